What follows belongs to an exercise in optimizing a design on an open flow for small area and a short achievable clock period; a production flow would make more cautious choices.
At most, simulation tests tie the RTL to the original design; equivalence was not proved.
Runs are listed by start time; runs that overlapped did not see each other's results, and the first one shown may already differ from the original design.
Some runs may be left out. An edit can pass the tests and still lose a function that they never use.
Only the layout flow was run in runs 2 to 12, 20, 21, 27, 28, 34, 35, 43, 46 to 48, 50, 58, 79 and 83 to 86; the RTL was not checked for function there.
No activity file was given, so power comes from the tool's default toggle rates.

$ cat config.mk
export PLATFORM = sky130hd
export DESIGN_NAME = fadd_sub
export DESIGN_NICKNAME = fadd_sub
export VERILOG_FILES = /design/flow/design.v
export SDC_FILE = /design/flow/constraint.sdc
export NUM_CORES = 4
export LEC_CHECK = 0
export CAP_MARGIN = 20
export CORE_MARGIN = 2
export CORE_UTILIZATION = 40
export SLEW_MARGIN = 20
$ cat constraint.sdc
create_clock -name core_clock -period 12.0 [get_ports {clk_i}]
set_input_delay 2.4000 -clock core_clock [delete_from_list [all_inputs] [get_ports {clk_i}]]
set_output_delay 2.4000 -clock core_clock [all_outputs]
set_load 0.01 [all_outputs]
$ cat run.sh
#!/bin/bash
# synth_recipe.tcl (not shown) runs the flow's synth.tcl, then flattens the netlist and writes it again
# the make line also repeats each setting of config.mk as NAME=value (left out here)
make -C /OpenROAD-flow-scripts/flow DESIGN_CONFIG=/design/flow/config.mk WORK_HOME=/design/flow/orfs CLKGATE_MAP_FILE= SYNTH_SCRIPT=/design/flow/synth_recipe.tcl finish
$ cat design.v
/*verilator lint_off UNUSEDSIGNAL*/
/*verilator lint_off MULTITOP*/
/*verilator lint_off WIDTH*//*verilator lint_off LATCH*/
module fadd_sub(
  input logic        clk_i,
  input logic [31:0] operand_a,
  input logic [31:0] operand_b,
  output logic[31:0] result_o
);
  logic [7:0]  a_exponent, b_exponent;             
  logic [7:0]  result_exponent;
  logic [23:0] a_mantissa, b_mantissa;             
  logic [24:0] result_mantissa;
  logic        a_sign, b_sign, result_sign;        
  logic [23:0] tmp_mantissa;
  logic [7:0]  in_e, out_e;
  logic [24:0] in_m, out_m;
  logic [7:0]  diff;
always_ff@(posedge(clk_i))
begin
  a_sign <= operand_a[31];
  b_sign <= operand_b[31];
  if(operand_a[30:23]==0)
    begin
      a_exponent <= (operand_a[22:0] != 0)? 8'b00000001 : 8'b00000000;
      a_mantissa <= {1'b0,operand_a[22:0]};
    end
  else
    begin
      a_exponent <= operand_a[30:23];
      a_mantissa <= {1'b1,operand_a[22:0]};
    end
  if(operand_b[30:23]==0)
    begin
      b_exponent <= (operand_b[22:0] != 0)? 8'b00000001 : 8'b00000000;
      b_mantissa <= {1'b0,operand_b[22:0]};
    end
  else
    begin
      b_exponent <= operand_b[30:23];
      b_mantissa <= {1'b1,operand_b[22:0]};
    end
end
always_comb
begin
  diff         = 8'd0;
  tmp_mantissa = 24'd0;
  if(a_exponent == b_exponent)
    begin
      result_exponent = a_exponent;
      if(a_sign == b_sign)                                                     
        begin
          result_sign           = a_sign;
          result_mantissa       = a_mantissa + b_mantissa;
        end
      else                                                                    
        begin
          if(a_mantissa > b_mantissa)
            begin
              result_sign     = a_sign;
              result_mantissa = a_mantissa - b_mantissa;
            end
          else
            begin
              result_sign     = b_sign;
              result_mantissa = b_mantissa - a_mantissa;
            end
        end
    end
  else                                                                               
    begin
      if(a_exponent > b_exponent)
        begin
          result_sign     = a_sign;
          result_exponent = a_exponent;
          diff            = a_exponent - b_exponent;
          tmp_mantissa    = b_mantissa >> diff;
          if(a_sign == b_sign)
            result_mantissa = a_mantissa + tmp_mantissa;
          else
            result_mantissa = a_mantissa - tmp_mantissa;
        end
      else
        begin
          result_sign      = b_sign;
          result_exponent  = b_exponent;
          diff             = b_exponent - a_exponent;
          tmp_mantissa     = a_mantissa >> diff;
          if(a_sign == b_sign)
            result_mantissa  = b_mantissa + tmp_mantissa;
          else
            result_mantissa  = b_mantissa - tmp_mantissa;
        end
    end
  if(result_mantissa[24]==1)
    begin
      result_exponent = result_exponent + 8'd1;
      result_mantissa = result_mantissa >> 1;
    end
  result_o = {result_sign, result_exponent, result_mantissa[22:0]};
end
endmodule
==> impl_metrics.tcl, run 1 <==
set metrics [dict create \
    status "timing/DRC/antenna clean" \
    syn2layout_area_growth_pct 11.4 \
    grt_pass1_wl_mm 86.0 \
    synth_top_cell_by_area "ha_1" \
    tritoncts "yes" \
    cp_slowest_cell "ha_1" \
    post-route-period-util_pct 94.9 \
    clockBufferDepth 2 \
    synthFlopType "dfxtp_1" \
    rows 68 \
    synth_edf_count 0 \
    antenna_found_initial 0 \
    grt_max_degree 57 \
    async_flop_share_pct 0 \
    cpLargestDelayFamily "simple AND/OR/NAND/NOR gates" \
    switching_share_pct 49.8 \
    synth_fp_nets 2126 \
    postPlaceCellArea_um2 15200 \
    drt-total-wl_mm 57.1 \
    power.switching_mw 1.13 \
    fin_nets 2141 \
    synth_cell_type_count 82 \
    firstDrtPassIters 7 \
    core_um2 34500 \
    cp_common_cell "ha_1" \
    grt_pass1_vias 14025 \
    drc_errors 0 \
    fmax_ghz 0.0878 \
    ys_seq_area_share_pct 9.47 \
    synth-seq-cells 66 \
    tns_ns 0 \
    cts_resized 0 \
    maxCapViolations 0 \
    drive_gt1_share_pct 8.07 \
    cts_num_sinks 66 \
    clk_pin_slew_ns 0.06 \
    antenna_left 0 \
    ir_drop_uv 123 \
    syn_inst 1914 \
    syn-cell-area_um2 13900 \
    cts_setup_buffers 0 \
    p_clk_share_pct 12.1 \
    arrival_ns 8.99 \
    pin_count 97 \
    startpoint_type "flop" \
    power.leakage_nw 6.71 \
    worstMarginPinSlew_ns 1.11 \
    cts_buffers 9 \
    seq_power_share_pct 11.8 \
    crit_path_max_fanout 21 \
    setup-violations-final 0 \
    ctsHoldBuffers 0 \
    period_needed_ns 11.39 \
    path_class "reg -> out" \
    synthTopCellsByCount "a21oi_1, nand2_1, nor2_1" \
    portBuffers 96 \
    avgSynthCellArea_um2 7.29 \
    die_w_um 191 \
    fillers 3493 \
    crit_required_ns 9.60 \
    globalRoute.totalOverflow 0 \
    hp-class "in -> reg" \
    fp.dieH_um 191 \
    first_iter_violations 1830 \
    post_drt_wl_per_cell_um 23.9 \
    dieArea_um2 36400 \
    hold_violations 0 \
    critPathBufInv 3 \
    crit_path_end_kind "output pin" \
    combinationalPowerShare_pct 76.1 \
    initial_core_util_pct 40.5 \
    p_int_mw 1.14 \
    yosys-top-cells-area "ha_1, dfxtp_1, mux2i_1" \
    finalPower_mw 2.27 \
    synth_top_area_share_pct 12.6 \
    grt_usage_pct 31.0 \
    dp_hpwl_mm 45.3 \
    final_area_um2 15500 \
    yosysWarnings 1 \
    vias_per_cell 6.38 \
    antennaDiodeCount 0 \
    rsz0062_at_grt "false" \
    cts_htree_levels 3 \
    gp_congestion 0.987 \
    routed-via-count 15241 \
    powerDensity_nw_per_um2 146 \
    relSlewSlack_pct 25.0 \
    slew_viol_final 0 \
    clock-root-buffer "clkbuf_16" \
    slowest_delay_ns 0.83 \
]
[cells in the final DEF (no fill, tap or decap), types with 9 or more instances in the layout]
cell	n
mux2i_1	101
o21bai_1	17
o31ai_1	23
nor3_1	49
nor4_1	26
a21o_1	55
clkdlybuf4s50_1	96
nor2_1	150
or3_1	15
xor2_1	44
o21ai_0	129
nand3_1	47
a211oi_1	31
and2_1	17
nor2b_1	16
nand4_1	14
nand2_1	168
a21oi_1	167
mux2_2	33
clkbuf_16	9
o211ai_1	33
or2_2	16
mux4_2	29
and3_1	12
nand2b_1	17
buf_4	28
inv_1	110
dfxtp_1	66
xnor2_1	52
ha_1	139
o21a_1	14
a31oi_1	30
[through the flow]
stage | instances | worst slack, ns | util, % | hold WS, ns
2_1_floorplan | 1914 | 2.95 | - | 2.43
3_3_place_gp | 2373 | 1.25 | 44.2 | 2.85
3_5_place_dp | 2373 | 1.17 | 44.2 | 2.86
4_1_cts | 2388 | 0.755 | 45.1 | 2.49
5_1_grt | 2388 | 0.0400 | 45.1 | 2.50
6_report | 2388 | 0.608 | 45.1 | 2.49
[sequential cells by signal, summed over array words and instances, names as in the netlist]
name / cells
a_exponent: 8
a_mantissa: 24
a_sign: 1
b_exponent: 8
b_mantissa: 24
b_sign: 1
[path summary, 6_finish.rpt]
check,startpoint,end,depth (start not counted)
worst max-delay path,a_exponent[2],result_o[4],27
worst min-delay path,operand_b[31],b_sign,1
[routing by layer]
metal,part of all wire [%],global-route usage (%)
met1,43,42.7
met2,41,45.4
met3,9.6,6.07
met4,6.0,16.2
met5,0,0
[final cells by class]
| cell class | count | area [um^2] | share of cell area (%) |
|---|---|---|---|
| Multi-Input combinational cell | 1618 | 11800 | 75.7 |
| Sequential cell | 66 | 1320 | 8.50 |
| Clock buffer | 11 | 253 | 1.63 |
| Tap cell | 455 | 569 | 3.66 |
| Clock inverter | 4 | 51.3 | 0.330 |
| Timing Repair Buffer | 124 | 1170 | 7.54 |
| Inverter | 110 | 413 | 2.66 |
[kinds of logic (layout without fill, tap and decap cells)]
family | Yosys count | after routing | share of synthesized area [%]
compound gates | 623 | 623 | 29.0
simple gates | 580 | 580 | 19.9
buf+inv | 230 | 249 | 6.62
mux | 167 | 167 | 14.9
fa+ha+maj | 147 | 147 | 13.6
xor+xnor | 101 | 101 | 6.48
flops | 66 | 66 | 9.47
[power by group through the flow]
stage	Clock, mW	Combinational (mW)	Sequential (mW)
2_1_floorplan	0	1.15	0.250
3_3_place_gp	0	1.67	0.272
3_5_place_dp	0	1.68	0.271
4_1_cts	0.277	1.69	0.267
5_1_grt	0.287	1.87	0.268
6_report	0.275	1.73	0.269
==> run 2: changes to the inputs <==
==> design.v (replaced) <==
module fadd_sub(
  input  logic        clk_i,
  input  logic [31:0] operand_a,
  input  logic [31:0] operand_b,
  output logic [31:0] result_o
);
  logic        za, zb;             
  logic        a_gt_b;             
  logic [7:0]  ea1, eb1;           
  logic [8:0]  dab, dba;
  logic [7:0]  d;                  
  logic        big_sign, sub;
  logic [7:0]  big_exp;
  logic [23:0] big_man, small_man;
  logic [23:0] sh1, sh2, sh4;
  assign za = (operand_a[30:23] == 8'd0);
  assign zb = (operand_b[30:23] == 8'd0);
  assign a_gt_b = operand_a[30:0] > operand_b[30:0];
  assign ea1 = {operand_a[30:24], operand_a[23] | za};
  assign eb1 = {operand_b[30:24], operand_b[23] | zb};
  assign dab = {1'b0, ea1} - {1'b0, eb1};
  assign dba = {1'b0, eb1} - {1'b0, ea1};
  assign d   = dab[8] ? dba[7:0] : dab[7:0];
  assign sub      = operand_a[31] ^ operand_b[31];
  assign big_sign = a_gt_b ? operand_a[31] : operand_b[31];
  assign big_exp  = a_gt_b ? {operand_a[30:24], operand_a[23] | (za & (operand_a[22:0] != 0))}
                           : {operand_b[30:24], operand_b[23] | (zb & (operand_b[22:0] != 0))};
  assign big_man   = a_gt_b ? {~za, operand_a[22:0]} : {~zb, operand_b[22:0]};
  assign small_man = a_gt_b ? {~zb, operand_b[22:0]} : {~za, operand_a[22:0]};
  assign sh1 = d[0] ? {1'b0, small_man[23:1]} : small_man;
  assign sh2 = d[1] ? {2'b0, sh1[23:2]}       : sh1;
  assign sh4 = d[2] ? {4'b0, sh2[23:4]}       : sh2;
  logic        r_sign, r_sub, r_zero;
  logic [1:0]  r_d;
  logic [7:0]  r_exp;
  logic [23:0] r_big, r_small;
  always_ff @(posedge clk_i) begin
    r_sign  <= big_sign;
    r_sub   <= sub;
    r_exp   <= big_exp;
    r_big   <= big_man;
    r_small <= sh4;
    r_d     <= d[4:3];
    r_zero  <= (d[7:5] != 3'd0) | (d[4] & d[3]);
  end
  logic [23:0] sh8, sh16, y;
  logic [24:0] rm;
  logic        norm;
  assign sh8  = r_d[0] ? {8'b0,  r_small[23:8]}  : r_small;
  assign sh16 = r_d[1] ? {16'b0, sh8[23:16]}     : sh8;
  assign y    = r_zero ? 24'd0 : sh16;
  assign rm   = r_sub ? {1'b0, r_big} - {1'b0, y} : {1'b0, r_big} + {1'b0, y};
  assign norm = rm[24];
  assign result_o = {r_sign,
                     norm ? r_exp + 8'd1 : r_exp,
                     norm ? rm[23:1] : rm[22:0]};
endmodule
==> run 2 against run 1 <==
Net effect:
- core utilization up 4.0 points
- largest power group unchanged
- cell count is 53% lower
- fmax increased by 34%
- cell area is 48% lower
- critical path type unchanged
==> impl_metrics.tcl, run 2 <==
set metrics [dict create \
    synthFlopType "dfxtp_1" \
    drive_gt1_share_pct 9.28 \
    fin_nets 1033 \
    status "timing/DRC/antenna clean" \
    hold_violations 0 \
    gp_congestion 0.894 \
    worstMarginPinSlew_ns 0.987 \
    drt-total-wl_mm 18.7 \
    ir_drop_uv 186 \
    seq_cell_power_mw 0.310 \
    cts_htree_levels 3 \
    clockBufferDepth 2 \
    dp_slack_ns 3.88 \
    grt_usage_pct 20.7 \
    p_clk_mw 0.229 \
    core_um2 16500 \
    syn_inst 829 \
    postPlaceCellArea_um2 7830 \
    post-route-period-util_pct 70.7 \
    cts_setup_buffers 0 \
    synth-seq-cells 61 \
    mostFrequentLayoutCell "nand2_1" \
    antenna_left 0 \
    portBuffers 96 \
    startpoint_type "flop" \
    hp-start "operand_a[31]" \
    worstHoldEndpoint "r_sub" \
    crit_path_max_fanout 34 \
    power.switching_mw 0.762 \
    ctsHoldBuffers 0 \
    pin_count 97 \
    yosys-top-cells-area "dfxtp_1, ha_1, mux4_2" \
    antenna_found_initial 0 \
    synth_top_area_share_pct 18.1 \
    async_flop_share_pct 0 \
    syn2layout_area_growth_pct 20.1 \
    arrival_ns 6.08 \
    power.leakage_nw 3.34 \
    setup-violations-final 0 \
    maxCapViolations 0 \
    whs_path_depth 2 \
    clk_pin_slew_ns 0.05 \
    synth_edf_count 0 \
    crit_required_ns 9.60 \
    p_clk_share_pct 12.6 \
    cp_num_cells 20 \
    crit_path_start "r_d[0]" \
    rows 47 \
    cp_slowest_cell "dfxtp_1" \
    relSlewSlack_pct 34.1 \
    crit_path_end_kind "output pin" \
    p_int_mw 1.05 \
    dp_hpwl_mm 15.6 \
    path_class "reg -> out" \
    tns_ns 0 \
    slowest_delay_ns 0.97 \
    cpLargestDelayFamily "simple AND/OR/NAND/NOR gates" \
    dieArea_um2 17900 \
    first_iter_violations 514 \
    synth_cell_type_count 72 \
    ys_seq_area_share_pct 18.1 \
    combinationalPowerShare_pct 70.3 \
    fmax_ghz 0.118 \
    powerComb_mw 1.28 \
    synthTopCellsByCount "nand2_1, ha_1, inv_1" \
    grt_pass1_vias 5717 \
    antennaDiodeCount 0 \
    avgSynthCellArea_um2 8.14 \
    synth_top_cell_by_area "dfxtp_1" \
    initial_core_util_pct 40.9 \
    endpoint "result_o[28]" \
]
==> run 2: cell count changes in the layout (fill, tap and decap cells not counted), moves of 46 or more <==
cell / change
a21oi_1: -121
ha_1: -74
inv_1: -46
mux2i_1: -71
nand2_1: -70
nor2_1: -96
o21ai_0: -73
==> run 2: kinds of logic after synthesis <==
| group | Yosys count | synth area share, % |
|---|---|---|
| AND/OR/NAND/NOR | 249 | 17.4 |
| AO/OA/AOI/OAI | 223 | 22.5 |
| buffers and inverters | 106 | 6.73 |
| multiplexers | 73 | 15.7 |
| adder cells (fa/ha/maj) | 68 | 12.9 |
| flip-flops | 61 | 18.1 |
| XOR/XNOR | 49 | 6.63 |
==> run 2: layout make-up <==
type,count,area (um^2)
Fill cell,1611,8420
Multi-Input combinational cell,662,5090
Sequential cell,61,1220
Timing Repair Buffer,102,1010
Tap cell,220,275
Inverter,64,240
Clock buffer,9,225
Clock inverter,7,52.6
==> run 2: routing by layer <==
layer	share of wire (%)	global-route usage [%]	routed length, um
met3	4.6	1.70	868
met4	1.4	5.56	266
met2	43	31.7	8130
met1	50	31.2	9450
met5	0	0	0
==> run 3: changes to the inputs <==
==> design.v (replaced) <==
module fadd_sub(input logic clk_i, input logic [31:0] operand_a, input logic [31:0] operand_b, output logic [31:0] result_o);
  logic [31:0] A, B;
  assign A = operand_a;
  assign B = operand_b;
  logic        za, zb;
  logic        a_gt_b;
  logic [7:0]  ea1, eb1;
  logic [8:0]  dab, dba;
  logic [7:0]  d;
  logic        big_sign, sub, zero;
  logic [7:0]  big_exp;
  logic [23:0] big_man, small_man;
  logic [23:0] sh1, sh2, sh4, sh8, sh16, y;
  logic [24:0] rm;
  logic        norm;
  logic [31:0] f;
  assign za = (A[30:23] == 8'd0);
  assign zb = (B[30:23] == 8'd0);
  assign a_gt_b = A[30:0] > B[30:0];
  assign ea1 = {A[30:24], A[23] | za};
  assign eb1 = {B[30:24], B[23] | zb};
  assign dab = {1'b0, ea1} - {1'b0, eb1};
  assign dba = {1'b0, eb1} - {1'b0, ea1};
  assign d   = dab[8] ? dba[7:0] : dab[7:0];
  assign zero = (d[7:5] != 3'd0) | (d[4] & d[3]);
  assign sub      = A[31] ^ B[31];
  assign big_sign = a_gt_b ? A[31] : B[31];
  assign big_exp  = a_gt_b ? {A[30:24], A[23] | (za & (A[22:0] != 0))}
                           : {B[30:24], B[23] | (zb & (B[22:0] != 0))};
  assign big_man   = a_gt_b ? {~za, A[22:0]} : {~zb, B[22:0]};
  assign small_man = a_gt_b ? {~zb, B[22:0]} : {~za, A[22:0]};
  assign sh1  = d[0] ? {1'b0, small_man[23:1]} : small_man;
  assign sh2  = d[1] ? {2'b0, sh1[23:2]}       : sh1;
  assign sh4  = d[2] ? {4'b0, sh2[23:4]}       : sh2;
  assign sh8  = d[3] ? {8'b0, sh4[23:8]}       : sh4;
  assign sh16 = d[4] ? {16'b0, sh8[23:16]}     : sh8;
  assign y    = zero ? 24'd0 : sh16;
  assign rm   = sub ? {1'b0, big_man} - {1'b0, y} : {1'b0, big_man} + {1'b0, y};
  assign norm = rm[24];
  assign f = {big_sign, norm ? big_exp + 8'd1 : big_exp, norm ? rm[23:1] : rm[22:0]};
  always_ff @(posedge clk_i) result_o <= f;
endmodule
==> run 3 against run 2 <==
Net effect:
- sequential cell count shrank 29
- synthesized cell count grew 23%
- total power fell by 7.1%
- clock power is 44% lower
- count of clock-buffer cells in the layout decreased by 2
- worst setup slack got worse by 2.7 ns
- hold slack better by 0.094 ns
- cell count is 18% higher
- via count is 28% higher
- critical path depth grew 12
- routed wire length is 41% higher
- combinational power up 8%
- critical path type is now in -> reg
- highest routed layer unchanged
==> impl_metrics.tcl, run 3 <==
set metrics [dict create \
    multiInputGateArea_um2 6270 \
    syn_inst 1016 \
    dieArea_um2 19700 \
    core_um2 18100 \
    antenna_left 0 \
    seq_area_um2 641 \
    antenna_found_initial 0 \
    cpLargestDelayFamily "compound AO/OA/AOI/OAI gates" \
    synthFlopType "dfxtp_1" \
    fmax_ghz 0.0891 \
    setup-violations-final 0 \
    mostFrequentLayoutCell "nand2_1" \
    clockBufferDepth 2 \
    fillers 1840 \
    pin_count 97 \
    yosys-top-cells-area "ha_1, dfxtp_1, mux2i_1" \
    grt_pass1_vias 7477 \
    clk_pin_slew_ns 0.05 \
    synth_top_cell_by_area "ha_1" \
    cts_htree_levels 2 \
    avgSynthCellArea_um2 7.32 \
    cp_slowest_cell "xnor2_4" \
    fin_nets 1227 \
    initial_core_util_pct 41.1 \
    path_class "in -> reg" \
    first_iter_violations 686 \
    cts_setup_buffers 0 \
    synth-seq-cells 32 \
    syn2layout_area_growth_pct 18.0 \
    combinationalPowerShare_pct 81.6 \
    crit_path_max_fanout 35 \
    dp_hpwl_mm 21.4 \
    async_flop_share_pct 0 \
    gp_congestion 0.984 \
    portBuffers 96 \
    seq_cell_power_mw 0.182 \
    hold_violations 0 \
    post-route-period-util_pct 93.5 \
    synth_edf_count 0 \
    power.switching_mw 0.808 \
    antennaDiodeCount 0 \
    crit_required_ns 12.16 \
    p_clk_share_pct 7.6 \
    status "timing/DRC/antenna clean" \
    hp-start "operand_b[31]" \
    synthTopCellsByCount "nand2_1, nor2_1, a21oi_1" \
    maxCapViolations 0 \
    drt-total-wl_mm 26.4 \
    p_clk_mw 0.128 \
]
==> run 3: per-stage QoR <==
step           cell area, um^2  utilization [%]  worst slack (ns)  power (mW)
2_1_floorplan             7430                -              2.57        1.20
3_3_place_gp              8620             47.6             0.549        1.53
3_5_place_dp              8620             47.6             0.329        1.55
4_1_cts                   8770             48.5             0.602        1.69
5_1_grt                   8770             48.5            0.0137        1.84
6_report                  8770             48.5             0.780        1.69
==> run 3: path summary, 6_finish.rpt <==
path / end / slack, ns / cells after the start
worst min-delay path: result_o[31] / 2.77 / 3
worst max-delay path: result_o[3] / 0.78 / 32
==> run 3: area by class of cell <==
cell class	instances	share of cell area (%)
multi-input combinational	867	71.5
timing repair buffer	127	13.6
sequential	32	7.30
tap	229	3.27
inverter	61	2.61
clock buffer	7	1.74
==> run 3: metal layers <==
layer	track usage, %	part of all wire (%)
met1	36.8	45
met2	41.4	44
met3	3.73	7.7
met4	8.67	3.2
met5	0	0
==> run 3: cells by family after synthesis <==
family | Yosys count | synth area share (%)
DFF | 32 | 8.62
adders and majority gates | 68 | 11.7
xor gates and xnor gates | 53 | 6.60
and+or+nand+nor | 362 | 24.5
buffers and inverters | 117 | 7.09
AOI/OAI and AO/OA | 292 | 26.5
muxes | 92 | 15.0
==> run 4: changes to the inputs <==
==> design.v (replaced) <==
module fadd_sub(
  input  logic        clk_i,
  input  logic [31:0] operand_a,
  input  logic [31:0] operand_b,
  output logic [31:0] result_o
);
  logic        za, zb;             
  logic        a_gt_b;             
  logic [7:0]  ea1, eb1;           
  logic [8:0]  dab, dba;
  logic [7:0]  d;                  
  logic        zero;               
  logic [23:0] big_man, small_man;
  logic [23:0] sh1, sh2, sh4, sh8, sh16;
  assign za = (operand_a[30:23] == 8'd0);
  assign zb = (operand_b[30:23] == 8'd0);
  assign a_gt_b = operand_a[30:0] > operand_b[30:0];
  assign ea1 = {operand_a[30:24], operand_a[23] | za};
  assign eb1 = {operand_b[30:24], operand_b[23] | zb};
  assign dab = {1'b0, ea1} - {1'b0, eb1};
  assign dba = {1'b0, eb1} - {1'b0, ea1};
  assign d   = dab[8] ? dba[7:0] : dab[7:0];
  assign zero = (d[7:5] != 3'd0) | (d[4] & d[3]);
  assign big_man   = a_gt_b ? {~za, operand_a[22:0]} : {~zb, operand_b[22:0]};
  assign small_man = a_gt_b ? {~zb, operand_b[22:0]} : {~za, operand_a[22:0]};
  assign sh1  = d[0] ? {1'b0,  small_man[23:1]} : small_man;
  assign sh2  = d[1] ? {2'b0,  sh1[23:2]}       : sh1;
  assign sh4  = d[2] ? {4'b0,  sh2[23:4]}       : sh2;
  assign sh8  = d[3] ? {8'b0,  sh4[23:8]}       : sh4;
  assign sh16 = d[4] ? {16'b0, sh8[23:16]}      : sh8;
  logic        r_sign, r_sub;
  logic [7:0]  r_exp;
  logic [23:0] r_big, r_small;
  always_ff @(posedge clk_i) begin
    r_sign  <= a_gt_b ? operand_a[31] : operand_b[31];
    r_sub   <= operand_a[31] ^ operand_b[31];
    r_exp   <= a_gt_b ? {operand_a[30:24], operand_a[23] | (za & (operand_a[22:0] != 0))}
                      : {operand_b[30:24], operand_b[23] | (zb & (operand_b[22:0] != 0))};
    r_big   <= big_man;
    r_small <= zero ? 24'd0 : sh16;
  end
  logic [25:0] s;
  logic        norm;
  assign s    = {1'b0, r_big, r_sub} + {1'b0, r_small ^ {24{r_sub}}, r_sub};
  assign norm = s[25] & ~r_sub;
  assign result_o = {r_sign,
                     norm ? r_exp + 8'd1 : r_exp,
                     norm ? s[24:2] : s[23:1]};
endmodule
--- a/config.mk
+++ b/config.mk
@@ -10,2 +10,3 @@
 export CORE_UTILIZATION = 40
+export SETUP_SLACK_MARGIN = 5
 export SLEW_MARGIN = 20
==> run 4 against run 3 <==
Net effect:
- sequential cell count increased by 26
- cell area decreased by 4.9%
- hold slack got worse by 0.092 ns
- area after synthesis decreased by 6.9%
- die area decreased by 6.7%
- clock power increased by 87%
- critical path type is now reg -> out
- critical endpoint is now result_o[9]
==> impl_metrics.tcl, run 4 <==
set metrics [dict create \
    status "timing/DRC/antenna clean" \
    cpLargestDelayFamily "compound AO/OA/AOI/OAI gates" \
    cts_htree_levels 3 \
    fin_ws_ns 5.33 \
    portBuffers 96 \
    drt-total-wl_mm 22.7 \
    dp_slack_ns 4.85 \
    antennaDiodeCount 0 \
    fin_nets 1092 \
    grt_use_met3_pct 3.52 \
    mostFrequentLayoutCell "clkdlybuf4s50_1" \
    initial_core_util_pct 40.4 \
    pin_count 97 \
    syn2layout_area_growth_pct 20.5 \
    grt_use_met1_pct 35.5 \
    crit_path_max_fanout 34 \
    endpoint "result_o[9]" \
    synth-seq-cells 58 \
    rows 48 \
    finalPower_mw 1.31 \
    wl_met2_mm 9.80 \
    highest_layer "met5" \
    grt_use_met2_pct 37.3 \
    setup-violations-final 0 \
    relSlewSlack_pct 21.5 \
    avgSynthCellArea_um2 7.77 \
    core_um2 17100 \
    first_iter_violations 571 \
    synthFlopType "dfxtp_1" \
    wl_met3_mm 1.71 \
    holdWs_ns 2.68 \
    yosys-top-cells-area "dfxtp_1, ha_1, o21ai_0" \
    hp-start "operand_b[31]" \
    synthTopCellsByCount "nand2_1, o21ai_0, nor2_1" \
    vias_per_cell 5.93 \
    path_class "reg -> out" \
    syn_inst 890 \
    synth_top_cell_by_area "dfxtp_1" \
    antenna_left 0 \
    postPlaceCellArea_um2 8020 \
    synth_edf_count 0 \
    crit_required_ns 9.60 \
    antenna_found_initial 4 \
    async_flop_share_pct 0 \
    wl_met1_mm 10.5 \
    clockBufferDepth 2 \
    dp_hpwl_mm 18.3 \
    fmax_ghz 0.150 \
    hold_violations 0 \
]
==> run 4: logic make-up after synthesis <==
kind of cell | Yosys count | synth area share [%]
fa+ha+maj | 66 | 12.2
xor+xnor | 57 | 7.33
flops | 58 | 16.8
buf+inv | 99 | 5.88
mux | 55 | 11.0
simple gates | 289 | 20.4
compound gates | 266 | 26.4
==> run 4: worst min path at each step <==
stage | endpoint | slack [ns] | cells after the start
after floorplan | r_sub | 2.49 | 1
after global placement | r_sign | 3.00 | 3
after detailed placement | r_sign | 3.00 | 3
after CTS | r_sign | 2.66 | 3
after global routing | r_sign | 2.71 | 3
final | r_sign | 2.68 | 3
==> run 4: timing repair <==
action                                  in CTS  in global routing
cloned                                       0                  1
resized for setup                            1                  5
pin swaps                                    1                  1
setup buffers                                0                  0
endpoints found under the setup margin      25                 32
==> run 4: final cells by class <==
type / count / area, um^2
sequential: 58 / 1160
inverter: 55 / 210
multi-input combinational: 734 / 5380
tap: 225 / 282
timing repair buffer: 103 / 1020
clock buffer: 10 / 229
clock inverter: 5 / 56.3
fill: 1730 / 8780
==> run 4: report_power, final <==
part | switching, mW | internal [mW]
combinational | 0.444 | 0.393
clock | 0.0808 | 0.158
sequential | 0.0144 | 0.220
==> run 5: changes to the inputs <==
==> flow/run.sh (new file) <==
#!/bin/bash
# Own layout flow: the standard ORFS flow (standard.sh), with two changes:
#  - ports are buffered with sky130_fd_sc_hd__buf_1 (which repair may upsize)
#    instead of the clkdlybuf4s50_1 that buffer_ports picks by default;
#  - repair_timing aims for a setup slack margin of MARGIN ns.
# Every tool's output goes to the ORFS logs under orfs/logs and to standard.log.
set -euo pipefail
MARGIN=$(cat flow/margin 2>/dev/null || echo 5)
export BUFFER_PORTS_ARGS="-buffer_cell sky130_fd_sc_hd__buf_1"
bash standard.sh SETUP_SLACK_MARGIN=$MARGIN finish > standard.log 2>&1
==> flow/margin (new file) <==
5
==> standard.sh (new file) <==
#!/bin/bash
# synth_recipe.tcl (not shown) runs the flow's synth.tcl, then flattens the netlist and writes it again
# the make line also repeats each setting of config.mk as NAME=value (left out here)
make -C /OpenROAD-flow-scripts/flow DESIGN_CONFIG=/design/flow/config.mk WORK_HOME=/design/flow/orfs CLKGATE_MAP_FILE= SYNTH_SCRIPT=/design/flow/synth_recipe.tcl "${@:-finish}"
--- a/config.mk
+++ b/config.mk
@@ -10,3 +10,2 @@
 export CORE_UTILIZATION = 40
-export SETUP_SLACK_MARGIN = 5
 export SLEW_MARGIN = 20
removed: run.sh
==> run 5 against run 4 <==
Net effect:
- combinational power down 12%
- fmax is 1.7% higher
- worst setup slack better by 0.11 ns
- via count increased by 0.71%
==> impl_metrics.tcl, run 5 <==
set metrics [dict create \
    avgSynthCellArea_um2 7.77 \
    crit_path_max_fanout 33 \
    drt-total-wl_mm 22.0 \
    cts_htree_levels 3 \
    finalPower_mw 1.21 \
    antenna_left 0 \
    synth_edf_count 0 \
    first_iter_violations 505 \
    vias_per_cell 5.97 \
    holdWs_ns 2.32 \
    cts_setup_buffers 0 \
    fmax_ghz 0.152 \
    yosys-top-cells-area "dfxtp_1, ha_1, o21ai_0" \
    core_um2 17100 \
    setup-violations-final 0 \
    portBuffers 96 \
    pin_count 97 \
    status "timing/DRC/antenna clean" \
    syn2layout_area_growth_pct 11.5 \
    cpLargestDelayFamily "compound AO/OA/AOI/OAI gates" \
    dp_hpwl_mm 17.8 \
    antennaDiodeCount 0 \
    initial_core_util_pct 40.4 \
    relSlewSlack_pct 30.0 \
    dp_slack_ns 5.25 \
    synthTopCellsByCount "nand2_1, o21ai_0, nor2_1" \
    hp-class "in -> reg" \
    mostFrequentLayoutCell "buf_1" \
    synth_compound_area_share_pct 26.4 \
    synth_top_family_by_area "compound AO/OA/AOI/OAI gates" \
    hold_violations 0 \
    path_class "reg -> out" \
    postPlaceCellArea_um2 7420 \
    synth_top_cell_by_area "dfxtp_1" \
    antenna_found_initial 2 \
    synthXorXnorAreaFrac_pct 7.33 \
    yosysMostFrequentCell "nand2_1" \
    rows 48 \
    yosys.area_share.adder_pct 12.2 \
    arrival_ns 4.16 \
    gp_congestion 0.935 \
    synthFlopType "dfxtp_1" \
    synthSimpleGateAreaFrac_pct 20.4 \
    synth-seq-cells 58 \
    crit_required_ns 9.60 \
    async_flop_share_pct 0 \
    muxShareOfSynthArea_pct 11.0 \
    fin_nets 1091 \
    fp.dieH_um 136 \
]
run 5: cell counts after synthesis:
Identical to the previous run, type by type.
run 5: layout make-up:
type | count | area [um^2]
fill | 1772 | 9400
multi-input combinational | 733 | 5360
sequential | 58 | 1160
timing repair buffer | 103 | 413
tap | 225 | 282
clock buffer | 11 | 233
inverter | 55 | 206
clock inverter | 5 | 55.1
run 5: logic make-up after synthesis:
family                     Yosys count
AOI/OAI and AO/OA                  266
xor gates and xnor gates            57
adders and majority gates           66
buffers and inverters               99
DFF                                 58
muxes                               55
and+or+nand+nor                    289
run 5: report_power, final:
part           internal (mW)  switching, mW  total, mW
Sequential             0.220         0.0140      0.234
Combinational          0.292          0.441      0.734
Clock                  0.159         0.0810      0.241
Total                  0.672          0.536       1.21
run 5: path summary, 6_finish.rpt:
kind                      endpoint  cells past startpoint           from  slack [ns]
worst max-delay path  result_o[28]                     13          r_sub        5.44
worst min-delay path         r_sub                      2  operand_b[31]        2.32
run 5: routing by layer:
layer	wire length [um]	share of wire, %	GRT usage [%]	up-vias
li1	-	-	-	3460
met1	10100	46	34.1	3278
met2	9630	44	37.7	320
met3	1760	8.0	2.99	44
met4	553	2.5	7.58	2
met5	10	0.045	0	-
==> run 6: changes to the inputs <==
==> flow/margin (replaced) <==
7
==> run 6 against run 5 <==
Net effect:
- still clean
- count of clock-buffer cells in the layout unchanged
- routed wire length up 28%
- cell count up 14%
- highest routed layer is now met4
==> impl_metrics.tcl, run 6 <==
set metrics [dict create \
    hp-start "operand_a[31]" \
    crit_path_start "r_sub" \
    gp_congestion 0.926 \
    async_flop_share_pct 0 \
    portBuffers 96 \
    multiInputGateArea_um2 6680 \
    crit_required_ns 9.60 \
    synthFlopType "dfxtp_1" \
    synth-seq-cells 58 \
    crit_path_end_kind "output pin" \
    antenna_found_initial 1 \
    dp_slack_ns 5.17 \
    dp_hpwl_mm 18.0 \
    synth_edf_count 0 \
    period_needed_ns 5.70 \
    hp-class "in -> reg" \
    relSlewSlack_pct 58.4 \
    mostFrequentLayoutCell "buf_4" \
    fmax_ghz 0.176 \
    first_iter_violations 852 \
    worstHoldEndpoint "r_sub" \
    grt_usage_pct 28.5 \
    arrival_ns 3.30 \
    fillers 1349 \
    cts_htree_levels 3 \
    hold_violations 0 \
    syn-cell-area_um2 6920 \
    status "timing/DRC/antenna clean" \
    routed-via-count 8253 \
    setup-violations-final 0 \
    seq_area_um2 1160 \
    endpoint "result_o[30]" \
    synthTopCellsByCount "nand2_1, o21ai_0, nor2_1" \
    vias_per_cell 6.10 \
    yosys-top-cells-area "dfxtp_1, ha_1, o21ai_0" \
    synth_top_cell_by_area "dfxtp_1" \
    rows 48 \
    antennaDiodeCount 0 \
    avgSynthCellArea_um2 7.77 \
    initial_core_util_pct 40.4 \
    path_class "reg -> out" \
    cts_setup_buffers 119 \
    crit_path_max_fanout 6 \
    ys_seq_area_share_pct 16.8 \
    synth_fp_nets 1021 \
    pin_count 97 \
    core_um2 17100 \
    syn2layout_area_growth_pct 56.3 \
    antenna_left 0 \
]
==> run 6: report_power, final <==
part	internal [mW]	leakage, nW	total, mW	switching [mW]
Combinational	0.545	3.98	1.16	0.611
Sequential	0.220	0.481	0.237	0.0174
Clock	0.186	0.156	0.270	0.0838
Total	0.951	4.61	1.66	0.712
==> run 6: cell type report <==
cell class	count	area share, %
clock inverter	5	0.717
tap	225	2.60
sequential	58	10.8
multi-input combinational	739	61.7
inverter	55	2.23
timing repair buffer	261	19.7
clock buffer	11	2.24
==> run 6: worst max-delay path: cells and delay by family (launching register included) <==
kind / cells / cell delay [ns]
fa+ha+maj: 1 / 0.37
buf+inv: 4 / 0.63
simple gates: 5 / 0.70
flops: 1 / 0.38
xor+xnor: 2 / 0.30
compound gates: 3 / 0.59
==> run 6: cell families after synthesis <==
group,Yosys count,synth area share (%)
buffers and inverters,99,5.88
DFF,58,16.8
muxes,55,11.0
AOI/OAI and AO/OA,266,26.4
and+or+nand+nor,289,20.4
xor gates and xnor gates,57,7.33
adders and majority gates,66,12.2
==> run 6: metal layers <==
layer  part of all wire (%)  GRT usage [%]
met5                      0              0
met2                     46           46.0
met1                     40           37.9
met4                    5.3           12.9
met3                    8.7           4.00
==> run 7: changes to the inputs <==
==> design.v (replaced) <==
module fadd_sub(
  input  logic        clk_i,
  input  logic [31:0] operand_a,
  input  logic [31:0] operand_b,
  output logic [31:0] result_o
);
  wire        sa = operand_a[31], sb = operand_b[31];
  wire [7:0]  fa = operand_a[30:23], fb = operand_b[30:23];
  wire        za = (fa == 8'd0), zb = (fb == 8'd0);    
  wire [7:0]  ea1 = {fa[7:1], fa[0] | za};             
  wire [7:0]  eb1 = {fb[7:1], fb[0] | zb};
  wire [23:0] ma = {~za, operand_a[22:0]};
  wire [23:0] mb = {~zb, operand_b[22:0]};
  wire [7:0]  ea = {fa[7:1], fa[0] | (za & (operand_a[22:0] != 23'd0))};
  wire [7:0]  eb = {fb[7:1], fb[0] | (zb & (operand_b[22:0] != 23'd0))};
  wire [7:0]  xp = fa ^ ~fb;
  wire [7:0]  xg = fa & ~fb;
  wire eg0 = xg[1] | (xp[1] & xg[0]);
  wire ep0 = xp[1] & xp[0];
  wire eg1 = xg[3] | (xp[3] & xg[2]);
  wire ep1 = xp[3] & xp[2];
  wire eg2 = xg[5] | (xp[5] & xg[4]);
  wire ep2 = xp[5] & xp[4];
  wire eg3 = xg[7] | (xp[7] & xg[6]);
  wire ep3 = xp[7] & xp[6];
  wire eg4 = xg[2] | (xp[2] & eg0);
  wire ep4 = xp[2] & ep0;
  wire eg5 = eg1 | (ep1 & eg0);
  wire ep5 = ep1 & ep0;
  wire eg6 = xg[6] | (xp[6] & eg2);
  wire ep6 = xp[6] & ep2;
  wire eg7 = eg3 | (ep3 & eg2);
  wire ep7 = ep3 & ep2;
  wire eg8 = xg[4] | (xp[4] & eg5);
  wire ep8 = xp[4] & ep5;
  wire eg9 = eg2 | (ep2 & eg5);
  wire ep9 = ep2 & ep5;
  wire eg10 = eg6 | (ep6 & eg5);
  wire ep10 = ep6 & ep5;
  wire eg11 = eg7 | (ep7 & eg5);
  wire ep11 = ep7 & ep5;
  wire [7:0]  xG = {eg11, eg10, eg9, eg8, eg5, eg4, eg0, xg[0]};
  wire [7:0]  xP;
  assign xP[0] = xp[0];
  assign xP[1] = xP[0] & xp[1];
  assign xP[2] = xP[1] & xp[2];
  assign xP[3] = xP[2] & xp[3];
  assign xP[4] = xP[3] & xp[4];
  assign xP[5] = xP[4] & xp[5];
  assign xP[6] = xP[5] & xp[6];
  assign xP[7] = xP[6] & xp[7];
  wire        a_exp_gt = xG[7];               
  wire        exp_eq = xP[7];                 
  wire [7:0]  d;                              
  wire        corr = za ^ zb;
  assign d[0] = a_exp_gt ? (xp[0] ^ ~corr) : ~(xp[0] ^ corr);
  assign d[1] = a_exp_gt ? (xp[1] ^ (xG[0] | (xP[0] & ~corr))) : ~(xp[1] ^ (xG[0] | (xP[0] & corr)));
  assign d[2] = a_exp_gt ? (xp[2] ^ (xG[1] | (xP[1] & ~corr))) : ~(xp[2] ^ (xG[1] | (xP[1] & corr)));
  assign d[3] = a_exp_gt ? (xp[3] ^ (xG[2] | (xP[2] & ~corr))) : ~(xp[3] ^ (xG[2] | (xP[2] & corr)));
  assign d[4] = a_exp_gt ? (xp[4] ^ (xG[3] | (xP[3] & ~corr))) : ~(xp[4] ^ (xG[3] | (xP[3] & corr)));
  assign d[5] = a_exp_gt ? (xp[5] ^ (xG[4] | (xP[4] & ~corr))) : ~(xp[5] ^ (xG[4] | (xP[4] & corr)));
  assign d[6] = a_exp_gt ? (xp[6] ^ (xG[5] | (xP[5] & ~corr))) : ~(xp[6] ^ (xG[5] | (xP[5] & corr)));
  assign d[7] = a_exp_gt ? (xp[7] ^ (xG[6] | (xP[6] & ~corr))) : ~(xp[7] ^ (xG[6] | (xP[6] & corr)));
  wire [23:0] ma_s = ma, mb_s = mb;
  wire        a_gt_b = a_exp_gt | (exp_eq & (operand_a[22:0] > operand_b[22:0]));
  wire        zero = (d[7:5] != 3'd0);                      
  wire        sub = sa ^ sb;
  wire [23:0] big   = a_gt_b ? ma : mb;
  wire [23:0] small = a_gt_b ? mb_s : ma_s;
  wire [23:0] sh1 = d[0] ? {1'b0, small[23:1]} : small;
  wire [23:0] sh2 = d[1] ? {2'b0, sh1[23:2]} : sh1;
  wire [23:0] sh4 = d[2] ? {4'b0, sh2[23:4]} : sh2;
  wire [23:0] sh8 = d[3] ? {8'b0, sh4[23:8]} : sh4;
  wire [23:0] sh16 = d[4] ? {16'b0, sh8[23:16]} : sh8;
  wire [23:0] y = (zero ? 24'd0 : sh16) ^ {24{sub}};
  logic        r_sign, r_sub;
  logic [7:0]  r_exp;
  logic [23:0] r_x, r_y;
  always_ff @(posedge clk_i) begin
    r_sign <= a_gt_b ? sa : sb;
    r_sub  <= sub;
    r_exp  <= a_gt_b ? ea : eb;
    r_x    <= big;
    r_y    <= y;
  end
  wire [24:0] p = {r_x ^ r_y, 1'b0};
  wire [24:0] g = {r_x & r_y, r_sub};
  wire [24:0] s;    
  wire cg12 = g[1] | (p[1] & g[0]);
  wire cp12 = p[1] & p[0];
  wire cg13 = g[3] | (p[3] & g[2]);
  wire cp13 = p[3] & p[2];
  wire cg14 = g[5] | (p[5] & g[4]);
  wire cp14 = p[5] & p[4];
  wire cg15 = g[7] | (p[7] & g[6]);
  wire cp15 = p[7] & p[6];
  wire cg16 = g[9] | (p[9] & g[8]);
  wire cp16 = p[9] & p[8];
  wire cg17 = g[11] | (p[11] & g[10]);
  wire cp17 = p[11] & p[10];
  wire cg18 = g[13] | (p[13] & g[12]);
  wire cp18 = p[13] & p[12];
  wire cg19 = g[15] | (p[15] & g[14]);
  wire cp19 = p[15] & p[14];
  wire cg20 = g[17] | (p[17] & g[16]);
  wire cp20 = p[17] & p[16];
  wire cg21 = g[19] | (p[19] & g[18]);
  wire cp21 = p[19] & p[18];
  wire cg22 = g[21] | (p[21] & g[20]);
  wire cp22 = p[21] & p[20];
  wire cg23 = g[23] | (p[23] & g[22]);
  wire cp23 = p[23] & p[22];
  wire cg24 = g[2] | (p[2] & cg12);
  wire cp24 = p[2] & cp12;
  wire cg25 = cg13 | (cp13 & cg12);
  wire cp25 = cp13 & cp12;
  wire cg26 = g[6] | (p[6] & cg14);
  wire cp26 = p[6] & cp14;
  wire cg27 = cg15 | (cp15 & cg14);
  wire cp27 = cp15 & cp14;
  wire cg28 = g[10] | (p[10] & cg16);
  wire cp28 = p[10] & cp16;
  wire cg29 = cg17 | (cp17 & cg16);
  wire cp29 = cp17 & cp16;
  wire cg30 = g[14] | (p[14] & cg18);
  wire cp30 = p[14] & cp18;
  wire cg31 = cg19 | (cp19 & cg18);
  wire cp31 = cp19 & cp18;
  wire cg32 = g[18] | (p[18] & cg20);
  wire cp32 = p[18] & cp20;
  wire cg33 = cg21 | (cp21 & cg20);
  wire cp33 = cp21 & cp20;
  wire cg34 = g[22] | (p[22] & cg22);
  wire cp34 = p[22] & cp22;
  wire cg35 = cg23 | (cp23 & cg22);
  wire cp35 = cp23 & cp22;
  wire cg36 = g[4] | (p[4] & cg25);
  wire cp36 = p[4] & cp25;
  wire cg37 = cg14 | (cp14 & cg25);
  wire cp37 = cp14 & cp25;
  wire cg38 = cg26 | (cp26 & cg25);
  wire cp38 = cp26 & cp25;
  wire cg39 = cg27 | (cp27 & cg25);
  wire cp39 = cp27 & cp25;
  wire cg40 = g[12] | (p[12] & cg29);
  wire cp40 = p[12] & cp29;
  wire cg41 = cg18 | (cp18 & cg29);
  wire cp41 = cp18 & cp29;
  wire cg42 = cg30 | (cp30 & cg29);
  wire cp42 = cp30 & cp29;
  wire cg43 = cg31 | (cp31 & cg29);
  wire cp43 = cp31 & cp29;
  wire cg44 = g[20] | (p[20] & cg33);
  wire cp44 = p[20] & cp33;
  wire cg45 = cg22 | (cp22 & cg33);
  wire cp45 = cp22 & cp33;
  wire cg46 = cg34 | (cp34 & cg33);
  wire cp46 = cp34 & cp33;
  wire cg47 = cg35 | (cp35 & cg33);
  wire cp47 = cp35 & cp33;
  wire cg48 = g[8] | (p[8] & cg39);
  wire cp48 = p[8] & cp39;
  wire cg49 = cg16 | (cp16 & cg39);
  wire cp49 = cp16 & cp39;
  wire cg50 = cg28 | (cp28 & cg39);
  wire cp50 = cp28 & cp39;
  wire cg51 = cg29 | (cp29 & cg39);
  wire cp51 = cp29 & cp39;
  wire cg52 = cg40 | (cp40 & cg39);
  wire cp52 = cp40 & cp39;
  wire cg53 = cg41 | (cp41 & cg39);
  wire cp53 = cp41 & cp39;
  wire cg54 = cg42 | (cp42 & cg39);
  wire cp54 = cp42 & cp39;
  wire cg55 = cg43 | (cp43 & cg39);
  wire cp55 = cp43 & cp39;
  wire cg56 = g[24] | (p[24] & cg47);
  wire cp56 = p[24] & cp47;
  wire cg57 = g[16] | (p[16] & cg55);
  wire cp57 = p[16] & cp55;
  wire cg58 = cg20 | (cp20 & cg55);
  wire cp58 = cp20 & cp55;
  wire cg59 = cg32 | (cp32 & cg55);
  wire cp59 = cp32 & cp55;
  wire cg60 = cg33 | (cp33 & cg55);
  wire cp60 = cp33 & cp55;
  wire cg61 = cg44 | (cp44 & cg55);
  wire cp61 = cp44 & cp55;
  wire cg62 = cg45 | (cp45 & cg55);
  wire cp62 = cp45 & cp55;
  wire cg63 = cg46 | (cp46 & cg55);
  wire cp63 = cp46 & cp55;
  wire cg64 = cg47 | (cp47 & cg55);
  wire cp64 = cp47 & cp55;
  wire cg65 = cg56 | (cp56 & cg55);
  wire cp65 = cp56 & cp55;
  assign s[0] = p[1] ^ g[0];
  assign s[1] = p[2] ^ cg12;
  assign s[2] = p[3] ^ cg24;
  assign s[3] = p[4] ^ cg25;
  assign s[4] = p[5] ^ cg36;
  assign s[5] = p[6] ^ cg37;
  assign s[6] = p[7] ^ cg38;
  assign s[7] = p[8] ^ cg39;
  assign s[8] = p[9] ^ cg48;
  assign s[9] = p[10] ^ cg49;
  assign s[10] = p[11] ^ cg50;
  assign s[11] = p[12] ^ cg51;
  assign s[12] = p[13] ^ cg52;
  assign s[13] = p[14] ^ cg53;
  assign s[14] = p[15] ^ cg54;
  assign s[15] = p[16] ^ cg55;
  assign s[16] = p[17] ^ cg57;
  assign s[17] = p[18] ^ cg58;
  assign s[18] = p[19] ^ cg59;
  assign s[19] = p[20] ^ cg60;
  assign s[20] = p[21] ^ cg61;
  assign s[21] = p[22] ^ cg62;
  assign s[22] = p[23] ^ cg63;
  assign s[23] = p[24] ^ cg64;
  assign s[24] = cg65;
  wire        norm = s[24] & ~r_sub;    
  assign result_o = {r_sign,
                     norm ? r_exp + 8'd1 : r_exp,
                     norm ? s[23:1] : s[22:0]};
endmodule
==> flow/margin (replaced) <==
5
==> run 7 against run 6 <==
Net effect:
- count of clock-buffer cells in the layout is 1 lower
- cell count is 16% lower
- still clean on timing, DRC and antenna
- fmax down 14%
==> impl_metrics.tcl, run 7 <==
set metrics [dict create \
    status "timing/DRC/antenna clean" \
    crit_path_start "r_sub" \
    seq_cells 58 \
    mostFrequentLayoutCell "buf_1" \
    powerComb_mw 0.653 \
    power-top-group "combinational cells" \
    synth_fp_nets 960 \
    path_class "reg -> out" \
    rows 47 \
    yosys-top-cells-area "dfxtp_1, ha_1, mux4_2" \
    portBuffers 96 \
    antenna_found_initial 0 \
    buf_share_pct 5.79 \
    dp_slack_ns 4.61 \
    fmax_ghz 0.151 \
    vias_per_cell 5.94 \
    initial_core_util_pct 40.8 \
    power.switching_mw 0.491 \
    fillers 1699 \
    worstHoldEndpoint "r_sign" \
    synthFlopType "dfxtp_1" \
    pin_count 97 \
    grt_usage_pct 22.8 \
    crit_required_ns 9.60 \
    async_flop_share_pct 0 \
    nClkBuffers 10 \
    antenna_left 0 \
    setup-violations-final 0 \
    seq_cell_power_mw 0.238 \
    crit_path_end_kind "output pin" \
    first_iter_violations 535 \
    gp_congestion 0.943 \
    nNonClkInverters 52 \
    core_um2 16600 \
    critPathBufInv 3 \
    seq_power_share_pct 20.8 \
    dp_hpwl_mm 16.7 \
    num-multi-input-gates 681 \
    nNonClkBuffers 106 \
    final-clk-cell-share_pct 4.02 \
    nWellTaps 220 \
    arrival_ns 4.21 \
    multi_input_area_share_pct 68.7 \
    synth_top_cell_by_area "dfxtp_1" \
    seq_area_share_pct 15.3 \
    switching_share_pct 43.0 \
    biggestCellCategory "multi-input combinational cells" \
    seq_area_um2 1160 \
    synth_edf_count 0 \
]
==> run 7: timing repair <==
action,4_1_cts,5_1_grt
endpoints found under the setup margin,3,8
resized for setup,2,2
pin swaps,0,1
cloned,0,0
buffers inserted,0,1
==> run 7: cell families after synthesis <==
family                   after synthesis  share of synthesized area [%]
adder cells (fa/ha/maj)               62                           12.2
flip-flops                            58                           17.2
AND/OR/NAND/NOR                      268                           20.1
AO/OA/AOI/OAI                        228                           22.5
multiplexers                          81                           16.2
buffers and inverters                 94                           6.05
XOR/XNOR                              42                           5.66
==> run 7: metal layers <==
layer  vias up  global-route usage, %  wire length, um
met2       274                   34.8             8870
met4         0                   8.25              600
met1      3135                   32.7             9630
met3        42                   3.10             1440
met5         -                      0                0
li1       3282                      -                -
==> run 7: through the flow <==
step / util, % / area [um^2]
after floorplan: - / 6760
after global placement: 43.8 / 7270
after detailed placement: 43.8 / 7270
after CTS: 45.7 / 7570
after global routing: 45.8 / 7590
final: 45.8 / 7590
==> run 7: worst max-delay path by stage <==
stage,to,slack (ns),depth (start not counted)
finish,result_o[11],5.39,14
global route,result_o[20],4.99,14
CTS,r_y[8],5.12,14
detailed placement,r_y[8],4.61,14
global placement,r_y[8],4.82,14
floorplan,r_y[8],5.96,12
==> run 8: changes to the inputs <==
--- a/design.v
+++ b/design.v
@@ -73,4 +73,2 @@
   wire [23:0] sh8 = d[3] ? {8'b0, sh4[23:8]} : sh4;
-  wire [23:0] sh16 = d[4] ? {16'b0, sh8[23:16]} : sh8;
-  wire [23:0] y = (zero ? 24'd0 : sh16) ^ {24{sub}};
   logic        r_sign, r_sub;
@@ -78,2 +76,4 @@
   logic [23:0] r_x, r_y;
+  logic [4:4] r_d;
+  logic        r_zero;
   always_ff @(posedge clk_i) begin
@@ -83,6 +83,10 @@
     r_x    <= big;
-    r_y    <= y;
+    r_y    <= sh8;
+    r_d    <= d[4:4];
+    r_zero <= zero;
   end
-  wire [24:0] p = {r_x ^ r_y, 1'b0};
-  wire [24:0] g = {r_x & r_y, r_sub};
+  wire [23:0] r_sh16 = r_d[4] ? {16'b0, r_y[23:16]} : r_y;
+  wire [23:0] y = (r_zero ? 24'd0 : r_sh16) ^ {24{r_sub}};
+  wire [24:0] p = {r_x ^ y, 1'b0};
+  wire [24:0] g = {r_x & y, r_sub};
   wire [24:0] s;    
==> run 8 against run 7 <==
Net effect:
- critical path depth down 1
- cell count down 13%
- sequential share of layout area up 1.6 points
- highest routed layer unchanged
==> impl_metrics.tcl, run 8 <==
set metrics [dict create \
    top_usage_layer "met2" \
    synthFlopType "dfxtp_1" \
    highest_layer "met4" \
    grt_pass1_vias 5139 \
    grt_use_met3_pct 2.00 \
    yosysMostFrequentCell "nand2_1" \
    grt_use_met2_pct 32.3 \
    synth_top_cell_by_area "dfxtp_1" \
    clock-root-buffer "clkbuf_16" \
    critPathBufInv 1 \
    dieArea_um2 16600 \
    fmax_ghz 0.148 \
    power-top-group "combinational cells" \
    crit_required_ns 9.60 \
    grt_usage_pct 21.1 \
    portBuffers 96 \
    final_area_um2 7110 \
    rows 45 \
    ctsHoldBuffers 0 \
    wl_met1_mm 8.57 \
    cp_num_cells 13 \
    arrival_ns 4.35 \
    synth_cell_type_count 67 \
    path_class "reg -> out" \
    final_util_pct 46.8 \
    die_w_um 129 \
    status "timing/DRC/antenna clean" \
    whs_path_depth 2 \
    tritoncts "yes" \
    synth_fp_nets 834 \
    synth_edf_count 0 \
    dp_hpwl_mm 13.8 \
    crit_path_start "r_d" \
    fp.dieH_um 129 \
    grt_use_met1_pct 31.8 \
    relSlewSlack_pct 37.8 \
    globalRoute.totalOverflow 0 \
    switching_share_pct 40.2 \
    mostFrequentLayoutCell "buf_1" \
    maxCapViolations 0 \
    postPlaceCellArea_um2 6730 \
    grt_max_degree 61 \
    gp_congestion 0.893 \
    async_flop_share_pct 0 \
    ys_seq_area_share_pct 19.3 \
    pin_count 97 \
    wl_met3_um 821 \
    dp_slack_ns 4.96 \
    cts_num_sinks 60 \
    initial_core_util_pct 41.0 \
    antennaDiodeCount 0 \
    setup-violations-final 0 \
    yosys-top-cells-area "dfxtp_1, ha_1, mux2_2" \
    vias_per_cell 5.68 \
    antenna_found_initial 0 \
    antenna_left 0 \
    first_iter_violations 424 \
    endpoint "result_o[13]" \
    avgSynthCellArea_um2 8.80 \
    powerComb_mw 0.643 \
    worstHoldEndpoint "r_sub" \
    seq_cell_power_mw 0.282 \
    crit_path_end_kind "output pin" \
    cts_setup_buffers 0 \
    core_um2 15200 \
    wl_met2_mm 7.78 \
    seq_power_share_pct 23.3 \
    power.switching_mw 0.486 \
    hold_violations 0 \
    clockBufferDepth 2 \
    synth_top_area_share_pct 19.3 \
]
-- run 8: changes by cell type in the layout (fill, tap and decap cells not counted), sizes merged, moves of 8 or more --
cell | previous run | this run
o211ai | 16 | 4
xor2 | 6 | 14
nor2 | 76 | 49
mux2 | 34 | 44
a21oi | 49 | 31
or4 | 8 | 0
o21ai | 57 | 25
o31ai | 9 | 1
mux2i | 28 | 38
-- run 8: kinds of logic after synthesis --
kind of cell / Yosys count / synth area share (%)
AND/OR/NAND/NOR: 210 / 16.1
buffers and inverters: 77 / 5.50
XOR/XNOR: 55 / 7.73
multiplexers: 105 / 22.7
adder cells (fa/ha/maj): 61 / 13.0
AO/OA/AOI/OAI: 140 / 15.7
flip-flops: 60 / 19.3
-- run 8: layout make-up --
type / count / area (um^2)
tap: 188 / 235
sequential: 60 / 1200
inverter: 46 / 173
clock inverter: 5 / 83.8
clock buffer: 11 / 253
timing repair buffer: 103 / 413
multi-input combinational: 573 / 4750
fill: 1526 / 8090
-- run 8: timing repair --
action                     in CTS  in global routing
hold endpoints to repair        0                  0
gates cloned                    1                  1
setup endpoints to repair      29                 27
pin swaps                       1                  1
resized for setup               3                  3
==> run 9: changes to the inputs <==
--- a/design.v
+++ b/design.v
@@ -73,2 +73,4 @@
   wire [23:0] sh8 = d[3] ? {8'b0, sh4[23:8]} : sh4;
+  wire [23:0] sh16 = d[4] ? {16'b0, sh8[23:16]} : sh8;
+  wire [23:0] y = (zero ? 24'd0 : sh16) ^ {24{sub}};
   logic        r_sign, r_sub;
@@ -76,4 +78,2 @@
   logic [23:0] r_x, r_y;
-  logic [4:4] r_d;
-  logic        r_zero;
   always_ff @(posedge clk_i) begin
@@ -83,10 +83,6 @@
     r_x    <= big;
-    r_y    <= sh8;
-    r_d    <= d[4:4];
-    r_zero <= zero;
+    r_y    <= y;
   end
-  wire [23:0] r_sh16 = r_d[4] ? {16'b0, r_y[23:16]} : r_y;
-  wire [23:0] y = (r_zero ? 24'd0 : r_sh16) ^ {24{r_sub}};
-  wire [24:0] p = {r_x ^ y, 1'b0};
-  wire [24:0] g = {r_x & y, r_sub};
+  wire [24:0] p = {r_x ^ r_y, 1'b0};
+  wire [24:0] g = {r_x & r_y, r_sub};
   wire [24:0] s;    
--- a/config.mk
+++ b/config.mk
@@ -7,2 +7,3 @@
 export LEC_CHECK = 0
+export ABC_AREA = 1
 export CAP_MARGIN = 20
==> run 9 against run 8 <==
Net effect:
- still clean on timing, DRC and antenna
- largest cell class unchanged
- clock power is 6% lower
- critical endpoint is now r_y[5]
- highest routed layer unchanged
- critical path depth is 8 higher
- synthesized cell count is 43% higher
- cell area is 0.32% higher
- non-clock buffer count is 3 lower
- cell count is 32% higher
- sequential cell count is 2 lower
==> impl_metrics.tcl, run 9 <==
set metrics [dict create \
    status "timing/DRC/antenna clean" \
    fp.dieH_um 130 \
    vias_per_cell 5.17 \
    fmax_ghz 0.156 \
    mostFrequentLayoutCell "nand2_1" \
    clock-root-buffer "clkbuf_16" \
    grt_max_degree 61 \
    fillers 1720 \
    grt_pass1_vias 6085 \
    seq_cell_power_mw 0.241 \
    core_um2 15700 \
    relSlewSlack_pct 25.8 \
    yosys-top-cells-area "dfxtp_1, nand2_1, nand3_1" \
    multiInputGateArea_um2 4590 \
    synthXorXnorAreaFrac_pct 7.01 \
    portBuffers 96 \
    antenna_left 0 \
    synth_fp_nets 1139 \
    avgSynthCellArea_um2 6.28 \
    grt_usage_pct 25.0 \
    dp_slack_ns 5.19 \
    seq_power_share_pct 21.4 \
    maxCapViolations 0 \
    postPlaceCellArea_um2 6790 \
    yosys.area_share.adder_pct 13.0 \
    yosysMostFrequentCell "nand2_1" \
    synth_compound_area_share_pct 10.2 \
    power-top-group "combinational cells" \
    dieArea_um2 16900 \
    muxShareOfSynthArea_pct 0.177 \
    ys_seq_area_share_pct 18.3 \
    initial_core_util_pct 40.4 \
    async_flop_share_pct 0 \
    synth_cell_type_count 43 \
    power.switching_mw 0.511 \
    globalRoute.totalOverflow 0 \
    tritoncts "yes" \
    final_util_pct 45.4 \
    setup-violations-final 0 \
    synthSimpleGateAreaFrac_pct 41.5 \
    antennaDiodeCount 0 \
    path_class "in -> reg" \
    crit_required_ns 12.21 \
    switching_share_pct 45.5 \
    top_usage_layer "met2" \
    clockBufferDepth 2 \
    gp_congestion 1.01 \
    first_iter_violations 617 \
    synth_top_area_share_pct 18.3 \
]
## run 9: cell count changes in the layout (fill, tap and decap cells not counted), sizes merged, moves of 10 or more
cell,change
nand2,+249
nand3,+181
inv,+55
mux2,-43
mux2i,-38
xnor2,-34
o21ai,+33
xor2,+26
mux4,-23
nor3,-16
a21oi,+13
nor4,-11
o21a,-10
## run 9: final timing paths
check	start	endpoint	cells after the start
worst min-delay path	operand_a[28]	r_exp[5]	3
worst max-delay path	operand_b[24]	r_y[5]	21
## run 9: metal layers
layer,wire length (um),vias up
li1,-,3476
met1,10000,3031
met2,9230,206
met3,1290,27
met4,414,0
met5,0,-
## run 9: final cells by class
| cell class | count | share of cell area (%) |
|---|---|---|
| Multi-Input combinational cell | 810 | 64.3 |
| Tap cell | 216 | 3.79 |
| Timing Repair Buffer | 100 | 5.47 |
| Clock inverter | 1 | 0.421 |
| Sequential cell | 58 | 16.3 |
| Clock buffer | 14 | 4.12 |
| Inverter | 104 | 5.56 |
| Timing Repair inverter | 1 | 0.0702 |
## run 9: repair_timing
item,CTS,global route
hold buffers,0,0
setup buffers,0,0
resized for setup,0,3
setup endpoints to repair,0,15
==> run 10: changes to the inputs <==
--- a/design.v
+++ b/design.v
@@ -73,4 +73,2 @@
   wire [23:0] sh8 = d[3] ? {8'b0, sh4[23:8]} : sh4;
-  wire [23:0] sh16 = d[4] ? {16'b0, sh8[23:16]} : sh8;
-  wire [23:0] y = (zero ? 24'd0 : sh16) ^ {24{sub}};
   logic        r_sign, r_sub;
@@ -78,2 +76,4 @@
   logic [23:0] r_x, r_y;
+  logic [4:4] r_d;
+  logic        r_zero;
   always_ff @(posedge clk_i) begin
@@ -83,6 +83,10 @@
     r_x    <= big;
-    r_y    <= y;
+    r_y    <= sh8;
+    r_d    <= d[4:4];
+    r_zero <= zero;
   end
-  wire [24:0] p = {r_x ^ r_y, 1'b0};
-  wire [24:0] g = {r_x & r_y, r_sub};
+  wire [23:0] r_sh16 = r_d[4] ? {16'b0, r_y[23:16]} : r_y;
+  wire [23:0] y = (r_zero ? 24'd0 : r_sh16) ^ {24{r_sub}};
+  wire [24:0] p = {r_x ^ y, 1'b0};
+  wire [24:0] g = {r_x & y, r_sub};
   wire [24:0] s;    
==> run 10 against run 9 <==
Net effect:
- worst setup slack improved by 0.13 ns
- global-route usage decreased by 3.1 points
- sequential share of layout area increased by 0.78 points
- cell count increased by 0.23%
==> impl_metrics.tcl, run 10 <==
set metrics [dict create \
    maxCapViolations 0 \
    dp_slack_ns 5.58 \
    fp.dieH_um 130 \
    dp_hpwl_mm 14.8 \
    grt_max_degree 92 \
    clock-root-buffer "clkbuf_16" \
    grt_pass1_vias 5975 \
    fmax_ghz 0.159 \
    fillers 1778 \
    async_flop_share_pct 0 \
    hold_violations 0 \
    grt_usage_pct 21.9 \
    dieArea_um2 16900 \
    core_um2 15700 \
    synth_top_area_share_pct 19.0 \
    initial_core_util_pct 40.5 \
    synth_cell_type_count 42 \
    crit_required_ns 9.60 \
    critPathBufInv 3 \
    yosys.area_share.adder_pct 12.8 \
    tritoncts "yes" \
    synthXorXnorAreaFrac_pct 6.77 \
    power.switching_mw 0.519 \
    seq_cell_power_mw 0.279 \
    post-route-period-util_pct 52.3 \
    antenna_left 0 \
    muxShareOfSynthArea_pct 0.178 \
    avgSynthCellArea_um2 6.21 \
    first_iter_violations 376 \
    synth_compound_area_share_pct 8.47 \
    path_class "reg -> out" \
    yosysMostFrequentCell "nand2_1" \
    seq_power_share_pct 24.4 \
    relSlewSlack_pct 27.6 \
    setup-violations-final 0 \
    vias_per_cell 5.06 \
    yosys-top-cells-area "dfxtp_1, nand2_1, nand3_1" \
    cts_setup_buffers 0 \
    portBuffers 96 \
    mostFrequentLayoutCell "nand2_1" \
    clk_pin_slew_ns 0.05 \
    synthSimpleGateAreaFrac_pct 43.0 \
    status "timing/DRC/antenna clean" \
    power-top-group "combinational cells" \
    globalRoute.totalOverflow 0 \
    placedCellCount 1291 \
    postPlaceCellArea_um2 6730 \
    switching_share_pct 45.3 \
    synth_fp_nets 1147 \
]
-- run 10: cell types whose count changed after synthesis, moves of 4 or more --
cell,before,now
a21oi_1,39,30
nand2_1,302,289
nand2_2,10,23
nand3_1,192,202
nand3_2,8,2
nor2_1,43,53
nor4_1,7,11
xor2_1,37,43
-- run 10: worst paths after layout --
| kind | startpoint | to | slack, ns | cells after the start |
|---|---|---|---|---|
| worst min-delay path | operand_a[31] | r_sub | 2.38 | 2 |
| worst max-delay path | r_d | result_o[12] | 5.72 | 18 |
-- run 10: area by class of cell --
cell class,instances,area [um^2],share of cell area (%)
inverters,103,389,5.53
clock buffers,10,239,3.39
repair buffers,96,360,5.12
multi-input cells,816,4520,64.2
flip-flops and latches,60,1200,17.1
clock inverters,6,63.8,0.906
well taps,216,270,3.84
-- run 10: repair_timing --
item,CTS,global route
hold endpoints to repair,0,0
setup endpoints to repair,0,26
hold buffers,0,0
gates resized for setup,0,2
-- run 10: routing by layer --
layer  part of all wire, %  wire length (um)  track usage [%]  vias to the layer above
li1                      -                 -                -                     3488
met1                    50              9010             31.7                     2899
met2                    44              7840             34.9                      197
met3                   4.7               851             1.60                       25
met4                   1.6               283             6.33                        0
met5                     0                 0                0                        -
==> run 11: changes to the inputs <==
==> flow/margin (replaced) <==
5.8
==> run 11 against run 10 <==
Net effect:
- worst setup slack better by 0.49 ns
- cell count increased by 0.23%
- critical endpoint unchanged
- critical path depth is the same
- die area unchanged
- still clean on timing, DRC and antenna
- non-clock buffer count rose by 3
- global-route usage stayed put
- largest power group unchanged
- critical path type unchanged
- core utilization up 0.34 points
==> impl_metrics.tcl, run 11 <==
set metrics [dict create \
    relSlewSlack_pct 46.9 \
    wl_met1_mm 8.98 \
    grt_use_met1_pct 31.7 \
    top_usage_layer "met2" \
    multiInputGateArea_um2 4530 \
    clock-root-buffer "clkbuf_16" \
    nNonClkBuffers 99 \
    cts_setup_buffers 0 \
    maxCapViolations 0 \
    worstHoldEndpoint "r_sub" \
    power-top-group "combinational cells" \
    mostFrequentLayoutCell "nand2_1" \
    first_iter_violations 351 \
    fp.dieH_um 130 \
    buf_share_pct 5.57 \
    post-route-period-util_pct 48.2 \
    async_flop_share_pct 0 \
    yosys-top-cells-area "dfxtp_1, nand2_1, nand3_1" \
    final-clk-cell-share_pct 4.27 \
    seq_area_um2 1200 \
    crit_path_start "r_zero" \
    nClkBuffers 10 \
    num-multi-input-gates 816 \
    clk_pin_slew_ns 0.05 \
    core_um2 15700 \
    grt_max_degree 92 \
    grt_pass1_vias 5975 \
    highest_layer "met4" \
    switching_share_pct 45.3 \
    cts_resized 4 \
    globalRoute.totalOverflow 0 \
    initial_core_util_pct 40.5 \
    wl_met2_mm 7.81 \
    grt_use_met2_pct 34.9 \
    status "timing/DRC/antenna clean" \
    fillers 1772 \
    grt_use_met3_pct 1.60 \
    synth_cell_type_count 42 \
    tritoncts "yes" \
    biggestCellCategory "multi-input combinational cells" \
    multi_input_area_share_pct 63.8 \
    portBuffers 96 \
    synth_fp_nets 1147 \
    grt_usage_pct 21.9 \
    fmax_ghz 0.173 \
    whs_path_depth 2 \
    path_class "reg -> out" \
    vias_per_cell 5.12 \
    avgSynthCellArea_um2 6.21 \
]
==> run 11: cell counts after synthesis <==
No cell type changed its count.
==> run 11: stage by stage <==
stage               instance area, um^2  power [mW]  setup slack, ns  hold WS, ns  instances
finish                             7100        1.15             6.21         2.39       1310
global route                       7100        1.27             5.79         2.39       1310
CTS                                7050        1.15             5.96         2.37       1307
detailed placement                 6730       0.899             5.58         2.66       1291
global placement                   6730       0.899             5.71         2.65       1291
floorplan                          6340       0.746             6.53         2.49       1021
==> run 11: kinds of logic (layout without fill, tap and decap cells) <==
kind of cell             after synthesis  after routing  share of synthesized area (%)
AO/OA/AOI/OAI                         99             99                           8.47
XOR/XNOR                              49             49                           6.77
adder cells (fa/ha/maj)               61             61                           12.8
buffers and inverters                145            218                           9.85
flip-flops                            60             60                           19.0
multiplexers                           1              1                          0.178
AND/OR/NAND/NOR                      606            606                           43.0
==> run 11: how the worst max path moves through the flow <==
stage / end / depth (start not counted)
global route: result_o[15] / 18
global placement: result_o[12] / 18
detailed placement: result_o[12] / 18
finish: result_o[12] / 18
CTS: result_o[12] / 18
floorplan: result_o[25] / 18
==> run 12: changes to the inputs <==
==> flow/margin (replaced) <==
6.3
==> run 12 against run 11 <==
Net effect:
- still clean on timing, DRC and antenna
- hold slack got worse by 0.0039 ns
- total power increased by 7.3%
- cell area increased by 5.3%
- clock power about the same
- highest routed layer unchanged
==> impl_metrics.tcl, run 12 <==
set metrics [dict create \
    status "timing/DRC/antenna clean" \
    synth_fp_nets 1147 \
    syn2layout_area_growth_pct 17.9 \
    post-route-period-util_pct 46.4 \
    arrival_ns 3.17 \
    yosys-top-cells-area "dfxtp_1, nand2_1, nand3_1" \
    yosysMostFrequentCell "nand2_1" \
    cts_buffers 9 \
    drt-total-wl_mm 19.3 \
    startpoint_type "flop" \
    syn_inst 1021 \
    tns_ns 0 \
    seq_area_um2 1210 \
    clock-root-buffer "clkbuf_16" \
    maxCapViolations 0 \
    grt_usage_pct 22.3 \
    routed-via-count 6835 \
    clockBufferDepth 2 \
    avgSynthCellArea_um2 6.21 \
    placedCellCount 1291 \
    tritoncts "yes" \
    synth_top_area_share_pct 19.0 \
    final_util_pct 47.7 \
    cts_htree_levels 3 \
    slew_viol_final 0 \
    grt_pass1_vias 6042 \
    cp_num_cells 19 \
    die_w_um 130 \
    synth-seq-cells 60 \
    hp-start "operand_a[31]" \
    multiInputGateArea_um2 4680 \
    core_um2 15700 \
    endpoint "result_o[24]" \
    gp_congestion 0.882 \
    dp_slack_ns 5.58 \
    async_flop_share_pct 0 \
    grt_max_degree 92 \
    powerDensity_nw_per_um2 166 \
    layout.cells.non_filler 1333 \
    ir_drop_uv 66.0 \
    final_area_um2 7470 \
    grt_pass1_wl_mm 29.8 \
    postPlaceCellArea_um2 6730 \
    worstMarginPinSlew_ns 0.578 \
    drive_gt1_share_pct 11.5 \
    vias_per_cell 5.13 \
    antenna_left 0 \
    fillers 1728 \
    hp-class "in -> reg" \
    firstDrtPassIters 5 \
    crit_path_start "r_zero" \
    path_class "reg -> out" \
    synth_cell_type_count 42 \
    mostFrequentLayoutCell "nand2_1" \
    initial_core_util_pct 40.5 \
    whs_path_depth 2 \
    hold_violations 0 \
    portBuffers 96 \
    drc_errors 0 \
    fmax_ghz 0.180 \
    finalPower_mw 1.24 \
    holdWs_ns 2.39 \
    relSlewSlack_pct 61.1 \
    first_iter_violations 479 \
    ys_seq_area_share_pct 19.0 \
    fin_ws_ns 6.43 \
    fp.dieH_um 130 \
    worstHoldEndpoint "r_sub" \
    clk_pin_slew_ns 0.05 \
    globalRoute.totalOverflow 0 \
    rows 46 \
]
==> run 12: cell families after synthesis <==
kind of cell / share of synthesized area [%]
AO/OA/AOI/OAI: 8.47
buffers and inverters: 9.85
multiplexers: 0.178
XOR/XNOR: 6.77
AND/OR/NAND/NOR: 43.0
adder cells (fa/ha/maj): 12.8
flip-flops: 19.0
==> run 12: what timing repair did <==
item,in CTS,in global routing
endpoints found under the hold margin,0,0
hold buffers,0,0
gates resized for setup,15,56
pin swaps,3,8
gates cloned,1,3
buffers inserted,5,17
endpoints found under the setup margin,54,49
==> run 12: metal layers <==
metal,vias up,share of wire (%),track usage (%)
li1,3546,-,-
met1,3042,47,32.2
met2,222,46,35.9
met3,25,5.5,1.31
met4,0,1.6,6.33
met5,-,0,0
==> run 12: power breakdown <==
| group | leakage (nW) | switching (mW) | internal, mW |
|---|---|---|---|
| clock network | 0.144 | 0.0858 | 0.165 |
| registers | 0.504 | 0.0286 | 0.252 |
| logic | 3.03 | 0.443 | 0.264 |
==> run 12: cell type report <==
class	count	share of cell area, %
timing repair buffer	118	7.82
tap	216	3.62
timing repair inverter	1	0.101
clock buffer	10	3.20
inverter	103	5.60
sequential	60	16.2
multi-input combinational	819	62.6
clock inverter	6	0.854
==> run 13: changes to the inputs <==
--- a/design.v
+++ b/design.v
@@ -41,14 +41,14 @@
   wire ep11 = ep7 & ep5;
-  wire [7:0]  xG = {eg11, eg10, eg9, eg8, eg5, eg4, eg0, xg[0]};
-  wire [7:0]  xP;
-  assign xP[0] = xp[0];
-  assign xP[1] = xP[0] & xp[1];
-  assign xP[2] = xP[1] & xp[2];
-  assign xP[3] = xP[2] & xp[3];
-  assign xP[4] = xP[3] & xp[4];
-  assign xP[5] = xP[4] & xp[5];
-  assign xP[6] = xP[5] & xp[6];
-  assign xP[7] = xP[6] & xp[7];
-  wire        a_exp_gt = xG[7];               
-  wire        exp_eq = xP[7];                 
+  wire [7:0]  gE = {eg11, eg10, eg9, eg8, eg5, eg4, eg0, xg[0]};
+  wire [7:0]  pE;
+  assign pE[0] = xp[0];
+  assign pE[1] = pE[0] & xp[1];
+  assign pE[2] = pE[1] & xp[2];
+  assign pE[3] = pE[2] & xp[3];
+  assign pE[4] = pE[3] & xp[4];
+  assign pE[5] = pE[4] & xp[5];
+  assign pE[6] = pE[5] & xp[6];
+  assign pE[7] = pE[6] & xp[7];
+  wire        a_exp_gt = gE[7];               
+  wire        exp_eq = pE[7];                 
   wire [7:0]  d;                              
@@ -56,9 +56,9 @@
   assign d[0] = a_exp_gt ? (xp[0] ^ ~corr) : ~(xp[0] ^ corr);
-  assign d[1] = a_exp_gt ? (xp[1] ^ (xG[0] | (xP[0] & ~corr))) : ~(xp[1] ^ (xG[0] | (xP[0] & corr)));
-  assign d[2] = a_exp_gt ? (xp[2] ^ (xG[1] | (xP[1] & ~corr))) : ~(xp[2] ^ (xG[1] | (xP[1] & corr)));
-  assign d[3] = a_exp_gt ? (xp[3] ^ (xG[2] | (xP[2] & ~corr))) : ~(xp[3] ^ (xG[2] | (xP[2] & corr)));
-  assign d[4] = a_exp_gt ? (xp[4] ^ (xG[3] | (xP[3] & ~corr))) : ~(xp[4] ^ (xG[3] | (xP[3] & corr)));
-  assign d[5] = a_exp_gt ? (xp[5] ^ (xG[4] | (xP[4] & ~corr))) : ~(xp[5] ^ (xG[4] | (xP[4] & corr)));
-  assign d[6] = a_exp_gt ? (xp[6] ^ (xG[5] | (xP[5] & ~corr))) : ~(xp[6] ^ (xG[5] | (xP[5] & corr)));
-  assign d[7] = a_exp_gt ? (xp[7] ^ (xG[6] | (xP[6] & ~corr))) : ~(xp[7] ^ (xG[6] | (xP[6] & corr)));
+  assign d[1] = a_exp_gt ? (xp[1] ^ (gE[0] | (pE[0] & ~corr))) : ~(xp[1] ^ (gE[0] | (pE[0] & corr)));
+  assign d[2] = a_exp_gt ? (xp[2] ^ (gE[1] | (pE[1] & ~corr))) : ~(xp[2] ^ (gE[1] | (pE[1] & corr)));
+  assign d[3] = a_exp_gt ? (xp[3] ^ (gE[2] | (pE[2] & ~corr))) : ~(xp[3] ^ (gE[2] | (pE[2] & corr)));
+  assign d[4] = a_exp_gt ? (xp[4] ^ (gE[3] | (pE[3] & ~corr))) : ~(xp[4] ^ (gE[3] | (pE[3] & corr)));
+  assign d[5] = a_exp_gt ? (xp[5] ^ (gE[4] | (pE[4] & ~corr))) : ~(xp[5] ^ (gE[4] | (pE[4] & corr)));
+  assign d[6] = a_exp_gt ? (xp[6] ^ (gE[5] | (pE[5] & ~corr))) : ~(xp[6] ^ (gE[5] | (pE[5] & corr)));
+  assign d[7] = a_exp_gt ? (xp[7] ^ (gE[6] | (pE[6] & ~corr))) : ~(xp[7] ^ (gE[6] | (pE[6] & corr)));
   wire [23:0] ma_s = ma, mb_s = mb;
@@ -67,5 +67,5 @@
   wire        sub = sa ^ sb;
-  wire [23:0] big   = a_gt_b ? ma : mb;
-  wire [23:0] small = a_gt_b ? mb_s : ma_s;
-  wire [23:0] sh1 = d[0] ? {1'b0, small[23:1]} : small;
+  wire [23:0] m_big   = a_gt_b ? ma : mb;
+  wire [23:0] m_small = a_gt_b ? mb_s : ma_s;
+  wire [23:0] sh1 = d[0] ? {1'b0, m_small[23:1]} : m_small;
   wire [23:0] sh2 = d[1] ? {2'b0, sh1[23:2]} : sh1;
@@ -82,3 +82,3 @@
     r_exp  <= a_gt_b ? ea : eb;
-    r_x    <= big;
+    r_x    <= m_big;
     r_y    <= sh8;
==> flow/margin (replaced) <==
5.8
==> run 13 against run 12 <==
Net effect:
- sequential power about the same
- critical path depth decreased by 1
- fmax is 4.0% lower
- total power fell by 9.6%
- core utilization is 2.8 points lower
- global-route usage decreased by 0.27 points
- area after synthesis unchanged
- hold slack lost 0.046 ns
- cell area is 5.8% lower
- die area unchanged
- combinational power fell by 12%
- largest power group unchanged
==> impl_metrics.tcl, run 13 <==
set metrics [dict create \
    grt_usage_pct 22.0 \
    drive_gt1_share_pct 5.41 \
    p_int_mw 0.607 \
    globalRoute.totalOverflow 0 \
    nWellTaps 216 \
    status "timing/DRC/antenna clean" \
    tritoncts "yes" \
    seq_area_um2 1200 \
    yosys.area_share.adder_pct 12.8 \
    clockBufferDepth 2 \
    ctsHoldBuffers 0 \
    postPlaceCellArea_um2 6730 \
    clk_pin_slew_ns 0.05 \
    worstMarginPinSlew_ns 0.839 \
    synth_fp_nets 1147 \
    synth_cell_type_count 42 \
    multi_input_area_share_pct 64.3 \
    gp_congestion 0.883 \
    nClkBuffers 12 \
    async_flop_share_pct 0 \
    cts_setup_buffers 0 \
    core_um2 15700 \
    cts_resized 4 \
    arrival_ns 3.40 \
    drc_errors 0 \
    powerDensity_nw_per_um2 159 \
    multiInputGateArea_um2 4530 \
    hold_violations 0 \
    slew_viol_final 0 \
    fillers 1765 \
    num-multi-input-gates 816 \
    initial_core_util_pct 40.5 \
    synth_compound_area_share_pct 8.47 \
    seq_cell_power_mw 0.280 \
    buf_share_pct 5.34 \
    p_clk_mw 0.219 \
    power.switching_mw 0.513 \
    tns_ns 0 \
    final-clk-cell-share_pct 3.68 \
    mostFrequentLayoutCell "nand2_1" \
    seq_area_share_pct 17.1 \
    dp_slack_ns 5.56 \
    grt_pass1_vias 5958 \
    nNonClkBuffers 98 \
    fp.dieH_um 130 \
    ys_seq_area_share_pct 19.0 \
    yosysMostFrequentCell "nand2_1" \
    portBuffers 96 \
    routed-via-count 6630 \
]
-- run 13: worst max-delay path, cell delays in order, from the launching register on --
cell      delay (ns)
dfxtp_1         0.39
nor2_4          0.21
buf_4           0.17
nand2_1         0.06
xor2_1          0.14
ha_1            0.34
a21oi_1         0.09
nor2_1          0.09
nor2_1          0.05
o21bai_1        0.23
a31oi_1         0.15
nand2_2         0.21
nand3_2         0.10
nand2_2         0.11
nand2_4         0.22
inv_8           0.23
nand2_1         0.07
nand2_1         0.06
buf_1           0.15
-- run 13: per-stage QoR --
stage	power [mW]	util [%]
2_1_floorplan	0.746	-
3_3_place_gp	0.899	43.0
3_5_place_dp	0.899	43.0
4_1_cts	1.12	44.7
5_1_grt	1.23	44.9
6_report	1.12	44.9
-- run 13: per-layer routing --
layer | part of all wire (%) | vias to the layer above | GRT usage, % | routed length [um]
li1 | - | 3488 | - | -
met4 | 1.5 | 0 | 5.88 | 262
met1 | 49 | 2937 | 32.2 | 8880
met2 | 43 | 185 | 34.6 | 7810
met5 | 0 | - | 0 | 0
met3 | 5.7 | 20 | 1.97 | 1020
==> run 14: changes to the inputs <==
--- a/config.mk
+++ b/config.mk
@@ -10,3 +10,3 @@
 export CORE_MARGIN = 2
-export CORE_UTILIZATION = 40
+export CORE_UTILIZATION = 65
 export SLEW_MARGIN = 20
==> run 14 against run 13 <==
Net effect:
- worst setup slack gained 0.0015 ns
- cell area decreased by 1.9%
- combinational power down 0.8%
- sequential cell count unchanged
- sequential share of layout area rose by 0.30 points
- area after synthesis did not move
- die area decreased by 37%
- global-route usage is 10 points higher
- sequential power barely moved
- routed wire length down 8.3%
- critical path type is now in -> reg
- highest routed layer unchanged
==> impl_metrics.tcl, run 14 <==
set metrics [dict create \
    final_util_pct 71.9 \
    async_flop_share_pct 0 \
    status "timing/DRC/antenna clean" \
    dp_slack_ns 5.61 \
    crit_chain "buf_1 > nor2_1 > nand2_1 > nor2_1 > inv_1 > nand2_1 > nand2_1 > fa_1 > inv_1 > nand3_1 > nand3_1 > nand2_1 > nand3_1 > nand2_1" \
    wl_met3_mm 1.12 \
    p_int_mw 0.578 \
    yosysMostFrequentCell "nand2_1" \
    arrival_ns 6.07 \
    maxCapViolations 0 \
    mostFrequentLayoutCell "nand2_1" \
    grt_usage_pct 32.0 \
    clk_pin_slew_ns 0.07 \
    antenna_found_initial 0 \
    cp_common_cell "nand2_1" \
    hold_violations 0 \
    initial_core_util_pct 66.0 \
    seq_cell_power_mw 0.279 \
    grt_use_met2_pct 50.7 \
    tns_ns 0 \
    grt_pass1_vias 5633 \
    synth_fp_nets 1147 \
    core_um2 9590 \
    power.switching_mw 0.503 \
    postPlaceCellArea_um2 6630 \
    ys_seq_area_share_pct 19.0 \
    grt_use_met3_pct 3.73 \
    yosys-top-cells-area "dfxtp_1, nand2_1, nand3_1" \
    slowest_delay_ns 1.18 \
    grt_use_met1_pct 45.6 \
    critPathBufInv 3 \
    drc_errors 0 \
    highest_layer "met4" \
    tritoncts "yes" \
    wl_met2_mm 7.35 \
    globalRoute.totalOverflow 0 \
    cp_slowest_cell "fa_1" \
    cpLargestDelayFamily "simple AND/OR/NAND/NOR gates" \
    top_usage_layer "met2" \
    routed-via-count 6621 \
    powerDensity_nw_per_um2 157 \
    worstMarginPinSlew_ns 0.988 \
    finalPower_mw 1.08 \
    synth_cell_type_count 42 \
    fp.dieH_um 103 \
    gp_congestion 0.972 \
    synth_top_area_share_pct 19.0 \
    portBuffers 96 \
    wl_met1_mm 7.60 \
]
## run 14: area by class of cell
| class | instances | area, um^2 |
|---|---|---|
| Multi-Input combinational cell | 816 | 4530 |
| Fill cell | 907 | 2690 |
| Sequential cell | 60 | 1200 |
| Inverter | 103 | 404 |
| Timing Repair Buffer | 99 | 383 |
| Clock buffer | 13 | 169 |
| Tap cell | 133 | 166 |
| Clock inverter | 3 | 43.8 |
## run 14: timing repair
| action | in CTS | in global routing |
|---|---|---|
| hold endpoints to repair | 0 | 0 |
| resized for setup | 4 | 7 |
| pin swaps | 0 | 1 |
| setup endpoints to repair | 30 | 30 |
| buffers inserted | 0 | 3 |
| hold buffers | 0 | 0 |
## run 14: path summary, 6_finish.rpt
check          start      end  cells past startpoint
min    operand_b[31]    r_sub                      2
max    operand_a[23]  r_y[10]                     14
## run 14: cells by family after synthesis
logic type                 after synthesis  synth area share (%)
AOI/OAI and AO/OA                       99                  8.47
xor gates and xnor gates                49                  6.77
adders and majority gates               61                  12.8
muxes                                    1                 0.178
and+or+nand+nor                        606                  43.0
DFF                                     60                  19.0
buffers and inverters                  145                  9.85
==> run 15: changes to the inputs <==
==> flow/run.sh (replaced) <==
#!/bin/bash
# Own layout flow: the standard ORFS flow (standard.sh), with these changes:
#  - ports are buffered with sky130_fd_sc_hd__buf_1 (which repair may upsize)
#    instead of the clkdlybuf4s50_1 that buffer_ports picks by default;
#  - repair_timing aims for a setup slack margin of MARGIN ns (flow/margin);
#  - any extra ORFS variables listed in flow/env (KEY=VALUE lines).
# Every tool's output goes to the ORFS logs under orfs/logs, and make's own
# output to standard.log in this folder.
set -euo pipefail
MARGIN=$(cat flow/margin 2>/dev/null || echo 5)
export BUFFER_PORTS_ARGS="-buffer_cell sky130_fd_sc_hd__buf_1"
if [[ -f flow/env ]]; then set -a; source flow/env; set +a; fi
bash standard.sh SETUP_SLACK_MARGIN=$MARGIN finish > standard.log 2>&1
==> flow/env (new file) <==
CTS_ARGS="-sink_clustering_enable -repair_clock_nets -dont_use_dummy_load -buf_list sky130_fd_sc_hd__clkbuf_8"
--- a/config.mk
+++ b/config.mk
@@ -10,3 +10,3 @@
 export CORE_MARGIN = 2
-export CORE_UTILIZATION = 65
+export CORE_UTILIZATION = 40
 export SLEW_MARGIN = 20
==> run 15 against run 14 <==
Net effect:
- sequential share of layout area hardly changed
- cell count is 6.1% higher
- sequential power hardly changed
- count of clock-buffer cells in the layout is 4 lower
- clock power is 31% lower
- die area is 60% higher
- routed wire length is 9.3% higher
==> impl_metrics.tcl, run 15 <==
set metrics [dict create \
    num-multi-input-gates 816 \
    core_um2 15700 \
    ys_seq_area_share_pct 19.0 \
    crit_chain "nor2_4 > buf_4 > nand2_1 > xor2_1 > ha_1 > a21oi_1 > nor2_1 > nor2_1 > o21bai_1 > a31oi_1 > nand2_2 > fa_1 > xor2_1 > nand2_1 > nand2_1 > buf_1" \
    grt_use_met1_pct 32.1 \
    async_flop_share_pct 0 \
    nClkBuffers 9 \
    buf_share_pct 5.43 \
    hp-start "operand_b[31]" \
    synth_top_area_share_pct 19.0 \
    wl_met3_um 884 \
    seq_area_share_pct 17.4 \
    biggestCellCategory "multi-input combinational cells" \
    mostFrequentLayoutCell "nand2_1" \
    clk_pin_slew_ns 0.06 \
    routed-via-count 6633 \
    portBuffers 96 \
    cpLargestDelayFamily "simple AND/OR/NAND/NOR gates" \
    synth_cell_type_count 42 \
    multiInputGateArea_um2 4530 \
    ctsHoldBuffers 0 \
    dp_slack_ns 5.56 \
    cts_resized 5 \
    cts_setup_buffers 0 \
    worstMarginPinSlew_ns 0.847 \
    grt_use_met3_pct 1.97 \
    seq_area_um2 1200 \
    tritoncts "yes" \
    arrival_ns 3.32 \
    final-clk-cell-share_pct 1.79 \
    globalRoute.totalOverflow 0 \
    nWellTaps 216 \
    synth_fp_nets 1147 \
    power.switching_mw 0.500 \
    yosysMostFrequentCell "nand2_1" \
    whs_path_depth 2 \
    wl_met2_mm 7.84 \
    seq_cells 60 \
    status "timing/DRC/antenna clean" \
    grt_usage_pct 21.9 \
    highest_layer "met4" \
    drc_errors 0 \
    cp_common_cell "nand2_1" \
    cp_slowest_cell "fa_1" \
    maxCapViolations 0 \
    tns_ns 0 \
    slowest_delay_ns 0.41 \
    worstHoldEndpoint "r_sub" \
    top_usage_layer "met2" \
]
## run 15: worst max path at each step
| stage | start | end | slack, ns | cells past startpoint |
|---|---|---|---|---|
| floorplan | r_d | result_o[25] | 6.53 | 18 |
| global placement | r_d | result_o[12] | 5.71 | 18 |
| detailed placement | r_d | result_o[1] | 5.56 | 18 |
| CTS | r_d | result_o[12] | 5.99 | 18 |
| global route | r_d | result_o[15] | 5.82 | 15 |
| finish | r_zero | result_o[16] | 6.28 | 16 |
## run 15: power by group through the flow
stage	combinational [mW]	clock, mW	sequential [mW]
after floorplan	0.477	0	0.269
after global placement	0.616	0	0.282
after detailed placement	0.617	0	0.282
after CTS	0.620	0.131	0.279
after global routing	0.719	0.140	0.284
final	0.624	0.128	0.280
## run 15: logic make-up (layout without fill, tap and decap cells)
kind of cell | count (synthesis) | in the layout | share of synthesized area (%)
mux | 1 | 1 | 0.178
fa+ha+maj | 61 | 61 | 12.8
flops | 60 | 60 | 19.0
compound gates | 99 | 99 | 8.47
xor+xnor | 49 | 49 | 6.77
simple gates | 606 | 606 | 43.0
buf+inv | 145 | 210 | 9.85
==> run 16: changes to the inputs <==
--- a/flow/run.sh
+++ b/flow/run.sh
@@ -5,2 +5,5 @@
 #  - repair_timing aims for a setup slack margin of MARGIN ns (flow/margin);
+#  - if flow/abc.script exists, synthesis is the standard synthesis script
+#    with that ABC script for the combinational mapping (flow/my_synth.tcl);
+#    flip-flops are mapped before ABC runs, so registers are unchanged;
 #  - any extra ORFS variables listed in flow/env (KEY=VALUE lines).
@@ -12,2 +15,7 @@
 if [[ -f flow/env ]]; then set -a; source flow/env; set +a; fi
-bash standard.sh SETUP_SLACK_MARGIN=$MARGIN finish > standard.log 2>&1
+EXTRA=()
+if [[ -f flow/abc.script ]]; then
+  export MY_ABC_SCRIPT="$PWD/flow/abc.script"
+  EXTRA+=("SYNTH_SCRIPT=$PWD/flow/my_synth.tcl")
+fi
+bash standard.sh "${EXTRA[@]}" SETUP_SLACK_MARGIN=$MARGIN finish > standard.log 2>&1
--- a/config.mk
+++ b/config.mk
@@ -11,2 +11,3 @@
 export CORE_UTILIZATION = 40
+export CTS_BUF_LIST = sky130_fd_sc_hd__clkbuf_8
 export SLEW_MARGIN = 20
removed: flow/env
==> run 16 against run 15 <==
Net effect:
- routed wire length up 0.22%
- non-clock buffer count unchanged
- first-iteration DRC count fell by 1.6%
- die area did not move
- sequential power hardly changed
- total power is 1.6% higher
- cell count grew 0.38%
- synthesized cell count unchanged
- fmax barely moved
- largest power group unchanged
- highest routed layer unchanged
==> impl_metrics.tcl, run 16 <==
set metrics [dict create \
    status "timing/DRC/antenna clean" \
    synth_edf_count 0 \
    rows 46 \
    muxShareOfSynthArea_pct 0.178 \
    maxCapViolations 0 \
    crit_chain "nor2_4 > buf_4 > nand2_1 > xor2_1 > ha_1 > a21oi_1 > nor2_1 > nor2_1 > o21bai_1 > a31oi_1 > nand2_2 > fa_1 > xor2_1 > nand2_1 > nand2_1 > buf_1" \
    power.switching_mw 0.507 \
    arrival_ns 3.32 \
    fillers 1780 \
    tritoncts "yes" \
    tns_ns 0 \
    final_cell_mix "nand2_1, nand3_1, inv_1, buf_1, dfxtp_1" \
    cp_common_cell "nand2_1" \
    seq_area_um2 1200 \
    cp_slowest_cell "fa_1" \
    clk_pin_slew_ns 0.06 \
    synth_fp_nets 1147 \
    grt_use_met1_pct 32.1 \
    worstMarginPinSlew_ns 0.843 \
    yosys.area_share.adder_pct 12.8 \
    grt_usage_pct 21.9 \
    portBuffers 96 \
    routed-via-count 6647 \
    mostFrequentLayoutCell "nand2_1" \
    multiInputGateArea_um2 4530 \
    synth_top_area_share_pct 19.0 \
    avgSynthCellArea_um2 6.21 \
    power-top-group "combinational cells" \
    seq_cell_power_mw 0.280 \
    cpLargestDelayFamily "simple AND/OR/NAND/NOR gates" \
    gp_congestion 0.883 \
    p_clk_mw 0.144 \
    synthXorXnorAreaFrac_pct 6.77 \
    grt_max_degree 92 \
    grt_use_met3_pct 1.97 \
    synth_compound_area_share_pct 8.47 \
    whs_path_depth 2 \
    powerComb_mw 0.624 \
    yosysMostFrequentCell "nand2_1" \
    final_util_pct 44.3 \
    synthSimpleGateAreaFrac_pct 43.0 \
    cp_num_cells 16 \
    ctsHoldBuffers 0 \
    async_flop_share_pct 0 \
    globalRoute.totalOverflow 0 \
    dp_slack_ns 5.56 \
    slowest_delay_ns 0.41 \
    drc_errors 0 \
    synth_top_family_by_area "simple AND/OR/NAND/NOR gates" \
]
## run 16: cell count changes in the layout (fill, tap and decap cells not counted), sizes merged
cell	previous run	this run
clkinv	0	1
inv	103	105
clkinvlp	0	1
clkbuf	9	10
## run 16: path summary, 6_finish.rpt
check  slack, ns            to
max         6.28  result_o[16]
min         2.33         r_sub
## run 16: repair_timing
item | CTS | global route
pin swaps | 0 | 1
gates resized for setup | 5 | 8
hold endpoints to repair | 0 | 0
setup endpoints to repair | 30 | 49
setup buffers | 0 | 2
## run 16: cell type report
cell class	instances	share of cell area, %
well taps	216	3.89
repair buffers	98	5.41
clock buffers	10	1.98
flip-flops and latches	60	17.3
clock inverters	4	0.288
multi-input cells	816	65.3
inverters	103	5.75
## run 16: cell families (layout without fill, tap and decap cells)
logic type | Yosys count | in the layout
compound gates | 99 | 99
xor+xnor | 49 | 49
fa+ha+maj | 61 | 61
buf+inv | 145 | 215
flops | 60 | 60
mux | 1 | 1
simple gates | 606 | 606
## run 16: routing by layer
layer / vias up / share of wire [%]
li1: 3488 / -
met1: 2956 / 50
met2: 187 / 44
met3: 16 / 4.8
met4: 0 / 1.1
met5: - / 0
==> run 17: changes to the inputs <==
==> flow/abc.script (new file) <==
strash
ifraig
scorr
dc2
dretime
strash
&get -n
&dch -f
&nf
&put
buffer -c
topo
stime -c
upsize -c
dnsize -c
==> flow/my_synth.tcl (new file) <==
# The standard synthesis script (synth_recipe.tcl), except that Yosys's abc
# step runs the ABC script named by MY_ABC_SCRIPT instead of ORFS's.
proc synth {args} { yosys synth -nofsm -noshare {*}$args }
proc abc {args} {
  set i [lsearch -exact $args -script]
  if {$i >= 0 && [info exists ::env(MY_ABC_SCRIPT)] && $::env(MY_ABC_SCRIPT) ne ""} {
    lset args [expr {$i + 1}] $::env(MY_ABC_SCRIPT)
  }
  yosys abc {*}$args
}
source $::env(SCRIPTS_DIR)/synth.tcl
# left out here: clear keep_hierarchy, flatten, clean up, hide names made inside functions, write 1_2_yosys.v
--- a/config.mk
+++ b/config.mk
@@ -11,3 +11,2 @@
 export CORE_UTILIZATION = 40
-export CTS_BUF_LIST = sky130_fd_sc_hd__clkbuf_8
 export SLEW_MARGIN = 20
==> run 17 against run 16 <==
Net effect:
- sequential cell count stayed put
- global-route usage increased by 1.9 points
- cell area grew 7.8%
- highest routed layer is now met5
- via count decreased by 17%
==> impl_metrics.tcl, run 17 <==
set metrics [dict create \
    portBuffers 96 \
    antennaDiodeCount 0 \
    cts_setup_buffers 43 \
    post-route-period-util_pct 63.5 \
    grt_use_met1_pct 31.9 \
    grt_usage_pct 23.8 \
    status "timing/DRC/antenna clean" \
    avgSynthCellArea_um2 7.88 \
    postPlaceCellArea_um2 6190 \
    mostFrequentLayoutCell "nand2_1" \
    cp_common_cell "a21oi_2" \
    drc_errors 0 \
    seq_cell_power_mw 0.283 \
    power-top-group "combinational cells" \
    yosys-top-cells-area "dfxtp_1, ha_1, mux2i_1" \
    cp_num_cells 29 \
    worstHoldEndpoint "r_sub" \
    yosysWarnings 1 \
    synth_top_area_share_pct 21.7 \
    dp_slack_ns 3.95 \
    final_util_pct 56.0 \
    clock-root-buffer "clkbuf_16" \
    tritoncts "yes" \
    routed-via-count 5506 \
    fillers 1211 \
    clk_pin_slew_ns 0.05 \
    arrival_ns 5.22 \
    maxCapViolations 0 \
    rows 42 \
    ctsHoldBuffers 0 \
    powerComb_mw 0.868 \
    cts_resized 61 \
    seq_area_um2 1210 \
    endpoint "result_o[0]" \
    cp_slowest_cell "dfxtp_4" \
    cpLargestDelayFamily "compound AO/OA/AOI/OAI gates" \
    final_cell_mix "nand2_1, buf_1, o21ai_0, dfxtp_1, ha_1" \
    dp_hpwl_mm 13.0 \
    grt_pass1_wl_mm 27.2 \
    worstMarginPinSlew_ns 0.770 \
    gp_congestion 1.02 \
    synth_edf_count 0 \
    synth_fp_nets 828 \
    grt_use_met3_pct 3.00 \
    globalRoute.totalOverflow 0 \
    async_flop_share_pct 0 \
    yosysMostFrequentCell "nand2_1" \
    power.switching_mw 0.548 \
    ys_seq_area_share_pct 21.7 \
]
[run 17: cell count changes in the layout (fill, tap and decap cells not counted), sizes merged, moves of 9 or more]
cell / delta
clkbuf: +9
o21ai: +26
nor2: -11
mux2i: +48
mux2: +14
nor3b: +9
a21oi: +26
nand3: -198
xor2: -16
buf: +64
xnor2: +23
inv: -57
nand2: -233
[run 17: routing by layer]
metal / up-vias / routed length, um
met5: - / 10
met4: 2 / 550
met3: 40 / 751
met2: 180 / 8490
met1: 2548 / 8290
li1: 2736 / -
[run 17: area by class of cell]
| class | count | share of cell area (%) |
|---|---|---|
| Clock buffer | 12 | 3.16 |
| Clock inverter | 3 | 0.201 |
| Tap cell | 176 | 2.94 |
| Inverter | 49 | 2.48 |
| Multi-Input combinational cell | 555 | 58.2 |
| Timing Repair Buffer | 170 | 16.9 |
| Sequential cell | 60 | 16.2 |
[run 17: cell families after synthesis]
logic type                 count (synthesis)  synth area share, %
buffers and inverters                     87                 6.17
muxes                                     65                 12.8
AOI/OAI and AO/OA                        179                 19.5
xor gates and xnor gates                  56                 8.87
and+or+nand+nor                          194                 16.3
DFF                                       60                 21.7
adders and majority gates                 61                 14.6
==> run 18: changes to the inputs <==
--- a/design.v
+++ b/design.v
@@ -73,2 +73,4 @@
   wire [23:0] sh8 = d[3] ? {8'b0, sh4[23:8]} : sh4;
+  wire [23:0] sh16 = d[4] ? {16'b0, sh8[23:16]} : sh8;
+  wire [23:0] y = (zero ? 24'd0 : sh16) ^ {24{sub}};
   logic        r_sign, r_sub;
@@ -76,4 +78,2 @@
   logic [23:0] r_x, r_y;
-  logic [4:4] r_d;
-  logic        r_zero;
   always_ff @(posedge clk_i) begin
@@ -83,10 +83,6 @@
     r_x    <= m_big;
-    r_y    <= sh8;
-    r_d    <= d[4:4];
-    r_zero <= zero;
+    r_y    <= y;
   end
-  wire [23:0] r_sh16 = r_d[4] ? {16'b0, r_y[23:16]} : r_y;
-  wire [23:0] y = (r_zero ? 24'd0 : r_sh16) ^ {24{r_sub}};
-  wire [24:0] p = {r_x ^ y, 1'b0};
-  wire [24:0] g = {r_x & y, r_sub};
+  wire [24:0] p = {r_x ^ r_y, 1'b0};
+  wire [24:0] g = {r_x & r_y, r_sub};
   wire [24:0] s;    
==> flow/env (new file) <==
CTS_ARGS="-sink_clustering_enable -repair_clock_nets -dont_use_dummy_load -buf_list sky130_fd_sc_hd__clkbuf_8"
==> flow/margin (replaced) <==
6.0
removed: flow/abc.script
removed: flow/my_synth.tcl
==> run 18 against run 17 <==
Net effect:
- cell area is 6.3% lower
- sequential cell count is 2 lower
- die area is 14% higher
- cell count is 27% higher
- combinational power is 28% lower
- sequential power is 14% lower
- clock power is 39% lower
- hold slack better by 0.042 ns
- critical path depth is 10 lower
- area after synthesis is 15% higher
- highest routed layer is now met4
==> impl_metrics.tcl, run 18 <==
set metrics [dict create \
    seq_cell_power_mw 0.242 \
    mostFrequentLayoutCell "nand2_1" \
    power.switching_mw 0.498 \
    grt_pass1_vias 5977 \
    wl_met1_mm 10.0 \
    p_clk_share_pct 13.2 \
    routed-via-count 6746 \
    postPlaceCellArea_um2 6790 \
    ys_seq_area_share_pct 18.3 \
    p_int_mw 0.499 \
    dp_slack_ns 5.15 \
    ctsHoldBuffers 0 \
    setup-violations-final 0 \
    grt_usage_pct 25.4 \
    final_util_pct 44.6 \
    drc_errors 0 \
    cp_common_cell "nand2_1" \
    dp_hpwl_mm 17.1 \
    clk_pin_slew_ns 0.06 \
    wl_met3_mm 1.30 \
    worstMarginPinSlew_ns 0.861 \
    yosysMostFrequentCell "nand2_1" \
    power-top-group "combinational cells" \
    portBuffers 96 \
    powerDensity_nw_per_um2 142 \
    synth_top_area_share_pct 18.3 \
    avgSynthCellArea_um2 6.28 \
    wl_met2_mm 9.07 \
    grt_pass1_wl_mm 32.9 \
    final_cell_mix "nand2_1, nand3_1, buf_1, inv_1, dfxtp_1" \
    tritoncts "yes" \
    die_w_um 130 \
    cp_slowest_cell "fa_1" \
    cpLargestDelayFamily "simple AND/OR/NAND/NOR gates" \
    rows 46 \
    gp_congestion 0.947 \
    cp_num_cells 19 \
    async_flop_share_pct 0 \
    synth_edf_count 0 \
    clock-root-buffer "clkbuf_8" \
    yosysWarnings 1 \
    maxCapViolations 0 \
    yosys-top-cells-area "dfxtp_1, nand2_1, nand3_1" \
    antennaDiodeCount 0 \
    post-route-period-util_pct 47.0 \
    synth_fp_nets 1139 \
    powerComb_mw 0.624 \
    status "timing/DRC/antenna clean" \
    seq_area_um2 1160 \
]
-- run 18: cells by family after synthesis --
kind of cell	Yosys count	synth area share (%)
AOI/OAI and AO/OA	114	10.2
and+or+nand+nor	586	41.5
DFF	58	18.3
muxes	1	0.177
xor gates and xnor gates	47	7.01
buffers and inverters	144	9.75
adders and majority gates	62	13.0
-- run 18: worst paths after layout --
kind | startpoint | slack [ns] | end
setup / recovery | r_sub | 6.36 | result_o[27]
hold / removal | operand_b[29] | 2.36 | r_exp[6]
-- run 18: per-layer routing --
metal	track usage (%)	vias to the layer above
met3	2.79	22
met4	6.83	0
met2	39.8	243
met5	0	-
li1	-	3480
met1	36.9	3001
-- run 18: cell type report --
| class | instances | share of cell area, % |
|---|---|---|
| Multi-Input combinational cell | 810 | 65.8 |
| Sequential cell | 58 | 16.6 |
| Timing Repair Buffer | 105 | 6.21 |
| Inverter | 104 | 5.84 |
| Tap cell | 216 | 3.86 |
| Clock buffer | 9 | 1.77 |
-- run 18: what timing repair did --
item                                    in CTS  in global routing
hold endpoints to repair                     0                  0
endpoints found under the setup margin      43                 36
pin swaps                                    1                  0
resized for setup                            6                 12
buffers inserted                             1                  4
==> run 19: changes to the inputs <==
--- a/design.v
+++ b/design.v
@@ -73,4 +73,2 @@
   wire [23:0] sh8 = d[3] ? {8'b0, sh4[23:8]} : sh4;
-  wire [23:0] sh16 = d[4] ? {16'b0, sh8[23:16]} : sh8;
-  wire [23:0] y = (zero ? 24'd0 : sh16) ^ {24{sub}};
   logic        r_sign, r_sub;
@@ -78,2 +76,4 @@
   logic [23:0] r_x, r_y;
+  logic [4:4] r_d;
+  logic        r_zero;
   always_ff @(posedge clk_i) begin
@@ -83,6 +83,10 @@
     r_x    <= m_big;
-    r_y    <= y;
+    r_y    <= sh8;
+    r_d    <= d[4:4];
+    r_zero <= zero;
   end
-  wire [24:0] p = {r_x ^ r_y, 1'b0};
-  wire [24:0] g = {r_x & r_y, r_sub};
+  wire [23:0] r_sh16 = r_d[4] ? {16'b0, r_y[23:16]} : r_y;
+  wire [23:0] y = (r_zero ? 24'd0 : r_sh16) ^ {24{r_sub}};
+  wire [24:0] p = {r_x ^ y, 1'b0};
+  wire [24:0] g = {r_x & y, r_sub};
   wire [24:0] s;    
==> flow/env (replaced) <==
CTS_ARGS="-sink_clustering_enable -repair_clock_nets -dont_use_dummy_load -buf_list sky130_fd_sc_hd__clkbuf_8 -sink_clustering_size 30 -sink_clustering_max_diameter 300"
==> flow/margin (replaced) <==
5.8
==> run 19 against run 18 <==
Net effect:
- largest cell class unchanged
- clock power barely moved
- largest power group unchanged
- highest routed layer unchanged
- sequential power is 16% higher
- area after synthesis is 0.24% lower
- critical path type unchanged
- routed wire length fell by 13%
- critical endpoint is now result_o[16]
- synthesized cell count is 0.89% higher
- still clean on timing, DRC and antenna
==> impl_metrics.tcl, run 19 <==
set metrics [dict create \
    grt_pass1_vias 5956 \
    buf_share_pct 5.43 \
    synth_fp_nets 1147 \
    async_flop_share_pct 0 \
    seq_cell_power_mw 0.280 \
    synth_edf_count 0 \
    num-multi-input-gates 816 \
    grt_pass1_wl_mm 29.5 \
    power.switching_mw 0.500 \
    power-top-group "combinational cells" \
    cp_slowest_cell "fa_1" \
    p_int_mw 0.531 \
    seq_area_share_pct 17.4 \
    clock-root-buffer "clkbuf_8" \
    dp_hpwl_mm 14.8 \
    yosysWarnings 1 \
    powerDensity_nw_per_um2 149 \
    avgSynthCellArea_um2 6.21 \
    die_w_um 130 \
    setup-violations-final 0 \
    multi_input_area_share_pct 65.7 \
    post-route-period-util_pct 47.7 \
    synth_top_family_by_area "simple AND/OR/NAND/NOR gates" \
    yosys-top-cells-area "dfxtp_1, nand2_1, nand3_1" \
    drc_errors 0 \
    worstHoldEndpoint "r_sub" \
    portBuffers 96 \
    worstMarginPinSlew_ns 0.847 \
    postPlaceCellArea_um2 6730 \
    gp_congestion 0.883 \
    nClkBuffers 9 \
    biggestCellCategory "multi-input combinational cells" \
    grt_usage_pct 21.9 \
    muxShareOfSynthArea_pct 0.178 \
    cp_num_cells 16 \
    nNonClkInverters 103 \
    nWellTaps 216 \
    nNonClkBuffers 98 \
    synth_top_area_share_pct 19.0 \
    ys_seq_area_share_pct 19.0 \
    cp_common_cell "nand2_1" \
    maxCapViolations 0 \
    cts_setup_buffers 0 \
    synthXorXnorAreaFrac_pct 6.77 \
    routed-via-count 6633 \
    mostFrequentLayoutCell "nand2_1" \
    antennaDiodeCount 0 \
    status "timing/DRC/antenna clean" \
    synth_compound_area_share_pct 8.47 \
]
-- run 19: changes by cell type in the layout (fill, tap and decap cells not counted), moves of 7 or more --
cell     before  now
nand3_1     192  202
nor2_1       43   52
xor2_1       36   43
a21oi_1      37   30
nand2_1     301  289
nand2_2       9   22
-- run 19: stage by stage --
step                      worst slack [ns]  instances  hold WS, ns  power [mW]
after floorplan                       6.53       1021         2.49       0.746
after detailed placement              5.56       1291         2.66       0.899
final                                 6.28       1302         2.34        1.03
after global routing                  5.82       1302         2.34        1.14
after global placement                5.71       1291         2.65       0.899
after CTS                             5.99       1300         2.32        1.03
-- run 19: worst max-delay path by stage --
| stage | start | to | slack, ns |
|---|---|---|---|
| CTS | r_d | result_o[12] | 5.99 |
| floorplan | r_d | result_o[25] | 6.53 |
| global route | r_d | result_o[15] | 5.82 |
| detailed placement | r_d | result_o[1] | 5.56 |
| global placement | r_d | result_o[12] | 5.71 |
| finish | r_zero | result_o[16] | 6.28 |
-- run 19: routing by layer --
layer / track usage, % / vias up / wire length, um
met5: 0 / - / 0
met4: 6.20 / 0 / 252
li1: - / 3482 / -
met2: 34.4 / 190 / 7840
met3: 1.97 / 23 / 884
met1: 32.1 / 2938 / 9040
==> run 20: changes to the inputs <==
--- a/design.v
+++ b/design.v
@@ -13,4 +13,3 @@
   wire [23:0] mb = {~zb, operand_b[22:0]};
-  wire [7:0]  ea = {fa[7:1], fa[0] | (za & (operand_a[22:0] != 23'd0))};
-  wire [7:0]  eb = {fb[7:1], fb[0] | (zb & (operand_b[22:0] != 23'd0))};
+  wire [7:0]  ea = fa, eb = fb;    
   wire [7:0]  xp = fa ^ ~fb;
@@ -65,3 +64,3 @@
   wire        a_gt_b = a_exp_gt | (exp_eq & (operand_a[22:0] > operand_b[22:0]));
-  wire        zero = (d[7:5] != 3'd0);                      
+  wire [4:0]  ds = d[4:0] | {5{d[7:5] != 3'd0}};    
   wire        sub = sa ^ sb;
@@ -69,6 +68,6 @@
   wire [23:0] m_small = a_gt_b ? mb_s : ma_s;
-  wire [23:0] sh1 = d[0] ? {1'b0, m_small[23:1]} : m_small;
-  wire [23:0] sh2 = d[1] ? {2'b0, sh1[23:2]} : sh1;
-  wire [23:0] sh4 = d[2] ? {4'b0, sh2[23:4]} : sh2;
-  wire [23:0] sh8 = d[3] ? {8'b0, sh4[23:8]} : sh4;
+  wire [23:0] sh1 = ds[0] ? {1'b0, m_small[23:1]} : m_small;
+  wire [23:0] sh2 = ds[1] ? {2'b0, sh1[23:2]} : sh1;
+  wire [23:0] sh4 = ds[2] ? {4'b0, sh2[23:4]} : sh2;
+  wire [23:0] sh8 = ds[3] ? {8'b0, sh4[23:8]} : sh4;
   logic        r_sign, r_sub;
@@ -77,3 +76,2 @@
   logic [4:4] r_d;
-  logic        r_zero;
   always_ff @(posedge clk_i) begin
@@ -84,7 +82,6 @@
     r_y    <= sh8;
-    r_d    <= d[4:4];
-    r_zero <= zero;
+    r_d    <= ds[4:4];
   end
   wire [23:0] r_sh16 = r_d[4] ? {16'b0, r_y[23:16]} : r_y;
-  wire [23:0] y = (r_zero ? 24'd0 : r_sh16) ^ {24{r_sub}};
+  wire [23:0] y = r_sh16 ^ {24{r_sub}};
   wire [24:0] p = {r_x ^ y, 1'b0};
@@ -226,4 +223,5 @@
   wire        norm = s[24] & ~r_sub;    
+  wire [7:0]  e_big = {r_exp[7:1], r_exp[0] | (~r_x[23] & (r_x[22:0] != 23'd0))};
   assign result_o = {r_sign,
-                     norm ? r_exp + 8'd1 : r_exp,
+                     norm ? e_big + 8'd1 : e_big,
                      norm ? s[23:1] : s[22:0]};
==> flow/env (replaced) <==
CTS_ARGS="-sink_clustering_enable -repair_clock_nets -dont_use_dummy_load -buf_list sky130_fd_sc_hd__clkbuf_8"
==> run 20 against run 19 <==
Net effect:
- cell area rose by 4.0%
- still clean
- critical endpoint is now result_o[25]
- synthesized cell count rose by 5.8%
- area after synthesis rose by 3.9%
==> impl_metrics.tcl, run 20 <==
set metrics [dict create \
    status "timing/DRC/antenna clean" \
    num-multi-input-gates 857 \
    power-top-group "combinational cells" \
    p_int_mw 0.496 \
    nNonClkInverters 119 \
    path_class "reg -> out" \
    finalPower_mw 0.959 \
    top_regs "r_x x24, r_y x24, r_exp x8" \
    nClkBuffers 9 \
    postPlaceCellArea_um2 6970 \
    multi_input_area_share_pct 65.9 \
    gp_congestion 0.873 \
    fin_ws_ns 6.19 \
    antennaDiodeCount 0 \
    mostFrequentLayoutCell "nand2_1" \
    crit_path_start "r_sub" \
    pin_count 97 \
    seq_area_share_pct 16.5 \
    seq_cells 59 \
    worstHoldEndpoint "r_sub" \
    cts_setup_buffers 0 \
    ys_seq_area_share_pct 17.9 \
    yosysWarnings 1 \
    cp_num_cells 19 \
    buf_share_pct 5.76 \
    nWellTaps 216 \
    endpoint "result_o[25]" \
    drc_errors 0 \
    die_w_um 132 \
    maxCapViolations 0 \
    biggestCellCategory "multi-input combinational cells" \
    cp_slowest_cell "ha_1" \
    cts_htree_levels 3 \
    fp.dieH_um 132 \
    clockBufferDepth 2 \
    ctsHoldBuffers 0 \
    post-route-period-util_pct 48.4 \
    drive_gt1_share_pct 5.50 \
    cpLargestDelayFamily "simple AND/OR/NAND/NOR gates" \
    holdWs_ns 2.34 \
    portBuffers 96 \
    power.switching_mw 0.463 \
    synth_top_cell_by_area "nand2_1" \
    avgSynthCellArea_um2 6.10 \
    layout.cells.non_filler 1361 \
    yosys-top-cells-area "nand2_1, dfxtp_1, nand3_1" \
    dp_hpwl_mm 15.6 \
    synth_top_area_share_pct 21.0 \
    clock-root-buffer "clkbuf_8" \
    seq_power_share_pct 26.7 \
    dp_slack_ns 5.61 \
    grt_usage_pct 21.5 \
    grt_pass1_vias 5990 \
    seq_cell_power_mw 0.256 \
    nNonClkBuffers 101 \
    post_drt_wl_per_cell_um 14.2 \
    synth_edf_count 0 \
    vias_per_cell 5.01 \
    setup-violations-final 0 \
    placedCellCount 1347 \
    syn2layout_area_growth_pct 9.12 \
    cp_common_cell "nor2_1" \
    powerDensity_nw_per_um2 133 \
    grt_pass1_wl_mm 30.6 \
    synth_fp_nets 1206 \
    globalRoute.totalOverflow 0 \
    async_flop_share_pct 0 \
    routed-via-count 6822 \
    hp-start "operand_b[31]" \
    cts_resized 1 \
    worstMarginPinSlew_ns 1.04 \
]
[run 20: changes by cell type after synthesis, sizes merged, moves of 4 or more]
cell / previous run / this run
o21ai: 53 / 61
xor2: 43 / 38
nand3: 204 / 152
buf: 32 / 36
o21bai: 5 / 1
inv: 103 / 118
nand2: 314 / 378
nand3b: 1 / 21
nor4: 11 / 7
nand4: 10 / 25
[run 20: logic make-up (layout without fill, tap and decap cells)]
group	Yosys count	count (layout)	synth area share (%)
AND/OR/NAND/NOR	649	650	44.3
buffers and inverters	166	229	10.8
multiplexers	1	1	0.171
flip-flops	59	59	17.9
AO/OA/AOI/OAI	102	103	8.93
XOR/XNOR	42	42	5.59
adder cells (fa/ha/maj)	61	61	12.3
[run 20: per-layer routing]
| metal | global-route usage, % | wire length [um] | part of all wire (%) | vias up |
|---|---|---|---|---|
| met2 | 33.4 | 8580 | 44 | 205 |
| met5 | 0 | 0 | 0 | - |
| li1 | - | - | - | 3640 |
| met4 | 6.27 | 341 | 1.8 | 0 |
| met3 | 0.846 | 878 | 4.6 | 18 |
| met1 | 32.1 | 9490 | 49 | 2959 |
==> run 21: changes to the inputs <==
--- a/design.v
+++ b/design.v
@@ -72,2 +72,4 @@
   wire [23:0] sh8 = ds[3] ? {8'b0, sh4[23:8]} : sh4;
+  wire [23:0] sh16 = ds[4] ? {16'b0, sh8[23:16]} : sh8;
+  wire [23:0] y = sh16 ^ {24{sub}};
   logic        r_sign, r_sub;
@@ -75,3 +77,2 @@
   logic [23:0] r_x, r_y;
-  logic [4:4] r_d;
   always_ff @(posedge clk_i) begin
@@ -81,9 +82,6 @@
     r_x    <= m_big;
-    r_y    <= sh8;
-    r_d    <= ds[4:4];
+    r_y    <= y;
   end
-  wire [23:0] r_sh16 = r_d[4] ? {16'b0, r_y[23:16]} : r_y;
-  wire [23:0] y = r_sh16 ^ {24{r_sub}};
-  wire [24:0] p = {r_x ^ y, 1'b0};
-  wire [24:0] g = {r_x & y, r_sub};
+  wire [24:0] p = {r_x ^ r_y, 1'b0};
+  wire [24:0] g = {r_x & r_y, r_sub};
   wire [24:0] s;    
==> flow/margin (replaced) <==
6.0
==> run 21 against run 20 <==
Net effect:
- fmax is 1.2% higher
- critical endpoint is now result_o[0]
- area after synthesis shrank 2.6%
- worst setup slack improved by 0.069 ns
- core utilization is 0.082 points lower
- still clean
- hold slack worse by 0.0055 ns
- die area decreased by 2.5%
- synthesized cell count decreased by 4.5%
==> impl_metrics.tcl, run 21 <==
set metrics [dict create \
    seq_area_share_pct 16.4 \
    grt_pass1_wl_mm 30.6 \
    multi_input_area_share_pct 65.7 \
    postPlaceCellArea_um2 6800 \
    synth_top_cell_by_area "dfxtp_1" \
    vias_per_cell 5.19 \
    maxCapViolations 0 \
    post-route-period-util_pct 47.8 \
    cpLargestDelayFamily "compound AO/OA/AOI/OAI gates" \
    status "timing/DRC/antenna clean" \
    dp_slack_ns 5.65 \
    cts_resized 5 \
    synth_edf_count 0 \
    gp_congestion 0.951 \
    post_drt_wl_per_cell_um 15.1 \
    cp_slowest_cell "ha_1" \
    cts_setup_buffers 0 \
    holdWs_ns 2.33 \
    yosys-top-cells-area "dfxtp_1, nand2_1, nand3_1" \
    grt_pass1_vias 6088 \
    nNonClkInverters 103 \
    worstMarginPinSlew_ns 0.751 \
    ctsHoldBuffers 0 \
    nWellTaps 216 \
    routed-via-count 6848 \
    cp_common_cell "nand2_1" \
    drc_errors 0 \
    cp_num_cells 16 \
    synth_fp_nets 1158 \
    biggestCellCategory "multi-input combinational cells" \
    buf_share_pct 6.34 \
    nClkBuffers 9 \
    crit_path_start "r_x[2]" \
    fp.dieH_um 131 \
    endpoint "result_o[0]" \
    yosysWarnings 1 \
    async_flop_share_pct 0 \
    ys_seq_area_share_pct 18.1 \
    seq_cells 58 \
    top_regs "r_x x24, r_y x24, r_exp x8" \
    powerDensity_nw_per_um2 134 \
    globalRoute.totalOverflow 0 \
    mostFrequentLayoutCell "nand2_1" \
    clockBufferDepth 2 \
    clock-root-buffer "clkbuf_8" \
    portBuffers 96 \
    pin_count 97 \
    layout.cells.non_filler 1319 \
    setup-violations-final 0 \
]
[run 21: cell count changes in the layout (fill, tap and decap cells not counted), moves of 5 or more]
cell	before	now
nor3_1	5	0
o21ai_1	9	3
nand3b_1	20	1
inv_1	109	89
nand3_1	149	192
xnor2_1	4	9
buf_4	3	10
nand4_1	25	32
nand2_1	366	301
xor2_1	38	32
o21ai_0	50	64
[run 21: per-layer routing]
layer / global-route usage (%) / routed length [um] / vias to the layer above / share of wire [%]
met5: 0 / 0 / - / 0
met1: 32.9 / 9800 / 3045 / 49
met2: 36.9 / 8730 / 223 / 44
met4: 6.20 / 366 / 0 / 1.8
li1: - / - / 3553 / -
met3: 3.09 / 1030 / 27 / 5.2
[run 21: cells by family after synthesis]
| logic type | share of synthesized area (%) |
|---|---|
| muxes | 0.176 |
| adders and majority gates | 12.9 |
| and+or+nand+nor | 43.2 |
| xor gates and xnor gates | 5.74 |
| buffers and inverters | 10.4 |
| AOI/OAI and AO/OA | 9.44 |
| DFF | 18.1 |
[run 21: power by group]
part | internal, mW | switching [mW] | total [mW]
combinational | 0.194 | 0.374 | 0.567
clock | 0.0665 | 0.0678 | 0.134
sequential | 0.222 | 0.0225 | 0.244
==> run 22: changes to the inputs <==
--- a/design.v
+++ b/design.v
@@ -13,3 +13,4 @@
   wire [23:0] mb = {~zb, operand_b[22:0]};
-  wire [7:0]  ea = fa, eb = fb;    
+  wire [7:0]  ea = {fa[7:1], fa[0] | (za & (operand_a[22:0] != 23'd0))};
+  wire [7:0]  eb = {fb[7:1], fb[0] | (zb & (operand_b[22:0] != 23'd0))};
   wire [7:0]  xp = fa ^ ~fb;
@@ -64,3 +65,3 @@
   wire        a_gt_b = a_exp_gt | (exp_eq & (operand_a[22:0] > operand_b[22:0]));
-  wire [4:0]  ds = d[4:0] | {5{d[7:5] != 3'd0}};    
+  wire        zero = (d[7:5] != 3'd0);                      
   wire        sub = sa ^ sb;
@@ -68,8 +69,6 @@
   wire [23:0] m_small = a_gt_b ? mb_s : ma_s;
-  wire [23:0] sh1 = ds[0] ? {1'b0, m_small[23:1]} : m_small;
-  wire [23:0] sh2 = ds[1] ? {2'b0, sh1[23:2]} : sh1;
-  wire [23:0] sh4 = ds[2] ? {4'b0, sh2[23:4]} : sh2;
-  wire [23:0] sh8 = ds[3] ? {8'b0, sh4[23:8]} : sh4;
-  wire [23:0] sh16 = ds[4] ? {16'b0, sh8[23:16]} : sh8;
-  wire [23:0] y = sh16 ^ {24{sub}};
+  wire [23:0] sh1 = d[0] ? {1'b0, m_small[23:1]} : m_small;
+  wire [23:0] sh2 = d[1] ? {2'b0, sh1[23:2]} : sh1;
+  wire [23:0] sh4 = d[2] ? {4'b0, sh2[23:4]} : sh2;
+  wire [23:0] sh8 = d[3] ? {8'b0, sh4[23:8]} : sh4;
   logic        r_sign, r_sub;
@@ -77,2 +76,4 @@
   logic [23:0] r_x, r_y;
+  logic [4:4] r_d;
+  logic        r_zero;
   always_ff @(posedge clk_i) begin
@@ -82,6 +83,10 @@
     r_x    <= m_big;
-    r_y    <= y;
+    r_y    <= sh8;
+    r_d    <= d[4:4];
+    r_zero <= zero;
   end
-  wire [24:0] p = {r_x ^ r_y, 1'b0};
-  wire [24:0] g = {r_x & r_y, r_sub};
+  wire [23:0] r_sh16 = r_d[4] ? {16'b0, r_y[23:16]} : r_y;
+  wire [23:0] y = (r_zero ? 24'd0 : r_sh16) ^ {24{r_sub}};
+  wire [24:0] p = {r_x ^ y, 1'b0};
+  wire [24:0] g = {r_x & y, r_sub};
   wire [24:0] s;    
@@ -221,5 +226,4 @@
   wire        norm = s[24] & ~r_sub;    
-  wire [7:0]  e_big = {r_exp[7:1], r_exp[0] | (~r_x[23] & (r_x[22:0] != 23'd0))};
   assign result_o = {r_sign,
-                     norm ? e_big + 8'd1 : e_big,
+                     norm ? r_exp + 8'd1 : r_exp,
                      norm ? s[23:1] : s[22:0]};
==> flow/abc.script (new file) <==
strash
dch
map -B 0.9 -D 4000
topo
stime -c
buffer -c
upsize -c -D 4000
dnsize -c -D 4000
==> flow/margin (replaced) <==
5.8
==> flow/my_synth.tcl (new file) <==
# The standard synthesis script (synth_recipe.tcl), except that Yosys's abc
# step runs the ABC script named by MY_ABC_SCRIPT instead of ORFS's.
proc synth {args} { yosys synth -nofsm -noshare {*}$args }
proc abc {args} {
  set i [lsearch -exact $args -script]
  if {$i >= 0 && [info exists ::env(MY_ABC_SCRIPT)] && $::env(MY_ABC_SCRIPT) ne ""} {
    lset args [expr {$i + 1}] $::env(MY_ABC_SCRIPT)
  }
  yosys abc {*}$args
}
source $::env(SCRIPTS_DIR)/synth.tcl
# left out here: clear keep_hierarchy, flatten, clean up, hide names made inside functions, write 1_2_yosys.v
==> run 22 against run 21 <==
Net effect:
- still clean on timing, DRC and antenna
- global-route usage shrank 1.3 points
- count of clock-buffer cells in the layout unchanged
- total power increased by 10%
- largest cell class unchanged
==> impl_metrics.tcl, run 22 <==
set metrics [dict create \
    nNonClkInverters 84 \
    synthSimpleGateAreaFrac_pct 35.0 \
    clockBufferDepth 2 \
    portBuffers 96 \
    worstMarginPinSlew_ns 0.579 \
    dp_slack_ns 5.07 \
    dp_hpwl_mm 13.4 \
    multi_input_area_share_pct 62.6 \
    cpLargestDelayFamily "compound AO/OA/AOI/OAI gates" \
    cp_common_cell "nor2_1" \
    post-route-period-util_pct 50.1 \
    top_regs "r_x x24, r_y x24, r_exp x8" \
    muxShareOfSynthArea_pct 0.196 \
    seq_power_share_pct 27.2 \
    p_int_mw 0.558 \
    buf_share_pct 8.71 \
    clock-root-buffer "clkbuf_8" \
    nWellTaps 180 \
    synthXorXnorAreaFrac_pct 8.54 \
    vias_per_cell 5.16 \
    yosys-top-cells-area "dfxtp_1, nand2_1, nand3_1" \
    mostFrequentLayoutCell "nand2_1" \
    seq_cells 60 \
    postPlaceCellArea_um2 6210 \
    fp.dieH_um 124 \
    drc_errors 0 \
    cp_slowest_cell "dfxtp_4" \
    power.switching_mw 0.486 \
    yosysWarnings 1 \
    status "timing/DRC/antenna clean" \
    biggestCellCategory "multi-input combinational cells" \
    cp_num_cells 20 \
    cts_resized 15 \
    async_flop_share_pct 0 \
    setup-violations-final 0 \
    synth_edf_count 0 \
    gp_congestion 0.888 \
    powerDensity_nw_per_um2 157 \
    synth_fp_nets 1031 \
    globalRoute.totalOverflow 0 \
    grt_pass1_wl_mm 26.3 \
    p_clk_share_pct 12.1 \
    synth_top_cell_by_area "dfxtp_1" \
    nClkBuffers 9 \
    ctsHoldBuffers 0 \
    cts_setup_buffers 9 \
    grt_pass1_vias 5224 \
    pin_count 97 \
    synth_top_family_by_area "simple AND/OR/NAND/NOR gates" \
]
## run 22: power by group through the flow
| stage | logic (mW) | registers [mW] | clock network (mW) |
|---|---|---|---|
| 5_1_grt | 0.721 | 0.289 | 0.138 |
| 3_5_place_dp | 0.580 | 0.285 | 0 |
| 6_report | 0.634 | 0.284 | 0.126 |
| 4_1_cts | 0.599 | 0.283 | 0.130 |
| 3_3_place_gp | 0.579 | 0.285 | 0 |
| 2_1_floorplan | 0.432 | 0.272 | 0 |
## run 22: final timing paths
path / startpoint / to / slack [ns]
worst min-delay path: operand_a[31] / r_sub / 2.32
worst max-delay path: r_d / result_o[15] / 5.98
## run 22: stage by stage
step / hold WS, ns / utilization, %
finish: 2.32 / 47.5
global route: 2.33 / 47.5
CTS: 2.31 / 46.3
detailed placement: 2.64 / 44.5
global placement: 2.64 / 44.5
floorplan: 2.49 / -
## run 22: routing by layer
layer / GRT usage (%) / routed length, um / vias to the layer above
met5: 0 / 0 / -
met4: 4.47 / 109 / 0
met1: 33.0 / 8500 / 2672
met3: 1.74 / 766 / 13
li1: - / - / 3220
met2: 33.6 / 7110 / 158
==> run 23: changes to the inputs <==
==> flow/abc.script (replaced) <==
strash
dch
map -B 0.9 -D 3000
topo
stime -c
buffer -c
upsize -c -D 3000
dnsize -c -D 3000
==> run 23 against run 22 <==
Net effect:
- first-iteration DRC count fell by 13%
- via count rose by 5.7%
- largest power group unchanged
- core utilization fell by 1.4 points
- sequential share of layout area fell by 0.24 points
- routed wire length rose by 9.4%
- critical path depth fell by 3
- count of clock-buffer cells in the layout did not move
- highest routed layer unchanged
==> impl_metrics.tcl, run 23 <==
set metrics [dict create \
    status "timing/DRC/antenna clean" \
    fmax_ghz 0.168 \
    final_util_pct 46.1 \
    nClkBuffers 9 \
    wl_met3_um 884 \
    cp_num_cells 17 \
    cpLargestDelayFamily "compound AO/OA/AOI/OAI gates" \
    holdWs_ns 2.32 \
    postPlaceCellArea_um2 6420 \
    dp_slack_ns 4.87 \
    buf_share_pct 7.04 \
    grt_use_met3_pct 1.36 \
    setup-violations-final 0 \
    cts_resized 9 \
    pin_count 97 \
    clock-root-buffer "clkbuf_8" \
    slowest_delay_ns 0.38 \
    synth_top_cell_by_area "dfxtp_1" \
    globalRoute.totalOverflow 0 \
    highest_layer "met4" \
    grt_pass1_vias 5858 \
    fp.dieH_um 126 \
    worstHoldEndpoint "r_sub" \
    biggestCellCategory "multi-input combinational cells" \
    post-route-period-util_pct 49.7 \
    wl_met2_mm 7.68 \
    top_regs "r_x x24, r_y x24, r_exp x8" \
    clockBufferDepth 2 \
    antennaDiodeCount 0 \
    dp_hpwl_mm 14.6 \
    portBuffers 96 \
    seq_cells 60 \
    gp_congestion 0.893 \
    crit_path_start "r_d" \
    synth_fp_nets 1086 \
    worstMarginPinSlew_ns 0.945 \
    endpoint "result_o[24]" \
    yosysWarnings 1 \
    grt_use_met1_pct 34.0 \
    vias_per_cell 5.23 \
    drc_errors 0 \
    avgSynthCellArea_um2 6.19 \
    cts_setup_buffers 4 \
    ctsHoldBuffers 0 \
    cp_slowest_cell "dfxtp_2" \
    nNonClkInverters 91 \
    synth_edf_count 0 \
    hp-start "operand_b[31]" \
    nWellTaps 184 \
]
==> run 23: cell types whose count changed in the layout (fill, tap and decap cells not counted), moves of 3 or more <==
| cell | before | now |
|---|---|---|
| nand3_1 | 153 | 194 |
| nand2_1 | 206 | 245 |
| buf_1 | 85 | 95 |
| buf_4 | 22 | 12 |
| clkbuf_2 | 11 | 1 |
| inv_1 | 76 | 86 |
| o21ai_0 | 80 | 71 |
| a31oi_1 | 5 | 1 |
| clkinvlp_4 | 7 | 3 |
| o21ai_2 | 4 | 0 |
| nand4_1 | 11 | 8 |
| o211ai_1 | 5 | 2 |
| xnor2_1 | 9 | 6 |
==> run 23: cells by family (layout without fill, tap and decap cells) <==
kind of cell / count (synthesis) / count (layout) / synth area share [%]
xor+xnor: 51 / 51 / 7.52
fa+ha+maj: 61 / 61 / 13.6
compound gates: 123 / 123 / 11.1
buf+inv: 128 / 209 / 8.15
simple gates: 536 / 537 / 39.2
flops: 60 / 60 / 20.2
mux: 1 / 1 / 0.190
==> run 23: power by group <==
group          internal, mW  leakage, nW  switching, mW
clock network        0.0664       0.0647         0.0611
registers             0.252        0.504         0.0249
logic                 0.216         2.65          0.406
total                 0.534         3.21          0.492
==> run 24: changes to the inputs <==
==> flow/abc.script (replaced) <==
strash
dch
map -B 0.9 -D 4000
topo
stime -c
buffer -c
upsize -c -D 4000
dnsize -c -D 4000
==> flow/margin (replaced) <==
6.3
==> run 24 against run 23 <==
Net effect:
- fmax up 1.0%
- area after synthesis down 3.3%
- sequential cell count did not move
- total power is 12% higher
- via count down 0.66%
- sequential share of layout area decreased by 0.87 points
- non-clock buffer count up 45
- combinational power up 18%
- die area down 3.2%
- global-route usage increased by 0.72 points
- routed wire length grew 0.13%
- largest power group unchanged
==> impl_metrics.tcl, run 24 <==
set metrics [dict create \
    clock-root-buffer "clkbuf_8" \
    cp_slowest_cell "dfxtp_4" \
    wl_met2_mm 8.01 \
    vias_per_cell 5.24 \
    maxCapViolations 0 \
    portBuffers 96 \
    worstMarginPinSlew_ns 0.509 \
    relSlewSlack_pct 65.7 \
    gp_congestion 0.897 \
    fillers 1447 \
    clockBufferDepth 2 \
    grt_max_degree 51 \
    fin_nets 1162 \
    antennaDiodeCount 0 \
    drc_errors 0 \
    dp_hpwl_mm 13.7 \
    cp_num_cells 23 \
    avgSynthCellArea_um2 6.34 \
    grt_use_met3_pct 1.42 \
    cpLargestDelayFamily "buffers and inverters" \
    globalRoute.totalOverflow 0 \
    fp.dieH_um 124 \
    hp-start "operand_b[31]" \
    synth_top_cell_by_area "dfxtp_1" \
    postPlaceCellArea_um2 6200 \
    status "timing/DRC/antenna clean" \
    setup-violations-final 0 \
    grt_pass1_vias 5541 \
    pin_count 97 \
    finalPower_mw 1.15 \
    endpoint "result_o[22]" \
    grt_usage_pct 23.4 \
    grt_use_met1_pct 34.8 \
    yosysWarnings 1 \
    highest_layer "met4" \
    wl_met3_um 682 \
    crit_path_start "r_zero" \
    cts_buffers 9 \
    tns_ns 0 \
    ys_seq_area_share_pct 20.9 \
    slowest_delay_ns 0.37 \
    top_usage_layer "met2" \
    routed-via-count 6367 \
    final_util_pct 50.9 \
    top_regs "r_x x24, r_y x24, r_exp x8" \
    fmax_ghz 0.169 \
    holdWs_ns 2.32 \
    synth_edf_count 0 \
    post-route-period-util_pct 49.2 \
]
## run 24: what timing repair did
action	4_1_cts	5_1_grt
setup buffers	39	15
endpoints found under the hold margin	0	0
resized for setup	84	34
pin swaps	21	19
hold buffers	0	0
gates cloned	4	4
endpoints found under the setup margin	66	55
## run 24: cell type report
| cell class | instances | area (um^2) | area share, % |
|---|---|---|---|
| Inverter | 82 | 329 | 4.64 |
| Sequential cell | 60 | 1210 | 17.1 |
| Clock buffer | 9 | 124 | 1.75 |
| Tap cell | 180 | 225 | 3.17 |
| Timing Repair inverter | 5 | 35.0 | 0.494 |
| Multi-Input combinational cell | 724 | 4270 | 60.2 |
| Timing Repair Buffer | 154 | 900 | 12.7 |
## run 24: cell families after synthesis
| family | count (synthesis) | share of synthesized area [%] |
|---|---|---|
| adders and majority gates | 61 | 14.1 |
| muxes | 1 | 0.196 |
| and+or+nand+nor | 461 | 35.0 |
| buffers and inverters | 124 | 8.17 |
| AOI/OAI and AO/OA | 142 | 13.1 |
| xor gates and xnor gates | 56 | 8.54 |
| DFF | 60 | 20.9 |
## run 24: where the power goes
group | internal [mW] | switching, mW
sequential | 0.254 | 0.0332
clock | 0.0663 | 0.0626
combinational | 0.304 | 0.430
total | 0.625 | 0.526
==> run 25: changes to the inputs <==
--- a/design.v
+++ b/design.v
@@ -73,2 +73,4 @@
   wire [23:0] sh8 = d[3] ? {8'b0, sh4[23:8]} : sh4;
+  wire [23:0] sh16 = d[4] ? {16'b0, sh8[23:16]} : sh8;
+  wire [23:0] y = (zero ? 24'd0 : sh16) ^ {24{sub}};
   logic        r_sign, r_sub;
@@ -76,4 +78,2 @@
   logic [23:0] r_x, r_y;
-  logic [4:4] r_d;
-  logic        r_zero;
   always_ff @(posedge clk_i) begin
@@ -83,10 +83,6 @@
     r_x    <= m_big;
-    r_y    <= sh8;
-    r_d    <= d[4:4];
-    r_zero <= zero;
+    r_y    <= y;
   end
-  wire [23:0] r_sh16 = r_d[4] ? {16'b0, r_y[23:16]} : r_y;
-  wire [23:0] y = (r_zero ? 24'd0 : r_sh16) ^ {24{r_sub}};
-  wire [24:0] p = {r_x ^ y, 1'b0};
-  wire [24:0] g = {r_x & y, r_sub};
+  wire [24:0] p = {r_x ^ r_y, 1'b0};
+  wire [24:0] g = {r_x & r_y, r_sub};
   wire [24:0] s;    
==> run 25 against run 24 <==
Net effect:
- still clean
- core utilization is 3.7 points lower
- cell count decreased by 2.1%
- synthesized cell count is 1.5% higher
- sequential cell count down 2
- combinational power fell by 16%
- sequential share of layout area grew 0.057 points
- area after synthesis is 1.0% higher
- fmax rose by 7.9%
- critical path type unchanged
- highest routed layer unchanged
==> impl_metrics.tcl, run 25 <==
set metrics [dict create \
    fmax_ghz 0.183 \
    p_int_mw 0.516 \
    synth_edf_count 0 \
    synthSimpleGateAreaFrac_pct 33.9 \
    top_usage_layer "met2" \
    routed-via-count 6079 \
    worstMarginPinSlew_ns 0.841 \
    globalRoute.totalOverflow 0 \
    grt_use_met3_pct 2.49 \
    wl_met2_mm 7.20 \
    cts_resized 43 \
    pin_count 97 \
    clock-root-buffer "clkbuf_8" \
    setup-violations-final 0 \
    ys_seq_area_share_pct 20.0 \
    p_clk_mw 0.123 \
    avgSynthCellArea_um2 6.31 \
    cts_buffers 9 \
    vias_per_cell 5.11 \
    yosys.area_share.adder_pct 14.3 \
    maxCapViolations 0 \
    seq_cell_power_mw 0.241 \
    p_clk_share_pct 12.6 \
    gp_congestion 0.842 \
    switching_share_pct 47.6 \
    grt_max_degree 53 \
    power-top-group "combinational cells" \
    power.switching_mw 0.468 \
    combinationalPowerShare_pct 63.0 \
    highest_layer "met4" \
    endpoint "result_o[26]" \
    wl_met3_um 721 \
    cts_setup_buffers 4 \
    tns_ns 0 \
    finalPower_mw 0.984 \
    ctsHoldBuffers 0 \
    relSlewSlack_pct 43.9 \
    fin_nets 1134 \
    post-route-period-util_pct 45.6 \
    status "timing/DRC/antenna clean" \
    grt_pass1_vias 5352 \
    antennaDiodeCount 0 \
    dp_hpwl_mm 12.8 \
    fillers 1564 \
    grt_use_met1_pct 30.1 \
    synth_top_family_by_area "simple AND/OR/NAND/NOR gates" \
    grt_usage_pct 20.3 \
    yosysWarnings 1 \
    synthXorXnorAreaFrac_pct 7.85 \
]
run 25: cell count changes after synthesis, sizes merged, moves of 6 or more:
cell | previous run | this run
nand3 | 153 | 159
o21ai | 89 | 82
nor2 | 63 | 25
o211ai | 5 | 15
a21oi | 33 | 47
inv | 80 | 100
nand2 | 210 | 228
run 25: area by class of cell:
class	instances	area, um^2	share of cell area (%)
multi-input cells	721	4290	63.2
flip-flops and latches	58	1160	17.1
repair buffers	111	541	7.97
inverters	103	415	6.13
well taps	184	230	3.40
clock buffers	9	124	1.83
repair inverters	3	21.3	0.314
run 25: stage by stage:
stage,cell area [um^2],hold slack [ns]
5_1_grt,6780,2.37
3_5_place_dp,6280,2.70
4_1_cts,6600,2.36
6_report,6780,2.37
3_3_place_gp,6280,2.68
2_1_floorplan,5800,2.51
run 25: worst max-delay path, cell delays in order (launching register included):
cell      delay, ns
dfxtp_2        0.33
inv_4          0.08
fa_1           0.41
inv_1          0.09
nand3_1        0.06
nand2_1        0.10
nand2_1        0.07
nand2_2        0.08
nand2_1        0.09
a21oi_4        0.16
a21oi_2        0.10
o21ai_2        0.16
a21boi_2       0.11
o21ai_2        0.17
a21o_4         0.18
nand2_8        0.10
nor2_1         0.13
xor2_1         0.17
buf_2          0.15
==> run 26: changes to the inputs <==
==> flow/margin (replaced) <==
6.6
==> run 26 against run 25 <==
Net effect:
- cell area is 12% higher
- cell count is 4.0% higher
- total power is 18% higher
- global-route usage is 2.1 points higher
- highest routed layer unchanged
==> impl_metrics.tcl, run 26 <==
set metrics [dict create \
    avgSynthCellArea_um2 6.31 \
    holdWs_ns 2.35 \
    slowest_delay_ns 0.36 \
    grt_usage_pct 22.5 \
    cp_slowest_cell "fa_2" \
    synth_top_cell_by_area "dfxtp_1" \
    grt_use_met1_pct 32.2 \
    power.switching_mw 0.540 \
    cp_common_cell "buf_6" \
    cpLargestDelayFamily "buffers and inverters" \
    top_usage_layer "met2" \
    worstMarginPinSlew_ns 0.847 \
    globalRoute.totalOverflow 0 \
    postPlaceCellArea_um2 6280 \
    ys_seq_area_share_pct 20.0 \
    status "timing/DRC/antenna clean" \
    grt_max_degree 53 \
    routed-via-count 6411 \
    grt_pass1_vias 5704 \
    tns_ns 0 \
    seq_area_um2 1170 \
    ctsHoldBuffers 0 \
    fillers 1452 \
    fin_nets 1181 \
    synthXorXnorAreaFrac_pct 7.85 \
    synthSimpleGateAreaFrac_pct 33.9 \
    switching_share_pct 46.5 \
    yosysWarnings 1 \
    clock-root-buffer "clkbuf_8" \
    dp_hpwl_mm 12.9 \
    crit_chain "clkinvlp_4 > fa_2 > inv_2 > buf_4 > buf_6 > buf_6 > buf_6 > buf_6 > buf_6 > buf_6 > buf_6 > buf_6 > buf_6 > buf_6 > buf_6 > fa_2 > xor2_2 > nand2_1 > o21ai_2 > buf_2" \
    cts_buffers 9 \
    antennaDiodeCount 0 \
    yosys.area_share.adder_pct 14.3 \
    finalPower_mw 1.16 \
    p_clk_share_pct 10.8 \
    synth_top_family_by_area "simple AND/OR/NAND/NOR gates" \
    maxCapViolations 0 \
    multiInputGateArea_um2 4560 \
    cts_resized 104 \
    final_area_um2 7580 \
    pin_count 97 \
    combinationalPowerShare_pct 68.2 \
    cp_num_cells 20 \
    cts_setup_buffers 37 \
    portBuffers 96 \
    setup-violations-final 0 \
    post-route-period-util_pct 45.4 \
    vias_per_cell 5.19 \
]
-- run 26: cell count changes in the layout (fill, tap and decap cells not counted), moves of 4 or more --
cell	before	now
buf_1	86	64
buf_2	7	29
buf_6	1	23
buf_4	10	29
o21ai_0	77	62
nand2_1	222	209
o21ai_2	2	13
nand2_2	3	12
a21oi_1	45	40
a21oi_2	1	5
dfxtp_1	57	53
dfxtp_2	1	5
inv_1	97	93
inv_2	0	4
-- run 26: worst paths after layout --
check	startpoint	endpoint	slack, ns
setup / recovery	r_sub	result_o[2]	6.55
hold / removal	operand_a[31]	r_sign	2.35
-- run 26: final cells by class --
type,instances,share of cell area (%)
Clock buffer,9,1.63
Timing Repair Buffer,154,13.5
Tap cell,184,3.04
Timing Repair inverter,5,0.743
Multi-Input combinational cell,723,60.2
Sequential cell,58,15.4
Inverter,103,5.53
-- run 26: power groups by stage --
stage	sequential, mW	combinational, mW	clock (mW)
after floorplan	0.240	0.429	0
after global placement	0.244	0.572	0
after detailed placement	0.245	0.573	0
after CTS	0.243	0.698	0.130
after global routing	0.247	0.877	0.137
final	0.244	0.792	0.125
-- run 26: metal layers --
metal,wire length (um),part of all wire (%)
met1,8810,48
met2,8670,47
met3,712,3.9
met4,199,1.1
met5,0,0
==> run 27: changes to the inputs <==
--- a/design.v
+++ b/design.v
@@ -112,111 +112,87 @@
   wire cp23 = p[23] & p[22];
-  wire cg24 = g[2] | (p[2] & cg12);
-  wire cp24 = p[2] & cp12;
-  wire cg25 = cg13 | (cp13 & cg12);
-  wire cp25 = cp13 & cp12;
-  wire cg26 = g[6] | (p[6] & cg14);
-  wire cp26 = p[6] & cp14;
-  wire cg27 = cg15 | (cp15 & cg14);
-  wire cp27 = cp15 & cp14;
-  wire cg28 = g[10] | (p[10] & cg16);
-  wire cp28 = p[10] & cp16;
-  wire cg29 = cg17 | (cp17 & cg16);
-  wire cp29 = cp17 & cp16;
-  wire cg30 = g[14] | (p[14] & cg18);
-  wire cp30 = p[14] & cp18;
-  wire cg31 = cg19 | (cp19 & cg18);
-  wire cp31 = cp19 & cp18;
-  wire cg32 = g[18] | (p[18] & cg20);
-  wire cp32 = p[18] & cp20;
-  wire cg33 = cg21 | (cp21 & cg20);
-  wire cp33 = cp21 & cp20;
-  wire cg34 = g[22] | (p[22] & cg22);
-  wire cp34 = p[22] & cp22;
-  wire cg35 = cg23 | (cp23 & cg22);
-  wire cp35 = cp23 & cp22;
-  wire cg36 = g[4] | (p[4] & cg25);
-  wire cp36 = p[4] & cp25;
-  wire cg37 = cg14 | (cp14 & cg25);
-  wire cp37 = cp14 & cp25;
-  wire cg38 = cg26 | (cp26 & cg25);
-  wire cp38 = cp26 & cp25;
-  wire cg39 = cg27 | (cp27 & cg25);
-  wire cp39 = cp27 & cp25;
-  wire cg40 = g[12] | (p[12] & cg29);
-  wire cp40 = p[12] & cp29;
-  wire cg41 = cg18 | (cp18 & cg29);
-  wire cp41 = cp18 & cp29;
-  wire cg42 = cg30 | (cp30 & cg29);
-  wire cp42 = cp30 & cp29;
-  wire cg43 = cg31 | (cp31 & cg29);
-  wire cp43 = cp31 & cp29;
-  wire cg44 = g[20] | (p[20] & cg33);
-  wire cp44 = p[20] & cp33;
-  wire cg45 = cg22 | (cp22 & cg33);
-  wire cp45 = cp22 & cp33;
-  wire cg46 = cg34 | (cp34 & cg33);
-  wire cp46 = cp34 & cp33;
-  wire cg47 = cg35 | (cp35 & cg33);
-  wire cp47 = cp35 & cp33;
-  wire cg48 = g[8] | (p[8] & cg39);
-  wire cp48 = p[8] & cp39;
-  wire cg49 = cg16 | (cp16 & cg39);
-  wire cp49 = cp16 & cp39;
-  wire cg50 = cg28 | (cp28 & cg39);
-  wire cp50 = cp28 & cp39;
-  wire cg51 = cg29 | (cp29 & cg39);
-  wire cp51 = cp29 & cp39;
-  wire cg52 = cg40 | (cp40 & cg39);
-  wire cp52 = cp40 & cp39;
-  wire cg53 = cg41 | (cp41 & cg39);
-  wire cp53 = cp41 & cp39;
-  wire cg54 = cg42 | (cp42 & cg39);
-  wire cp54 = cp42 & cp39;
-  wire cg55 = cg43 | (cp43 & cg39);
-  wire cp55 = cp43 & cp39;
-  wire cg56 = g[24] | (p[24] & cg47);
-  wire cp56 = p[24] & cp47;
-  wire cg57 = g[16] | (p[16] & cg55);
-  wire cp57 = p[16] & cp55;
-  wire cg58 = cg20 | (cp20 & cg55);
-  wire cp58 = cp20 & cp55;
-  wire cg59 = cg32 | (cp32 & cg55);
-  wire cp59 = cp32 & cp55;
-  wire cg60 = cg33 | (cp33 & cg55);
-  wire cp60 = cp33 & cp55;
-  wire cg61 = cg44 | (cp44 & cg55);
-  wire cp61 = cp44 & cp55;
-  wire cg62 = cg45 | (cp45 & cg55);
-  wire cp62 = cp45 & cp55;
-  wire cg63 = cg46 | (cp46 & cg55);
-  wire cp63 = cp46 & cp55;
-  wire cg64 = cg47 | (cp47 & cg55);
-  wire cp64 = cp47 & cp55;
-  wire cg65 = cg56 | (cp56 & cg55);
-  wire cp65 = cp56 & cp55;
+  wire cg24 = cg13 | (cp13 & cg12);
+  wire cp24 = cp13 & cp12;
+  wire cg25 = cg15 | (cp15 & cg14);
+  wire cp25 = cp15 & cp14;
+  wire cg26 = cg17 | (cp17 & cg16);
+  wire cp26 = cp17 & cp16;
+  wire cg27 = cg19 | (cp19 & cg18);
+  wire cp27 = cp19 & cp18;
+  wire cg28 = cg21 | (cp21 & cg20);
+  wire cp28 = cp21 & cp20;
+  wire cg29 = cg23 | (cp23 & cg22);
+  wire cp29 = cp23 & cp22;
+  wire cg30 = cg25 | (cp25 & cg24);
+  wire cp30 = cp25 & cp24;
+  wire cg31 = cg27 | (cp27 & cg26);
+  wire cp31 = cp27 & cp26;
+  wire cg32 = cg29 | (cp29 & cg28);
+  wire cp32 = cp29 & cp28;
+  wire cg33 = cg31 | (cp31 & cg30);
+  wire cp33 = cp31 & cp30;
+  wire cg34 = cg32 | (cp32 & cg33);
+  wire cp34 = cp32 & cp33;
+  wire cg35 = cg26 | (cp26 & cg30);
+  wire cp35 = cp26 & cp30;
+  wire cg36 = cg28 | (cp28 & cg33);
+  wire cp36 = cp28 & cp33;
+  wire cg37 = cg14 | (cp14 & cg24);
+  wire cp37 = cp14 & cp24;
+  wire cg38 = cg16 | (cp16 & cg30);
+  wire cp38 = cp16 & cp30;
+  wire cg39 = cg18 | (cp18 & cg35);
+  wire cp39 = cp18 & cp35;
+  wire cg40 = cg20 | (cp20 & cg33);
+  wire cp40 = cp20 & cp33;
+  wire cg41 = cg22 | (cp22 & cg36);
+  wire cp41 = cp22 & cp36;
+  wire cg42 = g[2] | (p[2] & cg12);
+  wire cp42 = p[2] & cp12;
+  wire cg43 = g[4] | (p[4] & cg24);
+  wire cp43 = p[4] & cp24;
+  wire cg44 = g[6] | (p[6] & cg37);
+  wire cp44 = p[6] & cp37;
+  wire cg45 = g[8] | (p[8] & cg30);
+  wire cp45 = p[8] & cp30;
+  wire cg46 = g[10] | (p[10] & cg38);
+  wire cp46 = p[10] & cp38;
+  wire cg47 = g[12] | (p[12] & cg35);
+  wire cp47 = p[12] & cp35;
+  wire cg48 = g[14] | (p[14] & cg39);
+  wire cp48 = p[14] & cp39;
+  wire cg49 = g[16] | (p[16] & cg33);
+  wire cp49 = p[16] & cp33;
+  wire cg50 = g[18] | (p[18] & cg40);
+  wire cp50 = p[18] & cp40;
+  wire cg51 = g[20] | (p[20] & cg36);
+  wire cp51 = p[20] & cp36;
+  wire cg52 = g[22] | (p[22] & cg41);
+  wire cp52 = p[22] & cp41;
+  wire cg53 = g[24] | (p[24] & cg34);
+  wire cp53 = p[24] & cp34;
   assign s[0] = p[1] ^ g[0];
   assign s[1] = p[2] ^ cg12;
-  assign s[2] = p[3] ^ cg24;
-  assign s[3] = p[4] ^ cg25;
-  assign s[4] = p[5] ^ cg36;
+  assign s[2] = p[3] ^ cg42;
+  assign s[3] = p[4] ^ cg24;
+  assign s[4] = p[5] ^ cg43;
   assign s[5] = p[6] ^ cg37;
-  assign s[6] = p[7] ^ cg38;
-  assign s[7] = p[8] ^ cg39;
-  assign s[8] = p[9] ^ cg48;
-  assign s[9] = p[10] ^ cg49;
-  assign s[10] = p[11] ^ cg50;
-  assign s[11] = p[12] ^ cg51;
-  assign s[12] = p[13] ^ cg52;
-  assign s[13] = p[14] ^ cg53;
-  assign s[14] = p[15] ^ cg54;
-  assign s[15] = p[16] ^ cg55;
-  assign s[16] = p[17] ^ cg57;
-  assign s[17] = p[18] ^ cg58;
-  assign s[18] = p[19] ^ cg59;
-  assign s[19] = p[20] ^ cg60;
-  assign s[20] = p[21] ^ cg61;
-  assign s[21] = p[22] ^ cg62;
-  assign s[22] = p[23] ^ cg63;
-  assign s[23] = p[24] ^ cg64;
-  assign s[24] = cg65;
+  assign s[6] = p[7] ^ cg44;
+  assign s[7] = p[8] ^ cg30;
+  assign s[8] = p[9] ^ cg45;
+  assign s[9] = p[10] ^ cg38;
+  assign s[10] = p[11] ^ cg46;
+  assign s[11] = p[12] ^ cg35;
+  assign s[12] = p[13] ^ cg47;
+  assign s[13] = p[14] ^ cg39;
+  assign s[14] = p[15] ^ cg48;
+  assign s[15] = p[16] ^ cg33;
+  assign s[16] = p[17] ^ cg49;
+  assign s[17] = p[18] ^ cg40;
+  assign s[18] = p[19] ^ cg50;
+  assign s[19] = p[20] ^ cg36;
+  assign s[20] = p[21] ^ cg51;
+  assign s[21] = p[22] ^ cg41;
+  assign s[22] = p[23] ^ cg52;
+  assign s[23] = p[24] ^ cg34;
+  assign s[24] = cg53;
   wire        norm = s[24] & ~r_sub;    
==> flow/margin (replaced) <==
6.3
==> run 27 against run 26 <==
Net effect:
- area after synthesis shrank 1.1%
- combinational power grew 5.2%
- non-clock buffer count shrank 10
- sequential power grew 2%
- critical endpoint is now result_o[24]
==> impl_metrics.tcl, run 27 <==
set metrics [dict create \
    combinationalPowerShare_pct 69.0 \
    synth_top_cell_by_area "dfxtp_1" \
    powerComb_mw 0.833 \
    dp_hpwl_mm 13.9 \
    vias_per_cell 5.41 \
    highest_layer "met4" \
    cp_slowest_cell "fa_2" \
    clock-root-buffer "clkbuf_8" \
    grt_usage_pct 24.7 \
    power.switching_mw 0.573 \
    slew_viol_final 0 \
    grt_pass1_vias 5755 \
    ctsHoldBuffers 0 \
    final_area_um2 7490 \
    cts_buffers 9 \
    power-top-group "combinational cells" \
    seq_area_um2 1170 \
    status "timing/DRC/antenna clean" \
    cp_common_cell "nand2_2" \
    fin_nets 1126 \
    seq_cell_power_mw 0.249 \
    crit_chain "inv_2 > fa_2 > inv_2 > a21oi_2 > inv_2 > a21oi_4 > o31ai_4 > nand4_1 > nand2_2 > nand3_2 > nand2_2 > nand3_2 > nand2_2 > nand3_2 > nand2_2 > a31oi_4 > o211ai_1 > fa_2 > nand2_4 > buf_6 > buf_12 > buf_12 > mux2_2 > buf_6" \
    worstMarginPinSlew_ns 0.659 \
    wl_met1_mm 8.89 \
    p_clk_mw 0.125 \
    routed-via-count 6330 \
    core_um2 13900 \
    top_usage_layer "met2" \
    fillers 1394 \
    switching_share_pct 47.5 \
    ys_seq_area_share_pct 20.2 \
    grt_max_degree 93 \
    antennaDiodeCount 0 \
    multiInputGateArea_um2 4590 \
    post-route-period-util_pct 51.6 \
    wl_met2_mm 8.99 \
    postPlaceCellArea_um2 6250 \
    pin_count 97 \
    holdWs_ns 2.36 \
    portBuffers 96 \
    yosysWarnings 1 \
    cpLargestDelayFamily "simple AND/OR/NAND/NOR gates" \
    setup-violations-final 0 \
    tns_ns 0 \
    wl_met3_mm 1.28 \
    maxCapViolations 0 \
    p_clk_share_pct 10.4 \
    grt_use_met1_pct 35.5 \
    avgSynthCellArea_um2 6.57 \
]
## run 27: changes by cell type in the layout (fill, tap and decap cells not counted), sizes merged, moves of 8 or more
cell / before / now
nand3b: 3 / 13
nor2: 26 / 39
fa: 7 / 15
o21ai: 82 / 60
buf: 151 / 140
nand2: 234 / 207
inv: 100 / 81
## run 27: cell families after synthesis
group	Yosys count	share of synthesized area, %
flip-flops	58	20.2
multiplexers	4	0.785
XOR/XNOR	44	6.72
AND/OR/NAND/NOR	442	34.4
AO/OA/AOI/OAI	133	12.7
adder cells (fa/ha/maj)	69	17.0
buffers and inverters	123	8.12
## run 27: worst paths after layout
path	start	to	slack, ns	cells past startpoint
setup / recovery	r_x[0]	result_o[24]	5.80	24
hold / removal	operand_a[31]	r_sign	2.36	2
## run 27: layout make-up
class / count / area share, %
Tap cell: 180 / 3.01
Sequential cell: 58 / 15.6
Clock buffer: 9 / 1.65
Timing Repair inverter: 1 / 0.100
Inverter: 85 / 4.50
Timing Repair Buffer: 144 / 13.9
Multi-Input combinational cell: 693 / 61.3
## run 27: what timing repair did
action,4_1_cts,5_1_grt
hold endpoints to repair,0,0
setup buffers,17,14
pin swaps,19,32
gates cloned,8,3
gates resized for setup,95,105
endpoints found under the setup margin,88,55
==> run 28: changes to the inputs <==
--- a/design.v
+++ b/design.v
@@ -90,109 +90,213 @@
   wire cp12 = p[1] & p[0];
-  wire cg13 = g[3] | (p[3] & g[2]);
-  wire cp13 = p[3] & p[2];
-  wire cg14 = g[5] | (p[5] & g[4]);
-  wire cp14 = p[5] & p[4];
-  wire cg15 = g[7] | (p[7] & g[6]);
-  wire cp15 = p[7] & p[6];
-  wire cg16 = g[9] | (p[9] & g[8]);
-  wire cp16 = p[9] & p[8];
-  wire cg17 = g[11] | (p[11] & g[10]);
-  wire cp17 = p[11] & p[10];
-  wire cg18 = g[13] | (p[13] & g[12]);
-  wire cp18 = p[13] & p[12];
-  wire cg19 = g[15] | (p[15] & g[14]);
-  wire cp19 = p[15] & p[14];
-  wire cg20 = g[17] | (p[17] & g[16]);
-  wire cp20 = p[17] & p[16];
-  wire cg21 = g[19] | (p[19] & g[18]);
-  wire cp21 = p[19] & p[18];
-  wire cg22 = g[21] | (p[21] & g[20]);
-  wire cp22 = p[21] & p[20];
-  wire cg23 = g[23] | (p[23] & g[22]);
-  wire cp23 = p[23] & p[22];
-  wire cg24 = cg13 | (cp13 & cg12);
-  wire cp24 = cp13 & cp12;
-  wire cg25 = cg15 | (cp15 & cg14);
-  wire cp25 = cp15 & cp14;
-  wire cg26 = cg17 | (cp17 & cg16);
-  wire cp26 = cp17 & cp16;
-  wire cg27 = cg19 | (cp19 & cg18);
-  wire cp27 = cp19 & cp18;
-  wire cg28 = cg21 | (cp21 & cg20);
-  wire cp28 = cp21 & cp20;
-  wire cg29 = cg23 | (cp23 & cg22);
-  wire cp29 = cp23 & cp22;
-  wire cg30 = cg25 | (cp25 & cg24);
-  wire cp30 = cp25 & cp24;
-  wire cg31 = cg27 | (cp27 & cg26);
-  wire cp31 = cp27 & cp26;
-  wire cg32 = cg29 | (cp29 & cg28);
-  wire cp32 = cp29 & cp28;
-  wire cg33 = cg31 | (cp31 & cg30);
-  wire cp33 = cp31 & cp30;
-  wire cg34 = cg32 | (cp32 & cg33);
-  wire cp34 = cp32 & cp33;
-  wire cg35 = cg26 | (cp26 & cg30);
-  wire cp35 = cp26 & cp30;
-  wire cg36 = cg28 | (cp28 & cg33);
-  wire cp36 = cp28 & cp33;
-  wire cg37 = cg14 | (cp14 & cg24);
-  wire cp37 = cp14 & cp24;
-  wire cg38 = cg16 | (cp16 & cg30);
-  wire cp38 = cp16 & cp30;
-  wire cg39 = cg18 | (cp18 & cg35);
-  wire cp39 = cp18 & cp35;
-  wire cg40 = cg20 | (cp20 & cg33);
-  wire cp40 = cp20 & cp33;
-  wire cg41 = cg22 | (cp22 & cg36);
-  wire cp41 = cp22 & cp36;
-  wire cg42 = g[2] | (p[2] & cg12);
-  wire cp42 = p[2] & cp12;
-  wire cg43 = g[4] | (p[4] & cg24);
-  wire cp43 = p[4] & cp24;
-  wire cg44 = g[6] | (p[6] & cg37);
-  wire cp44 = p[6] & cp37;
-  wire cg45 = g[8] | (p[8] & cg30);
-  wire cp45 = p[8] & cp30;
-  wire cg46 = g[10] | (p[10] & cg38);
-  wire cp46 = p[10] & cp38;
-  wire cg47 = g[12] | (p[12] & cg35);
-  wire cp47 = p[12] & cp35;
-  wire cg48 = g[14] | (p[14] & cg39);
-  wire cp48 = p[14] & cp39;
-  wire cg49 = g[16] | (p[16] & cg33);
-  wire cp49 = p[16] & cp33;
-  wire cg50 = g[18] | (p[18] & cg40);
-  wire cp50 = p[18] & cp40;
-  wire cg51 = g[20] | (p[20] & cg36);
-  wire cp51 = p[20] & cp36;
-  wire cg52 = g[22] | (p[22] & cg41);
-  wire cp52 = p[22] & cp41;
-  wire cg53 = g[24] | (p[24] & cg34);
-  wire cp53 = p[24] & cp34;
+  wire cg13 = g[2] | (p[2] & g[1]);
+  wire cp13 = p[2] & p[1];
+  wire cg14 = g[3] | (p[3] & g[2]);
+  wire cp14 = p[3] & p[2];
+  wire cg15 = g[4] | (p[4] & g[3]);
+  wire cp15 = p[4] & p[3];
+  wire cg16 = g[5] | (p[5] & g[4]);
+  wire cp16 = p[5] & p[4];
+  wire cg17 = g[6] | (p[6] & g[5]);
+  wire cp17 = p[6] & p[5];
+  wire cg18 = g[7] | (p[7] & g[6]);
+  wire cp18 = p[7] & p[6];
+  wire cg19 = g[8] | (p[8] & g[7]);
+  wire cp19 = p[8] & p[7];
+  wire cg20 = g[9] | (p[9] & g[8]);
+  wire cp20 = p[9] & p[8];
+  wire cg21 = g[10] | (p[10] & g[9]);
+  wire cp21 = p[10] & p[9];
+  wire cg22 = g[11] | (p[11] & g[10]);
+  wire cp22 = p[11] & p[10];
+  wire cg23 = g[12] | (p[12] & g[11]);
+  wire cp23 = p[12] & p[11];
+  wire cg24 = g[13] | (p[13] & g[12]);
+  wire cp24 = p[13] & p[12];
+  wire cg25 = g[14] | (p[14] & g[13]);
+  wire cp25 = p[14] & p[13];
+  wire cg26 = g[15] | (p[15] & g[14]);
+  wire cp26 = p[15] & p[14];
+  wire cg27 = g[16] | (p[16] & g[15]);
+  wire cp27 = p[16] & p[15];
+  wire cg28 = g[17] | (p[17] & g[16]);
+  wire cp28 = p[17] & p[16];
+  wire cg29 = g[18] | (p[18] & g[17]);
+  wire cp29 = p[18] & p[17];
+  wire cg30 = g[19] | (p[19] & g[18]);
+  wire cp30 = p[19] & p[18];
+  wire cg31 = g[20] | (p[20] & g[19]);
+  wire cp31 = p[20] & p[19];
+  wire cg32 = g[21] | (p[21] & g[20]);
+  wire cp32 = p[21] & p[20];
+  wire cg33 = g[22] | (p[22] & g[21]);
+  wire cp33 = p[22] & p[21];
+  wire cg34 = g[23] | (p[23] & g[22]);
+  wire cp34 = p[23] & p[22];
+  wire cg35 = g[24] | (p[24] & g[23]);
+  wire cp35 = p[24] & p[23];
+  wire cg36 = cg13 | (cp13 & g[0]);
+  wire cp36 = cp13 & p[0];
+  wire cg37 = cg14 | (cp14 & cg12);
+  wire cp37 = cp14 & cp12;
+  wire cg38 = cg15 | (cp15 & cg13);
+  wire cp38 = cp15 & cp13;
+  wire cg39 = cg16 | (cp16 & cg14);
+  wire cp39 = cp16 & cp14;
+  wire cg40 = cg17 | (cp17 & cg15);
+  wire cp40 = cp17 & cp15;
+  wire cg41 = cg18 | (cp18 & cg16);
+  wire cp41 = cp18 & cp16;
+  wire cg42 = cg19 | (cp19 & cg17);
+  wire cp42 = cp19 & cp17;
+  wire cg43 = cg20 | (cp20 & cg18);
+  wire cp43 = cp20 & cp18;
+  wire cg44 = cg21 | (cp21 & cg19);
+  wire cp44 = cp21 & cp19;
+  wire cg45 = cg22 | (cp22 & cg20);
+  wire cp45 = cp22 & cp20;
+  wire cg46 = cg23 | (cp23 & cg21);
+  wire cp46 = cp23 & cp21;
+  wire cg47 = cg24 | (cp24 & cg22);
+  wire cp47 = cp24 & cp22;
+  wire cg48 = cg25 | (cp25 & cg23);
+  wire cp48 = cp25 & cp23;
+  wire cg49 = cg26 | (cp26 & cg24);
+  wire cp49 = cp26 & cp24;
+  wire cg50 = cg27 | (cp27 & cg25);
+  wire cp50 = cp27 & cp25;
+  wire cg51 = cg28 | (cp28 & cg26);
+  wire cp51 = cp28 & cp26;
+  wire cg52 = cg29 | (cp29 & cg27);
+  wire cp52 = cp29 & cp27;
+  wire cg53 = cg30 | (cp30 & cg28);
+  wire cp53 = cp30 & cp28;
+  wire cg54 = cg31 | (cp31 & cg29);
+  wire cp54 = cp31 & cp29;
+  wire cg55 = cg32 | (cp32 & cg30);
+  wire cp55 = cp32 & cp30;
+  wire cg56 = cg33 | (cp33 & cg31);
+  wire cp56 = cp33 & cp31;
+  wire cg57 = cg34 | (cp34 & cg32);
+  wire cp57 = cp34 & cp32;
+  wire cg58 = cg35 | (cp35 & cg33);
+  wire cp58 = cp35 & cp33;
+  wire cg59 = cg38 | (cp38 & g[0]);
+  wire cp59 = cp38 & p[0];
+  wire cg60 = cg39 | (cp39 & cg12);
+  wire cp60 = cp39 & cp12;
+  wire cg61 = cg40 | (cp40 & cg36);
+  wire cp61 = cp40 & cp36;
+  wire cg62 = cg41 | (cp41 & cg37);
+  wire cp62 = cp41 & cp37;
+  wire cg63 = cg42 | (cp42 & cg38);
+  wire cp63 = cp42 & cp38;
+  wire cg64 = cg43 | (cp43 & cg39);
+  wire cp64 = cp43 & cp39;
+  wire cg65 = cg44 | (cp44 & cg40);
+  wire cp65 = cp44 & cp40;
+  wire cg66 = cg45 | (cp45 & cg41);
+  wire cp66 = cp45 & cp41;
+  wire cg67 = cg46 | (cp46 & cg42);
+  wire cp67 = cp46 & cp42;
+  wire cg68 = cg47 | (cp47 & cg43);
+  wire cp68 = cp47 & cp43;
+  wire cg69 = cg48 | (cp48 & cg44);
+  wire cp69 = cp48 & cp44;
+  wire cg70 = cg49 | (cp49 & cg45);
+  wire cp70 = cp49 & cp45;
+  wire cg71 = cg50 | (cp50 & cg46);
+  wire cp71 = cp50 & cp46;
+  wire cg72 = cg51 | (cp51 & cg47);
+  wire cp72 = cp51 & cp47;
+  wire cg73 = cg52 | (cp52 & cg48);
+  wire cp73 = cp52 & cp48;
+  wire cg74 = cg53 | (cp53 & cg49);
+  wire cp74 = cp53 & cp49;
+  wire cg75 = cg54 | (cp54 & cg50);
+  wire cp75 = cp54 & cp50;
+  wire cg76 = cg55 | (cp55 & cg51);
+  wire cp76 = cp55 & cp51;
+  wire cg77 = cg56 | (cp56 & cg52);
+  wire cp77 = cp56 & cp52;
+  wire cg78 = cg57 | (cp57 & cg53);
+  wire cp78 = cp57 & cp53;
+  wire cg79 = cg58 | (cp58 & cg54);
+  wire cp79 = cp58 & cp54;
+  wire cg80 = cg63 | (cp63 & g[0]);
+  wire cp80 = cp63 & p[0];
+  wire cg81 = cg64 | (cp64 & cg12);
+  wire cp81 = cp64 & cp12;
+  wire cg82 = cg65 | (cp65 & cg36);
+  wire cp82 = cp65 & cp36;
+  wire cg83 = cg66 | (cp66 & cg37);
+  wire cp83 = cp66 & cp37;
+  wire cg84 = cg67 | (cp67 & cg59);
+  wire cp84 = cp67 & cp59;
+  wire cg85 = cg68 | (cp68 & cg60);
+  wire cp85 = cp68 & cp60;
+  wire cg86 = cg69 | (cp69 & cg61);
+  wire cp86 = cp69 & cp61;
+  wire cg87 = cg70 | (cp70 & cg62);
+  wire cp87 = cp70 & cp62;
+  wire cg88 = cg71 | (cp71 & cg63);
+  wire cp88 = cp71 & cp63;
+  wire cg89 = cg72 | (cp72 & cg64);
+  wire cp89 = cp72 & cp64;
+  wire cg90 = cg73 | (cp73 & cg65);
+  wire cp90 = cp73 & cp65;
+  wire cg91 = cg74 | (cp74 & cg66);
+  wire cp91 = cp74 & cp66;
+  wire cg92 = cg75 | (cp75 & cg67);
+  wire cp92 = cp75 & cp67;
+  wire cg93 = cg76 | (cp76 & cg68);
+  wire cp93 = cp76 & cp68;
+  wire cg94 = cg77 | (cp77 & cg69);
+  wire cp94 = cp77 & cp69;
+  wire cg95 = cg78 | (cp78 & cg70);
+  wire cp95 = cp78 & cp70;
+  wire cg96 = cg79 | (cp79 & cg71);
+  wire cp96 = cp79 & cp71;
+  wire cg97 = cg88 | (cp88 & g[0]);
+  wire cp97 = cp88 & p[0];
+  wire cg98 = cg89 | (cp89 & cg12);
+  wire cp98 = cp89 & cp12;
+  wire cg99 = cg90 | (cp90 & cg36);
+  wire cp99 = cp90 & cp36;
+  wire cg100 = cg91 | (cp91 & cg37);
+  wire cp100 = cp91 & cp37;
+  wire cg101 = cg92 | (cp92 & cg59);
+  wire cp101 = cp92 & cp59;
+  wire cg102 = cg93 | (cp93 & cg60);
+  wire cp102 = cp93 & cp60;
+  wire cg103 = cg94 | (cp94 & cg61);
+  wire cp103 = cp94 & cp61;
+  wire cg104 = cg95 | (cp95 & cg62);
+  wire cp104 = cp95 & cp62;
+  wire cg105 = cg96 | (cp96 & cg80);
+  wire cp105 = cp96 & cp80;
   assign s[0] = p[1] ^ g[0];
   assign s[1] = p[2] ^ cg12;
-  assign s[2] = p[3] ^ cg42;
-  assign s[3] = p[4] ^ cg24;
-  assign s[4] = p[5] ^ cg43;
-  assign s[5] = p[6] ^ cg37;
-  assign s[6] = p[7] ^ cg44;
-  assign s[7] = p[8] ^ cg30;
-  assign s[8] = p[9] ^ cg45;
-  assign s[9] = p[10] ^ cg38;
-  assign s[10] = p[11] ^ cg46;
-  assign s[11] = p[12] ^ cg35;
-  assign s[12] = p[13] ^ cg47;
-  assign s[13] = p[14] ^ cg39;
-  assign s[14] = p[15] ^ cg48;
-  assign s[15] = p[16] ^ cg33;
-  assign s[16] = p[17] ^ cg49;
-  assign s[17] = p[18] ^ cg40;
-  assign s[18] = p[19] ^ cg50;
-  assign s[19] = p[20] ^ cg36;
-  assign s[20] = p[21] ^ cg51;
-  assign s[21] = p[22] ^ cg41;
-  assign s[22] = p[23] ^ cg52;
-  assign s[23] = p[24] ^ cg34;
-  assign s[24] = cg53;
+  assign s[2] = p[3] ^ cg36;
+  assign s[3] = p[4] ^ cg37;
+  assign s[4] = p[5] ^ cg59;
+  assign s[5] = p[6] ^ cg60;
+  assign s[6] = p[7] ^ cg61;
+  assign s[7] = p[8] ^ cg62;
+  assign s[8] = p[9] ^ cg80;
+  assign s[9] = p[10] ^ cg81;
+  assign s[10] = p[11] ^ cg82;
+  assign s[11] = p[12] ^ cg83;
+  assign s[12] = p[13] ^ cg84;
+  assign s[13] = p[14] ^ cg85;
+  assign s[14] = p[15] ^ cg86;
+  assign s[15] = p[16] ^ cg87;
+  assign s[16] = p[17] ^ cg97;
+  assign s[17] = p[18] ^ cg98;
+  assign s[18] = p[19] ^ cg99;
+  assign s[19] = p[20] ^ cg100;
+  assign s[20] = p[21] ^ cg101;
+  assign s[21] = p[22] ^ cg102;
+  assign s[22] = p[23] ^ cg103;
+  assign s[23] = p[24] ^ cg104;
+  assign s[24] = cg105;
   wire        norm = s[24] & ~r_sub;    
==> run 28 against run 27 <==
Net effect:
- highest routed layer unchanged
- fmax grew 13%
- die area up 3.4%
- combinational power decreased by 14%
- largest cell class unchanged
- worst setup slack improved by 0.70 ns
- still clean on timing, DRC and antenna
- sequential power down 2%
- global-route usage decreased by 3.7 points
- sequential cell count stayed put
==> impl_metrics.tcl, run 28 <==
set metrics [dict create \
    status "timing/DRC/antenna clean" \
    synth_compound_area_share_pct 13.3 \
    grt_usage_pct 21.0 \
    slew_viol_final 0 \
    crit_chain "ha_4 > a21o_1 > inv_1 > nor2_1 > nor2_1 > nand3_2 > a21oi_4 > o21bai_4 > a21oi_2 > o21ai_2 > a21oi_2 > o21bai_2 > nand2_2 > buf_12 > clkinvlp_4 > buf_4 > nand4_1 > xor2_1 > buf_2" \
    synthSimpleGateAreaFrac_pct 36.3 \
    cp_num_cells 19 \
    portBuffers 96 \
    p_clk_share_pct 11.5 \
    ys_seq_area_share_pct 19.6 \
    muxShareOfSynthArea_pct 2.04 \
    seq_cell_power_mw 0.244 \
    cpLargestDelayFamily "compound AO/OA/AOI/OAI gates" \
    cts_buffers 9 \
    holdWs_ns 2.38 \
    combinationalPowerShare_pct 66.0 \
    p_clk_mw 0.124 \
    whs_path_depth 3 \
    tns_ns 0 \
    endpoint "result_o[29]" \
    post-route-period-util_pct 45.8 \
    power-top-group "combinational cells" \
    synthXorXnorAreaFrac_pct 7.97 \
    grt_max_degree 67 \
    clock-root-buffer "clkbuf_8" \
    fin_nets 1175 \
    cp_slowest_cell "dfxtp_2" \
    vias_per_cell 5.17 \
    power.switching_mw 0.511 \
    hp-class "in -> reg" \
    final_cell_mix "nand2_1, nand3_1, buf_1, inv_1, o21ai_0" \
    switching_share_pct 47.2 \
    dp_hpwl_mm 13.7 \
    avgSynthCellArea_um2 6.27 \
    powerComb_mw 0.714 \
    clockBufferDepth 2 \
    synth_top_cell_by_area "dfxtp_1" \
    routed-via-count 6377 \
    yosys.area_share.adder_pct 12.8 \
    synth_edf_count 0 \
    core_um2 14500 \
    setup-violations-final 0 \
    worstMarginPinSlew_ns 0.522 \
    crit_path_start "r_x[5]" \
    grt_pass1_vias 5525 \
    syn_inst 946 \
    hp-start "operand_a[26]" \
    synth_top_family_by_area "simple AND/OR/NAND/NOR gates" \
    yosysWarnings 1 \
]
-- run 28: cell type report --
| type | count | area [um^2] |
|---|---|---|
| Fill cell | 1602 | 7430 |
| Multi-Input combinational cell | 763 | 4530 |
| Sequential cell | 58 | 1160 |
| Timing Repair Buffer | 127 | 684 |
| Inverter | 90 | 363 |
| Tap cell | 184 | 230 |
| Clock buffer | 9 | 124 |
| Timing Repair inverter | 2 | 12.5 |
-- run 28: metal layers --
metal	up-vias	routed length [um]	track usage, %
met5	-	0	0
met4	0	234	5.62
met3	16	920	1.53
met2	196	7260	31.2
met1	2773	8860	32.7
li1	3392	-	-
-- run 28: metrics by stage --
stage	instance area (um^2)	cells	util, %	worst slack [ns]
2_1_floorplan	5940	946	-	6.59
3_3_place_gp	6430	1196	44.3	4.99
3_5_place_dp	6430	1196	44.3	4.93
4_1_cts	6750	1210	46.4	6.32
5_1_grt	7100	1233	48.9	6.32
6_report	7100	1233	48.9	6.51
-- run 28: timing repair --
action	in CTS	in global routing
resized for setup	31	44
pin swaps	4	9
setup endpoints to repair	80	39
hold endpoints to repair	0	0
gates cloned	1	4
buffers inserted	4	19
hold buffers	0	0
==> run 29: changes to the inputs <==
==> design.v: back to that of run 18 <==
==> flow/abc.script (replaced) <==
strash
dch
map -B 0.9 -D 5000
topo
stime -c
buffer -c
upsize -c -D 5000
dnsize -c -D 5000
==> run 29 against run 28 <==
Net effect:
- still clean
- critical path depth increased by 8
- hold slack got worse by 0.027 ns
- combinational power increased by 2%
==> impl_metrics.tcl, run 29 <==
set metrics [dict create \
    status "timing/DRC/antenna clean" \
    synth_top_area_share_pct 20.6 \
    nWellTaps 180 \
    final_util_pct 51.6 \
    nNonClkBuffers 138 \
    portBuffers 96 \
    nClkBuffers 9 \
    worstMarginPinSlew_ns 0.890 \
    multi_input_area_share_pct 60.4 \
    top_usage_layer "met2" \
    highest_layer "met4" \
    power-top-group "combinational cells" \
    wl_met1_mm 8.85 \
    dp_slack_ns 5.01 \
    synth_edf_count 0 \
    wl_met2_mm 8.05 \
    cpLargestDelayFamily "buffers and inverters" \
    layout.cells.non_filler 1195 \
    switching_share_pct 47.6 \
    clock-root-buffer "clkbuf_8" \
    grt_pass1_vias 5488 \
    fillers 1413 \
    cts_buffers 9 \
    ys_seq_area_share_pct 20.6 \
    nNonClkInverters 125 \
    whs_path_depth 2 \
    tns_ns 0 \
    final_cell_mix "nand2_1, inv_1, buf_1, dfxtp_1, o21ai_0" \
    powerDensity_nw_per_um2 154 \
    cp_slowest_cell "fa_2" \
    setup-violations-final 0 \
    slowest_delay_ns 0.37 \
    wl_met3_um 992 \
    seq_area_um2 1160 \
    powerComb_mw 0.726 \
    final-clk-cell-share_pct 1.74 \
    vias_per_cell 5.18 \
    power.switching_mw 0.522 \
    yosysWarnings 1 \
    seq_cells 58 \
    syn2layout_area_growth_pct 26.2 \
    antennaDiodeCount 1 \
    combinationalPowerShare_pct 66.3 \
    dp_hpwl_mm 13.3 \
    clockBufferDepth 2 \
    num-multi-input-gates 684 \
    rsz0062_at_grt "true" \
    syn_inst 892 \
    placedCellCount 1133 \
    holdWs_ns 2.35 \
    grt_use_met3_pct 2.65 \
    crit_path_max_fanout 3 \
    hp-start "operand_a[31]" \
    die_w_um 123 \
    slew_viol_final 0 \
    multiInputGateArea_um2 4300 \
    relSlewSlack_pct 40.6 \
    fin_ws_ns 6.32 \
    final_area_um2 7130 \
    avgSynthCellArea_um2 6.33 \
    buf_share_pct 10.7 \
    hp-class "in -> reg" \
    grt_pass1_wl_mm 28.3 \
    core_um2 13800 \
    grt_usage_pct 24.1 \
    p_clk_mw 0.127 \
    drt-total-wl_mm 18.3 \
    fin_nets 1143 \
    grt_use_met2_pct 38.0 \
    post-route-period-util_pct 47.3 \
    p_clk_share_pct 11.6 \
]
-- run 29: cell count changes in the layout (fill, tap and decap cells not counted), sizes merged, moves of 12 or more --
cell    before  now
buf        120  136
nand3      169   57
nand2      246  258
o211ai       4   18
o21ai       67   92
inv         86  111
-- run 29: repair_timing --
action,4_1_cts,5_1_grt
hold buffers,0,0
pin swaps,17,22
buffers inserted,16,19
gates cloned,10,7
setup endpoints to repair,55,55
gates resized for setup,88,75
-- run 29: cell families after synthesis --
| family | count (synthesis) | share of synthesized area (%) |
|---|---|---|
| compound gates | 179 | 17.3 |
| xor+xnor | 58 | 8.99 |
| fa+ha+maj | 62 | 14.7 |
| buf+inv | 155 | 10.4 |
| flops | 58 | 20.6 |
| mux | 2 | 0.377 |
| simple gates | 378 | 27.7 |
-- run 29: worst max path at each step --
stage                     slack (ns)           end  cells past startpoint  startpoint
after floorplan                 6.31  result_o[10]                     24       r_sub
after global placement          5.10  result_o[28]                     25       r_sub
after detailed placement        5.01  result_o[25]                     25       r_sub
after CTS                       6.14  result_o[29]                     24      r_y[0]
after global routing            6.10  result_o[29]                     24      r_y[0]
final                           6.32  result_o[22]                     27      r_y[0]
==> run 30: changes to the inputs <==
==> flow/abc.script (replaced) <==
strash
dch
map -B 0.9 -D 3500
topo
stime -c
buffer -c
upsize -c -D 3500
dnsize -c -D 3500
==> run 30 against run 29 <==
Net effect:
- routed wire length down 5.2%
- cell area is 4.2% lower
- hold slack gained 0.0090 ns
- total power fell by 13%
- worst setup slack improved by 0.24 ns
- sequential share of layout area rose by 0.68 points
- sequential power is 2% lower
- largest power group unchanged
- first-iteration DRC count increased by 5.1%
- area after synthesis grew 4.4%
- clock power barely moved
- critical path depth decreased by 9
==> impl_metrics.tcl, run 30 <==
set metrics [dict create \
    slowest_delay_ns 0.38 \
    grt_pass1_wl_mm 27.4 \
    worstMarginPinSlew_ns 0.698 \
    fin_nets 1178 \
    synth_edf_count 0 \
    antennaDiodeCount 0 \
    cpLargestDelayFamily "compound AO/OA/AOI/OAI gates" \
    setup-violations-final 0 \
    powerDensity_nw_per_um2 140 \
    wl_met1_mm 8.87 \
    synth_top_family_by_area "simple AND/OR/NAND/NOR gates" \
    endpoint "result_o[26]" \
    highest_layer "met4" \
    core_um2 14500 \
    relSlewSlack_pct 53.4 \
    antenna_left 0 \
    wl_met2_mm 7.52 \
    slew_viol_final 0 \
    cp_slowest_cell "fa_2" \
    grt_use_met2_pct 30.9 \
    dp_hpwl_mm 13.5 \
    layout.cells.non_filler 1233 \
    syn_inst 962 \
    post-route-period-util_pct 45.4 \
    whs_path_depth 2 \
    hp-start "operand_a[31]" \
    final_cell_mix "nand2_1, nand3_1, buf_1, inv_1, o21ai_0" \
    wl_met3_um 853 \
    synthSimpleGateAreaFrac_pct 40.3 \
    drt-total-wl_mm 17.4 \
    syn2layout_area_growth_pct 15.8 \
    grt_usage_pct 21.1 \
    synth_compound_area_share_pct 10.5 \
    tns_ns 0 \
    vias_per_cell 5.17 \
    grt_pass1_vias 5468 \
    crit_path_start "r_sub" \
    status "timing/DRC/antenna clean" \
    synthXorXnorAreaFrac_pct 6.98 \
    synth_top_area_share_pct 19.7 \
    grt_use_met3_pct 1.88 \
    top_usage_layer "met1" \
    ctsHoldBuffers 0 \
    avgSynthCellArea_um2 6.13 \
    clock-root-buffer "clkbuf_8" \
    portBuffers 96 \
    crit_path_max_fanout 15 \
    muxShareOfSynthArea_pct 0.191 \
    cts_buffers 9 \
]
run 30: report_power, final:
part,internal [mW],switching [mW]
Clock,0.0663,0.0605
Sequential,0.222,0.0142
Combinational,0.212,0.379
Total,0.501,0.454
run 30: per-stage QoR:
| stage | cell area (um^2) | hold slack, ns | worst slack (ns) | utilization (%) | total power [mW] |
|---|---|---|---|---|---|
| floorplan | 5900 | 2.51 | 6.63 | - | 0.641 |
| global placement | 6390 | 2.69 | 5.46 | 44.1 | 0.781 |
| detailed placement | 6390 | 2.69 | 5.52 | 44.1 | 0.783 |
| CTS | 6620 | 2.35 | 6.29 | 45.7 | 0.927 |
| global route | 6830 | 2.36 | 6.28 | 47.1 | 1.05 |
| finish | 6830 | 2.36 | 6.56 | 47.1 | 0.954 |
run 30: cell type report:
class                   count  area [um^2]
well taps                 184          230
inverters                  90          365
repair inverters            3         22.5
multi-input cells         776         4370
repair buffers            113          558
clock buffers               9          124
fillers                  1569         7650
flip-flops and latches     58         1160
run 30: what timing repair did:
action / 4_1_cts / 5_1_grt
hold endpoints to repair: 0 / 0
cloned: 2 / 4
buffers inserted: 2 / 7
resized for setup: 24 / 29
pin swaps: 2 / 6
endpoints found under the setup margin: 55 / 55
==> run 31: changes to the inputs <==
==> flow/abc.script (replaced) <==
strash
dch
map -B 0.9 -D 4000
topo
stime -c
buffer -c
upsize -c -D 4000
dnsize -c -D 4000
--- a/config.mk
+++ b/config.mk
@@ -11,2 +11,3 @@
 export CORE_UTILIZATION = 40
+export GPL_TIMING_DRIVEN = 1
 export SLEW_MARGIN = 20
==> run 31 against run 30 <==
Net effect:
- non-clock buffer count is 2 lower
- area after synthesis is 1.7% lower
- hold slack better by 0.0047 ns
- synthesized cell count is 4.5% lower
- die area is 1.6% lower
- sequential power up 2%
- highest routed layer unchanged
==> impl_metrics.tcl, run 31 <==
set metrics [dict create \
    status "timing/DRC/antenna clean" \
    hold_violations 0 \
    clock-root-buffer "clkbuf_8" \
    fin_nets 1134 \
    hp-start "operand_b[31]" \
    synth_edf_count 0 \
    cts_buffers 9 \
    dp_slack_ns 4.94 \
    drt-total-wl_mm 16.4 \
    synth_top_area_share_pct 20.0 \
    grt_use_met3_pct 2.49 \
    finalPower_mw 0.984 \
    cp_slowest_cell "fa_1" \
    ctsHoldBuffers 0 \
    core_um2 14400 \
    highest_layer "met4" \
    slowest_delay_ns 0.41 \
    syn_inst 919 \
    tns_ns 0 \
    grt_pass1_wl_mm 26.1 \
    wl_met2_mm 7.20 \
    antennaDiodeCount 0 \
    powerDensity_nw_per_um2 145 \
    synthXorXnorAreaFrac_pct 7.85 \
    holdWs_ns 2.37 \
    mostFrequentLayoutCell "nand2_1" \
    final_cell_mix "nand2_1, nand3_1, inv_1, buf_1, o21ai_0" \
    avgSynthCellArea_um2 6.31 \
    synth_compound_area_share_pct 14.0 \
    worstMarginPinSlew_ns 0.841 \
    vias_per_cell 5.11 \
    muxShareOfSynthArea_pct 0.539 \
    dp_hpwl_mm 12.8 \
    grt_usage_pct 20.3 \
    grt_pass1_vias 5352 \
    syn2layout_area_growth_pct 16.9 \
    wl_met1_mm 8.28 \
    whs_path_depth 2 \
    crit_path_start "r_sub" \
    endpoint "result_o[26]" \
    wl_met3_um 721 \
    setup-violations-final 0 \
    synthSimpleGateAreaFrac_pct 33.9 \
    antenna_left 0 \
    postPlaceCellArea_um2 6280 \
    post-route-period-util_pct 45.6 \
    fin_ws_ns 6.53 \
    rsz0062_at_grt "true" \
    final_area_um2 6780 \
]
==> run 31: cell count changes after synthesis, sizes merged, moves of 8 or more <==
cell    before  now
o211ai       5   15
clkbuf      30   38
nand3      177  159
inv         89  100
nand2      299  228
o21ai       61   82
==> run 31: final cells by class <==
| type | instances | area, um^2 |
|---|---|---|
| timing repair inverter | 3 | 21.3 |
| multi-input combinational | 721 | 4290 |
| fill | 1564 | 7590 |
| inverter | 103 | 415 |
| sequential | 58 | 1160 |
| clock buffer | 9 | 124 |
| tap | 184 | 230 |
| timing repair buffer | 111 | 541 |
==> run 31: repair_timing <==
item                       in CTS  in global routing
cloned                          4                  4
gates resized for setup        43                 23
hold endpoints to repair        0                  0
buffers inserted                4                  6
setup endpoints to repair      66                 55
pin swaps                       5                  9
==> run 31: where the power goes <==
part	internal, mW	leakage, nW	total, mW	switching (mW)
Clock	0.0661	0.0647	0.123	0.0574
Sequential	0.225	0.489	0.241	0.0154
Combinational	0.225	2.67	0.620	0.395
Total	0.516	3.22	0.984	0.468
==> run 31: stage by stage <==
step	utilization, %	cells
floorplan	-	919
finish	47.2	1189
global placement	43.7	1162
CTS	45.9	1179
detailed placement	43.7	1162
global route	47.2	1189
==> run 32: changes to the inputs <==
--- a/design.v
+++ b/design.v
@@ -64,3 +64,49 @@
   wire [23:0] ma_s = ma, mb_s = mb;
-  wire        a_gt_b = a_exp_gt | (exp_eq & (operand_a[22:0] > operand_b[22:0]));
+  wire [22:0] cg = operand_a[22:0] & ~operand_b[22:0];
+  wire [22:0] cp = operand_a[22:0] | ~operand_b[22:0];
+  wire fcg0 = cg[1] | (cp[1] & cg[0]);
+  wire fcp0 = cp[1] & cp[0];
+  wire fcg1 = cg[3] | (cp[3] & cg[2]);
+  wire fcp1 = cp[3] & cp[2];
+  wire fcg2 = cg[5] | (cp[5] & cg[4]);
+  wire fcp2 = cp[5] & cp[4];
+  wire fcg3 = cg[7] | (cp[7] & cg[6]);
+  wire fcp3 = cp[7] & cp[6];
+  wire fcg4 = cg[9] | (cp[9] & cg[8]);
+  wire fcp4 = cp[9] & cp[8];
+  wire fcg5 = cg[11] | (cp[11] & cg[10]);
+  wire fcp5 = cp[11] & cp[10];
+  wire fcg6 = cg[13] | (cp[13] & cg[12]);
+  wire fcp6 = cp[13] & cp[12];
+  wire fcg7 = cg[15] | (cp[15] & cg[14]);
+  wire fcp7 = cp[15] & cp[14];
+  wire fcg8 = cg[17] | (cp[17] & cg[16]);
+  wire fcp8 = cp[17] & cp[16];
+  wire fcg9 = cg[19] | (cp[19] & cg[18]);
+  wire fcp9 = cp[19] & cp[18];
+  wire fcg10 = cg[21] | (cp[21] & cg[20]);
+  wire fcp10 = cp[21] & cp[20];
+  wire fcg11 = fcg1 | (fcp1 & fcg0);
+  wire fcp11 = fcp1 & fcp0;
+  wire fcg12 = fcg3 | (fcp3 & fcg2);
+  wire fcp12 = fcp3 & fcp2;
+  wire fcg13 = fcg5 | (fcp5 & fcg4);
+  wire fcp13 = fcp5 & fcp4;
+  wire fcg14 = fcg7 | (fcp7 & fcg6);
+  wire fcp14 = fcp7 & fcp6;
+  wire fcg15 = fcg9 | (fcp9 & fcg8);
+  wire fcp15 = fcp9 & fcp8;
+  wire fcg16 = cg[22] | (cp[22] & fcg10);
+  wire fcp16 = cp[22] & fcp10;
+  wire fcg17 = fcg12 | (fcp12 & fcg11);
+  wire fcp17 = fcp12 & fcp11;
+  wire fcg18 = fcg14 | (fcp14 & fcg13);
+  wire fcp18 = fcp14 & fcp13;
+  wire fcg19 = fcg16 | (fcp16 & fcg15);
+  wire fcp19 = fcp16 & fcp15;
+  wire fcg20 = fcg18 | (fcp18 & fcg17);
+  wire fcp20 = fcp18 & fcp17;
+  wire fcg21 = fcg19 | (fcp19 & fcg20);
+  wire        f_gt = fcg21;    
+  wire        a_gt_b = a_exp_gt | (exp_eq & f_gt);
   wire        zero = (d[7:5] != 3'd0);                      
--- a/config.mk
+++ b/config.mk
@@ -11,3 +11,2 @@
 export CORE_UTILIZATION = 40
-export GPL_TIMING_DRIVEN = 1
 export SLEW_MARGIN = 20
==> run 32 against run 31 <==
Net effect:
- still clean on timing, DRC and antenna
- core utilization increased by 3.5 points
- hold slack got worse by 0.055 ns
- via count grew 9.5%
- sequential power about the same
- worst setup slack got worse by 0.14 ns
- fmax decreased by 2.6%
- non-clock buffer count is 30 higher
- first-iteration DRC count increased by 110%
- cell area up 3.3%
- critical endpoint is now result_o[13]
- largest power group unchanged
==> impl_metrics.tcl, run 32 <==
set metrics [dict create \
    syn2layout_area_growth_pct 24.0 \
    holdWs_ns 2.31 \
    syn_inst 944 \
    powerDensity_nw_per_um2 159 \
    mostFrequentLayoutCell "nand2_1" \
    hp-start "operand_a[31]" \
    seq_area_um2 1160 \
    final_cell_mix "nand2_1, nand3_1, inv_1, buf_1, o21ai_0" \
    crit_path_start "r_sub" \
    slowest_delay_ns 0.37 \
    post-route-period-util_pct 46.8 \
    drt-total-wl_mm 20.1 \
    rsz0062_at_grt "true" \
    cp_slowest_cell "fa_2" \
    p_int_mw 0.574 \
    synth_edf_count 0 \
    seq_cell_power_mw 0.242 \
    wl_met2_mm 8.92 \
    postPlaceCellArea_um2 6130 \
    worstMarginPinSlew_ns 0.692 \
    grt_use_met3_pct 4.37 \
    seq_power_share_pct 21.8 \
    layout.cells.non_filler 1243 \
    syn-cell-area_um2 5650 \
    tns_ns 0 \
    placedCellCount 1188 \
    antenna_left 0 \
    status "timing/DRC/antenna clean" \
    dp_hpwl_mm 14.9 \
    synth_top_area_share_pct 20.6 \
    fillers 1472 \
    wl_met1_mm 9.26 \
    highest_layer "met4" \
    hold_violations 0 \
    cts_setup_buffers 12 \
    powerComb_mw 0.737 \
    combinationalPowerShare_pct 66.4 \
    grt_pass1_vias 5963 \
    cts_resized 83 \
    avgSynthCellArea_um2 5.98 \
    wl_met3_mm 1.42 \
    grt_usage_pct 26.8 \
    multiInputGateArea_um2 4190 \
    p_clk_mw 0.131 \
    dp_slack_ns 5.03 \
    final_util_pct 50.6 \
    switching_share_pct 48.3 \
    ctsHoldBuffers 0 \
    power-top-group "combinational cells" \
]
run 32: cell count changes after synthesis, sizes merged, moves of 4 or more:
cell    change
nand3       +8
o22ai       +4
nand2      +60
o211ai      -9
nor2       +17
clkbuf      -5
nor3        -4
o21ai       -4
ha         -23
inv        -10
a21oi      -10
run 32: cell type report:
class                           count  share of cell area (%)
Timing Repair inverter              4                   0.393
Inverter                           95                    5.47
Timing Repair Buffer              141                    12.7
Sequential cell                    58                    16.6
Tap cell                          180                    3.22
Clock buffer                        9                    1.77
Multi-Input combinational cell    756                    59.9
run 32: kinds of logic after synthesis:
| family | Yosys count | synth area share (%) |
|---|---|---|
| AOI/OAI and AO/OA | 132 | 12.3 |
| muxes | 1 | 0.177 |
| buffers and inverters | 132 | 8.84 |
| and+or+nand+nor | 530 | 40.4 |
| adders and majority gates | 39 | 9.57 |
| xor gates and xnor gates | 52 | 8.07 |
| DFF | 58 | 20.6 |
run 32: worst max-delay path, delay by kind of cell (launching register included):
kind	cells	cell delay, ns
adder cells (fa/ha/maj)	1	0.37
buffers and inverters	7	0.72
AND/OR/NAND/NOR	7	0.46
flip-flops	1	0.32
AO/OA/AOI/OAI	7	0.98
==> run 33: changes to the inputs <==
--- a/design.v
+++ b/design.v
@@ -111,3 +111,3 @@
   wire        a_gt_b = a_exp_gt | (exp_eq & f_gt);
-  wire        zero = (d[7:5] != 3'd0);                      
+  wire [4:0]  ds = d[4:0] | {5{d[7:5] != 3'd0}};    
   wire        sub = sa ^ sb;
@@ -115,8 +115,8 @@
   wire [23:0] m_small = a_gt_b ? mb_s : ma_s;
-  wire [23:0] sh1 = d[0] ? {1'b0, m_small[23:1]} : m_small;
-  wire [23:0] sh2 = d[1] ? {2'b0, sh1[23:2]} : sh1;
-  wire [23:0] sh4 = d[2] ? {4'b0, sh2[23:4]} : sh2;
-  wire [23:0] sh8 = d[3] ? {8'b0, sh4[23:8]} : sh4;
-  wire [23:0] sh16 = d[4] ? {16'b0, sh8[23:16]} : sh8;
-  wire [23:0] y = (zero ? 24'd0 : sh16) ^ {24{sub}};
+  wire [23:0] sh1 = ds[0] ? {1'b0, m_small[23:1]} : m_small;
+  wire [23:0] sh2 = ds[1] ? {2'b0, sh1[23:2]} : sh1;
+  wire [23:0] sh4 = ds[2] ? {4'b0, sh2[23:4]} : sh2;
+  wire [23:0] sh8 = ds[3] ? {8'b0, sh4[23:8]} : sh4;
+  wire [23:0] sh16 = ds[4] ? {16'b0, sh8[23:16]} : sh8;
+  wire [23:0] y = sh16 ^ {24{sub}};
   logic        r_sign, r_sub;
==> run 33 against run 32 <==
Net effect:
- total power decreased by 12%
- routed wire length rose by 8.1%
- non-clock buffer count fell by 2
- fmax is 0.78% higher
- critical endpoint is now r_y[20]
- clock power barely moved
- highest routed layer unchanged
- largest cell class unchanged
==> impl_metrics.tcl, run 33 <==
set metrics [dict create \
    status "timing/DRC/antenna clean" \
    cpLargestDelayFamily "buffers and inverters" \
    yosys.area_share.adder_pct 9.39 \
    critPathBufInv 6 \
    multiInputGateArea_um2 4330 \
    synthXorXnorAreaFrac_pct 6.39 \
    seq_power_share_pct 24.5 \
    synthSimpleGateAreaFrac_pct 42.0 \
    postPlaceCellArea_um2 6250 \
    worstMarginPinSlew_ns 0.853 \
    syn-cell-area_um2 5750 \
    muxShareOfSynthArea_pct 0.370 \
    synth_compound_area_share_pct 12.4 \
    hold_violations 0 \
    buf_share_pct 11.4 \
    synth_top_family_by_area "simple AND/OR/NAND/NOR gates" \
    num-multi-input-gates 785 \
    synth_edf_count 0 \
    p_int_mw 0.515 \
    final-clk-cell-share_pct 1.75 \
    holdWs_ns 2.35 \
    nNonClkInverters 103 \
    wl_met1_mm 9.85 \
    ctsHoldBuffers 0 \
    placedCellCount 1223 \
    post-route-period-util_pct 46.5 \
    nClkBuffers 9 \
    highest_layer "met4" \
    nWellTaps 180 \
    biggestCellCategory "multi-input combinational cells" \
    syn_inst 980 \
    drt-total-wl_mm 21.8 \
    final_cell_mix "nand2_1, nand3_1, inv_1, buf_1, o21ai_0" \
    grt_pass1_vias 6154 \
    wl_met3_mm 1.72 \
    seq_area_um2 1160 \
    synth_top_area_share_pct 20.2 \
    mostFrequentLayoutCell "nand2_1" \
    rsz0062_at_grt "false" \
    grt_usage_pct 27.6 \
    dp_slack_ns 4.69 \
    antenna_left 0 \
    slowest_delay_ns 0.39 \
    grt_use_met3_pct 4.49 \
    nNonClkBuffers 139 \
    switching_share_pct 47.5 \
    layout.cells.non_filler 1274 \
    cp_slowest_cell "nor3_1" \
    final_util_pct 50.5 \
]
==> run 33: changes by cell type in the layout (fill, tap and decap cells not counted), moves of 7 or more <==
cell     previous run  this run
buf_1              75        85
nand2_2            13         4
o21ai_0            60        74
nand2_1           270       295
xor2_1             45        33
buf_2              22         8
o21ai_2            10         3
==> run 33: cell families (layout without fill, tap and decap cells) <==
kind of cell	Yosys count	after routing
adders and majority gates	39	39
xor gates and xnor gates	42	42
buffers and inverters	141	251
AOI/OAI and AO/OA	136	136
and+or+nand+nor	562	566
DFF	58	58
muxes	2	2
==> run 33: final timing paths <==
path	from	end	slack, ns	cells past startpoint
worst max-delay path	operand_b[23]	r_y[20]	6.42	18
worst min-delay path	operand_b[31]	r_sign	2.35	2
==> run 33: repair_timing <==
action	4_1_cts	5_1_grt
buffers inserted	15	15
setup endpoints to repair	55	55
resized for setup	46	53
pin swaps	12	11
cloned	8	4
==> run 33: power groups by stage <==
stage	logic (mW)	clock network (mW)	registers, mW
floorplan	0.366	0	0.236
detailed placement	0.501	0	0.244
finish	0.607	0.134	0.240
global placement	0.501	0	0.244
global route	0.683	0.145	0.243
CTS	0.554	0.137	0.240
==> run 34: changes to the inputs <==
--- a/design.v
+++ b/design.v
@@ -123,3 +123,3 @@
   logic [7:0]  r_exp;
-  logic [23:0] r_x, r_y;
+  logic [23:0] r_p, r_g;
   always_ff @(posedge clk_i) begin
@@ -128,7 +128,7 @@
     r_exp  <= a_gt_b ? ea : eb;
-    r_x    <= m_big;
-    r_y    <= y;
+    r_p    <= m_big ^ y;
+    r_g    <= m_big & y;
   end
-  wire [24:0] p = {r_x ^ r_y, 1'b0};
-  wire [24:0] g = {r_x & r_y, r_sub};
+  wire [24:0] p = {r_p, 1'b0};
+  wire [24:0] g = {r_g, r_sub};
   wire [24:0] s;    
==> run 34 against run 33 <==
Net effect:
- die area shrank 2.1%
- count of clock-buffer cells in the layout stayed put
- sequential share of layout area grew 0.079 points
- highest routed layer unchanged
- sequential cell count did not move
- area after synthesis fell by 2.2%
- routed wire length decreased by 9.3%
- still clean
- largest cell class unchanged
- largest power group unchanged
- core utilization is 0.35 points higher
==> impl_metrics.tcl, run 34 <==
set metrics [dict create \
    routed-via-count 6859 \
    status "timing/DRC/antenna clean" \
    rsz0062_at_grt "false" \
    async_flop_share_pct 0 \
    synth_top_area_share_pct 20.6 \
    wl_met3_mm 1.36 \
    highest_layer "met4" \
    synth_top_family_by_area "simple AND/OR/NAND/NOR gates" \
    muxShareOfSynthArea_pct 0.200 \
    period_needed_ns 5.50 \
    cts_resized 40 \
    syn_inst 950 \
    yosys.area_share.adder_pct 9.16 \
    antenna_left 0 \
    grt_usage_pct 24.7 \
    seq_power_share_pct 27.8 \
    nWellTaps 180 \
    p_clk_mw 0.124 \
    post-route-period-util_pct 45.8 \
    multiInputGateArea_um2 4260 \
    power-top-group "combinational cells" \
    final_util_pct 50.9 \
    wl_met1_mm 8.92 \
    crit_path_start "operand_b[29]" \
    grt_pass1_vias 5762 \
    worstMarginPinSlew_ns 0.686 \
    endpoint "r_p[1]" \
    num-multi-input-gates 765 \
    cts_setup_buffers 14 \
    synth_edf_count 0 \
    synthXorXnorAreaFrac_pct 7.31 \
    mostFrequentLayoutCell "nand2_1" \
    worstHoldEndpoint "r_exp[1]" \
    drt-total-wl_mm 19.7 \
    grt_use_met3_pct 2.14 \
    biggestCellCategory "multi-input combinational cells" \
    seq_cell_power_mw 0.263 \
    dp_slack_ns 5.11 \
    switching_share_pct 45.0 \
    seq_area_um2 1160 \
    synthSimpleGateAreaFrac_pct 41.0 \
    nNonClkBuffers 147 \
    nNonClkInverters 94 \
    hold_violations 0 \
    fin_ws_ns 6.50 \
    syn-cell-area_um2 5630 \
    final-clk-cell-share_pct 1.76 \
    buf_share_pct 12.5 \
    p_int_mw 0.521 \
]
[run 34: cell count changes after synthesis, sizes merged, moves of 4 or more]
cell / previous run / this run
a21oi: 36 / 31
fa: 7 / 2
ha: 32 / 38
inv: 99 / 87
nand2: 302 / 278
nand4: 17 / 11
o21ai: 80 / 84
[run 34: critical path: stages]
cell        delay (ns)
buf_1             0.07
inv_1             0.14
nand4_1           0.18
nor2_4            0.19
nand2_1           0.14
nand2_2           0.16
inv_1             0.14
fa_1              0.40
xnor2_1           0.17
nand2_1           0.08
nand2_1           0.08
nor2_4            0.12
buf_12            0.15
clkinvlp_4        0.12
buf_4             0.17
nand3_1           0.10
nand2_1           0.07
nand2_1           0.08
nand3_1           0.12
nand2_1           0.12
nand2_1           0.06
nand2_1           0.05
nand2_1           0.10
ha_1              0.29
[run 34: metrics by stage]
stage               hold slack, ns  total power [mW]  instance area, um^2  instances
detailed placement            2.71             0.729                 6150       1195
CTS                           2.38             0.893                 6570       1225
finish                        2.40             0.947                 7040       1253
floorplan                     2.51             0.595                 5640        950
global placement              2.71             0.726                 6150       1195
global route                  2.44              1.03                 7040       1253
==> run 35: changes to the inputs <==
--- a/design.v
+++ b/design.v
@@ -111,3 +111,3 @@
   wire        a_gt_b = a_exp_gt | (exp_eq & f_gt);
-  wire [4:0]  ds = d[4:0] | {5{d[7:5] != 3'd0}};    
+  wire        zero = (d[7:5] != 3'd0);                      
   wire        sub = sa ^ sb;
@@ -115,8 +115,8 @@
   wire [23:0] m_small = a_gt_b ? mb_s : ma_s;
-  wire [23:0] sh1 = ds[0] ? {1'b0, m_small[23:1]} : m_small;
-  wire [23:0] sh2 = ds[1] ? {2'b0, sh1[23:2]} : sh1;
-  wire [23:0] sh4 = ds[2] ? {4'b0, sh2[23:4]} : sh2;
-  wire [23:0] sh8 = ds[3] ? {8'b0, sh4[23:8]} : sh4;
-  wire [23:0] sh16 = ds[4] ? {16'b0, sh8[23:16]} : sh8;
-  wire [23:0] y = sh16 ^ {24{sub}};
+  wire [23:0] sh1 = d[0] ? {1'b0, m_small[23:1]} : m_small;
+  wire [23:0] sh2 = d[1] ? {2'b0, sh1[23:2]} : sh1;
+  wire [23:0] sh4 = d[2] ? {4'b0, sh2[23:4]} : sh2;
+  wire [23:0] sh8 = d[3] ? {8'b0, sh4[23:8]} : sh4;
+  wire [23:0] sh16 = d[4] ? {16'b0, sh8[23:16]} : sh8;
+  wire [23:0] y = (zero ? 24'd0 : sh16) ^ {24{sub}};
   logic        r_sign, r_sub;
==> run 35 against run 34 <==
Net effect:
- sequential cell count stayed put
- largest cell class unchanged
- synthesized cell count stayed put
- critical path depth is 3 lower
- non-clock buffer count is 24 lower
- clock power hardly changed
- sequential share of layout area is 0.56 points higher
- worst setup slack worse by 0.0031 ns
- critical path type is now reg -> out
- combinational power is 18% higher
- core utilization is 1.6 points lower
==> impl_metrics.tcl, run 35 <==
set metrics [dict create \
    hp-class "in -> reg" \
    fin_ws_ns 6.50 \
    synth_edf_count 0 \
    syn-cell-area_um2 5620 \
    synth_top_family_by_area "simple AND/OR/NAND/NOR gates" \
    cts_setup_buffers 5 \
    seq_power_share_pct 25.6 \
    syn_inst 950 \
    cp_num_cells 21 \
    final_util_pct 49.3 \
    finalPower_mw 1.05 \
    cpLargestDelayFamily "compound AO/OA/AOI/OAI gates" \
    avgSynthCellArea_um2 5.92 \
    hold_violations 0 \
    rsz0062_at_grt "true" \
    drt-total-wl_mm 18.6 \
    cts_num_sinks 58 \
    synthSimpleGateAreaFrac_pct 39.8 \
    fmax_ghz 0.182 \
    period_needed_ns 5.50 \
    top_usage_layer "met2" \
    highest_layer "met4" \
    slowest_delay_ns 0.35 \
    synth_top_area_share_pct 20.7 \
    tns_ns 0 \
    status "timing/DRC/antenna clean" \
    wl_met3_mm 1.18 \
    cp_common_cell "nand2_2" \
    muxShareOfSynthArea_pct 0.200 \
    antenna_found_initial 0 \
    wl_met1_mm 8.93 \
    critPathBufInv 5 \
    yosys.area_share.adder_pct 9.17 \
    dp_slack_ns 4.48 \
    antenna_left 0 \
    switching_share_pct 47.7 \
    crit_chain "ha_1 > inv_1 > nand2_2 > a21oi_1 > o21bai_1 > nand2_1 > nand2_2 > nand2_1 > a21oi_2 > a21oi_2 > o21ai_2 > nand2_1 > nand2_2 > inv_1 > o21ai_2 > nand2_2 > a21oi_4 > buf_4 > clkbuf_16 > xor2_1 > buf_1" \
    grt_usage_pct 24.9 \
    synthXorXnorAreaFrac_pct 7.64 \
    synth_cell_type_count 31 \
    post-route-period-util_pct 45.9 \
    p_int_mw 0.552 \
    routed-via-count 6518 \
    cp_slowest_cell "dfxtp_4" \
    grt_pass1_vias 5663 \
    ys_seq_area_share_pct 20.7 \
    cts_resized 44 \
    async_flop_share_pct 0 \
    grt_use_met3_pct 2.74 \
]
## run 35: metrics by stage
step	instance area [um^2]	cells	hold slack, ns
floorplan	5620	950	2.51
global placement	6110	1192	2.73
detailed placement	6110	1192	2.73
CTS	6540	1211	2.39
global route	6820	1225	2.42
finish	6820	1225	2.41
## run 35: path summary, 6_finish.rpt
| check | startpoint | end | slack, ns |
|---|---|---|---|
| worst max-delay path | r_sub | result_o[23] | 6.50 |
| worst min-delay path | operand_a[28] | r_exp[5] | 2.41 |
## run 35: cell type report
cell class / instances / area, um^2 / share of cell area (%)
inverters: 93 / 387 / 5.67
well taps: 180 / 225 / 3.30
flip-flops and latches: 58 / 1160 / 17.1
multi-input cells: 760 / 4170 / 61.1
clock buffers: 9 / 124 / 1.82
repair buffers: 123 / 737 / 10.8
repair inverters: 2 / 15.0 / 0.220
## run 35: power by group through the flow
stage / registers, mW / logic, mW / clock network [mW]
after global routing: 0.276 / 0.743 / 0.140
final: 0.270 / 0.658 / 0.126
after global placement: 0.274 / 0.571 / 0
after floorplan: 0.263 / 0.417 / 0
after detailed placement: 0.274 / 0.569 / 0
after CTS: 0.270 / 0.616 / 0.130
==> run 36: changes to the inputs <==
--- a/design.v
+++ b/design.v
@@ -64,49 +64,3 @@
   wire [23:0] ma_s = ma, mb_s = mb;
-  wire [22:0] cg = operand_a[22:0] & ~operand_b[22:0];
-  wire [22:0] cp = operand_a[22:0] | ~operand_b[22:0];
-  wire fcg0 = cg[1] | (cp[1] & cg[0]);
-  wire fcp0 = cp[1] & cp[0];
-  wire fcg1 = cg[3] | (cp[3] & cg[2]);
-  wire fcp1 = cp[3] & cp[2];
-  wire fcg2 = cg[5] | (cp[5] & cg[4]);
-  wire fcp2 = cp[5] & cp[4];
-  wire fcg3 = cg[7] | (cp[7] & cg[6]);
-  wire fcp3 = cp[7] & cp[6];
-  wire fcg4 = cg[9] | (cp[9] & cg[8]);
-  wire fcp4 = cp[9] & cp[8];
-  wire fcg5 = cg[11] | (cp[11] & cg[10]);
-  wire fcp5 = cp[11] & cp[10];
-  wire fcg6 = cg[13] | (cp[13] & cg[12]);
-  wire fcp6 = cp[13] & cp[12];
-  wire fcg7 = cg[15] | (cp[15] & cg[14]);
-  wire fcp7 = cp[15] & cp[14];
-  wire fcg8 = cg[17] | (cp[17] & cg[16]);
-  wire fcp8 = cp[17] & cp[16];
-  wire fcg9 = cg[19] | (cp[19] & cg[18]);
-  wire fcp9 = cp[19] & cp[18];
-  wire fcg10 = cg[21] | (cp[21] & cg[20]);
-  wire fcp10 = cp[21] & cp[20];
-  wire fcg11 = fcg1 | (fcp1 & fcg0);
-  wire fcp11 = fcp1 & fcp0;
-  wire fcg12 = fcg3 | (fcp3 & fcg2);
-  wire fcp12 = fcp3 & fcp2;
-  wire fcg13 = fcg5 | (fcp5 & fcg4);
-  wire fcp13 = fcp5 & fcp4;
-  wire fcg14 = fcg7 | (fcp7 & fcg6);
-  wire fcp14 = fcp7 & fcp6;
-  wire fcg15 = fcg9 | (fcp9 & fcg8);
-  wire fcp15 = fcp9 & fcp8;
-  wire fcg16 = cg[22] | (cp[22] & fcg10);
-  wire fcp16 = cp[22] & fcp10;
-  wire fcg17 = fcg12 | (fcp12 & fcg11);
-  wire fcp17 = fcp12 & fcp11;
-  wire fcg18 = fcg14 | (fcp14 & fcg13);
-  wire fcp18 = fcp14 & fcp13;
-  wire fcg19 = fcg16 | (fcp16 & fcg15);
-  wire fcp19 = fcp16 & fcp15;
-  wire fcg20 = fcg18 | (fcp18 & fcg17);
-  wire fcp20 = fcp18 & fcp17;
-  wire fcg21 = fcg19 | (fcp19 & fcg20);
-  wire        f_gt = fcg21;    
-  wire        a_gt_b = a_exp_gt | (exp_eq & f_gt);
+  wire        a_gt_b = a_exp_gt | (exp_eq & (operand_a[22:0] > operand_b[22:0]));
   wire        zero = (d[7:5] != 3'd0);                      
@@ -123,3 +77,3 @@
   logic [7:0]  r_exp;
-  logic [23:0] r_p, r_g;
+  logic [23:0] r_x, r_y;
   always_ff @(posedge clk_i) begin
@@ -128,7 +82,7 @@
     r_exp  <= a_gt_b ? ea : eb;
-    r_p    <= m_big ^ y;
-    r_g    <= m_big & y;
+    r_x    <= m_big;
+    r_y    <= y;
   end
-  wire [24:0] p = {r_p, 1'b0};
-  wire [24:0] g = {r_g, r_sub};
+  wire [24:0] p = {r_x ^ r_y, 1'b0};
+  wire [24:0] g = {r_x & r_y, r_sub};
   wire [24:0] s;    
--- a/config.mk
+++ b/config.mk
@@ -12 +12,2 @@
 export SLEW_MARGIN = 20
+export TNS_END_PERCENT = 20
==> run 36 against run 35 <==
Net effect:
- still clean on timing, DRC and antenna
- core utilization down 2.2 points
- routed wire length fell by 11%
- non-clock buffer count decreased by 11
- hold slack worse by 0.043 ns
- first-iteration DRC count shrank 25%
- critical endpoint is now result_o[21]
- largest power group unchanged
==> impl_metrics.tcl, run 36 <==
set metrics [dict create \
    status "timing/DRC/antenna clean" \
    avgSynthCellArea_um2 6.31 \
    async_flop_share_pct 0 \
    cts_num_sinks 58 \
    wl_met3_um 743 \
    period_needed_ns 5.53 \
    ys_seq_area_share_pct 20.0 \
    drive_gt1_share_pct 6.86 \
    top_usage_layer "met2" \
    final_util_pct 47.1 \
    placedCellCount 1162 \
    fmax_ghz 0.181 \
    synth_top_area_share_pct 20.0 \
    highest_layer "met4" \
    grt_pass1_vias 5308 \
    powerComb_mw 0.618 \
    seq_cell_power_mw 0.241 \
    p_clk_mw 0.124 \
    power-top-group "combinational cells" \
    critPathBufInv 3 \
    tns_ns 0 \
    combinationalPowerShare_pct 62.9 \
    cts_htree_levels 3 \
    ir_drop_uv 44.8 \
    p_int_mw 0.514 \
    syn_inst 919 \
    drt-total-wl_mm 16.5 \
    maxCapViolations 0 \
    portBuffers 96 \
    cp_num_cells 17 \
    routed-via-count 6081 \
    crit_chain "inv_4 > fa_1 > inv_1 > nand3_1 > nand2_1 > nand2_1 > nand2_1 > nand2_1 > a21oi_4 > a21oi_2 > o21ai_2 > a21boi_2 > o21ai_0 > a21oi_1 > xor2_1 > mux2i_1 > buf_1" \
    antenna_found_initial 0 \
    crit_required_ns 9.60 \
    post-route-period-util_pct 46.1 \
    switching_share_pct 47.6 \
    wl_met1_mm 8.31 \
    grt_usage_pct 20.2 \
    hold_violations 0 \
    cpLargestDelayFamily "compound AO/OA/AOI/OAI gates" \
    cp_common_cell "nand2_1" \
    rsz0062_at_grt "true" \
    hp-class "in -> reg" \
    finalPower_mw 0.982 \
    layout.cells.non_filler 1190 \
    synth_cell_type_count 28 \
    holdWs_ns 2.37 \
    syn-cell-area_um2 5800 \
    synth_edf_count 0 \
]
run 36: what timing repair did:
item	4_1_cts	5_1_grt
endpoints found under the setup margin	66	55
pin swaps	5	9
setup buffers	3	8
cloned	3	5
resized for setup	40	19
run 36: kinds of logic after synthesis:
kind of cell / synth area share (%)
xor gates and xnor gates: 7.85
muxes: 0.539
AOI/OAI and AO/OA: 14.0
and+or+nand+nor: 33.9
buffers and inverters: 9.45
DFF: 20.0
adders and majority gates: 14.3
run 36: worst paths after layout:
check / endpoint / slack [ns] / start
max: result_o[21] / 6.47 / r_sub
min: r_sign / 2.37 / operand_b[31]
run 36: cell type report:
cell class / instances / area, um^2 / area share [%]
Timing Repair Buffer: 112 / 546 / 8.06
Clock buffer: 9 / 124 / 1.83
Multi-Input combinational cell: 721 / 4270 / 63.1
Sequential cell: 58 / 1160 / 17.1
Inverter: 103 / 415 / 6.13
Timing Repair inverter: 3 / 21.3 / 0.314
Tap cell: 184 / 230 / 3.40
run 36: through the flow:
stage               worst slack, ns  area (um^2)
finish                         6.47         6770
global route                   6.16         6770
CTS                            6.30         6570
detailed placement             4.94         6280
global placement               5.04         6280
floorplan                      6.40         5800
==> run 37: changes to the inputs <==
--- a/config.mk
+++ b/config.mk
@@ -12,2 +12,2 @@
 export SLEW_MARGIN = 20
-export TNS_END_PERCENT = 20
+export TNS_END_PERCENT = 0
==> run 37 against run 36 <==
Net effect:
- worst setup slack worse by 0.0011 ns
- still clean
- highest routed layer unchanged
- critical path depth stayed put
- sequential share of layout area is 0.054 points higher
- largest power group unchanged
- count of clock-buffer cells in the layout stayed put
- sequential power hardly changed
- non-clock buffer count stayed put
- via count is 0.82% lower
- total power is 0.24% lower
==> impl_metrics.tcl, run 37 <==
set metrics [dict create \
    placedCellCount 1162 \
    final_util_pct 47.0 \
    cts_num_sinks 58 \
    cts_htree_levels 3 \
    yosysWarnings 1 \
    tritoncts "yes" \
    crit_chain "inv_4 > fa_1 > inv_1 > nand3_1 > nand2_1 > nand2_1 > nand2_1 > nand2_1 > a21oi_4 > a21oi_2 > o21ai_2 > a21boi_2 > o21ai_0 > a21oi_1 > xor2_1 > mux2i_1 > buf_1" \
    period_needed_ns 5.53 \
    grt_usage_pct 20.2 \
    final_area_um2 6750 \
    cts_setup_buffers 3 \
    syn-cell-area_um2 5800 \
    worstMarginPinSlew_ns 0.843 \
    routed-via-count 6031 \
    top_usage_layer "met2" \
    layout.cells.non_filler 1189 \
    postPlaceCellArea_um2 6280 \
    startpoint_type "flop" \
    fmax_ghz 0.181 \
    synth_cell_type_count 28 \
    fin_ws_ns 6.47 \
    antenna_found_initial 0 \
    tns_ns 0 \
    hold_violations 0 \
    cp_common_cell "nand2_1" \
    wl_met3_um 634 \
    synth_top_area_share_pct 20.0 \
    hp-class "in -> reg" \
    maxCapViolations 0 \
    ys_seq_area_share_pct 20.0 \
    fillers 1561 \
    cts_resized 40 \
    crit_path_end_kind "output pin" \
    cpLargestDelayFamily "compound AO/OA/AOI/OAI gates" \
    async_flop_share_pct 0 \
    portBuffers 96 \
    rsz0062_at_grt "true" \
    dp_slack_ns 4.94 \
    drt-total-wl_mm 16.4 \
    crit_required_ns 9.60 \
    ir_drop_uv 44.7 \
    drive_gt1_share_pct 6.67 \
    status "timing/DRC/antenna clean" \
    highest_layer "met4" \
    syn_inst 919 \
    post-route-period-util_pct 46.1 \
    avgSynthCellArea_um2 6.31 \
    finalPower_mw 0.979 \
    holdWs_ns 2.37 \
]
[run 37: area by class of cell]
type	count	area, um^2	share of cell area [%]
Inverter	103	415	6.15
Multi-Input combinational cell	720	4260	63.1
Sequential cell	58	1160	17.2
Timing Repair Buffer	112	538	7.97
Timing Repair inverter	3	21.3	0.315
Clock buffer	9	124	1.84
Tap cell	184	230	3.41
[run 37: path summary, 6_finish.rpt]
| path | slack (ns) | depth (start not counted) | start | endpoint |
|---|---|---|---|---|
| hold / removal | 2.37 | 2 | operand_b[31] | r_sign |
| setup / recovery | 6.47 | 17 | r_sub | result_o[21] |
[run 37: cell families after synthesis]
group                    after synthesis  share of synthesized area (%)
XOR/XNOR                              52                           7.85
flip-flops                            58                           20.0
AO/OA/AOI/OAI                        151                           14.0
AND/OR/NAND/NOR                      448                           33.9
adder cells (fa/ha/maj)               62                           14.3
multiplexers                           3                          0.539
buffers and inverters                145                           9.45
[run 37: report_power, final]
| group | leakage, nW | internal [mW] | switching [mW] | total (mW) |
|---|---|---|---|---|
| registers | 0.489 | 0.225 | 0.0155 | 0.241 |
| clock network | 0.0647 | 0.0661 | 0.0576 | 0.124 |
| logic | 2.66 | 0.222 | 0.393 | 0.615 |
==> run 38: changes to the inputs <==
==> flow/margin (replaced) <==
6.2
--- a/config.mk
+++ b/config.mk
@@ -12,2 +12 @@
 export SLEW_MARGIN = 20
-export TNS_END_PERCENT = 0
==> run 38 against run 37 <==
Net effect:
- still clean
- hold slack got worse by 0.0011 ns
- sequential cell count stayed put
- sequential power about the same
- non-clock buffer count is 2 lower
- count of clock-buffer cells in the layout unchanged
- via count grew 0.55%
- core utilization fell by 0.32 points
- synthesized cell count unchanged
- clock power is essentially flat
- combinational power down 0.7%
- critical path depth is 1 higher
==> impl_metrics.tcl, run 38 <==
set metrics [dict create \
    avgSynthCellArea_um2 6.31 \
    switching_share_pct 47.8 \
    post-route-period-util_pct 46.6 \
    layout.cells.non_filler 1186 \
    crit_path_end_kind "output pin" \
    combinationalPowerShare_pct 62.6 \
    whs_path_depth 2 \
    top_usage_layer "met2" \
    hold_violations 0 \
    crit_chain "inv_2 > fa_1 > inv_1 > nand3_1 > nand2_1 > nand2_1 > nand2_1 > nand2_1 > a21oi_4 > a21oi_2 > o21ai_2 > a21boi_2 > o21ai_2 > a21o_2 > nand2_8 > nor2_1 > xor2_1 > clkbuf_2" \
    seq_power_share_pct 24.7 \
    syn-cell-area_um2 5800 \
    p_int_mw 0.509 \
    worstMarginPinSlew_ns 0.844 \
    placedCellCount 1162 \
    power.switching_mw 0.466 \
    yosysWarnings 1 \
    synthSimpleGateAreaFrac_pct 33.9 \
    final_area_um2 6700 \
    wl_met3_um 660 \
    postPlaceCellArea_um2 6280 \
    startpoint_type "flop" \
    tns_ns 0 \
    grt_usage_pct 20.1 \
    hp-class "in -> reg" \
    hp-start "operand_b[31]" \
    yosys.area_share.adder_pct 14.3 \
    synth_cell_type_count 28 \
    antenna_found_initial 0 \
    cp_num_cells 18 \
    rsz0062_at_grt "true" \
    maxCapViolations 0 \
    syn_inst 919 \
    drt-total-wl_mm 16.4 \
    portBuffers 96 \
    status "timing/DRC/antenna clean" \
    period_needed_ns 5.59 \
    cp_common_cell "nand2_1" \
    cpLargestDelayFamily "compound AO/OA/AOI/OAI gates" \
    crit_path_start "r_sub" \
    tritoncts "yes" \
    worstHoldEndpoint "r_sign" \
    holdWs_ns 2.36 \
    routed-via-count 6064 \
    muxShareOfSynthArea_pct 0.539 \
    fin_ws_ns 6.41 \
    crit_required_ns 9.60 \
    highest_layer "met4" \
    dp_slack_ns 4.94 \
]
## run 38: cell type report
cell class | count | area (um^2)
clock buffers | 9 | 124
repair buffers | 110 | 507
fillers | 1558 | 7660
flip-flops and latches | 58 | 1160
inverters | 103 | 412
multi-input cells | 719 | 4250
repair inverters | 3 | 21.3
well taps | 184 | 230
## run 38: what timing repair did
action	in CTS	in global routing
setup endpoints to repair	55	55
gates cloned	2	4
pin swaps	4	5
hold buffers	0	0
setup buffers	3	6
resized for setup	27	29
## run 38: power by group through the flow
stage               Sequential (mW)  Clock [mW]  Combinational [mW]
detailed placement            0.244           0               0.570
global placement              0.244           0               0.569
CTS                           0.241       0.127               0.592
finish                        0.240       0.124               0.611
floorplan                     0.240           0               0.426
global route                  0.244       0.136               0.695
## run 38: through the flow
stage          total power, mW  utilization [%]
2_1_floorplan            0.665                -
3_3_place_gp             0.812             43.7
3_5_place_dp             0.814             43.7
4_1_cts                  0.960             45.5
5_1_grt                   1.07             46.7
6_report                 0.975             46.7
==> run 39: changes to the inputs <==
==> flow/margin (replaced) <==
6.4
==> run 39 against run 38 <==
Net effect:
- still clean on timing, DRC and antenna
- total power grew 2.1%
- cell count grew 0.84%
- count of clock-buffer cells in the layout is the same
- global-route usage grew 0.31 points
- cell area grew 2.5%
- via count grew 0.71%
- worst setup slack gained 0.22 ns
- non-clock buffer count grew 8
- sequential share of layout area shrank 0.41 points
- critical path depth shrank 2
- hold slack gained 0.00074 ns
- clock power is essentially flat
- critical endpoint is now result_o[22]
==> impl_metrics.tcl, run 39 <==
set metrics [dict create \
    highest_layer "met4" \
    maxCapViolations 0 \
    postPlaceCellArea_um2 6280 \
    muxShareOfSynthArea_pct 0.539 \
    hp-class "in -> reg" \
    startpoint_type "flop" \
    combinationalPowerShare_pct 63.4 \
    final_area_um2 6870 \
    fin_ws_ns 6.63 \
    syn-cell-area_um2 5800 \
    layout.cells.non_filler 1196 \
    multiInputGateArea_um2 4310 \
    cp_common_cell "nand2_2" \
    cp_num_cells 16 \
    rsz0062_at_grt "true" \
    seq_area_um2 1160 \
    crit_path_end_kind "output pin" \
    dp_slack_ns 4.94 \
    crit_chain "ha_1 > a21oi_1 > nand2_2 > nand2_1 > nand2_2 > nand2_2 > a21oi_4 > a21oi_2 > o21ai_2 > a21boi_2 > o21ai_2 > a21o_4 > nand2_8 > clkinv_4 > o21ai_0 > buf_1" \
    gp_congestion 0.842 \
    cpLargestDelayFamily "compound AO/OA/AOI/OAI gates" \
    drt-total-wl_mm 16.6 \
    final_util_pct 47.8 \
    powerComb_mw 0.631 \
    p_int_mw 0.521 \
    power-top-group "combinational cells" \
    routed-via-count 6107 \
    power.switching_mw 0.474 \
    switching_share_pct 47.6 \
    syn_inst 919 \
    avgSynthCellArea_um2 6.31 \
    post-route-period-util_pct 44.7 \
    synthSimpleGateAreaFrac_pct 33.9 \
    seq_cell_power_mw 0.241 \
    crit_required_ns 9.60 \
    seq_power_share_pct 24.2 \
    grt_usage_pct 20.4 \
    finalPower_mw 0.995 \
    status "timing/DRC/antenna clean" \
    worstMarginPinSlew_ns 0.846 \
    ctsHoldBuffers 0 \
    antenna_found_initial 0 \
    yosys.area_share.adder_pct 14.3 \
    portBuffers 96 \
    p_clk_mw 0.124 \
    synth_cell_type_count 28 \
    period_needed_ns 5.37 \
    crit_path_start "r_x[2]" \
    fillers 1567 \
]
-- run 39: cell counts after synthesis --
Identical to the previous run, type by type.
-- run 39: area by class of cell --
cell class / instances / share of cell area [%]
Clock buffer: 9 / 1.80
Inverter: 103 / 6.12
Tap cell: 184 / 3.35
Sequential cell: 58 / 16.9
Timing Repair Buffer: 118 / 8.86
Multi-Input combinational cell: 721 / 62.7
Timing Repair inverter: 3 / 0.309
-- run 39: repair_timing --
action | 4_1_cts | 5_1_grt
setup endpoints to repair | 71 | 55
setup buffers | 7 | 10
cloned | 4 | 4
pin swaps | 8 | 12
gates resized for setup | 48 | 24
-- run 39: how the worst min path moves through the flow --
| stage | from | end | slack, ns | cells after the start |
|---|---|---|---|---|
| after floorplan | operand_a[24] | r_exp[1] | 2.51 | 2 |
| after global placement | operand_a[31] | r_sign | 2.68 | 2 |
| after detailed placement | operand_a[31] | r_sign | 2.70 | 2 |
| after CTS | operand_b[31] | r_sign | 2.36 | 2 |
| after global routing | operand_b[31] | r_sign | 2.37 | 2 |
| final | operand_b[31] | r_sign | 2.37 | 2 |
-- run 39: routing by layer --
metal  vias up  GRT usage, %
li1       3267             -
met1      2698          30.1
met2       127          31.9
met3        15          2.49
met4         0          4.30
met5         -             0
==> run 40: changes to the inputs <==
==> flow/abc.script (replaced) <==
strash
dch
map -B 0.9 -D 4500
topo
stime -c
buffer -c
upsize -c -D 4500
dnsize -c -D 4500
==> flow/margin (replaced) <==
6.3
==> run 40 against run 39 <==
Net effect:
- sequential power is essentially flat
- critical endpoint is now result_o[29]
- combinational power is 14% higher
- cell count grew 2.0%
- sequential cell count unchanged
- still clean
==> impl_metrics.tcl, run 40 <==
set metrics [dict create \
    rsz0062_at_grt "true" \
    fillers 1501 \
    final-clk-cell-share_pct 1.74 \
    yosys.area_share.adder_pct 14.4 \
    period_needed_ns 5.68 \
    maxCapViolations 0 \
    syn_inst 919 \
    ctsHoldBuffers 0 \
    grt_usage_pct 25.7 \
    multiInputGateArea_um2 4360 \
    worstMarginPinSlew_ns 0.792 \
    seq_area_um2 1160 \
    portBuffers 96 \
    crit_required_ns 9.60 \
    syn-cell-area_um2 5740 \
    power.switching_mw 0.523 \
    seq_power_share_pct 22.2 \
    cts_setup_buffers 21 \
    nNonClkInverters 97 \
    powerComb_mw 0.721 \
    crit_path_end_kind "output pin" \
    cpLargestDelayFamily "simple AND/OR/NAND/NOR gates" \
    p_int_mw 0.565 \
    hp-class "in -> reg" \
    final_util_pct 51.0 \
    drt-total-wl_mm 19.6 \
    powerDensity_nw_per_um2 153 \
    startpoint_type "flop" \
    post-route-period-util_pct 47.4 \
    seq_cell_power_mw 0.241 \
    synth_cell_type_count 32 \
    muxShareOfSynthArea_pct 0.545 \
    power-top-group "combinational cells" \
    routed-via-count 6466 \
    post_drt_wl_per_cell_um 16.1 \
    nWellTaps 180 \
    multi_input_area_share_pct 61.3 \
    nClkBuffers 9 \
    crit_chain "inv_2 > fa_2 > inv_2 > nand3_2 > nand2_2 > nand2_2 > nand2_4 > nand2_2 > a21oi_2 > nand3_1 > nand2_2 > inv_2 > o21ai_2 > inv_2 > o21ai_4 > nand2_1 > nand2_2 > inv_2 > o21ai_2 > a21o_4 > nand2_8 > nor3_4 > xor2_1 > buf_2" \
    nNonClkBuffers 141 \
    initial_core_util_pct 41.2 \
    switching_share_pct 48.1 \
    fmax_ghz 0.176 \
    antenna_found_initial 1 \
    num-multi-input-gates 734 \
    drc_errors 0 \
    biggestCellCategory "multi-input combinational cells" \
    p_clk_mw 0.126 \
    status "timing/DRC/antenna clean" \
]
## run 40: cell types whose count changed after synthesis, moves of 3 or more
cell      before  now
nand2_1      228  292
nand3_1      159  112
inv_1         99   88
or2_2          0    5
a21oi_1       47   43
nand4_1       14   10
nor3_1         8   12
o211ai_1      15   11
clkbuf_1      38   35
nor2_1        25   22
o22ai_1        0    3
## run 40: worst paths after layout
| check | from | cells past startpoint | end |
|---|---|---|---|
| max | r_y[0] | 24 | result_o[29] |
| min | operand_b[27] | 3 | r_exp[4] |
## run 40: per-stage QoR
step           instances  power, mW  instance area [um^2]  setup WS (ns)
6_report            1220       1.09                  7110           6.32
3_5_place_dp        1162      0.830                  6220           4.91
3_3_place_gp        1162      0.827                  6220           4.89
4_1_cts             1199       1.04                  6790           6.19
2_1_floorplan        919      0.666                  5740           6.35
5_1_grt             1219       1.19                  7110           6.08
## run 40: layer usage
metal	global-route usage (%)	part of all wire (%)	up-vias
met3	3.43	7.4	25
li1	-	-	3291
met4	7.17	1.9	0
met2	40.8	45	268
met5	0	0	-
met1	36.6	46	2882
## run 40: worst min-delay path, stage by stage
cell     delay [ns]
buf_1          0.08
inv_1          0.07
o21ai_0        0.09
==> run 41: changes to the inputs <==
==> flow/abc.script (replaced) <==
strash
dch -f
map -B 0.9 -D 4000
mfs2
topo
stime -c
buffer -c
upsize -c -D 4000
dnsize -c -D 4000
==> run 41 against run 40 <==
Net effect:
- the run now fails in synthesis (1_2_yosys)
==> impl_metrics.tcl, run 41 <==
set metrics [dict create \
    status "stopped before the end" \
    failed_stage "synthesis (1_2_yosys)" \
    stop_error "ERROR: ABC script did not complete successfully" \
    yosysWarnings 1 \
]
==> run 42: changes to the inputs <==
==> flow/abc.script (replaced) <==
strash
dch
map -B 0.9 -D 4000
topo
stime -c
buffer -c
upsize -c -D 4000
dnsize -c -D 4000
--- a/config.mk
+++ b/config.mk
@@ -11,2 +11,3 @@
 export CORE_UTILIZATION = 40
+export PLACE_DENSITY = 0.8
 export SLEW_MARGIN = 20
==> run 42 against run 41 <==
Net effect:
- the run now finishes clean
==> impl_metrics.tcl, run 42 <==
set metrics [dict create \
    status "timing/DRC/antenna clean" \
    die_w_um 124 \
    first_iter_violations 475 \
    nNonClkBuffers 115 \
    maxCapViolations 0 \
    seq_area_um2 1160 \
    syn2layout_area_growth_pct 18.5 \
    core_um2 14400 \
    hp-class "in -> reg" \
    power.switching_mw 0.485 \
    yosysWarnings 1 \
    mostFrequentLayoutCell "nand2_1" \
    synth_top_family_by_area "simple AND/OR/NAND/NOR gates" \
    synthTopCellsByCount "nand2_1, nand3_1, inv_1" \
    powerDensity_nw_per_um2 148 \
    p_clk_share_pct 12.3 \
    critPathBufInv 4 \
    syn-cell-area_um2 5800 \
    fin_ws_ns 6.48 \
    drive_gt1_share_pct 8.83 \
    final_area_um2 6870 \
    hold_violations 0 \
    path_class "reg -> out" \
    synth_top_cell_by_area "dfxtp_1" \
    dieArea_um2 15500 \
    hp-start "operand_a[29]" \
    seq_area_share_pct 16.9 \
    synthFlopType "dfxtp_1" \
    p_int_mw 0.530 \
    post_drt_wl_per_cell_um 14.2 \
    synth_compound_area_share_pct 14.0 \
    globalRoute.totalOverflow 0 \
    slew_viol_final 0 \
    cp_slowest_cell "fa_2" \
    avgSynthCellArea_um2 6.31 \
    buf_share_pct 8.70 \
    multi_input_area_share_pct 62.6 \
    multiInputGateArea_um2 4300 \
    power.leakage_nw 3.27 \
    synth_fp_nets 1046 \
    synthXorXnorAreaFrac_pct 7.85 \
    worstHoldEndpoint "r_exp[6]" \
    antenna_left 0 \
    routed-via-count 6311 \
    setup-violations-final 0 \
    worstMarginPinSlew_ns 1.03 \
    grt_pass1_vias 5563 \
    top_regs "r_x x24, r_y x24, r_exp x8" \
    ctsHoldBuffers 0 \
]
-- run 42: power by group through the flow --
stage          clock [mW]  sequential [mW]  combinational (mW)
4_1_cts             0.128            0.241               0.621
3_5_place_dp            0            0.245               0.571
2_1_floorplan           0            0.240               0.426
5_1_grt             0.134            0.244               0.738
6_report            0.124            0.241               0.649
3_3_place_gp            0            0.243               0.563
-- run 42: worst max-delay path by stage --
stage                   from  cells after the start           end  slack, ns
2_1_floorplan          r_sub                     18  result_o[10]       6.40
3_3_place_gp          r_x[2]                     16   result_o[0]       5.12
3_5_place_dp          r_x[2]                     17  result_o[25]       4.87
4_1_cts                r_sub                     19  result_o[25]       6.29
5_1_grt        operand_b[24]                     24        r_y[2]       6.26
6_report               r_sub                     19  result_o[25]       6.48
-- run 42: per-layer routing --
metal  GRT usage, %  part of all wire [%]  up-vias
met5              0                     0        -
met4           6.61                   2.4        0
met3           3.09                   6.2       25
met2           34.4                    45      218
met1           28.3                    46     2808
li1               -                     -     3260
-- run 42: what timing repair did --
item	in CTS	in global routing
cloned	5	4
gates resized for setup	50	34
setup endpoints to repair	55	55
pin swaps	8	8
buffers inserted	10	3
==> run 43: changes to the inputs <==
--- a/design.v
+++ b/design.v
@@ -15,4 +15,4 @@
   wire [7:0]  eb = {fb[7:1], fb[0] | (zb & (operand_b[22:0] != 23'd0))};
-  wire [7:0]  xp = fa ^ ~fb;
-  wire [7:0]  xg = fa & ~fb;
+  wire [7:0]  xp = ea1 ^ ~eb1;
+  wire [7:0]  xg = ea1 & ~eb1;
   wire eg0 = xg[1] | (xp[1] & xg[0]);
@@ -51,16 +51,15 @@
   assign pE[7] = pE[6] & xp[7];
-  wire        a_exp_gt = gE[7];               
-  wire        exp_eq = pE[7];                 
-  wire [7:0]  d;                              
-  wire        corr = za ^ zb;
-  assign d[0] = a_exp_gt ? (xp[0] ^ ~corr) : ~(xp[0] ^ corr);
-  assign d[1] = a_exp_gt ? (xp[1] ^ (gE[0] | (pE[0] & ~corr))) : ~(xp[1] ^ (gE[0] | (pE[0] & corr)));
-  assign d[2] = a_exp_gt ? (xp[2] ^ (gE[1] | (pE[1] & ~corr))) : ~(xp[2] ^ (gE[1] | (pE[1] & corr)));
-  assign d[3] = a_exp_gt ? (xp[3] ^ (gE[2] | (pE[2] & ~corr))) : ~(xp[3] ^ (gE[2] | (pE[2] & corr)));
-  assign d[4] = a_exp_gt ? (xp[4] ^ (gE[3] | (pE[3] & ~corr))) : ~(xp[4] ^ (gE[3] | (pE[3] & corr)));
-  assign d[5] = a_exp_gt ? (xp[5] ^ (gE[4] | (pE[4] & ~corr))) : ~(xp[5] ^ (gE[4] | (pE[4] & corr)));
-  assign d[6] = a_exp_gt ? (xp[6] ^ (gE[5] | (pE[5] & ~corr))) : ~(xp[6] ^ (gE[5] | (pE[5] & corr)));
-  assign d[7] = a_exp_gt ? (xp[7] ^ (gE[6] | (pE[6] & ~corr))) : ~(xp[7] ^ (gE[6] | (pE[6] & corr)));
-  wire [23:0] ma_s = ma, mb_s = mb;
-  wire        a_gt_b = a_exp_gt | (exp_eq & (operand_a[22:0] > operand_b[22:0]));
+  wire        a_exp_gt = gE[7];
+  wire        b_exp_gt = ~gE[7] & ~pE[7];
+  wire [7:0]  d;
+  assign d[0] = a_exp_gt ? ~xp[0] : ~xp[0];
+  assign d[1] = a_exp_gt ? (xp[1] ^ (gE[0] | pE[0])) : ~(xp[1] ^ gE[0]);
+  assign d[2] = a_exp_gt ? (xp[2] ^ (gE[1] | pE[1])) : ~(xp[2] ^ gE[1]);
+  assign d[3] = a_exp_gt ? (xp[3] ^ (gE[2] | pE[2])) : ~(xp[3] ^ gE[2]);
+  assign d[4] = a_exp_gt ? (xp[4] ^ (gE[3] | pE[3])) : ~(xp[4] ^ gE[3]);
+  assign d[5] = a_exp_gt ? (xp[5] ^ (gE[4] | pE[4])) : ~(xp[5] ^ gE[4]);
+  assign d[6] = a_exp_gt ? (xp[6] ^ (gE[5] | pE[5])) : ~(xp[6] ^ gE[5]);
+  assign d[7] = a_exp_gt ? (xp[7] ^ (gE[6] | pE[6])) : ~(xp[7] ^ gE[6]);
+  wire        m_gt = ma > mb;
+  wire        a_gt_b = a_exp_gt | (~b_exp_gt & m_gt);      
   wire        zero = (d[7:5] != 3'd0);                      
@@ -68,3 +67,3 @@
   wire [23:0] m_big   = a_gt_b ? ma : mb;
-  wire [23:0] m_small = a_gt_b ? mb_s : ma_s;
+  wire [23:0] m_small = a_gt_b ? mb : ma;
   wire [23:0] sh1 = d[0] ? {1'b0, m_small[23:1]} : m_small;
==> flow/margin (replaced) <==

--- a/config.mk
+++ b/config.mk
@@ -7,3 +7,2 @@
 export LEC_CHECK = 0
-export ABC_AREA = 1
 export CAP_MARGIN = 20
@@ -11,3 +10,2 @@
 export CORE_UTILIZATION = 40
-export PLACE_DENSITY = 0.8
 export SLEW_MARGIN = 20
removed: flow/abc.script
removed: flow/my_synth.tcl
==> run 43 against run 42 <==
Net effect:
- first-iteration DRC count fell by 15%
- non-clock buffer count fell by 12
- combinational power rose by 1%
- clock power barely moved
- critical path depth fell by 4
- critical endpoint is now result_o[30]
- largest cell class unchanged
==> impl_metrics.tcl, run 43 <==
set metrics [dict create \
    status "timing/DRC/antenna clean" \
    crit_path_end_kind "output pin" \
    die_w_um 131 \
    powerDensity_nw_per_um2 144 \
    hp-class "in -> reg" \
    tritoncts "yes" \
    syn-cell-area_um2 6500 \
    fin_ws_ns 4.88 \
    synth_fp_nets 906 \
    path_class "reg -> out" \
    synth_cell_type_count 80 \
    antenna_left 0 \
    avgSynthCellArea_um2 8.37 \
    grt_use_met2_pct 32.2 \
    top_regs "r_x x24, r_y x24, r_exp x8" \
    critPathBufInv 3 \
    wl_met1_mm 9.21 \
    relSlewSlack_pct 33.5 \
    cts_setup_buffers 0 \
    maxCapViolations 0 \
    worstMarginPinSlew_ns 0.998 \
    synth-seq-cells 58 \
    final_cell_mix "buf_1, nand2_1, mux2i_1, dfxtp_1, ha_1" \
    drive_gt1_share_pct 8.69 \
    mostFrequentLayoutCell "buf_1" \
    post_drt_wl_per_cell_um 17.4 \
    first_iter_violations 405 \
    setup-violations-final 0 \
    dieArea_um2 17300 \
    cpLargestDelayFamily "compound AO/OA/AOI/OAI gates" \
    syn2layout_area_growth_pct 9.69 \
    globalRoute.totalOverflow 0 \
    highest_layer "met4" \
    cp_slowest_cell "o31ai_4" \
    power.leakage_nw 2.95 \
    yosysWarnings 1 \
    pin_count 97 \
    cts_resized 0 \
    top_usage_layer "met2" \
    wl_met2_mm 7.93 \
    synth_top_cell_by_area "dfxtp_1" \
    wl_met3_mm 1.08 \
    arrival_ns 4.72 \
    synthFlopType "dfxtp_1" \
    grt_use_met1_pct 30.5 \
    hold_violations 0 \
    clock-root-buffer "clkbuf_8" \
    routed-via-count 5937 \
    ctsHoldBuffers 0 \
]
run 43: path summary, 6_finish.rpt:
path	from	end	slack [ns]	depth (start not counted)
worst min-delay path	operand_b[31]	r_sign	2.35	2
worst max-delay path	r_sub	result_o[30]	4.88	15
run 43: layout make-up:
class	instances	area [um^2]	share of cell area, %
multi-input cells	628	4950	69.5
flip-flops and latches	58	1160	16.3
repair buffers	103	413	5.79
well taps	216	270	3.79
inverters	54	203	2.84
clock buffers	9	124	1.74
run 43: kinds of logic after synthesis:
family | Yosys count | share of synthesized area [%]
muxes | 101 | 19.4
and+or+nand+nor | 241 | 18.3
xor gates and xnor gates | 49 | 6.61
AOI/OAI and AO/OA | 172 | 18.1
buffers and inverters | 90 | 6.26
DFF | 58 | 17.9
adders and majority gates | 65 | 13.4
run 43: power breakdown:
group / internal (mW) / switching [mW]
logic: 0.272 / 0.386
registers: 0.226 / 0.0166
clock network: 0.0661 / 0.0589
run 43: stage by stage:
stage | instance area (um^2) | utilization [%] | cells
2_1_floorplan | 6500 | - | 776
3_3_place_gp | 7000 | 44.1 | 1059
3_5_place_dp | 7000 | 44.1 | 1059
4_1_cts | 7130 | 44.9 | 1068
5_1_grt | 7130 | 44.9 | 1068
6_report | 7130 | 44.9 | 1068
==> run 44: changes to the inputs <==
--- a/design.v
+++ b/design.v
@@ -15,4 +15,4 @@
   wire [7:0]  eb = {fb[7:1], fb[0] | (zb & (operand_b[22:0] != 23'd0))};
-  wire [7:0]  xp = ea1 ^ ~eb1;
-  wire [7:0]  xg = ea1 & ~eb1;
+  wire [7:0]  xp = fa ^ ~fb;
+  wire [7:0]  xg = fa & ~fb;
   wire eg0 = xg[1] | (xp[1] & xg[0]);
@@ -51,15 +51,16 @@
   assign pE[7] = pE[6] & xp[7];
-  wire        a_exp_gt = gE[7];
-  wire        b_exp_gt = ~gE[7] & ~pE[7];
-  wire [7:0]  d;
-  assign d[0] = a_exp_gt ? ~xp[0] : ~xp[0];
-  assign d[1] = a_exp_gt ? (xp[1] ^ (gE[0] | pE[0])) : ~(xp[1] ^ gE[0]);
-  assign d[2] = a_exp_gt ? (xp[2] ^ (gE[1] | pE[1])) : ~(xp[2] ^ gE[1]);
-  assign d[3] = a_exp_gt ? (xp[3] ^ (gE[2] | pE[2])) : ~(xp[3] ^ gE[2]);
-  assign d[4] = a_exp_gt ? (xp[4] ^ (gE[3] | pE[3])) : ~(xp[4] ^ gE[3]);
-  assign d[5] = a_exp_gt ? (xp[5] ^ (gE[4] | pE[4])) : ~(xp[5] ^ gE[4]);
-  assign d[6] = a_exp_gt ? (xp[6] ^ (gE[5] | pE[5])) : ~(xp[6] ^ gE[5]);
-  assign d[7] = a_exp_gt ? (xp[7] ^ (gE[6] | pE[6])) : ~(xp[7] ^ gE[6]);
-  wire        m_gt = ma > mb;
-  wire        a_gt_b = a_exp_gt | (~b_exp_gt & m_gt);      
+  wire        a_exp_gt = gE[7];               
+  wire        exp_eq = pE[7];                 
+  wire [7:0]  d;                              
+  wire        corr = za ^ zb;
+  assign d[0] = a_exp_gt ? (xp[0] ^ ~corr) : ~(xp[0] ^ corr);
+  assign d[1] = a_exp_gt ? (xp[1] ^ (gE[0] | (pE[0] & ~corr))) : ~(xp[1] ^ (gE[0] | (pE[0] & corr)));
+  assign d[2] = a_exp_gt ? (xp[2] ^ (gE[1] | (pE[1] & ~corr))) : ~(xp[2] ^ (gE[1] | (pE[1] & corr)));
+  assign d[3] = a_exp_gt ? (xp[3] ^ (gE[2] | (pE[2] & ~corr))) : ~(xp[3] ^ (gE[2] | (pE[2] & corr)));
+  assign d[4] = a_exp_gt ? (xp[4] ^ (gE[3] | (pE[3] & ~corr))) : ~(xp[4] ^ (gE[3] | (pE[3] & corr)));
+  assign d[5] = a_exp_gt ? (xp[5] ^ (gE[4] | (pE[4] & ~corr))) : ~(xp[5] ^ (gE[4] | (pE[4] & corr)));
+  assign d[6] = a_exp_gt ? (xp[6] ^ (gE[5] | (pE[5] & ~corr))) : ~(xp[6] ^ (gE[5] | (pE[5] & corr)));
+  assign d[7] = a_exp_gt ? (xp[7] ^ (gE[6] | (pE[6] & ~corr))) : ~(xp[7] ^ (gE[6] | (pE[6] & corr)));
+  wire [23:0] ma_s = ma, mb_s = mb;
+  wire        a_gt_b = a_exp_gt | (exp_eq & (operand_a[22:0] > operand_b[22:0]));
   wire        zero = (d[7:5] != 3'd0);                      
@@ -67,3 +68,3 @@
   wire [23:0] m_big   = a_gt_b ? ma : mb;
-  wire [23:0] m_small = a_gt_b ? mb : ma;
+  wire [23:0] m_small = a_gt_b ? mb_s : ma_s;
   wire [23:0] sh1 = d[0] ? {1'b0, m_small[23:1]} : m_small;
==> flow/abc.script (new file) <==
strash
dch
map -B 0.9 -D 4000
topo
stime -c
buffer -c
upsize -c -D 4000
dnsize -c -D 4000
==> flow/env (replaced) <==
CTS_ARGS="-sink_clustering_enable -repair_clock_nets -dont_use_dummy_load -buf_list sky130_fd_sc_hd__clkbuf_8"
ADDER_MAP_FILE=
==> flow/margin (replaced) <==
6.3
==> flow/my_synth.tcl (new file) <==
# The standard synthesis script (synth_recipe.tcl), except that Yosys's abc
# step runs the ABC script named by MY_ABC_SCRIPT instead of ORFS's.
proc synth {args} { yosys synth -nofsm -noshare {*}$args }
proc abc {args} {
  set i [lsearch -exact $args -script]
  if {$i >= 0 && [info exists ::env(MY_ABC_SCRIPT)] && $::env(MY_ABC_SCRIPT) ne ""} {
    lset args [expr {$i + 1}] $::env(MY_ABC_SCRIPT)
  }
  yosys abc {*}$args
}
source $::env(SCRIPTS_DIR)/synth.tcl
# left out here: clear keep_hierarchy, flatten, clean up, hide names made inside functions, write 1_2_yosys.v
--- a/config.mk
+++ b/config.mk
@@ -7,2 +7,3 @@
 export LEC_CHECK = 0
+export ABC_AREA = 1
 export CAP_MARGIN = 20
==> run 44 against run 43 <==
Net effect:
- first-iteration DRC count rose by 47%
- global-route usage grew 4.5 points
- area after synthesis fell by 10%
- die area fell by 10%
- via count increased by 18%
- largest power group unchanged
==> impl_metrics.tcl, run 44 <==
set metrics [dict create \
    cp_slowest_cell "dfxtp_1" \
    cts_resized 28 \
    power.switching_mw 0.488 \
    clock-root-buffer "clkbuf_8" \
    maxCapViolations 0 \
    relSlewSlack_pct 46.6 \
    hold_violations 0 \
    whs_path_depth 2 \
    p_int_mw 0.499 \
    drive_gt1_share_pct 5.44 \
    layout.cells.non_filler 1342 \
    postPlaceCellArea_um2 6310 \
    cpLargestDelayFamily "compound AO/OA/AOI/OAI gates" \
    ctsHoldBuffers 0 \
    yosysWarnings 1 \
    dieArea_um2 15500 \
    critPathBufInv 3 \
    grt_use_met2_pct 40.0 \
    wl_met1_mm 9.50 \
    power.leakage_nw 3.28 \
    top_regs "r_x x24, r_y x24, r_exp x8" \
    syn2layout_area_growth_pct 14.9 \
    setup-violations-final 0 \
    hp-class "in -> reg" \
    mostFrequentLayoutCell "nand2_1" \
    die_w_um 125 \
    combinationalPowerShare_pct 61.9 \
    routed-via-count 7026 \
    highest_layer "met4" \
    status "timing/DRC/antenna clean" \
    synth_fp_nets 1133 \
    switching_share_pct 49.4 \
    avgSynthCellArea_um2 5.45 \
    cts_setup_buffers 5 \
    first_iter_violations 595 \
    final_util_pct 46.5 \
    pin_count 97 \
    synthFlopType "dfxtp_1" \
    powerComb_mw 0.611 \
    fin_ws_ns 6.50 \
    synth_cell_type_count 34 \
    powerDensity_nw_per_um2 148 \
    worstMarginPinSlew_ns 0.801 \
    crit_path_end_kind "output pin" \
    hp-start "operand_a[31]" \
    post_drt_wl_per_cell_um 15.0 \
    antenna_left 0 \
    synth-seq-cells 58 \
    top_usage_layer "met2" \
]
==> run 44: cell types whose count changed after synthesis, moves of 20 or more <==
cell / delta
mux2i_1: -58
inv_1: +73
xnor2_1: -20
xor2_1: +32
nor2_1: +91
o21ai_0: +37
nand2_1: +201
ha_1: -57
nand3_1: +177
==> run 44: worst max-delay path by stage <==
stage | from | end | slack [ns] | cells past startpoint
after detailed placement | operand_a[24] | r_y[21] | 5.21 | 17
after global placement | operand_a[24] | r_y[1] | 5.26 | 21
final | r_y[0] | result_o[20] | 6.50 | 16
after floorplan | operand_b[24] | r_y[21] | 6.75 | 15
after CTS | operand_a[24] | r_y[21] | 6.33 | 17
after global routing | r_y[0] | result_o[20] | 6.24 | 16
==> run 44: layout make-up <==
type	instances	area, um^2	area share, %
multi-input combinational	846	4140	62.0
timing repair buffer	113	502	7.51
sequential	58	1160	17.4
clock buffer	9	124	1.85
timing repair inverter	3	22.5	0.337
tap	184	230	3.45
inverter	129	500	7.49
==> run 44: kinds of logic (layout without fill, tap and decap cells) <==
group           after synthesis  count (layout)  synth area share (%)
simple gates                650             651                  47.5
buf+inv                     165             254                  10.7
compound gates              131             131                  12.1
xor+xnor                     61              61                  9.19
flops                        58              58                  20.0
mux                           3               3                 0.538
==> run 45: changes to the inputs <==
--- a/design.v
+++ b/design.v
@@ -64,3 +64,49 @@
   wire [23:0] ma_s = ma, mb_s = mb;
-  wire        a_gt_b = a_exp_gt | (exp_eq & (operand_a[22:0] > operand_b[22:0]));
+  wire [22:0] cg = operand_a[22:0] & ~operand_b[22:0];
+  wire [22:0] cp = operand_a[22:0] | ~operand_b[22:0];
+  wire fcg0 = cg[1] | (cp[1] & cg[0]);
+  wire fcp0 = cp[1] & cp[0];
+  wire fcg1 = cg[3] | (cp[3] & cg[2]);
+  wire fcp1 = cp[3] & cp[2];
+  wire fcg2 = cg[5] | (cp[5] & cg[4]);
+  wire fcp2 = cp[5] & cp[4];
+  wire fcg3 = cg[7] | (cp[7] & cg[6]);
+  wire fcp3 = cp[7] & cp[6];
+  wire fcg4 = cg[9] | (cp[9] & cg[8]);
+  wire fcp4 = cp[9] & cp[8];
+  wire fcg5 = cg[11] | (cp[11] & cg[10]);
+  wire fcp5 = cp[11] & cp[10];
+  wire fcg6 = cg[13] | (cp[13] & cg[12]);
+  wire fcp6 = cp[13] & cp[12];
+  wire fcg7 = cg[15] | (cp[15] & cg[14]);
+  wire fcp7 = cp[15] & cp[14];
+  wire fcg8 = cg[17] | (cp[17] & cg[16]);
+  wire fcp8 = cp[17] & cp[16];
+  wire fcg9 = cg[19] | (cp[19] & cg[18]);
+  wire fcp9 = cp[19] & cp[18];
+  wire fcg10 = cg[21] | (cp[21] & cg[20]);
+  wire fcp10 = cp[21] & cp[20];
+  wire fcg11 = fcg1 | (fcp1 & fcg0);
+  wire fcp11 = fcp1 & fcp0;
+  wire fcg12 = fcg3 | (fcp3 & fcg2);
+  wire fcp12 = fcp3 & fcp2;
+  wire fcg13 = fcg5 | (fcp5 & fcg4);
+  wire fcp13 = fcp5 & fcp4;
+  wire fcg14 = fcg7 | (fcp7 & fcg6);
+  wire fcp14 = fcp7 & fcp6;
+  wire fcg15 = fcg9 | (fcp9 & fcg8);
+  wire fcp15 = fcp9 & fcp8;
+  wire fcg16 = cg[22] | (cp[22] & fcg10);
+  wire fcp16 = cp[22] & fcp10;
+  wire fcg17 = fcg12 | (fcp12 & fcg11);
+  wire fcp17 = fcp12 & fcp11;
+  wire fcg18 = fcg14 | (fcp14 & fcg13);
+  wire fcp18 = fcp14 & fcp13;
+  wire fcg19 = fcg16 | (fcp16 & fcg15);
+  wire fcp19 = fcp16 & fcp15;
+  wire fcg20 = fcg18 | (fcp18 & fcg17);
+  wire fcp20 = fcp18 & fcp17;
+  wire fcg21 = fcg19 | (fcp19 & fcg20);
+  wire        f_gt = fcg21;    
+  wire        a_gt_b = a_exp_gt | (exp_eq & f_gt);
   wire        zero = (d[7:5] != 3'd0);                      
==> run 45 against run 44 <==
Net effect:
- global-route usage down 1.4 points
- cell count down 3.1%
- die area down 2.5%
- total power down 2.6%
- area after synthesis down 2.6%
- sequential share of layout area up 0.30 points
- core utilization up 0.82 points
- critical path type unchanged
- largest power group unchanged
- highest routed layer unchanged
==> impl_metrics.tcl, run 45 <==
set metrics [dict create \
    first_iter_violations 836 \
    yosysWarnings 1 \
    pin_count 97 \
    worstMarginPinSlew_ns 0.685 \
    top_regs "r_x x24, r_y x24, r_exp x8" \
    synth_compound_area_share_pct 13.4 \
    critPathBufInv 4 \
    synthTopCellsByCount "nand2_1, nand3_1, inv_1" \
    crit_path_end_kind "output pin" \
    hp-class "in -> reg" \
    cpLargestDelayFamily "compound AO/OA/AOI/OAI gates" \
    final_util_pct 47.3 \
    synth_fp_nets 1099 \
    syn2layout_area_growth_pct 16.0 \
    synth-seq-cells 58 \
    postPlaceCellArea_um2 6150 \
    setup-violations-final 0 \
    dieArea_um2 15100 \
    antenna_left 0 \
    synthXorXnorAreaFrac_pct 8.66 \
    muxShareOfSynthArea_pct 0.552 \
    hold_violations 0 \
    yosys.area_share.adder_pct 0 \
    power.leakage_nw 3.27 \
    avgSynthCellArea_um2 5.48 \
    powerDensity_nw_per_um2 146 \
    synthSimpleGateAreaFrac_pct 45.4 \
    cts_htree_levels 3 \
    fin_ws_ns 6.56 \
    clock-root-buffer "clkbuf_8" \
    die_w_um 123 \
    synth_top_family_by_area "simple AND/OR/NAND/NOR gates" \
    post_drt_wl_per_cell_um 14.2 \
    fmax_ghz 0.184 \
    layout.cells.non_filler 1301 \
    mostFrequentLayoutCell "nand2_1" \
    cp_slowest_cell "dfxtp_1" \
    synth_cell_type_count 33 \
    maxCapViolations 0 \
    routed-via-count 6783 \
    drc_errors 0 \
    finalPower_mw 0.962 \
    slowest_delay_ns 0.34 \
    status "timing/DRC/antenna clean" \
    ir_drop_uv 45.9 \
    slew_viol_final 0 \
    drive_gt1_share_pct 5.17 \
    synthFlopType "dfxtp_1" \
    relSlewSlack_pct 54.3 \
]
==> run 45: report_power, final <==
group | switching [mW] | internal (mW) | total, mW
registers | 0.0201 | 0.226 | 0.246
logic | 0.389 | 0.201 | 0.590
clock network | 0.0597 | 0.0661 | 0.126
total | 0.469 | 0.493 | 0.962
==> run 45: what timing repair did <==
item,in CTS,in global routing
setup endpoints to repair,54,46
buffers inserted,2,6
cloned,3,3
resized for setup,24,25
hold buffers,0,0
pin swaps,1,6
==> run 45: cell type report <==
class | instances | area (um^2) | area share [%]
clock buffer | 9 | 124 | 1.89
timing repair inverter | 3 | 22.5 | 0.343
inverter | 136 | 528 | 8.04
timing repair buffer | 109 | 500 | 7.62
multi-input combinational | 806 | 4010 | 61.0
sequential | 58 | 1160 | 17.7
tap | 180 | 225 | 3.43
==> run 45: per-layer routing <==
metal	vias up	wire, um	track usage (%)
met1	3003	8500	34.9
met3	28	1300	2.68
li1	3519	-	-
met5	-	0	0
met2	233	8350	38.2
met4	0	267	5.75
==> run 45: path summary, 6_finish.rpt <==
check | start | end | cells after the start
worst max-delay path | r_y[0] | result_o[22] | 18
worst min-delay path | operand_a[19] | r_x[19] | 3
==> run 46: changes to the inputs <==
--- a/design.v
+++ b/design.v
@@ -64,49 +64,3 @@
   wire [23:0] ma_s = ma, mb_s = mb;
-  wire [22:0] cg = operand_a[22:0] & ~operand_b[22:0];
-  wire [22:0] cp = operand_a[22:0] | ~operand_b[22:0];
-  wire fcg0 = cg[1] | (cp[1] & cg[0]);
-  wire fcp0 = cp[1] & cp[0];
-  wire fcg1 = cg[3] | (cp[3] & cg[2]);
-  wire fcp1 = cp[3] & cp[2];
-  wire fcg2 = cg[5] | (cp[5] & cg[4]);
-  wire fcp2 = cp[5] & cp[4];
-  wire fcg3 = cg[7] | (cp[7] & cg[6]);
-  wire fcp3 = cp[7] & cp[6];
-  wire fcg4 = cg[9] | (cp[9] & cg[8]);
-  wire fcp4 = cp[9] & cp[8];
-  wire fcg5 = cg[11] | (cp[11] & cg[10]);
-  wire fcp5 = cp[11] & cp[10];
-  wire fcg6 = cg[13] | (cp[13] & cg[12]);
-  wire fcp6 = cp[13] & cp[12];
-  wire fcg7 = cg[15] | (cp[15] & cg[14]);
-  wire fcp7 = cp[15] & cp[14];
-  wire fcg8 = cg[17] | (cp[17] & cg[16]);
-  wire fcp8 = cp[17] & cp[16];
-  wire fcg9 = cg[19] | (cp[19] & cg[18]);
-  wire fcp9 = cp[19] & cp[18];
-  wire fcg10 = cg[21] | (cp[21] & cg[20]);
-  wire fcp10 = cp[21] & cp[20];
-  wire fcg11 = fcg1 | (fcp1 & fcg0);
-  wire fcp11 = fcp1 & fcp0;
-  wire fcg12 = fcg3 | (fcp3 & fcg2);
-  wire fcp12 = fcp3 & fcp2;
-  wire fcg13 = fcg5 | (fcp5 & fcg4);
-  wire fcp13 = fcp5 & fcp4;
-  wire fcg14 = fcg7 | (fcp7 & fcg6);
-  wire fcp14 = fcp7 & fcp6;
-  wire fcg15 = fcg9 | (fcp9 & fcg8);
-  wire fcp15 = fcp9 & fcp8;
-  wire fcg16 = cg[22] | (cp[22] & fcg10);
-  wire fcp16 = cp[22] & fcp10;
-  wire fcg17 = fcg12 | (fcp12 & fcg11);
-  wire fcp17 = fcp12 & fcp11;
-  wire fcg18 = fcg14 | (fcp14 & fcg13);
-  wire fcp18 = fcp14 & fcp13;
-  wire fcg19 = fcg16 | (fcp16 & fcg15);
-  wire fcp19 = fcp16 & fcp15;
-  wire fcg20 = fcg18 | (fcp18 & fcg17);
-  wire fcp20 = fcp18 & fcp17;
-  wire fcg21 = fcg19 | (fcp19 & fcg20);
-  wire        f_gt = fcg21;    
-  wire        a_gt_b = a_exp_gt | (exp_eq & f_gt);
+  wire        a_gt_b = a_exp_gt | (exp_eq & (operand_a[22:0] > operand_b[22:0]));
   wire        zero = (d[7:5] != 3'd0);                      
@@ -115,7 +69,55 @@
   wire [23:0] m_small = a_gt_b ? mb_s : ma_s;
-  wire [23:0] sh1 = d[0] ? {1'b0, m_small[23:1]} : m_small;
-  wire [23:0] sh2 = d[1] ? {2'b0, sh1[23:2]} : sh1;
-  wire [23:0] sh4 = d[2] ? {4'b0, sh2[23:4]} : sh2;
-  wire [23:0] sh8 = d[3] ? {8'b0, sh4[23:8]} : sh4;
-  wire [23:0] sh16 = d[4] ? {16'b0, sh8[23:16]} : sh8;
+  wire [3:0]  s01 = {d[1] & d[0], d[1] & ~d[0], ~d[1] & d[0], ~d[1] & ~d[0]};
+  wire [3:0]  s23 = {d[3] & d[2], d[3] & ~d[2], ~d[3] & d[2], ~d[3] & ~d[2]};
+  wire [23:0] sh4, sh16;
+  assign sh4[0] = (s01[0] & m_small[0]) | (s01[1] & m_small[1]) | (s01[2] & m_small[2]) | (s01[3] & m_small[3]);
+  assign sh4[1] = (s01[0] & m_small[1]) | (s01[1] & m_small[2]) | (s01[2] & m_small[3]) | (s01[3] & m_small[4]);
+  assign sh4[2] = (s01[0] & m_small[2]) | (s01[1] & m_small[3]) | (s01[2] & m_small[4]) | (s01[3] & m_small[5]);
+  assign sh4[3] = (s01[0] & m_small[3]) | (s01[1] & m_small[4]) | (s01[2] & m_small[5]) | (s01[3] & m_small[6]);
+  assign sh4[4] = (s01[0] & m_small[4]) | (s01[1] & m_small[5]) | (s01[2] & m_small[6]) | (s01[3] & m_small[7]);
+  assign sh4[5] = (s01[0] & m_small[5]) | (s01[1] & m_small[6]) | (s01[2] & m_small[7]) | (s01[3] & m_small[8]);
+  assign sh4[6] = (s01[0] & m_small[6]) | (s01[1] & m_small[7]) | (s01[2] & m_small[8]) | (s01[3] & m_small[9]);
+  assign sh4[7] = (s01[0] & m_small[7]) | (s01[1] & m_small[8]) | (s01[2] & m_small[9]) | (s01[3] & m_small[10]);
+  assign sh4[8] = (s01[0] & m_small[8]) | (s01[1] & m_small[9]) | (s01[2] & m_small[10]) | (s01[3] & m_small[11]);
+  assign sh4[9] = (s01[0] & m_small[9]) | (s01[1] & m_small[10]) | (s01[2] & m_small[11]) | (s01[3] & m_small[12]);
+  assign sh4[10] = (s01[0] & m_small[10]) | (s01[1] & m_small[11]) | (s01[2] & m_small[12]) | (s01[3] & m_small[13]);
+  assign sh4[11] = (s01[0] & m_small[11]) | (s01[1] & m_small[12]) | (s01[2] & m_small[13]) | (s01[3] & m_small[14]);
+  assign sh4[12] = (s01[0] & m_small[12]) | (s01[1] & m_small[13]) | (s01[2] & m_small[14]) | (s01[3] & m_small[15]);
+  assign sh4[13] = (s01[0] & m_small[13]) | (s01[1] & m_small[14]) | (s01[2] & m_small[15]) | (s01[3] & m_small[16]);
+  assign sh4[14] = (s01[0] & m_small[14]) | (s01[1] & m_small[15]) | (s01[2] & m_small[16]) | (s01[3] & m_small[17]);
+  assign sh4[15] = (s01[0] & m_small[15]) | (s01[1] & m_small[16]) | (s01[2] & m_small[17]) | (s01[3] & m_small[18]);
+  assign sh4[16] = (s01[0] & m_small[16]) | (s01[1] & m_small[17]) | (s01[2] & m_small[18]) | (s01[3] & m_small[19]);
+  assign sh4[17] = (s01[0] & m_small[17]) | (s01[1] & m_small[18]) | (s01[2] & m_small[19]) | (s01[3] & m_small[20]);
+  assign sh4[18] = (s01[0] & m_small[18]) | (s01[1] & m_small[19]) | (s01[2] & m_small[20]) | (s01[3] & m_small[21]);
+  assign sh4[19] = (s01[0] & m_small[19]) | (s01[1] & m_small[20]) | (s01[2] & m_small[21]) | (s01[3] & m_small[22]);
+  assign sh4[20] = (s01[0] & m_small[20]) | (s01[1] & m_small[21]) | (s01[2] & m_small[22]) | (s01[3] & m_small[23]);
+  assign sh4[21] = (s01[0] & m_small[21]) | (s01[1] & m_small[22]) | (s01[2] & m_small[23]);
+  assign sh4[22] = (s01[0] & m_small[22]) | (s01[1] & m_small[23]);
+  assign sh4[23] = (s01[0] & m_small[23]);
+  wire [23:0] sh12;
+  assign sh12[0] = (s23[0] & sh4[0]) | (s23[1] & sh4[4]) | (s23[2] & sh4[8]) | (s23[3] & sh4[12]);
+  assign sh12[1] = (s23[0] & sh4[1]) | (s23[1] & sh4[5]) | (s23[2] & sh4[9]) | (s23[3] & sh4[13]);
+  assign sh12[2] = (s23[0] & sh4[2]) | (s23[1] & sh4[6]) | (s23[2] & sh4[10]) | (s23[3] & sh4[14]);
+  assign sh12[3] = (s23[0] & sh4[3]) | (s23[1] & sh4[7]) | (s23[2] & sh4[11]) | (s23[3] & sh4[15]);
+  assign sh12[4] = (s23[0] & sh4[4]) | (s23[1] & sh4[8]) | (s23[2] & sh4[12]) | (s23[3] & sh4[16]);
+  assign sh12[5] = (s23[0] & sh4[5]) | (s23[1] & sh4[9]) | (s23[2] & sh4[13]) | (s23[3] & sh4[17]);
+  assign sh12[6] = (s23[0] & sh4[6]) | (s23[1] & sh4[10]) | (s23[2] & sh4[14]) | (s23[3] & sh4[18]);
+  assign sh12[7] = (s23[0] & sh4[7]) | (s23[1] & sh4[11]) | (s23[2] & sh4[15]) | (s23[3] & sh4[19]);
+  assign sh12[8] = (s23[0] & sh4[8]) | (s23[1] & sh4[12]) | (s23[2] & sh4[16]) | (s23[3] & sh4[20]);
+  assign sh12[9] = (s23[0] & sh4[9]) | (s23[1] & sh4[13]) | (s23[2] & sh4[17]) | (s23[3] & sh4[21]);
+  assign sh12[10] = (s23[0] & sh4[10]) | (s23[1] & sh4[14]) | (s23[2] & sh4[18]) | (s23[3] & sh4[22]);
+  assign sh12[11] = (s23[0] & sh4[11]) | (s23[1] & sh4[15]) | (s23[2] & sh4[19]) | (s23[3] & sh4[23]);
+  assign sh12[12] = (s23[0] & sh4[12]) | (s23[1] & sh4[16]) | (s23[2] & sh4[20]);
+  assign sh12[13] = (s23[0] & sh4[13]) | (s23[1] & sh4[17]) | (s23[2] & sh4[21]);
+  assign sh12[14] = (s23[0] & sh4[14]) | (s23[1] & sh4[18]) | (s23[2] & sh4[22]);
+  assign sh12[15] = (s23[0] & sh4[15]) | (s23[1] & sh4[19]) | (s23[2] & sh4[23]);
+  assign sh12[16] = (s23[0] & sh4[16]) | (s23[1] & sh4[20]);
+  assign sh12[17] = (s23[0] & sh4[17]) | (s23[1] & sh4[21]);
+  assign sh12[18] = (s23[0] & sh4[18]) | (s23[1] & sh4[22]);
+  assign sh12[19] = (s23[0] & sh4[19]) | (s23[1] & sh4[23]);
+  assign sh12[20] = (s23[0] & sh4[20]);
+  assign sh12[21] = (s23[0] & sh4[21]);
+  assign sh12[22] = (s23[0] & sh4[22]);
+  assign sh12[23] = (s23[0] & sh4[23]);
+  assign sh16 = d[4] ? {16'b0, sh12[23:16]} : sh12;
   wire [23:0] y = (zero ? 24'd0 : sh16) ^ {24{sub}};
==> flow/env (replaced) <==
CTS_ARGS="-sink_clustering_enable -repair_clock_nets -dont_use_dummy_load -buf_list sky130_fd_sc_hd__clkbuf_8"
==> run 46 against run 45 <==
Net effect:
- first-iteration DRC count shrank 43%
- fmax is 2.9% lower
- count of clock-buffer cells in the layout unchanged
- via count down 3.0%
- core utilization rose by 1.8 points
- largest cell class unchanged
- hold slack got worse by 0.017 ns
- sequential share of layout area decreased by 1.3 points
- area after synthesis up 4.4%
==> impl_metrics.tcl, run 46 <==
set metrics [dict create \
    powerComb_mw 0.693 \
    die_w_um 126 \
    combinationalPowerShare_pct 65.2 \
    layout.cells.non_filler 1255 \
    ir_drop_uv 53.6 \
    final_util_pct 49.1 \
    buf_share_pct 10.0 \
    synth_fp_nets 1092 \
    p_clk_share_pct 12.1 \
    nNonClkBuffers 128 \
    slew_viol_final 0 \
    endpoint "result_o[28]" \
    seq_cells 58 \
    postPlaceCellArea_um2 6410 \
    ctsHoldBuffers 0 \
    cts_htree_levels 3 \
    power.leakage_nw 3.50 \
    synthTopCellsByCount "nand2_1, nand3_1, inv_1" \
    status "timing/DRC/antenna clean" \
    p_clk_mw 0.128 \
    relSlewSlack_pct 45.5 \
    cp_num_cells 24 \
    cp_slowest_cell "fa_2" \
    dieArea_um2 15800 \
    synth-seq-cells 58 \
    seq_power_share_pct 22.7 \
    hp-start "operand_a[31]" \
    top_regs "r_x x24, r_y x24, r_exp x8" \
    synth_cell_type_count 28 \
    slowest_delay_ns 0.38 \
    cpLargestDelayFamily "simple AND/OR/NAND/NOR gates" \
    fmax_ghz 0.178 \
    drive_gt1_share_pct 11.6 \
    final-clk-cell-share_pct 1.74 \
    nClkBuffers 9 \
    multi_input_area_share_pct 62.5 \
    biggestCellCategory "multi-input combinational cells" \
    maxCapViolations 0 \
    syn2layout_area_growth_pct 20.3 \
    nNonClkInverters 106 \
    nWellTaps 184 \
    routed-via-count 6578 \
    crit_path_end_kind "output pin" \
    p_int_mw 0.549 \
    pin_count 97 \
    num-multi-input-gates 770 \
    mostFrequentLayoutCell "nand2_1" \
    seq_area_share_pct 16.4 \
    fin_ws_ns 6.40 \
]
-- run 46: changes by cell type in the layout (fill, tap and decap cells not counted), sizes merged, moves of 11 or more --
cell / previous run / this run
a21oi: 35 / 49
nor2: 107 / 70
or2: 1 / 12
clkbuf: 11 / 22
ha: 0 / 55
nand3: 187 / 116
inv: 131 / 101
nand2: 283 / 268
nand4: 11 / 24
-- run 46: what timing repair did --
action / CTS / global route
setup buffers: 14 / 11
gates resized for setup: 55 / 45
pin swaps: 13 / 12
gates cloned: 4 / 2
hold endpoints to repair: 0 / 0
setup endpoints to repair: 56 / 55
-- run 46: logic make-up (layout without fill, tap and decap cells) --
family                   count (synthesis)  in the layout  synth area share (%)
flip-flops                              58             58                  19.6
XOR/XNOR                                48             48                  7.11
adder cells (fa/ha/maj)                 62             62                  14.0
AO/OA/AOI/OAI                          151            151                  13.5
buffers and inverters                  139            243                  8.89
AND/OR/NAND/NOR                        507            509                  36.8
-- run 46: routing by layer --
layer / wire length [um] / GRT usage [%]
met2: 8580 / 37.5
met1: 9370 / 34.8
met5: 0 / 0
met3: 1190 / 3.64
met4: 329 / 6.34
==> run 47: changes to the inputs <==
==> flow/env (replaced) <==
CTS_ARGS="-sink_clustering_enable -repair_clock_nets -dont_use_dummy_load -buf_list sky130_fd_sc_hd__clkbuf_8"
ADDER_MAP_FILE=
==> run 47 against run 46 <==
Net effect:
- core utilization is 2.6 points lower
- routed wire length fell by 9.5%
- synthesized cell count rose by 18%
- clock power about the same
- critical path type unchanged
- critical endpoint is now result_o[20]
==> impl_metrics.tcl, run 47 <==
set metrics [dict create \
    status "timing/DRC/antenna clean" \
    dp_slack_ns 5.60 \
    die_w_um 126 \
    synth-seq-cells 58 \
    mostFrequentLayoutCell "nand2_1" \
    hp-start "operand_a[26]" \
    slew_viol_final 0 \
    cts_htree_levels 3 \
    synthTopCellsByCount "nand2_1, nor2_1, nand3_1" \
    avgSynthCellArea_um2 5.29 \
    core_um2 14600 \
    endpoint "result_o[20]" \
    hold_violations 0 \
    synth_edf_count 0 \
    grt_pass1_wl_mm 28.6 \
    p_clk_share_pct 13.3 \
    placedCellCount 1385 \
    maxCapViolations 0 \
    ctsHoldBuffers 0 \
    p_int_mw 0.486 \
    routed-via-count 6945 \
    power.leakage_nw 3.48 \
    powerComb_mw 0.580 \
    combinationalPowerShare_pct 61.2 \
    pin_count 97 \
    seq_power_share_pct 25.5 \
    postPlaceCellArea_um2 6500 \
    finalPower_mw 0.948 \
    layout.cells.non_filler 1402 \
    synth_cell_type_count 33 \
    fmax_ghz 0.186 \
    final_area_um2 6790 \
    antennaDiodeCount 0 \
    ir_drop_uv 51.7 \
    cp_slowest_cell "dfxtp_1" \
    crit_path_end_kind "output pin" \
    drive_gt1_share_pct 3.69 \
    synth_fp_nets 1199 \
    p_clk_mw 0.126 \
    relSlewSlack_pct 51.3 \
    syn2layout_area_growth_pct 13.3 \
    seq_cell_power_mw 0.242 \
    fin_ws_ns 6.61 \
    clockBufferDepth 2 \
    slowest_delay_ns 0.33 \
    globalRoute.totalOverflow 0 \
    top_regs "r_x x24, r_y x24, r_exp x8" \
    dieArea_um2 16000 \
    final_util_pct 46.5 \
]
[run 47: logic make-up after synthesis]
family,count (synthesis),synth area share (%)
multiplexers,3,0.522
AO/OA/AOI/OAI,141,12.9
flip-flops,58,19.4
XOR/XNOR,52,7.60
AND/OR/NAND/NOR,699,48.2
buffers and inverters,181,11.4
[run 47: worst max-delay path, delay by kind of cell, from the launching register on]
family	cells	cell delay (ns)
compound gates	7	1.14
simple gates	5	0.56
mux	1	0.19
flops	1	0.33
buf+inv	3	0.44
[run 47: per-layer routing]
| metal | routed length [um] | GRT usage, % |
|---|---|---|
| met1 | 9280 | 33.7 |
| met2 | 7230 | 30.8 |
| met3 | 895 | 2.36 |
| met4 | 207 | 5.43 |
| met5 | 0 | 0 |
[run 47: final cells by class]
class | instances | area [um^2]
timing repair inverter | 2 | 12.5
inverter | 145 | 552
multi-input combinational | 896 | 4230
clock buffer | 9 | 124
fill | 1630 | 7800
tap | 184 | 230
sequential | 58 | 1160
timing repair buffer | 108 | 480
[run 47: repair_timing]
action,4_1_cts,5_1_grt
gates cloned,2,2
pin swaps,2,1
resized for setup,13,18
endpoints found under the setup margin,52,55
endpoints found under the hold margin,0,0
buffers inserted,4,0
==> run 48: changes to the inputs <==
==> design.v: back to that of run 35 <==
==> run 48 against run 47 <==
Net effect:
- combinational power is 4.7% higher
- hold slack better by 0.021 ns
- sequential share of layout area fell by 0.56 points
- die area is 1.7% higher
- fmax decreased by 0.15%
- count of clock-buffer cells in the layout did not move
- worst setup slack lost 0.0079 ns
- first-iteration DRC count decreased by 13%
- synthesized cell count fell by 3.8%
- sequential cell count is the same
- largest cell class unchanged
- core utilization up 0.15 points
- cell area up 3.4%
- still clean
==> impl_metrics.tcl, run 48 <==
set metrics [dict create \
    status "timing/DRC/antenna clean" \
    nWellTaps 188 \
    avgSynthCellArea_um2 5.59 \
    endpoint "r_p[4]" \
    postPlaceCellArea_um2 6550 \
    highest_layer "met4" \
    fmax_ghz 0.185 \
    seq_area_share_pct 16.5 \
    mostFrequentLayoutCell "nand2_1" \
    synthXorXnorAreaFrac_pct 11.0 \
    seq_area_um2 1160 \
    cts_htree_levels 3 \
    p_int_mw 0.515 \
    ir_drop_uv 45.3 \
    yosys.area_share.adder_pct 0.164 \
    cp_slowest_cell "a21oi_1" \
    critPathBufInv 4 \
    core_um2 15000 \
    synth-seq-cells 58 \
    fillers 1677 \
    nClkBuffers 9 \
    synth_compound_area_share_pct 12.2 \
    routed-via-count 7224 \
    globalRoute.totalOverflow 0 \
    synth_fp_nets 1156 \
    wl_met1_mm 9.46 \
    buf_share_pct 8.08 \
    seq_cells 58 \
    grt_pass1_wl_mm 30.0 \
    cpLargestDelayFamily "simple AND/OR/NAND/NOR gates" \
    hp-start "operand_a[26]" \
    cp_num_cells 24 \
    combinationalPowerShare_pct 60.9 \
    syn2layout_area_growth_pct 15.1 \
    p_clk_share_pct 12.6 \
    top_usage_layer "met1" \
    slowest_delay_ns 0.38 \
    synthSimpleGateAreaFrac_pct 47.0 \
    final_area_um2 7020 \
    biggestCellCategory "multi-input combinational cells" \
    slew_viol_final 0 \
    synthTopCellsByCount "nand2_1, nand3_1, inv_1" \
    p_clk_mw 0.126 \
    maxCapViolations 0 \
    dieArea_um2 16200 \
    crit_path_end_kind "flop" \
    power.leakage_nw 3.41 \
    muxShareOfSynthArea_pct 0.185 \
    pin_count 97 \
]
## run 48: cell count changes after synthesis, sizes merged, moves of 10 or more
| cell | before | now |
|---|---|---|
| nor2 | 196 | 86 |
| inv | 145 | 113 |
| a21oi | 30 | 45 |
| o21ai | 86 | 74 |
| nand2 | 314 | 302 |
| nor3 | 12 | 2 |
| nand3 | 154 | 240 |
## run 48: through the flow
| stage | power [mW] | hold WS (ns) | std cells | worst slack, ns | utilization [%] |
|---|---|---|---|---|---|
| after detailed placement | 0.830 | 2.70 | 1331 | 5.31 | 43.6 |
| after CTS | 0.973 | 2.35 | 1343 | 6.32 | 45.2 |
| after global placement | 0.828 | 2.73 | 1331 | 5.34 | 43.6 |
| final | 0.997 | 2.37 | 1357 | 6.60 | 46.7 |
| after floorplan | 0.685 | 2.51 | 1091 | 6.81 | - |
| after global routing | 1.10 | 2.40 | 1357 | 6.29 | 46.7 |
## run 48: what timing repair did
| item | CTS | global route |
|---|---|---|
| pin swaps | 0 | 6 |
| hold buffers | 0 | 0 |
| buffers inserted | 0 | 11 |
| endpoints found under the setup margin | 79 | 79 |
| resized for setup | 24 | 28 |
| gates cloned | 3 | 3 |
| endpoints found under the hold margin | 0 | 0 |
==> run 49: changes to the inputs <==
--- a/design.v
+++ b/design.v
@@ -123,3 +123,3 @@
   logic [7:0]  r_exp;
-  logic [23:0] r_p, r_g;
+  logic [23:0] r_x, r_y;
   always_ff @(posedge clk_i) begin
@@ -128,7 +128,7 @@
     r_exp  <= a_gt_b ? ea : eb;
-    r_p    <= m_big ^ y;
-    r_g    <= m_big & y;
+    r_x    <= m_big;
+    r_y    <= y;
   end
-  wire [24:0] p = {r_p, 1'b0};
-  wire [24:0] g = {r_g, r_sub};
+  wire [24:0] p = {r_x ^ r_y, 1'b0};
+  wire [24:0] g = {r_x & r_y, r_sub};
   wire [24:0] s;    
==> flow/abc.script (replaced) <==
strash
dch
map -B 0.9 -D 3500
topo
stime -c
buffer -c
upsize -c -D 3500
dnsize -c -D 3500
==> run 49 against run 48 <==
Net effect:
- hold slack got worse by 0.031 ns
- combinational power barely moved
- fmax fell by 0.98%
- sequential share of layout area rose by 0.50 points
- clock power barely moved
- core utilization rose by 0.17 points
- die area fell by 2.2%
- sequential cell count did not move
- via count fell by 0.36%
- critical endpoint is now r_y[15]
==> impl_metrics.tcl, run 49 <==
set metrics [dict create \
    status "timing/DRC/antenna clean" \
    wl_met1_mm 9.89 \
    p_clk_mw 0.128 \
    synth_top_area_share_pct 21.4 \
    p_clk_share_pct 13.1 \
    path_class "in -> reg" \
    routed-via-count 7198 \
    fmax_ghz 0.183 \
    postPlaceCellArea_um2 6420 \
    grt_pass1_wl_mm 31.4 \
    cts_htree_levels 3 \
    layout.cells.non_filler 1380 \
    seq_area_um2 1160 \
    avgSynthCellArea_um2 5.34 \
    critPathBufInv 5 \
    finalPower_mw 0.983 \
    grt_usage_pct 24.2 \
    p_int_mw 0.499 \
    crit_path_end_kind "flop" \
    fillers 1666 \
    fin_ws_ns 6.55 \
    dp_slack_ns 5.21 \
    maxCapViolations 0 \
    post-route-period-util_pct 45.4 \
    holdWs_ns 2.34 \
    mostFrequentLayoutCell "nand2_1" \
    synth-seq-cells 58 \
    worstMarginPinSlew_ns 1.12 \
    slowest_delay_ns 0.41 \
    switching_share_pct 49.3 \
    startpoint_type "primary input" \
    cp_num_cells 16 \
    synth_fp_nets 1182 \
    placedCellCount 1356 \
    synthTopCellsByCount "nand2_1, nand3_1, inv_1" \
    hp-start "operand_a[9]" \
    highest_layer "met4" \
    final_util_pct 46.9 \
    pin_count 97 \
    endpoint "r_y[15]" \
    top_regs "r_x x24, r_y x24, r_exp x8" \
    slew_viol_final 0 \
    syn2layout_area_growth_pct 14.3 \
    cpLargestDelayFamily "simple AND/OR/NAND/NOR gates" \
    combinationalPowerShare_pct 61.8 \
    cp_slowest_cell "clkinv_1" \
    final_area_um2 6810 \
    dieArea_um2 15900 \
    power.leakage_nw 3.46 \
]
-- run 49: cell count changes in the layout (fill, tap and decap cells not counted), moves of 6 or more --
| cell | delta |
|---|---|
| a21oi_1 | -6 |
| inv_1 | +17 |
| nand2_1 | +35 |
| nand3_1 | -11 |
| nor2_1 | +22 |
| xnor3_1 | -8 |
-- run 49: repair_timing --
action	4_1_cts	5_1_grt
gates resized for setup	17	28
pin swaps	0	2
setup buffers	2	8
gates cloned	3	2
endpoints found under the setup margin	45	46
hold buffers	0	0
-- run 49: routing by layer --
layer | vias up | GRT usage, %
met5 | - | 0
met4 | 0 | 5.75
met3 | 25 | 3.02
met2 | 262 | 35.6
met1 | 3147 | 37.3
li1 | 3764 | -
-- run 49: kinds of logic after synthesis --
kind of cell	count (synthesis)	synth area share, %
buffers and inverters	179	11.3
AND/OR/NAND/NOR	701	50.2
multiplexers	1	0.189
flip-flops	58	19.5
XOR/XNOR	52	7.64
AO/OA/AOI/OAI	126	11.2
-- run 49: cell type report --
cell class              count  share of cell area, %
clock buffers               9                   1.82
inverters                 134                   7.64
multi-input cells         880                   62.0
flip-flops and latches     58                   17.0
well taps                 184                   3.38
repair buffers            111                   7.62
repair inverters            4                  0.441
==> run 50: changes to the inputs <==
--- a/design.v
+++ b/design.v
@@ -136,133 +136,213 @@
   wire cp12 = p[1] & p[0];
-  wire cg13 = g[3] | (p[3] & g[2]);
-  wire cp13 = p[3] & p[2];
-  wire cg14 = g[5] | (p[5] & g[4]);
-  wire cp14 = p[5] & p[4];
-  wire cg15 = g[7] | (p[7] & g[6]);
-  wire cp15 = p[7] & p[6];
-  wire cg16 = g[9] | (p[9] & g[8]);
-  wire cp16 = p[9] & p[8];
-  wire cg17 = g[11] | (p[11] & g[10]);
-  wire cp17 = p[11] & p[10];
-  wire cg18 = g[13] | (p[13] & g[12]);
-  wire cp18 = p[13] & p[12];
-  wire cg19 = g[15] | (p[15] & g[14]);
-  wire cp19 = p[15] & p[14];
-  wire cg20 = g[17] | (p[17] & g[16]);
-  wire cp20 = p[17] & p[16];
-  wire cg21 = g[19] | (p[19] & g[18]);
-  wire cp21 = p[19] & p[18];
-  wire cg22 = g[21] | (p[21] & g[20]);
-  wire cp22 = p[21] & p[20];
-  wire cg23 = g[23] | (p[23] & g[22]);
-  wire cp23 = p[23] & p[22];
-  wire cg24 = g[2] | (p[2] & cg12);
-  wire cp24 = p[2] & cp12;
-  wire cg25 = cg13 | (cp13 & cg12);
-  wire cp25 = cp13 & cp12;
-  wire cg26 = g[6] | (p[6] & cg14);
-  wire cp26 = p[6] & cp14;
-  wire cg27 = cg15 | (cp15 & cg14);
-  wire cp27 = cp15 & cp14;
-  wire cg28 = g[10] | (p[10] & cg16);
-  wire cp28 = p[10] & cp16;
-  wire cg29 = cg17 | (cp17 & cg16);
-  wire cp29 = cp17 & cp16;
-  wire cg30 = g[14] | (p[14] & cg18);
-  wire cp30 = p[14] & cp18;
-  wire cg31 = cg19 | (cp19 & cg18);
-  wire cp31 = cp19 & cp18;
-  wire cg32 = g[18] | (p[18] & cg20);
-  wire cp32 = p[18] & cp20;
-  wire cg33 = cg21 | (cp21 & cg20);
-  wire cp33 = cp21 & cp20;
-  wire cg34 = g[22] | (p[22] & cg22);
-  wire cp34 = p[22] & cp22;
-  wire cg35 = cg23 | (cp23 & cg22);
-  wire cp35 = cp23 & cp22;
-  wire cg36 = g[4] | (p[4] & cg25);
-  wire cp36 = p[4] & cp25;
-  wire cg37 = cg14 | (cp14 & cg25);
-  wire cp37 = cp14 & cp25;
-  wire cg38 = cg26 | (cp26 & cg25);
-  wire cp38 = cp26 & cp25;
-  wire cg39 = cg27 | (cp27 & cg25);
-  wire cp39 = cp27 & cp25;
-  wire cg40 = g[12] | (p[12] & cg29);
-  wire cp40 = p[12] & cp29;
-  wire cg41 = cg18 | (cp18 & cg29);
-  wire cp41 = cp18 & cp29;
-  wire cg42 = cg30 | (cp30 & cg29);
-  wire cp42 = cp30 & cp29;
-  wire cg43 = cg31 | (cp31 & cg29);
-  wire cp43 = cp31 & cp29;
-  wire cg44 = g[20] | (p[20] & cg33);
-  wire cp44 = p[20] & cp33;
-  wire cg45 = cg22 | (cp22 & cg33);
-  wire cp45 = cp22 & cp33;
-  wire cg46 = cg34 | (cp34 & cg33);
-  wire cp46 = cp34 & cp33;
-  wire cg47 = cg35 | (cp35 & cg33);
-  wire cp47 = cp35 & cp33;
-  wire cg48 = g[8] | (p[8] & cg39);
-  wire cp48 = p[8] & cp39;
-  wire cg49 = cg16 | (cp16 & cg39);
-  wire cp49 = cp16 & cp39;
-  wire cg50 = cg28 | (cp28 & cg39);
-  wire cp50 = cp28 & cp39;
-  wire cg51 = cg29 | (cp29 & cg39);
-  wire cp51 = cp29 & cp39;
-  wire cg52 = cg40 | (cp40 & cg39);
-  wire cp52 = cp40 & cp39;
-  wire cg53 = cg41 | (cp41 & cg39);
-  wire cp53 = cp41 & cp39;
-  wire cg54 = cg42 | (cp42 & cg39);
-  wire cp54 = cp42 & cp39;
-  wire cg55 = cg43 | (cp43 & cg39);
-  wire cp55 = cp43 & cp39;
-  wire cg56 = g[24] | (p[24] & cg47);
-  wire cp56 = p[24] & cp47;
-  wire cg57 = g[16] | (p[16] & cg55);
-  wire cp57 = p[16] & cp55;
-  wire cg58 = cg20 | (cp20 & cg55);
-  wire cp58 = cp20 & cp55;
-  wire cg59 = cg32 | (cp32 & cg55);
-  wire cp59 = cp32 & cp55;
-  wire cg60 = cg33 | (cp33 & cg55);
-  wire cp60 = cp33 & cp55;
-  wire cg61 = cg44 | (cp44 & cg55);
-  wire cp61 = cp44 & cp55;
-  wire cg62 = cg45 | (cp45 & cg55);
-  wire cp62 = cp45 & cp55;
-  wire cg63 = cg46 | (cp46 & cg55);
-  wire cp63 = cp46 & cp55;
-  wire cg64 = cg47 | (cp47 & cg55);
-  wire cp64 = cp47 & cp55;
-  wire cg65 = cg56 | (cp56 & cg55);
-  wire cp65 = cp56 & cp55;
+  wire cg13 = g[2] | (p[2] & g[1]);
+  wire cp13 = p[2] & p[1];
+  wire cg14 = g[3] | (p[3] & g[2]);
+  wire cp14 = p[3] & p[2];
+  wire cg15 = g[4] | (p[4] & g[3]);
+  wire cp15 = p[4] & p[3];
+  wire cg16 = g[5] | (p[5] & g[4]);
+  wire cp16 = p[5] & p[4];
+  wire cg17 = g[6] | (p[6] & g[5]);
+  wire cp17 = p[6] & p[5];
+  wire cg18 = g[7] | (p[7] & g[6]);
+  wire cp18 = p[7] & p[6];
+  wire cg19 = g[8] | (p[8] & g[7]);
+  wire cp19 = p[8] & p[7];
+  wire cg20 = g[9] | (p[9] & g[8]);
+  wire cp20 = p[9] & p[8];
+  wire cg21 = g[10] | (p[10] & g[9]);
+  wire cp21 = p[10] & p[9];
+  wire cg22 = g[11] | (p[11] & g[10]);
+  wire cp22 = p[11] & p[10];
+  wire cg23 = g[12] | (p[12] & g[11]);
+  wire cp23 = p[12] & p[11];
+  wire cg24 = g[13] | (p[13] & g[12]);
+  wire cp24 = p[13] & p[12];
+  wire cg25 = g[14] | (p[14] & g[13]);
+  wire cp25 = p[14] & p[13];
+  wire cg26 = g[15] | (p[15] & g[14]);
+  wire cp26 = p[15] & p[14];
+  wire cg27 = g[16] | (p[16] & g[15]);
+  wire cp27 = p[16] & p[15];
+  wire cg28 = g[17] | (p[17] & g[16]);
+  wire cp28 = p[17] & p[16];
+  wire cg29 = g[18] | (p[18] & g[17]);
+  wire cp29 = p[18] & p[17];
+  wire cg30 = g[19] | (p[19] & g[18]);
+  wire cp30 = p[19] & p[18];
+  wire cg31 = g[20] | (p[20] & g[19]);
+  wire cp31 = p[20] & p[19];
+  wire cg32 = g[21] | (p[21] & g[20]);
+  wire cp32 = p[21] & p[20];
+  wire cg33 = g[22] | (p[22] & g[21]);
+  wire cp33 = p[22] & p[21];
+  wire cg34 = g[23] | (p[23] & g[22]);
+  wire cp34 = p[23] & p[22];
+  wire cg35 = g[24] | (p[24] & g[23]);
+  wire cp35 = p[24] & p[23];
+  wire cg36 = cg13 | (cp13 & g[0]);
+  wire cp36 = cp13 & p[0];
+  wire cg37 = cg14 | (cp14 & cg12);
+  wire cp37 = cp14 & cp12;
+  wire cg38 = cg15 | (cp15 & cg13);
+  wire cp38 = cp15 & cp13;
+  wire cg39 = cg16 | (cp16 & cg14);
+  wire cp39 = cp16 & cp14;
+  wire cg40 = cg17 | (cp17 & cg15);
+  wire cp40 = cp17 & cp15;
+  wire cg41 = cg18 | (cp18 & cg16);
+  wire cp41 = cp18 & cp16;
+  wire cg42 = cg19 | (cp19 & cg17);
+  wire cp42 = cp19 & cp17;
+  wire cg43 = cg20 | (cp20 & cg18);
+  wire cp43 = cp20 & cp18;
+  wire cg44 = cg21 | (cp21 & cg19);
+  wire cp44 = cp21 & cp19;
+  wire cg45 = cg22 | (cp22 & cg20);
+  wire cp45 = cp22 & cp20;
+  wire cg46 = cg23 | (cp23 & cg21);
+  wire cp46 = cp23 & cp21;
+  wire cg47 = cg24 | (cp24 & cg22);
+  wire cp47 = cp24 & cp22;
+  wire cg48 = cg25 | (cp25 & cg23);
+  wire cp48 = cp25 & cp23;
+  wire cg49 = cg26 | (cp26 & cg24);
+  wire cp49 = cp26 & cp24;
+  wire cg50 = cg27 | (cp27 & cg25);
+  wire cp50 = cp27 & cp25;
+  wire cg51 = cg28 | (cp28 & cg26);
+  wire cp51 = cp28 & cp26;
+  wire cg52 = cg29 | (cp29 & cg27);
+  wire cp52 = cp29 & cp27;
+  wire cg53 = cg30 | (cp30 & cg28);
+  wire cp53 = cp30 & cp28;
+  wire cg54 = cg31 | (cp31 & cg29);
+  wire cp54 = cp31 & cp29;
+  wire cg55 = cg32 | (cp32 & cg30);
+  wire cp55 = cp32 & cp30;
+  wire cg56 = cg33 | (cp33 & cg31);
+  wire cp56 = cp33 & cp31;
+  wire cg57 = cg34 | (cp34 & cg32);
+  wire cp57 = cp34 & cp32;
+  wire cg58 = cg35 | (cp35 & cg33);
+  wire cp58 = cp35 & cp33;
+  wire cg59 = cg38 | (cp38 & g[0]);
+  wire cp59 = cp38 & p[0];
+  wire cg60 = cg39 | (cp39 & cg12);
+  wire cp60 = cp39 & cp12;
+  wire cg61 = cg40 | (cp40 & cg36);
+  wire cp61 = cp40 & cp36;
+  wire cg62 = cg41 | (cp41 & cg37);
+  wire cp62 = cp41 & cp37;
+  wire cg63 = cg42 | (cp42 & cg38);
+  wire cp63 = cp42 & cp38;
+  wire cg64 = cg43 | (cp43 & cg39);
+  wire cp64 = cp43 & cp39;
+  wire cg65 = cg44 | (cp44 & cg40);
+  wire cp65 = cp44 & cp40;
+  wire cg66 = cg45 | (cp45 & cg41);
+  wire cp66 = cp45 & cp41;
+  wire cg67 = cg46 | (cp46 & cg42);
+  wire cp67 = cp46 & cp42;
+  wire cg68 = cg47 | (cp47 & cg43);
+  wire cp68 = cp47 & cp43;
+  wire cg69 = cg48 | (cp48 & cg44);
+  wire cp69 = cp48 & cp44;
+  wire cg70 = cg49 | (cp49 & cg45);
+  wire cp70 = cp49 & cp45;
+  wire cg71 = cg50 | (cp50 & cg46);
+  wire cp71 = cp50 & cp46;
+  wire cg72 = cg51 | (cp51 & cg47);
+  wire cp72 = cp51 & cp47;
+  wire cg73 = cg52 | (cp52 & cg48);
+  wire cp73 = cp52 & cp48;
+  wire cg74 = cg53 | (cp53 & cg49);
+  wire cp74 = cp53 & cp49;
+  wire cg75 = cg54 | (cp54 & cg50);
+  wire cp75 = cp54 & cp50;
+  wire cg76 = cg55 | (cp55 & cg51);
+  wire cp76 = cp55 & cp51;
+  wire cg77 = cg56 | (cp56 & cg52);
+  wire cp77 = cp56 & cp52;
+  wire cg78 = cg57 | (cp57 & cg53);
+  wire cp78 = cp57 & cp53;
+  wire cg79 = cg58 | (cp58 & cg54);
+  wire cp79 = cp58 & cp54;
+  wire cg80 = cg63 | (cp63 & g[0]);
+  wire cp80 = cp63 & p[0];
+  wire cg81 = cg64 | (cp64 & cg12);
+  wire cp81 = cp64 & cp12;
+  wire cg82 = cg65 | (cp65 & cg36);
+  wire cp82 = cp65 & cp36;
+  wire cg83 = cg66 | (cp66 & cg37);
+  wire cp83 = cp66 & cp37;
+  wire cg84 = cg67 | (cp67 & cg59);
+  wire cp84 = cp67 & cp59;
+  wire cg85 = cg68 | (cp68 & cg60);
+  wire cp85 = cp68 & cp60;
+  wire cg86 = cg69 | (cp69 & cg61);
+  wire cp86 = cp69 & cp61;
+  wire cg87 = cg70 | (cp70 & cg62);
+  wire cp87 = cp70 & cp62;
+  wire cg88 = cg71 | (cp71 & cg63);
+  wire cp88 = cp71 & cp63;
+  wire cg89 = cg72 | (cp72 & cg64);
+  wire cp89 = cp72 & cp64;
+  wire cg90 = cg73 | (cp73 & cg65);
+  wire cp90 = cp73 & cp65;
+  wire cg91 = cg74 | (cp74 & cg66);
+  wire cp91 = cp74 & cp66;
+  wire cg92 = cg75 | (cp75 & cg67);
+  wire cp92 = cp75 & cp67;
+  wire cg93 = cg76 | (cp76 & cg68);
+  wire cp93 = cp76 & cp68;
+  wire cg94 = cg77 | (cp77 & cg69);
+  wire cp94 = cp77 & cp69;
+  wire cg95 = cg78 | (cp78 & cg70);
+  wire cp95 = cp78 & cp70;
+  wire cg96 = cg79 | (cp79 & cg71);
+  wire cp96 = cp79 & cp71;
+  wire cg97 = cg88 | (cp88 & g[0]);
+  wire cp97 = cp88 & p[0];
+  wire cg98 = cg89 | (cp89 & cg12);
+  wire cp98 = cp89 & cp12;
+  wire cg99 = cg90 | (cp90 & cg36);
+  wire cp99 = cp90 & cp36;
+  wire cg100 = cg91 | (cp91 & cg37);
+  wire cp100 = cp91 & cp37;
+  wire cg101 = cg92 | (cp92 & cg59);
+  wire cp101 = cp92 & cp59;
+  wire cg102 = cg93 | (cp93 & cg60);
+  wire cp102 = cp93 & cp60;
+  wire cg103 = cg94 | (cp94 & cg61);
+  wire cp103 = cp94 & cp61;
+  wire cg104 = cg95 | (cp95 & cg62);
+  wire cp104 = cp95 & cp62;
+  wire cg105 = cg96 | (cp96 & cg80);
+  wire cp105 = cp96 & cp80;
   assign s[0] = p[1] ^ g[0];
   assign s[1] = p[2] ^ cg12;
-  assign s[2] = p[3] ^ cg24;
-  assign s[3] = p[4] ^ cg25;
-  assign s[4] = p[5] ^ cg36;
-  assign s[5] = p[6] ^ cg37;
-  assign s[6] = p[7] ^ cg38;
-  assign s[7] = p[8] ^ cg39;
-  assign s[8] = p[9] ^ cg48;
-  assign s[9] = p[10] ^ cg49;
-  assign s[10] = p[11] ^ cg50;
-  assign s[11] = p[12] ^ cg51;
-  assign s[12] = p[13] ^ cg52;
-  assign s[13] = p[14] ^ cg53;
-  assign s[14] = p[15] ^ cg54;
-  assign s[15] = p[16] ^ cg55;
-  assign s[16] = p[17] ^ cg57;
-  assign s[17] = p[18] ^ cg58;
-  assign s[18] = p[19] ^ cg59;
-  assign s[19] = p[20] ^ cg60;
-  assign s[20] = p[21] ^ cg61;
-  assign s[21] = p[22] ^ cg62;
-  assign s[22] = p[23] ^ cg63;
-  assign s[23] = p[24] ^ cg64;
-  assign s[24] = cg65;
+  assign s[2] = p[3] ^ cg36;
+  assign s[3] = p[4] ^ cg37;
+  assign s[4] = p[5] ^ cg59;
+  assign s[5] = p[6] ^ cg60;
+  assign s[6] = p[7] ^ cg61;
+  assign s[7] = p[8] ^ cg62;
+  assign s[8] = p[9] ^ cg80;
+  assign s[9] = p[10] ^ cg81;
+  assign s[10] = p[11] ^ cg82;
+  assign s[11] = p[12] ^ cg83;
+  assign s[12] = p[13] ^ cg84;
+  assign s[13] = p[14] ^ cg85;
+  assign s[14] = p[15] ^ cg86;
+  assign s[15] = p[16] ^ cg87;
+  assign s[16] = p[17] ^ cg97;
+  assign s[17] = p[18] ^ cg98;
+  assign s[18] = p[19] ^ cg99;
+  assign s[19] = p[20] ^ cg100;
+  assign s[20] = p[21] ^ cg101;
+  assign s[21] = p[22] ^ cg102;
+  assign s[22] = p[23] ^ cg103;
+  assign s[23] = p[24] ^ cg104;
+  assign s[24] = cg105;
   wire        norm = s[24] & ~r_sub;    
==> flow/abc.script (replaced) <==
strash
dch
map -B 0.9 -D 4000
topo
stime -c
buffer -c
upsize -c -D 4000
dnsize -c -D 4000
==> run 50 against run 49 <==
Net effect:
- still clean on timing, DRC and antenna
- total power shrank 1.4%
- via count down 5.3%
- sequential power hardly changed
- cell count shrank 3.8%
- first-iteration DRC count down 20%
- hold slack improved by 0.044 ns
- fmax is 0.11% lower
- combinational power decreased by 1%
- routed wire length shrank 13%
- core utilization fell by 1.1 points
- critical path type unchanged
- critical endpoint is now r_y[2]
- largest cell class unchanged
==> impl_metrics.tcl, run 50 <==
set metrics [dict create \
    status "timing/DRC/antenna clean" \
    grt_use_met1_pct 32.1 \
    routed-via-count 6813 \
    avgSynthCellArea_um2 5.49 \
    finalPower_mw 0.969 \
    p_clk_share_pct 12.7 \
    slew_viol_final 0 \
    maxCapViolations 0 \
    p_clk_mw 0.123 \
    buf_share_pct 7.23 \
    slowest_delay_ns 0.25 \
    synth_top_area_share_pct 19.9 \
    fillers 1621 \
    combinationalPowerShare_pct 62.0 \
    muxShareOfSynthArea_pct 0.707 \
    cts_setup_buffers 0 \
    grt_use_met3_pct 1.20 \
    yosys.area_share.adder_pct 0 \
    synthXorXnorAreaFrac_pct 8.70 \
    cpLargestDelayFamily "simple AND/OR/NAND/NOR gates" \
    post-route-period-util_pct 45.5 \
    seq_area_um2 1160 \
    worstMarginPinSlew_ns 0.638 \
    top_regs "r_x x24, r_y x24, r_exp x8" \
    synth_fp_nets 1130 \
    nNonClkInverters 135 \
    synthTopCellsByCount "nand2_1, nand3_1, inv_1" \
    grt_pass1_wl_mm 28.2 \
    hp-start "operand_a[29]" \
    multi_input_area_share_pct 61.9 \
    switching_share_pct 48.8 \
    fmax_ghz 0.183 \
    startpoint_type "primary input" \
    dieArea_um2 15600 \
    final-clk-cell-share_pct 1.88 \
    grt_use_met2_pct 33.7 \
    cp_slowest_cell "a21oi_1" \
    synth-seq-cells 58 \
    postPlaceCellArea_um2 6340 \
    seq_area_share_pct 17.6 \
    num-multi-input-gates 836 \
    grt_usage_pct 21.6 \
    wl_met1_mm 8.63 \
    dp_slack_ns 5.67 \
    nWellTaps 184 \
    nClkBuffers 9 \
    top_usage_layer "met2" \
    nNonClkBuffers 106 \
    power.leakage_nw 3.26 \
]
[run 50: cell types whose count changed in the layout (fill, tap and decap cells not counted), sizes merged, moves of 4 or more]
| cell | change |
|---|---|
| nand2 | -65 |
| o21bai | +6 |
| buf | -5 |
| o211ai | +5 |
| o22ai | +4 |
| xor2 | +10 |
| o21ai | +8 |
| clkinvlp | -4 |
| nor2 | +14 |
| nand3 | -43 |
| a21oi | +14 |
| nor3 | +4 |
| xnor2 | -4 |
[run 50: cells by family (layout without fill, tap and decap cells)]
group / count (synthesis) / in the layout
simple gates: 608 / 608
mux: 4 / 4
buf+inv: 171 / 250
compound gates: 166 / 166
flops: 58 / 58
xor+xnor: 58 / 58
[run 50: worst max-delay path by stage]
stage                       start      to  slack (ns)  cells after the start
detailed placement  operand_a[23]  r_y[7]        5.67                     20
floorplan           operand_a[24]  r_y[3]        6.98                     20
finish              operand_a[23]  r_y[2]        6.54                     27
CTS                 operand_a[23]  r_y[2]        6.37                     27
global placement    operand_a[23]  r_y[7]        5.71                     20
global route        operand_a[23]  r_y[2]        6.26                     27
[run 50: per-stage QoR]
stage,utilization [%],cells
finish,45.7,1328
global route,45.7,1328
CTS,45.0,1324
global placement,44.0,1314
floorplan,-,1065
detailed placement,44.0,1314
==> run 51: changes to the inputs <==
==> design.v: back to that of run 33 <==
==> run 51 against run 50 <==
Net effect:
- combinational power decreased by 13%
- sequential power hardly changed
- count of clock-buffer cells in the layout stayed put
- fmax up 0.11%
- non-clock buffer count is 7 higher
- routed wire length is 3.8% higher
- synthesized cell count decreased by 3.8%
- critical path type unchanged
- largest cell class unchanged
==> impl_metrics.tcl, run 51 <==
set metrics [dict create \
    crit_chain "buf_1 > inv_1 > nor2_1 > nor2_1 > inv_1 > nor2_1 > inv_1 > nor2_1 > a21oi_2 > buf_6 > clkinvlp_4 > buf_4 > buf_4 > o21ai_0 > xor2_1 > nand2_4 > inv_8 > nand4_1 > or2_2 > nand3_1 > nand2_1" \
    synthFlopType "dfxtp_1" \
    placedCellCount 1266 \
    grt_usage_pct 23.0 \
    cts_num_sinks 58 \
    power.leakage_nw 3.18 \
    layout.cells.non_filler 1295 \
    fmax_ghz 0.183 \
    core_um2 13800 \
    drc_errors 0 \
    cp_slowest_cell "or2_2" \
    dieArea_um2 14900 \
    post-route-period-util_pct 45.4 \
    syn_inst 1024 \
    combinationalPowerShare_pct 58.3 \
    synth_top_area_share_pct 21.5 \
    routed-via-count 6649 \
    p_clk_share_pct 14.6 \
    seq_area_um2 1160 \
    synth_fp_nets 1089 \
    dp_slack_ns 5.59 \
    finalPower_mw 0.896 \
    die_w_um 122 \
    p_clk_mw 0.131 \
    synthTopCellsByCount "nand2_1, nand3_1, inv_1" \
    cpLargestDelayFamily "buffers and inverters" \
    slew_viol_final 0 \
    grt_use_met3_pct 4.03 \
    grt_pass1_wl_mm 27.3 \
    grt_use_met2_pct 36.7 \
    crit_path_max_fanout 28 \
    maxCapViolations 0 \
    final_util_pct 47.3 \
    switching_share_pct 47.7 \
    postPlaceCellArea_um2 6060 \
    status "timing/DRC/antenna clean" \
    fillers 1564 \
    top_regs "r_x x24, r_y x24, r_exp x8" \
    startpoint_type "primary input" \
    cp_common_cell "nor2_1" \
    seq_power_share_pct 27.1 \
    avgSynthCellArea_um2 5.45 \
    ir_drop_uv 70.8 \
    slowest_delay_ns 0.32 \
    top_usage_layer "met2" \
    worstMarginPinSlew_ns 0.590 \
    synth-seq-cells 58 \
    antenna_found_initial 0 \
    antenna_left 0 \
]
[run 51: area by class of cell]
class / count / share of cell area (%)
clock buffers: 9 / 1.90
inverters: 122 / 7.42
multi-input cells: 808 / 61.1
flip-flops and latches: 58 / 17.9
well taps: 180 / 3.46
repair buffers: 113 / 7.80
repair inverters: 5 / 0.500
[run 51: cell families after synthesis]
kind of cell	Yosys count	synth area share, %
xor+xnor	55	8.63
mux	3	0.561
simple gates	610	46.1
compound gates	137	13.0
flops	58	20.8
buf+inv	161	10.9
[run 51: path summary, 6_finish.rpt]
path,from,to,slack [ns],depth (start not counted)
max,operand_a[28],r_y[5],6.55,21
min,operand_a[0],r_x[0],2.35,3
[run 51: routing by layer]
layer / part of all wire, % / wire length, um
met1: 46 / 8320
met2: 45 / 8100
met3: 6.6 / 1190
met4: 2.2 / 397
met5: 0 / 0
[run 51: timing repair]
item	CTS	global route
gates cloned	3	7
resized for setup	18	36
pin swaps	1	7
setup buffers	1	9
setup endpoints to repair	53	55
hold buffers	0	0
==> run 52: changes to the inputs <==
--- a/design.v
+++ b/design.v
@@ -111,3 +111,3 @@
   wire        a_gt_b = a_exp_gt | (exp_eq & f_gt);
-  wire [4:0]  ds = d[4:0] | {5{d[7:5] != 3'd0}};    
+  wire        zero = (d[7:5] != 3'd0);                      
   wire        sub = sa ^ sb;
@@ -115,8 +115,8 @@
   wire [23:0] m_small = a_gt_b ? mb_s : ma_s;
-  wire [23:0] sh1 = ds[0] ? {1'b0, m_small[23:1]} : m_small;
-  wire [23:0] sh2 = ds[1] ? {2'b0, sh1[23:2]} : sh1;
-  wire [23:0] sh4 = ds[2] ? {4'b0, sh2[23:4]} : sh2;
-  wire [23:0] sh8 = ds[3] ? {8'b0, sh4[23:8]} : sh4;
-  wire [23:0] sh16 = ds[4] ? {16'b0, sh8[23:16]} : sh8;
-  wire [23:0] y = sh16 ^ {24{sub}};
+  wire [23:0] sh1 = d[0] ? {1'b0, m_small[23:1]} : m_small;
+  wire [23:0] sh2 = d[1] ? {2'b0, sh1[23:2]} : sh1;
+  wire [23:0] sh4 = d[2] ? {4'b0, sh2[23:4]} : sh2;
+  wire [23:0] sh8 = d[3] ? {8'b0, sh4[23:8]} : sh4;
+  wire [23:0] sh16 = d[4] ? {16'b0, sh8[23:16]} : sh8;
+  wire [23:0] y = (zero ? 24'd0 : sh16) ^ {24{sub}};
   logic        r_sign, r_sub;
==> flow/margin (replaced) <==
6.4
==> run 52 against run 51 <==
Net effect:
- non-clock buffer count rose by 2
- critical endpoint is now result_o[30]
- total power grew 9.0%
- largest cell class unchanged
- still clean
- die area up 1.5%
- area after synthesis up 1.5%
- sequential power up 2%
- hold slack got worse by 0.013 ns
- fmax is 1.5% higher
==> impl_metrics.tcl, run 52 <==
set metrics [dict create \
    drc_errors 0 \
    cpLargestDelayFamily "simple AND/OR/NAND/NOR gates" \
    core_um2 13900 \
    whs_path_depth 3 \
    worstHoldEndpoint "r_x[19]" \
    setup-violations-final 0 \
    fillers 1590 \
    antenna_found_initial 0 \
    cp_slowest_cell "dfxtp_1" \
    final_util_pct 47.8 \
    top_regs "r_x x24, r_y x24, r_exp x8" \
    cts_setup_buffers 3 \
    status "timing/DRC/antenna clean" \
    syn2layout_area_growth_pct 17.3 \
    synthFlopType "dfxtp_1" \
    endpoint "result_o[30]" \
    hp-start "operand_a[19]" \
    fmax_ghz 0.186 \
    avgSynthCellArea_um2 5.48 \
    globalRoute.totalOverflow 0 \
    portBuffers 96 \
    post-route-period-util_pct 44.8 \
    drive_gt1_share_pct 6.57 \
    dieArea_um2 15100 \
    arrival_ns 2.97 \
    grt_use_met3_pct 2.08 \
    syn-cell-area_um2 5660 \
    top_usage_layer "met2" \
    worstMarginPinSlew_ns 0.683 \
    synth-seq-cells 58 \
    ctsHoldBuffers 0 \
    cp_num_cells 18 \
    maxCapViolations 0 \
    highest_layer "met4" \
    crit_chain "nand2_1 > a21boi_2 > o21ai_2 > nor2_2 > nor2_2 > nand2_1 > nand2_2 > nand2_1 > nand2_2 > a21oi_4 > inv_1 > a21oi_4 > o21bai_4 > nand4_1 > nor2_2 > nand3_1 > xnor2_1 > clkbuf_2" \
    power.leakage_nw 3.31 \
    routed-via-count 6771 \
    startpoint_type "flop" \
    ir_drop_uv 46.3 \
    synth_top_area_share_pct 20.5 \
    slowest_delay_ns 0.39 \
    syn_inst 1034 \
    crit_path_start "r_y[0]" \
    grt_use_met2_pct 38.6 \
    grt_usage_pct 24.3 \
    synth_edf_count 0 \
    die_w_um 123 \
    crit_path_max_fanout 6 \
    antenna_left 0 \
]
-- run 52: area by class of cell --
class,count,area (um^2),share of cell area [%]
Clock buffer,9,124,1.87
Sequential cell,58,1160,17.5
Timing Repair Buffer,115,551,8.29
Timing Repair inverter,3,22.5,0.339
Tap cell,180,225,3.39
Multi-Input combinational cell,806,4030,60.6
Inverter,136,532,8.01
-- run 52: stage by stage --
step	area [um^2]	instances	setup slack, ns	power (mW)
2_1_floorplan	5660	1034	6.85	0.652
3_3_place_gp	6150	1278	5.25	0.791
3_5_place_dp	6150	1278	5.04	0.791
4_1_cts	6440	1294	6.40	0.943
5_1_grt	6640	1307	6.34	1.07
6_report	6640	1307	6.63	0.977
-- run 52: cell families after synthesis --
group	count (synthesis)	share of synthesized area, %
buffers and inverters	172	11.5
XOR/XNOR	56	8.66
flip-flops	58	20.5
multiplexers	3	0.552
AO/OA/AOI/OAI	140	13.4
AND/OR/NAND/NOR	605	45.4
-- run 52: where the power goes --
group / total [mW] / leakage (nW) / switching [mW] / internal (mW)
clock: 0.126 / 0.0647 / 0.0602 / 0.0662
sequential: 0.246 / 0.489 / 0.0203 / 0.226
combinational: 0.605 / 2.76 / 0.395 / 0.210
total: 0.977 / 3.31 / 0.475 / 0.502
==> run 53: changes to the inputs <==
==> flow/margin (replaced) <==
6.1
==> run 53 against run 52 <==
Net effect:
- total power shrank 2.3%
- cell area shrank 2.1%
- first-iteration DRC count shrank 0.75%
- combinational power shrank 3.8%
- fmax shrank 5.0%
- sequential share of layout area grew 0.37 points
- sequential cell count is the same
- critical path depth is the same
- critical endpoint is now result_o[22]
- highest routed layer unchanged
- via count is essentially flat
- cell count shrank 0.77%
- count of clock-buffer cells in the layout is the same
- worst setup slack lost 0.28 ns
==> impl_metrics.tcl, run 53 <==
set metrics [dict create \
    seq_cell_power_mw 0.246 \
    syn-cell-area_um2 5660 \
    fmax_ghz 0.177 \
    synth_top_family_by_area "simple AND/OR/NAND/NOR gates" \
    grt_use_met3_pct 2.54 \
    synth_edf_count 0 \
    yosys.area_share.adder_pct 0 \
    top_usage_layer "met2" \
    fin_ws_ns 6.35 \
    seq_power_share_pct 25.8 \
    fillers 1590 \
    status "timing/DRC/antenna clean" \
    postPlaceCellArea_um2 6150 \
    combinationalPowerShare_pct 61.0 \
    synthSimpleGateAreaFrac_pct 45.4 \
    p_int_mw 0.488 \
    setup-violations-final 0 \
    antenna_found_initial 0 \
    worstMarginPinSlew_ns 0.684 \
    portBuffers 96 \
    drive_gt1_share_pct 4.21 \
    cts_setup_buffers 2 \
    placedCellCount 1278 \
    p_clk_mw 0.126 \
    grt_usage_pct 23.7 \
    synthXorXnorAreaFrac_pct 8.66 \
    top_regs "r_x x24, r_y x24, r_exp x8" \
    final_util_pct 46.9 \
    power.leakage_nw 3.24 \
    p_clk_share_pct 13.2 \
    power-top-group "combinational cells" \
    ctsHoldBuffers 0 \
    highest_layer "met4" \
    layout.cells.non_filler 1297 \
    avgSynthCellArea_um2 5.48 \
    grt_use_met2_pct 37.3 \
    maxCapViolations 0 \
    dieArea_um2 15100 \
    routed-via-count 6768 \
    crit_path_max_fanout 13 \
    globalRoute.totalOverflow 0 \
    post-route-period-util_pct 47.1 \
    powerComb_mw 0.582 \
    drc_errors 0 \
    final_area_um2 6500 \
    syn2layout_area_growth_pct 14.8 \
    synth_compound_area_share_pct 13.4 \
    dp_slack_ns 5.04 \
    syn_inst 1034 \
]
run 53: cell counts after synthesis:
No cell type changed its count.
run 53: worst paths after layout:
path	start	endpoint	slack (ns)	depth (start not counted)
setup / recovery	r_y[0]	result_o[22]	6.35	18
hold / removal	operand_a[19]	r_x[19]	2.33	3
run 53: layout make-up:
| type | count | area (um^2) | area share [%] |
|---|---|---|---|
| sequential | 58 | 1160 | 17.9 |
| timing repair buffer | 106 | 473 | 7.27 |
| clock buffer | 9 | 124 | 1.90 |
| tap | 180 | 225 | 3.46 |
| inverter | 136 | 531 | 8.16 |
| timing repair inverter | 3 | 22.5 | 0.346 |
| multi-input combinational | 805 | 3970 | 61.0 |
run 53: worst max-delay path, stage by stage, from the launching register on:
cell and delay, ns:
dfxtp_1 0.34, inv_1 0.06, nand2_1 0.06, a21boi_0 0.27
o21ai_1 0.14, nor2_1 0.10, nor2_1 0.07, nand2_1 0.06
nand2_1 0.09, nand2_1 0.07, nand2_1 0.13, a21oi_4 0.21
inv_1 0.10, a21oi_4 0.24, o21bai_4 0.12, nand2_4 0.23
clkinvlp_4 0.24, o21ai_0 0.22, buf_1 0.17
==> run 54: changes to the inputs <==
--- a/design.v
+++ b/design.v
@@ -111,3 +111,3 @@
   wire        a_gt_b = a_exp_gt | (exp_eq & f_gt);
-  wire        zero = (d[7:5] != 3'd0);                      
+  wire [4:0]  ds = d[4:0] | {5{d[7:5] != 3'd0}};    
   wire        sub = sa ^ sb;
@@ -115,8 +115,8 @@
   wire [23:0] m_small = a_gt_b ? mb_s : ma_s;
-  wire [23:0] sh1 = d[0] ? {1'b0, m_small[23:1]} : m_small;
-  wire [23:0] sh2 = d[1] ? {2'b0, sh1[23:2]} : sh1;
-  wire [23:0] sh4 = d[2] ? {4'b0, sh2[23:4]} : sh2;
-  wire [23:0] sh8 = d[3] ? {8'b0, sh4[23:8]} : sh4;
-  wire [23:0] sh16 = d[4] ? {16'b0, sh8[23:16]} : sh8;
-  wire [23:0] y = (zero ? 24'd0 : sh16) ^ {24{sub}};
+  wire [23:0] sh1 = ds[0] ? {1'b0, m_small[23:1]} : m_small;
+  wire [23:0] sh2 = ds[1] ? {2'b0, sh1[23:2]} : sh1;
+  wire [23:0] sh4 = ds[2] ? {4'b0, sh2[23:4]} : sh2;
+  wire [23:0] sh8 = ds[3] ? {8'b0, sh4[23:8]} : sh4;
+  wire [23:0] sh16 = ds[4] ? {16'b0, sh8[23:16]} : sh8;
+  wire [23:0] y = sh16 ^ {24{sub}};
   logic        r_sign, r_sub;
==> flow/abc.script (replaced) <==
strash
dch
map -B 0.9
topo
stime -c
buffer -c
upsize -c
dnsize -c
==> flow/margin (replaced) <==
6.3
==> run 54 against run 53 <==
Net effect:
- still clean
- total power fell by 4.8%
- critical path depth rose by 1
- area after synthesis rose by 6.6%
- sequential cell count did not move
- first-iteration DRC count fell by 16%
- worst setup slack improved by 0.26 ns
- sequential power barely moved
- clock power rose by 9.5%
- critical endpoint is now result_o[25]
==> impl_metrics.tcl, run 54 <==
set metrics [dict create \
    final_util_pct 45.6 \
    grt_usage_pct 22.6 \
    maxCapViolations 0 \
    fillers 1680 \
    final-clk-cell-share_pct 1.86 \
    yosysMostFrequentCell "nand2_1" \
    top_regs "r_x x24, r_y x24, r_exp x8" \
    fin_ws_ns 6.61 \
    fmax_ghz 0.185 \
    slew_viol_final 0 \
    buf_share_pct 5.83 \
    nClkBuffers 9 \
    globalRoute.totalOverflow 0 \
    whs_path_depth 3 \
    avgSynthCellArea_um2 5.49 \
    postPlaceCellArea_um2 6450 \
    setup-violations-final 0 \
    nNonClkInverters 126 \
    cp_slowest_cell "dfxtp_1" \
    cts_setup_buffers 0 \
    multiInputGateArea_um2 4280 \
    final_area_um2 6670 \
    drive_gt1_share_pct 6.49 \
    synthSimpleGateAreaFrac_pct 50.9 \
    synth_edf_count 0 \
    yosys.area_share.adder_pct 0.166 \
    multi_input_area_share_pct 64.1 \
    worstHoldEndpoint "r_x[3]" \
    synthXorXnorAreaFrac_pct 7.40 \
    dieArea_um2 16100 \
    status "timing/DRC/antenna clean" \
    endpoint "result_o[25]" \
    power.leakage_nw 3.35 \
    worstMarginPinSlew_ns 0.663 \
    synth_top_family_by_area "simple AND/OR/NAND/NOR gates" \
    crit_chain "nand2_1 > a21boi_2 > o21ai_2 > nor2_1 > nor2_2 > nand2_1 > nand2_1 > nand2_1 > nand2_2 > a21o_4 > nand2_1 > nand2_2 > nand3_1 > nand3_4 > nand2_8 > nor2_2 > nand2_1 > xnor2_1 > buf_1" \
    seq_area_um2 1160 \
    biggestCellCategory "multi-input combinational cells" \
    dp_slack_ns 5.82 \
    hp-start "operand_a[3]" \
    grt_use_met3_pct 3.21 \
    slowest_delay_ns 0.35 \
    nNonClkBuffers 99 \
    seq_area_share_pct 17.4 \
    synth_compound_area_share_pct 10.8 \
    nWellTaps 184 \
    routed-via-count 6899 \
    placedCellCount 1344 \
    cp_common_cell "nand2_1" \
]
## run 54: changes by cell type in the layout (fill, tap and decap cells not counted), sizes merged, moves of 4 or more
cell,before,now
nand2,282,365
nor2,107,125
buf,105,98
inv,132,125
a21oi,35,29
clkinvlp,6,0
o211ai,7,1
nand3,187,192
o21ai,80,76
o22ai,6,2
xor2,44,40
## run 54: worst max-delay path: cells and delay by family (launching register included)
kind | cells | cell delay [ns]
AO/OA/AOI/OAI | 3 | 0.48
XOR/XNOR | 1 | 0.14
buffers and inverters | 1 | 0.17
flip-flops | 1 | 0.35
AND/OR/NAND/NOR | 14 | 1.48
## run 54: repair_timing
action                     in CTS  in global routing
gates cloned                    0                  2
pin swaps                       0                  2
hold buffers                    0                  0
gates resized for setup         7                 12
setup endpoints to repair      38                 46
hold endpoints to repair        0                  0
## run 54: logic make-up after synthesis
kind of cell	after synthesis
and+or+nand+nor	704
buffers and inverters	165
AOI/OAI and AO/OA	120
DFF	58
xor gates and xnor gates	51
muxes	1
adders and majority gates	1
## run 54: report_power, final
part | switching, mW | internal [mW]
clock | 0.0719 | 0.0665
sequential | 0.0206 | 0.222
combinational | 0.352 | 0.175
total | 0.444 | 0.464
==> run 55: changes to the inputs <==
==> flow/abc.script (replaced) <==
strash
dch -f
map -B 0.9 -D 4000
topo
stime -c
buffer -c
upsize -c -D 4000
dnsize -c -D 4000
==> run 55 against run 54 <==
Net effect:
- hold slack improved by 0.038 ns
- area after synthesis down 6.6%
- cell count is 3.8% lower
- first-iteration DRC count down 11%
- worst setup slack worse by 0.026 ns
- sequential share of layout area rose by 0.24 points
- core utilization up 2.0 points
- count of clock-buffer cells in the layout unchanged
- sequential cell count unchanged
- clock power shrank 5%
- critical path type unchanged
- critical endpoint is now result_o[4]
- largest cell class unchanged
- largest power group unchanged
- highest routed layer unchanged
==> impl_metrics.tcl, run 55 <==
set metrics [dict create \
    status "timing/DRC/antenna clean" \
    whs_path_depth 3 \
    hp-start "operand_b[30]" \
    critPathBufInv 5 \
    highest_layer "met4" \
    avgSynthCellArea_um2 5.47 \
    slowest_delay_ns 0.34 \
    tritoncts "yes" \
    synthSimpleGateAreaFrac_pct 46.0 \
    postPlaceCellArea_um2 6120 \
    yosys.area_share.adder_pct 0 \
    crit_chain "inv_1 > nand2_1 > a21boi_2 > o21ai_2 > nand2_1 > nand2_1 > a21boi_2 > inv_1 > nand2_1 > nand2_1 > a21oi_4 > o21bai_4 > nand3_1 > nand3_4 > nand2_8 > clkinvlp_4 > buf_4 > o21ai_0 > buf_1" \
    top_regs "r_x x24, r_y x24, r_exp x8" \
    synth_top_family_by_area "simple AND/OR/NAND/NOR gates" \
    maxCapViolations 0 \
    setup-violations-final 0 \
    synth_compound_area_share_pct 13.2 \
    cts_resized 19 \
    final_area_um2 6580 \
    synthXorXnorAreaFrac_pct 8.39 \
    seq_area_um2 1160 \
    yosys-top-cells-area "dfxtp_1, nand2_1, nand3_1" \
    worstHoldEndpoint "r_exp[7]" \
    crit_path_start "r_y[0]" \
    dieArea_um2 15100 \
    power.leakage_nw 3.17 \
    final_util_pct 47.6 \
    dp_slack_ns 5.39 \
    worstMarginPinSlew_ns 0.638 \
    grt_usage_pct 23.9 \
    fillers 1563 \
    drive_gt1_share_pct 5.43 \
    layout.cells.non_filler 1304 \
    ctsHoldBuffers 0 \
    grt_use_met3_pct 1.30 \
    multiInputGateArea_um2 4000 \
    clk_pin_slew_ns 0.06 \
    placedCellCount 1273 \
    cp_common_cell "nand2_1" \
    cp_slowest_cell "dfxtp_1" \
    syn_inst 1031 \
    routed-via-count 6710 \
    cts_setup_buffers 6 \
    cpLargestDelayFamily "compound AO/OA/AOI/OAI gates" \
    slew_viol_final 0 \
    synth_edf_count 0 \
    yosysMostFrequentCell "nand2_1" \
    fmax_ghz 0.185 \
    grt_use_met1_pct 34.3 \
]
[run 55: cell types whose count changed after synthesis, moves of 7 or more]
cell	previous run	this run
a21oi_1	27	34
buf_2	18	0
buf_4	8	1
clkbuf_1	9	35
inv_1	110	125
inv_2	15	0
nand2_1	350	281
nand2_2	11	0
nand3_1	188	180
nor2_2	10	0
o21ai_0	69	88
o21ai_1	7	0
[run 55: worst max-delay path by stage]
stage	to	slack, ns	depth (start not counted)
final	result_o[4]	6.58	19
after global routing	r_y[7]	6.31	24
after CTS	r_y[3]	6.31	22
after detailed placement	result_o[22]	5.39	18
after global placement	result_o[22]	5.43	18
after floorplan	result_o[21]	6.79	17
[run 55: cell type report]
| cell class | count | area share, % |
|---|---|---|
| Timing Repair inverter | 6 | 0.647 |
| Multi-Input combinational cell | 810 | 60.8 |
| Tap cell | 180 | 3.42 |
| Clock buffer | 9 | 1.88 |
| Timing Repair Buffer | 115 | 8.18 |
| Inverter | 126 | 7.47 |
| Sequential cell | 58 | 17.6 |
[run 55: report_power, final]
group          internal [mW]  switching (mW)
clock                 0.0665          0.0641
combinational          0.174           0.327
sequential             0.222          0.0169
==> run 56: changes to the inputs <==
==> flow/abc.script (replaced) <==
strash
dch
map -B 0.9 -D 3800
topo
stime -c
buffer -c
upsize -c -D 3800
dnsize -c -D 3800
==> run 56 against run 55 <==
Net effect:
- still clean
- cell count grew 4.7%
- sequential cell count is the same
- routed wire length grew 3.1%
- sequential power is essentially flat
- largest cell class unchanged
- largest power group unchanged
==> impl_metrics.tcl, run 56 <==
set metrics [dict create \
    postPlaceCellArea_um2 6310 \
    grt_usage_pct 23.3 \
    avgSynthCellArea_um2 5.30 \
    power.switching_mw 0.433 \
    seq_area_um2 1160 \
    dp_slack_ns 5.15 \
    status "timing/DRC/antenna clean" \
    nClkBuffers 9 \
    multi_input_area_share_pct 62.4 \
    final_util_pct 46.5 \
    grt_use_met3_pct 1.16 \
    p_clk_share_pct 14.3 \
    seq_power_share_pct 26.6 \
    switching_share_pct 48.0 \
    final_area_um2 6680 \
    top_regs "r_x x24, r_y x24, r_exp x8" \
    worstMarginPinSlew_ns 0.716 \
    drive_gt1_share_pct 4.49 \
    placedCellCount 1346 \
    powerComb_mw 0.534 \
    p_clk_mw 0.129 \
    cts_resized 16 \
    seq_area_share_pct 17.4 \
    seq_cell_power_mw 0.240 \
    grt_use_met1_pct 35.3 \
    nNonClkInverters 129 \
    yosys-top-cells-area "nand2_1, dfxtp_1, nand3_1" \
    seq_cells 58 \
    power.leakage_nw 3.37 \
    syn_inst 1100 \
    yosysMostFrequentCell "nand2_1" \
    slew_viol_final 0 \
    num-multi-input-gates 878 \
    layout.cells.non_filler 1365 \
    highest_layer "met4" \
    power-top-group "combinational cells" \
    maxCapViolations 0 \
    buf_share_pct 7.27 \
    setup-violations-final 0 \
    dieArea_um2 15500 \
    multiInputGateArea_um2 4170 \
    routed-via-count 6967 \
    nWellTaps 184 \
    tritoncts "yes" \
    clk_pin_slew_ns 0.06 \
    combinationalPowerShare_pct 59.1 \
    synth_edf_count 0 \
    fmax_ghz 0.185 \
    ctsHoldBuffers 0 \
]
run 56: path summary, 6_finish.rpt:
check,depth (start not counted),start,endpoint,slack [ns]
worst max-delay path,19,operand_b[28],r_y[4],6.58
worst min-delay path,3,operand_a[3],r_x[3],2.34
run 56: cell families (layout without fill, tap and decap cells):
| logic type | count (synthesis) | in the layout | share of synthesized area (%) |
|---|---|---|---|
| AO/OA/AOI/OAI | 120 | 120 | 11.0 |
| XOR/XNOR | 51 | 51 | 7.67 |
| adder cells (fa/ha/maj) | 1 | 1 | 0.172 |
| buffers and inverters | 165 | 245 | 10.7 |
| flip-flops | 58 | 58 | 19.9 |
| multiplexers | 1 | 1 | 0.193 |
| AND/OR/NAND/NOR | 704 | 705 | 50.4 |
run 56: critical path, stage by stage:
cell and delay [ns]:
buf_1 0.13, inv_1 0.07, nand2_1 0.07, nand2_1 0.12, o21ai_0 0.35, nand2_1 0.17
nand3_4 0.20, clkinv_4 0.14, nand3_1 0.11, nand2_1 0.07, inv_1 0.05, nand3_1 0.07
nor2_2 0.31, nand2_2 0.35, inv_6 0.30, nand4_1 0.22, or2_2 0.33, nand3_1 0.08
nand2_1 0.07
==> run 57: changes to the inputs <==
==> flow/abc.script (replaced) <==
strash
dch
map -B 0.9 -D 4200
topo
stime -c
buffer -c
upsize -c -D 4200
dnsize -c -D 4200
==> run 57 against run 56 <==
Net effect:
- die area is 4.8% lower
- sequential power hardly changed
- cell area is 3.1% lower
- critical path depth is 3 lower
- clock power hardly changed
- global-route usage is 0.38 points higher
- still clean
- fmax is 1.1% lower
- count of clock-buffer cells in the layout stayed put
- highest routed layer unchanged
==> impl_metrics.tcl, run 57 <==
set metrics [dict create \
    yosys-top-cells-area "nand2_1, dfxtp_1, nand3_1" \
    yosysMostFrequentCell "nand2_1" \
    seq_area_um2 1160 \
    synth_edf_count 0 \
    power.leakage_nw 3.16 \
    dieArea_um2 14800 \
    nClkBuffers 9 \
    power.switching_mw 0.417 \
    synthXorXnorAreaFrac_pct 8.86 \
    seq_area_share_pct 17.9 \
    crit_chain "or2_2 > a21boi_2 > nor2_1 > nor2_2 > a21oi_2 > a21oi_2 > o21ai_4 > a21oi_4 > o21bai_4 > nand3_1 > nand2_4 > nand2_8 > clkinvlp_4 > buf_4 > o21ai_0 > buf_1" \
    fmax_ghz 0.183 \
    tritoncts "yes" \
    p_clk_mw 0.127 \
    highest_layer "met4" \
    critPathBufInv 3 \
    hold_violations 0 \
    seq_power_share_pct 27.0 \
    clk_pin_slew_ns 0.06 \
    antenna_left 0 \
    cts_resized 29 \
    seq_cells 58 \
    drive_gt1_share_pct 6.81 \
    grt_use_met3_pct 1.87 \
    status "timing/DRC/antenna clean" \
    setup-violations-final 0 \
    nWellTaps 176 \
    cpLargestDelayFamily "compound AO/OA/AOI/OAI gates" \
    worstMarginPinSlew_ns 0.525 \
    avgSynthCellArea_um2 5.47 \
    hp-class "in -> reg" \
    power-top-group "combinational cells" \
    yosys.area_share.adder_pct 0 \
    grt_usage_pct 23.7 \
    slew_viol_final 0 \
    hp-start "operand_b[30]" \
    routed-via-count 6559 \
    powerComb_mw 0.521 \
    buf_share_pct 8.05 \
    synthSimpleGateAreaFrac_pct 45.3 \
    synth_top_family_by_area "simple AND/OR/NAND/NOR gates" \
    cp_common_cell "a21oi_2" \
    muxShareOfSynthArea_pct 0.565 \
    maxCapViolations 0 \
    seq_cell_power_mw 0.240 \
    num-multi-input-gates 800 \
    multi_input_area_share_pct 61.0 \
    syn_inst 1012 \
    p_clk_share_pct 14.3 \
]
==> run 57: cell types whose count changed after synthesis, moves of 7 or more <==
| cell | change |
|---|---|
| nand3_1 | -41 |
| o21ai_0 | +13 |
| a21oi_1 | +10 |
| inv_1 | -7 |
| nor2_1 | -24 |
| nand2_1 | -53 |
==> run 57: path summary, 6_finish.rpt <==
| kind | cells after the start | endpoint | slack [ns] |
|---|---|---|---|
| max | 16 | result_o[2] | 6.52 |
| min | 3 | r_exp[7] | 2.37 |
==> run 57: through the flow <==
| stage | hold slack [ns] | util, % | instance area [um^2] | setup WS [ns] | std cells |
|---|---|---|---|---|---|
| floorplan | 2.51 | - | 5530 | 6.68 | 1012 |
| global placement | 2.68 | 44.8 | 6010 | 5.17 | 1250 |
| detailed placement | 2.68 | 44.8 | 6010 | 5.09 | 1250 |
| CTS | 2.34 | 47.2 | 6320 | 6.32 | 1272 |
| global route | 2.39 | 48.3 | 6480 | 6.30 | 1278 |
| finish | 2.37 | 48.3 | 6480 | 6.52 | 1278 |
==> run 58: changes to the inputs <==
--- a/design.v
+++ b/design.v
@@ -13,4 +13,3 @@
   wire [23:0] mb = {~zb, operand_b[22:0]};
-  wire [7:0]  ea = {fa[7:1], fa[0] | (za & (operand_a[22:0] != 23'd0))};
-  wire [7:0]  eb = {fb[7:1], fb[0] | (zb & (operand_b[22:0] != 23'd0))};
+  wire [7:0]  ea = fa, eb = fb;    
   wire [7:0]  xp = fa ^ ~fb;
@@ -268,4 +267,5 @@
   wire        norm = s[24] & ~r_sub;    
+  wire [7:0]  e_big = {r_exp[7:1], r_exp[0] | (~r_x[23] & (r_x[22:0] != 23'd0))};
   assign result_o = {r_sign,
-                     norm ? r_exp + 8'd1 : r_exp,
+                     norm ? e_big + 8'd1 : e_big,
                      norm ? s[23:1] : s[22:0]};
==> flow/abc.script (replaced) <==
strash
dch
map -B 0.9 -D 4000
topo
stime -c
buffer -c
upsize -c -D 4000
dnsize -c -D 4000
==> run 58 against run 57 <==
Net effect:
- non-clock buffer count up 5
- cell count up 3.3%
- largest power group unchanged
- largest cell class unchanged
- still clean on timing, DRC and antenna
- critical path type unchanged
- core utilization down 1.0 points
==> impl_metrics.tcl, run 58 <==
set metrics [dict create \
    status "timing/DRC/antenna clean" \
    worstHoldEndpoint "r_exp[7]" \
    whs_path_depth 3 \
    crit_chain "inv_1 > nand2_1 > a21boi_2 > o21ai_2 > nor2_1 > nor2_2 > nand2_1 > nand2_1 > nand2_1 > nand2_2 > a21oi_4 > inv_1 > a21oi_4 > o21ai_2 > nand2_1 > buf_12 > clkinvlp_4 > buf_4 > nand2_1 > xnor2_1 > buf_1" \
    holdWs_ns 2.33 \
    final_area_um2 6540 \
    cp_num_cells 21 \
    grt_usage_pct 22.7 \
    maxCapViolations 0 \
    power.switching_mw 0.422 \
    drive_gt1_share_pct 5.70 \
    dieArea_um2 15000 \
    endpoint "result_o[25]" \
    p_clk_share_pct 14.8 \
    tritoncts "yes" \
    final_util_pct 47.3 \
    cpLargestDelayFamily "buffers and inverters" \
    startpoint_type "flop" \
    power.leakage_nw 3.27 \
    highest_layer "met4" \
    synth_edf_count 0 \
    syn_inst 1046 \
    avgSynthCellArea_um2 5.38 \
    fmax_ghz 0.184 \
    fin_ws_ns 6.57 \
    layout.cells.non_filler 1320 \
    powerComb_mw 0.518 \
    hold_violations 0 \
    seq_area_um2 1160 \
    seq_power_share_pct 27.3 \
    routed-via-count 6605 \
    clk_pin_slew_ns 0.06 \
    seq_cell_power_mw 0.244 \
    yosys-top-cells-area "nand2_1, dfxtp_1, nand3_1" \
    placedCellCount 1293 \
    postPlaceCellArea_um2 6140 \
    slew_viol_final 0 \
    worstMarginPinSlew_ns 0.583 \
    crit_path_max_fanout 27 \
    p_clk_mw 0.132 \
    cp_common_cell "nand2_1" \
    antenna_left 0 \
    critPathBufInv 6 \
    setup-violations-final 0 \
    hp-start "operand_a[30]" \
    grt_use_met3_pct 2.00 \
    cts_resized 21 \
    dp_slack_ns 5.53 \
    pin_count 97 \
]
==> run 58: cell count changes in the layout (fill, tap and decap cells not counted), sizes merged, moves of 2 or more <==
cell | before | now
a21oi | 39 | 32
and2 | 0 | 2
buf | 109 | 114
clkinv | 3 | 1
clkinvlp | 9 | 7
inv | 111 | 119
nand2 | 312 | 336
nor2 | 100 | 111
o2111ai | 2 | 0
o21ai | 89 | 96
xor2 | 43 | 38
==> run 58: cells by family (layout without fill, tap and decap cells) <==
group,Yosys count,in the layout,share of synthesized area [%]
AO/OA/AOI/OAI,141,141,13.1
XOR/XNOR,51,51,7.94
buffers and inverters,160,253,10.7
flip-flops,58,58,20.6
multiplexers,3,3,0.556
AND/OR/NAND/NOR,633,634,47.0
==> run 58: area by class of cell <==
class | instances | share of cell area, %
clock buffers | 9 | 1.89
inverters | 124 | 7.46
multi-input cells | 829 | 60.8
flip-flops and latches | 58 | 17.7
well taps | 180 | 3.44
repair buffers | 117 | 8.36
repair inverters | 3 | 0.344
==> run 59: changes to the inputs <==
--- a/design.v
+++ b/design.v
@@ -13,3 +13,4 @@
   wire [23:0] mb = {~zb, operand_b[22:0]};
-  wire [7:0]  ea = fa, eb = fb;    
+  wire [7:0]  ea = {fa[7:1], fa[0] | (za & (operand_a[22:0] != 23'd0))};
+  wire [7:0]  eb = {fb[7:1], fb[0] | (zb & (operand_b[22:0] != 23'd0))};
   wire [7:0]  xp = fa ^ ~fb;
@@ -267,5 +268,4 @@
   wire        norm = s[24] & ~r_sub;    
-  wire [7:0]  e_big = {r_exp[7:1], r_exp[0] | (~r_x[23] & (r_x[22:0] != 23'd0))};
   assign result_o = {r_sign,
-                     norm ? e_big + 8'd1 : e_big,
+                     norm ? r_exp + 8'd1 : r_exp,
                      norm ? s[23:1] : s[22:0]};
==> flow/abc.script (replaced) <==
&get -n
&st
&dch
&nf
&st
&syn2
&if -g -K 6
&synch2
&nf
&st
&syn2
&if -g -K 6
&synch2
&nf
&st
&syn2
&if -g -K 6
&synch2
&nf
&st
&syn2
&if -g -K 6
&synch2
&nf
&st
&syn2
&if -g -K 6
&synch2
&nf
&put
buffer -c
topo
stime -c
upsize -c
dnsize -c
==> run 59 against run 58 <==
Net effect:
- still clean
- count of clock-buffer cells in the layout unchanged
- hold slack got worse by 0.037 ns
- sequential power is 9.8% higher
- non-clock buffer count up 135
- combinational power is 120% higher
- total power up 72%
- die area up 26%
- sequential share of layout area is 7.0 points lower
- first-iteration DRC count grew to 2.7 times the previous value
- synthesized cell count decreased by 0.57%
- core utilization grew 16 points
- area after synthesis rose by 27%
- critical endpoint is now r_y[0]
- highest routed layer unchanged
==> impl_metrics.tcl, run 59 <==
set metrics [dict create \
    routed-via-count 9335 \
    nNonClkBuffers 252 \
    highest_layer "met4" \
    seq_cells 58 \
    maxCapViolations 0 \
    top_regs "r_x x24, r_y x24, r_exp x8" \
    avgSynthCellArea_um2 6.85 \
    dieArea_um2 18900 \
    tritoncts "yes" \
    worstMarginPinSlew_ns 0.724 \
    seq_area_share_pct 10.7 \
    slew_viol_final 0 \
    dp_slack_ns 4.40 \
    clk_pin_slew_ns 0.06 \
    clockBufferDepth 2 \
    pin_count 97 \
    grt_usage_pct 29.3 \
    fillers 1400 \
    buf_share_pct 21.3 \
    drive_gt1_share_pct 36.5 \
    mostFrequentLayoutCell "nand2_1" \
    yosys-top-cells-area "dfxtp_1, nand2_1, xnor2_1" \
    nNonClkInverters 36 \
    biggestCellCategory "multi-input combinational cells" \
    final_area_um2 10900 \
    multi_input_area_share_pct 63.0 \
    nWellTaps 225 \
    synth-seq-cells 58 \
    final_util_pct 63.0 \
    antenna_left 0 \
    cpLargestDelayFamily "compound AO/OA/AOI/OAI gates" \
    hold_violations 0 \
    fin_ws_ns 5.98 \
    synth_edf_count 0 \
    placedCellCount 1298 \
    crit_path_end_kind "flop" \
    power.leakage_nw 4.18 \
    fmax_ghz 0.166 \
    crit_path_max_fanout 16 \
    syn_inst 1040 \
    crit_chain "buf_8 > or4_4 > a211o_4 > and2_4 > a21o_1 > o21a_1 > o221a_4 > buf_6 > o211a_4 > buf_4 > nand2_8 > o21ai_1 > o2111a_1 > a211oi_2 > nand2_1 > a222oi_1 > xnor2_1" \
    holdWs_ns 2.30 \
    grt_use_met3_pct 6.62 \
    nClkBuffers 9 \
    status "timing/DRC/antenna clean" \
    postPlaceCellArea_um2 7640 \
    seq_area_um2 1170 \
    tns_ns 0 \
    critPathBufInv 3 \
]
[run 59: changes by cell type in the layout (fill, tap and decap cells not counted), moves of 25 or more]
cell     previous run  this run
inv_1             117        34
buf_6               2        48
xnor2_1            11        59
nand2_1           331       147
mux2i_1             2        27
buf_1              93        48
nor2_1            107        62
buf_2               1        37
buf_4              16        78
o21ai_0            93        40
nand3_1           151        22
[run 59: cell families after synthesis]
logic type | share of synthesized area [%]
AND/OR/NAND/NOR | 23.9
AO/OA/AOI/OAI | 29.5
buffers and inverters | 6.78
XOR/XNOR | 11.8
multiplexers | 8.36
flip-flops | 16.3
adder cells (fa/ha/maj) | 3.37
[run 59: worst paths after layout]
path           from        to  depth (start not counted)
max   operand_a[29]    r_y[0]                         17
min   operand_a[30]  r_exp[7]                          2
[run 59: what timing repair did]
item,4_1_cts,5_1_grt
setup endpoints to repair,55,54
resized for setup,242,204
cloned,13,7
setup buffers,82,48
pin swaps,73,97
endpoints found under the hold margin,0,0
[run 59: report_power, final]
group	switching (mW)	internal, mW
clock	0.0620	0.0662
sequential	0.0409	0.227
combinational	0.592	0.547
total	0.695	0.841
==> run 60: changes to the inputs <==
==> flow/abc.script (replaced) <==
strash
dch
map -B 0.9 -D 3000
topo
stime -c
buffer -c
upsize -c -D 3000
dnsize -c -D 3000
==> run 60 against run 59 <==
Net effect:
- critical endpoint is now result_o[25]
- cell count shrank 6.3%
- via count down 25%
- routed wire length is 40% lower
- core utilization is 16 points lower
- non-clock buffer count shrank 145
- fmax increased by 11%
- sequential share of layout area up 6.6 points
- global-route usage decreased by 6.0 points
- largest power group unchanged
- total power decreased by 41%
- die area decreased by 18%
- area after synthesis fell by 18%
==> impl_metrics.tcl, run 60 <==
set metrics [dict create \
    yosys-top-cells-area "nand2_1, dfxtp_1, nand3_1" \
    tritoncts "yes" \
    cp_slowest_cell "dfxtp_1" \
    seq_area_um2 1160 \
    crit_path_max_fanout 9 \
    p_clk_mw 0.133 \
    tns_ns 0 \
    buf_share_pct 7.62 \
    nNonClkInverters 129 \
    mostFrequentLayoutCell "nand2_1" \
    powerComb_mw 0.534 \
    crit_chain "nand2_1 > a21boi_2 > o21ai_2 > nor2_1 > nor2_2 > nand2_1 > nand2_1 > nand2_1 > nand2_1 > a21o_1 > nand2_1 > nand2_2 > nand3_1 > nand3_4 > nand2_8 > nor2_2 > nand2_1 > xnor2_1 > buf_1" \
    status "timing/DRC/antenna clean" \
    pin_count 97 \
    power-top-group "combinational cells" \
    nWellTaps 184 \
    seq_power_share_pct 26.5 \
    maxCapViolations 0 \
    whs_path_depth 3 \
    crit_path_end_kind "output pin" \
    crit_path_start "r_y[0]" \
    clk_pin_slew_ns 0.06 \
    seq_cell_power_mw 0.241 \
    final_area_um2 6700 \
    fin_ws_ns 6.55 \
    worstHoldEndpoint "r_x[3]" \
    final_util_pct 46.6 \
    biggestCellCategory "multi-input combinational cells" \
    switching_share_pct 47.9 \
    power.leakage_nw 3.38 \
    critPathBufInv 1 \
    fmax_ghz 0.184 \
    grt_usage_pct 23.3 \
    endpoint "result_o[25]" \
    p_clk_share_pct 14.7 \
    clockBufferDepth 2 \
    slew_viol_final 0 \
    cpLargestDelayFamily "simple AND/OR/NAND/NOR gates" \
    multi_input_area_share_pct 62.1 \
    hp-start "operand_a[3]" \
    hold_violations 0 \
    synth_edf_count 0 \
    postPlaceCellArea_um2 6310 \
    fillers 1611 \
    top_regs "r_x x24, r_y x24, r_exp x8" \
    syn_inst 1100 \
    worstMarginPinSlew_ns 0.679 \
    avgSynthCellArea_um2 5.30 \
    seq_cells 58 \
]
[run 60: cell types whose count changed after synthesis, sizes merged, moves of 43 or more]
| cell | delta |
|---|---|
| xnor2 | -57 |
| a21oi | -43 |
| nand2 | +197 |
| nor2 | +51 |
| nand3 | +165 |
| mux2i | -46 |
| inv | +88 |
[run 60: kinds of logic after synthesis]
kind of cell,after synthesis,share of synthesized area (%)
adders and majority gates,1,0.172
DFF,58,19.9
xor gates and xnor gates,51,7.67
and+or+nand+nor,704,50.4
buffers and inverters,165,10.7
muxes,1,0.193
AOI/OAI and AO/OA,120,11.0
[run 60: metal layers]
metal  GRT usage, %  vias to the layer above  wire [um]
li1               -                     3685          -
met1           34.1                     3050       9000
met2           35.3                      207       8080
met3           3.57                       33       1110
met4           6.61                        0        425
met5              0                        -          0
[run 60: worst min-delay path: cells and delay by family]
family                 cells  cell delay [ns]
and+or+nand+nor            1             0.06
AOI/OAI and AO/OA          1             0.07
buffers and inverters      1             0.11
[run 60: what timing repair did]
action / CTS / global route
resized for setup: 17 / 34
setup endpoints to repair: 55 / 54
cloned: 1 / 4
pin swaps: 0 / 2
buffers inserted: 1 / 4
==> run 61: changes to the inputs <==
==> flow/abc.script (replaced) <==
strash
dch
map -B 0.9 -D 4000
strash
dch
map -B 0.9 -D 4000
topo
stime -c
buffer -c
upsize -c -D 4000
dnsize -c -D 4000
==> run 61 against run 60 <==
Net effect:
- critical path type unchanged
- largest cell class unchanged
- global-route usage about the same
- die area down 3.6%
- largest power group unchanged
- first-iteration DRC count down 4.0%
==> impl_metrics.tcl, run 61 <==
set metrics [dict create \
    cts_setup_buffers 2 \
    critPathBufInv 1 \
    syn_inst 1046 \
    grt_use_met1_pct 31.4 \
    grt_usage_pct 23.3 \
    grt_use_met2_pct 38.8 \
    core_um2 13800 \
    crit_path_max_fanout 5 \
    cp_slowest_cell "dfxtp_1" \
    wl_met2_mm 8.26 \
    slew_viol_final 0 \
    yosys.area_share.adder_pct 0 \
    worstMarginPinSlew_ns 0.544 \
    setup-violations-final 0 \
    wl_met1_mm 7.97 \
    top_regs "r_x x24, r_y x24, r_exp x8" \
    antenna_left 0 \
    mostFrequentLayoutCell "nand2_1" \
    tritoncts "yes" \
    pin_count 97 \
    cpLargestDelayFamily "simple AND/OR/NAND/NOR gates" \
    status "timing/DRC/antenna clean" \
    top_usage_layer "met2" \
    synthXorXnorAreaFrac_pct 7.80 \
    fmax_ghz 0.183 \
    synthTopCellsByCount "nand2_1, nand3_1, inv_1" \
    grt_use_met3_pct 3.30 \
    cts_buffers 9 \
    crit_path_end_kind "output pin" \
    postPlaceCellArea_um2 6100 \
    crit_chain "nand2_1 > nand2_1 > nand2_1 > o21a_1 > o21ai_2 > nand2_2 > a31oi_4 > nand2_1 > nand2_2 > nand2_1 > nand2_2 > nand2_1 > nand2_2 > nand2_1 > nand2_4 > nand3_2 > nor2_4 > nand2_2 > nor2_4 > xor2_1 > buf_1" \
    vias_per_cell 5.09 \
    muxShareOfSynthArea_pct 0.557 \
    clk_pin_slew_ns 0.06 \
    synth_compound_area_share_pct 12.1 \
    highest_layer "met4" \
    synthSimpleGateAreaFrac_pct 48.3 \
    initial_core_util_pct 40.7 \
    clockBufferDepth 2 \
    synth_edf_count 0 \
    avgSynthCellArea_um2 5.36 \
    arrival_ns 3.05 \
    hold_violations 0 \
    wl_met3_mm 1.07 \
    cts_resized 25 \
    final_area_um2 6510 \
    yosys-top-cells-area "nand2_1, dfxtp_1, nand3_1" \
    synth_cell_type_count 32 \
    synth_top_family_by_area "simple AND/OR/NAND/NOR gates" \
]
==> run 61: area by class of cell <==
class / instances / area [um^2]
tap: 180 / 225
inverter: 125 / 505
timing repair buffer: 109 / 473
timing repair inverter: 5 / 37.5
fill: 1584 / 7260
sequential: 58 / 1160
multi-input combinational: 832 / 3980
clock buffer: 9 / 124
==> run 61: final timing paths <==
check | start | end | slack (ns) | cells after the start
setup / recovery | r_x[0] | result_o[29] | 6.55 | 21
hold / removal | operand_a[0] | r_x[0] | 2.29 | 3
==> run 61: where the power goes <==
part / internal [mW] / total, mW / switching (mW)
clock network: 0.0664 / 0.134 / 0.0672
logic: 0.175 / 0.512 / 0.338
registers: 0.222 / 0.241 / 0.0181
total: 0.463 / 0.886 / 0.423
==> run 61: through the flow <==
stage               util [%]  power (mW)  worst slack, ns  hold WS (ns)
floorplan                  -       0.594             6.83          2.51
global placement        44.3       0.717             4.86          2.64
detailed placement      44.3       0.716             4.79          2.64
CTS                     46.1       0.867             6.32          2.28
global route            47.3       0.969             6.28          2.30
finish                  47.3       0.886             6.55          2.29
==> run 62: changes to the inputs <==
--- a/flow/run.sh
+++ b/flow/run.sh
@@ -6,4 +6,6 @@
 #  - if flow/abc.script exists, synthesis is the standard synthesis script
-#    with that ABC script for the combinational mapping (flow/my_synth.tcl);
-#    flip-flops are mapped before ABC runs, so registers are unchanged;
+#    with its ABC step replaced (flow/my_synth.tcl): the logic from the
+#    registers to result_o is mapped with flow/abc_out.script (if present),
+#    the rest with flow/abc.script. Flip-flops are mapped before ABC runs, so
+#    the registers are exactly the standard synthesis's;
 #  - any extra ORFS variables listed in flow/env (KEY=VALUE lines).
@@ -18,2 +20,3 @@
   export MY_ABC_SCRIPT="$PWD/flow/abc.script"
+  if [[ -f flow/abc_out.script ]]; then export MY_ABC_OUT_SCRIPT="$PWD/flow/abc_out.script"; fi
   EXTRA+=("SYNTH_SCRIPT=$PWD/flow/my_synth.tcl")
==> flow/abc_out.script (new file) <==
strash
dch
map -B 0.9 -D 1500
topo
stime -c
buffer -c
upsize -c -D 1500
dnsize -c -D 1500
==> flow/margin (replaced) <==
6.5
==> flow/my_synth.tcl (replaced) <==
# The standard synthesis script (synth_recipe.tcl), except that Yosys's abc
# step maps the logic that drives the outputs (from the registers to result_o)
# with the ABC script MY_ABC_OUT_SCRIPT, and the rest with MY_ABC_SCRIPT.
proc synth {args} { yosys synth -nofsm -noshare {*}$args }
proc abc {args} {
  set i [lsearch -exact $args -script]
  if {[info exists ::env(MY_ABC_OUT_SCRIPT)] && $::env(MY_ABC_OUT_SCRIPT) ne ""} {
    set out_args $args
    lset out_args [expr {$i + 1}] $::env(MY_ABC_OUT_SCRIPT)
    yosys select -set outcone o:result_o %ci*:-sky130_fd_sc_hd__dfxtp_1
    yosys abc {*}$out_args @outcone
    yosys select -clear
  }
  if {[info exists ::env(MY_ABC_SCRIPT)] && $::env(MY_ABC_SCRIPT) ne ""} {
    lset args [expr {$i + 1}] $::env(MY_ABC_SCRIPT)
  }
  yosys abc {*}$args
}
source $::env(SCRIPTS_DIR)/synth.tcl
# left out here: clear keep_hierarchy, flatten, clean up, hide names made inside functions, write 1_2_yosys.v
==> run 62 against run 61 <==
Net effect:
- total power rose by 3.9%
- still clean on timing, DRC and antenna
- first-iteration DRC count is 7.5% lower
- routed wire length grew 6.7%
- core utilization is essentially flat
- highest routed layer unchanged
- sequential cell count did not move
- fmax increased by 3.8%
==> impl_metrics.tcl, run 62 <==
set metrics [dict create \
    mostFrequentLayoutCell "nand2_1" \
    synthSimpleGateAreaFrac_pct 53.3 \
    vias_per_cell 5.03 \
    tritoncts "yes" \
    postPlaceCellArea_um2 6520 \
    endpoint "r_y[7]" \
    cts_setup_buffers 4 \
    nWellTaps 184 \
    nNonClkInverters 138 \
    synth_cell_type_count 41 \
    crit_path_max_fanout 14 \
    clockBufferDepth 2 \
    nClkBuffers 9 \
    clk_pin_slew_ns 0.07 \
    arrival_ns 5.47 \
    pin_count 97 \
    final_util_pct 47.3 \
    seq_area_share_pct 16.8 \
    synthXorXnorAreaFrac_pct 5.94 \
    cts_buffers 9 \
    synth_edf_count 0 \
    core_um2 14600 \
    slew_viol_final 0 \
    yosys.area_share.adder_pct 0 \
    hold_violations 0 \
    crit_path_end_kind "flop" \
    seq_cells 58 \
    worstMarginPinSlew_ns 0.585 \
    initial_core_util_pct 41.3 \
    synth_top_family_by_area "simple AND/OR/NAND/NOR gates" \
    cts_resized 15 \
    yosys-top-cells-area "nand2_1, dfxtp_1, nand3_1" \
    num-multi-input-gates 924 \
    fin_ws_ns 6.75 \
    biggestCellCategory "multi-input combinational cells" \
    top_regs "r_x x24, r_y x24, r_exp x8" \
    dp_slack_ns 5.66 \
    status "timing/DRC/antenna clean" \
    cp_slowest_cell "nand2_1" \
    synth_compound_area_share_pct 10.3 \
    buf_share_pct 7.38 \
    final_area_um2 6920 \
    finalPower_mw 0.921 \
    avgSynthCellArea_um2 5.25 \
    antenna_left 0 \
    syn_inst 1151 \
    muxShareOfSynthArea_pct 0.186 \
    seq_area_um2 1160 \
    holdWs_ns 2.35 \
]
-- run 62: where the power goes --
part	switching, mW	internal [mW]
logic	0.367	0.186
clock network	0.0602	0.0663
registers	0.0183	0.223
-- run 62: how the worst min path moves through the flow --
stage / slack, ns / depth (start not counted) / startpoint / end
after global routing: 2.35 / 3 / operand_a[1] / r_x[1]
after floorplan: 2.51 / 2 / operand_b[30] / r_exp[7]
after CTS: 2.34 / 3 / operand_a[1] / r_x[1]
final: 2.35 / 3 / operand_a[1] / r_x[1]
after detailed placement: 2.69 / 3 / operand_b[30] / r_exp[7]
after global placement: 2.67 / 3 / operand_a[24] / r_exp[1]
-- run 62: metal layers --
metal / up-vias / GRT usage (%) / wire (um)
met2: 199 / 35.9 / 8130
met3: 30 / 2.24 / 973
met4: 0 / 7.82 / 471
met1: 3103 / 33.6 / 9250
li1: 3844 / - / -
met5: - / 0 / 0
-- run 62: kinds of logic after synthesis --
family,Yosys count
buf+inv,170
flops,58
simple gates,772
compound gates,109
xor+xnor,41
mux,1
-- run 62: worst max-delay path, delay by kind of cell --
family	cells	cell delay, ns
compound gates	1	0.07
simple gates	18	2.29
buf+inv	5	0.70
==> run 63: changes to the inputs <==
==> flow/margin (replaced) <==
6.8
==> run 63 against run 62 <==
Net effect:
- sequential power about the same
- combinational power up 5.2%
- total power up 3.0%
- clock power about the same
- cell area up 3.6%
- routed wire length up 4.3%
- fmax up 4.1%
- first-iteration DRC count up 16%
- cell count up 1.3%
- count of clock-buffer cells in the layout unchanged
- via count up 3.8%
- critical path type unchanged
- critical endpoint is now r_y[6]
==> impl_metrics.tcl, run 63 <==
set metrics [dict create \
    status "timing/DRC/antenna clean" \
    power.switching_mw 0.458 \
    power-top-group "combinational cells" \
    cpLargestDelayFamily "simple AND/OR/NAND/NOR gates" \
    grt_use_met1_pct 33.7 \
    avgSynthCellArea_um2 5.25 \
    endpoint "r_y[6]" \
    syn_inst 1151 \
    grt_use_met2_pct 36.7 \
    synth_edf_count 0 \
    antenna_left 0 \
    wl_met2_mm 8.48 \
    mostFrequentLayoutCell "nand2_1" \
    critPathBufInv 6 \
    cp_slowest_cell "xor2_1" \
    wl_met1_mm 9.23 \
    seq_area_um2 1160 \
    top_regs "r_x x24, r_y x24, r_exp x8" \
    wl_met3_mm 1.29 \
    powerComb_mw 0.582 \
    worstHoldEndpoint "r_exp[1]" \
    slew_viol_final 0 \
    synthXorXnorAreaFrac_pct 5.94 \
    yosys-top-cells-area "nand2_1, dfxtp_1, nand3_1" \
    whs_path_depth 3 \
    top_usage_layer "met2" \
    switching_share_pct 48.2 \
    combinationalPowerShare_pct 61.4 \
    clk_pin_slew_ns 0.05 \
    seq_cell_power_mw 0.242 \
    p_clk_mw 0.125 \
    arrival_ns 5.26 \
    crit_path_max_fanout 7 \
    worstMarginPinSlew_ns 0.566 \
    synth_top_family_by_area "simple AND/OR/NAND/NOR gates" \
    synth_compound_area_share_pct 10.3 \
    seq_power_share_pct 25.5 \
    core_um2 14600 \
    crit_path_end_kind "flop" \
    finalPower_mw 0.949 \
    yosys.area_share.adder_pct 0 \
    antenna_found_initial 0 \
    tritoncts "yes" \
    p_int_mw 0.491 \
    hp-start "operand_a[24]" \
    clockBufferDepth 2 \
    vias_per_cell 5.16 \
    cp_num_cells 19 \
    synth_cell_type_count 41 \
]
run 63: cell types whose count changed in the layout (fill, tap and decap cells not counted), sizes merged:
cell      previous run  this run
clkinvlp             6        10
clkbuf              10        11
inv                131       129
nor2                98        99
buf                112       126
nand2              461       462
run 63: layout make-up:
type	instances	area share (%)
clock buffer	9	1.73
inverter	134	7.47
multi-input combinational	926	61.5
sequential	58	16.2
tap	184	3.21
timing repair buffer	128	9.25
timing repair inverter	6	0.628
run 63: timing repair:
| item | CTS | global route |
|---|---|---|
| resized for setup | 26 | 52 |
| buffers inserted | 4 | 20 |
| hold buffers | 0 | 0 |
| cloned | 6 | 6 |
| setup endpoints to repair | 29 | 50 |
| pin swaps | 1 | 12 |
run 63: through the flow:
stage	utilization (%)	setup slack, ns	hold slack, ns	cell area (um^2)
3_3_place_gp	44.6	5.21	2.69	6530
4_1_cts	46.4	6.81	2.36	6800
6_report	49.0	6.95	2.37	7170
2_1_floorplan	-	6.83	2.51	6050
5_1_grt	49.0	6.74	2.37	7170
3_5_place_dp	44.6	5.05	2.69	6530
run 63: tightest hold or removal path, delay by kind of cell:
kind	cells	cell delay [ns]
AO/OA/AOI/OAI	1	0.07
buffers and inverters	1	0.12
AND/OR/NAND/NOR	1	0.06
==> run 64: changes to the inputs <==
==> flow/abc_out.script (replaced) <==
strash
dch
map -B 0.9 -D 2000
topo
stime -c
buffer -c
upsize -c -D 2000
dnsize -c -D 2000
==> flow/margin (replaced) <==
6.5
==> run 64 against run 63 <==
Net effect:
- synthesized cell count is the same
- total power shrank 3.1%
- clock power barely moved
- via count down 1.8%
- sequential cell count did not move
- area after synthesis down 0.99%
- global-route usage decreased by 0.51 points
- worst setup slack worse by 0.35 ns
- fmax shrank 6.5%
- first-iteration DRC count increased by 6.0%
- critical path type unchanged
==> impl_metrics.tcl, run 64 <==
set metrics [dict create \
    status "timing/DRC/antenna clean" \
    worstMarginPinSlew_ns 0.567 \
    whs_path_depth 3 \
    p_clk_mw 0.125 \
    hold_violations 0 \
    post-route-period-util_pct 45.0 \
    mostFrequentLayoutCell "nand2_1" \
    slew_viol_final 0 \
    vias_per_cell 5.11 \
    clk_pin_slew_ns 0.05 \
    grt_use_met1_pct 33.2 \
    avgSynthCellArea_um2 5.20 \
    ctsHoldBuffers 0 \
    hp-start "operand_a[24]" \
    crit_path_end_kind "flop" \
    finalPower_mw 0.919 \
    core_um2 14600 \
    grt_use_met2_pct 35.9 \
    p_int_mw 0.477 \
    syn-cell-area_um2 5990 \
    top_regs "r_x x24, r_y x24, r_exp x8" \
    seq_cell_power_mw 0.241 \
    holdWs_ns 2.36 \
    endpoint "r_y[6]" \
    grt_max_degree 88 \
    clockBufferDepth 2 \
    final_area_um2 6910 \
    tritoncts "yes" \
    synth_edf_count 0 \
    arrival_ns 5.59 \
    postPlaceCellArea_um2 6490 \
    fin_ws_ns 6.61 \
    antenna_left 0 \
    critPathBufInv 7 \
    final_util_pct 47.3 \
    top_usage_layer "met2" \
    ys_seq_area_share_pct 19.4 \
    worstHoldEndpoint "r_exp[1]" \
    switching_share_pct 48.1 \
    p_clk_share_pct 13.6 \
    grt_pass1_vias 6212 \
    syn_inst 1151 \
    yosys-top-cells-area "nand2_1, dfxtp_1, nand3_1" \
    power.switching_mw 0.442 \
    power-top-group "combinational cells" \
    cp_slowest_cell "xor2_1" \
    cpLargestDelayFamily "simple AND/OR/NAND/NOR gates" \
    cp_num_cells 21 \
    synth_cell_type_count 34 \
]
==> run 64: timing repair <==
action | in CTS | in global routing
cloned | 3 | 3
gates resized for setup | 16 | 24
endpoints found under the setup margin | 54 | 50
hold endpoints to repair | 0 | 0
buffers inserted | 3 | 11
==> run 64: layer usage <==
layer  vias to the layer above  wire length [um]
met5                         -                 0
met4                         0               406
met3                        29              1200
met2                       274              8180
met1                      3148              9050
li1                       3864                 -
==> run 64: logic make-up after synthesis <==
family	after synthesis	synth area share, %
compound gates	109	10.3
xor+xnor	41	6.00
buf+inv	170	10.8
flops	58	19.4
mux	1	0.188
simple gates	772	53.3
==> run 64: cell type report <==
| cell class | instances | area, um^2 | share of cell area, % |
|---|---|---|---|
| tap | 184 | 230 | 3.33 |
| clock buffer | 9 | 124 | 1.79 |
| multi-input combinational | 924 | 4260 | 61.7 |
| timing repair inverter | 4 | 30.0 | 0.435 |
| inverter | 134 | 523 | 7.57 |
| sequential | 58 | 1160 | 16.8 |
| timing repair buffer | 118 | 576 | 8.33 |
==> run 64: tightest hold or removal path: stages <==
cell     delay [ns]
buf_1          0.11
nand2_1        0.06
o21ai_0        0.06
==> run 65: changes to the inputs <==
==> flow/abc_out.script (replaced) <==
strash
dch
map -B 0.9 -D 1500
topo
stime -c
buffer -c
upsize -c -D 1500
dnsize -c -D 1500
==> flow/margin (replaced) <==
6.2
==> run 65 against run 64 <==
Net effect:
- still clean
- sequential cell count unchanged
- cell area decreased by 2.0%
- worst setup slack got worse by 0.090 ns
- routed wire length decreased by 0.70%
- non-clock buffer count decreased by 10
- sequential share of layout area increased by 0.34 points
- combinational power decreased by 2%
- fmax decreased by 1.6%
- total power decreased by 1.3%
- count of clock-buffer cells in the layout unchanged
- area after synthesis increased by 1.0%
- critical path type unchanged
- highest routed layer unchanged
==> impl_metrics.tcl, run 65 <==
set metrics [dict create \
    p_clk_share_pct 13.9 \
    hp-start "operand_a[1]" \
    synthXorXnorAreaFrac_pct 5.94 \
    post-route-period-util_pct 45.7 \
    finalPower_mw 0.907 \
    clk_pin_slew_ns 0.07 \
    postPlaceCellArea_um2 6520 \
    core_um2 14600 \
    fin_ws_ns 6.51 \
    tritoncts "yes" \
    rows 44 \
    power-top-group "combinational cells" \
    wl_met3_mm 1.05 \
    grt_use_met1_pct 33.3 \
    synth_compound_area_share_pct 10.3 \
    mostFrequentLayoutCell "nand2_1" \
    hold_violations 0 \
    wl_met1_mm 9.18 \
    seq_area_um2 1160 \
    synth_cell_type_count 41 \
    power.switching_mw 0.438 \
    status "timing/DRC/antenna clean" \
    cp_slowest_cell "nor2_1" \
    ctsHoldBuffers 0 \
    vias_per_cell 5.05 \
    synthSimpleGateAreaFrac_pct 53.3 \
    ys_seq_area_share_pct 19.2 \
    worstMarginPinSlew_ns 0.826 \
    arrival_ns 5.72 \
    p_clk_mw 0.126 \
    syn-cell-area_um2 6050 \
    grt_max_degree 55 \
    tns_ns 0 \
    yosys.area_share.adder_pct 0 \
    clockBufferDepth 2 \
    top_usage_layer "met2" \
    grt_use_met2_pct 35.9 \
    multiInputGateArea_um2 4270 \
    highest_layer "met4" \
    grt_pass1_vias 6256 \
    switching_share_pct 48.3 \
    holdWs_ns 2.35 \
    final_area_um2 6770 \
    seq_cell_power_mw 0.241 \
    syn_inst 1151 \
    final_util_pct 46.2 \
    top_regs "r_x x24, r_y x24, r_exp x8" \
    muxShareOfSynthArea_pct 0.186 \
    avgSynthCellArea_um2 5.25 \
]
run 65: cell types whose count changed after synthesis, moves of 3 or more:
cell	before	now
nand2_1	460	455
clkbuf_1	32	29
o21ai_1	0	3
o21ai_0	50	46
nand2_4	0	3
run 65: final cells by class:
| cell class | count | share of cell area, % |
|---|---|---|
| repair buffers | 108 | 6.78 |
| flip-flops and latches | 58 | 17.2 |
| repair inverters | 2 | 0.222 |
| well taps | 184 | 3.40 |
| clock buffers | 9 | 1.83 |
| multi-input cells | 924 | 63.0 |
| inverters | 134 | 7.61 |
run 65: what timing repair did:
| action | in CTS | in global routing |
|---|---|---|
| gates cloned | 2 | 2 |
| buffers inserted | 4 | 1 |
| setup endpoints to repair | 23 | 24 |
| gates resized for setup | 4 | 13 |
run 65: worst max-delay path: cells and delay by family:
| kind | cells | cell delay [ns] |
|---|---|---|
| buffers and inverters | 8 | 1.10 |
| AO/OA/AOI/OAI | 1 | 0.11 |
| AND/OR/NAND/NOR | 15 | 1.90 |
| XOR/XNOR | 1 | 0.16 |
run 65: worst paths after layout:
path / cells after the start / to / slack (ns)
worst max-delay path: 25 / r_y[9] / 6.51
worst min-delay path: 3 / r_x[1] / 2.35
==> run 66: changes to the inputs <==
--- a/flow/run.sh
+++ b/flow/run.sh
@@ -10,3 +10,4 @@
 #    the registers are exactly the standard synthesis's;
-#  - any extra ORFS variables listed in flow/env (KEY=VALUE lines).
+#  - any extra ORFS variables listed in flow/env (KEY=VALUE lines), and
+#    make variable assignments in flow/make_args (one line).
 # Every tool's output goes to the ORFS logs under orfs/logs, and make's own
@@ -23,2 +24,3 @@
 fi
+if [[ -f flow/make_args ]]; then read -r -a MARGS < flow/make_args; EXTRA+=("${MARGS[@]}"); fi
 bash standard.sh "${EXTRA[@]}" SETUP_SLACK_MARGIN=$MARGIN finish > standard.log 2>&1
==> flow/make_args (new file) <==
MATCH_CELL_FOOTPRINT=0
==> flow/margin (replaced) <==
6.3
removed: flow/abc_out.script
==> run 66 against run 65 <==
Net effect:
- clock power rose by 6%
- critical endpoint is now result_o[29]
- die area is 7.0% lower
- fmax grew 0.34%
- hold slack worse by 0.065 ns
- critical path type is now reg -> out
- count of clock-buffer cells in the layout stayed put
- total power shrank 1.9%
- cell count down 7.0%
- largest power group unchanged
- combinational power down 4.8%
- critical path depth decreased by 4
==> impl_metrics.tcl, run 66 <==
set metrics [dict create \
    final_util_pct 47.3 \
    tritoncts "yes" \
    ys_seq_area_share_pct 20.7 \
    wl_met3_um 901 \
    tns_ns 0 \
    grt_use_met3_pct 3.39 \
    multiInputGateArea_um2 3980 \
    syn_inst 1046 \
    core_um2 13800 \
    power.leakage_nw 3.30 \
    first_iter_violations 625 \
    clk_pin_slew_ns 0.06 \
    grt_pass1_vias 5682 \
    grt_use_met2_pct 38.7 \
    highest_layer "met4" \
    synthSimpleGateAreaFrac_pct 48.3 \
    synthXorXnorAreaFrac_pct 7.80 \
    grt_max_degree 99 \
    final_area_um2 6520 \
    synth_cell_type_count 32 \
    cpLargestDelayFamily "simple AND/OR/NAND/NOR gates" \
    cp_slowest_cell "dfxtp_1" \
    top_regs "r_x x24, r_y x24, r_exp x8" \
    yosysWarnings 1 \
    yosys.area_share.adder_pct 0 \
    post_drt_wl_per_cell_um 13.5 \
    critPathBufInv 1 \
    finalPower_mw 0.890 \
    postPlaceCellArea_um2 6100 \
    status "timing/DRC/antenna clean" \
    holdWs_ns 2.29 \
    arrival_ns 3.07 \
    clockBufferDepth 2 \
    cp_num_cells 21 \
    yosysMostFrequentCell "nand2_1" \
    seq_area_um2 1160 \
    post-route-period-util_pct 45.6 \
    top_usage_layer "met2" \
    fin_ws_ns 6.53 \
    wl_met1_mm 8.24 \
    whs_path_depth 3 \
    worstMarginPinSlew_ns 0.593 \
    synth_compound_area_share_pct 12.1 \
    grt_use_met1_pct 31.5 \
    synth_edf_count 0 \
    syn-cell-area_um2 5610 \
    avgSynthCellArea_um2 5.36 \
    vias_per_cell 5.12 \
    hold_violations 0 \
]
## run 66: changes by cell type in the layout (fill, tap and decap cells not counted), sizes merged, moves of 4 or more
cell	before	now
or2	3	7
clkinvlp	4	11
nand3	187	147
nand2	461	364
o21ai	50	77
xor2	31	44
nor2	98	108
inv	131	117
xnor2	10	6
## run 66: timing repair
| action | CTS | global route |
|---|---|---|
| gates cloned | 4 | 2 |
| hold buffers | 0 | 0 |
| gates resized for setup | 23 | 28 |
| hold endpoints to repair | 0 | 0 |
| endpoints found under the setup margin | 54 | 44 |
| buffers inserted | 4 | 8 |
| pin swaps | 1 | 2 |
## run 66: power by group
group          internal [mW]  switching (mW)  total [mW]
sequential             0.222          0.0182       0.241
clock                 0.0664          0.0681       0.134
combinational          0.176           0.339       0.514
## run 66: area by class of cell
cell class | instances | area share [%]
Multi-Input combinational cell | 832 | 61.1
Sequential cell | 58 | 17.8
Inverter | 125 | 7.64
Timing Repair Buffer | 112 | 7.60
Tap cell | 180 | 3.45
Clock buffer | 9 | 1.90
Timing Repair inverter | 4 | 0.461
## run 66: final timing paths
path	from	endpoint	slack (ns)
max	r_x[0]	result_o[29]	6.53
min	operand_a[0]	r_x[0]	2.29
==> run 67: changes to the inputs <==
==> flow/abc_out.script (new file) <==
strash
dch
map -B 0.9 -D 1500
topo
stime -c
buffer -c
upsize -c -D 1500
dnsize -c -D 1500
==> flow/margin (replaced) <==
6.5
==> run 67 against run 66 <==
Net effect:
- count of clock-buffer cells in the layout stayed put
- non-clock buffer count is 1 higher
- total power is 3.5% higher
- critical endpoint is now r_y[7]
- area after synthesis is 7.8% higher
- cell area is 6.2% higher
- clock power is 6% lower
==> impl_metrics.tcl, run 67 <==
set metrics [dict create \
    wl_met3_um 973 \
    worstMarginPinSlew_ns 0.585 \
    synthXorXnorAreaFrac_pct 5.94 \
    p_clk_share_pct 13.7 \
    synthSimpleGateAreaFrac_pct 53.3 \
    power.switching_mw 0.446 \
    holdWs_ns 2.35 \
    seq_area_share_pct 16.8 \
    switching_share_pct 48.4 \
    tritoncts "yes" \
    synth_compound_area_share_pct 10.3 \
    syn-cell-area_um2 6050 \
    arrival_ns 5.47 \
    nWellTaps 184 \
    core_um2 14600 \
    multiInputGateArea_um2 4350 \
    wl_met1_mm 9.25 \
    yosys.area_share.adder_pct 0 \
    clk_pin_slew_ns 0.07 \
    multi_input_area_share_pct 62.8 \
    highest_layer "met4" \
    whs_path_depth 3 \
    nNonClkBuffers 113 \
    clockBufferDepth 2 \
    post_drt_wl_per_cell_um 13.2 \
    tns_ns 0 \
    grt_use_met2_pct 35.9 \
    crit_path_start "operand_b[24]" \
    grt_use_met3_pct 2.24 \
    final_area_um2 6920 \
    nClkBuffers 9 \
    first_iter_violations 554 \
    syn_inst 1151 \
    power.leakage_nw 3.63 \
    status "timing/DRC/antenna clean" \
    cp_slowest_cell "nand2_1" \
    combinationalPowerShare_pct 60.1 \
    final-clk-cell-share_pct 1.79 \
    hp-start "operand_a[1]" \
    biggestCellCategory "multi-input combinational cells" \
    p_int_mw 0.475 \
    ys_seq_area_share_pct 19.2 \
    post-route-period-util_pct 43.8 \
    grt_max_degree 55 \
    final_util_pct 47.3 \
    synth_cell_type_count 41 \
    grt_pass1_vias 6320 \
    top_regs "r_x x24, r_y x24, r_exp x8" \
    avgSynthCellArea_um2 5.25 \
]
-- run 67: worst max path at each step --
stage | endpoint | cells after the start
floorplan | r_y[23] | 19
global placement | r_y[9] | 22
detailed placement | r_y[9] | 22
CTS | r_y[9] | 25
global route | r_y[9] | 21
finish | r_y[7] | 24
-- run 67: metrics by stage --
| stage | setup slack, ns | power, mW |
|---|---|---|
| CTS | 6.51 | 0.906 |
| finish | 6.75 | 0.921 |
| detailed placement | 5.66 | 0.767 |
| global route | 6.48 | 1.01 |
| global placement | 5.72 | 0.765 |
| floorplan | 6.72 | 0.640 |
-- run 67: power groups by stage --
stage	registers [mW]	logic, mW	clock network [mW]
floorplan	0.239	0.401	0
global placement	0.245	0.520	0
detailed placement	0.245	0.521	0
CTS	0.241	0.535	0.130
global route	0.245	0.632	0.137
finish	0.241	0.553	0.126
-- run 67: critical path, delay by kind of cell --
kind / cells / cell delay, ns
AOI/OAI and AO/OA: 1 / 0.07
buffers and inverters: 5 / 0.70
and+or+nand+nor: 18 / 2.29
-- run 67: what timing repair did --
item	in CTS	in global routing
cloned	4	2
buffers inserted	4	6
hold buffers	0	0
hold endpoints to repair	0	0
resized for setup	16	30
setup endpoints to repair	24	24
pin swaps	0	2
==> run 68: changes to the inputs <==
==> flow/abc.script (replaced) <==
strash
dch
map -B 0.9 -D 3000
strash
dch
map -B 0.9 -D 3000
topo
stime -c
buffer -c
upsize -c -D 3000
dnsize -c -D 3000
removed: flow/make_args
==> run 68 against run 67 <==
Net effect:
- core utilization decreased by 1.0 points
- cell count increased by 7.9%
- area after synthesis increased by 5.8%
- sequential power about the same
- combinational power increased by 3%
- largest power group unchanged
==> impl_metrics.tcl, run 68 <==
set metrics [dict create \
    tns_ns 0 \
    ys_seq_area_share_pct 18.2 \
    finalPower_mw 0.942 \
    grt_pass1_wl_mm 31.1 \
    final_util_pct 46.2 \
    crit_path_start "operand_a[25]" \
    p_int_mw 0.476 \
    ctsHoldBuffers 0 \
    final_area_um2 7290 \
    powerDensity_nw_per_um2 129 \
    grt_max_degree 64 \
    core_um2 15800 \
    avgSynthCellArea_um2 5.14 \
    post_drt_wl_per_cell_um 12.6 \
    worstMarginPinSlew_ns 0.861 \
    tritoncts "yes" \
    seq_cell_power_mw 0.241 \
    p_clk_share_pct 14.1 \
    cpLargestDelayFamily "simple AND/OR/NAND/NOR gates" \
    power.leakage_nw 3.88 \
    post-route-period-util_pct 44.0 \
    clk_pin_slew_ns 0.06 \
    arrival_ns 5.51 \
    grt_pass1_vias 6326 \
    p_clk_mw 0.132 \
    endpoint "r_y[5]" \
    dp_slack_ns 4.68 \
    yosysMostFrequentCell "nand2_1" \
    powerComb_mw 0.569 \
    critPathBufInv 5 \
    switching_share_pct 49.5 \
    syn_inst 1245 \
    power.switching_mw 0.466 \
    path_class "in -> reg" \
    multiInputGateArea_um2 4660 \
    clockBufferDepth 2 \
    status "timing/DRC/antenna clean" \
    power-top-group "combinational cells" \
    fin_ws_ns 6.72 \
    top_regs "r_x x24, r_y x24, r_exp x8" \
    whs_path_depth 3 \
    antennaDiodeCount 0 \
    cp_num_cells 24 \
    syn-cell-area_um2 6400 \
    synth_cell_type_count 37 \
    cp_slowest_cell "a21oi_2" \
    combinationalPowerShare_pct 60.4 \
    hp-start "operand_a[0]" \
    first_iter_violations 609 \
]
[run 68: cell types whose count changed after synthesis, sizes merged, moves of 4 or more]
cell    delta
inv       +15
o22ai      -5
o211ai     -4
clkbuf     +8
a22o       -4
nand2     +24
nor2      +13
nand3     +46
[run 68: repair_timing]
action | 4_1_cts | 5_1_grt
pin swaps | 2 | 5
cloned | 3 | 4
setup endpoints to repair | 24 | 26
resized for setup | 23 | 24
buffers inserted | 2 | 4
[run 68: cell families after synthesis]
logic type | Yosys count | synth area share [%]
compound gates | 99 | 8.33
simple gates | 854 | 56.1
buf+inv | 194 | 11.9
xor+xnor | 39 | 5.34
flops | 58 | 18.2
mux | 1 | 0.176
[run 68: cell type report]
type / count / area share (%)
well taps: 216 / 3.71
inverters: 149 / 8.01
flip-flops and latches: 58 / 15.9
multi-input cells: 997 / 63.9
repair inverters: 2 / 0.172
repair buffers: 107 / 6.57
clock buffers: 9 / 1.70
[run 68: metal layers]
metal	track usage, %	vias to the layer above	routed length (um)
met5	0	-	0
met2	34.9	232	8440
met4	5.51	0	289
met1	33.7	3251	9390
met3	3.22	26	1230
li1	-	4106	-
==> run 69: changes to the inputs <==
==> flow/abc.script (replaced) <==
strash
dch
map -B 0.9 -D 4000
strash
dch
map -B 0.9 -D 4000
topo
stime -c
buffer -c
upsize -c -D 4000
dnsize -c -D 4000
==> flow/env (replaced) <==
CTS_ARGS="-sink_clustering_enable -repair_clock_nets -dont_use_dummy_load -buf_list sky130_fd_sc_hd__clkbuf_16"
ADDER_MAP_FILE=
==> flow/margin (replaced) <==
6.3
removed: flow/abc_out.script
==> run 69 against run 68 <==
Net effect:
- still clean on timing, DRC and antenna
- clock power increased by 55%
- routed wire length fell by 8.7%
- sequential cell count unchanged
- critical endpoint is now result_o[29]
- largest power group unchanged
==> impl_metrics.tcl, run 69 <==
set metrics [dict create \
    first_iter_violations 736 \
    grt_pass1_vias 5712 \
    hp-start "operand_a[0]" \
    critPathBufInv 1 \
    powerDensity_nw_per_um2 145 \
    final-clk-cell-share_pct 3.41 \
    antenna_left 0 \
    ctsHoldBuffers 0 \
    syn-cell-area_um2 5610 \
    cpLargestDelayFamily "simple AND/OR/NAND/NOR gates" \
    seq_cells 58 \
    synth_cell_type_count 32 \
    vias_per_cell 5.11 \
    biggestCellCategory "multi-input combinational cells" \
    finalPower_mw 0.958 \
    cp_slowest_cell "dfxtp_1" \
    buf_share_pct 7.25 \
    num-multi-input-gates 832 \
    cts_setup_buffers 5 \
    core_um2 13800 \
    path_class "reg -> out" \
    globalRoute.totalOverflow 0 \
    grt_pass1_wl_mm 27.6 \
    dp_slack_ns 4.79 \
    fin_ws_ns 6.55 \
    post_drt_wl_per_cell_um 13.4 \
    worstMarginPinSlew_ns 0.574 \
    tns_ns 0 \
    final_area_um2 6610 \
    avgSynthCellArea_um2 5.36 \
    slowest_delay_ns 0.35 \
    cts_resized 24 \
    top_regs "r_x x24, r_y x24, r_exp x8" \
    nNonClkBuffers 109 \
    nWellTaps 180 \
    clk_pin_slew_ns 0.05 \
    final_util_pct 48.0 \
    multi_input_area_share_pct 60.2 \
    syn_inst 1046 \
    arrival_ns 3.05 \
    tritoncts "yes" \
    antennaDiodeCount 0 \
    nClkBuffers 9 \
    multiInputGateArea_um2 3980 \
    clockBufferDepth 2 \
    relSlewSlack_pct 61.4 \
    status "timing/DRC/antenna clean" \
    crit_path_start "r_x[0]" \
    post-route-period-util_pct 45.4 \
]
==> run 69: cell types whose count changed after synthesis, moves of 4 or more <==
cell and change:
a21boi_0 -4, o21ai_0 +30, xnor2_1 -4, nand2_1 -116, nand3_1 -86, or2_2 +5
o22ai_1 +4, clkbuf_1 -9, a21oi_1 -6, nor3_1 +5, inv_1 -23, xor2_1 +15
==> run 69: per-layer routing <==
metal  up-vias  part of all wire (%)  GRT usage [%]
met1      2951                    46           31.2
met5         -                     0              0
met4         0                   1.8           6.32
met3        28                   5.8           3.30
li1       3535                     -              -
met2       224                    47           39.0
==> run 69: power by group <==
group / leakage, nW / total (mW) / internal (mW) / switching, mW
clock network: 0.111 / 0.205 / 0.130 / 0.0748
logic: 2.74 / 0.511 / 0.174 / 0.337
registers: 0.489 / 0.241 / 0.223 / 0.0181
total: 3.34 / 0.958 / 0.528 / 0.430
==> run 69: worst paths after layout <==
check	endpoint	slack [ns]	cells after the start
worst max-delay path	result_o[29]	6.55	21
worst min-delay path	r_x[0]	2.32	3
==> run 69: cells by family after synthesis <==
family	synth area share (%)
and+or+nand+nor	48.3
buffers and inverters	10.6
AOI/OAI and AO/OA	12.1
DFF	20.7
xor gates and xnor gates	7.80
muxes	0.557
==> run 70: changes to the inputs <==
==> flow/abc.script (replaced) <==
strash
dch
map -B 0.9 -D 3000
strash
dch
map -B 0.9 -D 3000
topo
stime -c
buffer -c
upsize -c -D 3000
dnsize -c -D 3000
==> flow/abc_out.script (new file) <==
strash
dch
map -B 0.9 -D 1500
topo
stime -c
buffer -c
upsize -c -D 1500
dnsize -c -D 1500
==> flow/env (replaced) <==
CTS_ARGS="-sink_clustering_enable -repair_clock_nets -dont_use_dummy_load -buf_list sky130_fd_sc_hd__clkbuf_8"
ADDER_MAP_FILE=
==> flow/margin (replaced) <==
7.0
==> run 70 against run 69 <==
Net effect:
- still clean on timing, DRC and antenna
- count of clock-buffer cells in the layout unchanged
- critical path depth up 4
- sequential power about the same
- via count up 18%
- critical path type is now in -> reg
- largest cell class unchanged
- highest routed layer unchanged
==> impl_metrics.tcl, run 70 <==
set metrics [dict create \
    status "timing/DRC/antenna clean" \
    final_area_um2 7900 \
    hp-start "operand_a[0]" \
    worstMarginPinSlew_ns 0.569 \
    clk_pin_slew_ns 0.06 \
    powerDensity_nw_per_um2 127 \
    path_class "in -> reg" \
    cp_slowest_cell "o21ai_0" \
    cts_resized 54 \
    top_regs "r_x x24, r_y x24, r_exp x8" \
    combinationalPowerShare_pct 63.0 \
    whs_path_depth 3 \
    final-clk-cell-share_pct 1.57 \
    powerComb_mw 0.634 \
    fin_ws_ns 7.03 \
    nWellTaps 216 \
    globalRoute.totalOverflow 0 \
    first_iter_violations 617 \
    nNonClkBuffers 135 \
    cts_setup_buffers 11 \
    final_util_pct 50.1 \
    crit_path_start "operand_b[25]" \
    syn_inst 1245 \
    seq_cell_power_mw 0.241 \
    synth_cell_type_count 37 \
    avgSynthCellArea_um2 5.14 \
    core_um2 15800 \
    switching_share_pct 49.2 \
    biggestCellCategory "multi-input combinational cells" \
    post-route-period-util_pct 41.4 \
    post_drt_wl_per_cell_um 13.3 \
    antennaDiodeCount 0 \
    cp_num_cells 25 \
    worstHoldEndpoint "r_x[0]" \
    buf_share_pct 9.95 \
    relSlewSlack_pct 61.9 \
    p_clk_share_pct 13.1 \
    power-top-group "combinational cells" \
    grt_pass1_wl_mm 33.0 \
    num-multi-input-gates 1001 \
    multi_input_area_share_pct 62.2 \
    vias_per_cell 5.06 \
    tritoncts "yes" \
    arrival_ns 5.24 \
    multiInputGateArea_um2 4910 \
    nClkBuffers 9 \
    clockBufferDepth 2 \
    p_clk_mw 0.132 \
    seq_cells 58 \
]
-- run 70: cell count changes after synthesis, moves of 4 or more --
| cell | before | now |
|---|---|---|
| nand2_1 | 363 | 479 |
| nand3_1 | 147 | 233 |
| o21ai_0 | 77 | 47 |
| inv_1 | 120 | 143 |
| xor2_1 | 44 | 29 |
| clkbuf_1 | 28 | 37 |
| a21oi_1 | 27 | 33 |
| nor3_1 | 8 | 3 |
| or2_2 | 7 | 2 |
| a21boi_0 | 1 | 5 |
| o22ai_1 | 6 | 2 |
| xnor2_1 | 6 | 10 |
-- run 70: cells by family after synthesis --
| kind of cell | synth area share (%) |
|---|---|
| DFF | 18.2 |
| AOI/OAI and AO/OA | 8.33 |
| xor gates and xnor gates | 5.34 |
| buffers and inverters | 11.9 |
| and+or+nand+nor | 56.1 |
| muxes | 0.176 |
-- run 70: metal layers --
| layer | share of wire (%) | global-route usage [%] | vias up |
|---|---|---|---|
| met5 | 0 | 0 | - |
| met4 | 2.6 | 7.45 | 0 |
| met3 | 6.7 | 4.80 | 44 |
| met2 | 44 | 38.4 | 272 |
| met1 | 46 | 33.7 | 3463 |
| li1 | - | - | 4173 |
==> run 71: changes to the inputs <==
==> flow/abc.script (replaced) <==
strash
dch
map -B 0.9 -D 2500
strash
dch
map -B 0.9 -D 2500
topo
stime -c
buffer -c
upsize -c -D 2500
dnsize -c -D 2500
==> run 71 against run 70 <==
Net effect:
- critical path depth is 2 lower
- largest cell class unchanged
- hold slack better by 0.065 ns
- still clean
- first-iteration DRC count is 32% higher
- synthesized cell count stayed put
- core utilization is 1.1 points lower
==> impl_metrics.tcl, run 71 <==
set metrics [dict create \
    clk_pin_slew_ns 0.07 \
    switching_share_pct 49.5 \
    p_clk_share_pct 12.9 \
    wl_met3_mm 1.43 \
    wl_met1_mm 9.93 \
    status "timing/DRC/antenna clean" \
    fin_ws_ns 7.05 \
    grt_pass1_wl_mm 33.3 \
    combinationalPowerShare_pct 62.9 \
    synth_cell_type_count 38 \
    avgSynthCellArea_um2 5.16 \
    globalRoute.totalOverflow 0 \
    synth_compound_area_share_pct 8.29 \
    relSlewSlack_pct 50.6 \
    slew_viol_final 0 \
    power.leakage_nw 4.05 \
    ys_seq_area_share_pct 18.1 \
    async_flop_share_pct 0 \
    antennaDiodeCount 0 \
    final_area_um2 7720 \
    highest_layer "met4" \
    crit_path_start "operand_b[25]" \
    first_iter_violations 814 \
    cp_num_cells 23 \
    synth_top_family_by_area "simple AND/OR/NAND/NOR gates" \
    synthSimpleGateAreaFrac_pct 56.0 \
    grt_use_met2_pct 40.0 \
    finalPower_mw 0.985 \
    post-route-period-util_pct 41.3 \
    powerDensity_nw_per_um2 127 \
    grt_use_met1_pct 33.5 \
    top_usage_layer "met2" \
    arrival_ns 5.23 \
    synthXorXnorAreaFrac_pct 5.31 \
    cp_slowest_cell "clkinvlp_2" \
    vias_per_cell 5.12 \
    grt_use_met3_pct 4.19 \
    yosys.area_share.adder_pct 0 \
    core_um2 15800 \
    seq_cell_power_mw 0.239 \
    top_regs "r_x x24, r_y x24, r_exp x8" \
    path_class "in -> reg" \
    power-top-group "combinational cells" \
    yosys-top-cells-area "nand2_1, nand3_1, dfxtp_1" \
    muxShareOfSynthArea_pct 0.175 \
    p_clk_mw 0.127 \
    tritoncts "yes" \
    worstMarginPinSlew_ns 0.735 \
    syn_inst 1245 \
]
==> run 71: cell count changes after synthesis, sizes merged <==
cell	delta
buf	+15
clkbuf	-15
==> run 71: how the worst min path moves through the flow <==
| stage | startpoint | to | depth (start not counted) | slack, ns |
|---|---|---|---|---|
| floorplan | operand_a[30] | r_exp[7] | 2 | 2.50 |
| global placement | operand_a[24] | r_exp[1] | 3 | 2.69 |
| finish | operand_a[0] | r_x[0] | 3 | 2.37 |
| global route | operand_a[22] | r_x[22] | 3 | 2.36 |
| CTS | operand_a[24] | r_exp[1] | 3 | 2.35 |
| detailed placement | operand_a[24] | r_exp[1] | 3 | 2.70 |
==> run 71: cell type report <==
cell class | count | area [um^2]
fill | 1796 | 8050
inverter | 149 | 593
sequential | 58 | 1160
timing repair buffer | 124 | 638
tap | 216 | 270
clock buffer | 9 | 124
multi-input combinational | 1002 | 4910
timing repair inverter | 4 | 27.5
==> run 71: repair_timing <==
| action | 4_1_cts | 5_1_grt |
|---|---|---|
| gates resized for setup | 53 | 58 |
| gates cloned | 12 | 4 |
| endpoints found under the setup margin | 66 | 54 |
| hold endpoints to repair | 0 | 0 |
| buffers inserted | 12 | 10 |
| pin swaps | 10 | 7 |
==> run 72: changes to the inputs <==
==> flow/abc.script (replaced) <==
strash
dch
map -B 0.9 -D 4000
strash
dch
map -B 0.9 -D 4000
strash
dch
map -B 0.9 -D 4000
topo
stime -c
buffer -c
upsize -c -D 4000
dnsize -c -D 4000
==> flow/margin (replaced) <==
6.3
removed: flow/abc_out.script
==> run 72 against run 71 <==
Net effect:
- area after synthesis down 12%
- worst setup slack worse by 0.49 ns
- critical path depth unchanged
- critical path type is now reg -> out
- largest cell class unchanged
- highest routed layer unchanged
==> impl_metrics.tcl, run 72 <==
set metrics [dict create \
    final_util_pct 47.7 \
    portBuffers 96 \
    initial_core_util_pct 41.0 \
    async_flop_share_pct 0 \
    status "timing/DRC/antenna clean" \
    synth_compound_area_share_pct 11.2 \
    p_clk_share_pct 14.6 \
    ir_drop_uv 47.0 \
    path_class "reg -> out" \
    cts_resized 27 \
    wl_met1_mm 8.95 \
    first_iter_violations 546 \
    power-top-group "combinational cells" \
    cts_setup_buffers 4 \
    post-route-period-util_pct 45.4 \
    powerDensity_nw_per_um2 133 \
    switching_share_pct 47.4 \
    whs_path_depth 3 \
    wl_met3_um 939 \
    cts_htree_levels 3 \
    seq_cell_power_mw 0.239 \
    p_clk_mw 0.128 \
    syn_inst 1069 \
    muxShareOfSynthArea_pct 0 \
    top_regs "r_x x24, r_y x24, r_exp x8" \
    globalRoute.totalOverflow 0 \
    relSlewSlack_pct 62.6 \
    synth_top_family_by_area "simple AND/OR/NAND/NOR gates" \
    hp-start "operand_b[31]" \
    worstMarginPinSlew_ns 0.556 \
    grt_pass1_wl_mm 29.6 \
    fin_ws_ns 6.55 \
    arrival_ns 3.05 \
    synthXorXnorAreaFrac_pct 8.01 \
    slew_viol_final 0 \
    yosys.area_share.adder_pct 0.176 \
    yosys-top-cells-area "nand2_1, dfxtp_1, nand3_1" \
    final_area_um2 6620 \
    worstHoldEndpoint "r_sign" \
    cp_slowest_cell "dfxtp_2" \
    drt-total-wl_mm 18.6 \
    avgSynthCellArea_um2 5.32 \
    synth_cell_type_count 32 \
    tritoncts "yes" \
    highest_layer "met4" \
    power.leakage_nw 3.38 \
    vias_per_cell 5.13 \
    startpoint_type "flop" \
    dp_hpwl_mm 14.4 \
]
run 72: changes by cell type after synthesis, moves of 6 or more:
cell / delta
nand2_1: -76
nand3_1: -73
o21ai_0: +27
inv_1: -26
xor2_1: +17
a21oi_1: -13
buf_2: -11
nor2_1: -9
clkbuf_1: +7
o22ai_1: +6
run 72: worst max path at each step:
stage	end	startpoint	slack, ns	depth (start not counted)
after floorplan	r_y[11]	operand_b[23]	6.87	23
after global placement	r_y[10]	operand_b[23]	5.46	20
after detailed placement	r_y[5]	operand_a[28]	5.33	20
after CTS	result_o[25]	r_sub	6.34	23
after global routing	result_o[17]	r_y[0]	6.30	21
final	result_o[25]	r_sub	6.55	23
run 72: layout make-up:
class                   instances  area, um^2
multi-input cells             857        4060
clock buffers                   9         124
repair buffers                116         552
flip-flops and latches         58        1160
fillers                      1587        7260
inverters                     119         468
repair inverters                4        27.5
well taps                     180         225
run 72: stage by stage:
step	instances	power, mW
after detailed placement	1314	0.705
final	1343	0.878
after global routing	1343	0.966
after floorplan	1069	0.584
after global placement	1314	0.703
after CTS	1332	0.851
run 72: metal layers:
metal,GRT usage (%),up-vias
met5,0,-
met4,8.17,0
met3,2.31,28
met2,38.8,217
met1,35.5,3028
li1,-,3612
==> run 73: changes to the inputs <==
==> flow/abc.script (replaced) <==
strash
dch
map -B 0.9 -D 4400
strash
dch
map -B 0.9 -D 4400
topo
stime -c
buffer -c
upsize -c -D 4400
dnsize -c -D 4400
==> run 73 against run 72 <==
Net effect:
- still clean
- cell area fell by 2.3%
- die area down 3.4%
- fmax is 0.47% lower
- sequential power is essentially flat
- sequential share of layout area up 0.44 points
- synthesized cell count fell by 6.2%
- worst setup slack got worse by 0.026 ns
- highest routed layer unchanged
==> impl_metrics.tcl, run 73 <==
set metrics [dict create \
    cp_slowest_cell "dfxtp_2" \
    maxCapViolations 0 \
    ir_drop_uv 51.4 \
    finalPower_mw 0.885 \
    muxShareOfSynthArea_pct 0.547 \
    dp_hpwl_mm 13.2 \
    portBuffers 96 \
    hp-start "operand_a[18]" \
    crit_path_end_kind "output pin" \
    worstMarginPinSlew_ns 0.539 \
    crit_path_start "r_x[0]" \
    relSlewSlack_pct 63.7 \
    drt-total-wl_mm 17.0 \
    synth_cell_type_count 29 \
    worstHoldEndpoint "r_x[18]" \
    syn_inst 1003 \
    avgSynthCellArea_um2 5.47 \
    layout.cells.non_filler 1274 \
    cts_resized 31 \
    whs_path_depth 3 \
    arrival_ns 3.07 \
    globalRoute.totalOverflow 0 \
    yosys.area_share.adder_pct 0 \
    first_iter_violations 538 \
    top_regs "r_x x24, r_y x24, r_exp x8" \
    powerDensity_nw_per_um2 137 \
    cts_setup_buffers 8 \
    tritoncts "yes" \
    fillers 1487 \
    slew_viol_final 0 \
    synth_top_family_by_area "simple AND/OR/NAND/NOR gates" \
    synth_compound_area_share_pct 13.8 \
    fin_ws_ns 6.53 \
    endpoint "result_o[29]" \
    async_flop_share_pct 0 \
    status "timing/DRC/antenna clean" \
    startpoint_type "flop" \
    final_area_um2 6470 \
    placedCellCount 1244 \
    yosys-top-cells-area "dfxtp_1, nand2_1, nand3_1" \
    synthXorXnorAreaFrac_pct 8.30 \
    grt_pass1_wl_mm 26.8 \
    initial_core_util_pct 41.3 \
    final_util_pct 48.6 \
    path_class "reg -> out" \
    power.leakage_nw 3.19 \
    cts_htree_levels 3 \
    post-route-period-util_pct 45.6 \
    vias_per_cell 5.08 \
]
==> run 73: cell types whose count changed after synthesis, moves of 4 or more <==
cell	previous run	this run
o21ai_0	73	94
a211oi_1	0	4
nand4_1	15	10
clkbuf_1	29	33
nand3_1	160	156
inv_1	117	125
nor4_1	2	6
nand2_1	401	303
nor3_1	6	11
==> run 73: final cells by class <==
type / instances / area [um^2] / share of cell area (%)
timing repair inverter: 1 / 7.51 / 0.116
multi-input combinational: 783 / 3870 / 59.9
timing repair buffer: 120 / 588 / 9.09
clock buffer: 9 / 124 / 1.92
sequential: 58 / 1170 / 18.0
tap: 176 / 220 / 3.40
inverter: 127 / 489 / 7.56
==> run 73: worst max-delay path, delay by kind of cell (launching register included) <==
family          cells  cell delay (ns)
compound gates      5             0.80
xor+xnor            1             0.12
buf+inv             1             0.14
simple gates       12             1.31
flops               1             0.35
==> run 73: where the power goes <==
part	switching, mW	leakage, nW	internal (mW)
clock	0.0661	0.0647	0.0664
combinational	0.327	2.63	0.183
sequential	0.0192	0.489	0.223
total	0.413	3.19	0.472
==> run 73: routing by layer <==
layer	part of all wire, %	track usage [%]	wire (um)
met1	48	32.5	8150
met2	45	36.6	7690
met3	4.6	2.07	772
met4	2.0	6.54	345
met5	0	0	0
==> run 74: changes to the inputs <==
==> flow/margin (replaced) <==
6.2
==> run 74 against run 73 <==
Net effect:
- total power down 0.71%
- clock power about the same
- first-iteration DRC count up 5.9%
- routed wire length decreased by 0.19%
- sequential share of layout area rose by 0.14 points
- largest cell class unchanged
- core utilization shrank 0.41 points
- hold slack better by 0.0024 ns
- worst setup slack worse by 0.096 ns
- global-route usage is 0.17 points lower
- synthesized cell count did not move
==> impl_metrics.tcl, run 74 <==
set metrics [dict create \
    status "timing/DRC/antenna clean" \
    worstHoldEndpoint "r_x[18]" \
    cts_resized 27 \
    cpLargestDelayFamily "simple AND/OR/NAND/NOR gates" \
    first_iter_violations 570 \
    multiInputGateArea_um2 3840 \
    initial_core_util_pct 41.3 \
    critPathBufInv 1 \
    finalPower_mw 0.878 \
    seq_area_um2 1160 \
    cp_num_cells 19 \
    tritoncts "yes" \
    switching_share_pct 46.7 \
    relSlewSlack_pct 60.0 \
    path_class "reg -> out" \
    crit_path_start "r_x[0]" \
    final_area_um2 6410 \
    startpoint_type "flop" \
    post-route-period-util_pct 46.4 \
    async_flop_share_pct 0 \
    ctsHoldBuffers 0 \
    seq_power_share_pct 27.6 \
    cts_setup_buffers 3 \
    arrival_ns 3.17 \
    avgSynthCellArea_um2 5.47 \
    p_int_mw 0.468 \
    synth_cell_type_count 29 \
    cp_slowest_cell "dfxtp_2" \
    drt-total-wl_mm 16.9 \
    power.leakage_nw 3.16 \
    grt_pass1_wl_mm 26.6 \
    combinationalPowerShare_pct 57.3 \
    layout.cells.non_filler 1271 \
    placedCellCount 1244 \
    fin_ws_ns 6.43 \
    ir_drop_uv 50.8 \
    top_regs "r_x x24, r_y x24, r_exp x8" \
    fillers 1486 \
    hp-start "operand_a[18]" \
    dp_hpwl_mm 13.2 \
    portBuffers 96 \
    globalRoute.totalOverflow 0 \
    crit_path_end_kind "output pin" \
    slew_viol_final 0 \
    power.switching_mw 0.410 \
    final_util_pct 48.2 \
    worstMarginPinSlew_ns 0.598 \
    vias_per_cell 5.09 \
    whs_path_depth 3 \
]
[run 74: cell counts after synthesis]
No cell type changed its count.
[run 74: power by group through the flow]
| stage | sequential, mW | clock [mW] | combinational, mW |
|---|---|---|---|
| after floorplan | 0.238 | 0 | 0.349 |
| after global placement | 0.246 | 0 | 0.461 |
| after detailed placement | 0.246 | 0 | 0.461 |
| after CTS | 0.242 | 0.133 | 0.481 |
| after global routing | 0.246 | 0.144 | 0.569 |
| final | 0.243 | 0.132 | 0.504 |
[run 74: cell type report]
class                      instances  area share, %
multi-input combinational        783           59.9
sequential                        58           18.2
tap                              176           3.43
timing repair buffer             117           8.78
timing repair inverter             1          0.117
inverter                         127           7.63
clock buffer                       9           1.93
[run 74: layer usage]
metal	track usage (%)	routed length, um
met5	0	0
met4	6.54	321
met3	2.07	786
met2	36.1	7690
met1	32.4	8130
[run 74: kinds of logic after synthesis]
family	after synthesis	synth area share, %
AND/OR/NAND/NOR	587	45.0
multiplexers	3	0.547
XOR/XNOR	52	8.30
flip-flops	58	21.2
AO/OA/AOI/OAI	140	13.8
buffers and inverters	163	11.2
==> run 75: changes to the inputs <==
==> flow/abc.script (replaced) <==
strash
dch
map -B 0.9 -D 4000
strash
dch
map -B 0.9 -D 4000
topo
stime -c
buffer -c
upsize -c -D 4000
dnsize -c -D 4000
==> flow/env (replaced) <==
CTS_ARGS="-sink_clustering_enable -repair_clock_nets -dont_use_dummy_load -buf_list sky130_fd_sc_hd__clkbuf_4"
ADDER_MAP_FILE=
==> flow/margin (replaced) <==
6.4
==> run 75 against run 74 <==
Net effect:
- still clean
- cell count increased by 4.2%
- total power decreased by 1.1%
- critical path depth increased by 2
- routed wire length increased by 6.0%
- cell area increased by 2.4%
- first-iteration DRC count increased by 15%
- die area increased by 2.2%
- sequential cell count unchanged
- critical path type unchanged
==> impl_metrics.tcl, run 75 <==
set metrics [dict create \
    fin_ws_ns 6.57 \
    slew_viol_final 0 \
    power-top-group "combinational cells" \
    period_needed_ns 5.43 \
    startpoint_type "flop" \
    post-route-period-util_pct 45.3 \
    power.leakage_nw 3.33 \
    relSlewSlack_pct 63.5 \
    final_area_um2 6570 \
    seq_power_share_pct 27.7 \
    first_iter_violations 656 \
    worstHoldEndpoint "r_x[0]" \
    powerComb_mw 0.531 \
    cpLargestDelayFamily "simple AND/OR/NAND/NOR gates" \
    layout.cells.non_filler 1324 \
    combinationalPowerShare_pct 61.2 \
    seq_cell_power_mw 0.241 \
    hp-start "operand_a[0]" \
    placedCellCount 1293 \
    critPathBufInv 2 \
    finalPower_mw 0.869 \
    grt_pass1_wl_mm 28.0 \
    synth_cell_type_count 32 \
    dp_hpwl_mm 13.6 \
    gp_congestion 0.979 \
    synth_edf_count 0 \
    crit_path_end_kind "output pin" \
    portBuffers 96 \
    maxCapViolations 0 \
    p_int_mw 0.442 \
    ir_drop_uv 40.3 \
    tritoncts "yes" \
    crit_path_start "r_sub" \
    cp_num_cells 21 \
    globalRoute.totalOverflow 0 \
    whs_path_depth 3 \
    status "timing/DRC/antenna clean" \
    final_util_pct 47.7 \
    arrival_ns 3.03 \
    power.switching_mw 0.427 \
    vias_per_cell 5.12 \
    async_flop_share_pct 0 \
    avgSynthCellArea_um2 5.36 \
    synth-seq-cells 58 \
    path_class "reg -> out" \
    cp_slowest_cell "dfxtp_4" \
    cts_num_sinks 58 \
    switching_share_pct 49.1 \
    top_regs "r_x x24, r_y x24, r_exp x8" \
]
run 75: cell count changes in the layout (fill, tap and decap cells not counted), sizes merged, moves of 6 or more:
cell	before	now
a21oi	21	27
clkinvlp	3	11
nand2	303	364
nand3	156	148
nor2	96	108
o21ai	94	77
run 75: timing repair:
action / CTS / global route
setup endpoints to repair: 55 / 44
setup buffers: 10 / 3
pin swaps: 4 / 9
gates cloned: 5 / 3
resized for setup: 35 / 46
hold buffers: 0 / 0
run 75: cells by family after synthesis:
kind of cell / Yosys count / synth area share [%]
AOI/OAI and AO/OA: 126 / 12.1
xor gates and xnor gates: 50 / 7.80
buffers and inverters: 157 / 10.6
DFF: 58 / 20.7
muxes: 3 / 0.557
and+or+nand+nor: 652 / 48.3
run 75: layer usage:
layer	track usage [%]	vias to the layer above	wire length [um]	share of wire [%]
met5	0	-	0	0
met4	6.97	0	373	2.1
met3	3.53	31	1120	6.3
met2	39.7	211	8410	47
met1	31.4	2990	8050	45
li1	-	3543	-	-
run 75: cell type report:
class                      instances  area, um^2
timing repair buffer             113         514
tap                              180         225
sequential                        58        1170
timing repair inverter             5        37.5
inverter                         125         504
clock buffer                       9        67.6
antenna                            1        2.50
fill                            1587        7210
multi-input combinational        833        4050
==> run 76: changes to the inputs <==
==> flow/abc.script (replaced) <==
strash
dch
map -B 0.9 -D 4400
strash
dch
map -B 0.9 -D 4400
topo
stime -c
buffer -c
upsize -c -D 4400
dnsize -c -D 4400
==> flow/margin (replaced) <==
6.3
==> run 76 against run 75 <==
Net effect:
- sequential power hardly changed
- area after synthesis is 2.3% lower
- clock power hardly changed
- critical endpoint unchanged
- largest cell class unchanged
- highest routed layer unchanged
==> impl_metrics.tcl, run 76 <==
set metrics [dict create \
    fin_ws_ns 6.52 \
    buf_share_pct 9.05 \
    grt_use_met1_pct 32.4 \
    async_flop_share_pct 0 \
    switching_share_pct 48.3 \
    seq_cell_power_mw 0.242 \
    nClkBuffers 9 \
    tns_ns 0 \
    startpoint_type "flop" \
    finalPower_mw 0.851 \
    slew_viol_final 0 \
    core_um2 13300 \
    placedCellCount 1244 \
    final_util_pct 48.3 \
    post-route-period-util_pct 45.6 \
    wl_met1_mm 8.20 \
    crit_path_start "r_sub" \
    top_usage_layer "met2" \
    path_class "reg -> out" \
    synth_top_cell_by_area "dfxtp_1" \
    final_area_um2 6420 \
    nNonClkInverters 128 \
    maxCapViolations 0 \
    biggestCellCategory "multi-input combinational cells" \
    nNonClkBuffers 119 \
    cts_resized 32 \
    seq_area_um2 1170 \
    grt_use_met2_pct 36.5 \
    crit_path_end_kind "output pin" \
    multi_input_area_share_pct 60.5 \
    hp-start "operand_a[4]" \
    vias_per_cell 5.07 \
    nWellTaps 176 \
    cts_num_sinks 58 \
    synth_edf_count 0 \
    final-clk-cell-share_pct 1.05 \
    seq_area_share_pct 18.2 \
    period_needed_ns 5.48 \
    tritoncts "yes" \
    wl_met3_um 779 \
    p_clk_share_pct 11.3 \
    globalRoute.totalOverflow 0 \
    relSlewSlack_pct 60.2 \
    synth-seq-cells 58 \
    power.leakage_nw 3.16 \
    seq_power_share_pct 28.4 \
    powerComb_mw 0.513 \
    p_clk_mw 0.0964 \
    power-top-group "combinational cells" \
    combinationalPowerShare_pct 60.3 \
    wl_met2_mm 7.78 \
    antennaDiodeCount 1 \
    seq_cells 58 \
    whs_path_depth 3 \
    status "timing/DRC/antenna clean" \
    gp_congestion 0.882 \
    portBuffers 96 \
    grt_pass1_wl_mm 26.8 \
    p_int_mw 0.440 \
    arrival_ns 3.08 \
    grt_use_met3_pct 2.49 \
    highest_layer "met4" \
    avgSynthCellArea_um2 5.47 \
    top_regs "r_x x24, r_y x24, r_exp x8" \
    cp_slowest_cell "dfxtp_4" \
    layout.cells.non_filler 1274 \
    ir_drop_uv 39.5 \
    cts_setup_buffers 6 \
    power.switching_mw 0.411 \
    num-multi-input-gates 783 \
    dp_hpwl_mm 13.2 \
]
-- run 76: changes by cell type in the layout (fill, tap and decap cells not counted), moves of 3 or more --
cell,delta
clkbuf_2,-3
nand2_4,-4
nand3_1,+10
nand2_2,-3
buf_4,+6
nand2_1,-54
inv_1,+8
nor2_1,-10
a211oi_1,+3
a21oi_1,-7
o21ai_0,+17
or2_2,-4
buf_1,+4
clkinvlp_4,-8
-- run 76: final timing paths --
check,end
worst max-delay path,result_o[29]
worst min-delay path,r_x[4]
-- run 76: logic make-up (layout without fill, tap and decap cells) --
logic type / Yosys count / after routing / synth area share [%]
AO/OA/AOI/OAI: 140 / 140 / 13.8
XOR/XNOR: 52 / 52 / 8.30
buffers and inverters: 163 / 256 / 11.2
flip-flops: 58 / 58 / 21.2
multiplexers: 3 / 3 / 0.547
other: 0 / 1 / 0
AND/OR/NAND/NOR: 587 / 588 / 45.0
-- run 76: critical path: cells and delay by family (launching register included) --
family | cells | cell delay [ns]
xor gates and xnor gates | 1 | 0.12
and+or+nand+nor | 11 | 1.16
AOI/OAI and AO/OA | 5 | 0.76
buffers and inverters | 2 | 0.21
DFF | 1 | 0.38
==> run 77: changes to the inputs <==
==> flow/abc.script (replaced) <==
strash
dch
map -B 0.9 -D 4000
strash
dch
map -B 0.9 -D 4000
topo
stime -c
buffer -c
upsize -c -D 4000
dnsize -c -D 4000
==> run 77 against run 76 <==
Net effect:
- sequential power hardly changed
- critical path depth unchanged
- hold slack worse by 0.014 ns
- cell area rose by 0.64%
- via count rose by 4.5%
- cell count up 3.6%
- routed wire length grew 2.7%
- sequential share of layout area is 0.15 points lower
- total power is 0.26% lower
- sequential cell count unchanged
- worst setup slack gained 0.0080 ns
- critical path type unchanged
- largest power group unchanged
==> impl_metrics.tcl, run 77 <==
set metrics [dict create \
    fin_ws_ns 6.53 \
    grt_use_met2_pct 38.6 \
    arrival_ns 3.07 \
    top_regs "r_x x24, r_y x24, r_exp x8" \
    worstHoldEndpoint "r_x[0]" \
    relSlewSlack_pct 64.3 \
    startpoint_type "flop" \
    dp_hpwl_mm 13.6 \
    synth-seq-cells 58 \
    synth_top_cell_by_area "nand2_1" \
    status "timing/DRC/antenna clean" \
    top_usage_layer "met2" \
    power.leakage_nw 3.28 \
    gp_congestion 0.979 \
    crit_path_start "r_x[0]" \
    cp_num_cells 19 \
    cp_slowest_cell "dfxtp_2" \
    endpoint "result_o[17]" \
    path_class "reg -> out" \
    globalRoute.totalOverflow 0 \
    tns_ns 0 \
    maxCapViolations 0 \
    grt_pass1_wl_mm 27.4 \
    async_flop_share_pct 0 \
    post-route-period-util_pct 45.6 \
    yosys.area_share.adder_pct 0 \
    muxShareOfSynthArea_pct 0.557 \
    whs_path_depth 3 \
    period_needed_ns 5.47 \
    finalPower_mw 0.849 \
    synth_edf_count 0 \
    wl_met1_mm 8.02 \
    ir_drop_uv 40.2 \
    wl_met2_mm 8.20 \
    die_w_um 122 \
    wl_met3_mm 1.02 \
    core_um2 13800 \
    layout.cells.non_filler 1320 \
    synthXorXnorAreaFrac_pct 7.80 \
    cts_setup_buffers 3 \
    cpLargestDelayFamily "simple AND/OR/NAND/NOR gates" \
    avgSynthCellArea_um2 5.36 \
    cts_num_sinks 58 \
    crit_path_end_kind "output pin" \
    synthSimpleGateAreaFrac_pct 48.3 \
    synth_top_family_by_area "simple AND/OR/NAND/NOR gates" \
    grt_use_met3_pct 3.49 \
    portBuffers 96 \
    tritoncts "yes" \
]
==> run 77: cell types whose count changed in the layout (fill, tap and decap cells not counted), sizes merged, moves of 6 or more <==
cell / before / now
nand2: 303 / 364
o21ai: 94 / 77
nor2: 96 / 108
nand3: 156 / 147
clkinvlp: 3 / 11
buf: 115 / 108
a21oi: 21 / 27
inv: 123 / 117
==> run 77: cell families (layout without fill, tap and decap cells) <==
logic type / count (synthesis) / after routing
simple gates: 652 / 653
buf+inv: 157 / 249
compound gates: 126 / 126
flops: 58 / 58
xor+xnor: 50 / 50
mux: 3 / 3
other cells: 0 / 1
==> run 77: area by class of cell <==
cell class | instances | area share (%)
clock buffer | 9 | 1.05
sequential | 58 | 18.0
inverter | 125 | 7.73
timing repair buffer | 110 | 7.52
timing repair inverter | 5 | 0.543
antenna | 1 | 0.0388
multi-input combinational | 832 | 61.6
tap | 180 | 3.49
==> run 77: power by group <==
group / internal [mW] / switching, mW / total (mW) / leakage, nW
registers: 0.222 / 0.0182 / 0.240 / 0.489
logic: 0.176 / 0.336 / 0.513 / 2.75
clock network: 0.0347 / 0.0616 / 0.0963 / 0.0414
==> run 78: changes to the inputs <==
--- a/design.v
+++ b/design.v
@@ -111,3 +111,3 @@
   wire        a_gt_b = a_exp_gt | (exp_eq & f_gt);
-  wire [4:0]  ds = d[4:0] | {5{d[7:5] != 3'd0}};    
+  wire        zero = (d[7:5] != 3'd0);                      
   wire        sub = sa ^ sb;
@@ -115,8 +115,8 @@
   wire [23:0] m_small = a_gt_b ? mb_s : ma_s;
-  wire [23:0] sh1 = ds[0] ? {1'b0, m_small[23:1]} : m_small;
-  wire [23:0] sh2 = ds[1] ? {2'b0, sh1[23:2]} : sh1;
-  wire [23:0] sh4 = ds[2] ? {4'b0, sh2[23:4]} : sh2;
-  wire [23:0] sh8 = ds[3] ? {8'b0, sh4[23:8]} : sh4;
-  wire [23:0] sh16 = ds[4] ? {16'b0, sh8[23:16]} : sh8;
-  wire [23:0] y = sh16 ^ {24{sub}};
+  wire [23:0] sh1 = d[0] ? {1'b0, m_small[23:1]} : m_small;
+  wire [23:0] sh2 = d[1] ? {2'b0, sh1[23:2]} : sh1;
+  wire [23:0] sh4 = d[2] ? {4'b0, sh2[23:4]} : sh2;
+  wire [23:0] sh8 = d[3] ? {8'b0, sh4[23:8]} : sh4;
+  wire [23:0] sh16 = d[4] ? {16'b0, sh8[23:16]} : sh8;
+  wire [23:0] y = (zero ? 24'd0 : sh16) ^ {24{sub}};
   logic        r_sign, r_sub;
==> run 78 against run 77 <==
Net effect:
- still clean
- sequential cell count unchanged
- routed wire length increased by 2.7%
- sequential share of layout area shrank 0.093 points
- clock power decreased by 8.7%
- fmax up 0.46%
- total power increased by 10%
- largest cell class unchanged
==> impl_metrics.tcl, run 78 <==
set metrics [dict create \
    tns_ns 0 \
    path_class "in -> reg" \
    synth_top_cell_by_area "nand2_1" \
    synthSimpleGateAreaFrac_pct 47.2 \
    grt_usage_pct 23.6 \
    grt_pass1_wl_mm 28.2 \
    post-route-period-util_pct 45.4 \
    multi_input_area_share_pct 60.7 \
    wl_met1_mm 8.69 \
    nClkBuffers 9 \
    grt_pass1_vias 5780 \
    status "timing/DRC/antenna clean" \
    core_um2 13800 \
    wl_met2_mm 7.98 \
    avgSynthCellArea_um2 5.44 \
    yosysWarnings 1 \
    seq_power_share_pct 26.2 \
    biggestCellCategory "multi-input combinational cells" \
    arrival_ns 5.72 \
    fp.dieH_um 122 \
    portBuffers 96 \
    globalRoute.totalOverflow 0 \
    cts_num_sinks 58 \
    seq_area_share_pct 17.9 \
    buf_share_pct 8.46 \
    switching_share_pct 49.6 \
    yosys.area_share.adder_pct 0 \
    finalPower_mw 0.936 \
    final-clk-cell-share_pct 1.04 \
    dp_hpwl_mm 14.0 \
    period_needed_ns 5.44 \
    startpoint_type "primary input" \
    synthXorXnorAreaFrac_pct 8.48 \
    wl_met3_mm 1.04 \
    p_clk_share_pct 9.4 \
    crit_path_max_fanout 25 \
    crit_path_end_kind "flop" \
    nNonClkInverters 134 \
    tritoncts "yes" \
    grt_use_met3_pct 2.29 \
    num-multi-input-gates 805 \
    cts_setup_buffers 1 \
    seq_area_um2 1170 \
    routed-via-count 6642 \
    cts_buffers 9 \
    maxCapViolations 0 \
    seq_cells 58 \
    top_usage_layer "met2" \
    ir_drop_uv 39.9 \
    relSlewSlack_pct 53.4 \
    antennaDiodeCount 1 \
    power.switching_mw 0.465 \
    dieArea_um2 14900 \
    top_regs "r_x x24, r_y x24, r_exp x8" \
    synth_edf_count 0 \
    muxShareOfSynthArea_pct 0.359 \
    layout.cells.non_filler 1304 \
    gp_congestion 0.933 \
    async_flop_share_pct 0 \
    synth_cell_type_count 32 \
    synth-seq-cells 58 \
    p_int_mw 0.471 \
    grt_max_degree 84 \
    nWellTaps 180 \
    synth_top_family_by_area "simple AND/OR/NAND/NOR gates" \
    grt_use_met2_pct 36.7 \
    combinationalPowerShare_pct 64.4 \
    power.leakage_nw 3.31 \
    nNonClkBuffers 117 \
    die_w_um 122 \
    fin_ws_ns 6.56 \
]
run 78: worst max-delay path: stages:
cell and delay, ns:
buf_1 0.11, nor2_1 0.11, nand3_1 0.09, nor3_1 0.28, nand3_1 0.21, nand2_1 0.24, inv_1 0.12, nand2_1 0.20
inv_1 0.06, nor2_1 0.09, buf_4 0.32, clkinvlp_4 0.35, nor4_1 0.53, nand2_1 0.15, a21oi_1 0.26, nand2_1 0.08
nand2_1 0.06, nand2_1 0.04
run 78: power by group through the flow:
| stage | Clock [mW] | Combinational (mW) | Sequential, mW |
|---|---|---|---|
| 2_1_floorplan | 0 | 0.412 | 0.243 |
| 3_3_place_gp | 0 | 0.543 | 0.249 |
| 3_5_place_dp | 0 | 0.544 | 0.250 |
| 4_1_cts | 0.0919 | 0.562 | 0.245 |
| 5_1_grt | 0.100 | 0.684 | 0.250 |
| 6_report | 0.0879 | 0.603 | 0.246 |
run 78: path summary, 6_finish.rpt:
check,start,endpoint,cells after the start
max,operand_a[24],r_y[7],18
min,operand_a[31],r_sign,3
==> run 79: changes to the inputs <==
--- a/design.v
+++ b/design.v
@@ -13,4 +13,3 @@
   wire [23:0] mb = {~zb, operand_b[22:0]};
-  wire [7:0]  ea = {fa[7:1], fa[0] | (za & (operand_a[22:0] != 23'd0))};
-  wire [7:0]  eb = {fb[7:1], fb[0] | (zb & (operand_b[22:0] != 23'd0))};
+  wire [7:0]  ea = fa, eb = fb;    
   wire [7:0]  xp = fa ^ ~fb;
@@ -111,3 +110,3 @@
   wire        a_gt_b = a_exp_gt | (exp_eq & f_gt);
-  wire        zero = (d[7:5] != 3'd0);                      
+  wire [4:0]  ds = d[4:0] | {5{d[7:5] != 3'd0}};    
   wire        sub = sa ^ sb;
@@ -115,8 +114,8 @@
   wire [23:0] m_small = a_gt_b ? mb_s : ma_s;
-  wire [23:0] sh1 = d[0] ? {1'b0, m_small[23:1]} : m_small;
-  wire [23:0] sh2 = d[1] ? {2'b0, sh1[23:2]} : sh1;
-  wire [23:0] sh4 = d[2] ? {4'b0, sh2[23:4]} : sh2;
-  wire [23:0] sh8 = d[3] ? {8'b0, sh4[23:8]} : sh4;
-  wire [23:0] sh16 = d[4] ? {16'b0, sh8[23:16]} : sh8;
-  wire [23:0] y = (zero ? 24'd0 : sh16) ^ {24{sub}};
+  wire [23:0] sh1 = ds[0] ? {1'b0, m_small[23:1]} : m_small;
+  wire [23:0] sh2 = ds[1] ? {2'b0, sh1[23:2]} : sh1;
+  wire [23:0] sh4 = ds[2] ? {4'b0, sh2[23:4]} : sh2;
+  wire [23:0] sh8 = ds[3] ? {8'b0, sh4[23:8]} : sh4;
+  wire [23:0] sh16 = ds[4] ? {16'b0, sh8[23:16]} : sh8;
+  wire [23:0] y = sh16 ^ {24{sub}};
   logic        r_sign, r_sub;
@@ -268,4 +267,5 @@
   wire        norm = s[24] & ~r_sub;    
+  wire [7:0]  e_big = {r_exp[7:1], r_exp[0] | (~r_x[23] & (r_x[22:0] != 23'd0))};
   assign result_o = {r_sign,
-                     norm ? r_exp + 8'd1 : r_exp,
+                     norm ? e_big + 8'd1 : e_big,
                      norm ? s[23:1] : s[22:0]};
==> run 79 against run 78 <==
Net effect:
- fmax shrank 0.59%
- core utilization is essentially flat
- area after synthesis grew 0.58%
- first-iteration DRC count shrank 19%
- still clean
- sequential cell count is the same
- routed wire length shrank 0.95%
- global-route usage grew 0.29 points
- highest routed layer unchanged
- total power shrank 8.9%
- via count shrank 0.29%
- cell count grew 1.5%
- cell area is essentially flat
- synthesized cell count grew 2.2%
==> impl_metrics.tcl, run 79 <==
set metrics [dict create \
    critPathBufInv 2 \
    whs_path_depth 3 \
    path_class "reg -> out" \
    fp.dieH_um 122 \
    crit_path_end_kind "output pin" \
    portBuffers 96 \
    grt_usage_pct 23.9 \
    tritoncts "yes" \
    cts_num_sinks 58 \
    grt_max_degree 63 \
    cp_slowest_cell "dfxtp_2" \
    cts_buffers 9 \
    gp_congestion 0.922 \
    yosysWarnings 1 \
    multi_input_area_share_pct 61.5 \
    grt_pass1_vias 5650 \
    seq_cells 58 \
    synth_cell_type_count 31 \
    endpoint "result_o[0]" \
    dp_hpwl_mm 13.9 \
    synth_top_cell_by_area "nand2_1" \
    dieArea_um2 15000 \
    hp-start "operand_a[0]" \
    cp_num_cells 19 \
    nNonClkBuffers 114 \
    tns_ns 0 \
    nNonClkInverters 127 \
    crit_path_max_fanout 6 \
    worstHoldEndpoint "r_x[0]" \
    grt_pass1_wl_mm 28.5 \
    globalRoute.totalOverflow 0 \
    avgSynthCellArea_um2 5.35 \
    arrival_ns 3.07 \
    status "timing/DRC/antenna clean" \
    fin_ws_ns 6.53 \
    relSlewSlack_pct 51.8 \
    power.leakage_nw 3.30 \
    wl_met1_mm 8.72 \
    nClkBuffers 9 \
    maxCapViolations 0 \
    synth-seq-cells 58 \
    routed-via-count 6623 \
    ir_drop_uv 39.5 \
    die_w_um 122 \
    crit_path_start "r_x[0]" \
    antennaDiodeCount 1 \
    seq_area_um2 1170 \
    cp_common_cell "nand2_2" \
    layout.cells.non_filler 1323 \
]
-- run 79: cell count changes after synthesis, sizes merged, moves of 4 or more --
cell   previous run  this run
inv             128       123
nand2           310       356
nand3           173       162
o21ai            69        81
o22ai            10         6
xnor2             4         8
xor2             50        38
-- run 79: where the power goes --
part / switching, mW / total (mW) / internal (mW)
logic: 0.336 / 0.520 / 0.184
registers: 0.0199 / 0.243 / 0.223
clock network: 0.0549 / 0.0895 / 0.0346
total: 0.411 / 0.852 / 0.441
-- run 79: per-stage QoR --
stage,hold slack (ns),utilization (%)
floorplan,2.50,-
global placement,2.67,44.4
detailed placement,2.69,44.4
CTS,2.26,46.1
global route,2.26,47.2
finish,2.26,47.2
-- run 79: logic make-up (layout without fill, tap and decap cells) --
family | Yosys count | in the layout | share of synthesized area (%)
other cells | 0 | 1 | 0
xor+xnor | 46 | 46 | 7.18
compound gates | 128 | 128 | 12.2
mux | 3 | 3 | 0.557
flops | 58 | 58 | 20.7
buf+inv | 158 | 250 | 10.6
simple gates | 656 | 657 | 48.7
-- run 79: metal layers --
layer  up-vias  global-route usage, %
li1       3546                      -
met1      2857                   35.1
met2       184                   37.1
met3        36                   2.23
met4         0                   7.04
met5         -                      0
==> run 80: changes to the inputs <==
--- a/design.v
+++ b/design.v
@@ -13,3 +13,4 @@
   wire [23:0] mb = {~zb, operand_b[22:0]};
-  wire [7:0]  ea = fa, eb = fb;    
+  wire [7:0]  ea = {fa[7:1], fa[0] | (za & (operand_a[22:0] != 23'd0))};
+  wire [7:0]  eb = {fb[7:1], fb[0] | (zb & (operand_b[22:0] != 23'd0))};
   wire [7:0]  xp = fa ^ ~fb;
@@ -267,5 +268,4 @@
   wire        norm = s[24] & ~r_sub;    
-  wire [7:0]  e_big = {r_exp[7:1], r_exp[0] | (~r_x[23] & (r_x[22:0] != 23'd0))};
   assign result_o = {r_sign,
-                     norm ? e_big + 8'd1 : e_big,
+                     norm ? r_exp + 8'd1 : r_exp,
                      norm ? s[23:1] : s[22:0]};
==> flow/margin (replaced) <==
6.2
==> run 80 against run 79 <==
Net effect:
- clock power increased by 7.3%
- critical path type unchanged
- sequential share of layout area up 0.24 points
- largest power group unchanged
- hold slack got worse by 0.033 ns
- still clean
- via count grew 1.2%
- area after synthesis is essentially flat
- cell area is 1.5% lower
- total power is 1.3% lower
==> impl_metrics.tcl, run 80 <==
set metrics [dict create \
    seq_area_um2 1160 \
    gp_congestion 0.979 \
    dp_slack_ns 4.79 \
    tritoncts "yes" \
    fin_nets 1202 \
    antennaDiodeCount 1 \
    crit_path_max_fanout 13 \
    fin_ws_ns 6.45 \
    synth-seq-cells 58 \
    seq_cells 58 \
    grt_usage_pct 23.0 \
    maxCapViolations 0 \
    synth_top_cell_by_area "nand2_1" \
    dp_hpwl_mm 13.6 \
    grt_pass1_wl_mm 27.3 \
    rows 43 \
    fp.dieH_um 122 \
    cts_num_sinks 58 \
    dieArea_um2 15000 \
    nClkBuffers 9 \
    crit_path_start "r_x[0]" \
    multi_input_area_share_pct 61.9 \
    ir_drop_uv 40.4 \
    cpLargestDelayFamily "simple AND/OR/NAND/NOR gates" \
    power.leakage_nw 3.26 \
    avgSynthCellArea_um2 5.36 \
    holdWs_ns 2.23 \
    arrival_ns 3.15 \
    cp_common_cell "nand2_1" \
    grt_max_degree 99 \
    tns_ns 0 \
    cts_buffers 9 \
    yosysWarnings 1 \
    globalRoute.totalOverflow 0 \
    nNonClkInverters 129 \
    critPathBufInv 2 \
    synth_top_area_share_pct 24.3 \
    crit_path_end_kind "output pin" \
    status "timing/DRC/antenna clean" \
    hp-start "operand_a[0]" \
    nNonClkBuffers 107 \
    routed-via-count 6703 \
    path_class "reg -> out" \
    cp_slowest_cell "dfxtp_2" \
    die_w_um 122 \
    core_um2 13800 \
    synth_cell_type_count 32 \
    relSlewSlack_pct 64.5 \
    period_needed_ns 5.55 \
]
run 80: worst paths after layout:
check | to | slack (ns) | cells past startpoint
min | r_x[0] | 2.23 | 3
max | result_o[17] | 6.45 | 19
run 80: kinds of logic (layout without fill, tap and decap cells):
logic type / count (synthesis) / in the layout / synth area share, %
xor gates and xnor gates: 50 / 50 / 7.80
DFF: 58 / 58 / 20.7
other: 0 / 1 / 0
and+or+nand+nor: 652 / 653 / 48.3
buffers and inverters: 157 / 245 / 10.6
AOI/OAI and AO/OA: 126 / 126 / 12.1
muxes: 3 / 3 / 0.557
run 80: power by group:
group          total (mW)  switching (mW)  internal [mW]
Sequential          0.240          0.0182          0.222
Clock              0.0960          0.0613         0.0347
Combinational       0.505           0.334          0.171
Total               0.841           0.413          0.428
run 80: routing by layer:
metal / up-vias / share of wire [%] / GRT usage (%)
li1: 3526 / - / -
met2: 227 / 47 / 38.4
met1: 2924 / 45 / 30.6
met5: - / 0 / 0
met3: 26 / 6.4 / 3.49
met4: 0 / 1.9 / 6.82
run 80: stage by stage:
step	cells	utilization [%]
6_report	1316	46.5
5_1_grt	1316	46.5
4_1_cts	1306	45.4
3_5_place_dp	1293	44.3
3_3_place_gp	1293	44.3
2_1_floorplan	1046	-
==> run 81: changes to the inputs <==
==> flow/abc.script (replaced) <==
strash
dch
map -B 0.9 -D 3800
strash
dch
map -B 0.9 -D 3800
topo
stime -c
buffer -c
upsize -c -D 3800
dnsize -c -D 3800
==> flow/margin (replaced) <==
6.3
==> run 81 against run 80 <==
Net effect:
- critical path depth rose by 1
- sequential cell count unchanged
- cell count is 3.0% higher
- count of clock-buffer cells in the layout unchanged
- largest power group unchanged
- non-clock buffer count up 7
==> impl_metrics.tcl, run 81 <==
set metrics [dict create \
    status "timing/DRC/antenna clean" \
    wl_met1_mm 9.26 \
    synth_cell_type_count 28 \
    worstHoldEndpoint "r_sign" \
    core_um2 14000 \
    synthSimpleGateAreaFrac_pct 52.5 \
    wl_met2_mm 8.63 \
    rows 43 \
    dp_slack_ns 5.14 \
    synth_top_family_by_area "simple AND/OR/NAND/NOR gates" \
    fin_nets 1241 \
    globalRoute.totalOverflow 0 \
    fp.dieH_um 124 \
    cp_common_cell "nand2_2" \
    top_usage_layer "met2" \
    arrival_ns 3.07 \
    placedCellCount 1325 \
    tns_ns 0 \
    fin_ws_ns 6.53 \
    synth-seq-cells 58 \
    crit_path_start "r_x[0]" \
    grt_use_met2_pct 37.6 \
    crit_path_end_kind "output pin" \
    grt_use_met1_pct 36.3 \
    cts_num_sinks 58 \
    yosys.area_share.adder_pct 0 \
    synth_top_area_share_pct 23.5 \
    relSlewSlack_pct 42.8 \
    dp_hpwl_mm 14.7 \
    layout.cells.non_filler 1355 \
    dieArea_um2 15400 \
    path_class "reg -> out" \
    routed-via-count 7107 \
    synthXorXnorAreaFrac_pct 6.82 \
    holdWs_ns 2.24 \
    grt_use_met3_pct 3.07 \
    power.leakage_nw 3.40 \
    synth_compound_area_share_pct 10.2 \
    ir_drop_uv 39.6 \
    cp_slowest_cell "dfxtp_2" \
    tritoncts "yes" \
    cp_num_cells 20 \
    cts_buffers 9 \
    critPathBufInv 3 \
    maxCapViolations 0 \
    endpoint "result_o[4]" \
    grt_usage_pct 24.8 \
    crit_path_max_fanout 9 \
    cpLargestDelayFamily "simple AND/OR/NAND/NOR gates" \
]
==> run 81: power breakdown <==
| group | internal, mW | switching, mW | leakage, nW |
|---|---|---|---|
| registers | 0.222 | 0.0206 | 0.489 |
| logic | 0.193 | 0.370 | 2.87 |
| clock network | 0.0347 | 0.0617 | 0.0414 |
| total | 0.450 | 0.452 | 3.40 |
==> run 81: area by class of cell <==
cell class | count | area [um^2] | share of cell area (%)
Timing Repair inverter | 2 | 15.0 | 0.224
Multi-Input combinational cell | 873 | 4240 | 63.3
Antenna cell | 1 | 2.50 | 0.0374
Timing Repair Buffer | 114 | 526 | 7.85
Inverter | 118 | 455 | 6.80
Tap cell | 180 | 225 | 3.36
Clock buffer | 9 | 67.6 | 1.01
Sequential cell | 58 | 1170 | 17.4
==> run 81: tightest hold or removal path, delay by kind of cell <==
kind                   cells  cell delay (ns)
and+or+nand+nor            2             0.11
buffers and inverters      1             0.09
==> run 81: cell families (layout without fill, tap and decap cells) <==
group	Yosys count	after routing
AND/OR/NAND/NOR	714	717
buffers and inverters	159	243
AO/OA/AOI/OAI	110	111
flip-flops	58	58
XOR/XNOR	45	45
other	0	1
==> run 82: changes to the inputs <==
==> flow/abc.script (replaced) <==
strash
dch
map -B 0.9 -D 4200
strash
dch
map -B 0.9 -D 4200
topo
stime -c
buffer -c
upsize -c -D 4200
dnsize -c -D 4200
==> run 82 against run 81 <==
Net effect:
- still clean
- core utilization grew 0.099 points
- area after synthesis down 3.8%
- sequential power about the same
- die area fell by 3.6%
- sequential share of layout area increased by 0.27 points
- combinational power fell by 1%
- synthesized cell count down 5.2%
- routed wire length decreased by 7.7%
- count of clock-buffer cells in the layout stayed put
- via count shrank 5.4%
- cell area down 1.7%
- largest cell class unchanged
- largest power group unchanged
- highest routed layer unchanged
==> impl_metrics.tcl, run 82 <==
set metrics [dict create \
    status "timing/DRC/antenna clean" \
    multiInputGateArea_um2 4010 \
    crit_path_max_fanout 8 \
    synth_top_area_share_pct 23.6 \
    power.leakage_nw 3.36 \
    power-top-group "combinational cells" \
    tns_ns 0 \
    fin_ws_ns 6.53 \
    tritoncts "yes" \
    dieArea_um2 14900 \
    relSlewSlack_pct 54.2 \
    wl_met1_mm 8.60 \
    ir_drop_uv 48.9 \
    multi_input_area_share_pct 61.0 \
    synth-seq-cells 58 \
    yosys.area_share.adder_pct 0 \
    synthSimpleGateAreaFrac_pct 47.2 \
    nNonClkBuffers 124 \
    p_clk_share_pct 10.1 \
    synth_compound_area_share_pct 12.6 \
    rows 43 \
    cts_buffers 9 \
    arrival_ns 3.07 \
    seq_area_um2 1160 \
    wl_met2_mm 8.15 \
    switching_share_pct 48.9 \
    seq_power_share_pct 27.4 \
    path_class "reg -> out" \
    synth_top_family_by_area "simple AND/OR/NAND/NOR gates" \
    antennaDiodeCount 0 \
    cts_num_sinks 58 \
    num-multi-input-gates 818 \
    holdWs_ns 2.27 \
    fp.dieH_um 122 \
    fin_nets 1200 \
    core_um2 13700 \
    powerComb_mw 0.556 \
    routed-via-count 6720 \
    p_int_mw 0.455 \
    seq_area_share_pct 17.7 \
    final-clk-cell-share_pct 1.03 \
    p_clk_mw 0.0898 \
    combinationalPowerShare_pct 62.5 \
    grt_usage_pct 24.2 \
    seq_cells 58 \
    synthXorXnorAreaFrac_pct 8.35 \
    biggestCellCategory "multi-input combinational cells" \
    crit_path_end_kind "output pin" \
    dp_hpwl_mm 14.0 \
]
## run 82: per-stage QoR
step | instances | power (mW)
2_1_floorplan | 1029 | 0.606
3_3_place_gp | 1275 | 0.738
3_5_place_dp | 1275 | 0.738
4_1_cts | 1295 | 0.852
5_1_grt | 1313 | 0.976
6_report | 1313 | 0.890
## run 82: worst paths after layout
path	from	end	slack, ns	depth (start not counted)
worst max-delay path	r_y[0]	result_o[25]	6.53	20
worst min-delay path	operand_a[30]	r_exp[7]	2.27	3
## run 82: per-layer routing
metal | vias to the layer above | GRT usage (%)
li1 | 3519 | -
met1 | 2937 | 34.6
met2 | 238 | 37.5
met3 | 26 | 2.76
met4 | 0 | 8.69
met5 | - | 0
## run 82: critical path: stages, from the launching register on
cell and delay (ns):
dfxtp_2 0.35, or2_4 0.12, nand2_2 0.05, o21a_1 0.20, o21ai_2 0.17, nand2_2 0.10
a31oi_4 0.19, nand2_1 0.07, o211ai_1 0.17, nand2_1 0.11, nand2_2 0.10, nand2_2 0.07
nand3_4 0.09, nand2_4 0.06, nand2_4 0.11, nand2_8 0.08, clkinvlp_4 0.18, nand2_4 0.08
nor2_4 0.10, xor2_1 0.14, buf_2 0.15
==> run 83: changes to the inputs <==
--- a/design.v
+++ b/design.v
@@ -136,133 +136,213 @@
   wire cp12 = p[1] & p[0];
-  wire cg13 = g[3] | (p[3] & g[2]);
-  wire cp13 = p[3] & p[2];
-  wire cg14 = g[5] | (p[5] & g[4]);
-  wire cp14 = p[5] & p[4];
-  wire cg15 = g[7] | (p[7] & g[6]);
-  wire cp15 = p[7] & p[6];
-  wire cg16 = g[9] | (p[9] & g[8]);
-  wire cp16 = p[9] & p[8];
-  wire cg17 = g[11] | (p[11] & g[10]);
-  wire cp17 = p[11] & p[10];
-  wire cg18 = g[13] | (p[13] & g[12]);
-  wire cp18 = p[13] & p[12];
-  wire cg19 = g[15] | (p[15] & g[14]);
-  wire cp19 = p[15] & p[14];
-  wire cg20 = g[17] | (p[17] & g[16]);
-  wire cp20 = p[17] & p[16];
-  wire cg21 = g[19] | (p[19] & g[18]);
-  wire cp21 = p[19] & p[18];
-  wire cg22 = g[21] | (p[21] & g[20]);
-  wire cp22 = p[21] & p[20];
-  wire cg23 = g[23] | (p[23] & g[22]);
-  wire cp23 = p[23] & p[22];
-  wire cg24 = g[2] | (p[2] & cg12);
-  wire cp24 = p[2] & cp12;
-  wire cg25 = cg13 | (cp13 & cg12);
-  wire cp25 = cp13 & cp12;
-  wire cg26 = g[6] | (p[6] & cg14);
-  wire cp26 = p[6] & cp14;
-  wire cg27 = cg15 | (cp15 & cg14);
-  wire cp27 = cp15 & cp14;
-  wire cg28 = g[10] | (p[10] & cg16);
-  wire cp28 = p[10] & cp16;
-  wire cg29 = cg17 | (cp17 & cg16);
-  wire cp29 = cp17 & cp16;
-  wire cg30 = g[14] | (p[14] & cg18);
-  wire cp30 = p[14] & cp18;
-  wire cg31 = cg19 | (cp19 & cg18);
-  wire cp31 = cp19 & cp18;
-  wire cg32 = g[18] | (p[18] & cg20);
-  wire cp32 = p[18] & cp20;
-  wire cg33 = cg21 | (cp21 & cg20);
-  wire cp33 = cp21 & cp20;
-  wire cg34 = g[22] | (p[22] & cg22);
-  wire cp34 = p[22] & cp22;
-  wire cg35 = cg23 | (cp23 & cg22);
-  wire cp35 = cp23 & cp22;
-  wire cg36 = g[4] | (p[4] & cg25);
-  wire cp36 = p[4] & cp25;
-  wire cg37 = cg14 | (cp14 & cg25);
-  wire cp37 = cp14 & cp25;
-  wire cg38 = cg26 | (cp26 & cg25);
-  wire cp38 = cp26 & cp25;
-  wire cg39 = cg27 | (cp27 & cg25);
-  wire cp39 = cp27 & cp25;
-  wire cg40 = g[12] | (p[12] & cg29);
-  wire cp40 = p[12] & cp29;
-  wire cg41 = cg18 | (cp18 & cg29);
-  wire cp41 = cp18 & cp29;
-  wire cg42 = cg30 | (cp30 & cg29);
-  wire cp42 = cp30 & cp29;
-  wire cg43 = cg31 | (cp31 & cg29);
-  wire cp43 = cp31 & cp29;
-  wire cg44 = g[20] | (p[20] & cg33);
-  wire cp44 = p[20] & cp33;
-  wire cg45 = cg22 | (cp22 & cg33);
-  wire cp45 = cp22 & cp33;
-  wire cg46 = cg34 | (cp34 & cg33);
-  wire cp46 = cp34 & cp33;
-  wire cg47 = cg35 | (cp35 & cg33);
-  wire cp47 = cp35 & cp33;
-  wire cg48 = g[8] | (p[8] & cg39);
-  wire cp48 = p[8] & cp39;
-  wire cg49 = cg16 | (cp16 & cg39);
-  wire cp49 = cp16 & cp39;
-  wire cg50 = cg28 | (cp28 & cg39);
-  wire cp50 = cp28 & cp39;
-  wire cg51 = cg29 | (cp29 & cg39);
-  wire cp51 = cp29 & cp39;
-  wire cg52 = cg40 | (cp40 & cg39);
-  wire cp52 = cp40 & cp39;
-  wire cg53 = cg41 | (cp41 & cg39);
-  wire cp53 = cp41 & cp39;
-  wire cg54 = cg42 | (cp42 & cg39);
-  wire cp54 = cp42 & cp39;
-  wire cg55 = cg43 | (cp43 & cg39);
-  wire cp55 = cp43 & cp39;
-  wire cg56 = g[24] | (p[24] & cg47);
-  wire cp56 = p[24] & cp47;
-  wire cg57 = g[16] | (p[16] & cg55);
-  wire cp57 = p[16] & cp55;
-  wire cg58 = cg20 | (cp20 & cg55);
-  wire cp58 = cp20 & cp55;
-  wire cg59 = cg32 | (cp32 & cg55);
-  wire cp59 = cp32 & cp55;
-  wire cg60 = cg33 | (cp33 & cg55);
-  wire cp60 = cp33 & cp55;
-  wire cg61 = cg44 | (cp44 & cg55);
-  wire cp61 = cp44 & cp55;
-  wire cg62 = cg45 | (cp45 & cg55);
-  wire cp62 = cp45 & cp55;
-  wire cg63 = cg46 | (cp46 & cg55);
-  wire cp63 = cp46 & cp55;
-  wire cg64 = cg47 | (cp47 & cg55);
-  wire cp64 = cp47 & cp55;
-  wire cg65 = cg56 | (cp56 & cg55);
-  wire cp65 = cp56 & cp55;
+  wire cg13 = g[2] | (p[2] & g[1]);
+  wire cp13 = p[2] & p[1];
+  wire cg14 = g[3] | (p[3] & g[2]);
+  wire cp14 = p[3] & p[2];
+  wire cg15 = g[4] | (p[4] & g[3]);
+  wire cp15 = p[4] & p[3];
+  wire cg16 = g[5] | (p[5] & g[4]);
+  wire cp16 = p[5] & p[4];
+  wire cg17 = g[6] | (p[6] & g[5]);
+  wire cp17 = p[6] & p[5];
+  wire cg18 = g[7] | (p[7] & g[6]);
+  wire cp18 = p[7] & p[6];
+  wire cg19 = g[8] | (p[8] & g[7]);
+  wire cp19 = p[8] & p[7];
+  wire cg20 = g[9] | (p[9] & g[8]);
+  wire cp20 = p[9] & p[8];
+  wire cg21 = g[10] | (p[10] & g[9]);
+  wire cp21 = p[10] & p[9];
+  wire cg22 = g[11] | (p[11] & g[10]);
+  wire cp22 = p[11] & p[10];
+  wire cg23 = g[12] | (p[12] & g[11]);
+  wire cp23 = p[12] & p[11];
+  wire cg24 = g[13] | (p[13] & g[12]);
+  wire cp24 = p[13] & p[12];
+  wire cg25 = g[14] | (p[14] & g[13]);
+  wire cp25 = p[14] & p[13];
+  wire cg26 = g[15] | (p[15] & g[14]);
+  wire cp26 = p[15] & p[14];
+  wire cg27 = g[16] | (p[16] & g[15]);
+  wire cp27 = p[16] & p[15];
+  wire cg28 = g[17] | (p[17] & g[16]);
+  wire cp28 = p[17] & p[16];
+  wire cg29 = g[18] | (p[18] & g[17]);
+  wire cp29 = p[18] & p[17];
+  wire cg30 = g[19] | (p[19] & g[18]);
+  wire cp30 = p[19] & p[18];
+  wire cg31 = g[20] | (p[20] & g[19]);
+  wire cp31 = p[20] & p[19];
+  wire cg32 = g[21] | (p[21] & g[20]);
+  wire cp32 = p[21] & p[20];
+  wire cg33 = g[22] | (p[22] & g[21]);
+  wire cp33 = p[22] & p[21];
+  wire cg34 = g[23] | (p[23] & g[22]);
+  wire cp34 = p[23] & p[22];
+  wire cg35 = g[24] | (p[24] & g[23]);
+  wire cp35 = p[24] & p[23];
+  wire cg36 = cg13 | (cp13 & g[0]);
+  wire cp36 = cp13 & p[0];
+  wire cg37 = cg14 | (cp14 & cg12);
+  wire cp37 = cp14 & cp12;
+  wire cg38 = cg15 | (cp15 & cg13);
+  wire cp38 = cp15 & cp13;
+  wire cg39 = cg16 | (cp16 & cg14);
+  wire cp39 = cp16 & cp14;
+  wire cg40 = cg17 | (cp17 & cg15);
+  wire cp40 = cp17 & cp15;
+  wire cg41 = cg18 | (cp18 & cg16);
+  wire cp41 = cp18 & cp16;
+  wire cg42 = cg19 | (cp19 & cg17);
+  wire cp42 = cp19 & cp17;
+  wire cg43 = cg20 | (cp20 & cg18);
+  wire cp43 = cp20 & cp18;
+  wire cg44 = cg21 | (cp21 & cg19);
+  wire cp44 = cp21 & cp19;
+  wire cg45 = cg22 | (cp22 & cg20);
+  wire cp45 = cp22 & cp20;
+  wire cg46 = cg23 | (cp23 & cg21);
+  wire cp46 = cp23 & cp21;
+  wire cg47 = cg24 | (cp24 & cg22);
+  wire cp47 = cp24 & cp22;
+  wire cg48 = cg25 | (cp25 & cg23);
+  wire cp48 = cp25 & cp23;
+  wire cg49 = cg26 | (cp26 & cg24);
+  wire cp49 = cp26 & cp24;
+  wire cg50 = cg27 | (cp27 & cg25);
+  wire cp50 = cp27 & cp25;
+  wire cg51 = cg28 | (cp28 & cg26);
+  wire cp51 = cp28 & cp26;
+  wire cg52 = cg29 | (cp29 & cg27);
+  wire cp52 = cp29 & cp27;
+  wire cg53 = cg30 | (cp30 & cg28);
+  wire cp53 = cp30 & cp28;
+  wire cg54 = cg31 | (cp31 & cg29);
+  wire cp54 = cp31 & cp29;
+  wire cg55 = cg32 | (cp32 & cg30);
+  wire cp55 = cp32 & cp30;
+  wire cg56 = cg33 | (cp33 & cg31);
+  wire cp56 = cp33 & cp31;
+  wire cg57 = cg34 | (cp34 & cg32);
+  wire cp57 = cp34 & cp32;
+  wire cg58 = cg35 | (cp35 & cg33);
+  wire cp58 = cp35 & cp33;
+  wire cg59 = cg38 | (cp38 & g[0]);
+  wire cp59 = cp38 & p[0];
+  wire cg60 = cg39 | (cp39 & cg12);
+  wire cp60 = cp39 & cp12;
+  wire cg61 = cg40 | (cp40 & cg36);
+  wire cp61 = cp40 & cp36;
+  wire cg62 = cg41 | (cp41 & cg37);
+  wire cp62 = cp41 & cp37;
+  wire cg63 = cg42 | (cp42 & cg38);
+  wire cp63 = cp42 & cp38;
+  wire cg64 = cg43 | (cp43 & cg39);
+  wire cp64 = cp43 & cp39;
+  wire cg65 = cg44 | (cp44 & cg40);
+  wire cp65 = cp44 & cp40;
+  wire cg66 = cg45 | (cp45 & cg41);
+  wire cp66 = cp45 & cp41;
+  wire cg67 = cg46 | (cp46 & cg42);
+  wire cp67 = cp46 & cp42;
+  wire cg68 = cg47 | (cp47 & cg43);
+  wire cp68 = cp47 & cp43;
+  wire cg69 = cg48 | (cp48 & cg44);
+  wire cp69 = cp48 & cp44;
+  wire cg70 = cg49 | (cp49 & cg45);
+  wire cp70 = cp49 & cp45;
+  wire cg71 = cg50 | (cp50 & cg46);
+  wire cp71 = cp50 & cp46;
+  wire cg72 = cg51 | (cp51 & cg47);
+  wire cp72 = cp51 & cp47;
+  wire cg73 = cg52 | (cp52 & cg48);
+  wire cp73 = cp52 & cp48;
+  wire cg74 = cg53 | (cp53 & cg49);
+  wire cp74 = cp53 & cp49;
+  wire cg75 = cg54 | (cp54 & cg50);
+  wire cp75 = cp54 & cp50;
+  wire cg76 = cg55 | (cp55 & cg51);
+  wire cp76 = cp55 & cp51;
+  wire cg77 = cg56 | (cp56 & cg52);
+  wire cp77 = cp56 & cp52;
+  wire cg78 = cg57 | (cp57 & cg53);
+  wire cp78 = cp57 & cp53;
+  wire cg79 = cg58 | (cp58 & cg54);
+  wire cp79 = cp58 & cp54;
+  wire cg80 = cg63 | (cp63 & g[0]);
+  wire cp80 = cp63 & p[0];
+  wire cg81 = cg64 | (cp64 & cg12);
+  wire cp81 = cp64 & cp12;
+  wire cg82 = cg65 | (cp65 & cg36);
+  wire cp82 = cp65 & cp36;
+  wire cg83 = cg66 | (cp66 & cg37);
+  wire cp83 = cp66 & cp37;
+  wire cg84 = cg67 | (cp67 & cg59);
+  wire cp84 = cp67 & cp59;
+  wire cg85 = cg68 | (cp68 & cg60);
+  wire cp85 = cp68 & cp60;
+  wire cg86 = cg69 | (cp69 & cg61);
+  wire cp86 = cp69 & cp61;
+  wire cg87 = cg70 | (cp70 & cg62);
+  wire cp87 = cp70 & cp62;
+  wire cg88 = cg71 | (cp71 & cg63);
+  wire cp88 = cp71 & cp63;
+  wire cg89 = cg72 | (cp72 & cg64);
+  wire cp89 = cp72 & cp64;
+  wire cg90 = cg73 | (cp73 & cg65);
+  wire cp90 = cp73 & cp65;
+  wire cg91 = cg74 | (cp74 & cg66);
+  wire cp91 = cp74 & cp66;
+  wire cg92 = cg75 | (cp75 & cg67);
+  wire cp92 = cp75 & cp67;
+  wire cg93 = cg76 | (cp76 & cg68);
+  wire cp93 = cp76 & cp68;
+  wire cg94 = cg77 | (cp77 & cg69);
+  wire cp94 = cp77 & cp69;
+  wire cg95 = cg78 | (cp78 & cg70);
+  wire cp95 = cp78 & cp70;
+  wire cg96 = cg79 | (cp79 & cg71);
+  wire cp96 = cp79 & cp71;
+  wire cg97 = cg88 | (cp88 & g[0]);
+  wire cp97 = cp88 & p[0];
+  wire cg98 = cg89 | (cp89 & cg12);
+  wire cp98 = cp89 & cp12;
+  wire cg99 = cg90 | (cp90 & cg36);
+  wire cp99 = cp90 & cp36;
+  wire cg100 = cg91 | (cp91 & cg37);
+  wire cp100 = cp91 & cp37;
+  wire cg101 = cg92 | (cp92 & cg59);
+  wire cp101 = cp92 & cp59;
+  wire cg102 = cg93 | (cp93 & cg60);
+  wire cp102 = cp93 & cp60;
+  wire cg103 = cg94 | (cp94 & cg61);
+  wire cp103 = cp94 & cp61;
+  wire cg104 = cg95 | (cp95 & cg62);
+  wire cp104 = cp95 & cp62;
+  wire cg105 = cg96 | (cp96 & cg80);
+  wire cp105 = cp96 & cp80;
   assign s[0] = p[1] ^ g[0];
   assign s[1] = p[2] ^ cg12;
-  assign s[2] = p[3] ^ cg24;
-  assign s[3] = p[4] ^ cg25;
-  assign s[4] = p[5] ^ cg36;
-  assign s[5] = p[6] ^ cg37;
-  assign s[6] = p[7] ^ cg38;
-  assign s[7] = p[8] ^ cg39;
-  assign s[8] = p[9] ^ cg48;
-  assign s[9] = p[10] ^ cg49;
-  assign s[10] = p[11] ^ cg50;
-  assign s[11] = p[12] ^ cg51;
-  assign s[12] = p[13] ^ cg52;
-  assign s[13] = p[14] ^ cg53;
-  assign s[14] = p[15] ^ cg54;
-  assign s[15] = p[16] ^ cg55;
-  assign s[16] = p[17] ^ cg57;
-  assign s[17] = p[18] ^ cg58;
-  assign s[18] = p[19] ^ cg59;
-  assign s[19] = p[20] ^ cg60;
-  assign s[20] = p[21] ^ cg61;
-  assign s[21] = p[22] ^ cg62;
-  assign s[22] = p[23] ^ cg63;
-  assign s[23] = p[24] ^ cg64;
-  assign s[24] = cg65;
+  assign s[2] = p[3] ^ cg36;
+  assign s[3] = p[4] ^ cg37;
+  assign s[4] = p[5] ^ cg59;
+  assign s[5] = p[6] ^ cg60;
+  assign s[6] = p[7] ^ cg61;
+  assign s[7] = p[8] ^ cg62;
+  assign s[8] = p[9] ^ cg80;
+  assign s[9] = p[10] ^ cg81;
+  assign s[10] = p[11] ^ cg82;
+  assign s[11] = p[12] ^ cg83;
+  assign s[12] = p[13] ^ cg84;
+  assign s[13] = p[14] ^ cg85;
+  assign s[14] = p[15] ^ cg86;
+  assign s[15] = p[16] ^ cg87;
+  assign s[16] = p[17] ^ cg97;
+  assign s[17] = p[18] ^ cg98;
+  assign s[18] = p[19] ^ cg99;
+  assign s[19] = p[20] ^ cg100;
+  assign s[20] = p[21] ^ cg101;
+  assign s[21] = p[22] ^ cg102;
+  assign s[22] = p[23] ^ cg103;
+  assign s[23] = p[24] ^ cg104;
+  assign s[24] = cg105;
   wire        norm = s[24] & ~r_sub;    
==> flow/abc.script (replaced) <==
strash
dch
map -B 0.9 -D 4000
strash
dch
map -B 0.9 -D 4000
topo
stime -c
buffer -c
upsize -c -D 4000
dnsize -c -D 4000
==> run 83 against run 82 <==
Net effect:
- still clean
- count of clock-buffer cells in the layout stayed put
- synthesized cell count is 6.7% higher
- first-iteration DRC count is 2.9% higher
- sequential power hardly changed
- combinational power hardly changed
- fmax is 0.62% higher
- critical endpoint is now result_o[30]
- largest cell class unchanged
==> impl_metrics.tcl, run 83 <==
set metrics [dict create \
    status "timing/DRC/antenna clean" \
    seq_area_um2 1160 \
    multiInputGateArea_um2 4140 \
    top_usage_layer "met2" \
    tns_ns 0 \
    nNonClkBuffers 112 \
    ir_drop_uv 52.9 \
    powerComb_mw 0.554 \
    clockBufferDepth 2 \
    synth-seq-cells 58 \
    fin_ws_ns 6.56 \
    crit_path_start "r_sub" \
    hp-start "operand_a[30]" \
    path_class "reg -> out" \
    grt_usage_pct 23.6 \
    final-clk-cell-share_pct 1.02 \
    power.switching_mw 0.454 \
    power.leakage_nw 3.36 \
    grt_use_met1_pct 33.9 \
    fp.dieH_um 124 \
    p_clk_mw 0.101 \
    placedCellCount 1345 \
    finalPower_mw 0.898 \
    dp_hpwl_mm 14.9 \
    wl_met1_mm 8.91 \
    grt_use_met3_pct 2.92 \
    synth_top_area_share_pct 22.7 \
    crit_path_end_kind "output pin" \
    endpoint "result_o[30]" \
    arrival_ns 3.04 \
    crit_path_max_fanout 5 \
    antennaDiodeCount 1 \
    switching_share_pct 50.5 \
    relSlewSlack_pct 53.5 \
    cts_buffers 9 \
    combinationalPowerShare_pct 61.7 \
    synth_edf_count 0 \
    wl_met2_mm 8.57 \
    layout.cells.non_filler 1368 \
    rows 43 \
    whs_path_depth 3 \
    p_int_mw 0.444 \
    dieArea_um2 15400 \
    num-multi-input-gates 877 \
    holdWs_ns 2.24 \
    cts_num_sinks 58 \
    worstHoldEndpoint "r_exp[7]" \
    seq_power_share_pct 27.1 \
    grt_use_met2_pct 36.8 \
]
-- run 83: cell count changes in the layout (fill, tap and decap cells not counted), sizes merged, moves of 3 or more --
cell   previous run  this run
a21oi            23        31
nand3           143       184
xor2             46        33
or2               6         1
inv             119       124
nand4            13        10
buf             124       110
nor2            103       136
-- run 83: critical path, stage by stage, from the launching register on --
cell and delay [ns]:
dfxtp_2 0.34, inv_1 0.07, a21oi_2 0.16, nand2_1 0.10, nand2_1 0.09, nand3_2 0.10
a31oi_4 0.23, nand3_2 0.09, nand2_2 0.11, nand3_2 0.08, nand2_2 0.09, nand2_1 0.06
nand2_2 0.08, nand2_1 0.07, nand2_2 0.06, nand2_2 0.07, buf_12 0.14, clkinvlp_4 0.14
nand3_4 0.11, nor2_4 0.13, xor2_1 0.14, buf_2 0.14
-- run 83: cell families (layout without fill, tap and decap cells) --
| group | count (synthesis) | after routing | synth area share (%) |
|---|---|---|---|
| muxes | 2 | 2 | 0.368 |
| xor gates and xnor gates | 40 | 40 | 6.06 |
| and+or+nand+nor | 697 | 697 | 50.2 |
| DFF | 58 | 58 | 20.1 |
| AOI/OAI and AO/OA | 138 | 138 | 12.7 |
| other | 0 | 1 | 0 |
| buffers and inverters | 163 | 252 | 10.6 |
==> run 84: changes to the inputs <==
==> design.v (replaced) <==
module fadd_sub(
  input  logic        clk_i,
  input  logic [31:0] operand_a,
  input  logic [31:0] operand_b,
  output logic [31:0] result_o
);
  wire        sa = operand_a[31], sb = operand_b[31];
  wire [7:0]  fa = operand_a[30:23], fb = operand_b[30:23];
  wire        za = (fa == 8'd0), zb = (fb == 8'd0);    
  wire [7:0]  ea1 = {fa[7:1], fa[0] | za};             
  wire [7:0]  eb1 = {fb[7:1], fb[0] | zb};
  wire [23:0] ma = {~za, operand_a[22:0]};
  wire [23:0] mb = {~zb, operand_b[22:0]};
  wire [7:0]  ea = {fa[7:1], fa[0] | (za & (operand_a[22:0] != 23'd0))};
  wire [7:0]  eb = {fb[7:1], fb[0] | (zb & (operand_b[22:0] != 23'd0))};
  wire [7:0]  xp = fa ^ ~fb;
  wire [7:0]  xg = fa & ~fb;
  wire eg0 = xg[1] | (xp[1] & xg[0]);
  wire ep0 = xp[1] & xp[0];
  wire eg1 = xg[3] | (xp[3] & xg[2]);
  wire ep1 = xp[3] & xp[2];
  wire eg2 = xg[5] | (xp[5] & xg[4]);
  wire ep2 = xp[5] & xp[4];
  wire eg3 = xg[7] | (xp[7] & xg[6]);
  wire ep3 = xp[7] & xp[6];
  wire eg4 = xg[2] | (xp[2] & eg0);
  wire ep4 = xp[2] & ep0;
  wire eg5 = eg1 | (ep1 & eg0);
  wire ep5 = ep1 & ep0;
  wire eg6 = xg[6] | (xp[6] & eg2);
  wire ep6 = xp[6] & ep2;
  wire eg7 = eg3 | (ep3 & eg2);
  wire ep7 = ep3 & ep2;
  wire eg8 = xg[4] | (xp[4] & eg5);
  wire ep8 = xp[4] & ep5;
  wire eg9 = eg2 | (ep2 & eg5);
  wire ep9 = ep2 & ep5;
  wire eg10 = eg6 | (ep6 & eg5);
  wire ep10 = ep6 & ep5;
  wire eg11 = eg7 | (ep7 & eg5);
  wire ep11 = ep7 & ep5;
  wire [7:0]  gE = {eg11, eg10, eg9, eg8, eg5, eg4, eg0, xg[0]};
  wire [7:0]  pE;
  assign pE[0] = xp[0];
  assign pE[1] = pE[0] & xp[1];
  assign pE[2] = pE[1] & xp[2];
  assign pE[3] = pE[2] & xp[3];
  assign pE[4] = pE[3] & xp[4];
  assign pE[5] = pE[4] & xp[5];
  assign pE[6] = pE[5] & xp[6];
  assign pE[7] = pE[6] & xp[7];
  wire        a_exp_gt = gE[7];               
  wire        exp_eq = pE[7];                 
  wire [7:0]  d;                              
  wire        corr = za ^ zb;
  assign d[0] = a_exp_gt ? (xp[0] ^ ~corr) : ~(xp[0] ^ corr);
  assign d[1] = a_exp_gt ? (xp[1] ^ (gE[0] | (pE[0] & ~corr))) : ~(xp[1] ^ (gE[0] | (pE[0] & corr)));
  assign d[2] = a_exp_gt ? (xp[2] ^ (gE[1] | (pE[1] & ~corr))) : ~(xp[2] ^ (gE[1] | (pE[1] & corr)));
  assign d[3] = a_exp_gt ? (xp[3] ^ (gE[2] | (pE[2] & ~corr))) : ~(xp[3] ^ (gE[2] | (pE[2] & corr)));
  assign d[4] = a_exp_gt ? (xp[4] ^ (gE[3] | (pE[3] & ~corr))) : ~(xp[4] ^ (gE[3] | (pE[3] & corr)));
  assign d[5] = a_exp_gt ? (xp[5] ^ (gE[4] | (pE[4] & ~corr))) : ~(xp[5] ^ (gE[4] | (pE[4] & corr)));
  assign d[6] = a_exp_gt ? (xp[6] ^ (gE[5] | (pE[5] & ~corr))) : ~(xp[6] ^ (gE[5] | (pE[5] & corr)));
  assign d[7] = a_exp_gt ? (xp[7] ^ (gE[6] | (pE[6] & ~corr))) : ~(xp[7] ^ (gE[6] | (pE[6] & corr)));
  wire [23:0] ma_s = ma, mb_s = mb;
  wire [22:0] cg = operand_a[22:0] & ~operand_b[22:0];
  wire [22:0] cp = operand_a[22:0] | ~operand_b[22:0];
  wire fcg0 = cg[1] | (cp[1] & cg[0]);
  wire fcp0 = cp[1] & cp[0];
  wire fcg1 = cg[3] | (cp[3] & cg[2]);
  wire fcp1 = cp[3] & cp[2];
  wire fcg2 = cg[5] | (cp[5] & cg[4]);
  wire fcp2 = cp[5] & cp[4];
  wire fcg3 = cg[7] | (cp[7] & cg[6]);
  wire fcp3 = cp[7] & cp[6];
  wire fcg4 = cg[9] | (cp[9] & cg[8]);
  wire fcp4 = cp[9] & cp[8];
  wire fcg5 = cg[11] | (cp[11] & cg[10]);
  wire fcp5 = cp[11] & cp[10];
  wire fcg6 = cg[13] | (cp[13] & cg[12]);
  wire fcp6 = cp[13] & cp[12];
  wire fcg7 = cg[15] | (cp[15] & cg[14]);
  wire fcp7 = cp[15] & cp[14];
  wire fcg8 = cg[17] | (cp[17] & cg[16]);
  wire fcp8 = cp[17] & cp[16];
  wire fcg9 = cg[19] | (cp[19] & cg[18]);
  wire fcp9 = cp[19] & cp[18];
  wire fcg10 = cg[21] | (cp[21] & cg[20]);
  wire fcp10 = cp[21] & cp[20];
  wire fcg11 = fcg1 | (fcp1 & fcg0);
  wire fcp11 = fcp1 & fcp0;
  wire fcg12 = fcg3 | (fcp3 & fcg2);
  wire fcp12 = fcp3 & fcp2;
  wire fcg13 = fcg5 | (fcp5 & fcg4);
  wire fcp13 = fcp5 & fcp4;
  wire fcg14 = fcg7 | (fcp7 & fcg6);
  wire fcp14 = fcp7 & fcp6;
  wire fcg15 = fcg9 | (fcp9 & fcg8);
  wire fcp15 = fcp9 & fcp8;
  wire fcg16 = cg[22] | (cp[22] & fcg10);
  wire fcp16 = cp[22] & fcp10;
  wire fcg17 = fcg12 | (fcp12 & fcg11);
  wire fcp17 = fcp12 & fcp11;
  wire fcg18 = fcg14 | (fcp14 & fcg13);
  wire fcp18 = fcp14 & fcp13;
  wire fcg19 = fcg16 | (fcp16 & fcg15);
  wire fcp19 = fcp16 & fcp15;
  wire fcg20 = fcg18 | (fcp18 & fcg17);
  wire fcp20 = fcp18 & fcp17;
  wire fcg21 = fcg19 | (fcp19 & fcg20);
  wire        f_gt = fcg21;    
  wire        a_gt_b = a_exp_gt | (exp_eq & f_gt);
  wire [4:0]  ds = d[4:0] | {5{d[7:5] != 3'd0}};    
  wire        sub = sa ^ sb;
  wire [23:0] m_big   = a_gt_b ? ma : mb;
  wire [23:0] m_small = a_gt_b ? mb_s : ma_s;
  wire [23:0] sh1 = ds[0] ? {1'b0, m_small[23:1]} : m_small;
  wire [23:0] sh2 = ds[1] ? {2'b0, sh1[23:2]} : sh1;
  wire [23:0] sh4 = ds[2] ? {4'b0, sh2[23:4]} : sh2;
  wire [23:0] sh8 = ds[3] ? {8'b0, sh4[23:8]} : sh4;
  logic        r_sign, r_sub;
  logic [7:0]  r_exp;
  logic [23:0] r_x, r_y;
  logic [4:4] r_d;
  always_ff @(posedge clk_i) begin
    r_sign <= a_gt_b ? sa : sb;
    r_sub  <= sub;
    r_exp  <= a_gt_b ? ea : eb;
    r_x    <= m_big;
    r_y    <= sh8;
    r_d    <= ds[4:4];
  end
  wire [23:0] r_sh16 = r_d[4] ? {16'b0, r_y[23:16]} : r_y;
  wire [23:0] y = r_sh16 ^ {24{r_sub}};
  wire [24:0] p = {r_x ^ y, 1'b0};
  wire [24:0] g = {r_x & y, r_sub};
  wire [24:0] s;    
  wire cg12 = g[1] | (p[1] & g[0]);
  wire cp12 = p[1] & p[0];
  wire cg13 = g[3] | (p[3] & g[2]);
  wire cp13 = p[3] & p[2];
  wire cg14 = g[5] | (p[5] & g[4]);
  wire cp14 = p[5] & p[4];
  wire cg15 = g[7] | (p[7] & g[6]);
  wire cp15 = p[7] & p[6];
  wire cg16 = g[9] | (p[9] & g[8]);
  wire cp16 = p[9] & p[8];
  wire cg17 = g[11] | (p[11] & g[10]);
  wire cp17 = p[11] & p[10];
  wire cg18 = g[13] | (p[13] & g[12]);
  wire cp18 = p[13] & p[12];
  wire cg19 = g[15] | (p[15] & g[14]);
  wire cp19 = p[15] & p[14];
  wire cg20 = g[17] | (p[17] & g[16]);
  wire cp20 = p[17] & p[16];
  wire cg21 = g[19] | (p[19] & g[18]);
  wire cp21 = p[19] & p[18];
  wire cg22 = g[21] | (p[21] & g[20]);
  wire cp22 = p[21] & p[20];
  wire cg23 = g[23] | (p[23] & g[22]);
  wire cp23 = p[23] & p[22];
  wire cg24 = g[2] | (p[2] & cg12);
  wire cp24 = p[2] & cp12;
  wire cg25 = cg13 | (cp13 & cg12);
  wire cp25 = cp13 & cp12;
  wire cg26 = g[6] | (p[6] & cg14);
  wire cp26 = p[6] & cp14;
  wire cg27 = cg15 | (cp15 & cg14);
  wire cp27 = cp15 & cp14;
  wire cg28 = g[10] | (p[10] & cg16);
  wire cp28 = p[10] & cp16;
  wire cg29 = cg17 | (cp17 & cg16);
  wire cp29 = cp17 & cp16;
  wire cg30 = g[14] | (p[14] & cg18);
  wire cp30 = p[14] & cp18;
  wire cg31 = cg19 | (cp19 & cg18);
  wire cp31 = cp19 & cp18;
  wire cg32 = g[18] | (p[18] & cg20);
  wire cp32 = p[18] & cp20;
  wire cg33 = cg21 | (cp21 & cg20);
  wire cp33 = cp21 & cp20;
  wire cg34 = g[22] | (p[22] & cg22);
  wire cp34 = p[22] & cp22;
  wire cg35 = cg23 | (cp23 & cg22);
  wire cp35 = cp23 & cp22;
  wire cg36 = g[4] | (p[4] & cg25);
  wire cp36 = p[4] & cp25;
  wire cg37 = cg14 | (cp14 & cg25);
  wire cp37 = cp14 & cp25;
  wire cg38 = cg26 | (cp26 & cg25);
  wire cp38 = cp26 & cp25;
  wire cg39 = cg27 | (cp27 & cg25);
  wire cp39 = cp27 & cp25;
  wire cg40 = g[12] | (p[12] & cg29);
  wire cp40 = p[12] & cp29;
  wire cg41 = cg18 | (cp18 & cg29);
  wire cp41 = cp18 & cp29;
  wire cg42 = cg30 | (cp30 & cg29);
  wire cp42 = cp30 & cp29;
  wire cg43 = cg31 | (cp31 & cg29);
  wire cp43 = cp31 & cp29;
  wire cg44 = g[20] | (p[20] & cg33);
  wire cp44 = p[20] & cp33;
  wire cg45 = cg22 | (cp22 & cg33);
  wire cp45 = cp22 & cp33;
  wire cg46 = cg34 | (cp34 & cg33);
  wire cp46 = cp34 & cp33;
  wire cg47 = cg35 | (cp35 & cg33);
  wire cp47 = cp35 & cp33;
  wire cg48 = g[8] | (p[8] & cg39);
  wire cp48 = p[8] & cp39;
  wire cg49 = cg16 | (cp16 & cg39);
  wire cp49 = cp16 & cp39;
  wire cg50 = cg28 | (cp28 & cg39);
  wire cp50 = cp28 & cp39;
  wire cg51 = cg29 | (cp29 & cg39);
  wire cp51 = cp29 & cp39;
  wire cg52 = cg40 | (cp40 & cg39);
  wire cp52 = cp40 & cp39;
  wire cg53 = cg41 | (cp41 & cg39);
  wire cp53 = cp41 & cp39;
  wire cg54 = cg42 | (cp42 & cg39);
  wire cp54 = cp42 & cp39;
  wire cg55 = cg43 | (cp43 & cg39);
  wire cp55 = cp43 & cp39;
  wire cg56 = g[24] | (p[24] & cg47);
  wire cp56 = p[24] & cp47;
  wire cg57 = g[16] | (p[16] & cg55);
  wire cp57 = p[16] & cp55;
  wire cg58 = cg20 | (cp20 & cg55);
  wire cp58 = cp20 & cp55;
  wire cg59 = cg32 | (cp32 & cg55);
  wire cp59 = cp32 & cp55;
  wire cg60 = cg33 | (cp33 & cg55);
  wire cp60 = cp33 & cp55;
  wire cg61 = cg44 | (cp44 & cg55);
  wire cp61 = cp44 & cp55;
  wire cg62 = cg45 | (cp45 & cg55);
  wire cp62 = cp45 & cp55;
  wire cg63 = cg46 | (cp46 & cg55);
  wire cp63 = cp46 & cp55;
  wire cg64 = cg47 | (cp47 & cg55);
  wire cp64 = cp47 & cp55;
  wire cg65 = cg56 | (cp56 & cg55);
  wire cp65 = cp56 & cp55;
  assign s[0] = p[1] ^ g[0];
  assign s[1] = p[2] ^ cg12;
  assign s[2] = p[3] ^ cg24;
  assign s[3] = p[4] ^ cg25;
  assign s[4] = p[5] ^ cg36;
  assign s[5] = p[6] ^ cg37;
  assign s[6] = p[7] ^ cg38;
  assign s[7] = p[8] ^ cg39;
  assign s[8] = p[9] ^ cg48;
  assign s[9] = p[10] ^ cg49;
  assign s[10] = p[11] ^ cg50;
  assign s[11] = p[12] ^ cg51;
  assign s[12] = p[13] ^ cg52;
  assign s[13] = p[14] ^ cg53;
  assign s[14] = p[15] ^ cg54;
  assign s[15] = p[16] ^ cg55;
  assign s[16] = p[17] ^ cg57;
  assign s[17] = p[18] ^ cg58;
  assign s[18] = p[19] ^ cg59;
  assign s[19] = p[20] ^ cg60;
  assign s[20] = p[21] ^ cg61;
  assign s[21] = p[22] ^ cg62;
  assign s[22] = p[23] ^ cg63;
  assign s[23] = p[24] ^ cg64;
  assign s[24] = cg65;
  wire        norm = s[24] & ~r_sub;    
  assign result_o = {r_sign,
                     norm ? r_exp + 8'd1 : r_exp,
                     norm ? s[23:1] : s[22:0]};
endmodule
==> flow/abc_out.script (new file) <==
strash
dch
map -B 0.9 -D 1500
topo
stime -c
buffer -c
upsize -c -D 1500
dnsize -c -D 1500
==> flow/margin (replaced) <==
6.5
==> run 84 against run 83 <==
Net effect:
- highest routed layer unchanged
- critical path depth fell by 4
- critical endpoint is now result_o[17]
- sequential share of layout area shrank 1.1 points
- fmax grew 3.9%
- via count increased by 6.3%
- largest cell class unchanged
- still clean
- cell area increased by 8.6%
- total power rose by 5.4%
- sequential cell count up 1
==> impl_metrics.tcl, run 84 <==
set metrics [dict create \
    status "timing/DRC/antenna clean" \
    power.leakage_nw 3.75 \
    crit_path_max_fanout 20 \
    cts_buffers 9 \
    synth_top_area_share_pct 26.6 \
    clockBufferDepth 2 \
    yosys.area_share.adder_pct 0 \
    synthSimpleGateAreaFrac_pct 53.3 \
    crit_path_end_kind "output pin" \
    synth-seq-cells 59 \
    synth_fp_nets 1261 \
    path_class "reg -> out" \
    fin_ws_ns 6.77 \
    dieArea_um2 16900 \
    grt_use_met2_pct 32.0 \
    critPathBufInv 3 \
    fp.dieH_um 130 \
    crit_path_start "r_d" \
    whs_path_depth 3 \
    wl_met2_mm 8.07 \
    ir_drop_uv 41.5 \
    cp_slowest_cell "dfxtp_4" \
    synthXorXnorAreaFrac_pct 3.58 \
    grt_use_met1_pct 33.0 \
    grt_usage_pct 21.4 \
    wl_met1_mm 9.59 \
    cp_common_cell "nand2_1" \
    rows 46 \
    cp_num_cells 17 \
    nNonClkBuffers 115 \
    dp_hpwl_mm 14.2 \
    tns_ns 0 \
    muxShareOfSynthArea_pct 0 \
    top_usage_layer "met1" \
    hp-start "operand_b[31]" \
    nWellTaps 216 \
    arrival_ns 2.83 \
    relSlewSlack_pct 61.6 \
    cts_num_sinks 59 \
    synth_edf_count 0 \
    synth_compound_area_share_pct 12.1 \
    seq_area_um2 1190 \
    num-multi-input-gates 952 \
    slowest_delay_ns 0.40 \
    antennaDiodeCount 1 \
    cpLargestDelayFamily "simple AND/OR/NAND/NOR gates" \
    mostFrequentLayoutCell "nand2_1" \
    final-clk-cell-share_pct 0.935 \
    crit_chain "buf_4 > inv_6 > nand2_1 > nand2_1 > nand3_1 > nand2_1 > nor2_1 > nand3b_1 > nand2_1 > a21oi_2 > nand2_4 > nand2_2 > nand2_8 > nand2_4 > nand3_1 > nand2_1 > buf_1" \
]
-- run 84: cell count changes in the layout (fill, tap and decap cells not counted), moves of 5 or more --
cell and change:
a21boi_0 +5, nand2_4 +6, nand3_1 +38, nand2_1 +108
nor2_1 -58, a21oi_1 -14, a21o_1 +11, o21ai_0 -14
inv_1 +9, inv_2 +7, xor2_1 -12
-- run 84: path summary, 6_finish.rpt --
kind | to
hold / removal | r_sign
setup / recovery | result_o[17]
-- run 84: power by group --
part / switching, mW / internal, mW
combinational: 0.385 / 0.205
sequential: 0.0282 / 0.235
clock: 0.0579 / 0.0348
-- run 84: stage by stage --
stage / area, um^2 / hold WS [ns] / cells / power (mW) / utilization (%)
final: 7230 / 2.26 / 1503 / 0.946 / 46.0
after global placement: 6780 / 2.64 / 1469 / 0.801 / 43.2
after global routing: 7230 / 2.25 / 1503 / 1.05 / 46.0
after CTS: 6900 / 2.22 / 1479 / 0.901 / 43.9
after floorplan: 6360 / 2.49 / 1196 / 0.681 / -
after detailed placement: 6780 / 2.66 / 1469 / 0.804 / 43.2
-- run 84: repair_timing --
action                                  4_1_cts  5_1_grt
gates resized for setup                      16       34
cloned                                        1        8
setup buffers                                 0       15
endpoints found under the setup margin       54       53
pin swaps                                     0        7
==> run 85: changes to the inputs <==
==> flow/abc_out.script (replaced) <==
strash
dch
map -B 0.9 -D 2000
topo
stime -c
buffer -c
upsize -c -D 2000
dnsize -c -D 2000
==> flow/margin (replaced) <==
6.4
==> run 85 against run 84 <==
Net effect:
- synthesized cell count did not move
- fmax fell by 2.3%
- count of clock-buffer cells in the layout did not move
- total power fell by 4.5%
- cell count fell by 0.67%
- sequential share of layout area rose by 0.50 points
- largest cell class unchanged
- cell area fell by 2.9%
- via count fell by 3.5%
==> impl_metrics.tcl, run 85 <==
set metrics [dict create \
    status "timing/DRC/antenna clean" \
    fp.dieH_um 129 \
    crit_path_end_kind "output pin" \
    powerDensity_nw_per_um2 129 \
    synth-seq-cells 59 \
    worstHoldEndpoint "r_sign" \
    top_usage_layer "met1" \
    finalPower_mw 0.903 \
    power.leakage_nw 3.68 \
    setup-violations-final 0 \
    synth_edf_count 0 \
    crit_path_max_fanout 17 \
    clockBufferDepth 2 \
    synth_compound_area_share_pct 12.0 \
    synth_top_area_share_pct 27.5 \
    holdWs_ns 2.27 \
    whs_path_depth 3 \
    wl_met1_mm 9.32 \
    dieArea_um2 16600 \
    yosys.area_share.adder_pct 0 \
    grt_use_met2_pct 29.8 \
    cp_slowest_cell "dfxtp_4" \
    path_class "reg -> out" \
    postPlaceCellArea_um2 6700 \
    hp-start "operand_b[31]" \
    cts_setup_buffers 2 \
    synth_fp_nets 1261 \
    relSlewSlack_pct 68.9 \
    final_util_pct 46.0 \
    rows 45 \
    synthSimpleGateAreaFrac_pct 53.1 \
    crit_required_ns 9.60 \
    wl_met2_mm 7.28 \
    synthXorXnorAreaFrac_pct 3.65 \
    final_area_um2 7020 \
    seq_area_um2 1190 \
    cts_num_sinks 59 \
    tns_ns 0 \
    dp_hpwl_mm 13.8 \
    layout.cells.non_filler 1493 \
    drc_errors 0 \
    cp_common_cell "nand2_1" \
    ir_drop_uv 40.0 \
    placedCellCount 1465 \
    fin_ws_ns 6.65 \
    arrival_ns 2.95 \
    muxShareOfSynthArea_pct 0 \
    cts_resized 13 \
    slowest_delay_ns 0.42 \
]
run 85: cell count changes after synthesis, moves of 4 or more:
cell	previous run	this run
buf_2	5	10
inv_2	9	3
o21ai_1	5	0
o21ai_0	73	78
nand2_2	8	4
nand2_1	450	458
inv_1	135	144
run 85: layout make-up:
class	instances	area share (%)
timing repair buffer	111	7.10
inverter	147	8.42
clock buffer	9	0.963
antenna	1	0.0357
multi-input combinational	948	62.1
sequential	59	16.9
timing repair inverter	7	0.713
tap	211	3.76
run 85: how the worst max path moves through the flow:
stage | from | endpoint | slack [ns] | depth (start not counted)
after floorplan | operand_b[24] | r_y[8] | 6.95 | 19
after global placement | r_sub | result_o[3] | 5.44 | 17
after detailed placement | r_sub | result_o[22] | 5.37 | 17
after CTS | r_d | result_o[22] | 6.41 | 19
after global routing | r_d | result_o[3] | 6.38 | 20
final | r_d | result_o[9] | 6.65 | 20
run 85: where the power goes:
part / switching (mW) / internal (mW)
combinational: 0.369 / 0.187
sequential: 0.0240 / 0.234
clock: 0.0532 / 0.0347
total: 0.447 / 0.457
run 85: critical path: cells and delay by family, from the launching register on:
kind | cells | cell delay [ns]
buf+inv | 3 | 0.45
simple gates | 17 | 1.69
flops | 1 | 0.42
==> run 86: changes to the inputs <==
--- a/design.v
+++ b/design.v
@@ -119,2 +119,4 @@
   wire [23:0] sh8 = ds[3] ? {8'b0, sh4[23:8]} : sh4;
+  wire [23:0] sh16 = ds[4] ? {16'b0, sh8[23:16]} : sh8;
+  wire [23:0] y = sh16 ^ {24{sub}};
   logic        r_sign, r_sub;
@@ -122,3 +124,2 @@
   logic [23:0] r_x, r_y;
-  logic [4:4] r_d;
   always_ff @(posedge clk_i) begin
@@ -128,9 +129,6 @@
     r_x    <= m_big;
-    r_y    <= sh8;
-    r_d    <= ds[4:4];
+    r_y    <= y;
   end
-  wire [23:0] r_sh16 = r_d[4] ? {16'b0, r_y[23:16]} : r_y;
-  wire [23:0] y = r_sh16 ^ {24{r_sub}};
-  wire [24:0] p = {r_x ^ y, 1'b0};
-  wire [24:0] g = {r_x & y, r_sub};
+  wire [24:0] p = {r_x ^ r_y, 1'b0};
+  wire [24:0] g = {r_x & r_y, r_sub};
   wire [24:0] s;    
@@ -160,111 +158,87 @@
   wire cp23 = p[23] & p[22];
-  wire cg24 = g[2] | (p[2] & cg12);
-  wire cp24 = p[2] & cp12;
-  wire cg25 = cg13 | (cp13 & cg12);
-  wire cp25 = cp13 & cp12;
-  wire cg26 = g[6] | (p[6] & cg14);
-  wire cp26 = p[6] & cp14;
-  wire cg27 = cg15 | (cp15 & cg14);
-  wire cp27 = cp15 & cp14;
-  wire cg28 = g[10] | (p[10] & cg16);
-  wire cp28 = p[10] & cp16;
-  wire cg29 = cg17 | (cp17 & cg16);
-  wire cp29 = cp17 & cp16;
-  wire cg30 = g[14] | (p[14] & cg18);
-  wire cp30 = p[14] & cp18;
-  wire cg31 = cg19 | (cp19 & cg18);
-  wire cp31 = cp19 & cp18;
-  wire cg32 = g[18] | (p[18] & cg20);
-  wire cp32 = p[18] & cp20;
-  wire cg33 = cg21 | (cp21 & cg20);
-  wire cp33 = cp21 & cp20;
-  wire cg34 = g[22] | (p[22] & cg22);
-  wire cp34 = p[22] & cp22;
-  wire cg35 = cg23 | (cp23 & cg22);
-  wire cp35 = cp23 & cp22;
-  wire cg36 = g[4] | (p[4] & cg25);
-  wire cp36 = p[4] & cp25;
-  wire cg37 = cg14 | (cp14 & cg25);
-  wire cp37 = cp14 & cp25;
-  wire cg38 = cg26 | (cp26 & cg25);
-  wire cp38 = cp26 & cp25;
-  wire cg39 = cg27 | (cp27 & cg25);
-  wire cp39 = cp27 & cp25;
-  wire cg40 = g[12] | (p[12] & cg29);
-  wire cp40 = p[12] & cp29;
-  wire cg41 = cg18 | (cp18 & cg29);
-  wire cp41 = cp18 & cp29;
-  wire cg42 = cg30 | (cp30 & cg29);
-  wire cp42 = cp30 & cp29;
-  wire cg43 = cg31 | (cp31 & cg29);
-  wire cp43 = cp31 & cp29;
-  wire cg44 = g[20] | (p[20] & cg33);
-  wire cp44 = p[20] & cp33;
-  wire cg45 = cg22 | (cp22 & cg33);
-  wire cp45 = cp22 & cp33;
-  wire cg46 = cg34 | (cp34 & cg33);
-  wire cp46 = cp34 & cp33;
-  wire cg47 = cg35 | (cp35 & cg33);
-  wire cp47 = cp35 & cp33;
-  wire cg48 = g[8] | (p[8] & cg39);
-  wire cp48 = p[8] & cp39;
-  wire cg49 = cg16 | (cp16 & cg39);
-  wire cp49 = cp16 & cp39;
-  wire cg50 = cg28 | (cp28 & cg39);
-  wire cp50 = cp28 & cp39;
-  wire cg51 = cg29 | (cp29 & cg39);
-  wire cp51 = cp29 & cp39;
-  wire cg52 = cg40 | (cp40 & cg39);
-  wire cp52 = cp40 & cp39;
-  wire cg53 = cg41 | (cp41 & cg39);
-  wire cp53 = cp41 & cp39;
-  wire cg54 = cg42 | (cp42 & cg39);
-  wire cp54 = cp42 & cp39;
-  wire cg55 = cg43 | (cp43 & cg39);
-  wire cp55 = cp43 & cp39;
-  wire cg56 = g[24] | (p[24] & cg47);
-  wire cp56 = p[24] & cp47;
-  wire cg57 = g[16] | (p[16] & cg55);
-  wire cp57 = p[16] & cp55;
-  wire cg58 = cg20 | (cp20 & cg55);
-  wire cp58 = cp20 & cp55;
-  wire cg59 = cg32 | (cp32 & cg55);
-  wire cp59 = cp32 & cp55;
-  wire cg60 = cg33 | (cp33 & cg55);
-  wire cp60 = cp33 & cp55;
-  wire cg61 = cg44 | (cp44 & cg55);
-  wire cp61 = cp44 & cp55;
-  wire cg62 = cg45 | (cp45 & cg55);
-  wire cp62 = cp45 & cp55;
-  wire cg63 = cg46 | (cp46 & cg55);
-  wire cp63 = cp46 & cp55;
-  wire cg64 = cg47 | (cp47 & cg55);
-  wire cp64 = cp47 & cp55;
-  wire cg65 = cg56 | (cp56 & cg55);
-  wire cp65 = cp56 & cp55;
+  wire cg24 = cg13 | (cp13 & cg12);
+  wire cp24 = cp13 & cp12;
+  wire cg25 = cg15 | (cp15 & cg14);
+  wire cp25 = cp15 & cp14;
+  wire cg26 = cg17 | (cp17 & cg16);
+  wire cp26 = cp17 & cp16;
+  wire cg27 = cg19 | (cp19 & cg18);
+  wire cp27 = cp19 & cp18;
+  wire cg28 = cg21 | (cp21 & cg20);
+  wire cp28 = cp21 & cp20;
+  wire cg29 = cg23 | (cp23 & cg22);
+  wire cp29 = cp23 & cp22;
+  wire cg30 = cg25 | (cp25 & cg24);
+  wire cp30 = cp25 & cp24;
+  wire cg31 = cg27 | (cp27 & cg26);
+  wire cp31 = cp27 & cp26;
+  wire cg32 = cg29 | (cp29 & cg28);
+  wire cp32 = cp29 & cp28;
+  wire cg33 = cg31 | (cp31 & cg30);
+  wire cp33 = cp31 & cp30;
+  wire cg34 = cg32 | (cp32 & cg33);
+  wire cp34 = cp32 & cp33;
+  wire cg35 = cg26 | (cp26 & cg30);
+  wire cp35 = cp26 & cp30;
+  wire cg36 = cg28 | (cp28 & cg33);
+  wire cp36 = cp28 & cp33;
+  wire cg37 = cg14 | (cp14 & cg24);
+  wire cp37 = cp14 & cp24;
+  wire cg38 = cg16 | (cp16 & cg30);
+  wire cp38 = cp16 & cp30;
+  wire cg39 = cg18 | (cp18 & cg35);
+  wire cp39 = cp18 & cp35;
+  wire cg40 = cg20 | (cp20 & cg33);
+  wire cp40 = cp20 & cp33;
+  wire cg41 = cg22 | (cp22 & cg36);
+  wire cp41 = cp22 & cp36;
+  wire cg42 = g[2] | (p[2] & cg12);
+  wire cp42 = p[2] & cp12;
+  wire cg43 = g[4] | (p[4] & cg24);
+  wire cp43 = p[4] & cp24;
+  wire cg44 = g[6] | (p[6] & cg37);
+  wire cp44 = p[6] & cp37;
+  wire cg45 = g[8] | (p[8] & cg30);
+  wire cp45 = p[8] & cp30;
+  wire cg46 = g[10] | (p[10] & cg38);
+  wire cp46 = p[10] & cp38;
+  wire cg47 = g[12] | (p[12] & cg35);
+  wire cp47 = p[12] & cp35;
+  wire cg48 = g[14] | (p[14] & cg39);
+  wire cp48 = p[14] & cp39;
+  wire cg49 = g[16] | (p[16] & cg33);
+  wire cp49 = p[16] & cp33;
+  wire cg50 = g[18] | (p[18] & cg40);
+  wire cp50 = p[18] & cp40;
+  wire cg51 = g[20] | (p[20] & cg36);
+  wire cp51 = p[20] & cp36;
+  wire cg52 = g[22] | (p[22] & cg41);
+  wire cp52 = p[22] & cp41;
+  wire cg53 = g[24] | (p[24] & cg34);
+  wire cp53 = p[24] & cp34;
   assign s[0] = p[1] ^ g[0];
   assign s[1] = p[2] ^ cg12;
-  assign s[2] = p[3] ^ cg24;
-  assign s[3] = p[4] ^ cg25;
-  assign s[4] = p[5] ^ cg36;
+  assign s[2] = p[3] ^ cg42;
+  assign s[3] = p[4] ^ cg24;
+  assign s[4] = p[5] ^ cg43;
   assign s[5] = p[6] ^ cg37;
-  assign s[6] = p[7] ^ cg38;
-  assign s[7] = p[8] ^ cg39;
-  assign s[8] = p[9] ^ cg48;
-  assign s[9] = p[10] ^ cg49;
-  assign s[10] = p[11] ^ cg50;
-  assign s[11] = p[12] ^ cg51;
-  assign s[12] = p[13] ^ cg52;
-  assign s[13] = p[14] ^ cg53;
-  assign s[14] = p[15] ^ cg54;
-  assign s[15] = p[16] ^ cg55;
-  assign s[16] = p[17] ^ cg57;
-  assign s[17] = p[18] ^ cg58;
-  assign s[18] = p[19] ^ cg59;
-  assign s[19] = p[20] ^ cg60;
-  assign s[20] = p[21] ^ cg61;
-  assign s[21] = p[22] ^ cg62;
-  assign s[22] = p[23] ^ cg63;
-  assign s[23] = p[24] ^ cg64;
-  assign s[24] = cg65;
+  assign s[6] = p[7] ^ cg44;
+  assign s[7] = p[8] ^ cg30;
+  assign s[8] = p[9] ^ cg45;
+  assign s[9] = p[10] ^ cg38;
+  assign s[10] = p[11] ^ cg46;
+  assign s[11] = p[12] ^ cg35;
+  assign s[12] = p[13] ^ cg47;
+  assign s[13] = p[14] ^ cg39;
+  assign s[14] = p[15] ^ cg48;
+  assign s[15] = p[16] ^ cg33;
+  assign s[16] = p[17] ^ cg49;
+  assign s[17] = p[18] ^ cg40;
+  assign s[18] = p[19] ^ cg50;
+  assign s[19] = p[20] ^ cg36;
+  assign s[20] = p[21] ^ cg51;
+  assign s[21] = p[22] ^ cg41;
+  assign s[22] = p[23] ^ cg52;
+  assign s[23] = p[24] ^ cg34;
+  assign s[24] = cg53;
   wire        norm = s[24] & ~r_sub;    
==> flow/margin (replaced) <==
6.3
removed: flow/abc_out.script
==> run 86 against run 85 <==
Net effect:
- still clean on timing, DRC and antenna
- cell area fell by 7.5%
- hold slack got worse by 0.016 ns
- fmax fell by 1.6%
- sequential share of layout area rose by 1.0 points
- worst setup slack got worse by 0.088 ns
- critical path depth rose by 1
- routed wire length rose by 1.7%
- total power fell by 2.5%
- critical path type is now in -> reg
==> impl_metrics.tcl, run 86 <==
set metrics [dict create \
    layout.cells.non_filler 1315 \
    seq_power_share_pct 27.5 \
    synth-seq-cells 58 \
    fin_ws_ns 6.56 \
    power-top-group "combinational cells" \
    crit_required_ns 12.28 \
    combinationalPowerShare_pct 61.3 \
    clockBufferDepth 2 \
    seq_cell_power_mw 0.242 \
    p_int_mw 0.448 \
    cp_slowest_cell "o21ai_0" \
    crit_path_end_kind "flop" \
    crit_path_start "operand_a[28]" \
    dieArea_um2 14900 \
    synth_fp_nets 1106 \
    cpLargestDelayFamily "simple AND/OR/NAND/NOR gates" \
    p_clk_mw 0.0992 \
    p_clk_share_pct 11.3 \
    finalPower_mw 0.881 \
    tns_ns 0 \
    power.leakage_nw 3.22 \
    drc_errors 0 \
    rows 43 \
    relSlewSlack_pct 59.7 \
    worstHoldEndpoint "r_x[21]" \
    placedCellCount 1279 \
    power.switching_mw 0.433 \
    cp_common_cell "nor2_1" \
    final_area_um2 6490 \
    whs_path_depth 3 \
    fp.dieH_um 122 \
    async_flop_share_pct 0 \
    ys_seq_area_share_pct 20.8 \
    final_util_pct 47.1 \
    syn2layout_area_growth_pct 16.0 \
    switching_share_pct 49.2 \
    powerDensity_nw_per_um2 136 \
    synth_edf_count 0 \
    setup-violations-final 0 \
    cts_setup_buffers 11 \
    hp-start "operand_a[21]" \
    crit_path_max_fanout 92 \
    path_class "in -> reg" \
    powerComb_mw 0.539 \
    cts_resized 34 \
    status "timing/DRC/antenna clean" \
    slowest_delay_ns 0.36 \
    holdWs_ns 2.26 \
    arrival_ns 5.72 \
]
==> run 86: cell types whose count changed after synthesis, sizes merged, moves of 4 or more <==
cell	change
a21boi	-5
a21o	-11
a21oi	+12
buf	-12
clkbuf	+9
inv	-35
nand2	-123
nand3	-43
nor2	+22
nor3	-4
o21ai	+10
xor2	+17
==> run 86: routing by layer <==
layer	global-route usage (%)	wire length, um	part of all wire (%)
met5	0	0	0
met4	8.26	410	2.3
met3	1.91	1160	6.5
met2	35.7	7870	44
met1	34.5	8510	47
==> run 86: layout make-up <==
class,instances,area (um^2),area share [%]
Timing Repair Buffer,119,567,8.74
Timing Repair inverter,4,25.0,0.386
Tap cell,180,225,3.47
Inverter,115,459,7.08
Sequential cell,58,1160,17.9
Multi-Input combinational cell,829,3980,61.3
Clock buffer,9,67.6,1.04
Antenna cell,1,2.50,0.0386
==> run 86: kinds of logic after synthesis <==
family / Yosys count / synth area share, %
simple gates: 648 / 48.9
mux: 1 / 0.201
compound gates: 135 / 12.8
flops: 58 / 20.8
buf+inv: 155 / 10.5
xor+xnor: 44 / 6.89
==> run 87: changes to the inputs <==
==> design.v: back to that of run 33 <==
==> flow/abc_out.script (new file) <==
strash
dch
map -B 0.9 -D 3000
topo
stime -c
buffer -c
upsize -c -D 3000
dnsize -c -D 3000
==> run 87 against run 86 <==
Net effect:
- combinational power shrank 4.3%
- cell count grew 3.0%
- still clean on timing, DRC and antenna
- first-iteration DRC count grew 6.6%
- fmax grew 1.0%
- total power shrank 3.6%
- synthesized cell count grew 4.3%
- critical path depth shrank 3
- sequential cell count is the same
==> impl_metrics.tcl, run 87 <==
set metrics [dict create \
    cp_slowest_cell "xor2_1" \
    grt_use_met2_pct 36.8 \
    status "timing/DRC/antenna clean" \
    switching_share_pct 49.5 \
    wl_met2_mm 8.09 \
    final_area_um2 6490 \
    crit_path_start "operand_a[26]" \
    holdWs_ns 2.30 \
    p_clk_share_pct 10.8 \
    clockBufferDepth 2 \
    drc_errors 0 \
    synth_top_family_by_area "simple AND/OR/NAND/NOR gates" \
    highest_layer "met4" \
    synth_compound_area_share_pct 11.8 \
    hp-start "operand_a[1]" \
    grt_use_met1_pct 35.0 \
    yosys.area_share.adder_pct 0 \
    dieArea_um2 15400 \
    muxShareOfSynthArea_pct 0.195 \
    wl_met3_mm 1.23 \
    synthSimpleGateAreaFrac_pct 50.8 \
    seq_power_share_pct 28.5 \
    ys_seq_area_share_pct 20.2 \
    rows 43 \
    layout.cells.non_filler 1354 \
    fin_ws_ns 6.61 \
    seq_cell_power_mw 0.242 \
    top_usage_layer "met2" \
    p_int_mw 0.429 \
    worstHoldEndpoint "r_x[1]" \
    slowest_delay_ns 0.35 \
    synth_fp_nets 1151 \
    grt_use_met3_pct 2.56 \
    async_flop_share_pct 0 \
    crit_required_ns 12.26 \
    combinationalPowerShare_pct 60.7 \
    final_util_pct 46.4 \
    crit_path_max_fanout 27 \
    wl_met1_mm 8.71 \
    power.switching_mw 0.420 \
    powerDensity_nw_per_um2 131 \
    power-top-group "combinational cells" \
    placedCellCount 1334 \
    whs_path_depth 3 \
    synthXorXnorAreaFrac_pct 6.84 \
    fp.dieH_um 124 \
    tns_ns 0 \
    finalPower_mw 0.849 \
    syn2layout_area_growth_pct 12.6 \
]
-- run 87: changes by cell type in the layout (fill, tap and decap cells not counted), moves of 8 or more --
| cell | change |
|---|---|
| buf_4 | -9 |
| o21ai_0 | -22 |
| nand3_1 | -10 |
| nand2_1 | +79 |
| xnor2_1 | +9 |
| inv_1 | +8 |
-- run 87: cell type report --
class                           count  area (um^2)  share of cell area, %
Timing Repair inverter              3         22.5                  0.347
Antenna cell                        1         2.50                 0.0386
Inverter                          119          459                   7.08
Timing Repair Buffer              110          470                   7.25
Tap cell                          180          225                   3.47
Clock buffer                        9         67.6                   1.04
Multi-Input combinational cell    874         4080                   62.9
Sequential cell                    58         1160                   17.9
-- run 87: logic make-up after synthesis --
| kind of cell | Yosys count |
|---|---|
| buffers and inverters | 155 |
| AO/OA/AOI/OAI | 121 |
| multiplexers | 1 |
| AND/OR/NAND/NOR | 706 |
| XOR/XNOR | 45 |
| flip-flops | 58 |
-- run 87: repair_timing --
item | in CTS | in global routing
cloned | 2 | 3
setup buffers | 2 | 3
pin swaps | 0 | 0
resized for setup | 6 | 21
endpoints found under the setup margin | 44 | 54
hold buffers | 0 | 0
==> run 88: changes to the inputs <==
==> flow/abc_out.script (replaced) <==
strash
dch
map -B 0.9 -D 2500
topo
stime -c
buffer -c
upsize -c -D 2500
dnsize -c -D 2500
==> run 88 against run 87 <==
Net effect:
- total power grew 1.7%
- via count rose by 2.3%
- count of clock-buffer cells in the layout did not move
- core utilization decreased by 0.42 points
- sequential power about the same
- sequential share of layout area is 0.36 points lower
- hold slack lost 0.017 ns
- critical path type unchanged
- highest routed layer unchanged
==> impl_metrics.tcl, run 88 <==
set metrics [dict create \
    crit_path_max_fanout 27 \
    p_clk_share_pct 10.3 \
    dp_hpwl_mm 14.5 \
    yosys-top-cells-area "nand2_1, dfxtp_1, nand3_1" \
    tns_ns 0 \
    switching_share_pct 49.8 \
    synthXorXnorAreaFrac_pct 6.12 \
    yosys.area_share.adder_pct 0 \
    seq_area_um2 1160 \
    wl_met2_mm 8.19 \
    grt_use_met1_pct 34.4 \
    drc_errors 0 \
    syn2layout_area_growth_pct 13.0 \
    antenna_left 0 \
    multiInputGateArea_um2 4250 \
    worstHoldEndpoint "r_exp[1]" \
    fp.dieH_um 125 \
    clockBufferDepth 2 \
    fillers 1647 \
    crit_required_ns 12.27 \
    combinationalPowerShare_pct 61.8 \
    power.switching_mw 0.430 \
    synthSimpleGateAreaFrac_pct 52.2 \
    top_usage_layer "met2" \
    power-top-group "combinational cells" \
    grt_use_met3_pct 1.37 \
    synth_fp_nets 1178 \
    grt_use_met2_pct 35.7 \
    async_flop_share_pct 0 \
    cp_slowest_cell "xor2_1" \
    synth_compound_area_share_pct 11.9 \
    highest_layer "met4" \
    muxShareOfSynthArea_pct 0.192 \
    wl_met1_mm 9.05 \
    antennaDiodeCount 0 \
    crit_path_start "operand_a[23]" \
    rows 44 \
    hp-start "operand_a[24]" \
    finalPower_mw 0.863 \
    status "timing/DRC/antenna clean" \
    seq_power_share_pct 27.9 \
    dieArea_um2 15600 \
    p_int_mw 0.433 \
    ys_seq_area_share_pct 19.8 \
    p_clk_mw 0.0890 \
    powerDensity_nw_per_um2 130 \
    seq_cell_power_mw 0.241 \
    synth_top_family_by_area "simple AND/OR/NAND/NOR gates" \
    wl_met3_mm 1.09 \
]
-- run 88: per-stage QoR --
step / setup slack, ns / cell area [um^2] / utilization (%) / instances / hold slack (ns)
2_1_floorplan: 6.72 / 5870 / - / 1113 / 2.51
3_3_place_gp: 5.74 / 6380 / 44.3 / 1364 / 2.67
3_5_place_dp: 5.65 / 6380 / 44.3 / 1364 / 2.68
4_1_cts: 6.37 / 6530 / 45.3 / 1378 / 2.26
5_1_grt: 6.33 / 6630 / 46.0 / 1382 / 2.30
6_report: 6.50 / 6630 / 46.0 / 1382 / 2.29
-- run 88: cell type report --
| type | instances | share of cell area [%] |
|---|---|---|
| Inverter | 116 | 6.72 |
| Tap cell | 184 | 3.47 |
| Sequential cell | 58 | 17.5 |
| Timing Repair Buffer | 107 | 6.89 |
| Clock buffer | 9 | 1.02 |
| Multi-Input combinational cell | 905 | 64.0 |
| Timing Repair inverter | 3 | 0.340 |
-- run 88: repair_timing --
action,in CTS,in global routing
setup buffers,2,1
setup endpoints to repair,53,54
pin swaps,1,1
hold buffers,0,0
gates cloned,3,3
gates resized for setup,13,20

==> port drivers added, routing unchanged <==
In the flow no input, the clock included, has a driving cell. The finished layouts below were timed again as built, in two steps. Step 1: set_driving_cell puts a clkbuf_16 on clk_i and a buf_2 on each other input, an assumption about the parent block. Step 2, shift: input delay + t, output delay - t, t = (earliest + latest rising clock arrival at the registers) / 2. This alone moves slack from input paths to output paths. Slacks: no drivers / after step 1 / after step 2; pairs: no drivers / after step 1.
run | shift t [ns] | slack for setup (ns) | worst slew at a driven data input, ns
run 1 | 0.397 | 0.608 / 0.562 / 0.959 | 0.05
run 2 | 0.359 | 3.520 / 3.480 / 3.839 | 0.05
run 3 | 0.311 | 0.780 / 0.794 / 0.483 | 0.05
run 4 | 0.352 | 5.327 / 5.291 / 5.016 | 0.04
run 5 | 0.349 | 5.441 / 5.404 / 5.408 | 0.04
run 6 | 0.359 | 6.303 / 6.263 / 6.137 | 0.06
run 7 | 0.356 | 5.393 / 5.353 / 5.065 | 0.07
run 8 | 0.354 | 5.248 / 5.214 / 5.526 | 0.04
run 9 | 0.354 | 5.598 / 5.608 / 5.253 | 0.06
run 10 | 0.347 | 5.724 / 5.691 / 5.723 | 0.05
run 11 | 0.350 | 6.214 / 6.181 / 6.205 | 0.05
run 12 | 0.349 | 6.429 / 6.396 / 6.455 | 0.05
run 13 | 0.349 | 6.197 / 6.163 / 6.185 | 0.05
run 14 | 0.350 | 6.199 / 6.187 / 5.855 | 0.05
run 15 | 0.342 | 6.279 / 6.250 / 6.196 | 0.05
run 16 | 0.348 | 6.276 / 6.247 / 6.154 | 0.05
run 17 | 0.353 | 4.381 / 4.347 / 4.701 | 0.04
run 18 | 0.356 | 6.363 / 6.326 / 6.081 | 0.05
run 19 | 0.342 | 6.279 / 6.250 / 6.196 | 0.05
run 20 | 0.340 | 6.189 / 6.159 / 5.879 | 0.05
run 21 | 0.363 | 6.258 / 6.228 / 5.955 | 0.06
run 22 | 0.340 | 5.984 / 5.955 / 5.882 | 0.04
run 23 | 0.344 | 6.036 / 6.006 / 5.782 | 0.05
run 24 | 0.347 | 6.095 / 6.066 / 6.386 | 0.05
run 25 | 0.347 | 6.525 / 6.492 / 6.265 | 0.04
run 26 | 0.353 | 6.550 / 6.517 / 6.461 | 0.05
run 27 | 0.343 | 5.805 / 5.773 / 6.116 | 0.05
run 28 | 0.346 | 6.510 / 6.476 / 6.301 | 0.04
run 29 | 0.351 | 6.322 / 6.291 / 6.166 | 0.09
run 30 | 0.350 | 6.557 / 6.528 / 6.238 | 0.04
run 31 | 0.347 | 6.525 / 6.492 / 6.265 | 0.04
run 32 | 0.364 | 6.381 / 6.348 / 6.228 | 0.06
run 33 | 0.359 | 6.425 / 6.423 / 6.063 | 0.04
run 34 | 0.337 | 6.499 / 6.480 / 6.169 | 0.05
run 35 | 0.343 | 6.496 / 6.468 / 6.175 | 0.04
run 36 | 0.347 | 6.466 / 6.433 / 6.269 | 0.04
run 37 | 0.346 | 6.465 / 6.432 / 6.267 | 0.04
run 38 | 0.348 | 6.408 / 6.375 / 6.237 | 0.04
run 39 | 0.348 | 6.633 / 6.599 / 6.331 | 0.04
run 40 | 0.346 | 6.317 / 6.287 / 6.203 | 0.05
run 42 | 0.348 | 6.485 / 6.454 / 6.287 | 0.05
run 43 | 0.347 | 4.882 / 4.852 / 4.628 | 0.04
run 44 | 0.367 | 6.495 / 6.459 / 6.183 | 0.05
run 45 | 0.347 | 6.560 / 6.533 / 6.272 | 0.04
run 46 | 0.351 | 6.397 / 6.365 / 6.232 | 0.04
run 47 | 0.346 | 6.611 / 6.582 / 6.327 | 0.04
run 48 | 0.352 | 6.603 / 6.579 / 6.257 | 0.03
run 49 | 0.360 | 6.549 / 6.564 / 6.204 | 0.05
run 50 | 0.337 | 6.543 / 6.555 / 6.218 | 0.06
run 51 | 0.349 | 6.549 / 6.555 / 6.206 | 0.05
run 52 | 0.350 | 6.629 / 6.602 / 6.325 | 0.04
run 53 | 0.349 | 6.346 / 6.319 / 6.117 | 0.05
run 54 | 0.378 | 6.608 / 6.574 / 6.306 | 0.06
run 55 | 0.354 | 6.582 / 6.547 / 6.244 | 0.05
run 56 | 0.351 | 6.583 / 6.553 / 6.242 | 0.06
run 57 | 0.343 | 6.523 / 6.494 / 6.288 | 0.06
run 58 | 0.356 | 6.569 / 6.536 / 6.264 | 0.06
run 59 | 0.353 | 5.978 / 5.972 / 5.619 | 0.08
run 60 | 0.368 | 6.553 / 6.520 / 6.312 | 0.06
run 61 | 0.375 | 6.546 / 6.512 / 6.285 | 0.05
run 62 | 0.346 | 6.746 / 6.753 / 6.407 | 0.06
run 63 | 0.340 | 6.954 / 6.960 / 6.621 | 0.05
run 64 | 0.340 | 6.605 / 6.613 / 6.274 | 0.06
run 65 | 0.345 | 6.515 / 6.520 / 6.175 | 0.06
run 66 | 0.376 | 6.534 / 6.501 / 6.254 | 0.05
run 67 | 0.346 | 6.746 / 6.753 / 6.407 | 0.06
run 68 | 0.369 | 6.725 / 6.738 / 6.368 | 0.03
run 69 | 0.356 | 6.549 / 6.510 / 6.320 | 0.05
run 70 | 0.371 | 7.033 / 7.045 / 6.674 | 0.03
run 71 | 0.356 | 7.045 / 7.056 / 6.701 | 0.06
run 72 | 0.355 | 6.555 / 6.524 / 6.212 | 0.07
run 73 | 0.362 | 6.529 / 6.498 / 6.335 | 0.05
run 74 | 0.359 | 6.433 / 6.402 / 6.151 | 0.05
run 75 | 0.428 | 6.568 / 6.534 / 6.299 | 0.05
run 76 | 0.423 | 6.524 / 6.495 / 6.108 | 0.05
run 77 | 0.426 | 6.532 / 6.498 / 6.174 | 0.05
run 78 | 0.387 | 6.557 / 6.532 / 6.177 | 0.06
run 79 | 0.418 | 6.525 / 6.492 / 6.222 | 0.06
run 80 | 0.430 | 6.454 / 6.419 / 6.195 | 0.05
run 81 | 0.443 | 6.528 / 6.497 / 6.117 | 0.05
run 82 | 0.381 | 6.528 / 6.500 / 6.277 | 0.06
run 83 | 0.433 | 6.561 / 6.527 / 6.243 | 0.06
run 84 | 0.401 | 6.767 / 6.739 / 6.476 | 0.04
run 85 | 0.385 | 6.646 / 6.622 / 6.369 | 0.03
run 86 | 0.427 | 6.558 / 6.534 / 6.140 | 0.06
run 87 | 0.404 | 6.614 / 6.623 / 6.218 | 0.06
run 88 | 0.395 | 6.504 / 6.508 / 6.113 | 0.06
After both steps every run listed still meets setup and hold. The setup slack of run 86, which loses most, moves by -0.024 ns with the drivers and by -0.418 ns with both steps.
